Source: an optimization exercise on an open RTL-to-GDS flow (aim: small area, a short achievable clock period and few clock cycles). Production flows keep margins and buffers that such runs may drop.
RTL that was checked went through simulation tests only; none was proved equivalent to the original.
Order is by start time. A run may have started before the one above it ended, and the first run may already hold edits.
Some runs may be left out. An edit can pass the tests and still lose a function that they never use.
No functional check of the RTL was part of runs 1, 11, 13, 21 and 24 to 26.
No activity file was given, so power comes from the tool's default toggle rates.

### flow/config.mk
export PLATFORM = sky130hd
export DESIGN_NAME = crossbar
export DESIGN_NICKNAME = crossbar
export VERILOG_FILES = /design/flow/design.v
export SDC_FILE = /design/flow/constraint.sdc
export NUM_CORES = 4
export LEC_CHECK = 0
export CAP_MARGIN = 20
export CORE_AREA = 5 5 295 295
export DIE_AREA = 0 0 300 300
export SLEW_MARGIN = 20
### flow/constraint.sdc
create_clock -name core_clock -period 6.0 [get_ports {clk}]
set_input_delay 1.2000 -clock core_clock [delete_from_list [all_inputs] [get_ports {clk}]]
set_output_delay 1.2000 -clock core_clock [all_outputs]
set_load 0.01 [all_outputs]
### flow/design.v
module arbiter (
	clk,    
	reset,    
	req3,
	req2,
	req1,
	req0,   
	gnt3,   
	gnt2,   
	gnt1,   
	gnt0
	);
	input  clk;    
	input  reset;    
	input  req3;             
	input  req2;   
	input  req1;                          
	input  req0;   
	output gnt3;             
	output gnt2;   
	output gnt1;   
	output gnt0;
	wire beg       ;         
        wire comreq    ;         
	wire [1:0] gnt ;         
	reg  lgnt0     ;         
	reg  lgnt1     ;
	reg  lgnt2     ;
	reg  lgnt3     ;
	reg  enmask    ;         
	reg  mask0     ;         
	reg  mask1     ;  
	always @ (posedge clk)
	if (reset) begin         
	  lgnt0 <= 0;
	  lgnt1 <= 0;
	  lgnt2 <= 0;
	  lgnt3 <= 0;
	end 
        else 
          begin 
            lgnt0 <= (~comreq & ~mask1 & ~mask0 & ~req3 & ~req2 & ~req1 & req0)     
                   | (~comreq & ~mask1 &  mask0 & ~req3 & ~req2 &  req0)             
                   | (~comreq &  mask1 & ~mask0 & ~req3 &  req0)                     
                   | (~comreq &  mask1 &  mask0 & req0)                              
                   | ( comreq &  lgnt0);
            lgnt1 <= (~comreq & ~mask1 & ~mask0 &  req1)
                   | (~comreq & ~mask1 &  mask0 & ~req3 & ~req2 &  req1 & ~req0)
                   | (~comreq &  mask1 & ~mask0 & ~req3 &  req1 & ~req0)
                   | (~comreq &  mask1 &  mask0 &  req1 & ~req0)
                   | ( comreq &  lgnt1);
            lgnt2 <= (~comreq & ~mask1 & ~mask0 &  req2 & ~req1)
                   | (~comreq & ~mask1 &  mask0 &  req2)
                   | (~comreq &  mask1 & ~mask0 & ~req3 &  req2 & ~req1 & ~req0)
                   | (~comreq &  mask1 &  mask0 &  req2 & ~req1 & ~req0)
                   | ( comreq &  lgnt2);
            lgnt3 <= (~comreq & ~mask1 & ~mask0 & req3  & ~req2 & ~req1)
                   | (~comreq & ~mask1 &  mask0 & req3  & ~req2)
                   | (~comreq &  mask1 & ~mask0 & req3)
                   | (~comreq &  mask1 &  mask0 & req3  & ~req2 & ~req1 & ~req0)
                   | ( comreq &  lgnt3);
	  end 
	assign beg = (req3 | req2 | req1 | req0) & ~comreq;  
	always @ (posedge clk) begin                                                                       
          enmask <= (beg & ~enmask);                            
	end 
	assign comreq = (req3 & lgnt3)
		      | (req2 & lgnt2)
		      | (req1 & lgnt1)
		      | (req0 & lgnt0);
	assign gnt = {(lgnt3 | lgnt2),(lgnt3 | lgnt1)};
	always @ (posedge clk) begin
	  if(reset) begin
	    mask1 <= 0;
	    mask0 <= 0;
	  end else if (enmask) begin  
	    mask1 <= gnt[1];         
	    mask0 <= gnt[0];
	  end else begin
	    mask1 <= mask1;
	    mask0 <= mask0;
	  end 
        end
	assign gnt3 = lgnt3;   
	assign gnt2 = lgnt2;
	assign gnt1 = lgnt1;
	assign gnt0 = lgnt0;
endmodule
module crossbar (
	input clk,                                        
	input reset,                                      
	input  master_0_req,				  
	output master_0_ack,                              
	input  master_0_cmd,				  
	output master_0_resp,                             
	input  [31:0] master_0_addr,                      
	input  [31:0] master_0_wdata,                     
	output [31:0] master_0_rdata,                     
	input  master_1_req,				
	output master_1_ack,
	input  master_1_cmd,				
	output master_1_resp,
	input  [31:0] master_1_addr,
	input  [31:0] master_1_wdata,
	output [31:0] master_1_rdata,
	input  master_2_req,
	output master_2_ack,
	input  master_2_cmd,
	output master_2_resp,
	input  [31:0] master_2_addr,
	input  [31:0] master_2_wdata,
	output [31:0] master_2_rdata,
	input  master_3_req,
	output master_3_ack,
	input  master_3_cmd,
	output master_3_resp,
	input  [31:0] master_3_addr,
	input  [31:0] master_3_wdata,
	output [31:0] master_3_rdata,
	output slave_0_req,
	input  slave_0_ack,
	output slave_0_cmd,
	input  slave_0_resp,
	input  [31:0] slave_0_rdata,
	output [31:0] slave_0_wdata,
	output [31:0] slave_0_addr,
	output slave_1_req,
	input  slave_1_ack,
	output slave_1_cmd,
	input  slave_1_resp,
	input  [31:0] slave_1_rdata,
	output [31:0] slave_1_wdata,
	output [31:0] slave_1_addr,
	output slave_2_req,
	input  slave_2_ack,
	output slave_2_cmd,
	input  slave_2_resp,
	input  [31:0] slave_2_rdata,
	output [31:0] slave_2_wdata,
	output [31:0] slave_2_addr,
	output slave_3_req,
	input  slave_3_ack,
	output slave_3_cmd,
	input  slave_3_resp,
	input  [31:0] slave_3_rdata,
	output [31:0] slave_3_wdata,
	output [31:0] slave_3_addr
	);
	wire [3:0] slave_resp = {slave_3_resp, slave_2_resp, slave_1_resp, slave_0_resp}; 
	wire [3:0] slave_ack = {slave_3_ack, slave_2_ack, slave_1_ack, slave_0_ack};
	wire [3:0] master;
	reg  [3:0] master_read;	 
	arbiter arb(
	  .clk(clk),
	  .reset(reset),
	  .req0(master_0_req),
	  .req1(master_1_req),
	  .req2(master_2_req),
	  .req3(master_3_req),
	  .gnt0(master[0]),
	  .gnt1(master[1]),
	  .gnt2(master[2]),
	  .gnt3(master[3])
	);   
	always @(posedge clk) begin
	  if (reset)
	    master_read <= 0;  
	  else if (slave_resp)
	    master_read <= 0;
	  else if (master)
	    master_read <= (master[0] && !master_0_cmd) ? 4'b0001 :
			   (master[1] && !master_1_cmd) ? 4'b0010 :
			   (master[2] && !master_2_cmd) ? 4'b0100 : 
			   (master[3] && !master_3_cmd) ? 4'b1000 : 4'b0000;
	end    
	assign master_0_rdata = (master_0_resp) ?
				   slave_0_resp ? slave_0_rdata:
				   slave_1_resp ? slave_1_rdata:
				   slave_2_resp ? slave_2_rdata:
				   slave_3_resp ? slave_3_rdata: 0 : 0;
	assign master_1_rdata = (master_1_resp) ?
			           slave_0_resp ? slave_0_rdata:
				   slave_1_resp ? slave_1_rdata:
				   slave_2_resp ? slave_2_rdata:
				   slave_3_resp ? slave_3_rdata: 0 : 0;
	assign master_2_rdata = (master_2_resp) ?
				   slave_0_resp ? slave_0_rdata:
				   slave_1_resp ? slave_1_rdata:
			           slave_2_resp ? slave_2_rdata:
				   slave_3_resp ? slave_3_rdata: 0 : 0;
	assign master_3_rdata = (master_3_resp) ?
				   slave_0_resp ? slave_0_rdata:
				   slave_1_resp ? slave_1_rdata:
				   slave_2_resp ? slave_2_rdata:
				   slave_3_resp ? slave_3_rdata: 0 : 0;
	assign master_0_resp = (master_read == 4'b0001 && slave_resp) ? 1'b1 : 1'b0;  
	assign master_1_resp = (master_read == 4'b0010 && slave_resp) ? 1'b1 : 1'b0;
	assign master_2_resp = (master_read == 4'b0100 && slave_resp) ? 1'b1 : 1'b0;
	assign master_3_resp = (master_read == 4'b1000 && slave_resp) ? 1'b1 : 1'b0; 
	assign master_0_ack = (master == 4'b0001 && slave_ack) ? 1'b1 : 1'b0;     
	assign master_1_ack = (master == 4'b0010 && slave_ack) ? 1'b1 : 1'b0;
	assign master_2_ack = (master == 4'b0100 && slave_ack) ? 1'b1 : 1'b0;
	assign master_3_ack = (master == 4'b1000 && slave_ack) ? 1'b1 : 1'b0;  
	assign slave_0_addr = (slave_0_req) ?
		        (master == 4'b0001) ? master_0_addr:
			(master == 4'b0010) ? master_1_addr:
			(master == 4'b0100) ? master_2_addr:
			(master == 4'b1000) ? master_3_addr: 0 : 0;
	assign slave_1_addr = (slave_1_req) ?
		        (master == 4'b0001) ? master_0_addr:
		        (master == 4'b0010) ? master_1_addr:
		        (master == 4'b0100) ? master_2_addr:
		        (master == 4'b1000) ? master_3_addr: 0 : 0;
	assign slave_2_addr = (slave_2_req) ?
		        (master == 4'b0001) ? master_0_addr:
		        (master == 4'b0010) ? master_1_addr:
			(master == 4'b0100) ? master_2_addr:
			(master == 4'b1000) ? master_3_addr: 0 : 0;
	assign slave_3_addr = (slave_3_req) ?
		        (master == 4'b0001) ? master_0_addr:
		        (master == 4'b0010) ? master_1_addr:
		        (master == 4'b0100) ? master_2_addr:
		        (master == 4'b1000) ? master_3_addr: 0 : 0;
	assign slave_0_cmd = (slave_0_req) ?
		       (master == 4'b0001) ? master_0_cmd:
		       (master == 4'b0010) ? master_1_cmd:
		       (master == 4'b0100) ? master_2_cmd:
		       (master == 4'b1000) ? master_3_cmd: 1'b0 : 1'b0;
	assign slave_1_cmd = (slave_1_req) ?
		       (master == 4'b0001) ? master_0_cmd:
		       (master == 4'b0010) ? master_1_cmd:
		       (master == 4'b0100) ? master_2_cmd:
		       (master == 4'b1000) ? master_3_cmd: 1'b0 : 1'b0;
	assign slave_2_cmd = (slave_2_req) ?
		       (master == 4'b0001) ? master_0_cmd:
		       (master == 4'b0010) ? master_1_cmd:
		       (master == 4'b0100) ? master_2_cmd:
		       (master == 4'b1000) ? master_3_cmd: 1'b0 : 1'b0;
	assign slave_3_cmd = (slave_3_req) ?
		       (master == 4'b0001) ? master_0_cmd:
		       (master == 4'b0010) ? master_1_cmd:
		       (master == 4'b0100) ? master_2_cmd:
		       (master == 4'b1000) ? master_3_cmd: 1'b0 : 1'b0;
	assign slave_0_wdata = (slave_0_req) ?
		         (master == 4'b0001) ? master_0_wdata:
		         (master == 4'b0010) ? master_1_wdata:
			 (master == 4'b0100) ? master_2_wdata:
			 (master == 4'b1000) ? master_3_wdata: 0 : 0;
	assign slave_1_wdata = (slave_1_req) ?
			 (master == 4'b0001) ? master_0_wdata:
			 (master == 4'b0010) ? master_1_wdata:
		         (master == 4'b0100) ? master_2_wdata:
		         (master == 4'b1000) ? master_3_wdata: 0 : 0;
	assign slave_2_wdata = (slave_2_req) ?
			 (master == 4'b0001) ? master_0_wdata:
		         (master == 4'b0010) ? master_1_wdata:
			 (master == 4'b0100) ? master_2_wdata:
			 (master == 4'b1000) ? master_3_wdata: 0 : 0;
	assign slave_3_wdata = (slave_3_req) ?
			 (master == 4'b0001) ? master_0_wdata:
			 (master == 4'b0010) ? master_1_wdata:
			 (master == 4'b0100) ? master_2_wdata:
			 (master == 4'b1000) ? master_3_wdata: 0 : 0;
        reg slave_0_ack_delayed;
        reg slave_1_ack_delayed;
        reg slave_2_ack_delayed;
        reg slave_3_ack_delayed;
        always @(posedge clk) begin
          slave_0_ack_delayed <= slave_0_ack;
          slave_1_ack_delayed <= slave_1_ack;
          slave_2_ack_delayed <= slave_2_ack;
          slave_3_ack_delayed <= slave_3_ack;
        end
        assign slave_0_req = (((master == 4'b0001 && master_0_addr[31:30] == 2'b00) ||
			       (master == 4'b0010 && master_1_addr[31:30] == 2'b00) ||
			       (master == 4'b0100 && master_2_addr[31:30] == 2'b00) ||
			       (master == 4'b1000 && master_3_addr[31:30] == 2'b00)) && ~slave_0_ack_delayed) ? 1'b1 : 1'b0;
        assign slave_1_req = (((master == 4'b0001 && master_0_addr[31:30] == 2'b01) ||
			       (master == 4'b0010 && master_1_addr[31:30] == 2'b01) ||
			       (master == 4'b0100 && master_2_addr[31:30] == 2'b01) ||
			       (master == 4'b1000 && master_3_addr[31:30] == 2'b01)) && ~slave_1_ack_delayed) ? 1'b1 : 1'b0;
        assign slave_2_req = (((master == 4'b0001 && master_0_addr[31:30] == 2'b10) ||
			       (master == 4'b0010 && master_1_addr[31:30] == 2'b10) ||
			       (master == 4'b0100 && master_2_addr[31:30] == 2'b10) ||
			       (master == 4'b1000 && master_3_addr[31:30] == 2'b10)) && ~slave_2_ack_delayed) ? 1'b1 : 1'b0;
        assign slave_3_req = (((master == 4'b0001 && master_0_addr[31:30] == 2'b11) ||
			       (master == 4'b0010 && master_1_addr[31:30] == 2'b11) ||
			       (master == 4'b0100 && master_2_addr[31:30] == 2'b11) ||
			       (master == 4'b1000 && master_3_addr[31:30] == 2'b11)) && ~slave_3_ack_delayed) ? 1'b1 : 1'b0;
endmodule
### flow/run.sh
#!/bin/bash
# synth_recipe.tcl (not shown) runs the flow's synth.tcl, then flattens the netlist and writes it again
# the make line also repeats each setting of config.mk as NAME=value (left out here)
make -C /OpenROAD-flow-scripts/flow DESIGN_CONFIG=/design/flow/config.mk WORK_HOME=/design/flow/orfs CLKGATE_MAP_FILE= SYNTH_SCRIPT=/design/flow/synth_recipe.tcl finish
==> results of run 1 <==
==> report_power, final <==
group	total [mW]	switching [mW]	internal (mW)	leakage, nW
Sequential	0.152	0.0379	0.114	0.126
Combinational	1.55	0.926	0.626	5.14
Clock	0.154	0.0632	0.0907	0.0371
==> sequential cells by signal, summed over array words and instances (netlist names) <==
| name | flops |
|---|---|
| arb.lgnt1 | 1 |
| arb.mask0 | 1 |
| slave_0_ack_delayed | 1 |
| arb.lgnt2 | 1 |
| arb.mask1 | 1 |
| master_read | 4 |
| slave_3_ack_delayed | 1 |
| slave_2_ack_delayed | 1 |
| arb.lgnt3 | 1 |
| arb.lgnt0 | 1 |
| slave_1_ack_delayed | 1 |
| arb.enmask | 1 |
==> layout make-up <==
| type | count | share of cell area (%) |
|---|---|---|
| sequential | 15 | 2.02 |
| tap | 1080 | 8.81 |
| antenna | 4 | 0.0653 |
| inverter | 82 | 2.01 |
| multi-input combinational | 862 | 31.9 |
| clock inverter | 1 | 0.0490 |
| timing repair buffer | 848 | 54.7 |
| clock buffer | 3 | 0.490 |
==> through the flow <==
stage          instance area (um^2)  total power [mW]  util (%)  worst slack [ns]  cells
2_1_floorplan                  5960             0.772         -              2.38   1087
3_3_place_gp                  15200              1.72      18.2             0.743   2887
3_5_place_dp                  15200              1.72      18.2             0.707   2887
4_1_cts                       15300              1.89      18.3             0.691   2891
5_1_grt                       15300              1.98      18.3             0.527   2891
6_report                      15300              1.86      18.4             0.682   2895
==> worst paths after layout <==
check | slack [ns] | start | endpoint | cells after the start
min | 0.51 | arb.enmask$_DFF_P_ | arb.enmask$_DFF_P_ | 1
max reg2reg | 4.00 | arb.lgnt0$_SDFF_PP0_ | arb.lgnt3$_SDFF_PP0_ | 6
min reg2reg | 0.51 | arb.enmask$_DFF_P_ | arb.enmask$_DFF_P_ | 1
max | 0.68 | slave_2_resp | master_3_rdata[16] | 7
==> worst max-delay path: stages <==
cell	delay, ns
clkdlybuf4s50_1	0.56
buf_4	0.33
nor4_1	0.13
nor2_1	0.20
nand3_2	0.72
nor2_1	0.35
clkdlybuf4s50_1	0.58
==> routing by layer <==
layer | vias to the layer above | part of all wire [%] | global-route usage, % | routed length [um]
met5 | - | 0.061 | 0 | 41
met3 | 58 | 8.1 | 3.72 | 5460
li1 | 5211 | - | - | -
met2 | 681 | 49 | 24.4 | 32900
met4 | 6 | 1.9 | 2.13 | 1280
met1 | 5352 | 41 | 17.0 | 28000
==> cells in the final DEF (no fill, tap or decap), drive strengths merged, types with 9 or more instances in the layout <==
cell type | Yosys | routed
clkdlybuf4s50 | 0 | 795
nor2 | 395 | 395
a21oi | 95 | 95
inv | 82 | 82
a22oi | 64 | 64
buf | 23 | 53
nand3b | 45 | 45
nand2 | 41 | 41
a221o | 33 | 33
o211ai | 32 | 32
or4bb | 27 | 27
o22ai | 22 | 22
a21o | 21 | 21
dfxtp | 15 | 15
a22o | 11 | 11
a222oi | 10 | 10
nor3 | 9 | 9
==> kinds of logic (layout without fill, tap and decap cells) <==
| group | after synthesis | count (layout) | synth area share (%) |
|---|---|---|---|
| buffers and inverters | 210 | 934 | 14.4 |
| muxes | 1 | 1 | 0.168 |
| AOI/OAI and AO/OA | 306 | 306 | 36.5 |
| and+or+nand+nor | 551 | 551 | 43.9 |
| DFF | 15 | 15 | 5.05 |
| other | 1 | 8 | 0.0631 |
==> results by group, run 1 <==
Pwr
  – Max VDD drop: 0.0897 mV
  – Standby leakage power: 5.30 nW
  – Power per standard cell area: 121 mW/mm^2

Layout
  – Fill cell total of the finished layout: 9486
  – Footprint of the multi-input gates: 0.00488 mm^2
  – Fraction of final layout cells with drive strength greater than 1: 4.36%
  – Number of nets at the end of the flow: 2214
  – Combined flip-flop and latch cell area: 310 um^2
  – Post-synthesis to final-layout area growth: 158%

Clock network
  – Number of clock buffers inserted by TritonCTS: 3
  – Clk pin slew, worst setup/hold paths: 0.06 ns
  – Hold buffers post-CTS: 0
  – Htree depth: 1
  – Clock net sink count: 15
  – Setup bufs post-CTS: 0
  – Root Driver: clkbuf_16
  – CTS resizes: 0
  – Buffer levels on the longest clock path: 2
  – Clock tree from TritonCTS: yes
  – Clock insertion delay at the later pin of the skew report: 0.27 ns

Drt
  – Number of vias per cell after detailed routing: 3.91
  – Number of routed nets with antenna violations: 0
  – Detailed Route WL: 67700 um
  – Count of routing violations after the opening detailed-route iteration: 1049
  – Number of iterations in the first detailed-routing pass: 8
  – Total via count in the routed design: 11300
  – DRC: 0
  – Routed len/inst: 23.4 um

GRT
  – Initial antenna violation count: 7
  – Global-route usage over all layers: 13.8%
  – Global-route wire length before repair: 89200 um
  – Remaining global-route overflow: 0
  – Largest net degree at the start of global routing: 65
  – Vias in the first global route: 11100

Floorplan
  – Initial core utilization: 7.12%
  – Horizontal die dimension: 300 um
  – Die ar.: 0.0900 mm^2
  – Row cnt: 106
  – Total I/O pin count: 802
  – Floorplan core area: 0.0836 mm^2
  – Height of the die: 300 um

Place
  – IO buf count: 797
  – Final GP Congestion: 0.875
  – Half-perimeter wire length after detailed placement: 57300 um

Yosys
  – Distinct cell type count of the synthesized netlist: 48
  – Syn. warnings: 2
  – Library cell with the highest instance count after synthesis: nor2_1
  – Flip-flop and latch count after synthesis: 15
  – FFs w/ async S/R, synth: 0%
  – Main flop type after synthesis: dfxtp_1
  – Number of enable-type register cells in the synthesized netlist: 0
  – Area contributors post-synth: nor2_1 25%, a22oi_1 8.1%, a21oi_1 8.0%
  – Mean instance size in the synthesized netlist: 5.49 um^2
  – Cell accounting for the most synthesized area: nor2_1
  – Area share of the largest cell type after synthesis: 24.9%
  – Netlist area before placement: 0.00595 mm^2
  – Most frequent cells after synthesis: 395 x nor2_1, 105 x clkbuf_1, 95 x a21oi_1, 80 x inv_1, 64 x a22oi_1
  – Post-synthesis sequential area ratio: 5.05%
  – Syn Inst Count: 1084

Worst hold path
  – Type of the tightest min-delay check: flip-flop to flip-flop

STA
  – Number of hold violations in the final report: 0
  – Final-report max-slew violation count: 0
  – Final setup viols: 0
  – Worst-margin pin slew: 0.994 ns
  – Total negative slack: 0 ns
  – Min Clock Period, post-route: 5.32 ns
  – Period Utilization, post-route: 88.6%
  – Setup repair after global routing missed its margin: no
  – WHS: 0.513 ns
  – Layout Skew: 0.0113 ns
  – Max-slew headroom: 33.7%
  – Fmax: 188 MHz

Run
  – Maxcap violations: 0

Worst setup path
  – Endpoint type of the worst setup path: primary output
  – CP startpoint kind: input pin
  – Kind of critical path: input pin to primary output
  – Worst Path Arrival: 4.12 ns
  – Data required time of the worst path: 4.80 ns
  – Top fanout value on the critical path: 33

Run status
  – Status: no timing/DRC/antenna violations
==> inputs of run 2 (changes only) <==
==> flow/design.v (replaced) <==
module arbiter (
	input        clk,
	input        reset,
	input  [3:0] req,
	input        ack,           
	output [3:0] gnt
	);
	reg [1:0] last;             
	reg [3:0] beats [0:3];
	integer m, k;
	always @(*) begin
	  for (m = 0; m < 4; m = m + 1) begin
	    beats[m] = 4'b0000;
	    for (k = 0; k < 4; k = k + 1)
	      if (k != m && ((k - last - 1) & 3) < ((m - last - 1) & 3))
	        beats[m][k] = 1'b1;
	  end
	end
	assign gnt[0] = req[0] & ~|(req & beats[0]);
	assign gnt[1] = req[1] & ~|(req & beats[1]);
	assign gnt[2] = req[2] & ~|(req & beats[2]);
	assign gnt[3] = req[3] & ~|(req & beats[3]);
	always @(posedge clk) begin
	  if (reset)
	    last <= 2'd3;
	  else if (ack && |gnt)
	    last <= {gnt[3] | gnt[2], gnt[3] | gnt[1]};
	end
endmodule
module crossbar (
	input clk,                                        
	input reset,                                      
	input  master_0_req,				  
	output master_0_ack,                              
	input  master_0_cmd,				  
	output master_0_resp,                             
	input  [31:0] master_0_addr,                      
	input  [31:0] master_0_wdata,                     
	output [31:0] master_0_rdata,                     
	input  master_1_req,				
	output master_1_ack,
	input  master_1_cmd,				
	output master_1_resp,
	input  [31:0] master_1_addr,
	input  [31:0] master_1_wdata,
	output [31:0] master_1_rdata,
	input  master_2_req,
	output master_2_ack,
	input  master_2_cmd,
	output master_2_resp,
	input  [31:0] master_2_addr,
	input  [31:0] master_2_wdata,
	output [31:0] master_2_rdata,
	input  master_3_req,
	output master_3_ack,
	input  master_3_cmd,
	output master_3_resp,
	input  [31:0] master_3_addr,
	input  [31:0] master_3_wdata,
	output [31:0] master_3_rdata,
	output slave_0_req,
	input  slave_0_ack,
	output slave_0_cmd,
	input  slave_0_resp,
	input  [31:0] slave_0_rdata,
	output [31:0] slave_0_wdata,
	output [31:0] slave_0_addr,
	output slave_1_req,
	input  slave_1_ack,
	output slave_1_cmd,
	input  slave_1_resp,
	input  [31:0] slave_1_rdata,
	output [31:0] slave_1_wdata,
	output [31:0] slave_1_addr,
	output slave_2_req,
	input  slave_2_ack,
	output slave_2_cmd,
	input  slave_2_resp,
	input  [31:0] slave_2_rdata,
	output [31:0] slave_2_wdata,
	output [31:0] slave_2_addr,
	output slave_3_req,
	input  slave_3_ack,
	output slave_3_cmd,
	input  slave_3_resp,
	input  [31:0] slave_3_rdata,
	output [31:0] slave_3_wdata,
	output [31:0] slave_3_addr
	);
	wire [3:0]  m_req   = {master_3_req, master_2_req, master_1_req, master_0_req};
	wire [3:0]  m_cmd   = {master_3_cmd, master_2_cmd, master_1_cmd, master_0_cmd};
	wire [31:0] m_addr [0:3];
	wire [31:0] m_wdata[0:3];
	assign m_addr[0] = master_0_addr;  assign m_wdata[0] = master_0_wdata;
	assign m_addr[1] = master_1_addr;  assign m_wdata[1] = master_1_wdata;
	assign m_addr[2] = master_2_addr;  assign m_wdata[2] = master_2_wdata;
	assign m_addr[3] = master_3_addr;  assign m_wdata[3] = master_3_wdata;
	wire [3:0]  s_ack   = {slave_3_ack, slave_2_ack, slave_1_ack, slave_0_ack};
	wire [3:0]  s_resp  = {slave_3_resp, slave_2_resp, slave_1_resp, slave_0_resp};
	wire [31:0] s_rdata[0:3];
	assign s_rdata[0] = slave_0_rdata;
	assign s_rdata[1] = slave_1_rdata;
	assign s_rdata[2] = slave_2_rdata;
	assign s_rdata[3] = slave_3_rdata;
	wire [3:0] r [0:3];
	wire [3:0] g [0:3];           
	genvar s, m;
	generate
	  for (s = 0; s < 4; s = s + 1) begin : sl
	    for (m = 0; m < 4; m = m + 1) begin : ms
	      assign r[s][m] = m_req[m] & (m_addr[m][31:30] == s);
	    end
	    arbiter arb (
	      .clk(clk), .reset(reset),
	      .req(r[s]), .ack(s_ack[s]), .gnt(g[s])
	    );
	  end
	endgenerate
	wire [3:0]  sl_req, sl_cmd;
	wire [31:0] sl_addr [0:3];
	wire [31:0] sl_wdata[0:3];
	generate
	  for (s = 0; s < 4; s = s + 1) begin : so
	    assign sl_req[s] = |g[s];
	    assign sl_cmd[s] = |(g[s] & m_cmd);
	    assign sl_addr[s][31:30] = sl_req[s] ? s : 2'b00;
	    assign sl_addr[s][29:0] = ({30{g[s][0]}} & m_addr[0][29:0])
	                            | ({30{g[s][1]}} & m_addr[1][29:0])
	                            | ({30{g[s][2]}} & m_addr[2][29:0])
	                            | ({30{g[s][3]}} & m_addr[3][29:0]);
	    assign sl_wdata[s] = ({32{g[s][0]}} & m_wdata[0])
	                       | ({32{g[s][1]}} & m_wdata[1])
	                       | ({32{g[s][2]}} & m_wdata[2])
	                       | ({32{g[s][3]}} & m_wdata[3]);
	  end
	endgenerate
	assign slave_0_req = sl_req[0]; assign slave_0_cmd = sl_cmd[0];
	assign slave_1_req = sl_req[1]; assign slave_1_cmd = sl_cmd[1];
	assign slave_2_req = sl_req[2]; assign slave_2_cmd = sl_cmd[2];
	assign slave_3_req = sl_req[3]; assign slave_3_cmd = sl_cmd[3];
	assign slave_0_addr = sl_addr[0]; assign slave_0_wdata = sl_wdata[0];
	assign slave_1_addr = sl_addr[1]; assign slave_1_wdata = sl_wdata[1];
	assign slave_2_addr = sl_addr[2]; assign slave_2_wdata = sl_wdata[2];
	assign slave_3_addr = sl_addr[3]; assign slave_3_wdata = sl_wdata[3];
	wire [3:0] m_ack;
	generate
	  for (m = 0; m < 4; m = m + 1) begin : ma
	    assign m_ack[m] = (g[0][m] & s_ack[0]) | (g[1][m] & s_ack[1])
	                    | (g[2][m] & s_ack[2]) | (g[3][m] & s_ack[3]);
	  end
	endgenerate
	assign master_0_ack = m_ack[0];
	assign master_1_ack = m_ack[1];
	assign master_2_ack = m_ack[2];
	assign master_3_ack = m_ack[3];
	reg  [3:0] rsel [0:3];
	wire [3:0] rv   [0:3];
	wire [31:0] m_rdata[0:3];
	generate
	  for (m = 0; m < 4; m = m + 1) begin : mr
	    always @(posedge clk) begin
	      if (reset)
	        rsel[m] <= 4'b0000;
	      else
	        rsel[m] <= {g[3][m] & s_ack[3], g[2][m] & s_ack[2],
	                    g[1][m] & s_ack[1], g[0][m] & s_ack[0]} & {4{~m_cmd[m]}};
	    end
	    assign rv[m] = rsel[m] & s_resp;
	    assign m_rdata[m] = ({32{rv[m][0]}} & s_rdata[0])
	                      | ({32{rv[m][1]}} & s_rdata[1])
	                      | ({32{rv[m][2]}} & s_rdata[2])
	                      | ({32{rv[m][3]}} & s_rdata[3]);
	  end
	endgenerate
	assign master_0_resp = |rv[0]; assign master_0_rdata = m_rdata[0];
	assign master_1_resp = |rv[1]; assign master_1_rdata = m_rdata[1];
	assign master_2_resp = |rv[2]; assign master_2_rdata = m_rdata[2];
	assign master_3_resp = |rv[3]; assign master_3_rdata = m_rdata[3];
endmodule
==> results by group, run 2 <==
Yosys
  – Netlist area before placement: 0.0100 mm^2 (was 0.00595 mm^2)
  – Syn. warnings: 5 (was 2)
  – Flip-flop and latch count after synthesis: 24 (was 15)
  – Area contributors post-synth: a22oi_1 57%, nand2_1 15%, dfxtp_1 4.8% (was nor2_1 25%, a22oi_1 8.1%, a21oi_1 8.0%)
  – Area share of the largest cell type after synthesis: 57.0% (was 24.9%)
  – Number of enable-type register cells in the synthesized netlist: 0 (unchanged)
  – Library cell with the highest instance count after synthesis: a22oi_1 (was nor2_1)
  – Cell accounting for the most synthesized area: a22oi_1 (was nor2_1)
  – Post-synthesis mux area share: 0% (was 0.168%)
  – Adder-cell share of the synthesized area: 2.00% (was 0%)
  – Most frequent cells after synthesis: 760 x a22oi_1, 396 x nand2_1, 91 x clkbuf_1, 75 x buf_2, 24 x dfxtp_1 (was 395 x nor2_1, 105 x clkbuf_1, 95 x a21oi_1, 80 x inv_1, 64 x a22oi_1)
  – Post-Synth Simple-Gate Area: 24.8% (was 43.9%)
  – Main flop type after synthesis: dfxtp_1 (unchanged)
  – Main combinational cell family by area after synthesis: compound AO/OA/AOI/OAI gates (was simple AND/OR/NAND/NOR gates)
  – Synth Area in XOR/XNOR: 0% (unchanged)
  – Complex-gate fraction of the synthesized area: 58.6% (was 36.5%)
  – Mean instance size in the synthesized netlist: 6.45 um^2 (was 5.49 um^2)
  – Post-synthesis sequential area ratio: 4.80% (was 5.05%)
  – Distinct cell type count of the synthesized netlist: 38 (was 48)
  – Syn Inst Count: 1554 (was 1084)
  – FFs w/ async S/R, synth: 0% (unchanged)

Clock network
  – Clock net sink count: 24 (was 15)
  – Number of clock buffers inserted by TritonCTS: 3 (unchanged)
  – Setup bufs post-CTS: 0 (unchanged)
  – Htree depth: 1 (unchanged)
  – Root Driver: clkbuf_16 (unchanged)
  – Buffer levels on the longest clock path: 2 (unchanged)
  – Hold buffers post-CTS: 0 (unchanged)
  – Clock tree from TritonCTS: yes (unchanged)
  – Clock insertion delay at the later pin of the skew report: 0.27 ns (about the same)
  – Clk pin slew, worst setup/hold paths: 0.07 ns (was 0.06 ns)
  – CTS resizes: 0 (unchanged)

Drt
  – Top Metal Used: met5 (unchanged)
  – Routed length on met2: 49700 um (was 32900 um)
  – Count of routing violations after the opening detailed-route iteration: 2249 (was 1049)
  – Number of iterations in the first detailed-routing pass: 6 (was 8)
  – Routed len/inst: 32.0 um (was 23.4 um)
  – Number of vias per cell after detailed routing: 5.40 (was 3.91)
  – DRC: 0 (unchanged)
  – Total via count in the routed design: 17800 (was 11300)
  – Number of routed nets with antenna violations: 0 (unchanged)
  – Detailed Route WL: 106000 um (was 67700 um)
  – Total met3 wirelength after detailed routing: 10900 um (was 5460 um)
  – Met1 layer wirelength in the final routing: 40700 um (was 28000 um)

Layout
  – Register name with the most flops: rsel (was master_read)
  – Leading cell types in the layout, fill and taps excluded: 791 x clkdlybuf4s50_1, 760 x a22oi_1, 396 x nand2_1, 30 x buf_12, 25 x buf_4 (was 795 x clkdlybuf4s50_1, 395 x nor2_1, 95 x a21oi_1, 80 x inv_1, 64 x a22oi_1)
  – Most frequent standard cell in the layout excluding fill and tap cells: clkdlybuf4s50_1 (unchanged)
  – Final cell count without fillers: 3307 (was 2895)
  – Fill cell total of the finished layout: 9259 (was 9486)
  – Largest registers in the final layout: rsel (16), sl.arb.last (8)
  – Number of flip-flops in the largest register: 16 (was 4)
  – Post-synthesis to final-layout area growth: 94.1% (was 158%)
  – Number of nets at the end of the flow: 2623 (was 2214)
  – Fraction of final layout cells with drive strength greater than 1: 4.22% (was 4.36%)

Place
  – Instance count after placement with tap cells included: 3280 (was 2887)
  – IO buf count: 797 (unchanged)
  – Half-perimeter wire length after detailed placement: 85500 um (was 57300 um)
  – Final GP Congestion: 0.921 (was 0.875)

STA
  – WHS: 0.568 ns (was 0.513 ns)
  – Period Utilization, post-route: 90.3% (was 88.6%)
  – Layout Skew: 0.00830 ns (was 0.0113 ns)
  – Final setup viols: 0 (unchanged)
  – Fmax: 185 MHz (was 188 MHz)
  – Final-report max-slew violation count: 0 (unchanged)
  – Total negative slack: 0 ns (unchanged)
  – Worst-margin pin slew: 1.06 ns (was 0.994 ns)
  – Setup repair after global routing missed its margin: no (unchanged)
  – Min Clock Period, post-route: 5.42 ns (was 5.32 ns)
  – Number of hold violations in the final report: 0 (unchanged)
  – Max-slew headroom: 28.9% (was 33.7%)

Worst setup path
  – Slowest cell on the critical path: clkdlybuf4s50_1 (was nand3_2)
  – Worst-path cell chain: clkdlybuf4s50_1, or3b_1, nor4_4, buf_4, a22oi_1, nand2_1, clkdlybuf4s50_1 (was clkdlybuf4s50_1, buf_4, nor4_1, nor2_1, nand3_2, nor2_1, clkdlybuf4s50_1)
  – Endpoint type of the worst setup path: primary output (unchanged)
  – Number of buffer and inverter instances along the worst setup path: 3 (unchanged)
  – Critical Path Max Stage Delay: 0.78 ns (was 0.72 ns)
  – Top fanout value on the critical path: 26 (was 33)
  – CP most frequent cell: clkdlybuf4s50_1
  – Data required time of the worst path: 4.80 ns (about the same)
  – CP startpoint kind: input pin (unchanged)
  – Worst Path Arrival: 4.22 ns (was 4.12 ns)
  – Kind of cell adding the most delay to the critical path: buffers and inverters (unchanged)
  – Kind of critical path: input pin to primary output (unchanged)
  – Total stage count of the critical path: 7 (unchanged)
  – Logic depth of the worst register-to-register path: 7 (was 6)

Pwr
  – Clock share of power: 10.9% (was 8.3%)
  – Pint: 0.993 mW (was 0.830 mW)
  – Total design power: 1.81 mW (was 1.86 mW)
  – Standby leakage power: 7.38 nW (was 5.30 nW)
  – Power spent charging and discharging nets: 0.815 mW (was 1.03 mW)
  – Max VDD drop: 0.0970 mV (was 0.0897 mV)
  – Relative contribution of sequential cells to total power: 9.3% (was 8.2%)
  – Power per standard cell area: 93.0 mW/mm^2 (was 121 mW/mm^2)
  – Combinational group share of total power: 79.7% (was 83.6%)
  – Sw frac: 45.1% (was 55.3%)

Floorplan
  – Total I/O pin count: 802 (unchanged)
  – Floorplan core area: 0.0836 mm^2 (unchanged)
  – Row cnt: 106 (unchanged)
  – Horizontal die dimension: 300 um (unchanged)
  – Die ar.: 0.0900 mm^2 (unchanged)
  – Initial core utilization: 12.0% (was 7.12%)
  – Height of the die: 300 um (unchanged)

GRT
  – Vias in the first global route: 17100 (was 11100)
  – Initial antenna violation count: 54 (was 7)
  – Global-route usage over all layers: 21.8% (was 13.8%)
  – Remaining global-route overflow: 0 (unchanged)
  – Global-route wire length before repair: 144000 um (was 89200 um)
  – Largest net degree at the start of global routing: 68 (was 65)

Worst hold path
  – Type of the tightest min-delay check: flip-flop to flip-flop (unchanged)
  – Number of cells on the worst hold path: 1 (unchanged)

Run status
  – Status: no timing/DRC/antenna violations (unchanged)

Run
  – Maxcap violations: 0 (unchanged)
==> run 2: cell types whose count changed after synthesis, sizes merged, moves of 38 or more <==
cell and delta:
a21oi -95, inv -74, nand2 +355, nor2 -395
nand3b -38, buf +89, a22oi +696
==> run 2: cells by family (layout without fill, tap and decap cells) <==
family	after synthesis	in the layout
flops	24	24
buf+inv	211	858
other cells	1	27
simple gates	520	520
compound gates	782	782
fa+ha+maj	16	16
==> run 2: through the flow <==
step                      cell area [um^2]  worst slack [ns]  util [%]
after floorplan                      10000              2.22         -
after global placement               19300             0.570      23.1
after detailed placement             19300             0.526      23.1
after CTS                            19400             0.511      23.2
after global routing                 19400             0.373      23.2
final                                19400             0.585      23.3
==> run 2: routing by layer <==
layer	up-vias	global-route usage, %
met5	-	0
met2	1366	36.8
met1	8696	26.6
met3	209	6.82
met4	36	6.86
li1	7537	-
==> run 2: path summary, 6_finish.rpt <==
check | startpoint | end | slack, ns
max | master_3_req | slave_0_wdata[30] | 0.58
min | sl[1].arb.last[0]$_SDFFE_PP1P_ | sl[1].arb.last[0]$_SDFFE_PP1P_ | 0.57
max reg2reg | sl[3].arb.last[0]$_SDFFE_PP1P_ | sl[3].arb.last[1]$_SDFFE_PP1P_ | 3.57
min reg2reg | sl[1].arb.last[0]$_SDFFE_PP1P_ | sl[1].arb.last[0]$_SDFFE_PP1P_ | 0.57
==> run 2: area by class of cell <==
cell class / count / area (um^2) / share of cell area, %
Tap cell: 1080 / 1350 / 6.95
Clock buffer: 3 / 75.1 / 0.386
Timing Repair Buffer: 846 / 8710 / 44.8
Inverter: 8 / 30.0 / 0.154
Antenna cell: 23 / 57.6 / 0.296
Multi-Input combinational cell: 1322 / 8720 / 44.8
Clock inverter: 1 / 30.0 / 0.154
Sequential cell: 24 / 480 / 2.47
==> run 2: power groups by stage <==
stage,clock network (mW),registers [mW],logic (mW)
floorplan,0,0.170,0.428
global placement,0,0.172,1.43
detailed placement,0,0.172,1.44
CTS,0.200,0.168,1.44
global route,0.205,0.169,1.51
finish,0.198,0.169,1.44
Testbench counts for the RTL of run 2, summed over its fixed seeds: cycles 3,369.
==> inputs of run 3 (changes only) <==
--- a/flow/config.mk
+++ b/flow/config.mk
@@ -10,2 +10,3 @@
 export DIE_AREA = 0 0 300 300
+export SETUP_SLACK_MARGIN = 3.0
 export SLEW_MARGIN = 20
==> results by group, run 3 <==
Clock network
  – Clk pin slew, worst setup/hold paths: 0.08 ns (was 0.07 ns)
  – Clock net sink count: 24 (unchanged)
  – Number of clock buffers inserted by TritonCTS: 3 (unchanged)
  – Buffer levels on the longest clock path: 2 (unchanged)
  – Hold buffers post-CTS: 0 (unchanged)
  – Root Driver: clkbuf_16 (unchanged)
  – Clock tree from TritonCTS: yes (unchanged)
  – Clock insertion delay at the later pin of the skew report: 0.27 ns (about the same)
  – Htree depth: 1 (unchanged)

Worst setup path
  – CP startpoint kind: input pin (unchanged)
  – Data required time of the worst path: 4.80 ns (about the same)
  – Top fanout value on the critical path: 15 (was 26)
  – Worst Path Arrival: 3.10 ns (was 4.22 ns)
  – Kind of critical path: input pin to primary output (unchanged)
  – Endpoint type of the worst setup path: primary output (unchanged)
  – Critical register-to-register path startpoint: sl[0].arb.last[1]$_SDFFE_PP1P_ (was sl[3].arb.last[0]$_SDFFE_PP1P_)
  – Reg2Reg Setup Slack: 3.12 ns (was 3.57 ns)
  – Startpoint of the worst setup timing path: master_2_addr[31] (was master_3_req)

Drt
  – Number of routed nets with antenna violations: 0 (unchanged)
  – Number of vias per cell after detailed routing: 5.74 (was 5.40)
  – Detailed Route WL: 159000 um (was 106000 um)
  – Total via count in the routed design: 23000 (was 17800)
  – DRC: 0 (unchanged)
  – Count of routing violations after the opening detailed-route iteration: 2130 (was 2249)
  – Number of iterations in the first detailed-routing pass: 6 (unchanged)
  – Routed len/inst: 39.5 um (was 32.0 um)

GRT
  – Initial antenna violation count: 40 (was 54)
  – Global-route wire length before repair: 194000 um (was 144000 um)
  – Vias in the first global route: 21800 (was 17100)
  – Largest net degree at the start of global routing: 45 (was 68)
  – Remaining global-route overflow: 0 (unchanged)
  – Global-route usage over all layers: 30.5% (was 21.8%)

Floorplan
  – Die ar.: 0.0900 mm^2 (unchanged)
  – Row cnt: 106 (unchanged)
  – Floorplan core area: 0.0836 mm^2 (unchanged)
  – Initial core utilization: 12.0% (unchanged)
  – Total I/O pin count: 802 (unchanged)
  – Height of the die: 300 um (unchanged)
  – Horizontal die dimension: 300 um (unchanged)

Layout
  – Leading cell types in the layout, fill and taps excluded: 646 x a22oi_2, 415 x buf_6, 323 x nand2_1, 257 x clkdlybuf4s50_1, 211 x buf_4 (was 791 x clkdlybuf4s50_1, 760 x a22oi_1, 396 x nand2_1, 30 x buf_12, 25 x buf_4)
  – Number of flip-flops in the largest register: 16 (unchanged)
  – Register name with the most flops: rsel (unchanged)
  – Largest registers in the final layout: rsel (16), sl.arb.last (8) (unchanged)
  – Fraction of final layout cells with drive strength greater than 1: 67.7% (was 4.22%)
  – Post-synthesis to final-layout area growth: 235% (was 94.1%)
  – Most frequent standard cell in the layout excluding fill and tap cells: a22oi_2 (was clkdlybuf4s50_1)
  – Number of nets at the end of the flow: 3331 (was 2623)

STA
  – Total negative slack: 0 ns (unchanged)
  – Period Utilization, post-route: 71.6% (was 90.3%)
  – Max-slew headroom: 25.9% (was 28.9%)
  – Final-report max-slew violation count: 0 (unchanged)
  – Layout Skew: 0.0101 ns (was 0.00830 ns)
  – Min Clock Period, post-route: 4.30 ns (was 5.42 ns)
  – Number of hold violations in the final report: 0 (unchanged)
  – Final setup viols: 0 (unchanged)
  – Fmax: 233 MHz (was 185 MHz)
  – Setup repair after global routing missed its margin: yes (was no)
  – Worst-margin pin slew: 1.11 ns (was 1.06 ns)
  – Setup slack of the critical path after layout: 1.70 ns (was 0.585 ns)

Pwr
  – Max VDD drop: 0.0990 mV (was 0.0970 mV)
  – Combinational group share of total power: 85.8% (was 79.7%)
  – Standby leakage power: 14.2 nW (was 7.38 nW)
  – Relative contribution of sequential cells to total power: 6.5% (was 9.3%)
  – Power per standard cell area: 78.9 mW/mm^2 (was 93.0 mW/mm^2)
  – Power spent charging and discharging nets: 1.23 mW (was 0.815 mW)
  – Clock share of power: 7.7% (was 10.9%)
  – Sw frac: 46.6% (was 45.1%)
  – Pint: 1.41 mW (was 0.993 mW)

Yosys
  – Syn Inst Count: 1554 (unchanged)
  – Number of enable-type register cells in the synthesized netlist: 0 (unchanged)
  – Flip-flop and latch count after synthesis: 24 (unchanged)
  – Mean instance size in the synthesized netlist: 6.45 um^2 (unchanged)
  – Main flop type after synthesis: dfxtp_1 (unchanged)
  – FFs w/ async S/R, synth: 0% (unchanged)
  – Syn. warnings: 5 (unchanged)
  – Post-synthesis sequential area ratio: 4.80% (unchanged)
  – Library cell with the highest instance count after synthesis: a22oi_1 (unchanged)
  – Netlist area before placement: 0.0100 mm^2 (unchanged)
  – Area share of the largest cell type after synthesis: 57.0% (unchanged)
  – Most frequent cells after synthesis: 760 x a22oi_1, 396 x nand2_1, 91 x clkbuf_1, 75 x buf_2, 24 x dfxtp_1 (unchanged)
  – Area contributors post-synth: a22oi_1 57%, nand2_1 15%, dfxtp_1 4.8% (unchanged)
  – Cell accounting for the most synthesized area: a22oi_1 (unchanged)
  – Distinct cell type count of the synthesized netlist: 38 (unchanged)

Worst hold path
  – Worst min-delay path startpoint: sl[3].arb.last[0]$_SDFFE_PP1P_ (was sl[1].arb.last[0]$_SDFFE_PP1P_)
  – Type of the tightest min-delay check: flip-flop to flip-flop (unchanged)

Place
  – Final GP Congestion: 0.925 (was 0.921)
  – Setup WS pre-CTS: 0.620 ns (was 0.526 ns)
  – IO buf count: 797 (unchanged)
  – Half-perimeter wire length after detailed placement: 80100 um (was 85500 um)

Run
  – Maxcap violations: 0 (unchanged)

Run status
  – Status: no timing/DRC/antenna violations (unchanged)
## run 3: cell counts after synthesis
No cell type changed its count.
## run 3: worst max-delay path, stage by stage
cell and delay, ns:
buf_12 0.11, buf_4 0.13, nor4bb_2 0.48, nor4b_4 0.11
buf_12 0.17, buf_12 0.12, buf_16 0.16, a22oi_1 0.18
nand2_1 0.15, clkdlybuf4s15_2 0.26
## run 3: area by class of cell
class	instances	area, um^2
clock buffers	3	75.1
well taps	1080	1350
inverters	8	30.0
multi-input cells	1347	12800
clock inverters	1	30.0
fillers	7953	50000
flip-flops and latches	24	480
diodes	26	65.1
repair buffers	1529	18700
## run 3: logic make-up after synthesis
logic type	count (synthesis)	share of synthesized area (%)
adder cells (fa/ha/maj)	16	2.00
AO/OA/AOI/OAI	782	58.6
AND/OR/NAND/NOR	520	24.8
buffers and inverters	211	9.70
flip-flops	24	4.80
other	1	0.0374
## run 3: per-layer routing
| metal | track usage (%) | vias up | share of wire (%) |
|---|---|---|---|
| met5 | 0 | - | 0.13 |
| met4 | 18.6 | 20 | 10 |
| met3 | 7.96 | 695 | 10 |
| met2 | 53.6 | 2047 | 47 |
| met1 | 32.7 | 11200 | 33 |
| li1 | - | 9070 | - |
## run 3: what timing repair did
item                                    4_1_cts  5_1_grt
endpoints found under the setup margin      420      398
resized for setup                          2518      535
gates cloned                                107       33
setup buffers                               401      165
hold endpoints to repair                      0        0
pin swaps                                   281      374
## run 3: power groups by stage
stage	Sequential (mW)	Combinational, mW	Clock [mW]
after floorplan	0.170	0.527	0
after global placement	0.172	1.52	0
after detailed placement	0.172	1.52	0
after CTS	0.171	1.97	0.203
after global routing	0.172	2.32	0.210
final	0.172	2.27	0.202
## run 3: path summary, 6_finish.rpt
check / to / cells after the start
worst max-delay path: slave_1_addr[22] / 10
worst min-delay path: sl[3].arb.last[0]$_SDFFE_PP1P_ / 1
worst max register to register: sl[0].arb.last[0]$_SDFFE_PP1P_ / 12
worst min register to register: sl[3].arb.last[0]$_SDFFE_PP1P_ / 1
## run 3: through the flow
| stage | util [%] | hold slack [ns] | instances | power [mW] | area [um^2] |
|---|---|---|---|---|---|
| final | 40.1 | 0.568 | 4018 | 2.64 | 33500 |
| after global routing | 40.1 | 0.585 | 4006 | 2.70 | 33500 |
| after CTS | 35.1 | 0.570 | 3794 | 2.34 | 29300 |
| after detailed placement | 25.6 | 0.552 | 3282 | 1.69 | 21400 |
| after global placement | 25.6 | 0.517 | 3282 | 1.69 | 21400 |
| after floorplan | - | 0.490 | 1557 | 0.697 | 13700 |
==> inputs of run 4 (changes only) <==
--- a/flow/design.v
+++ b/flow/design.v
@@ -8,16 +8,15 @@
 	reg [1:0] last;             
-	reg [3:0] beats [0:3];
-	integer m, k;
+	reg [3:0] b0, b1, b2, b3;
 	always @(*) begin
-	  for (m = 0; m < 4; m = m + 1) begin
-	    beats[m] = 4'b0000;
-	    for (k = 0; k < 4; k = k + 1)
-	      if (k != m && ((k - last - 1) & 3) < ((m - last - 1) & 3))
-	        beats[m][k] = 1'b1;
-	  end
+	  case (last)
+	    2'd0:    begin b0 = 4'b1110; b1 = 4'b0000; b2 = 4'b0010; b3 = 4'b0110; end  
+	    2'd1:    begin b0 = 4'b1100; b1 = 4'b1101; b2 = 4'b0000; b3 = 4'b0100; end  
+	    2'd2:    begin b0 = 4'b1000; b1 = 4'b1001; b2 = 4'b1011; b3 = 4'b0000; end  
+	    default: begin b0 = 4'b0000; b1 = 4'b0001; b2 = 4'b0011; b3 = 4'b0111; end  
+	  endcase
 	end
-	assign gnt[0] = req[0] & ~|(req & beats[0]);
-	assign gnt[1] = req[1] & ~|(req & beats[1]);
-	assign gnt[2] = req[2] & ~|(req & beats[2]);
-	assign gnt[3] = req[3] & ~|(req & beats[3]);
+	assign gnt[0] = req[0] & ~|(req & b0);
+	assign gnt[1] = req[1] & ~|(req & b1);
+	assign gnt[2] = req[2] & ~|(req & b2);
+	assign gnt[3] = req[3] & ~|(req & b3);
 	always @(posedge clk) begin
@@ -104,5 +103,11 @@
 	assign s_rdata[3] = slave_3_rdata;
+	wire [3:0] sel [0:3];
+	genvar s, m;
+	generate
+	  for (m = 0; m < 4; m = m + 1) begin : md
+	    assign sel[m] = 4'b0001 << m_addr[m][31:30];
+	  end
+	endgenerate
 	wire [3:0] r [0:3];
-	wire [3:0] g [0:3];           
-	genvar s, m;
+	wire [3:0] g [0:3];
 	generate
@@ -110,3 +115,3 @@
 	    for (m = 0; m < 4; m = m + 1) begin : ms
-	      assign r[s][m] = m_req[m] & (m_addr[m][31:30] == s);
+	      assign r[s][m] = m_req[m] & sel[m][s];
 	    end
@@ -155,15 +160,14 @@
 	assign master_3_ack = m_ack[3];
-	reg  [3:0] rsel [0:3];
-	wire [3:0] rv   [0:3];
+	reg  [3:0]  rpend;
+	wire [3:0]  rv   [0:3];
 	wire [31:0] m_rdata[0:3];
+	always @(posedge clk) begin
+	  if (reset)
+	    rpend <= 4'b0000;
+	  else
+	    rpend <= m_ack & ~m_cmd;
+	end
 	generate
 	  for (m = 0; m < 4; m = m + 1) begin : mr
-	    always @(posedge clk) begin
-	      if (reset)
-	        rsel[m] <= 4'b0000;
-	      else
-	        rsel[m] <= {g[3][m] & s_ack[3], g[2][m] & s_ack[2],
-	                    g[1][m] & s_ack[1], g[0][m] & s_ack[0]} & {4{~m_cmd[m]}};
-	    end
-	    assign rv[m] = rsel[m] & s_resp;
+	    assign rv[m] = sel[m] & s_resp & {4{rpend[m]}};
 	    assign m_rdata[m] = ({32{rv[m][0]}} & s_rdata[0])
--- a/flow/config.mk
+++ b/flow/config.mk
@@ -10,3 +10,2 @@
 export DIE_AREA = 0 0 300 300
-export SETUP_SLACK_MARGIN = 3.0
 export SLEW_MARGIN = 20
==> results by group, run 4 <==
GRT
  – Global-route usage over all layers: 19.4% (was 30.5%)
  – Largest net degree at the start of global routing: 68 (was 45)
  – Initial antenna violation count: 27 (was 40)
  – Remaining global-route overflow: 0 (unchanged)
  – Vias in the first global route: 16100 (was 21800)
  – Global-route wire length before repair: 130000 um (was 194000 um)

Yosys
  – Syn Inst Count: 1428 (was 1554)
  – Post-Synth Simple-Gate Area: 28.4% (was 24.8%)
  – Library cell with the highest instance count after synthesis: nand2_1 (was a22oi_1)
  – Mean instance size in the synthesized netlist: 6.54 um^2 (was 6.45 um^2)
  – FFs w/ async S/R, synth: 0% (unchanged)
  – Post-synthesis mux area share: 0% (unchanged)
  – Syn. warnings: 2 (was 5)
  – Area contributors post-synth: a222oi_1 27%, nand2_1 22%, a221o_1 11% (was a22oi_1 57%, nand2_1 15%, dfxtp_1 4.8%)
  – Cell accounting for the most synthesized area: a222oi_1 (was a22oi_1)
  – Complex-gate fraction of the synthesized area: 55.8% (was 58.6%)
  – Adder-cell share of the synthesized area: 3.21% (was 2.00%)
  – Flip-flop and latch count after synthesis: 12 (was 24)
  – Number of enable-type register cells in the synthesized netlist: 0 (unchanged)
  – Most frequent cells after synthesis: 545 x nand2_1, 252 x a222oi_1, 105 x clkbuf_1, 99 x a221o_1, 96 x a22o_1 (was 760 x a22oi_1, 396 x nand2_1, 91 x clkbuf_1, 75 x buf_2, 24 x dfxtp_1)
  – Post-synthesis sequential area ratio: 2.57% (was 4.80%)
  – Distinct cell type count of the synthesized netlist: 55 (was 38)
  – Synth Area in XOR/XNOR: 0% (unchanged)
  – Main combinational cell family by area after synthesis: compound AO/OA/AOI/OAI gates (unchanged)
  – Area share of the largest cell type after synthesis: 27.0% (was 57.0%)
  – Main flop type after synthesis: dfxtp_1 (unchanged)
  – Netlist area before placement: 0.00935 mm^2 (was 0.0100 mm^2)

Run status
  – Status: no timing/DRC/antenna violations (unchanged)

STA
  – Number of hold violations in the final report: 0 (unchanged)
  – Min Clock Period, post-route: 5.89 ns (was 4.30 ns)
  – Final-report max-slew violation count: 0 (unchanged)
  – Worst-margin pin slew: 0.811 ns (was 1.11 ns)
  – Layout Skew: 0.00867 ns (was 0.0101 ns)
  – Final setup viols: 0 (unchanged)
  – Fmax: 170 MHz (was 233 MHz)
  – Total negative slack: 0 ns (unchanged)
  – Setup slack of the critical path after layout: 0.110 ns (was 1.70 ns)
  – Period Utilization, post-route: 98.2% (was 71.6%)
  – WHS: 0.556 ns (was 0.568 ns)
  – Setup repair after global routing missed its margin: no (was yes)
  – Max-slew headroom: 45.9% (was 25.9%)

Clock network
  – Clk pin slew, worst setup/hold paths: 0.04 ns (was 0.08 ns)
  – Buffer levels on the longest clock path: 2 (unchanged)
  – Clock insertion delay at the later pin of the skew report: 0.25 ns (was 0.27 ns)
  – Root Driver: clkbuf_16 (unchanged)
  – Setup bufs post-CTS: 0 (was 401)
  – Htree depth: 1 (unchanged)
  – Clock tree from TritonCTS: yes (unchanged)
  – Clock net sink count: 12 (was 24)
  – Hold buffers post-CTS: 0 (unchanged)
  – Number of clock buffers inserted by TritonCTS: 3 (unchanged)
  – CTS resizes: 0 (was 2518)

Floorplan
  – Row cnt: 106 (unchanged)
  – Floorplan core area: 0.0836 mm^2 (unchanged)
  – Die ar.: 0.0900 mm^2 (unchanged)
  – Height of the die: 300 um (unchanged)
  – Initial core utilization: 11.2% (was 12.0%)
  – Horizontal die dimension: 300 um (unchanged)
  – Total I/O pin count: 802 (unchanged)

Layout
  – Register name with the most flops: sl.arb.last (was rsel)
  – Footprint of the multi-input gates: 0.00834 mm^2 (was 0.0128 mm^2)
  – Number of nets at the end of the flow: 2519 (was 3331)
  – Leading cell types in the layout, fill and taps excluded: 796 x clkdlybuf4s50_1, 545 x nand2_1, 252 x a222oi_1, 99 x a221o_1, 96 x a22o_1 (was 646 x a22oi_2, 415 x buf_6, 323 x nand2_1, 257 x clkdlybuf4s50_1, 211 x buf_4)
  – Most frequent standard cell in the layout excluding fill and tap cells: clkdlybuf4s50_1 (was a22oi_2)
  – Largest registers in the final layout: sl.arb.last (8), rpend (4) (was rsel (16), sl.arb.last (8))
  – Combined flip-flop and latch cell area: 240 um^2 (was 480 um^2)
  – Number of flip-flops in the largest register: 8 (was 16)
  – Final cell count without fillers: 3179 (was 4018)
  – Post-route cell area: 0.0187 mm^2 (was 0.0335 mm^2)
  – Final standard cell utilization of the core: 22.4% (was 40.1%)
  – Fill cell total of the finished layout: 9320 (was 7953)
  – Post-synthesis to final-layout area growth: 100% (was 235%)
  – Fraction of final layout cells with drive strength greater than 1: 3.87% (was 67.7%)

Worst setup path
  – Startpoint of the worst setup timing path: master_2_addr[31] (unchanged)
  – CP startpoint kind: input pin (unchanged)
  – CP most frequent cell: clkdlybuf4s50_1 (was buf_12)
  – Critical Path Max Stage Delay: 0.80 ns (was 0.48 ns)
  – Number of buffer and inverter instances along the worst setup path: 3 (was 6)
  – Endpoint type of the worst setup path: primary output (unchanged)
  – Kind of critical path: input pin to primary output (unchanged)
  – Critical register-to-register path startpoint: sl[0].arb.last[0]$_SDFFE_PP1P_ (was sl[0].arb.last[1]$_SDFFE_PP1P_)
  – Top fanout value on the critical path: 67 (was 15)
  – Worst-path cell chain: clkdlybuf4s50_1, nor3b_1, nor3b_2, a311oi_4, buf_12, a222oi_1, nand2_1, clkdlybuf4s50_1 (was buf_12, buf_4, nor4bb_2, nor4b_4, buf_12, buf_12, buf_16, a22oi_1, nand2_1, clkdlybuf4s15_2)
  – Slowest cell on the critical path: a222oi_1 (was nor4bb_2)
  – Data required time of the worst path: 4.80 ns (about the same)
  – Worst Path Arrival: 4.69 ns (was 3.10 ns)
  – Kind of cell adding the most delay to the critical path: buffers and inverters (unchanged)

Drt
  – Detailed Route WL: 95500 um (was 159000 um)
  – DRC: 0 (unchanged)
  – Number of iterations in the first detailed-routing pass: 19 (was 6)
  – Routed len/inst: 30.1 um (was 39.5 um)
  – Number of routed nets with antenna violations: 0 (unchanged)
  – Count of routing violations after the opening detailed-route iteration: 3021 (was 2130)
  – Number of vias per cell after detailed routing: 5.39 (was 5.74)
  – Total via count in the routed design: 17200 (was 23000)

Pwr
  – Max VDD drop: 0.0769 mV (was 0.0990 mV)
  – Standby leakage power: 7.25 nW (was 14.2 nW)
  – Total design power: 1.66 mW (was 2.64 mW)
  – Power per standard cell area: 88.5 mW/mm^2 (was 78.9 mW/mm^2)

Place
  – Final GP Congestion: 0.931 (was 0.925)
  – Instance area after placement: 0.0186 mm^2 (was 0.0214 mm^2)
  – Instance count after placement with tap cells included: 3168 (was 3282)
  – IO buf count: 797 (unchanged)
  – Half-perimeter wire length after detailed placement: 74400 um (was 80100 um)
  – Setup WS pre-CTS: 0.265 ns (was 0.620 ns)

Run
  – Maxcap violations: 0 (unchanged)

Worst hold path
  – Type of the tightest min-delay check: flip-flop to flip-flop (unchanged)
  – Worst min-delay path startpoint: sl[0].arb.last[1]$_SDFFE_PP1P_ (was sl[3].arb.last[0]$_SDFFE_PP1P_)
[run 4: cell count changes in the layout (fill, tap and decap cells not counted), moves of 96 or more]
cell,delta
dlygate4sd2_1,-126
buf_16,-104
a222oi_1,+252
buf_4,-177
clkdlybuf4s50_1,+539
nand2_1,+222
a22o_1,+96
buf_2,-155
buf_12,-161
a22oi_2,-646
buf_6,-415
[run 4: worst reg2reg max path: cells and delay by family (launching register included)]
kind | cells | cell delay, ns
adders and majority gates | 1 | 0.28
and+or+nand+nor | 1 | 0.58
AOI/OAI and AO/OA | 4 | 1.00
buffers and inverters | 1 | 0.30
DFF | 1 | 0.42
[run 4: layer usage]
layer / up-vias / share of wire, % / GRT usage [%]
met2: 1469 / 49 / 34.6
li1: 7245 / - / -
met1: 8226 / 37 / 24.0
met4: 4 / 4.0 / 5.01
met5: - / 0.035 / 0
met3: 206 / 10 / 3.72
[run 4: power by group]
| group | internal (mW) | leakage, nW | switching, mW |
|---|---|---|---|
| combinational | 0.698 | 7.10 | 0.722 |
| sequential | 0.0842 | 0.0982 | 0.00880 |
| clock | 0.101 | 0.0442 | 0.0425 |
| total | 0.883 | 7.25 | 0.773 |
[run 4: final timing paths]
kind / to / slack [ns] / cells past startpoint
setup / recovery: slave_0_addr[6] / 0.11 / 8
hold / removal: sl[0].arb.last[1]$_SDFFE_PP1P_ / 0.56 / 1
hold reg to reg: sl[0].arb.last[1]$_SDFFE_PP1P_ / 0.56 / 1
setup reg to reg: sl[0].arb.last[1]$_SDFFE_PP1P_ / 3.31 / 7
[run 4: cell type report]
| cell class | count | area share [%] |
|---|---|---|
| Antenna cell | 7 | 0.0936 |
| Clock buffer | 4 | 0.475 |
| Inverter | 13 | 0.261 |
| Multi-Input combinational cell | 1213 | 44.6 |
| Sequential cell | 12 | 1.28 |
| Tap cell | 1080 | 7.22 |
| Timing Repair Buffer | 850 | 46.1 |
[run 4: cell families (layout without fill, tap and decap cells)]
logic type	Yosys count	count (layout)
adder cells (fa/ha/maj)	24	24
buffers and inverters	206	867
other	1	11
flip-flops	12	12
AND/OR/NAND/NOR	626	626
AO/OA/AOI/OAI	559	559
Testbench counts for the RTL of run 4, summed over its fixed seeds: cycles 3,369.
==> inputs of run 5 (changes only) <==
--- a/flow/config.mk
+++ b/flow/config.mk
@@ -8,4 +8,4 @@
 export CAP_MARGIN = 20
-export CORE_AREA = 5 5 295 295
-export DIE_AREA = 0 0 300 300
+export CORE_AREA = 5 5 195 195
+export DIE_AREA = 0 0 200 200
 export SLEW_MARGIN = 20
==> results by group, run 5 <==
Run status
  – Error that halted the flow: [ERROR PPL-0024] Number of IO pins (802) exceeds maximum number of available positions (718). Increase the die perimeter from 800.00um to 1090.72um.
  – Stage where the flow stopped: I/O pin placement (3_2_place_iop)
  – Status: stopped before the end (was no timing/DRC/antenna violations)

Yosys
  – Main flop type after synthesis: dfxtp_1 (unchanged)
  – Syn Inst Count: 1428 (unchanged)
  – Post-synthesis sequential area ratio: 2.57% (unchanged)
  – Mean instance size in the synthesized netlist: 6.54 um^2 (unchanged)
  – Number of enable-type register cells in the synthesized netlist: 0 (unchanged)
  – Library cell with the highest instance count after synthesis: nand2_1 (unchanged)
  – FFs w/ async S/R, synth: 0% (unchanged)
  – Distinct cell type count of the synthesized netlist: 55 (unchanged)
  – Netlist area before placement: 0.00935 mm^2 (unchanged)
  – Cell accounting for the most synthesized area: a222oi_1 (unchanged)
  – Flip-flop and latch count after synthesis: 12 (unchanged)
  – Syn. warnings: 2 (unchanged)
  – Area share of the largest cell type after synthesis: 27.0% (unchanged)
  – Most frequent cells after synthesis: 545 x nand2_1, 252 x a222oi_1, 105 x clkbuf_1, 99 x a221o_1, 96 x a22o_1 (unchanged)
  – Area contributors post-synth: a222oi_1 27%, nand2_1 22%, a221o_1 11% (unchanged)

Floorplan
  – Initial core utilization: 26.3% (was 11.2%)
  – Height of the die: 200 um (was 300 um)
  – Row cnt: 69 (was 106)
  – Horizontal die dimension: 200 um (was 300 um)
## run 5: kinds of logic after synthesis
logic type,Yosys count,synth area share [%]
and+or+nand+nor,626,28.4
AOI/OAI and AO/OA,559,55.8
buffers and inverters,206,9.97
adders and majority gates,24,3.21
DFF,12,2.57
other,1,0.0401
==> inputs of run 6 (changes only) <==
--- a/flow/config.mk
+++ b/flow/config.mk
@@ -8,4 +8,6 @@
 export CAP_MARGIN = 20
-export CORE_AREA = 5 5 195 195
-export DIE_AREA = 0 0 200 200
+export CELL_PAD_IN_SITES_DETAIL_PLACEMENT = 1
+export CORE_AREA = 5 5 295 295
+export DIE_AREA = 0 0 300 300
+export PLACE_DENSITY = 0.35
 export SLEW_MARGIN = 20
==> results by group, run 6 <==
STA
  – Max-slew headroom: 43.1%
  – Fmax: 172 MHz
  – Period Utilization, post-route: 96.8%
  – Total negative slack: 0 ns
  – Final-report max-slew violation count: 0
  – Worst-margin pin slew: 0.853 ns
  – Number of hold violations in the final report: 0
  – Setup repair after global routing missed its margin: no
  – Final setup viols: 0
  – Layout Skew: 0.000421 ns
  – Min Clock Period, post-route: 5.81 ns

Layout
  – Fraction of final layout cells with drive strength greater than 1: 3.96%
  – Leading cell types in the layout, fill and taps excluded: 797 x clkdlybuf4s50_1, 545 x nand2_1, 252 x a222oi_1, 99 x a221o_1, 96 x a22o_1
  – Post-synthesis to final-layout area growth: 100%
  – Register name with the most flops: sl.arb.last
  – Most frequent standard cell in the layout excluding fill and tap cells: clkdlybuf4s50_1
  – Number of nets at the end of the flow: 2521
  – Largest registers in the final layout: sl.arb.last (8), rpend (4)
  – Number of flip-flops in the largest register: 8

Worst setup path
  – Top fanout value on the critical path: 67
  – Slowest cell on the critical path: clkdlybuf4s50_1
  – CP most frequent cell: clkdlybuf4s50_1
  – CP startpoint kind: input pin
  – Data required time of the worst path: 4.80 ns
  – Reg2Reg Setup Slack: 3.14 ns
  – Kind of critical path: input pin to primary output
  – Worst-path cell chain: clkdlybuf4s50_1, nand3b_1, o311ai_1, a31oi_4, buf_12, a222oi_1, nand2_1, clkdlybuf4s50_1
  – Endpoint type of the worst setup path: primary output
  – Crit Reg-Reg Endpoint: rpend[0]$_SDFF_PP0_
  – Critical register-to-register path startpoint: sl[3].arb.last[0]$_SDFFE_PP1P_
  – Worst Path Arrival: 4.61 ns
  – Logic depth of the worst register-to-register path: 9
  – Critical Path Max Stage Delay: 0.78 ns

Worst hold path
  – Worst min-delay path startpoint: sl[2].arb.last[1]$_SDFFE_PP1P_
  – Type of the tightest min-delay check: flip-flop to flip-flop
  – Number of cells on the worst hold path: 1
  – Min-Delay Endpoint: sl[2].arb.last[1]$_SDFFE_PP1P_

Place
  – Half-perimeter wire length after detailed placement: 75500 um
  – IO buf count: 797
  – Final GP Congestion: 0.907

GRT
  – Initial antenna violation count: 37
  – Largest net degree at the start of global routing: 68
  – Global-route usage over all layers: 20.7%
  – Global-route wire length before repair: 140000 um
  – Vias in the first global route: 17400
  – Remaining global-route overflow: 0

Yosys
  – Flip-flop and latch count after synthesis: 12 (unchanged)
  – Area share of the largest cell type after synthesis: 27.0% (unchanged)
  – Number of enable-type register cells in the synthesized netlist: 0 (unchanged)
  – Main flop type after synthesis: dfxtp_1 (unchanged)
  – Post-synthesis sequential area ratio: 2.57% (unchanged)
  – Most frequent cells after synthesis: 545 x nand2_1, 252 x a222oi_1, 105 x clkbuf_1, 99 x a221o_1, 96 x a22o_1 (unchanged)
  – FFs w/ async S/R, synth: 0% (unchanged)
  – Mean instance size in the synthesized netlist: 6.54 um^2 (unchanged)
  – Syn Inst Count: 1428 (unchanged)
  – Distinct cell type count of the synthesized netlist: 55 (unchanged)
  – Netlist area before placement: 0.00935 mm^2 (unchanged)
  – Syn. warnings: 2 (unchanged)
  – Area contributors post-synth: a222oi_1 27%, nand2_1 22%, a221o_1 11% (unchanged)
  – Cell accounting for the most synthesized area: a222oi_1 (unchanged)
  – Library cell with the highest instance count after synthesis: nand2_1 (unchanged)

Clock network
  – Number of clock buffers inserted by TritonCTS: 3
  – Clock net sink count: 12
  – Root Driver: clkbuf_16
  – Clock insertion delay at the later pin of the skew report: 0.25 ns
  – Htree depth: 1
  – Clk pin slew, worst setup/hold paths: 0.05 ns
  – Buffer levels on the longest clock path: 2
  – Hold buffers post-CTS: 0
  – Clock tree from TritonCTS: yes

Floorplan
  – Initial core utilization: 11.2% (was 26.3%)
  – Floorplan core area: 0.0836 mm^2
  – Height of the die: 300 um (was 200 um)
  – Horizontal die dimension: 300 um (was 200 um)
  – Die ar.: 0.0900 mm^2
  – Total I/O pin count: 802
  – Row cnt: 106 (was 69)

Run
  – Maxcap violations: 0

Drt
  – Number of iterations in the first detailed-routing pass: 10
  – Routed len/inst: 31.7 um
  – Number of routed nets with antenna violations: 0
  – Number of vias per cell after detailed routing: 5.30
  – Count of routing violations after the opening detailed-route iteration: 2310
  – DRC: 0
  – Detailed Route WL: 101000 um
  – Total via count in the routed design: 16900

Run status
  – Status: no timing/DRC/antenna violations (was stopped before the end)

Pwr
  – Max VDD drop: 0.0762 mV
  – Standby leakage power: 7.25 nW
  – Power per standard cell area: 87.9 mW/mm^2
  – Total design power: 1.65 mW
-- run 6: worst max-delay path, delay by kind of cell --
kind | cells | cell delay [ns]
buffers and inverters | 3 | 1.56
AND/OR/NAND/NOR | 2 | 0.43
AO/OA/AOI/OAI | 3 | 1.28
-- run 6: cell type report --
class                           instances  area [um^2]
Fill cell                            9972        64800
Timing Repair Buffer                  852         8600
Multi-Input combinational cell       1213         8350
Tap cell                             1080         1350
Sequential cell                        12          240
Clock buffer                            4         88.8
Inverter                               13         48.8
Antenna cell                           17         42.5
-- run 6: power by group --
group          switching [mW]  leakage (nW)  internal, mW  total [mW]
registers             0.00800        0.0982        0.0843      0.0923
logic                   0.718          7.11         0.694        1.41
clock network          0.0409        0.0443         0.101       0.142
-- run 6: worst max path at each step --
| stage | endpoint | startpoint | depth (start not counted) | slack, ns |
|---|---|---|---|---|
| after floorplan | slave_1_addr[30] | master_2_req | 7 | 2.02 |
| after global placement | slave_1_cmd | master_2_addr[30] | 8 | 0.24 |
| after detailed placement | slave_0_addr[26] | master_2_addr[30] | 8 | 0.23 |
| after CTS | slave_1_cmd | master_2_addr[30] | 8 | 0.21 |
| after global routing | slave_1_cmd | master_2_addr[30] | 8 | 0.06 |
| final | slave_1_cmd | master_2_addr[30] | 8 | 0.19 |
-- run 6: stage by stage --
stage          area (um^2)  cells  util, %  setup slack (ns)  hold slack [ns]
3_3_place_gp         18600   3170     22.2             0.240            0.522
6_report             18700   3191     22.4             0.194            0.553
5_1_grt              18700   3187     22.4            0.0621            0.587
3_5_place_dp         18600   3170     22.2             0.226            0.544
4_1_cts              18700   3174     22.3             0.206            0.556
2_1_floorplan         9360   1431        -              2.02            0.490
-- run 6: cell families after synthesis --
logic type / Yosys count / share of synthesized area (%)
AOI/OAI and AO/OA: 559 / 55.8
adders and majority gates: 24 / 3.21
buffers and inverters: 206 / 9.97
DFF: 12 / 2.57
other: 1 / 0.0401
and+or+nand+nor: 626 / 28.4
-- run 6: routing by layer --
metal | wire, um | global-route usage (%)
met5 | 141 | 0
met4 | 2650 | 4.80
met3 | 9980 | 6.14
met2 | 51500 | 38.1
met1 | 37000 | 23.6
-- run 6: timing repair --
item | 4_1_cts | 5_1_grt
endpoints found under the setup margin | 0 | 2
gates resized for setup | 0 | 1
setup buffers | 0 | 0
==> inputs of run 7 (changes only) <==
--- a/flow/config.mk
+++ b/flow/config.mk
@@ -12,2 +12,3 @@
 export PLACE_DENSITY = 0.35
+export SETUP_SLACK_MARGIN = 1.5
 export SLEW_MARGIN = 20
==> results by group, run 7 <==
Layout
  – Fill cell total of the finished layout: 9899 (was 9972)
  – Register name with the most flops: sl.arb.last (unchanged)
  – Final standard cell utilization of the core: 24.5% (was 22.4%)
  – Fraction of final layout cells with drive strength greater than 1: 10.4% (was 3.96%)
  – Most frequent standard cell in the layout excluding fill and tap cells: clkdlybuf4s50_1 (unchanged)
  – Post-route cell area: 0.0205 mm^2 (was 0.0187 mm^2)
  – Footprint of the multi-input gates: 0.00867 mm^2 (was 0.00835 mm^2)
  – Largest registers in the final layout: sl.arb.last (8), rpend (4) (unchanged)
  – Number of flip-flops in the largest register: 8 (unchanged)
  – Post-synthesis to final-layout area growth: 119% (was 100%)
  – Leading cell types in the layout, fill and taps excluded: 556 x clkdlybuf4s50_1, 545 x nand2_1, 252 x a222oi_1, 177 x dlygate4sd2_1, 99 x a221o_1 (was 797 x clkdlybuf4s50_1, 545 x nand2_1, 252 x a222oi_1, 99 x a221o_1, 96 x a22o_1)
  – Final cell count without fillers: 3282 (was 3191)
  – Combined flip-flop and latch cell area: 240 um^2 (unchanged)
  – Number of nets at the end of the flow: 2610 (was 2521)

Yosys
  – Area share of the largest cell type after synthesis: 27.0% (unchanged)
  – Netlist area before placement: 0.00935 mm^2 (unchanged)
  – Syn Inst Count: 1428 (unchanged)
  – Most frequent cells after synthesis: 545 x nand2_1, 252 x a222oi_1, 105 x clkbuf_1, 99 x a221o_1, 96 x a22o_1 (unchanged)
  – Mean instance size in the synthesized netlist: 6.54 um^2 (unchanged)
  – FFs w/ async S/R, synth: 0% (unchanged)
  – Syn. warnings: 2 (unchanged)
  – Post-synthesis sequential area ratio: 2.57% (unchanged)
  – Flip-flop and latch count after synthesis: 12 (unchanged)
  – Number of enable-type register cells in the synthesized netlist: 0 (unchanged)
  – Cell accounting for the most synthesized area: a222oi_1 (unchanged)
  – Distinct cell type count of the synthesized netlist: 55 (unchanged)
  – Library cell with the highest instance count after synthesis: nand2_1 (unchanged)
  – Area contributors post-synth: a222oi_1 27%, nand2_1 22%, a221o_1 11% (unchanged)
  – Main flop type after synthesis: dfxtp_1 (unchanged)

STA
  – Setup slack of the critical path after layout: 1.38 ns (was 0.194 ns)
  – Final-report max-slew violation count: 0 (unchanged)
  – Worst-margin pin slew: 0.836 ns (was 0.853 ns)
  – WHS: 0.555 ns (was 0.553 ns)
  – Min Clock Period, post-route: 4.62 ns (was 5.81 ns)
  – Final setup viols: 0 (unchanged)
  – Layout Skew: 0.000493 ns (was 0.000421 ns)
  – Period Utilization, post-route: 77.0% (was 96.8%)
  – Fmax: 216 MHz (was 172 MHz)
  – Total negative slack: 0 ns (unchanged)
  – Setup repair after global routing missed its margin: yes (was no)
  – Max-slew headroom: 44.3% (was 43.1%)
  – Number of hold violations in the final report: 0 (unchanged)

Floorplan
  – Initial core utilization: 11.2% (unchanged)
  – Row cnt: 106 (unchanged)
  – Total I/O pin count: 802 (unchanged)
  – Height of the die: 300 um (unchanged)
  – Floorplan core area: 0.0836 mm^2 (unchanged)
  – Horizontal die dimension: 300 um (unchanged)
  – Die ar.: 0.0900 mm^2 (unchanged)

Worst setup path
  – Top fanout value on the critical path: 33 (was 67)
  – Worst Path Arrival: 3.42 ns (was 4.61 ns)
  – Crit Reg-Reg Endpoint: rpend[0]$_SDFF_PP0_ (unchanged)
  – Critical register-to-register path startpoint: sl[3].arb.last[0]$_SDFFE_PP1P_ (unchanged)
  – CP startpoint kind: input pin (unchanged)
  – Kind of critical path: input pin to primary output (unchanged)
  – Data required time of the worst path: 4.80 ns (about the same)
  – Logic depth of the worst register-to-register path: 9 (unchanged)
  – Reg2Reg Setup Slack: 3.31 ns (was 3.14 ns)
  – Endpoint type of the worst setup path: primary output (unchanged)

Drt
  – Detailed Route WL: 118000 um (was 101000 um)
  – Number of iterations in the first detailed-routing pass: 10 (unchanged)
  – Number of vias per cell after detailed routing: 5.40 (was 5.30)
  – Total via count in the routed design: 17700 (was 16900)
  – DRC: 0 (unchanged)
  – Number of routed nets with antenna violations: 0 (unchanged)
  – Count of routing violations after the opening detailed-route iteration: 2616 (was 2310)
  – Routed len/inst: 36.1 um (was 31.7 um)

Pwr
  – Max VDD drop: 0.0771 mV (was 0.0762 mV)
  – Power per standard cell area: 84.6 mW/mm^2 (was 87.9 mW/mm^2)
  – Standby leakage power: 9.29 nW (was 7.25 nW)
  – Total design power: 1.73 mW (was 1.65 mW)

Place
  – Instance area after placement: 0.0186 mm^2 (unchanged)
  – Instance count after placement with tap cells included: 3170 (unchanged)
  – Half-perimeter wire length after detailed placement: 75500 um (unchanged)
  – Final GP Congestion: 0.907 (unchanged)
  – IO buf count: 797 (unchanged)
  – Setup WS pre-CTS: 0.226 ns (unchanged)

GRT
  – Largest net degree at the start of global routing: 41 (was 68)
  – Remaining global-route overflow: 0 (unchanged)
  – Initial antenna violation count: 31 (was 37)
  – Global-route usage over all layers: 24.0% (was 20.7%)
  – Global-route wire length before repair: 157000 um (was 140000 um)
  – Vias in the first global route: 18500 (was 17400)

Clock network
  – Htree depth: 1 (unchanged)
  – Clock insertion delay at the later pin of the skew report: 0.25 ns (about the same)
  – Number of clock buffers inserted by TritonCTS: 3 (unchanged)
  – Root Driver: clkbuf_16 (unchanged)
  – Clock net sink count: 12 (unchanged)
  – Clk pin slew, worst setup/hold paths: 0.05 ns (about the same)
  – Hold buffers post-CTS: 0 (unchanged)
  – Clock tree from TritonCTS: yes (unchanged)
  – Buffer levels on the longest clock path: 2 (unchanged)

Run
  – Maxcap violations: 0 (unchanged)

Worst hold path
  – Worst min-delay path startpoint: sl[2].arb.last[1]$_SDFFE_PP1P_ (unchanged)
  – Min-Delay Endpoint: sl[2].arb.last[1]$_SDFFE_PP1P_ (unchanged)
  – Number of cells on the worst hold path: 1 (unchanged)
  – Type of the tightest min-delay check: flip-flop to flip-flop (unchanged)

Run status
  – Status: no timing/DRC/antenna violations (unchanged)
run 7: area by class of cell:
type / instances / area share, %
repair buffers: 939 / 49.0
multi-input cells: 1215 / 42.4
well taps: 1080 / 6.60
flip-flops and latches: 12 / 1.17
clock buffers: 4 / 0.434
inverters: 13 / 0.238
diodes: 19 / 0.232
run 7: worst max-delay path by stage:
stage                       from               end  slack [ns]  cells after the start
3_5_place_dp   master_2_addr[30]  slave_0_addr[26]        0.23                      8
4_1_cts             master_0_req  slave_1_addr[15]        1.33                     10
2_1_floorplan       master_2_req  slave_1_addr[30]        2.02                      7
6_report       master_2_addr[31]       slave_1_cmd        1.38                      9
5_1_grt        master_2_addr[31]  slave_2_addr[20]        1.34                     11
3_3_place_gp   master_2_addr[30]       slave_1_cmd        0.24                      8
run 7: worst max-delay path: stages:
cell	delay [ns]
buf_2	0.15
nand3b_1	0.25
o311ai_2	0.33
a31oi_4	0.06
buf_12	0.16
buf_16	0.21
a222oi_1	0.74
nand2_1	0.11
buf_2	0.19
run 7: repair_timing:
item,CTS,global route
setup endpoints to repair,396,145
setup buffers,50,8
gates cloned,27,4
pin swaps,72,39
gates resized for setup,404,83
run 7: cell families after synthesis:
| group | synth area share [%] |
|---|---|
| buf+inv | 9.97 |
| fa+ha+maj | 3.21 |
| compound gates | 55.8 |
| flops | 2.57 |
| simple gates | 28.4 |
| other cells | 0.0401 |
run 7: per-layer routing:
metal	global-route usage [%]	up-vias	part of all wire, %
met5	0	-	0.078
met4	6.17	12	2.7
met3	6.73	150	9.3
met2	44.3	1123	51
met1	27.2	8975	37
li1	-	7478	-
run 7: report_power, final:
group | internal (mW) | leakage (nW) | switching, mW
combinational | 0.695 | 9.14 | 0.800
sequential | 0.0842 | 0.0982 | 0.00805
clock | 0.101 | 0.0443 | 0.0429
total | 0.881 | 9.29 | 0.851
==> inputs of run 8 (changes only) <==
==> flow/flow/run.sh (new file) <==
#!/bin/bash
# Standard ORFS layout; the only change is the cell used for the port
# buffers (a plain buffer instead of the delay cell buffer_ports picks).
set -euo pipefail
BUF=${PORT_BUF:-sky130_fd_sc_hd__buf_1}
bash standard.sh "BUFFER_PORTS_ARGS=-buffer_cell $BUF" finish > flow_make.log 2>&1
==> flow/standard.sh (new file) <==
#!/bin/bash
# synth_recipe.tcl (not shown) runs the flow's synth.tcl, then flattens the netlist and writes it again
# the make line also repeats each setting of config.mk as NAME=value (left out here)
make -C /OpenROAD-flow-scripts/flow DESIGN_CONFIG=/design/flow/config.mk WORK_HOME=/design/flow/orfs CLKGATE_MAP_FILE= SYNTH_SCRIPT=/design/flow/synth_recipe.tcl "${@:-finish}"
removed: flow/run.sh
==> results by group, run 8 <==
Run status
  – Status: no timing/DRC/antenna violations (unchanged)

GRT
  – Largest net degree at the start of global routing: 68 (was 41)
  – Remaining global-route overflow: 0 (unchanged)
  – Global-route usage over all layers: 18.2% (was 24.0%)
  – Global-route wire length before repair: 125000 um (was 157000 um)
  – Initial antenna violation count: 33 (was 31)
  – Vias in the first global route: 16700 (was 18500)

Yosys
  – Main flop type after synthesis: dfxtp_1 (unchanged)
  – Area contributors post-synth: a222oi_1 27%, nand2_1 22%, a221o_1 11% (unchanged)
  – Area share of the largest cell type after synthesis: 27.0% (unchanged)
  – Number of enable-type register cells in the synthesized netlist: 0 (unchanged)
  – Syn. warnings: 2 (unchanged)
  – Netlist area before placement: 0.00935 mm^2 (unchanged)
  – Distinct cell type count of the synthesized netlist: 55 (unchanged)
  – Library cell with the highest instance count after synthesis: nand2_1 (unchanged)
  – Post-synthesis sequential area ratio: 2.57% (unchanged)
  – Most frequent cells after synthesis: 545 x nand2_1, 252 x a222oi_1, 105 x clkbuf_1, 99 x a221o_1, 96 x a22o_1 (unchanged)
  – Syn Inst Count: 1428 (unchanged)
  – Flip-flop and latch count after synthesis: 12 (unchanged)
  – FFs w/ async S/R, synth: 0% (unchanged)
  – Mean instance size in the synthesized netlist: 6.54 um^2 (unchanged)
  – Cell accounting for the most synthesized area: a222oi_1 (unchanged)

Pwr
  – Power per standard cell area: 88.0 mW/mm^2 (was 84.6 mW/mm^2)
  – Power spent charging and discharging nets: 0.742 mW (was 0.851 mW)
  – Clock share of power: 10.1% (was 8.3%)
  – Sw frac: 60.2% (was 49.1%)
  – Standby leakage power: 5.35 nW (was 9.29 nW)
  – Combinational group share of total power: 82.4% (was 86.3%)
  – Relative contribution of sequential cells to total power: 7.5% (was 5.3%)
  – Max VDD drop: 0.0675 mV (was 0.0771 mV)
  – Pint: 0.490 mW (was 0.881 mW)

Run
  – Maxcap violations: 0 (unchanged)

Layout
  – Register name with the most flops: sl.arb.last (unchanged)
  – Largest registers in the final layout: sl.arb.last (8), rpend (4) (unchanged)
  – Leading cell types in the layout, fill and taps excluded: 785 x buf_1, 545 x nand2_1, 252 x a222oi_1, 99 x a221o_1, 96 x a22o_1 (was 556 x clkdlybuf4s50_1, 545 x nand2_1, 252 x a222oi_1, 177 x dlygate4sd2_1, 99 x a221o_1)
  – Number of flip-flops in the largest register: 8 (unchanged)
  – Number of nets at the end of the flow: 2532 (was 2610)
  – Post-synthesis to final-layout area growth: 49.8% (was 119%)
  – Fraction of final layout cells with drive strength greater than 1: 5.42% (was 10.4%)
  – Most frequent standard cell in the layout excluding fill and tap cells: buf_1 (was clkdlybuf4s50_1)
  – Final cell count without fillers: 3199 (was 3282)

Floorplan
  – Die ar.: 0.0900 mm^2 (unchanged)
  – Initial core utilization: 11.2% (unchanged)
  – Floorplan core area: 0.0836 mm^2 (unchanged)
  – Total I/O pin count: 802 (unchanged)
  – Horizontal die dimension: 300 um (unchanged)
  – Height of the die: 300 um (unchanged)
  – Row cnt: 106 (unchanged)

Worst setup path
  – Data required time of the worst path: 4.80 ns (about the same)
  – Kind of critical path: input pin to primary output (unchanged)
  – Critical register-to-register path startpoint: sl[3].arb.last[0]$_SDFFE_PP1P_ (unchanged)
  – Kind of cell adding the most delay to the critical path: buffers and inverters (was compound AO/OA/AOI/OAI gates)
  – Worst-path cell chain: clkbuf_4, buf_4, nor4bb_2, nor4_4, bufbuf_16, buf_6, a222oi_1, nand2_1, buf_1 (was buf_2, nand3b_1, o311ai_2, a31oi_4, buf_12, buf_16, a222oi_1, nand2_1, buf_2)
  – Crit Reg-Reg Endpoint: rpend[0]$_SDFF_PP0_ (unchanged)
  – Reg2Reg Setup Slack: 2.88 ns (was 3.31 ns)
  – Worst Path Arrival: 3.35 ns (was 3.42 ns)
  – CP startpoint kind: input pin (unchanged)
  – Top fanout value on the critical path: 22 (was 33)
  – Number of buffer and inverter instances along the worst setup path: 5 (was 4)
  – Slowest cell on the critical path: a222oi_1 (unchanged)
  – Endpoint type of the worst setup path: primary output (unchanged)
  – Critical Path Max Stage Delay: 0.52 ns (was 0.74 ns)
  – Logic depth of the worst register-to-register path: 8 (was 9)

Clock network
  – Clock tree from TritonCTS: yes (unchanged)
  – Clock insertion delay at the later pin of the skew report: 0.24 ns (was 0.25 ns)
  – Clk pin slew, worst setup/hold paths: 0.04 ns (was 0.05 ns)
  – Buffer levels on the longest clock path: 2 (unchanged)
  – Clock net sink count: 12 (unchanged)
  – Root Driver: clkbuf_16 (unchanged)
  – Htree depth: 1 (unchanged)
  – Number of clock buffers inserted by TritonCTS: 3 (unchanged)

STA
  – Setup repair after global routing missed its margin: yes (unchanged)
  – Min Clock Period, post-route: 4.55 ns (was 4.62 ns)
  – Layout Skew: 0.00594 ns (was 0.000493 ns)
  – Final setup viols: 0 (unchanged)
  – Period Utilization, post-route: 75.8% (was 77.0%)
  – Fmax: 220 MHz (was 216 MHz)
  – Final-report max-slew violation count: 0 (unchanged)
  – Max-slew headroom: 36.0% (was 44.3%)
  – Number of hold violations in the final report: 0 (unchanged)
  – Worst-margin pin slew: 0.954 ns (was 0.836 ns)
  – WHS: 0.531 ns (was 0.555 ns)
  – Total negative slack: 0 ns (unchanged)

Place
  – Half-perimeter wire length after detailed placement: 67500 um (was 75500 um)
  – IO buf count: 797 (unchanged)
  – Final GP Congestion: 0.919 (was 0.907)
  – Instance count after placement with tap cells included: 3165 (was 3170)

Drt
  – Routed len/inst: 28.5 um (was 36.1 um)
  – Number of iterations in the first detailed-routing pass: 9 (was 10)
  – Detailed Route WL: 91200 um (was 118000 um)
  – Number of routed nets with antenna violations: 0 (unchanged)
  – Number of vias per cell after detailed routing: 5.29 (was 5.40)
  – Total via count in the routed design: 16900 (was 17700)
  – DRC: 0 (unchanged)
  – Count of routing violations after the opening detailed-route iteration: 2607 (was 2616)

Worst hold path
  – Worst min-delay path startpoint: sl[0].arb.last[1]$_SDFFE_PP1P_ (was sl[2].arb.last[1]$_SDFFE_PP1P_)
  – Min-Delay Endpoint: sl[0].arb.last[1]$_SDFFE_PP1P_ (was sl[2].arb.last[1]$_SDFFE_PP1P_)
  – Number of cells on the worst hold path: 1 (unchanged)
  – Type of the tightest min-delay check: flip-flop to flip-flop (unchanged)
-- run 8: cell count changes in the layout (fill, tap and decap cells not counted), sizes merged, moves of 4 or more --
cell           before  now
buf               144  857
clkdlybuf4s50     556    0
dlygate4sd2       177    0
dlymetal6s2s       34    0
clkbuf             16    6
bufbuf              9    1
clkdlybuf4s15       7    0
diode              19   15
-- run 8: metal layers --
metal | global-route usage [%] | vias up | share of wire (%)
li1 | - | 7291 | -
met1 | 22.4 | 8368 | 39
met2 | 32.2 | 1136 | 49
met3 | 3.35 | 134 | 8.6
met4 | 5.45 | 4 | 3.5
met5 | 0 | - | 0.030
-- run 8: what timing repair did --
action | 4_1_cts | 5_1_grt
buffers inserted | 6 | 5
pin swaps | 5 | 6
resized for setup | 30 | 11
endpoints found under the setup margin | 263 | 119
hold buffers | 0 | 0
gates cloned | 3 | 2
-- run 8: power groups by stage --
stage / registers (mW) / logic, mW / clock network, mW
final: 0.0920 / 1.02 / 0.125
after global routing: 0.0930 / 1.09 / 0.131
after CTS: 0.0922 / 1.00 / 0.128
after detailed placement: 0.0938 / 0.975 / 0
after global placement: 0.0935 / 0.975 / 0
after floorplan: 0.0895 / 0.436 / 0
-- run 8: layout make-up --
class	instances	area [um^2]
repair buffers	861	3790
fillers	10600	69600
diodes	15	37.5
well taps	1080	1350
inverters	13	48.8
clock buffers	3	75.1
flip-flops and latches	12	240
multi-input cells	1215	8450
-- run 8: worst max path at each step --
stage,startpoint,cells after the start,to
detailed placement,master_2_addr[30],8,slave_1_addr[1]
CTS,master_0_addr[30],7,slave_3_cmd
global route,master_0_addr[31],9,slave_2_wdata[25]
finish,master_0_addr[31],9,slave_2_wdata[2]
global placement,master_0_addr[30],6,slave_3_addr[31]
floorplan,master_2_req,7,slave_1_addr[30]
-- run 8: worst reg2reg max path, stage by stage, from the launching register on --
cell and delay, ns:
dfxtp_1 0.48, inv_1 0.14, ha_1 0.34, o21bai_1 0.18, o22ai_1 0.13, a211oi_4 0.22
buf_12 0.29, a22oi_1 0.35, a311oi_1 0.79
-- run 8: per-stage QoR --
stage / total power, mW / util [%] / setup WS [ns] / instance area, um^2
after CTS: 1.22 / 16.5 / 1.49 / 13800
after global routing: 1.31 / 16.8 / 1.41 / 14000
after floorplan: 0.526 / - / 2.02 / 9360
final: 1.23 / 16.8 / 1.45 / 14000
after global placement: 1.07 / 16.2 / 1.02 / 13500
after detailed placement: 1.07 / 16.2 / 0.989 / 13500
-- run 8: cell families (layout without fill, tap and decap cells) --
family / count (synthesis) / in the layout / share of synthesized area (%)
adders and majority gates: 24 / 24 / 3.21
and+or+nand+nor: 626 / 626 / 28.4
other: 1 / 19 / 0.0401
DFF: 12 / 12 / 2.57
buffers and inverters: 206 / 877 / 9.97
AOI/OAI and AO/OA: 559 / 561 / 55.8
==> inputs of run 9 (changes only) <==
--- a/flow/config.mk
+++ b/flow/config.mk
@@ -9,4 +9,4 @@
 export CELL_PAD_IN_SITES_DETAIL_PLACEMENT = 1
-export CORE_AREA = 5 5 295 295
-export DIE_AREA = 0 0 300 300
+export CORE_AREA = 5 5 275 275
+export DIE_AREA = 0 0 280 280
 export PLACE_DENSITY = 0.35
==> results by group, run 9 <==
Run status
  – Status: no timing/DRC/antenna violations (unchanged)

Drt
  – Count of routing violations after the opening detailed-route iteration: 2674 (was 2607)
  – Number of vias per cell after detailed routing: 5.59 (was 5.29)
  – DRC: 0 (unchanged)
  – Total via count in the routed design: 17300 (was 16900)
  – Number of routed nets with antenna violations: 0 (unchanged)
  – Number of iterations in the first detailed-routing pass: 11 (was 9)
  – Routed len/inst: 30.5 um (was 28.5 um)
  – Detailed Route WL: 94300 um (was 91200 um)

STA
  – Max-slew headroom: 34.5% (was 36.0%)
  – Period Utilization, post-route: 76.4% (was 75.8%)
  – Total negative slack: 0 ns (unchanged)
  – Number of hold violations in the final report: 0 (unchanged)
  – Setup repair after global routing missed its margin: yes (unchanged)
  – Final setup viols: 0 (unchanged)
  – Worst-margin pin slew: 0.982 ns (was 0.954 ns)
  – Final-report max-slew violation count: 0 (unchanged)
  – Fmax: 218 MHz (was 220 MHz)
  – Layout Skew: 0.00150 ns (was 0.00594 ns)
  – Min Clock Period, post-route: 4.58 ns (was 4.55 ns)

Layout
  – Footprint of the multi-input gates: 0.00857 mm^2 (was 0.00845 mm^2)
  – Final cell count without fillers: 3096 (was 3199)
  – Combined flip-flop and latch cell area: 240 um^2 (unchanged)
  – Leading cell types in the layout, fill and taps excluded: 781 x buf_1, 545 x nand2_1, 252 x a222oi_1, 99 x a221o_1, 96 x a22o_1 (was 785 x buf_1, 545 x nand2_1, 252 x a222oi_1, 99 x a221o_1, 96 x a22o_1)
  – Post-synthesis to final-layout area growth: 52.1% (was 49.8%)
  – Final standard cell utilization of the core: 19.6% (was 16.8%)
  – Fraction of final layout cells with drive strength greater than 1: 7.10% (was 5.42%)
  – Largest registers in the final layout: sl.arb.last (8), rpend (4) (unchanged)
  – Number of nets at the end of the flow: 2554 (was 2532)
  – Number of flip-flops in the largest register: 8 (unchanged)
  – Register name with the most flops: sl.arb.last (unchanged)
  – Fill cell total of the finished layout: 9281 (was 10600)
  – Post-route cell area: 0.0142 mm^2 (was 0.0140 mm^2)
  – Most frequent standard cell in the layout excluding fill and tap cells: buf_1 (unchanged)

Clock network
  – Clock net sink count: 12 (unchanged)
  – Clk pin slew, worst setup/hold paths: 0.05 ns (was 0.04 ns)
  – Hold buffers post-CTS: 0 (unchanged)
  – Number of clock buffers inserted by TritonCTS: 3 (unchanged)
  – Clock tree from TritonCTS: yes (unchanged)
  – Root Driver: clkbuf_16 (unchanged)
  – Htree depth: 1 (unchanged)
  – Clock insertion delay at the later pin of the skew report: 0.24 ns (about the same)
  – Buffer levels on the longest clock path: 2 (unchanged)

Place
  – Half-perimeter wire length after detailed placement: 64700 um (was 67500 um)
  – Instance area after placement: 0.0133 mm^2 (was 0.0135 mm^2)
  – IO buf count: 797 (unchanged)
  – Instance count after placement with tap cells included: 3042 (was 3165)
  – Final GP Congestion: 0.932 (was 0.919)

Yosys
  – Mean instance size in the synthesized netlist: 6.54 um^2 (unchanged)
  – Synth Area in XOR/XNOR: 0% (unchanged)
  – Post-synthesis sequential area ratio: 2.57% (unchanged)
  – Post-synthesis mux area share: 0% (unchanged)
  – Most frequent cells after synthesis: 545 x nand2_1, 252 x a222oi_1, 105 x clkbuf_1, 99 x a221o_1, 96 x a22o_1 (unchanged)
  – Area contributors post-synth: a222oi_1 27%, nand2_1 22%, a221o_1 11% (unchanged)
  – Netlist area before placement: 0.00935 mm^2 (unchanged)
  – Area share of the largest cell type after synthesis: 27.0% (unchanged)
  – Number of enable-type register cells in the synthesized netlist: 0 (unchanged)
  – Library cell with the highest instance count after synthesis: nand2_1 (unchanged)
  – Main flop type after synthesis: dfxtp_1 (unchanged)
  – Cell accounting for the most synthesized area: a222oi_1 (unchanged)
  – Post-Synth Simple-Gate Area: 28.4% (unchanged)
  – Syn. warnings: 2 (unchanged)
  – Syn Inst Count: 1428 (unchanged)
  – FFs w/ async S/R, synth: 0% (unchanged)
  – Distinct cell type count of the synthesized netlist: 55 (unchanged)
  – Complex-gate fraction of the synthesized area: 55.8% (unchanged)
  – Main combinational cell family by area after synthesis: compound AO/OA/AOI/OAI gates (unchanged)
  – Flip-flop and latch count after synthesis: 12 (unchanged)
  – Adder-cell share of the synthesized area: 3.21% (unchanged)

Worst setup path
  – CP startpoint kind: input pin (unchanged)
  – Worst Path Arrival: 3.38 ns (was 3.35 ns)
  – Critical Path Max Stage Delay: 0.52 ns (about the same)
  – CP most frequent cell: buf_1
  – Kind of critical path: input pin to primary output (unchanged)
  – Data required time of the worst path: 4.80 ns (about the same)
  – Slowest cell on the critical path: nand4b_1 (was a222oi_1)
  – Worst-path cell chain: buf_1, buf_6, nand4b_1, o2111a_4, buf_12, a222oi_1, nand2_1, buf_1 (was clkbuf_4, buf_4, nor4bb_2, nor4_4, bufbuf_16, buf_6, a222oi_1, nand2_1, buf_1)
  – Top fanout value on the critical path: 11 (was 22)
  – Endpoint type of the worst setup path: primary output (unchanged)

Floorplan
  – Floorplan core area: 0.0726 mm^2 (was 0.0836 mm^2)
  – Horizontal die dimension: 280 um (was 300 um)
  – Initial core utilization: 12.9% (was 11.2%)
  – Height of the die: 280 um (was 300 um)
  – Row cnt: 99 (was 106)
  – Total I/O pin count: 802 (unchanged)
  – Die ar.: 0.0784 mm^2 (was 0.0900 mm^2)

Pwr
  – Power spent charging and discharging nets: 0.767 mW (was 0.742 mW)
  – Sw frac: 59.6% (was 60.2%)
  – Power per standard cell area: 90.6 mW/mm^2 (was 88.0 mW/mm^2)
  – Combinational group share of total power: 81.7% (was 82.4%)
  – Max VDD drop: 0.0989 mV (was 0.0675 mV)
  – Clock share of power: 11.0% (was 10.1%)
  – Relative contribution of sequential cells to total power: 7.3% (was 7.5%)
  – Pint: 0.521 mW (was 0.490 mW)
  – Standby leakage power: 5.53 nW (was 5.35 nW)

GRT
  – Vias in the first global route: 17200 (was 16700)
  – Global-route usage over all layers: 21.7% (was 18.2%)
  – Remaining global-route overflow: 0 (unchanged)
  – Global-route wire length before repair: 129000 um (was 125000 um)
  – Largest net degree at the start of global routing: 68 (unchanged)
  – Initial antenna violation count: 22 (was 33)

Worst hold path
  – Type of the tightest min-delay check: flip-flop to flip-flop (unchanged)

Run
  – Maxcap violations: 0 (unchanged)
run 9: through the flow:
step / total power, mW / hold slack [ns] / setup WS, ns
final: 1.29 / 0.601 / 1.42
after global routing: 1.37 / 0.657 / 1.45
after CTS: 1.27 / 0.607 / 1.51
after detailed placement: 1.07 / 0.595 / 0.819
after global placement: 1.07 / 0.596 / 0.845
after floorplan: 0.526 / 0.490 / 2.02
run 9: timing repair:
item	4_1_cts	5_1_grt
gates cloned	8	2
hold endpoints to repair	0	0
buffers inserted	19	11
pin swaps	8	21
setup endpoints to repair	288	125
resized for setup	28	42
run 9: worst max-delay path: cells and delay by family:
family	cells	cell delay (ns)
and+or+nand+nor	2	0.70
AOI/OAI and AO/OA	2	0.87
buffers and inverters	4	0.59
run 9: cells by family after synthesis:
| kind of cell | count (synthesis) |
|---|---|
| other | 1 |
| adder cells (fa/ha/maj) | 24 |
| buffers and inverters | 206 |
| flip-flops | 12 |
| AND/OR/NAND/NOR | 626 |
| AO/OA/AOI/OAI | 559 |
run 9: layout make-up:
| class | instances | area share, % |
|---|---|---|
| tap | 959 | 8.44 |
| antenna | 10 | 0.176 |
| clock buffer | 4 | 0.625 |
| timing repair buffer | 879 | 28.4 |
| sequential | 12 | 1.69 |
| multi-input combinational | 1219 | 60.3 |
| inverter | 13 | 0.343 |
run 9: path summary, 6_finish.rpt:
check                            startpoint                             end  slack [ns]  depth (start not counted)
max                       master_2_addr[31]                slave_3_addr[22]        1.42                          8
min          sl[0].arb.last[1]$_SDFFE_PP1P_  sl[0].arb.last[1]$_SDFFE_PP1P_        0.60                          1
max reg2reg  sl[3].arb.last[0]$_SDFFE_PP1P_             rpend[0]$_SDFF_PP0_        2.96                          8
min reg2reg  sl[0].arb.last[1]$_SDFFE_PP1P_  sl[0].arb.last[1]$_SDFFE_PP1P_        0.60                          1
run 9: power groups by stage:
stage,registers [mW],clock network (mW),logic [mW]
after floorplan,0.0895,0,0.436
after global placement,0.0961,0,0.973
after detailed placement,0.0961,0,0.971
after CTS,0.0944,0.148,1.02
after global routing,0.0951,0.151,1.12
final,0.0944,0.141,1.05
run 9: metal layers:
layer | global-route usage [%] | vias to the layer above | part of all wire (%)
met5 | 0 | - | 0
met4 | 7.61 | 0 | 4.0
met3 | 3.80 | 171 | 8.8
met2 | 38.5 | 1255 | 49
met1 | 26.4 | 8527 | 38
li1 | - | 7341 | -
==> inputs of run 10 (changes only) <==
--- a/flow/config.mk
+++ b/flow/config.mk
@@ -9,6 +9,6 @@
 export CELL_PAD_IN_SITES_DETAIL_PLACEMENT = 1
-export CORE_AREA = 5 5 275 275
-export DIE_AREA = 0 0 280 280
+export CORE_AREA = 5 5 295 295
+export DIE_AREA = 0 0 300 300
 export PLACE_DENSITY = 0.35
-export SETUP_SLACK_MARGIN = 1.5
+export SETUP_SLACK_MARGIN = 1.8
 export SLEW_MARGIN = 20
==> results by group, run 10 <==
Run status
  – Status: no timing/DRC/antenna violations (unchanged)

GRT
  – Initial antenna violation count: 34 (was 22)
  – Vias in the first global route: 17400 (was 17200)
  – Remaining global-route overflow: 0 (unchanged)
  – Largest net degree at the start of global routing: 68 (unchanged)
  – Global-route wire length before repair: 137000 um (was 129000 um)
  – Global-route usage over all layers: 20.3% (was 21.7%)

Yosys
  – FFs w/ async S/R, synth: 0% (unchanged)
  – Flip-flop and latch count after synthesis: 12 (unchanged)
  – Area share of the largest cell type after synthesis: 27.0% (unchanged)
  – Mean instance size in the synthesized netlist: 6.54 um^2 (unchanged)
  – Main flop type after synthesis: dfxtp_1 (unchanged)
  – Syn Inst Count: 1428 (unchanged)
  – Area contributors post-synth: a222oi_1 27%, nand2_1 22%, a221o_1 11% (unchanged)
  – Library cell with the highest instance count after synthesis: nand2_1 (unchanged)
  – Cell accounting for the most synthesized area: a222oi_1 (unchanged)
  – Most frequent cells after synthesis: 545 x nand2_1, 252 x a222oi_1, 105 x clkbuf_1, 99 x a221o_1, 96 x a22o_1 (unchanged)
  – Netlist area before placement: 0.00935 mm^2 (unchanged)
  – Number of enable-type register cells in the synthesized netlist: 0 (unchanged)
  – Distinct cell type count of the synthesized netlist: 55 (unchanged)
  – Syn. warnings: 2 (unchanged)
  – Post-synthesis sequential area ratio: 2.57% (unchanged)

Place
  – Half-perimeter wire length after detailed placement: 67500 um (was 64700 um)
  – Final GP Congestion: 0.919 (was 0.932)
  – IO buf count: 797 (unchanged)
  – Setup WS pre-CTS: 0.989 ns (was 0.819 ns)

STA
  – Setup repair after global routing missed its margin: yes (unchanged)
  – Max-slew headroom: 32.6% (was 34.5%)
  – Final-report max-slew violation count: 0 (unchanged)
  – Layout Skew: 0.00565 ns (was 0.00150 ns)
  – Min Clock Period, post-route: 4.34 ns (was 4.58 ns)
  – Period Utilization, post-route: 72.4% (was 76.4%)
  – Number of hold violations in the final report: 0 (unchanged)
  – Setup slack of the critical path after layout: 1.66 ns (was 1.42 ns)
  – Final setup viols: 0 (unchanged)
  – WHS: 0.541 ns (was 0.601 ns)
  – Worst-margin pin slew: 1.00 ns (was 0.982 ns)
  – Fmax: 230 MHz (was 218 MHz)
  – Total negative slack: 0 ns (unchanged)

Clock network
  – Clk pin slew, worst setup/hold paths: 0.04 ns (was 0.05 ns)
  – Number of clock buffers inserted by TritonCTS: 3 (unchanged)
  – Root Driver: clkbuf_16 (unchanged)
  – Htree depth: 1 (unchanged)
  – Clock tree from TritonCTS: yes (unchanged)
  – Clock net sink count: 12 (unchanged)
  – Buffer levels on the longest clock path: 2 (unchanged)
  – Hold buffers post-CTS: 0 (unchanged)
  – Clock insertion delay at the later pin of the skew report: 0.24 ns (about the same)

Layout
  – Number of flip-flops in the largest register: 8 (unchanged)
  – Register name with the most flops: sl.arb.last (unchanged)
  – Largest registers in the final layout: sl.arb.last (8), rpend (4) (unchanged)
  – Number of nets at the end of the flow: 2640 (was 2554)
  – Most frequent standard cell in the layout excluding fill and tap cells: buf_1 (unchanged)
  – Leading cell types in the layout, fill and taps excluded: 675 x buf_1, 543 x nand2_1, 252 x a222oi_1, 99 x a221o_1, 96 x a22o_1 (was 781 x buf_1, 545 x nand2_1, 252 x a222oi_1, 99 x a221o_1, 96 x a22o_1)
  – Fraction of final layout cells with drive strength greater than 1: 16.2% (was 7.10%)
  – Post-synthesis to final-layout area growth: 76.6% (was 52.1%)

Floorplan
  – Die ar.: 0.0900 mm^2 (was 0.0784 mm^2)
  – Initial core utilization: 11.2% (was 12.9%)
  – Row cnt: 106 (was 99)
  – Horizontal die dimension: 300 um (was 280 um)
  – Height of the die: 300 um (was 280 um)
  – Total I/O pin count: 802 (unchanged)
  – Floorplan core area: 0.0836 mm^2 (was 0.0726 mm^2)

Worst setup path
  – CP most frequent cell: buf_12 (was buf_1)
  – Slowest cell on the critical path: a222oi_1 (was nand4b_1)
  – Kind of critical path: input pin to primary output (unchanged)
  – Worst-path cell chain: buf_12, nand3b_1, o311ai_4, a31oi_4, buf_12, buf_4, buf_16, a222oi_1, nand2_1, clkbuf_2 (was buf_1, buf_6, nand4b_1, o2111a_4, buf_12, a222oi_1, nand2_1, buf_1)
  – Data required time of the worst path: 4.80 ns (about the same)
  – Top fanout value on the critical path: 8 (was 11)
  – Reg2Reg Setup Slack: 2.74 ns (was 2.96 ns)
  – CP startpoint kind: input pin (unchanged)
  – Worst Path Arrival: 3.14 ns (was 3.38 ns)
  – Endpoint type of the worst setup path: primary output (unchanged)
  – Critical Path Max Stage Delay: 0.38 ns (was 0.52 ns)

Drt
  – Number of routed nets with antenna violations: 0 (unchanged)
  – Number of vias per cell after detailed routing: 5.52 (was 5.59)
  – Count of routing violations after the opening detailed-route iteration: 3065 (was 2674)
  – Routed len/inst: 33.7 um (was 30.5 um)
  – Total via count in the routed design: 18200 (was 17300)
  – DRC: 0 (unchanged)
  – Number of iterations in the first detailed-routing pass: 12 (was 11)
  – Detailed Route WL: 111000 um (was 94300 um)

Worst hold path
  – Type of the tightest min-delay check: flip-flop to flip-flop (unchanged)

Run
  – Maxcap violations: 0 (unchanged)

Pwr
  – Total design power: 1.49 mW (was 1.29 mW)
  – Standby leakage power: 6.77 nW (was 5.53 nW)
  – Max VDD drop: 0.0695 mV (was 0.0989 mV)
  – Power per standard cell area: 90.1 mW/mm^2 (was 90.6 mW/mm^2)
-- run 10: cell counts after synthesis --
No cell type changed its count.
-- run 10: power breakdown --
group,internal [mW],switching (mW),leakage (nW),total [mW]
Sequential,0.0843,0.00803,0.0982,0.0924
Clock,0.0871,0.0373,0.0371,0.124
Combinational,0.461,0.810,6.64,1.27
Total,0.632,0.855,6.77,1.49
-- run 10: final timing paths --
check | from | end | cells after the start
worst max-delay path | master_2_addr[31] | slave_1_wdata[2] | 10
worst min-delay path | sl[0].arb.last[1]$_SDFFE_PP1P_ | sl[0].arb.last[1]$_SDFFE_PP1P_ | 1
worst max register to register | sl[3].arb.last[0]$_SDFFE_PP1P_ | rpend[0]$_SDFF_PP0_ | 9
worst min register to register | sl[0].arb.last[1]$_SDFFE_PP1P_ | sl[0].arb.last[1]$_SDFFE_PP1P_ | 1
-- run 10: final cells by class --
cell class	count	area, um^2
sequential	12	240
multi-input combinational	1218	8690
inverter	13	48.8
tap	1080	1350
clock buffer	3	75.1
fill	10500	67100
antenna	14	35.0
timing repair buffer	966	6060
-- run 10: per-stage QoR --
step,std cells,utilization (%),area [um^2]
global placement,3165,16.2,13500
floorplan,1431,-,9360
finish,3306,19.7,16500
detailed placement,3165,16.2,13500
global route,3305,19.7,16500
CTS,3239,18.3,15300
-- run 10: timing repair --
item | 4_1_cts | 5_1_grt
resized for setup | 173 | 145
setup buffers | 44 | 28
setup endpoints to repair | 324 | 206
pin swaps | 88 | 119
gates cloned | 27 | 25
-- run 10: metal layers --
layer	track usage, %	vias up	routed length [um]	share of wire [%]
met3	4.05	237	10500	9.4
met1	25.2	9016	43200	39
met4	7.19	4	5350	4.8
met5	0	-	34	0.031
met2	35.2	1446	52300	47
li1	-	7534	-	-
-- run 10: critical path, delay by kind of cell --
family	cells	cell delay, ns
compound gates	3	0.81
buf+inv	5	0.77
simple gates	2	0.32
-- run 10: cells by family after synthesis --
group | after synthesis | share of synthesized area (%)
AND/OR/NAND/NOR | 626 | 28.4
AO/OA/AOI/OAI | 559 | 55.8
buffers and inverters | 206 | 9.97
adder cells (fa/ha/maj) | 24 | 3.21
flip-flops | 12 | 2.57
other | 1 | 0.0401
==> inputs of run 11 (changes only) <==
--- a/flow/design.v
+++ b/flow/design.v
@@ -104,3 +104,3 @@
 	wire [3:0] sel [0:3];
-	genvar s, m;
+	genvar s, m, b;
 	generate
@@ -128,13 +128,11 @@
 	  for (s = 0; s < 4; s = s + 1) begin : so
-	    assign sl_req[s] = |g[s];
+	    assign sl_req[s] = |r[s];
 	    assign sl_cmd[s] = |(g[s] & m_cmd);
 	    assign sl_addr[s][31:30] = sl_req[s] ? s : 2'b00;
-	    assign sl_addr[s][29:0] = ({30{g[s][0]}} & m_addr[0][29:0])
-	                            | ({30{g[s][1]}} & m_addr[1][29:0])
-	                            | ({30{g[s][2]}} & m_addr[2][29:0])
-	                            | ({30{g[s][3]}} & m_addr[3][29:0]);
-	    assign sl_wdata[s] = ({32{g[s][0]}} & m_wdata[0])
-	                       | ({32{g[s][1]}} & m_wdata[1])
-	                       | ({32{g[s][2]}} & m_wdata[2])
-	                       | ({32{g[s][3]}} & m_wdata[3]);
+	    for (b = 0; b < 30; b = b + 1) begin : ab
+	      andor4 u (.g(g[s]), .d({m_addr[3][b], m_addr[2][b], m_addr[1][b], m_addr[0][b]}), .y(sl_addr[s][b]));
+	    end
+	    for (b = 0; b < 32; b = b + 1) begin : wb
+	      andor4 u (.g(g[s]), .d({m_wdata[3][b], m_wdata[2][b], m_wdata[1][b], m_wdata[0][b]}), .y(sl_wdata[s][b]));
+	    end
 	  end
@@ -172,6 +170,5 @@
 	    assign rv[m] = sel[m] & s_resp & {4{rpend[m]}};
-	    assign m_rdata[m] = ({32{rv[m][0]}} & s_rdata[0])
-	                      | ({32{rv[m][1]}} & s_rdata[1])
-	                      | ({32{rv[m][2]}} & s_rdata[2])
-	                      | ({32{rv[m][3]}} & s_rdata[3]);
+	    for (b = 0; b < 32; b = b + 1) begin : rb
+	      andor4 u (.g(rv[m]), .d({s_rdata[3][b], s_rdata[2][b], s_rdata[1][b], s_rdata[0][b]}), .y(m_rdata[m][b]));
+	    end
 	  end
@@ -183 +180,8 @@
 endmodule
+module andor4 (
+	input  [3:0] g,
+	input  [3:0] d,
+	output       y
+	);
+	assign y = |(g & d);
+endmodule
--- a/flow/config.mk
+++ b/flow/config.mk
@@ -12,3 +12,5 @@
 export PLACE_DENSITY = 0.35
-export SETUP_SLACK_MARGIN = 1.8
+export SETUP_SLACK_MARGIN = 1.5
 export SLEW_MARGIN = 20
+export SYNTH_HIERARCHICAL = 1
+export SYNTH_MINIMUM_KEEP_SIZE = 0
==> results by group, run 11 <==
Yosys
  – Syn Inst Count: 1376 (was 1428)
  – Distinct cell type count of the synthesized netlist: 32 (was 55)
  – Main flop type after synthesis: dfxtp_1 (unchanged)
  – Number of enable-type register cells in the synthesized netlist: 0 (unchanged)
  – Library cell with the highest instance count after synthesis: a22oi_1 (was nand2_1)
  – Post-synthesis sequential area ratio: 2.66% (was 2.57%)
  – Area contributors post-synth: a22oi_1 64%, nand2_1 17%, ha_1 3.9% (was a222oi_1 27%, nand2_1 22%, a221o_1 11%)
  – Flip-flop and latch count after synthesis: 12 (unchanged)
  – Syn. warnings: 8 (was 2)
  – Mean instance size in the synthesized netlist: 6.57 um^2 (was 6.54 um^2)
  – FFs w/ async S/R, synth: 0% (unchanged)
  – Area share of the largest cell type after synthesis: 63.8% (was 27.0%)
  – Netlist area before placement: 0.00904 mm^2 (was 0.00935 mm^2)
  – Most frequent cells after synthesis: 768 x a22oi_1, 400 x nand2_1, 28 x ha_1, 20 x nand2b_1, 19 x inv_1 (was 545 x nand2_1, 252 x a222oi_1, 105 x clkbuf_1, 99 x a221o_1, 96 x a22o_1)
  – Cell accounting for the most synthesized area: a22oi_1 (was a222oi_1)

Clock network
  – Clk pin slew, worst setup/hold paths: 0.05 ns (was 0.04 ns)
  – Htree depth: 1 (unchanged)
  – Hold buffers post-CTS: 0 (unchanged)
  – Buffer levels on the longest clock path: 2 (unchanged)
  – Clock insertion delay at the later pin of the skew report: 0.24 ns (about the same)
  – Root Driver: clkbuf_16 (unchanged)
  – Clock net sink count: 12 (unchanged)
  – Number of clock buffers inserted by TritonCTS: 3 (unchanged)
  – Clock tree from TritonCTS: yes (unchanged)

Floorplan
  – Die ar.: 0.0900 mm^2 (unchanged)
  – Row cnt: 106 (unchanged)
  – Floorplan core area: 0.0836 mm^2 (unchanged)
  – Horizontal die dimension: 300 um (unchanged)
  – Total I/O pin count: 802 (unchanged)
  – Height of the die: 300 um (unchanged)
  – Initial core utilization: 10.8% (was 11.2%)

GRT
  – Initial antenna violation count: 34 (unchanged)
  – Global-route usage over all layers: 21.6% (was 20.3%)
  – Global-route wire length before repair: 144000 um (was 137000 um)
  – Vias in the first global route: 18100 (was 17400)
  – Remaining global-route overflow: 0 (unchanged)
  – Largest net degree at the start of global routing: 65 (was 68)

Drt
  – Count of routing violations after the opening detailed-route iteration: 1735 (was 3065)
  – Detailed Route WL: 108000 um (was 111000 um)
  – Number of vias per cell after detailed routing: 5.39 (was 5.52)
  – Number of routed nets with antenna violations: 0 (unchanged)
  – DRC: 0 (unchanged)
  – Number of iterations in the first detailed-routing pass: 6 (was 12)
  – Routed len/inst: 31.9 um (was 33.7 um)
  – Total via count in the routed design: 18200 (about the same)

Place
  – Final GP Congestion: 0.929 (was 0.919)
  – Half-perimeter wire length after detailed placement: 77000 um (was 67500 um)
  – IO buf count: 797 (unchanged)

Run
  – Maxcap violations: 0 (unchanged)

Worst setup path
  – Kind of critical path: input pin to primary output (unchanged)
  – Reg2Reg Setup Slack: 3.38 ns (was 2.74 ns)
  – Endpoint type of the worst setup path: primary output (unchanged)
  – Crit Reg-Reg Endpoint: rpend[0]$_SDFF_PP0_ (unchanged)
  – Critical register-to-register path startpoint: sl[3].arb.last[1]$_SDFFE_PP1P_ (was sl[3].arb.last[0]$_SDFFE_PP1P_)
  – CP startpoint kind: input pin (unchanged)
  – Logic depth of the worst register-to-register path: 8 (was 9)
  – Data required time of the worst path: 4.80 ns (about the same)
  – Top fanout value on the critical path: 20 (was 8)
  – Worst Path Arrival: 3.33 ns (was 3.14 ns)

Pwr
  – Power spent charging and discharging nets: 0.818 mW (was 0.855 mW)
  – Sw frac: 61.6% (was 57.5%)
  – Relative contribution of sequential cells to total power: 6.7% (was 6.2%)
  – Combinational group share of total power: 82.8% (was 85.4%)
  – Power per standard cell area: 89.4 mW/mm^2 (was 90.1 mW/mm^2)
  – Clock share of power: 10.5% (was 8.4%)
  – Max VDD drop: 0.0806 mV (was 0.0695 mV)
  – Pint: 0.510 mW (was 0.632 mW)
  – Standby leakage power: 5.70 nW (was 6.77 nW)

STA
  – Final-report max-slew violation count: 0 (unchanged)
  – Max-slew headroom: 28.4% (was 32.6%)
  – Fmax: 221 MHz (was 230 MHz)
  – Worst-margin pin slew: 1.07 ns (was 1.00 ns)
  – WHS: 0.591 ns (was 0.541 ns)
  – Setup repair after global routing missed its margin: yes (unchanged)
  – Layout Skew: 0.00624 ns (was 0.00565 ns)
  – Min Clock Period, post-route: 4.53 ns (was 4.34 ns)
  – Total negative slack: 0 ns (unchanged)
  – Period Utilization, post-route: 75.6% (was 72.4%)
  – Final setup viols: 0 (unchanged)
  – Number of hold violations in the final report: 0 (unchanged)

Layout
  – Largest registers in the final layout: sl.arb.last (8), rpend (4) (unchanged)
  – Number of flip-flops in the largest register: 8 (unchanged)
  – Number of nets at the end of the flow: 2711 (was 2640)
  – Most frequent standard cell in the layout excluding fill and tap cells: buf_1 (unchanged)
  – Combined flip-flop and latch cell area: 240 um^2 (unchanged)
  – Fraction of final layout cells with drive strength greater than 1: 8.90% (was 16.2%)
  – Register name with the most flops: sl.arb.last (unchanged)
  – Leading cell types in the layout, fill and taps excluded: 777 x buf_1, 763 x a22oi_1, 392 x nand2_1, 71 x buf_4, 28 x ha_1 (was 675 x buf_1, 543 x nand2_1, 252 x a222oi_1, 99 x a221o_1, 96 x a22o_1)
  – Post-synthesis to final-layout area growth: 64.4% (was 76.6%)
  – Footprint of the multi-input gates: 0.00902 mm^2 (was 0.00869 mm^2)
  – Fill cell total of the finished layout: 10700 (was 10500)

Worst hold path
  – Number of cells on the worst hold path: 2 (was 1)
  – Worst min-delay path startpoint: sl[3].arb.last[1]$_SDFFE_PP1P_ (was sl[0].arb.last[1]$_SDFFE_PP1P_)
  – Type of the tightest min-delay check: flip-flop to flip-flop (unchanged)
  – Min-Delay Endpoint: sl[3].arb.last[1]$_SDFFE_PP1P_ (was sl[0].arb.last[1]$_SDFFE_PP1P_)

Run status
  – Status: no timing/DRC/antenna violations (unchanged)
## run 11: cell count changes in the layout (fill, tap and decap cells not counted), moves of 15 or more
cell and delta:
buf_16 -29, buf_1 +102, buf_12 -15, buf_6 -27, nand2_1 -151, clkbuf_16 -22, buf_2 -38, a22oi_1 +694
nand2b_1 +15, a22o_1 -96, a222oi_1 -252, clkbuf_2 -40, a221o_1 -99
## run 11: worst max-delay path by stage
| stage | from | to | slack, ns | cells past startpoint |
|---|---|---|---|---|
| after floorplan | master_0_addr[30] | master_2_ack | 1.46 | 6 |
| after global placement | master_2_addr[31] | slave_3_wdata[5] | 1.07 | 10 |
| after detailed placement | master_2_addr[30] | slave_3_wdata[14] | 1.01 | 10 |
| after CTS | master_3_addr[31] | slave_1_wdata[17] | 1.40 | 7 |
| after global routing | master_3_addr[31] | slave_1_addr[18] | 1.42 | 8 |
| final | master_2_req | slave_0_wdata[2] | 1.47 | 8 |
## run 11: layout make-up
class | instances | share of cell area, %
Timing Repair inverter | 2 | 0.0926
Sequential cell | 12 | 1.62
Inverter | 23 | 0.977
Antenna cell | 17 | 0.286
Timing Repair Buffer | 889 | 26.6
Tap cell | 1080 | 9.09
Multi-Input combinational cell | 1350 | 60.7
Clock buffer | 4 | 0.598
## run 11: layer usage
| metal | GRT usage [%] | part of all wire, % | wire length (um) |
|---|---|---|---|
| met5 | 0 | 0.043 | 46 |
| met4 | 8.21 | 4.5 | 4890 |
| met3 | 5.21 | 8.6 | 9220 |
| met2 | 36.5 | 47 | 50900 |
| met1 | 26.5 | 40 | 42600 |
## run 11: logic make-up (layout without fill, tap and decap cells)
kind of cell	after synthesis	in the layout	share of synthesized area (%)
and+or+nand+nor	492	498	23.9
adders and majority gates	28	28	3.88
other	1	21	0.0415
DFF	12	12	2.66
AOI/OAI and AO/OA	812	820	67.9
buffers and inverters	31	918	1.62
## run 11: Yosys stat by module, one instance, submodules excluded
module	cells	copies in the design	flip-flops and latches
andor4	3	376	0
crossbar	84	1	4
arbiter	41	4	2
## run 11: repair_timing
| action | CTS | global route |
|---|---|---|
| resized for setup | 36 | 31 |
| buffers inserted | 29 | 6 |
| cloned | 12 | 4 |
| pin swaps | 12 | 9 |
| endpoints found under the setup margin | 250 | 138 |
## run 11: per-stage QoR
step                      instance area [um^2]  utilization (%)  total power [mW]  cells  setup slack, ns
final                                    14900             17.8              1.33   3377             1.47
after global routing                     14900             17.8              1.39   3374             1.42
after CTS                                14600             17.5              1.30   3350             1.40
after detailed placement                 14000             16.7              1.09   3305             1.01
after global placement                   14000             16.7              1.09   3305             1.07
after floorplan                           9070                -             0.486   1379             1.46
## run 11: worst max-delay path, stage by stage
cell and delay, ns:
buf_1 0.10, nor3b_1 0.15, buf_4 0.16, nand2b_1 0.32, and4_2 0.87, a22oi_1 0.19, nand2_1 0.15, buf_1 0.18
## run 11: power groups by stage
stage	combinational, mW	sequential (mW)	clock (mW)
floorplan	0.398	0.0879	0
global placement	1.00	0.0899	0
detailed placement	1.00	0.0899	0
CTS	1.07	0.0884	0.141
global route	1.16	0.0890	0.143
finish	1.10	0.0886	0.140
==> inputs of run 12 (changes only) <==
--- a/flow/design.v
+++ b/flow/design.v
@@ -104,3 +104,3 @@
 	wire [3:0] sel [0:3];
-	genvar s, m, b;
+	genvar s, m;
 	generate
@@ -128,11 +128,13 @@
 	  for (s = 0; s < 4; s = s + 1) begin : so
-	    assign sl_req[s] = |r[s];
+	    assign sl_req[s] = |g[s];
 	    assign sl_cmd[s] = |(g[s] & m_cmd);
 	    assign sl_addr[s][31:30] = sl_req[s] ? s : 2'b00;
-	    for (b = 0; b < 30; b = b + 1) begin : ab
-	      andor4 u (.g(g[s]), .d({m_addr[3][b], m_addr[2][b], m_addr[1][b], m_addr[0][b]}), .y(sl_addr[s][b]));
-	    end
-	    for (b = 0; b < 32; b = b + 1) begin : wb
-	      andor4 u (.g(g[s]), .d({m_wdata[3][b], m_wdata[2][b], m_wdata[1][b], m_wdata[0][b]}), .y(sl_wdata[s][b]));
-	    end
+	    assign sl_addr[s][29:0] = ({30{g[s][0]}} & m_addr[0][29:0])
+	                            | ({30{g[s][1]}} & m_addr[1][29:0])
+	                            | ({30{g[s][2]}} & m_addr[2][29:0])
+	                            | ({30{g[s][3]}} & m_addr[3][29:0]);
+	    assign sl_wdata[s] = ({32{g[s][0]}} & m_wdata[0])
+	                       | ({32{g[s][1]}} & m_wdata[1])
+	                       | ({32{g[s][2]}} & m_wdata[2])
+	                       | ({32{g[s][3]}} & m_wdata[3]);
 	  end
@@ -170,5 +172,6 @@
 	    assign rv[m] = sel[m] & s_resp & {4{rpend[m]}};
-	    for (b = 0; b < 32; b = b + 1) begin : rb
-	      andor4 u (.g(rv[m]), .d({s_rdata[3][b], s_rdata[2][b], s_rdata[1][b], s_rdata[0][b]}), .y(m_rdata[m][b]));
-	    end
+	    assign m_rdata[m] = ({32{rv[m][0]}} & s_rdata[0])
+	                      | ({32{rv[m][1]}} & s_rdata[1])
+	                      | ({32{rv[m][2]}} & s_rdata[2])
+	                      | ({32{rv[m][3]}} & s_rdata[3]);
 	  end
@@ -180,8 +183 @@
 endmodule
-module andor4 (
-	input  [3:0] g,
-	input  [3:0] d,
-	output       y
-	);
-	assign y = |(g & d);
-endmodule
--- a/flow/config.mk
+++ b/flow/config.mk
@@ -10,2 +10,3 @@
 export CORE_AREA = 5 5 295 295
+export CTS_BUF_LIST = sky130_fd_sc_hd__clkbuf_4 sky130_fd_sc_hd__clkbuf_8
 export DIE_AREA = 0 0 300 300
@@ -14,3 +15 @@
 export SLEW_MARGIN = 20
-export SYNTH_HIERARCHICAL = 1
-export SYNTH_MINIMUM_KEEP_SIZE = 0
==> results by group, run 12 <==
Layout
  – Post-synthesis to final-layout area growth: 49.5% (was 64.4%)
  – Most frequent standard cell in the layout excluding fill and tap cells: buf_1 (unchanged)
  – Fraction of final layout cells with drive strength greater than 1: 5.42% (was 8.90%)
  – Leading cell types in the layout, fill and taps excluded: 785 x buf_1, 545 x nand2_1, 252 x a222oi_1, 99 x a221o_1, 96 x a22o_1 (was 777 x buf_1, 763 x a22oi_1, 392 x nand2_1, 71 x buf_4, 28 x ha_1)
  – Footprint of the multi-input gates: 0.00845 mm^2 (was 0.00902 mm^2)
  – Final standard cell utilization of the core: 16.7% (was 17.8%)
  – Largest registers in the final layout: sl.arb.last (8), rpend (4) (unchanged)
  – Register name with the most flops: sl.arb.last (unchanged)
  – Combined flip-flop and latch cell area: 240 um^2 (unchanged)
  – Number of nets at the end of the flow: 2532 (was 2711)
  – Final cell count without fillers: 3201 (was 3377)
  – Number of flip-flops in the largest register: 8 (unchanged)
  – Fill cell total of the finished layout: 10600 (was 10700)

Floorplan
  – Floorplan core area: 0.0836 mm^2 (unchanged)
  – Row cnt: 106 (unchanged)
  – Initial core utilization: 11.2% (was 10.8%)
  – Height of the die: 300 um (unchanged)
  – Die ar.: 0.0900 mm^2 (unchanged)
  – Total I/O pin count: 802 (unchanged)
  – Horizontal die dimension: 300 um (unchanged)

STA
  – Setup slack of the critical path after layout: 1.47 ns (about the same)
  – Fmax: 221 MHz (about the same)
  – Final setup viols: 0 (unchanged)
  – Min Clock Period, post-route: 4.53 ns (about the same)
  – Final-report max-slew violation count: 0 (unchanged)
  – Total negative slack: 0 ns (unchanged)
  – Period Utilization, post-route: 75.5% (was 75.6%)
  – Number of hold violations in the final report: 0 (unchanged)
  – Setup repair after global routing missed its margin: yes (unchanged)
  – Max-slew headroom: 35.6% (was 28.4%)
  – Layout Skew: 0.00395 ns (was 0.00624 ns)
  – Worst-margin pin slew: 0.965 ns (was 1.07 ns)

Place
  – Half-perimeter wire length after detailed placement: 67500 um (was 77000 um)
  – IO buf count: 797 (unchanged)
  – Setup WS pre-CTS: 0.989 ns (was 1.01 ns)
  – Final GP Congestion: 0.919 (was 0.929)
  – Instance count after placement with tap cells included: 3165 (was 3305)

Yosys
  – Flip-flop and latch count after synthesis: 12 (unchanged)
  – Cell accounting for the most synthesized area: a222oi_1 (was a22oi_1)
  – Area contributors post-synth: a222oi_1 27%, nand2_1 22%, a221o_1 11% (was a22oi_1 64%, nand2_1 17%, ha_1 3.9%)
  – Distinct cell type count of the synthesized netlist: 55 (was 32)
  – Library cell with the highest instance count after synthesis: nand2_1 (was a22oi_1)
  – Syn Inst Count: 1428 (was 1376)
  – Syn. warnings: 2 (was 8)
  – Mean instance size in the synthesized netlist: 6.54 um^2 (was 6.57 um^2)
  – Number of enable-type register cells in the synthesized netlist: 0 (unchanged)
  – Main flop type after synthesis: dfxtp_1 (unchanged)
  – FFs w/ async S/R, synth: 0% (unchanged)
  – Netlist area before placement: 0.00935 mm^2 (was 0.00904 mm^2)
  – Post-synthesis sequential area ratio: 2.57% (was 2.66%)
  – Most frequent cells after synthesis: 545 x nand2_1, 252 x a222oi_1, 105 x clkbuf_1, 99 x a221o_1, 96 x a22o_1 (was 768 x a22oi_1, 400 x nand2_1, 28 x ha_1, 20 x nand2b_1, 19 x inv_1)
  – Area share of the largest cell type after synthesis: 27.0% (was 63.8%)

Worst setup path
  – Top fanout value on the critical path: 22 (was 20)
  – Logic depth of the worst register-to-register path: 8 (unchanged)
  – Reg2Reg Setup Slack: 2.89 ns (was 3.38 ns)
  – Data required time of the worst path: 4.80 ns (about the same)
  – Kind of critical path: input pin to primary output (unchanged)
  – Critical register-to-register path startpoint: sl[3].arb.last[0]$_SDFFE_PP1P_ (was sl[3].arb.last[1]$_SDFFE_PP1P_)
  – Endpoint type of the worst setup path: primary output (unchanged)
  – Crit Reg-Reg Endpoint: rpend[0]$_SDFF_PP0_ (unchanged)
  – CP startpoint kind: input pin (unchanged)
  – Worst Path Arrival: 3.33 ns (about the same)

Drt
  – Count of routing violations after the opening detailed-route iteration: 2608 (was 1735)
  – Routed len/inst: 28.5 um (was 31.9 um)
  – Total met3 wirelength after detailed routing: 7620 um (was 9220 um)
  – Top Metal Used: met5 (unchanged)
  – DRC: 0 (unchanged)
  – Met1 layer wirelength in the final routing: 35500 um (was 42600 um)
  – Total via count in the routed design: 17100 (was 18200)
  – Detailed Route WL: 91400 um (was 108000 um)
  – Number of iterations in the first detailed-routing pass: 14 (was 6)
  – Routed length on met2: 45100 um (was 50900 um)
  – Number of routed nets with antenna violations: 0 (unchanged)
  – Number of vias per cell after detailed routing: 5.34 (was 5.39)

Clock network
  – Root Driver: clkbuf_8 (was clkbuf_16)
  – Clk pin slew, worst setup/hold paths: 0.05 ns (about the same)
  – Clock net sink count: 12 (unchanged)
  – Buffer levels on the longest clock path: 2 (unchanged)
  – Clock insertion delay at the later pin of the skew report: 0.24 ns (about the same)
  – Hold buffers post-CTS: 0 (unchanged)
  – Htree depth: 1 (unchanged)
  – Clock tree from TritonCTS: yes (unchanged)
  – Number of clock buffers inserted by TritonCTS: 3 (unchanged)

Worst hold path
  – Min-Delay Endpoint: sl[0].arb.last[1]$_SDFFE_PP1P_ (was sl[3].arb.last[1]$_SDFFE_PP1P_)
  – Number of cells on the worst hold path: 1 (was 2)
  – Type of the tightest min-delay check: flip-flop to flip-flop (unchanged)
  – Worst min-delay path startpoint: sl[0].arb.last[1]$_SDFFE_PP1P_ (was sl[3].arb.last[1]$_SDFFE_PP1P_)

Pwr
  – Power per standard cell area: 84.8 mW/mm^2 (was 89.4 mW/mm^2)
  – Standby leakage power: 5.34 nW (was 5.70 nW)
  – Max VDD drop: 0.0444 mV (was 0.0806 mV)

GRT
  – Global-route usage over all layers: 18.2% (was 21.6%)
  – Global-route wire length before repair: 125000 um (was 144000 um)
  – Largest net degree at the start of global routing: 68 (was 65)
  – Remaining global-route overflow: 0 (unchanged)
  – Vias in the first global route: 16700 (was 18100)
  – Initial antenna violation count: 34 (unchanged)

Run status
  – Status: no timing/DRC/antenna violations (unchanged)

Run
  – Maxcap violations: 0 (unchanged)
==> run 12: cell families (layout without fill, tap and decap cells) <==
logic type,after synthesis,after routing,synth area share [%]
other cells,1,21,0.0401
flops,12,12,2.57
fa+ha+maj,24,24,3.21
buf+inv,206,877,9.97
simple gates,626,626,28.4
compound gates,559,561,55.8
==> run 12: layout make-up <==
type | count | area share (%)
Antenna cell | 17 | 0.304
Clock buffer | 3 | 0.295
Inverter | 13 | 0.349
Multi-Input combinational cell | 1215 | 60.5
Sequential cell | 12 | 1.72
Tap cell | 1080 | 9.67
Timing Repair Buffer | 861 | 27.2
==> run 12: through the flow <==
step	cell area [um^2]	power (mW)	hold slack, ns
global placement	13500	1.07	0.522
floorplan	9360	0.526	0.490
finish	14000	1.19	0.534
detailed placement	13500	1.07	0.537
global route	14000	1.26	0.572
CTS	13800	1.18	0.551
==> run 12: layer usage <==
| layer | up-vias | track usage (%) |
|---|---|---|
| met1 | 8446 | 22.4 |
| met2 | 1199 | 32.2 |
| met5 | - | 0 |
| li1 | 7296 | - |
| met3 | 135 | 3.33 |
| met4 | 4 | 5.45 |
==> run 12: repair_timing <==
action,CTS,global route
setup buffers,6,5
cloned,3,2
gates resized for setup,30,11
hold endpoints to repair,0,0
pin swaps,5,6
setup endpoints to repair,263,119
==> run 12: how the worst max path moves through the flow <==
stage                                 start           endpoint  slack, ns  cells past startpoint
final                     master_0_addr[31]        slave_2_req       1.47                      8
after detailed placement  master_2_addr[30]    slave_1_addr[1]       0.99                      8
after global routing      master_0_addr[31]  slave_2_wdata[25]       1.41                      9
after global placement    master_0_addr[30]   slave_3_addr[31]       1.02                      6
after CTS                 master_0_addr[30]        slave_3_cmd       1.49                      7
after floorplan                master_2_req   slave_1_addr[30]       2.02                      7
==> run 12: report_power, final <==
group | internal [mW] | leakage, nW | switching [mW]
combinational | 0.318 | 5.22 | 0.699
sequential | 0.0841 | 0.0982 | 0.00794
clock | 0.0443 | 0.0217 | 0.0317
total | 0.447 | 5.34 | 0.739
==> run 12: critical path: stages <==
cell and delay [ns]:
clkbuf_4 0.19, buf_4 0.18, nor4bb_2 0.34, nor4_4 0.09, bufbuf_16 0.33, or2_2 0.39, or3_1 0.41, buf_1 0.16
Testbench counts for the RTL of run 12, summed over its fixed seeds: cycles 3,369.
==> inputs of run 13 (changes only) <==
--- a/flow/design.v
+++ b/flow/design.v
@@ -104,3 +104,3 @@
 	wire [3:0] sel [0:3];
-	genvar s, m;
+	genvar s, m, b;
 	generate
@@ -128,13 +128,11 @@
 	  for (s = 0; s < 4; s = s + 1) begin : so
-	    assign sl_req[s] = |g[s];
+	    assign sl_req[s] = |r[s];
 	    assign sl_cmd[s] = |(g[s] & m_cmd);
 	    assign sl_addr[s][31:30] = sl_req[s] ? s : 2'b00;
-	    assign sl_addr[s][29:0] = ({30{g[s][0]}} & m_addr[0][29:0])
-	                            | ({30{g[s][1]}} & m_addr[1][29:0])
-	                            | ({30{g[s][2]}} & m_addr[2][29:0])
-	                            | ({30{g[s][3]}} & m_addr[3][29:0]);
-	    assign sl_wdata[s] = ({32{g[s][0]}} & m_wdata[0])
-	                       | ({32{g[s][1]}} & m_wdata[1])
-	                       | ({32{g[s][2]}} & m_wdata[2])
-	                       | ({32{g[s][3]}} & m_wdata[3]);
+	    for (b = 0; b < 30; b = b + 1) begin : ab
+	      andor4 u (.g(g[s]), .d({m_addr[3][b], m_addr[2][b], m_addr[1][b], m_addr[0][b]}), .y(sl_addr[s][b]));
+	    end
+	    for (b = 0; b < 32; b = b + 1) begin : wb
+	      andor4 u (.g(g[s]), .d({m_wdata[3][b], m_wdata[2][b], m_wdata[1][b], m_wdata[0][b]}), .y(sl_wdata[s][b]));
+	    end
 	  end
@@ -172,6 +170,5 @@
 	    assign rv[m] = sel[m] & s_resp & {4{rpend[m]}};
-	    assign m_rdata[m] = ({32{rv[m][0]}} & s_rdata[0])
-	                      | ({32{rv[m][1]}} & s_rdata[1])
-	                      | ({32{rv[m][2]}} & s_rdata[2])
-	                      | ({32{rv[m][3]}} & s_rdata[3]);
+	    for (b = 0; b < 32; b = b + 1) begin : rb
+	      andor4 u (.g(rv[m]), .d({s_rdata[3][b], s_rdata[2][b], s_rdata[1][b], s_rdata[0][b]}), .y(m_rdata[m][b]));
+	    end
 	  end
@@ -183 +180,23 @@
 endmodule
+module andor4 (
+	input  [3:0] g,
+	input  [3:0] d,
+	output       y
+	);
+	wire x, z;
+	aoi222 u0 (.a1(g[0]), .a2(d[0]), .b1(g[1]), .b2(d[1]), .c1(g[2]), .c2(d[2]), .y(x));
+	nand2  u1 (.a(g[3]), .b(d[3]), .y(z));
+	nand2  u2 (.a(x), .b(z), .y(y));
+endmodule
+module aoi222 (
+	input  a1, a2, b1, b2, c1, c2,
+	output y
+	);
+	assign y = ~((a1 & a2) | (b1 & b2) | (c1 & c2));
+endmodule
+module nand2 (
+	input  a, b,
+	output y
+	);
+	assign y = ~(a & b);
+endmodule
--- a/flow/config.mk
+++ b/flow/config.mk
@@ -10,3 +10,2 @@
 export CORE_AREA = 5 5 295 295
-export CTS_BUF_LIST = sky130_fd_sc_hd__clkbuf_4 sky130_fd_sc_hd__clkbuf_8
 export DIE_AREA = 0 0 300 300
@@ -15 +14,3 @@
 export SLEW_MARGIN = 20
+export SYNTH_HIERARCHICAL = 1
+export SYNTH_MINIMUM_KEEP_SIZE = 0
==> results by group, run 13 <==
Yosys
  – Netlist area before placement: 0.00857 mm^2 (was 0.00935 mm^2)
  – Most frequent cells after synthesis: 776 x nand2_1, 376 x a222oi_1, 28 x ha_1, 20 x nand2b_1, 19 x inv_1 (was 545 x nand2_1, 252 x a222oi_1, 105 x clkbuf_1, 99 x a221o_1, 96 x a22o_1)
  – Cell accounting for the most synthesized area: a222oi_1 (unchanged)
  – Syn. warnings: 8 (was 2)
  – Distinct cell type count of the synthesized netlist: 33 (was 55)
  – Post-synthesis sequential area ratio: 2.80% (was 2.57%)
  – Syn Inst Count: 1376 (was 1428)
  – Main flop type after synthesis: dfxtp_1 (unchanged)
  – Mean instance size in the synthesized netlist: 6.23 um^2 (was 6.54 um^2)
  – Library cell with the highest instance count after synthesis: nand2_1 (unchanged)
  – Area share of the largest cell type after synthesis: 43.9% (was 27.0%)
  – Area contributors post-synth: a222oi_1 44%, nand2_1 34%, ha_1 4.1% (was a222oi_1 27%, nand2_1 22%, a221o_1 11%)
  – FFs w/ async S/R, synth: 0% (unchanged)
  – Flip-flop and latch count after synthesis: 12 (unchanged)
  – Number of enable-type register cells in the synthesized netlist: 0 (unchanged)

STA
  – Number of hold violations in the final report: 0 (unchanged)
  – Min Clock Period, post-route: 4.56 ns (was 4.53 ns)
  – Total negative slack: 0 ns (unchanged)
  – Final setup viols: 0 (unchanged)
  – Layout Skew: 0.00767 ns (was 0.00395 ns)
  – Period Utilization, post-route: 76.0% (was 75.5%)
  – Final-report max-slew violation count: 0 (unchanged)
  – Worst-margin pin slew: 1.14 ns (was 0.965 ns)
  – Max-slew headroom: 24.3% (was 35.6%)
  – Fmax: 219 MHz (was 221 MHz)
  – Setup repair after global routing missed its margin: yes (unchanged)

Drt
  – Detailed Route WL: 122000 um (was 91400 um)
  – Number of routed nets with antenna violations: 0 (unchanged)
  – Number of iterations in the first detailed-routing pass: 13 (was 14)
  – Routed len/inst: 35.5 um (was 28.5 um)
  – Count of routing violations after the opening detailed-route iteration: 3961 (was 2608)
  – Number of vias per cell after detailed routing: 5.61 (was 5.34)
  – Total via count in the routed design: 19200 (was 17100)
  – DRC: 0 (unchanged)

Pwr
  – Sw frac: 61.5% (was 62.3%)
  – Standby leakage power: 6.19 nW (was 5.34 nW)
  – Clock share of power: 10.2% (was 6.4%)
  – Power per standard cell area: 95.4 mW/mm^2 (was 84.8 mW/mm^2)
  – Pint: 0.555 mW (was 0.447 mW)
  – Combinational group share of total power: 83.7% (was 85.8%)
  – Max VDD drop: 0.0750 mV (was 0.0444 mV)
  – Power spent charging and discharging nets: 0.886 mW (was 0.739 mW)
  – Relative contribution of sequential cells to total power: 6.1% (was 7.8%)

Layout
  – Most frequent standard cell in the layout excluding fill and tap cells: buf_1 (unchanged)
  – Register name with the most flops: sl.arb.last (unchanged)
  – Number of nets at the end of the flow: 2744 (was 2532)
  – Post-synthesis to final-layout area growth: 76.3% (was 49.5%)
  – Largest registers in the final layout: sl.arb.last (8), rpend (4) (unchanged)
  – Footprint of the multi-input gates: 0.00857 mm^2 (was 0.00845 mm^2)
  – Fill cell total of the finished layout: 10700 (was 10600)
  – Fraction of final layout cells with drive strength greater than 1: 10.8% (was 5.42%)
  – Number of flip-flops in the largest register: 8 (unchanged)
  – Leading cell types in the layout, fill and taps excluded: 773 x buf_1, 769 x nand2_1, 376 x a222oi_1, 78 x buf_4, 28 x ha_1 (was 785 x buf_1, 545 x nand2_1, 252 x a222oi_1, 99 x a221o_1, 96 x a22o_1)
  – Post-route cell area: 0.0151 mm^2 (was 0.0140 mm^2)
  – Combined flip-flop and latch cell area: 240 um^2 (unchanged)

Place
  – Final GP Congestion: 0.940 (was 0.919)
  – IO buf count: 797 (unchanged)
  – Half-perimeter wire length after detailed placement: 79800 um (was 67500 um)
  – Instance area after placement: 0.0134 mm^2 (was 0.0135 mm^2)

GRT
  – Global-route wire length before repair: 148000 um (was 125000 um)
  – Initial antenna violation count: 44 (was 34)
  – Remaining global-route overflow: 0 (unchanged)
  – Vias in the first global route: 17900 (was 16700)
  – Global-route usage over all layers: 22.5% (was 18.2%)
  – Largest net degree at the start of global routing: 65 (was 68)

Floorplan
  – Die ar.: 0.0900 mm^2 (unchanged)
  – Height of the die: 300 um (unchanged)
  – Initial core utilization: 10.3% (was 11.2%)
  – Total I/O pin count: 802 (unchanged)
  – Floorplan core area: 0.0836 mm^2 (unchanged)
  – Horizontal die dimension: 300 um (unchanged)
  – Row cnt: 106 (unchanged)

Clock network
  – Number of clock buffers inserted by TritonCTS: 3 (unchanged)
  – Clock insertion delay at the later pin of the skew report: 0.25 ns (was 0.24 ns)
  – Clock net sink count: 12 (unchanged)
  – Root Driver: clkbuf_16 (was clkbuf_8)
  – Htree depth: 1 (unchanged)
  – Clock tree from TritonCTS: yes (unchanged)
  – Clk pin slew, worst setup/hold paths: 0.05 ns (about the same)
  – Buffer levels on the longest clock path: 2 (unchanged)
  – Hold buffers post-CTS: 0 (unchanged)

Worst setup path
  – Data required time of the worst path: 4.80 ns (about the same)
  – Kind of critical path: input pin to primary output (unchanged)
  – CP startpoint kind: input pin (unchanged)
  – Critical register-to-register path startpoint: sl[3].arb.last[0]$_SDFFE_PP1P_ (unchanged)
  – Endpoint type of the worst setup path: primary output (unchanged)
  – Startpoint of the worst setup timing path: master_2_addr[30] (was master_0_addr[31])
  – Top fanout value on the critical path: 7 (was 22)
  – Worst Path Arrival: 3.36 ns (was 3.33 ns)

Worst hold path
  – Type of the tightest min-delay check: flip-flop to flip-flop (unchanged)
  – Worst min-delay path startpoint: sl[2].arb.last[1]$_SDFFE_PP1P_ (was sl[0].arb.last[1]$_SDFFE_PP1P_)

Run status
  – Status: no timing/DRC/antenna violations (unchanged)

Run
  – Maxcap violations: 0 (unchanged)
## run 13: cell count changes after synthesis, sizes merged, moves of 20 or more
cell | before | now
a221o | 99 | 4
a222oi | 252 | 376
a22o | 96 | 0
a22oi | 71 | 16
buf | 88 | 8
clkbuf | 105 | 0
nand2 | 545 | 776
nand2b | 0 | 20
## run 13: Yosys stat by module, one instance, submodules excluded, excerpt
module	copies in the design	cell area (um^2)	flops+latches
arbiter	4	322	2
crossbar	1	696	4
nand2	752	3.75	0
aoi222	376	10.0	0
## run 13: power groups by stage
stage               registers [mW]  clock network [mW]  logic [mW]
CTS                         0.0875               0.146        1.09
global route                0.0881               0.151        1.25
floorplan                   0.0879                   0       0.404
global placement            0.0892                   0        1.02
detailed placement          0.0892                   0        1.02
finish                      0.0877               0.147        1.21
## run 13: cell families after synthesis
kind of cell | count (synthesis) | share of synthesized area, %
simple gates | 868 | 41.6
fa+ha+maj | 28 | 4.09
compound gates | 436 | 49.7
buf+inv | 31 | 1.71
other cells | 1 | 0.0438
flops | 12 | 2.80
## run 13: layer usage
metal	share of wire (%)	global-route usage (%)	wire length, um
met5	0.16	0	200
met4	6.3	11.2	7650
met2	45	36.8	54700
met3	11	4.76	13000
met1	38	28.0	46100
## run 13: path summary, 6_finish.rpt
| check | depth (start not counted) | endpoint | slack [ns] |
|---|---|---|---|
| hold reg to reg | 2 | sl[2].arb.last[1]$_SDFFE_PP1P_ | 0.58 |
| setup reg to reg | 8 | rpend[0]$_SDFF_PP0_ | 3.29 |
| setup / recovery | 12 | slave_0_addr[4] | 1.44 |
| hold / removal | 2 | sl[2].arb.last[1]$_SDFFE_PP1P_ | 0.58 |
## run 13: worst max-delay path, cell delays in order
cell       delay [ns]
buf_12           0.11
nor3b_2          0.18
buf_4            0.19
nand2b_4         0.07
o2111ai_4        0.23
buf_12           0.16
clkinv_8         0.06
buf_16           0.16
buf_4            0.17
a222oi_1         0.54
nand2_1          0.11
clkbuf_2         0.16
## run 13: per-stage QoR
step	utilization [%]	power (mW)	setup slack, ns	hold WS (ns)	std cells
after global placement	16.0	1.11	0.992	0.572	3292
after CTS	16.9	1.33	1.44	0.581	3342
after global routing	18.1	1.49	1.46	0.619	3414
final	18.1	1.44	1.44	0.583	3421
after floorplan	-	0.492	1.48	0.527	1379
after detailed placement	16.0	1.11	0.968	0.570	3292
## run 13: what timing repair did
| action | in CTS | in global routing |
|---|---|---|
| endpoints found under the setup margin | 250 | 167 |
| hold endpoints to repair | 0 | 0 |
| pin swaps | 17 | 35 |
| buffers inserted | 34 | 32 |
| gates cloned | 12 | 19 |
| resized for setup | 41 | 76 |
## run 13: final cells by class
class                   count  area share, %
multi-input cells        1350           56.8
repair buffers            920           30.5
well taps                1080           8.95
flip-flops and latches     12           1.59
inverters                  23          0.961
clock buffers               4          0.588
diodes                     28          0.464
repair inverters            4          0.215
==> inputs of run 14 (changes only) <==
--- a/flow/design.v
+++ b/flow/design.v
@@ -7,16 +7,15 @@
 	);
-	reg [1:0] last;             
-	reg [3:0] b0, b1, b2, b3;
-	always @(*) begin
-	  case (last)
-	    2'd0:    begin b0 = 4'b1110; b1 = 4'b0000; b2 = 4'b0010; b3 = 4'b0110; end  
-	    2'd1:    begin b0 = 4'b1100; b1 = 4'b1101; b2 = 4'b0000; b3 = 4'b0100; end  
-	    2'd2:    begin b0 = 4'b1000; b1 = 4'b1001; b2 = 4'b1011; b3 = 4'b0000; end  
-	    default: begin b0 = 4'b0000; b1 = 4'b0001; b2 = 4'b0011; b3 = 4'b0111; end  
-	  endcase
-	end
-	assign gnt[0] = req[0] & ~|(req & b0);
-	assign gnt[1] = req[1] & ~|(req & b1);
-	assign gnt[2] = req[2] & ~|(req & b2);
-	assign gnt[3] = req[3] & ~|(req & b3);
+	reg  [1:0] last;            
+	wire [3:0] e = 4'b0001 << last;
+	genvar m;
+	generate
+	  for (m = 0; m < 4; m = m + 1) begin : gm
+	    wire p1 = ~e[(m + 3) % 4];
+	    wire p2 = e[m] | e[(m + 1) % 4];
+	    wire p3 = e[m];
+	    assign gnt[m] = req[m] & ~((req[(m + 3) % 4] & p1) |
+	                               (req[(m + 2) % 4] & p2) |
+	                               (req[(m + 1) % 4] & p3));
+	  end
+	endgenerate
 	always @(posedge clk) begin
@@ -24,3 +23,3 @@
 	    last <= 2'd3;
-	  else if (ack && |gnt)
+	  else if (ack && |req)
 	    last <= {gnt[3] | gnt[2], gnt[3] | gnt[1]};
@@ -185,18 +184,3 @@
 	);
-	wire x, z;
-	aoi222 u0 (.a1(g[0]), .a2(d[0]), .b1(g[1]), .b2(d[1]), .c1(g[2]), .c2(d[2]), .y(x));
-	nand2  u1 (.a(g[3]), .b(d[3]), .y(z));
-	nand2  u2 (.a(x), .b(z), .y(y));
+	assign y = |(g & d);
 endmodule
-module aoi222 (
-	input  a1, a2, b1, b2, c1, c2,
-	output y
-	);
-	assign y = ~((a1 & a2) | (b1 & b2) | (c1 & c2));
-endmodule
-module nand2 (
-	input  a, b,
-	output y
-	);
-	assign y = ~(a & b);
-endmodule
==> results by group, run 14 <==
Layout
  – Number of flip-flops in the largest register: 8 (unchanged)
  – Post-synthesis to final-layout area growth: 59.8% (was 76.3%)
  – Largest registers in the final layout: sl.arb.last (8), rpend (4) (unchanged)
  – Leading cell types in the layout, fill and taps excluded: 784 x buf_1, 768 x a22oi_1, 400 x nand2_1, 31 x buf_4, 20 x ha_1 (was 773 x buf_1, 769 x nand2_1, 376 x a222oi_1, 78 x buf_4, 28 x ha_1)
  – Number of nets at the end of the flow: 2621 (was 2744)
  – Register name with the most flops: sl.arb.last (unchanged)
  – Post-route cell area: 0.0140 mm^2 (was 0.0151 mm^2)
  – Fraction of final layout cells with drive strength greater than 1: 5.83% (was 10.8%)
  – Final cell count without fillers: 3287 (was 3421)
  – Most frequent standard cell in the layout excluding fill and tap cells: buf_1 (unchanged)

Pwr
  – Total design power: 1.31 mW (was 1.44 mW)
  – Standby leakage power: 5.32 nW (was 6.19 nW)
  – Max VDD drop: 0.0490 mV (was 0.0750 mV)
  – Power per standard cell area: 93.2 mW/mm^2 (was 95.4 mW/mm^2)

Worst setup path
  – Kind of critical path: input pin to primary output (unchanged)
  – Slowest cell on the critical path: bufinv_8 (was a222oi_1)
  – Kind of cell adding the most delay to the critical path: buffers and inverters (unchanged)
  – Data required time of the worst path: 4.80 ns (about the same)
  – Top fanout value on the critical path: 32 (was 7)
  – Endpoint type of the worst setup path: primary output (unchanged)
  – Worst-path cell chain: buf_1, and3b_2, nand2_1, nand4_1, bufinv_8, buf_12, a22oi_1, nand2_1, buf_1 (was buf_12, nor3b_2, buf_4, nand2b_4, o2111ai_4, buf_12, clkinv_8, buf_16, buf_4, a222oi_1, nand2_1, clkbuf_2)
  – Worst Path Arrival: 3.25 ns (was 3.36 ns)
  – Number of buffer and inverter instances along the worst setup path: 4 (was 7)
  – CP startpoint kind: input pin (unchanged)
  – Critical Path Max Stage Delay: 0.40 ns (was 0.54 ns)

Drt
  – Detailed Route WL: 101000 um (was 122000 um)
  – Count of routing violations after the opening detailed-route iteration: 1515 (was 3961)
  – Total via count in the routed design: 17500 (was 19200)
  – DRC: 0 (unchanged)
  – Routed len/inst: 30.9 um (was 35.5 um)
  – Number of iterations in the first detailed-routing pass: 7 (was 13)
  – Number of routed nets with antenna violations: 0 (unchanged)
  – Number of vias per cell after detailed routing: 5.32 (was 5.61)

Place
  – Instance area after placement: 0.0135 mm^2 (was 0.0134 mm^2)
  – IO buf count: 797 (unchanged)
  – Final GP Congestion: 0.894 (was 0.940)
  – Half-perimeter wire length after detailed placement: 79100 um (was 79800 um)
  – Instance count after placement with tap cells included: 3254 (was 3292)

STA
  – Layout Skew: 0.00208 ns (was 0.00767 ns)
  – Total negative slack: 0 ns (unchanged)
  – Fmax: 225 MHz (was 219 MHz)
  – Max-slew headroom: 25.6% (was 24.3%)
  – Final-report max-slew violation count: 0 (unchanged)
  – Period Utilization, post-route: 74.2% (was 76.0%)
  – Min Clock Period, post-route: 4.45 ns (was 4.56 ns)
  – Worst-margin pin slew: 1.12 ns (was 1.14 ns)
  – Number of hold violations in the final report: 0 (unchanged)
  – Setup repair after global routing missed its margin: yes (unchanged)
  – Final setup viols: 0 (unchanged)
  – WHS: 0.604 ns (was 0.583 ns)

Yosys
  – Area contributors post-synth: a22oi_1 66%, nand2_1 17%, ha_1 2.9% (was a222oi_1 44%, nand2_1 34%, ha_1 4.1%)
  – Mean instance size in the synthesized netlist: 6.51 um^2 (was 6.23 um^2)
  – Cell accounting for the most synthesized area: a22oi_1 (was a222oi_1)
  – Flip-flop and latch count after synthesis: 12 (unchanged)
  – FFs w/ async S/R, synth: 0% (unchanged)
  – Syn. warnings: 8 (unchanged)
  – Post-synthesis sequential area ratio: 2.74% (was 2.80%)
  – Main flop type after synthesis: dfxtp_1 (unchanged)
  – Netlist area before placement: 0.00877 mm^2 (was 0.00857 mm^2)
  – Area share of the largest cell type after synthesis: 65.7% (was 43.9%)
  – Distinct cell type count of the synthesized netlist: 29 (was 33)
  – Number of enable-type register cells in the synthesized netlist: 0 (unchanged)
  – Most frequent cells after synthesis: 768 x a22oi_1, 400 x nand2_1, 27 x inv_1, 20 x ha_1 (was 776 x nand2_1, 376 x a222oi_1, 28 x ha_1, 20 x nand2b_1, 19 x inv_1)
  – Library cell with the highest instance count after synthesis: a22oi_1 (was nand2_1)
  – Syn Inst Count: 1348 (was 1376)

Floorplan
  – Initial core utilization: 10.5% (was 10.3%)
  – Horizontal die dimension: 300 um (unchanged)
  – Die ar.: 0.0900 mm^2 (unchanged)
  – Row cnt: 106 (unchanged)
  – Floorplan core area: 0.0836 mm^2 (unchanged)
  – Height of the die: 300 um (unchanged)
  – Total I/O pin count: 802 (unchanged)

Clock network
  – Htree depth: 1 (unchanged)
  – Clk pin slew, worst setup/hold paths: 0.04 ns (was 0.05 ns)
  – Clock insertion delay at the later pin of the skew report: 0.24 ns (was 0.25 ns)
  – Clock tree from TritonCTS: yes (unchanged)
  – Root Driver: clkbuf_16 (unchanged)
  – Clock net sink count: 12 (unchanged)
  – Buffer levels on the longest clock path: 2 (unchanged)
  – Number of clock buffers inserted by TritonCTS: 3 (unchanged)
  – Hold buffers post-CTS: 0 (unchanged)

Run
  – Maxcap violations: 0 (unchanged)

GRT
  – Global-route wire length before repair: 139000 um (was 148000 um)
  – Largest net degree at the start of global routing: 65 (unchanged)
  – Initial antenna violation count: 30 (was 44)
  – Remaining global-route overflow: 0 (unchanged)
  – Global-route usage over all layers: 20.8% (was 22.5%)
  – Vias in the first global route: 17400 (was 17900)

Run status
  – Status: no timing/DRC/antenna violations (unchanged)

Worst hold path
  – Type of the tightest min-delay check: flip-flop to flip-flop (unchanged)
[run 14: changes by cell type after synthesis, sizes merged, moves of 8 or more]
cell | previous run | this run
nand3 | 16 | 0
a222oi | 376 | 0
nand4 | 0 | 8
nand2 | 776 | 400
a31oi | 0 | 8
nor3 | 0 | 8
a22oi | 16 | 768
nor2 | 8 | 0
ha | 28 | 20
nor2b | 0 | 8
nand2b | 20 | 12
[run 14: per-stage QoR]
stage                     util [%]  setup WS [ns]
after floorplan                  -           1.56
after global placement        16.1          0.968
after detailed placement      16.1          0.883
after CTS                     16.6           1.47
after global routing          16.8           1.48
final                         16.8           1.55
[run 14: worst paths after layout]
kind                                  start                              to  slack [ns]  cells past startpoint
max                       master_2_addr[31]               slave_1_wdata[15]        1.55                      9
max reg2reg  sl[3].arb.last[0]$_SDFFE_PP1P_             rpend[0]$_SDFF_PP0_        3.79                      7
min reg2reg  sl[3].arb.last[1]$_SDFFE_PP1P_  sl[3].arb.last[1]$_SDFFE_PP1P_        0.60                      2
min          sl[3].arb.last[1]$_SDFFE_PP1P_  sl[3].arb.last[1]$_SDFFE_PP1P_        0.60                      2
[run 14: Yosys stat by module, one instance, submodules excluded]
module	flops+latches	cells	area, um^2	copies in the design
arbiter	2	34	255	4
andor4	0	3	18.8	376
crossbar	4	84	696	1
[run 14: routing by layer]
layer	vias up	track usage [%]	share of wire, %
li1	7433	-	-
met1	8702	25.8	40
met2	1150	35.1	47
met3	186	4.12	7.9
met4	14	8.65	5.0
met5	-	0	0.095
[run 14: kinds of logic (layout without fill, tap and decap cells)]
| group | after synthesis | in the layout | share of synthesized area, % |
|---|---|---|---|
| buf+inv | 35 | 878 | 1.84 |
| fa+ha+maj | 20 | 20 | 2.85 |
| simple gates | 480 | 483 | 24.3 |
| other cells | 1 | 14 | 0.0427 |
| compound gates | 800 | 800 | 68.2 |
| flops | 12 | 12 | 2.74 |
[run 14: timing repair]
action | CTS | global route
endpoints found under the setup margin | 225 | 130
pin swaps | 5 | 2
gates resized for setup | 42 | 27
cloned | 4 | 0
setup buffers | 15 | 1
[run 14: power by group]
part	switching (mW)	leakage [nW]	internal (mW)	total (mW)
Clock	0.0360	0.0370	0.0869	0.123
Sequential	0.00736	0.0985	0.0858	0.0932
Combinational	0.770	5.19	0.321	1.09
Total	0.813	5.32	0.494	1.31
[run 14: cell type report]
type,count,area [um^2]
Fill cell,10700,69500
Multi-Input combinational cell,1307,8560
Timing Repair Buffer,847,3560
Tap cell,1080,1350
Sequential cell,12,240
Inverter,27,203
Clock buffer,3,75.1
Antenna cell,10,25.0
Timing Repair inverter,1,5.00
[run 14: worst min-delay path: cells and delay by family, from the launching register on]
kind | cells | cell delay, ns
AND/OR/NAND/NOR | 1 | 0.07
AO/OA/AOI/OAI | 1 | 0.12
flip-flops | 1 | 0.37
Testbench counts for the RTL of run 14, summed over its fixed seeds: cycles 3,369.
==> inputs of run 15 (changes only) <==
==> flow/design.v: back to that of run 4 <==
--- a/flow/config.mk
+++ b/flow/config.mk
@@ -10,7 +10,6 @@
 export CORE_AREA = 5 5 295 295
+export CTS_BUF_LIST = sky130_fd_sc_hd__clkbuf_4 sky130_fd_sc_hd__clkbuf_8
 export DIE_AREA = 0 0 300 300
 export PLACE_DENSITY = 0.35
-export SETUP_SLACK_MARGIN = 1.5
+export SETUP_SLACK_MARGIN = 1.65
 export SLEW_MARGIN = 20
-export SYNTH_HIERARCHICAL = 1
-export SYNTH_MINIMUM_KEEP_SIZE = 0
==> results by group, run 15 <==
Drt
  – Number of routed nets with antenna violations: 0 (unchanged)
  – Routed len/inst: 30.6 um (was 30.9 um)
  – DRC: 0 (unchanged)
  – Detailed Route WL: 98800 um (was 101000 um)
  – Total via count in the routed design: 17200 (was 17500)
  – Number of iterations in the first detailed-routing pass: 10 (was 7)
  – Number of vias per cell after detailed routing: 5.33 (was 5.32)
  – Count of routing violations after the opening detailed-route iteration: 2740 (was 1515)

STA
  – Number of hold violations in the final report: 0 (unchanged)
  – Total negative slack: 0 ns (unchanged)
  – Min Clock Period, post-route: 4.36 ns (was 4.45 ns)
  – Period Utilization, post-route: 72.7% (was 74.2%)
  – Setup slack of the critical path after layout: 1.64 ns (was 1.55 ns)
  – Final setup viols: 0 (unchanged)
  – Worst-margin pin slew: 0.981 ns (was 1.12 ns)
  – WHS: 0.543 ns (was 0.604 ns)
  – Max-slew headroom: 34.1% (was 25.6%)
  – Fmax: 229 MHz (was 225 MHz)
  – Setup repair after global routing missed its margin: yes (unchanged)
  – Final-report max-slew violation count: 0 (unchanged)
  – Layout Skew: 0.00421 ns (was 0.00208 ns)

Place
  – Instance count after placement with tap cells included: 3165 (was 3254)
  – Setup WS pre-CTS: 0.989 ns (was 0.883 ns)
  – Final GP Congestion: 0.919 (was 0.894)
  – Half-perimeter wire length after detailed placement: 67500 um (was 79100 um)
  – IO buf count: 797 (unchanged)
  – Instance area after placement: 0.0135 mm^2 (about the same)

GRT
  – Initial antenna violation count: 31 (was 30)
  – Largest net degree at the start of global routing: 68 (was 65)
  – Global-route usage over all layers: 18.8% (was 20.8%)
  – Remaining global-route overflow: 0 (unchanged)
  – Vias in the first global route: 16800 (was 17400)
  – Global-route wire length before repair: 128000 um (was 139000 um)

Worst setup path
  – Endpoint type of the worst setup path: primary output (unchanged)
  – Top fanout value on the critical path: 34 (was 32)
  – Critical register-to-register path startpoint: sl[3].arb.last[0]$_SDFFE_PP1P_ (unchanged)
  – Crit Reg-Reg Endpoint: rpend[0]$_SDFF_PP0_ (unchanged)
  – Worst Path Arrival: 3.16 ns (was 3.25 ns)
  – CP startpoint kind: input pin (unchanged)
  – Reg2Reg Setup Slack: 2.87 ns (was 3.79 ns)
  – Logic depth of the worst register-to-register path: 8 (was 7)
  – Data required time of the worst path: 4.80 ns (about the same)
  – Kind of critical path: input pin to primary output (unchanged)

Layout
  – Register name with the most flops: sl.arb.last (unchanged)
  – Number of nets at the end of the flow: 2561 (was 2621)
  – Final cell count without fillers: 3229 (was 3287)
  – Most frequent standard cell in the layout excluding fill and tap cells: buf_1 (unchanged)
  – Number of flip-flops in the largest register: 8 (unchanged)
  – Fill cell total of the finished layout: 10600 (was 10700)
  – Post-route cell area: 0.0147 mm^2 (was 0.0140 mm^2)
  – Post-synthesis to final-layout area growth: 57.1% (was 59.8%)
  – Largest registers in the final layout: sl.arb.last (8), rpend (4) (unchanged)
  – Final standard cell utilization of the core: 17.6% (was 16.8%)
  – Leading cell types in the layout, fill and taps excluded: 769 x buf_1, 545 x nand2_1, 252 x a222oi_1, 99 x a221o_1, 96 x a22o_1 (was 784 x buf_1, 768 x a22oi_1, 400 x nand2_1, 31 x buf_4, 20 x ha_1)
  – Fraction of final layout cells with drive strength greater than 1: 7.92% (was 5.83%)

Floorplan
  – Floorplan core area: 0.0836 mm^2 (unchanged)
  – Height of the die: 300 um (unchanged)
  – Initial core utilization: 11.2% (was 10.5%)
  – Die ar.: 0.0900 mm^2 (unchanged)
  – Total I/O pin count: 802 (unchanged)
  – Horizontal die dimension: 300 um (unchanged)
  – Row cnt: 106 (unchanged)

Clock network
  – Clock net sink count: 12 (unchanged)
  – Buffer levels on the longest clock path: 2 (unchanged)
  – Clock insertion delay at the later pin of the skew report: 0.24 ns (about the same)
  – Htree depth: 1 (unchanged)
  – Clk pin slew, worst setup/hold paths: 0.05 ns (was 0.04 ns)
  – Number of clock buffers inserted by TritonCTS: 3 (unchanged)
  – Root Driver: clkbuf_8 (was clkbuf_16)
  – Clock tree from TritonCTS: yes (unchanged)

Run status
  – Status: no timing/DRC/antenna violations (unchanged)

Yosys
  – Area contributors post-synth: a222oi_1 27%, nand2_1 22%, a221o_1 11% (was a22oi_1 66%, nand2_1 17%, ha_1 2.9%)
  – Number of enable-type register cells in the synthesized netlist: 0 (unchanged)
  – Main flop type after synthesis: dfxtp_1 (unchanged)
  – Library cell with the highest instance count after synthesis: nand2_1 (was a22oi_1)
  – Most frequent cells after synthesis: 545 x nand2_1, 252 x a222oi_1, 105 x clkbuf_1, 99 x a221o_1, 96 x a22o_1 (was 768 x a22oi_1, 400 x nand2_1, 27 x inv_1, 20 x ha_1)
  – Distinct cell type count of the synthesized netlist: 55 (was 29)
  – Post-synthesis sequential area ratio: 2.57% (was 2.74%)
  – Flip-flop and latch count after synthesis: 12 (unchanged)
  – Syn Inst Count: 1428 (was 1348)
  – FFs w/ async S/R, synth: 0% (unchanged)
  – Netlist area before placement: 0.00935 mm^2 (was 0.00877 mm^2)
  – Cell accounting for the most synthesized area: a222oi_1 (was a22oi_1)
  – Area share of the largest cell type after synthesis: 27.0% (was 65.7%)
  – Mean instance size in the synthesized netlist: 6.54 um^2 (was 6.51 um^2)
  – Syn. warnings: 2 (was 8)

Worst hold path
  – Worst min-delay path startpoint: sl[0].arb.last[1]$_SDFFE_PP1P_ (was sl[3].arb.last[1]$_SDFFE_PP1P_)
  – Min-Delay Endpoint: sl[0].arb.last[1]$_SDFFE_PP1P_ (was sl[3].arb.last[1]$_SDFFE_PP1P_)
  – Type of the tightest min-delay check: flip-flop to flip-flop (unchanged)
  – Number of cells on the worst hold path: 1 (was 2)

Pwr
  – Power per standard cell area: 85.8 mW/mm^2 (was 93.2 mW/mm^2)
  – Total design power: 1.26 mW (was 1.31 mW)
  – Standby leakage power: 5.68 nW (was 5.32 nW)
  – Max VDD drop: 0.0448 mV (was 0.0490 mV)

Run
  – Maxcap violations: 0 (unchanged)
-- run 15: cell types whose count changed after synthesis, moves of 12 or more --
cell      previous run  this run
a221o_1              0        99
a222oi_1             0       252
a22o_1               0        96
a22oi_1            768        71
buf_2                0        61
clkbuf_1             0       105
inv_1               27        13
nand2_1            400       545
nand2b_1            12         0
-- run 15: how the worst max path moves through the flow --
stage	to	from	cells after the start	slack, ns
5_1_grt	master_1_ack	master_1_addr[31]	7	1.61
3_3_place_gp	slave_3_addr[31]	master_0_addr[30]	6	1.02
2_1_floorplan	slave_1_addr[30]	master_2_req	7	2.02
6_report	slave_2_wdata[2]	master_1_addr[30]	9	1.64
3_5_place_dp	slave_1_addr[1]	master_2_addr[30]	8	0.99
4_1_cts	slave_3_addr[31]	master_1_addr[31]	6	1.55
-- run 15: where the power goes --
group	leakage (nW)	internal, mW	switching [mW]
combinational	5.56	0.355	0.736
clock	0.0217	0.0443	0.0322
sequential	0.0982	0.0841	0.00800
total	5.68	0.484	0.777
-- run 15: cell families after synthesis --
kind of cell,after synthesis,synth area share [%]
compound gates,559,55.8
buf+inv,206,9.97
fa+ha+maj,24,3.21
other cells,1,0.0401
simple gates,626,28.4
flops,12,2.57
-- run 15: critical path, stage by stage --
cell and delay (ns):
clkbuf_4 0.20, nand3b_1 0.32, o22ai_2 0.24, nor3_4 0.08
buf_12 0.15, clkbuf_16 0.19, a222oi_1 0.43, nand2_1 0.09
buf_2 0.16
-- run 15: layer usage --
layer  part of all wire [%]  vias to the layer above  global-route usage (%)  wire length [um]
met2                     47                     1236                    32.9             46900
met3                    8.8                      177                    3.43              8660
met1                     39                     8450                    23.2             38600
li1                       -                     7353                       -                 -
met5                  0.013                        -                       0                13
met4                    4.7                        2                    6.17              4660
-- run 15: what timing repair did --
| item | in CTS | in global routing |
|---|---|---|
| buffers inserted | 17 | 9 |
| gates resized for setup | 75 | 40 |
| pin swaps | 18 | 24 |
| setup endpoints to repair | 307 | 112 |
| hold buffers | 0 | 0 |
| gates cloned | 7 | 12 |
-- run 15: area by class of cell --
type / instances / area (um^2) / area share [%]
Tap cell: 1080 / 1350 / 9.20
Antenna cell: 16 / 40.0 / 0.273
Timing Repair Buffer: 889 / 4380 / 29.8
Inverter: 13 / 48.8 / 0.332
Multi-Input combinational cell: 1216 / 8580 / 58.5
Clock buffer: 3 / 41.3 / 0.281
Sequential cell: 12 / 240 / 1.64
Testbench counts for the RTL of run 15, summed over its fixed seeds: cycles 3,369.
==> inputs of run 16 (changes only) <==
==> flow/design.v: back to that of run 14 <==
--- a/flow/config.mk
+++ b/flow/config.mk
@@ -13,3 +13,5 @@
 export PLACE_DENSITY = 0.35
-export SETUP_SLACK_MARGIN = 1.65
+export SETUP_SLACK_MARGIN = 1.75
 export SLEW_MARGIN = 20
+export SYNTH_HIERARCHICAL = 1
+export SYNTH_MINIMUM_KEEP_SIZE = 0
==> results by group, run 16 <==
Run status
  – Status: no timing/DRC/antenna violations (unchanged)

Layout
  – Combined flip-flop and latch cell area: 240 um^2 (unchanged)
  – Largest registers in the final layout: sl.arb.last (8), rpend (4) (unchanged)
  – Leading cell types in the layout, fill and taps excluded: 703 x a22oi_1, 701 x buf_1, 387 x nand2_1, 65 x a22oi_2, 58 x buf_4 (was 769 x buf_1, 545 x nand2_1, 252 x a222oi_1, 99 x a221o_1, 96 x a22o_1)
  – Most frequent standard cell in the layout excluding fill and tap cells: a22oi_1 (was buf_1)
  – Post-route cell area: 0.0157 mm^2 (was 0.0147 mm^2)
  – Number of nets at the end of the flow: 2689 (was 2561)
  – Fill cell total of the finished layout: 10600 (about the same)
  – Number of flip-flops in the largest register: 8 (unchanged)
  – Post-synthesis to final-layout area growth: 79.2% (was 57.1%)
  – Fraction of final layout cells with drive strength greater than 1: 16.2% (was 7.92%)
  – Register name with the most flops: sl.arb.last (unchanged)
  – Footprint of the multi-input gates: 0.00910 mm^2 (was 0.00858 mm^2)

Floorplan
  – Total I/O pin count: 802 (unchanged)
  – Floorplan core area: 0.0836 mm^2 (unchanged)
  – Initial core utilization: 10.5% (was 11.2%)
  – Height of the die: 300 um (unchanged)
  – Row cnt: 106 (unchanged)
  – Die ar.: 0.0900 mm^2 (unchanged)
  – Horizontal die dimension: 300 um (unchanged)

Yosys
  – Number of enable-type register cells in the synthesized netlist: 0 (unchanged)
  – Distinct cell type count of the synthesized netlist: 29 (was 55)
  – Area contributors post-synth: a22oi_1 66%, nand2_1 17%, ha_1 2.9% (was a222oi_1 27%, nand2_1 22%, a221o_1 11%)
  – Flip-flop and latch count after synthesis: 12 (unchanged)
  – Most frequent cells after synthesis: 768 x a22oi_1, 400 x nand2_1, 27 x inv_1, 20 x ha_1 (was 545 x nand2_1, 252 x a222oi_1, 105 x clkbuf_1, 99 x a221o_1, 96 x a22o_1)
  – Cell accounting for the most synthesized area: a22oi_1 (was a222oi_1)
  – Syn. warnings: 8 (was 2)
  – Area share of the largest cell type after synthesis: 65.7% (was 27.0%)
  – Post-synthesis sequential area ratio: 2.74% (was 2.57%)
  – Netlist area before placement: 0.00877 mm^2 (was 0.00935 mm^2)
  – FFs w/ async S/R, synth: 0% (unchanged)
  – Library cell with the highest instance count after synthesis: a22oi_1 (was nand2_1)
  – Main flop type after synthesis: dfxtp_1 (unchanged)
  – Syn Inst Count: 1348 (was 1428)
  – Mean instance size in the synthesized netlist: 6.51 um^2 (was 6.54 um^2)

Clock network
  – Number of clock buffers inserted by TritonCTS: 3 (unchanged)
  – Clock insertion delay at the later pin of the skew report: 0.24 ns (about the same)
  – Htree depth: 1 (unchanged)
  – Clock tree from TritonCTS: yes (unchanged)
  – Hold buffers post-CTS: 0 (unchanged)
  – Clk pin slew, worst setup/hold paths: 0.06 ns (was 0.05 ns)
  – Root Driver: clkbuf_8 (unchanged)
  – Clock net sink count: 12 (unchanged)
  – Buffer levels on the longest clock path: 2 (unchanged)

Drt
  – Count of routing violations after the opening detailed-route iteration: 2107 (was 2740)
  – Total via count in the routed design: 18200 (was 17200)
  – Number of vias per cell after detailed routing: 5.42 (was 5.33)
  – DRC: 0 (unchanged)
  – Number of iterations in the first detailed-routing pass: 5 (was 10)
  – Number of routed nets with antenna violations: 0 (unchanged)
  – Routed len/inst: 34.1 um (was 30.6 um)
  – Detailed Route WL: 115000 um (was 98800 um)

Pwr
  – Total design power: 1.43 mW (was 1.26 mW)
  – Standby leakage power: 6.11 nW (was 5.68 nW)
  – Power per standard cell area: 90.8 mW/mm^2 (was 85.8 mW/mm^2)
  – Max VDD drop: 0.0511 mV (was 0.0448 mV)

Worst setup path
  – Endpoint type of the worst setup path: primary output (unchanged)
  – Kind of critical path: input pin to primary output (unchanged)
  – Worst-path cell chain: buf_2, and3_4, nor2b_2, a21oi_4, and3_4, buf_4, a22oi_1, nand2_1, buf_1 (was clkbuf_4, nand3b_1, o22ai_2, nor3_4, buf_12, clkbuf_16, a222oi_1, nand2_1, buf_2)
  – Worst Path Arrival: 3.06 ns (was 3.16 ns)
  – CP startpoint kind: input pin (unchanged)
  – Data required time of the worst path: 4.80 ns (about the same)
  – Slowest cell on the critical path: a22oi_1 (was a222oi_1)
  – Critical Path Max Stage Delay: 0.34 ns (was 0.43 ns)
  – CP most frequent cell: and3_4
  – Top fanout value on the critical path: 8 (was 34)

Place
  – Instance area after placement: 0.0134 mm^2 (was 0.0135 mm^2)
  – Final GP Congestion: 0.880 (was 0.919)
  – Setup WS pre-CTS: 0.899 ns (was 0.989 ns)
  – IO buf count: 797 (unchanged)
  – Half-perimeter wire length after detailed placement: 80000 um (was 67500 um)

STA
  – Total negative slack: 0 ns (unchanged)
  – Final setup viols: 0 (unchanged)
  – Final-report max-slew violation count: 0 (unchanged)
  – Layout Skew: 0.00326 ns (was 0.00421 ns)
  – Fmax: 235 MHz (was 229 MHz)
  – Setup slack of the critical path after layout: 1.74 ns (was 1.64 ns)
  – Period Utilization, post-route: 71.1% (was 72.7%)
  – Setup repair after global routing missed its margin: yes (unchanged)
  – Number of hold violations in the final report: 0 (unchanged)
  – Max-slew headroom: 25.6% (was 34.1%)
  – Min Clock Period, post-route: 4.26 ns (was 4.36 ns)
  – Worst-margin pin slew: 1.12 ns (was 0.981 ns)
  – WHS: 0.604 ns (was 0.543 ns)

GRT
  – Grt met2 use: 38.9% (was 32.9%)
  – Vias in the first global route: 17600 (was 16800)
  – Met3 Track Usage GR: 3.59% (was 3.43%)
  – Initial antenna violation count: 33 (was 31)
  – Global-route usage over all layers: 22.6% (was 18.8%)
  – Remaining global-route overflow: 0 (unchanged)
  – Met1 track demand over resource: 28.6% (was 23.2%)
  – Most crowded layer after global routing: met2 (unchanged)
  – Global-route wire length before repair: 148000 um (was 128000 um)
  – Largest net degree at the start of global routing: 65 (was 68)

Worst hold path
  – Type of the tightest min-delay check: flip-flop to flip-flop (unchanged)

Run
  – Maxcap violations: 0 (unchanged)
run 16: cell count changes in the layout (fill, tap and decap cells not counted), moves of 12 or more:
cell | previous run | this run
buf_2 | 2 | 44
a22o_1 | 96 | 0
nand2_2 | 0 | 13
nand2_1 | 545 | 387
a222oi_1 | 252 | 0
nand2b_1 | 0 | 12
and3_4 | 0 | 15
a221o_1 | 99 | 0
a22oi_1 | 71 | 703
a22oi_2 | 0 | 65
buf_1 | 769 | 701
clkbuf_2 | 14 | 36
run 16: stage by stage:
stage / instances / util (%)
2_1_floorplan: 1351 / -
3_3_place_gp: 3251 / 16.1
3_5_place_dp: 3251 / 16.1
4_1_cts: 3312 / 17.4
5_1_grt: 3360 / 18.8
6_report: 3363 / 18.8
run 16: worst paths after layout:
path / from / to / slack (ns) / depth (start not counted)
worst max-delay path: master_3_addr[31] / slave_3_addr[19] / 1.74 / 9
worst min-delay path: sl[1].arb.last[1]$_SDFFE_PP1P_ / sl[1].arb.last[1]$_SDFFE_PP1P_ / 0.60 / 2
worst max register to register: sl[2].arb.last[0]$_SDFFE_PP1P_ / rpend[0]$_SDFF_PP0_ / 3.53 / 7
worst min register to register: sl[1].arb.last[1]$_SDFFE_PP1P_ / sl[1].arb.last[1]$_SDFFE_PP1P_ / 0.60 / 2
run 16: power breakdown:
group          switching (mW)  internal, mW
registers             0.00746        0.0855
clock network          0.0326        0.0444
logic                   0.849         0.408
run 16: kinds of logic after synthesis:
group                    count (synthesis)  synth area share [%]
flip-flops                              12                  2.74
AO/OA/AOI/OAI                          800                  68.2
adder cells (fa/ha/maj)                 20                  2.85
AND/OR/NAND/NOR                        480                  24.3
other                                    1                0.0427
buffers and inverters                   35                  1.84
run 16: final cells by class:
class	count	area share, %
Antenna cell	18	0.287
Clock buffer	3	0.263
Inverter	27	0.995
Multi-Input combinational cell	1313	57.9
Sequential cell	12	1.53
Tap cell	1080	8.60
Timing Repair Buffer	907	30.3
Timing Repair inverter	3	0.103
run 16: Yosys stat by module (local to each module, per instance):
| module | cell area (um^2) | times used | flops+latches |
|---|---|---|---|
| crossbar | 696 | 1 | 4 |
| arbiter | 255 | 4 | 2 |
| andor4 | 18.8 | 376 | 0 |
run 16: metal layers:
layer | up-vias | wire length [um]
met1 | 9194 | 45400
li1 | 7588 | -
met2 | 1261 | 54600
met4 | 8 | 5530
met5 | - | 48
met3 | 187 | 9220
run 16: worst max-delay path, delay by kind of cell:
kind	cells	cell delay, ns
buf+inv	3	0.55
simple gates	4	0.89
compound gates	2	0.40
run 16: repair_timing:
| action | CTS | global route |
|---|---|---|
| gates cloned | 15 | 12 |
| pin swaps | 12 | 48 |
| endpoints found under the setup margin | 257 | 216 |
| buffers inserted | 43 | 21 |
| gates resized for setup | 130 | 224 |
| hold endpoints to repair | 0 | 0 |
Testbench counts for the RTL of run 16, summed over its fixed seeds: cycles 3,369.
==> inputs of run 17 (changes only) <==
--- a/flow/config.mk
+++ b/flow/config.mk
@@ -13,3 +13,3 @@
 export PLACE_DENSITY = 0.35
-export SETUP_SLACK_MARGIN = 1.75
+export SETUP_SLACK_MARGIN = 1.5
 export SLEW_MARGIN = 20
==> results by group, run 17 <==
Layout
  – Fill cell total of the finished layout: 10700 (was 10600)
  – Most frequent standard cell in the layout excluding fill and tap cells: buf_1 (was a22oi_1)
  – Final cell count without fillers: 3286 (was 3363)
  – Number of flip-flops in the largest register: 8 (unchanged)
  – Post-synthesis to final-layout area growth: 59.4% (was 79.2%)
  – Combined flip-flop and latch cell area: 240 um^2 (unchanged)
  – Fraction of final layout cells with drive strength greater than 1: 5.78% (was 16.2%)
  – Register name with the most flops: sl.arb.last (unchanged)
  – Number of nets at the end of the flow: 2621 (was 2689)
  – Footprint of the multi-input gates: 0.00856 mm^2 (was 0.00910 mm^2)
  – Leading cell types in the layout, fill and taps excluded: 785 x buf_1, 768 x a22oi_1, 400 x nand2_1, 31 x buf_4, 20 x ha_1 (was 703 x a22oi_1, 701 x buf_1, 387 x nand2_1, 65 x a22oi_2, 58 x buf_4)
  – Largest registers in the final layout: sl.arb.last (8), rpend (4) (unchanged)

GRT
  – Largest net degree at the start of global routing: 65 (unchanged)
  – Initial antenna violation count: 29 (was 33)
  – Global-route usage over all layers: 20.8% (was 22.6%)
  – Vias in the first global route: 17400 (was 17600)
  – Global-route wire length before repair: 139000 um (was 148000 um)
  – Remaining global-route overflow: 0 (unchanged)

Yosys
  – FFs w/ async S/R, synth: 0% (unchanged)
  – Syn. warnings: 8 (unchanged)
  – Main flop type after synthesis: dfxtp_1 (unchanged)
  – Netlist area before placement: 0.00877 mm^2 (unchanged)
  – Cell accounting for the most synthesized area: a22oi_1 (unchanged)
  – Area contributors post-synth: a22oi_1 66%, nand2_1 17%, ha_1 2.9% (unchanged)
  – Syn Inst Count: 1348 (unchanged)
  – Post-synthesis sequential area ratio: 2.74% (unchanged)
  – Mean instance size in the synthesized netlist: 6.51 um^2 (unchanged)
  – Most frequent cells after synthesis: 768 x a22oi_1, 400 x nand2_1, 27 x inv_1, 20 x ha_1 (unchanged)
  – Flip-flop and latch count after synthesis: 12 (unchanged)
  – Number of enable-type register cells in the synthesized netlist: 0 (unchanged)
  – Library cell with the highest instance count after synthesis: a22oi_1 (unchanged)
  – Area share of the largest cell type after synthesis: 65.7% (unchanged)
  – Distinct cell type count of the synthesized netlist: 29 (unchanged)

Pwr
  – Power per standard cell area: 90.0 mW/mm^2 (was 90.8 mW/mm^2)
  – Standby leakage power: 5.30 nW (was 6.11 nW)
  – Max VDD drop: 0.0349 mV (was 0.0511 mV)
  – Total design power: 1.26 mW (was 1.43 mW)

Drt
  – Detailed Route WL: 101000 um (was 115000 um)
  – Number of iterations in the first detailed-routing pass: 6 (was 5)
  – Count of routing violations after the opening detailed-route iteration: 1514 (was 2107)
  – Number of routed nets with antenna violations: 0 (unchanged)
  – Number of vias per cell after detailed routing: 5.30 (was 5.42)
  – Total via count in the routed design: 17400 (was 18200)
  – DRC: 0 (unchanged)
  – Routed len/inst: 30.8 um (was 34.1 um)

Worst setup path
  – Reg2Reg Setup Slack: 3.82 ns (was 3.53 ns)
  – CP startpoint kind: input pin (unchanged)
  – Data required time of the worst path: 4.80 ns (about the same)
  – Worst Path Arrival: 3.25 ns (was 3.06 ns)
  – Startpoint of the worst setup timing path: master_2_addr[31] (was master_3_addr[31])
  – Endpoint type of the worst setup path: primary output (unchanged)
  – Critical register-to-register path startpoint: sl[3].arb.last[0]$_SDFFE_PP1P_ (was sl[2].arb.last[0]$_SDFFE_PP1P_)
  – Top fanout value on the critical path: 32 (was 8)
  – Kind of critical path: input pin to primary output (unchanged)

STA
  – Final-report max-slew violation count: 0 (unchanged)
  – Period Utilization, post-route: 74.1% (was 71.1%)
  – Final setup viols: 0 (unchanged)
  – Worst-margin pin slew: 1.11 ns (was 1.12 ns)
  – WHS: 0.606 ns (was 0.604 ns)
  – Setup repair after global routing missed its margin: yes (unchanged)
  – Total negative slack: 0 ns (unchanged)
  – Min Clock Period, post-route: 4.45 ns (was 4.26 ns)
  – Number of hold violations in the final report: 0 (unchanged)
  – Max-slew headroom: 25.9% (was 25.6%)
  – Layout Skew: 0.00448 ns (was 0.00326 ns)
  – Fmax: 225 MHz (was 235 MHz)

Floorplan
  – Die ar.: 0.0900 mm^2 (unchanged)
  – Floorplan core area: 0.0836 mm^2 (unchanged)
  – Height of the die: 300 um (unchanged)
  – Row cnt: 106 (unchanged)
  – Horizontal die dimension: 300 um (unchanged)
  – Total I/O pin count: 802 (unchanged)
  – Initial core utilization: 10.5% (unchanged)

Place
  – Final GP Congestion: 0.894 (was 0.880)
  – Half-perimeter wire length after detailed placement: 79100 um (was 80000 um)
  – Instance count after placement with tap cells included: 3254 (was 3251)
  – IO buf count: 797 (unchanged)

Clock network
  – Clock insertion delay at the later pin of the skew report: 0.24 ns (about the same)
  – Htree depth: 1 (unchanged)
  – Hold buffers post-CTS: 0 (unchanged)
  – Clock net sink count: 12 (unchanged)
  – Clock tree from TritonCTS: yes (unchanged)
  – Root Driver: clkbuf_8 (unchanged)
  – Buffer levels on the longest clock path: 2 (unchanged)
  – Number of clock buffers inserted by TritonCTS: 3 (unchanged)
  – Clk pin slew, worst setup/hold paths: 0.06 ns (about the same)

Run
  – Maxcap violations: 0 (unchanged)

Worst hold path
  – Type of the tightest min-delay check: flip-flop to flip-flop (unchanged)
  – Worst min-delay path startpoint: sl[2].arb.last[1]$_SDFFE_PP1P_ (was sl[1].arb.last[1]$_SDFFE_PP1P_)

Run status
  – Status: no timing/DRC/antenna violations (unchanged)
==> run 17: area by class of cell <==
| type | count | share of cell area, % |
|---|---|---|
| diodes | 9 | 0.161 |
| clock buffers | 3 | 0.295 |
| inverters | 27 | 1.45 |
| multi-input cells | 1307 | 61.2 |
| flip-flops and latches | 12 | 1.72 |
| well taps | 1080 | 9.66 |
| repair buffers | 847 | 25.5 |
| repair inverters | 1 | 0.0358 |
==> run 17: where the power goes <==
group	internal, mW	switching (mW)
sequential	0.0856	0.00734
clock	0.0443	0.0306
combinational	0.321	0.770
total	0.451	0.808
==> run 17: cells by family after synthesis <==
family / Yosys count / share of synthesized area (%)
flops: 12 / 2.74
buf+inv: 35 / 1.84
fa+ha+maj: 20 / 2.85
other cells: 1 / 0.0427
compound gates: 800 / 68.2
simple gates: 480 / 24.3
==> run 17: metal layers <==
metal	track usage [%]	vias to the layer above	part of all wire [%]
met1	25.9	8686	40
met3	4.11	170	8.0
met2	35.1	1104	47
met4	8.53	14	5.0
met5	0	-	0.090
li1	-	7433	-
==> run 17: worst paths after layout <==
kind                                     to  depth (start not counted)
max reg2reg             rpend[0]$_SDFF_PP0_                          7
max                       slave_1_wdata[15]                          9
min reg2reg  sl[2].arb.last[1]$_SDFFE_PP1P_                          2
min          sl[2].arb.last[1]$_SDFFE_PP1P_                          2
==> run 17: worst max-delay path: stages <==
cell,delay (ns)
buf_1,0.24
and3b_2,0.31
nand2_1,0.08
nand4_1,0.18
bufinv_8,0.39
buf_12,0.25
a22oi_1,0.11
nand2_1,0.08
buf_1,0.36
==> run 17: modules after synthesis (local to each module, per instance) <==
module	cells inside	flip-flops and latches
andor4	3	0
arbiter	34	2
crossbar	84	4
==> run 17: timing repair <==
| item | 4_1_cts | 5_1_grt |
|---|---|---|
| pin swaps | 5 | 2 |
| endpoints found under the setup margin | 225 | 129 |
| resized for setup | 43 | 25 |
| setup buffers | 15 | 1 |
| gates cloned | 4 | 0 |
| hold endpoints to repair | 0 | 0 |
==> run 17: through the flow <==
step / setup WS [ns] / util (%) / cell area, um^2
6_report: 1.55 / 16.7 / 14000
5_1_grt: 1.48 / 16.7 / 14000
4_1_cts: 1.47 / 16.6 / 13900
3_5_place_dp: 0.883 / 16.1 / 13500
3_3_place_gp: 0.968 / 16.1 / 13500
2_1_floorplan: 1.56 / - / 8790
==> inputs of run 18 (changes only) <==
--- a/flow/config.mk
+++ b/flow/config.mk
@@ -7,3 +7,3 @@
 export LEC_CHECK = 0
-export CAP_MARGIN = 20
+export CAP_MARGIN = 0
 export CELL_PAD_IN_SITES_DETAIL_PLACEMENT = 1
@@ -14,3 +14,3 @@
 export SETUP_SLACK_MARGIN = 1.5
-export SLEW_MARGIN = 20
+export SLEW_MARGIN = 0
 export SYNTH_HIERARCHICAL = 1
==> results by group, run 18 <==
Layout
  – Number of nets at the end of the flow: 2621 (unchanged)
  – Post-route cell area: 0.0140 mm^2 (unchanged)
  – Leading cell types in the layout, fill and taps excluded: 785 x buf_1, 768 x a22oi_1, 400 x nand2_1, 31 x buf_4, 20 x ha_1 (unchanged)
  – Largest registers in the final layout: sl.arb.last (8), rpend (4) (unchanged)
  – Most frequent standard cell in the layout excluding fill and tap cells: buf_1 (unchanged)
  – Final cell count without fillers: 3286 (unchanged)
  – Post-synthesis to final-layout area growth: 59.4% (unchanged)
  – Fraction of final layout cells with drive strength greater than 1: 5.78% (unchanged)
  – Final standard cell utilization of the core: 16.7% (unchanged)
  – Register name with the most flops: sl.arb.last (unchanged)
  – Number of flip-flops in the largest register: 8 (unchanged)
  – Fill cell total of the finished layout: 10700 (unchanged)

GRT
  – Largest net degree at the start of global routing: 65 (unchanged)
  – Vias in the first global route: 17400 (unchanged)
  – Remaining global-route overflow: 0 (unchanged)
  – Initial antenna violation count: 29 (unchanged)
  – Global-route wire length before repair: 139000 um (unchanged)
  – Global-route usage over all layers: 20.8% (unchanged)

Clock network
  – Buffer levels on the longest clock path: 2 (unchanged)
  – Root Driver: clkbuf_8 (unchanged)
  – Hold buffers post-CTS: 0 (unchanged)
  – Clk pin slew, worst setup/hold paths: 0.06 ns (about the same)
  – Clock insertion delay at the later pin of the skew report: 0.24 ns (about the same)
  – Htree depth: 1 (unchanged)
  – Clock tree from TritonCTS: yes (unchanged)
  – Clock net sink count: 12 (unchanged)
  – Number of clock buffers inserted by TritonCTS: 3 (unchanged)

Yosys
  – Most frequent cells after synthesis: 768 x a22oi_1, 400 x nand2_1, 27 x inv_1, 20 x ha_1 (unchanged)
  – Flip-flop and latch count after synthesis: 12 (unchanged)
  – Cell accounting for the most synthesized area: a22oi_1 (unchanged)
  – Mean instance size in the synthesized netlist: 6.51 um^2 (unchanged)
  – Number of enable-type register cells in the synthesized netlist: 0 (unchanged)
  – Syn Inst Count: 1348 (unchanged)
  – Syn. warnings: 8 (unchanged)
  – Main flop type after synthesis: dfxtp_1 (unchanged)
  – Area share of the largest cell type after synthesis: 65.7% (unchanged)
  – FFs w/ async S/R, synth: 0% (unchanged)
  – Netlist area before placement: 0.00877 mm^2 (unchanged)
  – Distinct cell type count of the synthesized netlist: 29 (unchanged)
  – Area contributors post-synth: a22oi_1 66%, nand2_1 17%, ha_1 2.9% (unchanged)
  – Post-synthesis sequential area ratio: 2.74% (unchanged)
  – Library cell with the highest instance count after synthesis: a22oi_1 (unchanged)

STA
  – Min Clock Period, post-route: 4.45 ns (unchanged)
  – WHS: 0.606 ns (unchanged)
  – Final-report max-slew violation count: 0 (unchanged)
  – Total negative slack: 0 ns (unchanged)
  – Final setup viols: 0 (unchanged)
  – Layout Skew: 0.00448 ns (unchanged)
  – Fmax: 225 MHz (unchanged)
  – Setup slack of the critical path after layout: 1.55 ns (unchanged)
  – Setup repair after global routing missed its margin: yes (unchanged)
  – Worst-margin pin slew: 1.11 ns (unchanged)
  – Period Utilization, post-route: 74.1% (unchanged)
  – Max-slew headroom: 25.9% (unchanged)
  – Number of hold violations in the final report: 0 (unchanged)

Drt
  – Count of routing violations after the opening detailed-route iteration: 1514 (unchanged)
  – Number of routed nets with antenna violations: 0 (unchanged)
  – Number of vias per cell after detailed routing: 5.30 (unchanged)
  – Detailed Route WL: 101000 um (unchanged)
  – Total via count in the routed design: 17400 (unchanged)
  – Routed len/inst: 30.8 um (unchanged)
  – Number of iterations in the first detailed-routing pass: 6 (unchanged)
  – DRC: 0 (unchanged)

Worst setup path
  – Critical register-to-register path startpoint: sl[3].arb.last[0]$_SDFFE_PP1P_ (unchanged)
  – Data required time of the worst path: 4.80 ns (about the same)
  – Endpoint type of the worst setup path: primary output (unchanged)
  – Worst Path Arrival: 3.25 ns (about the same)
  – Reg2Reg Setup Slack: 3.82 ns (about the same)
  – CP startpoint kind: input pin (unchanged)
  – Kind of critical path: input pin to primary output (unchanged)
  – Startpoint of the worst setup timing path: master_2_addr[31] (unchanged)
  – Top fanout value on the critical path: 32 (unchanged)

Place
  – Instance count after placement with tap cells included: 3254 (unchanged)
  – Half-perimeter wire length after detailed placement: 79100 um (unchanged)
  – IO buf count: 797 (unchanged)
  – Final GP Congestion: 0.894 (unchanged)
  – Instance area after placement: 0.0135 mm^2 (unchanged)
  – Setup WS pre-CTS: 0.883 ns (unchanged)

Run
  – Maxcap violations: 0 (unchanged)

Floorplan
  – Floorplan core area: 0.0836 mm^2 (unchanged)
  – Total I/O pin count: 802 (unchanged)
  – Height of the die: 300 um (unchanged)
  – Horizontal die dimension: 300 um (unchanged)
  – Row cnt: 106 (unchanged)
  – Initial core utilization: 10.5% (unchanged)
  – Die ar.: 0.0900 mm^2 (unchanged)

Pwr
  – Standby leakage power: 5.30 nW (unchanged)
  – Max VDD drop: 0.0349 mV (unchanged)
  – Power per standard cell area: 90.0 mW/mm^2 (unchanged)
  – Total design power: 1.26 mW (unchanged)

Worst hold path
  – Type of the tightest min-delay check: flip-flop to flip-flop (unchanged)
  – Worst min-delay path startpoint: sl[2].arb.last[1]$_SDFFE_PP1P_ (unchanged)

Run status
  – Status: no timing/DRC/antenna violations (unchanged)
==> run 18: cell counts in the layout (fill, tap and decap cells not counted) <==
Identical to the previous run, type by type.
==> run 18: final timing paths <==
| kind | end | cells after the start |
|---|---|---|
| worst min-delay path | sl[2].arb.last[1]$_SDFFE_PP1P_ | 2 |
| worst max-delay path | slave_1_wdata[15] | 9 |
| worst max register to register | rpend[0]$_SDFF_PP0_ | 7 |
| worst min register to register | sl[2].arb.last[1]$_SDFFE_PP1P_ | 2 |
==> run 18: cells by family after synthesis <==
logic type / share of synthesized area [%]
DFF: 2.74
adders and majority gates: 2.85
other: 0.0427
buffers and inverters: 1.84
and+or+nand+nor: 24.3
AOI/OAI and AO/OA: 68.2
==> run 18: where the power goes <==
group	switching, mW	leakage [nW]	internal [mW]
clock	0.0306	0.0216	0.0443
combinational	0.770	5.18	0.321
sequential	0.00734	0.0985	0.0856
total	0.808	5.30	0.451
==> run 18: area by class of cell <==
| cell class | instances | area [um^2] | share of cell area (%) |
|---|---|---|---|
| multi-input cells | 1307 | 8560 | 61.2 |
| repair buffers | 847 | 3560 | 25.5 |
| well taps | 1080 | 1350 | 9.66 |
| flip-flops and latches | 12 | 240 | 1.72 |
| inverters | 27 | 203 | 1.45 |
| clock buffers | 3 | 41.3 | 0.295 |
| diodes | 9 | 22.5 | 0.161 |
| repair inverters | 1 | 5.00 | 0.0358 |
==> run 18: worst max-delay path, stage by stage <==
cell	delay [ns]
buf_1	0.24
and3b_2	0.31
nand2_1	0.08
nand4_1	0.18
bufinv_8	0.39
buf_12	0.25
a22oi_1	0.11
nand2_1	0.08
buf_1	0.36
==> run 18: per-module statistics from Yosys, one instance, submodules excluded <==
module	flip-flops and latches	area [um^2]	cells	times used
arbiter	2	255	34	4
crossbar	4	696	84	1
andor4	0	18.8	3	376
==> run 18: what timing repair did <==
| action | 4_1_cts | 5_1_grt |
|---|---|---|
| pin swaps | 5 | 2 |
| endpoints found under the setup margin | 225 | 129 |
| gates cloned | 4 | 0 |
| setup buffers | 15 | 1 |
| resized for setup | 43 | 25 |
==> run 18: metal layers <==
layer	up-vias	share of wire [%]	GRT usage [%]
met4	14	5.0	8.53
met5	-	0.090	0
met2	1104	47	35.1
met3	170	8.0	4.11
met1	8686	40	25.9
li1	7433	-	-
==> inputs of run 19 (changes only) <==
--- a/flow/config.mk
+++ b/flow/config.mk
@@ -7,3 +7,3 @@
 export LEC_CHECK = 0
-export CAP_MARGIN = 0
+export CAP_MARGIN = 20
 export CELL_PAD_IN_SITES_DETAIL_PLACEMENT = 1
@@ -12,5 +12,5 @@
 export DIE_AREA = 0 0 300 300
-export PLACE_DENSITY = 0.35
+export PLACE_DENSITY = 0.5
 export SETUP_SLACK_MARGIN = 1.5
-export SLEW_MARGIN = 0
+export SLEW_MARGIN = 20
 export SYNTH_HIERARCHICAL = 1
==> results by group, run 19 <==
GRT
  – Vias in the first global route: 17800 (was 17400)
  – Largest net degree at the start of global routing: 65 (unchanged)
  – Global-route usage over all layers: 22.4% (was 20.8%)
  – Remaining global-route overflow: 0 (unchanged)
  – Global-route wire length before repair: 147000 um (was 139000 um)
  – Initial antenna violation count: 45 (was 29)

Yosys
  – Distinct cell type count of the synthesized netlist: 29 (unchanged)
  – Adder-cell share of the synthesized area: 2.85% (unchanged)
  – Netlist area before placement: 0.00877 mm^2 (unchanged)
  – Syn Inst Count: 1348 (unchanged)
  – Library cell with the highest instance count after synthesis: a22oi_1 (unchanged)
  – Mean instance size in the synthesized netlist: 6.51 um^2 (unchanged)
  – Area share of the largest cell type after synthesis: 65.7% (unchanged)
  – Synth Area in XOR/XNOR: 0% (unchanged)
  – Syn. warnings: 8 (unchanged)
  – Post-Synth Simple-Gate Area: 24.3% (unchanged)
  – Post-synthesis mux area share: 0% (unchanged)
  – Area contributors post-synth: a22oi_1 66%, nand2_1 17%, ha_1 2.9% (unchanged)
  – Number of enable-type register cells in the synthesized netlist: 0 (unchanged)
  – Most frequent cells after synthesis: 768 x a22oi_1, 400 x nand2_1, 27 x inv_1, 20 x ha_1 (unchanged)
  – Complex-gate fraction of the synthesized area: 68.2% (unchanged)
  – Main flop type after synthesis: dfxtp_1 (unchanged)
  – Cell accounting for the most synthesized area: a22oi_1 (unchanged)
  – Flip-flop and latch count after synthesis: 12 (unchanged)
  – FFs w/ async S/R, synth: 0% (unchanged)
  – Main combinational cell family by area after synthesis: compound AO/OA/AOI/OAI gates (unchanged)
  – Post-synthesis sequential area ratio: 2.74% (unchanged)

STA
  – Max-slew headroom: 33.5% (was 25.9%)
  – Final-report max-slew violation count: 0 (unchanged)
  – Min Clock Period, post-route: 4.49 ns (was 4.45 ns)
  – Final setup viols: 0 (unchanged)
  – Total negative slack: 0 ns (unchanged)
  – Fmax: 223 MHz (was 225 MHz)
  – Period Utilization, post-route: 74.9% (was 74.1%)
  – Number of hold violations in the final report: 0 (unchanged)
  – Worst-margin pin slew: 0.998 ns (was 1.11 ns)
  – Setup slack of the critical path after layout: 1.51 ns (was 1.55 ns)
  – Setup repair after global routing missed its margin: yes (unchanged)
  – Layout Skew: 0.00116 ns (was 0.00448 ns)

Clock network
  – Clk pin slew, worst setup/hold paths: 0.06 ns (about the same)
  – Clock tree from TritonCTS: yes (unchanged)
  – Number of clock buffers inserted by TritonCTS: 3 (unchanged)
  – Clock insertion delay at the later pin of the skew report: 0.25 ns (was 0.24 ns)
  – Buffer levels on the longest clock path: 2 (unchanged)
  – Htree depth: 1 (unchanged)
  – Root Driver: clkbuf_8 (unchanged)
  – Clock net sink count: 12 (unchanged)
  – Hold buffers post-CTS: 0 (unchanged)

Floorplan
  – Initial core utilization: 10.5% (unchanged)
  – Row cnt: 106 (unchanged)
  – Height of the die: 300 um (unchanged)
  – Floorplan core area: 0.0836 mm^2 (unchanged)
  – Horizontal die dimension: 300 um (unchanged)
  – Die ar.: 0.0900 mm^2 (unchanged)
  – Total I/O pin count: 802 (unchanged)

Worst setup path
  – Logic depth of the worst register-to-register path: 8 (was 7)
  – Crit Reg-Reg Endpoint: rpend[2]$_SDFF_PP0_ (was rpend[0]$_SDFF_PP0_)
  – Kind of critical path: input pin to primary output (unchanged)
  – Slowest cell on the critical path: nor3b_4 (was bufinv_8)
  – Critical register-to-register path startpoint: sl[3].arb.last[0]$_SDFFE_PP1P_ (unchanged)
  – CP startpoint kind: input pin (unchanged)
  – Data required time of the worst path: 4.80 ns (about the same)
  – Reg2Reg Setup Slack: 3.65 ns (was 3.82 ns)
  – Startpoint of the worst setup timing path: master_0_addr[31] (was master_2_addr[31])
  – Worst Path Arrival: 3.29 ns (was 3.25 ns)
  – Worst-path cell chain: clkbuf_2, nor3b_4, buf_4, nand2b_1, nand4_1, clkinv_2, buf_12, a22oi_1, nand2_1, clkbuf_2 (was buf_1, and3b_2, nand2_1, nand4_1, bufinv_8, buf_12, a22oi_1, nand2_1, buf_1)
  – CP most frequent cell: clkbuf_2
  – Endpoint type of the worst setup path: primary output (unchanged)
  – Top fanout value on the critical path: 64 (was 32)
  – Critical Path Max Stage Delay: 0.31 ns (was 0.39 ns)

Drt
  – Number of iterations in the first detailed-routing pass: 6 (unchanged)
  – Number of vias per cell after detailed routing: 5.49 (was 5.30)
  – Routed len/inst: 33.3 um (was 30.8 um)
  – DRC: 0 (unchanged)
  – Total via count in the routed design: 18400 (was 17400)
  – Number of routed nets with antenna violations: 0 (unchanged)
  – Count of routing violations after the opening detailed-route iteration: 2107 (was 1514)
  – Detailed Route WL: 111000 um (was 101000 um)

Layout
  – Final standard cell utilization of the core: 17.5% (was 16.7%)
  – Register name with the most flops: sl.arb.last (unchanged)
  – Number of nets at the end of the flow: 2669 (was 2621)
  – Fraction of final layout cells with drive strength greater than 1: 8.68% (was 5.78%)
  – Number of flip-flops in the largest register: 8 (unchanged)
  – Final cell count without fillers: 3346 (was 3286)
  – Post-synthesis to final-layout area growth: 66.3% (was 59.4%)
  – Leading cell types in the layout, fill and taps excluded: 774 x buf_1, 767 x a22oi_1, 400 x nand2_1, 71 x buf_4, 21 x buf_12 (was 785 x buf_1, 768 x a22oi_1, 400 x nand2_1, 31 x buf_4, 20 x ha_1)
  – Largest registers in the final layout: sl.arb.last (8), rpend (4) (unchanged)
  – Most frequent standard cell in the layout excluding fill and tap cells: buf_1 (unchanged)

Worst hold path
  – Number of cells on the worst hold path: 2 (unchanged)
  – Min-Delay Endpoint: sl[1].arb.last[1]$_SDFFE_PP1P_ (was sl[2].arb.last[1]$_SDFFE_PP1P_)
  – Worst min-delay path startpoint: sl[1].arb.last[1]$_SDFFE_PP1P_ (was sl[2].arb.last[1]$_SDFFE_PP1P_)
  – Type of the tightest min-delay check: flip-flop to flip-flop (unchanged)

Place
  – Setup WS pre-CTS: 0.980 ns (was 0.883 ns)
  – Final GP Congestion: 1.01 (was 0.894)
  – IO buf count: 797 (unchanged)
  – Instance count after placement with tap cells included: 3280 (was 3254)
  – Half-perimeter wire length after detailed placement: 85100 um (was 79100 um)

Run status
  – Status: no timing/DRC/antenna violations (unchanged)

Pwr
  – Standby leakage power: 5.63 nW (was 5.30 nW)
  – Max VDD drop: 0.0530 mV (was 0.0349 mV)
  – Power per standard cell area: 93.5 mW/mm^2 (was 90.0 mW/mm^2)
  – Total design power: 1.36 mW (was 1.26 mW)

Run
  – Maxcap violations: 0 (unchanged)
[run 19: cell counts after synthesis]
Identical to the previous run, type by type.
[run 19: where the power goes]
group / total [mW] / leakage [nW] / switching [mW] / internal (mW)
clock: 0.0957 / 0.0289 / 0.0374 / 0.0583
sequential: 0.0925 / 0.0985 / 0.00702 / 0.0855
combinational: 1.18 / 5.50 / 0.827 / 0.349
[run 19: critical path: cells and delay by family]
| kind | cells | cell delay, ns |
|---|---|---|
| AO/OA/AOI/OAI | 1 | 0.30 |
| buffers and inverters | 5 | 0.85 |
| AND/OR/NAND/NOR | 4 | 0.75 |
[run 19: what timing repair did]
| action | in CTS | in global routing |
|---|---|---|
| pin swaps | 5 | 6 |
| gates resized for setup | 47 | 39 |
| cloned | 5 | 3 |
| setup endpoints to repair | 254 | 235 |
| buffers inserted | 19 | 15 |
[run 19: per-module statistics from Yosys (local to each module, per instance)]
| module | flip-flops and latches | times used | cells | cell area (um^2) |
|---|---|---|---|---|
| arbiter | 2 | 4 | 34 | 255 |
| andor4 | 0 | 376 | 3 | 18.8 |
| crossbar | 4 | 1 | 84 | 696 |
[run 19: logic make-up (layout without fill, tap and decap cells)]
group / Yosys count / count (layout)
DFF: 12 / 12
other: 1 / 24
adders and majority gates: 20 / 20
buffers and inverters: 35 / 926
and+or+nand+nor: 480 / 484
AOI/OAI and AO/OA: 800 / 800
[run 19: area by class of cell]
class | instances | area, um^2
Timing Repair Buffer | 892 | 4030
Multi-Input combinational cell | 1308 | 8620
Inverter | 27 | 225
Fill cell | 10700 | 69000
Sequential cell | 12 | 240
Tap cell | 1080 | 1350
Clock buffer | 4 | 55.1
Antenna cell | 20 | 50.0
Timing Repair inverter | 3 | 17.5
[run 19: how the worst max path moves through the flow]
stage / to / slack (ns) / cells after the start
after detailed placement: slave_0_wdata[17] / 0.98 / 9
final: slave_0_wdata[7] / 1.51 / 10
after global routing: slave_3_wdata[8] / 1.46 / 11
after global placement: slave_0_wdata[17] / 1.02 / 9
after floorplan: master_3_ack / 1.56 / 5
after CTS: slave_3_wdata[27] / 1.36 / 8
[run 19: through the flow]
step	instance area, um^2	hold WS (ns)
2_1_floorplan	8790	0.550
3_3_place_gp	13700	0.594
3_5_place_dp	13700	0.591
4_1_cts	14200	0.606
5_1_grt	14600	0.634
6_report	14600	0.608
[run 19: per-layer routing]
| metal | vias up | share of wire [%] | GRT usage [%] |
|---|---|---|---|
| li1 | 7544 | - | - |
| met1 | 8906 | 38 | 27.0 |
| met2 | 1589 | 45 | 36.8 |
| met3 | 316 | 11 | 6.20 |
| met4 | 16 | 6.5 | 10.7 |
| met5 | - | 0.097 | 0.920 |
==> inputs of run 20 (changes only) <==
--- a/flow/config.mk
+++ b/flow/config.mk
@@ -12,3 +12,3 @@
 export DIE_AREA = 0 0 300 300
-export PLACE_DENSITY = 0.5
+export PLACE_DENSITY = 0.25
 export SETUP_SLACK_MARGIN = 1.5
==> results by group, run 20 <==
Layout
  – Final cell count without fillers: 3335 (was 3346)
  – Fill cell total of the finished layout: 10600 (was 10700)
  – Register name with the most flops: sl.arb.last (unchanged)
  – Fraction of final layout cells with drive strength greater than 1: 7.60% (was 8.68%)
  – Number of nets at the end of the flow: 2661 (was 2669)
  – Final standard cell utilization of the core: 17.3% (was 17.5%)
  – Number of flip-flops in the largest register: 8 (unchanged)
  – Leading cell types in the layout, fill and taps excluded: 786 x buf_1, 764 x a22oi_1, 399 x nand2_1, 56 x buf_4, 20 x ha_1 (was 774 x buf_1, 767 x a22oi_1, 400 x nand2_1, 71 x buf_4, 21 x buf_12)
  – Post-synthesis to final-layout area growth: 64.4% (was 66.3%)
  – Post-route cell area: 0.0144 mm^2 (was 0.0146 mm^2)
  – Most frequent standard cell in the layout excluding fill and tap cells: buf_1 (unchanged)
  – Largest registers in the final layout: sl.arb.last (8), rpend (4) (unchanged)

Clock network
  – Clock tree from TritonCTS: yes (unchanged)
  – Clock insertion delay at the later pin of the skew report: 0.25 ns (about the same)
  – Buffer levels on the longest clock path: 2 (unchanged)
  – Root Driver: clkbuf_8 (unchanged)
  – Clk pin slew, worst setup/hold paths: 0.07 ns (was 0.06 ns)
  – Number of clock buffers inserted by TritonCTS: 3 (unchanged)
  – Hold buffers post-CTS: 0 (unchanged)
  – Htree depth: 1 (unchanged)
  – Clock net sink count: 12 (unchanged)

Yosys
  – Syn. warnings: 8 (unchanged)
  – FFs w/ async S/R, synth: 0% (unchanged)
  – Area contributors post-synth: a22oi_1 66%, nand2_1 17%, ha_1 2.9% (unchanged)
  – Distinct cell type count of the synthesized netlist: 29 (unchanged)
  – Syn Inst Count: 1348 (unchanged)
  – Post-synthesis sequential area ratio: 2.74% (unchanged)
  – Cell accounting for the most synthesized area: a22oi_1 (unchanged)
  – Netlist area before placement: 0.00877 mm^2 (unchanged)
  – Mean instance size in the synthesized netlist: 6.51 um^2 (unchanged)
  – Most frequent cells after synthesis: 768 x a22oi_1, 400 x nand2_1, 27 x inv_1, 20 x ha_1 (unchanged)
  – Number of enable-type register cells in the synthesized netlist: 0 (unchanged)
  – Area share of the largest cell type after synthesis: 65.7% (unchanged)
  – Library cell with the highest instance count after synthesis: a22oi_1 (unchanged)
  – Flip-flop and latch count after synthesis: 12 (unchanged)
  – Main flop type after synthesis: dfxtp_1 (unchanged)

Drt
  – Number of vias per cell after detailed routing: 5.36 (was 5.49)
  – Count of routing violations after the opening detailed-route iteration: 1415 (was 2107)
  – Routed len/inst: 34.5 um (was 33.3 um)
  – DRC: 0 (unchanged)
  – Number of iterations in the first detailed-routing pass: 5 (was 6)
  – Total via count in the routed design: 17900 (was 18400)
  – Number of routed nets with antenna violations: 0 (unchanged)
  – Detailed Route WL: 115000 um (was 111000 um)

Floorplan
  – Die ar.: 0.0900 mm^2 (unchanged)
  – Total I/O pin count: 802 (unchanged)
  – Initial core utilization: 10.5% (unchanged)
  – Horizontal die dimension: 300 um (unchanged)
  – Floorplan core area: 0.0836 mm^2 (unchanged)
  – Height of the die: 300 um (unchanged)
  – Row cnt: 106 (unchanged)

GRT
  – Global-route wire length before repair: 155000 um (was 147000 um)
  – Vias in the first global route: 18300 (was 17800)
  – Initial antenna violation count: 45 (unchanged)
  – Remaining global-route overflow: 0 (unchanged)
  – Largest net degree at the start of global routing: 65 (unchanged)
  – Global-route usage over all layers: 23.5% (was 22.4%)

Worst setup path
  – Endpoint type of the worst setup path: primary output (unchanged)
  – Startpoint of the worst setup timing path: master_3_addr[31] (was master_0_addr[31])
  – Critical register-to-register path startpoint: sl[1].arb.last[0]$_SDFFE_PP1P_ (was sl[3].arb.last[0]$_SDFFE_PP1P_)
  – Worst Path Arrival: 3.30 ns (was 3.29 ns)
  – Data required time of the worst path: 4.80 ns (about the same)
  – Kind of critical path: input pin to primary output (unchanged)
  – Top fanout value on the critical path: 10 (was 64)
  – CP startpoint kind: input pin (unchanged)

STA
  – Layout Skew: 0.00885 ns (was 0.00116 ns)
  – Worst-margin pin slew: 1.04 ns (was 0.998 ns)
  – Final setup viols: 0 (unchanged)
  – Min Clock Period, post-route: 4.50 ns (was 4.49 ns)
  – Max-slew headroom: 31.0% (was 33.5%)
  – Total negative slack: 0 ns (unchanged)
  – Period Utilization, post-route: 75.0% (was 74.9%)
  – Fmax: 222 MHz (was 223 MHz)
  – Number of hold violations in the final report: 0 (unchanged)
  – Final-report max-slew violation count: 0 (unchanged)
  – Setup repair after global routing missed its margin: yes (unchanged)

Place
  – Instance area after placement: 0.0135 mm^2 (was 0.0137 mm^2)
  – Final GP Congestion: 0.976 (was 1.01)
  – Instance count after placement with tap cells included: 3271 (was 3280)
  – IO buf count: 797 (unchanged)
  – Half-perimeter wire length after detailed placement: 84600 um (was 85100 um)

Worst hold path
  – Worst min-delay path startpoint: sl[2].arb.last[1]$_SDFFE_PP1P_ (was sl[1].arb.last[1]$_SDFFE_PP1P_)
  – Type of the tightest min-delay check: flip-flop to flip-flop (unchanged)

Pwr
  – Standby leakage power: 5.50 nW (was 5.63 nW)
  – Max VDD drop: 0.0543 mV (was 0.0530 mV)
  – Power per standard cell area: 92.6 mW/mm^2 (was 93.5 mW/mm^2)

Run
  – Maxcap violations: 0 (unchanged)

Run status
  – Status: no timing/DRC/antenna violations (unchanged)
## run 20: area by class of cell
type | instances | area, um^2 | area share [%]
multi-input combinational | 1313 | 8680 | 60.2
timing repair buffer | 876 | 3840 | 26.6
tap | 1080 | 1350 | 9.37
sequential | 12 | 240 | 1.67
inverter | 27 | 174 | 1.21
clock buffer | 4 | 55.1 | 0.382
antenna | 17 | 42.5 | 0.295
timing repair inverter | 6 | 41.3 | 0.286
## run 20: path summary, 6_finish.rpt
path	end	slack [ns]	depth (start not counted)
worst max-delay path	slave_3_addr[13]	1.50	9
worst min-delay path	sl[2].arb.last[1]$_SDFFE_PP1P_	0.61	2
worst max register to register	rpend[2]$_SDFF_PP0_	3.66	7
worst min register to register	sl[2].arb.last[1]$_SDFFE_PP1P_	0.61	2
## run 20: cell families after synthesis
kind of cell    count (synthesis)  synth area share, %
compound gates                800                 68.2
flops                          12                 2.74
buf+inv                        35                 1.84
fa+ha+maj                      20                 2.85
other cells                     1               0.0427
simple gates                  480                 24.3
## run 20: layer usage
metal,vias up,share of wire [%],GRT usage [%]
met5,-,0.15,0
met4,28,4.0,7.64
met3,181,8.4,5.75
met2,1023,50,42.4
met1,9106,38,27.3
li1,7536,-,-
## run 20: report_power, final
part	internal, mW	leakage, nW	switching, mW
registers	0.0855	0.0985	0.00759
logic	0.330	5.38	0.818
clock network	0.0582	0.0289	0.0365
## run 20: what timing repair did
item | in CTS | in global routing
pin swaps | 11 | 4
setup buffers | 22 | 5
gates cloned | 14 | 1
endpoints found under the setup margin | 256 | 207
resized for setup | 58 | 29
## run 20: metrics by stage
step           power, mW  setup WS, ns  hold WS [ns]
3_5_place_dp        1.17         0.904         0.603
3_3_place_gp        1.16         0.954         0.589
2_1_floorplan      0.510          1.56         0.550
4_1_cts             1.32          1.42         0.615
6_report            1.33          1.50         0.614
5_1_grt             1.40          1.47         0.652
## run 20: worst max-delay path, cell delays in order
cell and delay [ns]:
clkbuf_2 0.17, and3_2 0.27, nor2b_1 0.18, a21oi_4 0.25, and3_4 0.40, buf_4 0.27, a22oi_1 0.13, nand2_1 0.20
buf_1 0.22
## run 20: modules after synthesis (local to each module, per instance)
module | cells inside | flip-flops and latches | cell area [um^2]
andor4 | 3 | 0 | 18.8
crossbar | 84 | 4 | 696
arbiter | 34 | 2 | 255
==> inputs of run 21 (changes only) <==
--- a/flow/design.v
+++ b/flow/design.v
@@ -1,9 +1,15 @@
-module arbiter (
+module arbiter #(
+	parameter [1:0] SLAVE = 2'd0
+	) (
 	input        clk,
 	input        reset,
-	input  [3:0] req,
+	input  [3:0] req_in,
+	input  [3:0] a31,
+	input  [3:0] a30,
 	input        ack,           
-	output [3:0] gnt
+	output [3:0] gnt,
+	output       any            
 	);
 	reg  [1:0] last;            
+	wire [3:0] req = req_in & ~(a31 ^ {4{SLAVE[1]}}) & ~(a30 ^ {4{SLAVE[0]}});
 	wire [3:0] e = 4'b0001 << last;
@@ -20,2 +26,3 @@
 	endgenerate
+	assign any = |req;
 	always @(posedge clk) begin
@@ -109,12 +116,12 @@
 	endgenerate
-	wire [3:0] r [0:3];
 	wire [3:0] g [0:3];
+	wire [3:0] any;
+	wire [3:0] a31 = {m_addr[3][31], m_addr[2][31], m_addr[1][31], m_addr[0][31]};
+	wire [3:0] a30 = {m_addr[3][30], m_addr[2][30], m_addr[1][30], m_addr[0][30]};
 	generate
 	  for (s = 0; s < 4; s = s + 1) begin : sl
-	    for (m = 0; m < 4; m = m + 1) begin : ms
-	      assign r[s][m] = m_req[m] & sel[m][s];
-	    end
-	    arbiter arb (
+	    arbiter #(.SLAVE(s)) arb (
 	      .clk(clk), .reset(reset),
-	      .req(r[s]), .ack(s_ack[s]), .gnt(g[s])
+	      .req_in(m_req), .a31(a31), .a30(a30), .ack(s_ack[s]),
+	      .gnt(g[s]), .any(any[s])
 	    );
@@ -127,3 +134,3 @@
 	  for (s = 0; s < 4; s = s + 1) begin : so
-	    assign sl_req[s] = |r[s];
+	    assign sl_req[s] = any[s];
 	    assign sl_cmd[s] = |(g[s] & m_cmd);
--- a/flow/config.mk
+++ b/flow/config.mk
@@ -12,3 +12,3 @@
 export DIE_AREA = 0 0 300 300
-export PLACE_DENSITY = 0.25
+export PLACE_DENSITY = 0.35
 export SETUP_SLACK_MARGIN = 1.5
==> results by group, run 21 <==
STA
  – Setup repair after global routing missed its margin: yes (unchanged)
  – Final-report max-slew violation count: 0 (unchanged)
  – Final setup viols: 0 (unchanged)
  – Min Clock Period, post-route: 4.52 ns (was 4.50 ns)
  – Period Utilization, post-route: 75.3% (was 75.0%)
  – Max-slew headroom: 29.2% (was 31.0%)
  – Layout Skew: 0.00554 ns (was 0.00885 ns)
  – Number of hold violations in the final report: 0 (unchanged)
  – Worst-margin pin slew: 1.06 ns (was 1.04 ns)
  – Fmax: 221 MHz (was 222 MHz)
  – Total negative slack: 0 ns (unchanged)

GRT
  – Grt met2 use: 38.5% (was 42.4%)
  – Vias in the first global route: 17500 (was 18300)
  – Met1 track demand over resource: 26.8% (was 27.3%)
  – Largest net degree at the start of global routing: 67 (was 65)
  – Global-route usage over all layers: 21.6% (was 23.5%)
  – Remaining global-route overflow: 0 (unchanged)
  – Most crowded layer after global routing: met2 (unchanged)
  – Global-route wire length before repair: 144000 um (was 155000 um)
  – Initial antenna violation count: 38 (was 45)
  – Met3 Track Usage GR: 2.92% (was 5.75%)

Clock network
  – Clk pin slew, worst setup/hold paths: 0.08 ns (was 0.07 ns)
  – Htree depth: 1 (unchanged)
  – Clock net sink count: 12 (unchanged)
  – Buffer levels on the longest clock path: 2 (unchanged)
  – Root Driver: clkbuf_8 (unchanged)
  – Hold buffers post-CTS: 0 (unchanged)
  – Clock tree from TritonCTS: yes (unchanged)
  – Clock insertion delay at the later pin of the skew report: 0.26 ns (was 0.25 ns)
  – Number of clock buffers inserted by TritonCTS: 3 (unchanged)

Worst setup path
  – Data required time of the worst path: 4.80 ns (about the same)
  – Kind of critical path: input pin to primary output (unchanged)
  – CP startpoint kind: input pin (unchanged)
  – Top fanout value on the critical path: 65 (was 10)
  – Worst Path Arrival: 3.32 ns (was 3.30 ns)
  – Endpoint type of the worst setup path: primary output (unchanged)
  – Logic depth of the worst register-to-register path: 5 (was 7)

Layout
  – Number of nets at the end of the flow: 2624 (was 2661)
  – Most frequent standard cell in the layout excluding fill and tap cells: buf_1 (unchanged)
  – Largest registers in the final layout: sl.arb.last (8), rpend (4) (unchanged)
  – Post-synthesis to final-layout area growth: 61.6% (was 64.4%)
  – Register name with the most flops: sl.arb.last (unchanged)
  – Fraction of final layout cells with drive strength greater than 1: 7.53% (was 7.60%)
  – Fill cell total of the finished layout: 10600 (about the same)
  – Number of flip-flops in the largest register: 8 (unchanged)
  – Leading cell types in the layout, fill and taps excluded: 782 x buf_1, 767 x a22oi_1, 388 x nand2_1, 48 x buf_4, 17 x buf_12 (was 786 x buf_1, 764 x a22oi_1, 399 x nand2_1, 56 x buf_4, 20 x ha_1)

Yosys
  – Cell accounting for the most synthesized area: a22oi_1 (unchanged)
  – Area contributors post-synth: a22oi_1 64%, nand2_1 16%, dfxtp_1 2.7% (was a22oi_1 66%, nand2_1 17%, ha_1 2.9%)
  – Syn. warnings: 11 (was 8)
  – Netlist area before placement: 0.00904 mm^2 (was 0.00877 mm^2)
  – Post-synthesis sequential area ratio: 2.66% (was 2.74%)
  – Library cell with the highest instance count after synthesis: a22oi_1 (unchanged)
  – Distinct cell type count of the synthesized netlist: 51 (was 29)
  – Most frequent cells after synthesis: 768 x a22oi_1, 389 x nand2_1, 16 x ha_1, 13 x inv_1, 12 x dfxtp_1 (was 768 x a22oi_1, 400 x nand2_1, 27 x inv_1, 20 x ha_1)
  – Mean instance size in the synthesized netlist: 6.80 um^2 (was 6.51 um^2)
  – Area share of the largest cell type after synthesis: 63.8% (was 65.7%)
  – Main flop type after synthesis: dfxtp_1 (unchanged)
  – Syn Inst Count: 1329 (was 1348)
  – Flip-flop and latch count after synthesis: 12 (unchanged)
  – Number of enable-type register cells in the synthesized netlist: 0 (unchanged)
  – FFs w/ async S/R, synth: 0% (unchanged)

Place
  – Half-perimeter wire length after detailed placement: 77500 um (was 84600 um)
  – Final GP Congestion: 0.900 (was 0.976)
  – IO buf count: 797 (unchanged)

Drt
  – Detailed Route WL: 108000 um (was 115000 um)
  – Total via count in the routed design: 17700 (was 17900)
  – Routed len/inst: 32.7 um (was 34.5 um)
  – Number of vias per cell after detailed routing: 5.34 (was 5.36)
  – Count of routing violations after the opening detailed-route iteration: 1713 (was 1415)
  – Number of routed nets with antenna violations: 0 (unchanged)
  – DRC: 0 (unchanged)
  – Number of iterations in the first detailed-routing pass: 6 (was 5)

Floorplan
  – Floorplan core area: 0.0836 mm^2 (unchanged)
  – Row cnt: 106 (unchanged)
  – Initial core utilization: 10.8% (was 10.5%)
  – Horizontal die dimension: 300 um (unchanged)
  – Height of the die: 300 um (unchanged)
  – Die ar.: 0.0900 mm^2 (unchanged)
  – Total I/O pin count: 802 (unchanged)

Run status
  – Status: no timing/DRC/antenna violations (unchanged)

Pwr
  – Power per standard cell area: 91.2 mW/mm^2 (was 92.6 mW/mm^2)
  – Standby leakage power: 5.51 nW (was 5.50 nW)
  – Total design power: 1.33 mW (about the same)
  – Max VDD drop: 0.0615 mV (was 0.0543 mV)

Worst hold path
  – Number of cells on the worst hold path: 2 (unchanged)
  – Type of the tightest min-delay check: flip-flop to flip-flop (unchanged)

Run
  – Maxcap violations: 0 (unchanged)
-- run 21: cell types whose count changed after synthesis, sizes merged, moves of 7 or more --
cell,change
and3,-7
nor2b,-7
a31oi,-8
inv,-14
nand2b,-12
nand2,-10
nor2,+9
-- run 21: routing by layer --
layer	up-vias	wire length, um
li1	7514	-
met4	10	4360
met3	167	7150
met5	-	75
met2	1079	53800
met1	8904	42900
-- run 21: modules after synthesis (local to each module, per instance), a selection --
module / cells / cell area (um^2) / flops+latches / copies in the design
crossbar: 61 / 524 / 4 / 1
andor4: 3 / 18.8 / 0 / 376
-- run 21: power by group --
| part | internal, mW | total [mW] | switching [mW] |
|---|---|---|---|
| clock network | 0.0584 | 0.103 | 0.0442 |
| logic | 0.339 | 1.14 | 0.800 |
| registers | 0.0851 | 0.0907 | 0.00558 |
| total | 0.482 | 1.33 | 0.850 |
-- run 21: kinds of logic (layout without fill, tap and decap cells) --
kind of cell	after synthesis	after routing	synth area share (%)
AO/OA/AOI/OAI	804	810	68.5
AND/OR/NAND/NOR	475	475	25.4
buffers and inverters	21	888	1.20
adder cells (fa/ha/maj)	16	16	2.21
flip-flops	12	12	2.66
other	1	27	0.0415
-- run 21: cell type report --
| class | instances | area [um^2] | area share, % |
|---|---|---|---|
| multi-input combinational | 1305 | 8940 | 61.2 |
| clock buffer | 4 | 55.1 | 0.377 |
| inverter | 13 | 48.8 | 0.334 |
| tap | 1080 | 1350 | 9.25 |
| antenna | 23 | 57.6 | 0.394 |
| timing repair buffer | 871 | 3920 | 26.8 |
| sequential | 12 | 240 | 1.64 |
-- run 21: worst max-delay path, stage by stage --
cell and delay, ns:
buf_2 0.32, or3b_1 0.49, a21oi_2 0.21, nor3_4 0.06, buf_12 0.21, a22oi_1 0.40, nand2_1 0.22, buf_1 0.18
-- run 21: what timing repair did --
item | 4_1_cts | 5_1_grt
cloned | 7 | 4
setup buffers | 19 | 16
endpoints found under the hold margin | 0 | 0
gates resized for setup | 19 | 13
endpoints found under the setup margin | 297 | 53
pin swaps | 11 | 5
-- run 21: worst paths after layout --
path / startpoint / end / slack [ns]
worst max register to register: sl[2].arb.last[0]$_SDFFE_PP1P_ / sl[2].arb.last[1]$_SDFFE_PP1P_ / 3.34
worst min-delay path: sl[3].arb.last[0]$_SDFFE_PP1P_ / sl[3].arb.last[0]$_SDFFE_PP1P_ / 0.59
worst max-delay path: master_0_req / master_2_ack / 1.48
worst min register to register: sl[3].arb.last[0]$_SDFFE_PP1P_ / sl[3].arb.last[0]$_SDFFE_PP1P_ / 0.59
-- run 21: per-stage QoR --
stage	cell area (um^2)	std cells	util [%]	setup slack [ns]	hold slack, ns
finish	14600	3308	17.5	1.48	0.595
global route	14600	3305	17.5	1.42	0.629
CTS	14300	3265	17.1	1.48	0.594
detailed placement	13900	3235	16.6	0.990	0.583
global placement	13900	3235	16.6	1.00	0.588
floorplan	9170	1332	-	0.910	0.545
==> inputs of run 22 (changes only) <==
--- a/flow/design.v
+++ b/flow/design.v
@@ -1,15 +1,9 @@
-module arbiter #(
-	parameter [1:0] SLAVE = 2'd0
-	) (
+module arbiter (
 	input        clk,
 	input        reset,
-	input  [3:0] req_in,
-	input  [3:0] a31,
-	input  [3:0] a30,
+	input  [3:0] req,
 	input        ack,           
-	output [3:0] gnt,
-	output       any            
+	output [3:0] gnt
 	);
 	reg  [1:0] last;            
-	wire [3:0] req = req_in & ~(a31 ^ {4{SLAVE[1]}}) & ~(a30 ^ {4{SLAVE[0]}});
 	wire [3:0] e = 4'b0001 << last;
@@ -26,3 +20,2 @@
 	endgenerate
-	assign any = |req;
 	always @(posedge clk) begin
@@ -116,12 +109,12 @@
 	endgenerate
+	wire [3:0] r [0:3];
 	wire [3:0] g [0:3];
-	wire [3:0] any;
-	wire [3:0] a31 = {m_addr[3][31], m_addr[2][31], m_addr[1][31], m_addr[0][31]};
-	wire [3:0] a30 = {m_addr[3][30], m_addr[2][30], m_addr[1][30], m_addr[0][30]};
 	generate
 	  for (s = 0; s < 4; s = s + 1) begin : sl
-	    arbiter #(.SLAVE(s)) arb (
+	    for (m = 0; m < 4; m = m + 1) begin : ms
+	      assign r[s][m] = m_req[m] & sel[m][s];
+	    end
+	    arbiter arb (
 	      .clk(clk), .reset(reset),
-	      .req_in(m_req), .a31(a31), .a30(a30), .ack(s_ack[s]),
-	      .gnt(g[s]), .any(any[s])
+	      .req(r[s]), .ack(s_ack[s]), .gnt(g[s])
 	    );
@@ -134,3 +127,3 @@
 	  for (s = 0; s < 4; s = s + 1) begin : so
-	    assign sl_req[s] = any[s];
+	    assign sl_req[s] = |r[s];
 	    assign sl_cmd[s] = |(g[s] & m_cmd);
--- a/flow/config.mk
+++ b/flow/config.mk
@@ -13,3 +13,3 @@
 export PLACE_DENSITY = 0.35
-export SETUP_SLACK_MARGIN = 1.5
+export SETUP_SLACK_MARGIN = 1.4
 export SLEW_MARGIN = 20
==> results by group, run 22 <==
Place
  – Setup WS pre-CTS: 1.01 ns (was 0.990 ns)
  – Instance count after placement with tap cells included: 3257 (was 3235)
  – Instance area after placement: 0.0135 mm^2 (was 0.0139 mm^2)
  – Half-perimeter wire length after detailed placement: 79900 um (was 77500 um)
  – Final GP Congestion: 0.913 (was 0.900)
  – IO buf count: 797 (unchanged)

Pwr
  – Power per standard cell area: 91.5 mW/mm^2 (was 91.2 mW/mm^2)
  – Max VDD drop: 0.0540 mV (was 0.0615 mV)
  – Standby leakage power: 5.33 nW (was 5.51 nW)
  – Total design power: 1.28 mW (was 1.33 mW)

GRT
  – Largest net degree at the start of global routing: 65 (was 67)
  – Global-route usage over all layers: 20.0% (was 21.6%)
  – Most crowded layer after global routing: met2 (unchanged)
  – Global-route wire length before repair: 135000 um (was 144000 um)
  – Grt met2 use: 35.7% (was 38.5%)
  – Met3 Track Usage GR: 3.28% (was 2.92%)
  – Initial antenna violation count: 39 (was 38)
  – Remaining global-route overflow: 0 (unchanged)
  – Vias in the first global route: 16900 (was 17500)
  – Met1 track demand over resource: 24.5% (was 26.8%)

Layout
  – Combined flip-flop and latch cell area: 240 um^2 (unchanged)
  – Number of nets at the end of the flow: 2627 (was 2624)
  – Number of flip-flops in the largest register: 8 (unchanged)
  – Most frequent standard cell in the layout excluding fill and tap cells: buf_1 (unchanged)
  – Final cell count without fillers: 3297 (was 3308)
  – Largest registers in the final layout: sl.arb.last (8), rpend (4) (unchanged)
  – Final standard cell utilization of the core: 16.8% (was 17.5%)
  – Footprint of the multi-input gates: 0.00856 mm^2 (was 0.00894 mm^2)
  – Post-synthesis to final-layout area growth: 59.6% (was 61.6%)
  – Fill cell total of the finished layout: 10700 (was 10600)
  – Register name with the most flops: sl.arb.last (unchanged)
  – Leading cell types in the layout, fill and taps excluded: 784 x buf_1, 768 x a22oi_1, 400 x nand2_1, 36 x buf_4, 20 x ha_1 (was 782 x buf_1, 767 x a22oi_1, 388 x nand2_1, 48 x buf_4, 17 x buf_12)
  – Post-route cell area: 0.0140 mm^2 (was 0.0146 mm^2)
  – Fraction of final layout cells with drive strength greater than 1: 6.03% (was 7.53%)

Worst setup path
  – Top fanout value on the critical path: 11 (was 65)
  – Slowest cell on the critical path: and3_4 (was or3b_1)
  – Kind of critical path: input pin to primary output (unchanged)
  – Logic depth of the worst register-to-register path: 7 (was 5)
  – Critical register-to-register path startpoint: sl[2].arb.last[0]$_SDFFE_PP1P_ (unchanged)
  – Number of buffer and inverter instances along the worst setup path: 4 (was 3)
  – Worst-path cell chain: buf_1, nor3b_1, buf_4, o21ai_1, and3_4, buf_4, a22oi_1, nand2_1, buf_1 (was buf_2, or3b_1, a21oi_2, nor3_4, buf_12, a22oi_1, nand2_1, buf_1)
  – Reg2Reg Setup Slack: 3.15 ns (was 3.34 ns)
  – Critical Path Max Stage Delay: 0.42 ns (was 0.49 ns)
  – Crit Reg-Reg Endpoint: rpend[0]$_SDFF_PP0_ (was sl[2].arb.last[1]$_SDFFE_PP1P_)
  – Data required time of the worst path: 4.80 ns (about the same)
  – Worst Path Arrival: 3.38 ns (was 3.32 ns)
  – CP startpoint kind: input pin (unchanged)
  – Kind of cell adding the most delay to the critical path: buffers and inverters (was simple AND/OR/NAND/NOR gates)
  – Endpoint type of the worst setup path: primary output (unchanged)
  – Total stage count of the critical path: 9 (was 8)

Drt
  – Number of iterations in the first detailed-routing pass: 6 (unchanged)
  – Number of vias per cell after detailed routing: 5.28 (was 5.34)
  – Detailed Route WL: 101000 um (was 108000 um)
  – DRC: 0 (unchanged)
  – Number of routed nets with antenna violations: 0 (unchanged)
  – Routed len/inst: 30.6 um (was 32.7 um)
  – Total via count in the routed design: 17400 (was 17700)
  – Count of routing violations after the opening detailed-route iteration: 1465 (was 1713)

STA
  – WHS: 0.610 ns (was 0.595 ns)
  – Min Clock Period, post-route: 4.58 ns (was 4.52 ns)
  – Worst-margin pin slew: 1.11 ns (was 1.06 ns)
  – Period Utilization, post-route: 76.3% (was 75.3%)
  – Fmax: 218 MHz (was 221 MHz)
  – Max-slew headroom: 26.0% (was 29.2%)
  – Total negative slack: 0 ns (unchanged)
  – Layout Skew: 0.00379 ns (was 0.00554 ns)
  – Setup repair after global routing missed its margin: yes (unchanged)
  – Final setup viols: 0 (unchanged)
  – Setup slack of the critical path after layout: 1.42 ns (was 1.48 ns)
  – Number of hold violations in the final report: 0 (unchanged)
  – Final-report max-slew violation count: 0 (unchanged)

Run
  – Maxcap violations: 0 (unchanged)

Yosys
  – Syn. warnings: 8 (was 11)
  – Complex-gate fraction of the synthesized area: 68.2% (was 68.5%)
  – Netlist area before placement: 0.00877 mm^2 (was 0.00904 mm^2)
  – Number of enable-type register cells in the synthesized netlist: 0 (unchanged)
  – Adder-cell share of the synthesized area: 2.85% (was 2.21%)
  – Flip-flop and latch count after synthesis: 12 (unchanged)
  – Most frequent cells after synthesis: 768 x a22oi_1, 400 x nand2_1, 27 x inv_1, 20 x ha_1 (was 768 x a22oi_1, 389 x nand2_1, 16 x ha_1, 13 x inv_1, 12 x dfxtp_1)
  – Library cell with the highest instance count after synthesis: a22oi_1 (unchanged)
  – Post-Synth Simple-Gate Area: 24.3% (was 25.4%)
  – Main flop type after synthesis: dfxtp_1 (unchanged)
  – Mean instance size in the synthesized netlist: 6.51 um^2 (was 6.80 um^2)
  – Syn Inst Count: 1348 (was 1329)
  – Cell accounting for the most synthesized area: a22oi_1 (unchanged)
  – FFs w/ async S/R, synth: 0% (unchanged)
  – Synth Area in XOR/XNOR: 0% (unchanged)
  – Main combinational cell family by area after synthesis: compound AO/OA/AOI/OAI gates (unchanged)
  – Distinct cell type count of the synthesized netlist: 29 (was 51)
  – Post-synthesis mux area share: 0% (unchanged)
  – Area share of the largest cell type after synthesis: 65.7% (was 63.8%)
  – Post-synthesis sequential area ratio: 2.74% (was 2.66%)
  – Area contributors post-synth: a22oi_1 66%, nand2_1 17%, ha_1 2.9% (was a22oi_1 64%, nand2_1 16%, dfxtp_1 2.7%)

Floorplan
  – Row cnt: 106 (unchanged)
  – Die ar.: 0.0900 mm^2 (unchanged)
  – Initial core utilization: 10.5% (was 10.8%)
  – Height of the die: 300 um (unchanged)
  – Horizontal die dimension: 300 um (unchanged)
  – Floorplan core area: 0.0836 mm^2 (unchanged)
  – Total I/O pin count: 802 (unchanged)

Clock network
  – Clock insertion delay at the later pin of the skew report: 0.25 ns (was 0.26 ns)
  – Number of clock buffers inserted by TritonCTS: 3 (unchanged)
  – Clk pin slew, worst setup/hold paths: 0.06 ns (was 0.08 ns)
  – Root Driver: clkbuf_8 (unchanged)
  – Clock tree from TritonCTS: yes (unchanged)
  – Clock net sink count: 12 (unchanged)
  – Buffer levels on the longest clock path: 2 (unchanged)
  – Htree depth: 1 (unchanged)

Worst hold path
  – Worst min-delay path startpoint: sl[1].arb.last[1]$_SDFFE_PP1P_ (was sl[3].arb.last[0]$_SDFFE_PP1P_)
  – Type of the tightest min-delay check: flip-flop to flip-flop (unchanged)
  – Number of cells on the worst hold path: 2 (unchanged)
  – Min-Delay Endpoint: sl[1].arb.last[1]$_SDFFE_PP1P_ (was sl[3].arb.last[0]$_SDFFE_PP1P_)

Run status
  – Status: no timing/DRC/antenna violations (unchanged)
## run 22: Yosys stat by module (local to each module, per instance)
module,times used,cell area (um^2),flops+latches
crossbar,1,696,4
arbiter,4,255,2
andor4,376,18.8,0
## run 22: cells by family (layout without fill, tap and decap cells)
group | after synthesis | count (layout)
AOI/OAI and AO/OA | 800 | 800
adders and majority gates | 20 | 20
buffers and inverters | 35 | 884
DFF | 12 | 12
other | 1 | 17
and+or+nand+nor | 480 | 484
## run 22: cell type report
| cell class | instances | share of cell area (%) |
|---|---|---|
| Sequential cell | 12 | 1.72 |
| Timing Repair inverter | 2 | 0.0715 |
| Clock buffer | 4 | 0.393 |
| Timing Repair Buffer | 851 | 25.4 |
| Tap cell | 1080 | 9.65 |
| Multi-Input combinational cell | 1308 | 61.1 |
| Antenna cell | 13 | 0.232 |
| Inverter | 27 | 1.39 |
## run 22: worst max-delay path by stage
stage | endpoint | startpoint | slack, ns
after CTS | slave_1_addr[5] | master_3_addr[31] | 1.27
after floorplan | master_0_ack | master_3_req | 1.50
after detailed placement | slave_0_wdata[20] | master_1_addr[30] | 1.01
final | slave_0_wdata[31] | master_2_addr[30] | 1.42
after global routing | slave_0_wdata[31] | master_2_addr[30] | 1.25
after global placement | slave_0_addr[10] | master_1_addr[30] | 1.11
## run 22: timing repair
action / in CTS / in global routing
hold buffers: 0 / 0
endpoints found under the setup margin: 181 / 167
gates cloned: 3 / 3
buffers inserted: 2 / 15
resized for setup: 24 / 38
pin swaps: 0 / 6
## run 22: tightest hold or removal path: cells and delay by family, from the launching register on
kind	cells	cell delay (ns)
DFF	1	0.38
AOI/OAI and AO/OA	1	0.12
and+or+nand+nor	1	0.07
## run 22: per-layer routing
| layer | wire (um) | part of all wire (%) |
|---|---|---|
| met2 | 49500 | 49 |
| met5 | 91 | 0.090 |
| met3 | 7430 | 7.4 |
| met1 | 39800 | 39 |
| met4 | 4250 | 4.2 |
## run 22: power breakdown
group	switching [mW]	internal (mW)
Clock	0.0366	0.0582
Combinational	0.774	0.320
Sequential	0.00722	0.0855
Testbench counts for the RTL of run 22, summed over its fixed seeds: cycles 3,369.
==> inputs of run 23 (changes only) <==
--- a/flow/config.mk
+++ b/flow/config.mk
@@ -8,3 +8,3 @@
 export CAP_MARGIN = 20
-export CELL_PAD_IN_SITES_DETAIL_PLACEMENT = 1
+export CELL_PAD_IN_SITES_DETAIL_PLACEMENT = 0
 export CORE_AREA = 5 5 295 295
@@ -13,3 +13,3 @@
 export PLACE_DENSITY = 0.35
-export SETUP_SLACK_MARGIN = 1.4
+export SETUP_SLACK_MARGIN = 1.5
 export SLEW_MARGIN = 20
==> results by group, run 23 <==
Place
  – Setup WS pre-CTS: 0.886 ns (was 1.01 ns)
  – Half-perimeter wire length after detailed placement: 77800 um (was 79900 um)
  – Final GP Congestion: 0.894 (was 0.913)
  – IO buf count: 797 (unchanged)

Yosys
  – Area contributors post-synth: a22oi_1 66%, nand2_1 17%, ha_1 2.9% (unchanged)
  – Syn Inst Count: 1348 (unchanged)
  – Netlist area before placement: 0.00877 mm^2 (unchanged)
  – Post-synthesis sequential area ratio: 2.74% (unchanged)
  – Main flop type after synthesis: dfxtp_1 (unchanged)
  – Library cell with the highest instance count after synthesis: a22oi_1 (unchanged)
  – Area share of the largest cell type after synthesis: 65.7% (unchanged)
  – Cell accounting for the most synthesized area: a22oi_1 (unchanged)
  – Most frequent cells after synthesis: 768 x a22oi_1, 400 x nand2_1, 27 x inv_1, 20 x ha_1 (unchanged)
  – Flip-flop and latch count after synthesis: 12 (unchanged)
  – FFs w/ async S/R, synth: 0% (unchanged)
  – Syn. warnings: 8 (unchanged)
  – Number of enable-type register cells in the synthesized netlist: 0 (unchanged)
  – Distinct cell type count of the synthesized netlist: 29 (unchanged)
  – Mean instance size in the synthesized netlist: 6.51 um^2 (unchanged)

Drt
  – Number of iterations in the first detailed-routing pass: 7 (was 6)
  – DRC: 0 (unchanged)
  – Detailed Route WL: 101000 um (about the same)
  – Routed len/inst: 30.6 um (about the same)
  – Number of vias per cell after detailed routing: 5.31 (was 5.28)
  – Total via count in the routed design: 17500 (was 17400)
  – Count of routing violations after the opening detailed-route iteration: 1921 (was 1465)
  – Number of routed nets with antenna violations: 0 (unchanged)

Floorplan
  – Row cnt: 106 (unchanged)
  – Die ar.: 0.0900 mm^2 (unchanged)
  – Initial core utilization: 10.5% (unchanged)
  – Floorplan core area: 0.0836 mm^2 (unchanged)
  – Horizontal die dimension: 300 um (unchanged)
  – Height of the die: 300 um (unchanged)
  – Total I/O pin count: 802 (unchanged)

Worst setup path
  – Logic depth of the worst register-to-register path: 7 (unchanged)
  – Critical register-to-register path startpoint: sl[1].arb.last[0]$_SDFFE_PP1P_ (was sl[2].arb.last[0]$_SDFFE_PP1P_)
  – Critical Path Max Stage Delay: 0.34 ns (was 0.42 ns)
  – Reg2Reg Setup Slack: 3.80 ns (was 3.15 ns)
  – Top fanout value on the critical path: 63 (was 11)
  – Worst-path cell chain: buf_1, and3_2, inv_1, o2111ai_2, clkinv_2, buf_12, a22oi_1, nand2_1, buf_1 (was buf_1, nor3b_1, buf_4, o21ai_1, and3_4, buf_4, a22oi_1, nand2_1, buf_1)
  – Worst Path Arrival: 3.26 ns (was 3.38 ns)
  – Slowest cell on the critical path: and3_2 (was and3_4)
  – CP startpoint kind: input pin (unchanged)
  – Crit Reg-Reg Endpoint: rpend[0]$_SDFF_PP0_ (unchanged)
  – Endpoint type of the worst setup path: primary output (unchanged)
  – CP most frequent cell: buf_1
  – Kind of critical path: input pin to primary output (unchanged)
  – Data required time of the worst path: 4.80 ns (about the same)

STA
  – Max-slew headroom: 28.2% (was 26.0%)
  – Layout Skew: 0.00572 ns (was 0.00379 ns)
  – Min Clock Period, post-route: 4.46 ns (was 4.58 ns)
  – Period Utilization, post-route: 74.3% (was 76.3%)
  – Number of hold violations in the final report: 0 (unchanged)
  – Final setup viols: 0 (unchanged)
  – Setup slack of the critical path after layout: 1.54 ns (was 1.42 ns)
  – Fmax: 224 MHz (was 218 MHz)
  – Worst-margin pin slew: 1.08 ns (was 1.11 ns)
  – Total negative slack: 0 ns (unchanged)
  – Setup repair after global routing missed its margin: no (was yes)
  – Final-report max-slew violation count: 0 (unchanged)

Clock network
  – Clk pin slew, worst setup/hold paths: 0.06 ns (about the same)
  – Hold buffers post-CTS: 0 (unchanged)
  – Number of clock buffers inserted by TritonCTS: 3 (unchanged)
  – Clock tree from TritonCTS: yes (unchanged)
  – Clock insertion delay at the later pin of the skew report: 0.24 ns (was 0.25 ns)
  – Htree depth: 1 (unchanged)
  – Root Driver: clkbuf_8 (unchanged)
  – Buffer levels on the longest clock path: 2 (unchanged)
  – Clock net sink count: 12 (unchanged)

Layout
  – Most frequent standard cell in the layout excluding fill and tap cells: buf_1 (unchanged)
  – Fill cell total of the finished layout: 9960 (was 10700)
  – Number of flip-flops in the largest register: 8 (unchanged)
  – Largest registers in the final layout: sl.arb.last (8), rpend (4) (unchanged)
  – Fraction of final layout cells with drive strength greater than 1: 6.01% (was 6.03%)
  – Register name with the most flops: sl.arb.last (unchanged)
  – Footprint of the multi-input gates: 0.00856 mm^2 (about the same)
  – Leading cell types in the layout, fill and taps excluded: 781 x buf_1, 766 x a22oi_1, 400 x nand2_1, 31 x buf_4, 20 x ha_1 (was 784 x buf_1, 768 x a22oi_1, 400 x nand2_1, 36 x buf_4, 20 x ha_1)
  – Number of nets at the end of the flow: 2621 (was 2627)
  – Combined flip-flop and latch cell area: 240 um^2 (unchanged)
  – Post-synthesis to final-layout area growth: 59.7% (was 59.6%)

Worst hold path
  – Min-Delay Endpoint: sl[3].arb.last[1]$_SDFFE_PP1P_ (was sl[1].arb.last[1]$_SDFFE_PP1P_)
  – Number of cells on the worst hold path: 2 (unchanged)
  – Worst min-delay path startpoint: sl[3].arb.last[1]$_SDFFE_PP1P_ (was sl[1].arb.last[1]$_SDFFE_PP1P_)
  – Type of the tightest min-delay check: flip-flop to flip-flop (unchanged)

Pwr
  – Standby leakage power: 5.32 nW (was 5.33 nW)
  – Max VDD drop: 0.0389 mV (was 0.0540 mV)
  – Power per standard cell area: 89.6 mW/mm^2 (was 91.5 mW/mm^2)

GRT
  – Global-route wire length before repair: 134000 um (was 135000 um)
  – Vias in the first global route: 16600 (was 16900)
  – Global-route usage over all layers: 20.0% (about the same)
  – Largest net degree at the start of global routing: 65 (unchanged)
  – Initial antenna violation count: 29 (was 39)
  – Remaining global-route overflow: 0 (unchanged)

Run status
  – Status: no timing/DRC/antenna violations (unchanged)

Run
  – Maxcap violations: 0 (unchanged)
==> run 23: critical path: cells and delay by family <==
kind / cells / cell delay, ns
AO/OA/AOI/OAI: 2 / 0.54
buffers and inverters: 5 / 0.82
AND/OR/NAND/NOR: 2 / 0.49
==> run 23: where the power goes <==
part | total (mW) | internal [mW] | leakage, nW | switching [mW]
combinational | 1.09 | 0.322 | 5.20 | 0.767
clock | 0.0727 | 0.0441 | 0.0216 | 0.0286
sequential | 0.0927 | 0.0856 | 0.0985 | 0.00712
total | 1.26 | 0.452 | 5.32 | 0.803
==> run 23: what timing repair did <==
item | 4_1_cts | 5_1_grt
pin swaps | 3 | 4
buffers inserted | 8 | 8
resized for setup | 37 | 32
endpoints found under the setup margin | 225 | 160
cloned | 3 | 1
==> run 23: layout make-up <==
class                   instances  area share [%]
diodes                         12           0.214
repair inverters                1          0.0357
multi-input cells            1307            61.1
inverters                      27            1.45
clock buffers                   3           0.295
repair buffers                847            25.6
well taps                    1080            9.64
flip-flops and latches         12            1.71
==> run 23: worst max-delay path by stage <==
stage / startpoint / endpoint / slack [ns] / cells after the start
after floorplan: master_3_addr[31] / master_3_ack / 1.56 / 5
after CTS: master_3_addr[30] / slave_2_addr[8] / 1.49 / 10
after global routing: master_0_addr[31] / slave_0_addr[22] / 1.49 / 10
after detailed placement: master_3_req / slave_0_addr[17] / 0.89 / 8
final: master_2_addr[31] / slave_3_addr[9] / 1.54 / 9
after global placement: master_3_addr[31] / slave_0_addr[15] / 0.97 / 8
==> run 23: modules after synthesis (local to each module, per instance) <==
module	times used	cell area (um^2)	flops+latches	cells inside
crossbar	1	696	4	84
arbiter	4	255	2	34
andor4	376	18.8	0	3
==> run 23: logic make-up (layout without fill, tap and decap cells) <==
| logic type | count (synthesis) | count (layout) | share of synthesized area [%] |
|---|---|---|---|
| AOI/OAI and AO/OA | 800 | 800 | 68.2 |
| buffers and inverters | 35 | 878 | 1.84 |
| adders and majority gates | 20 | 20 | 2.85 |
| and+or+nand+nor | 480 | 483 | 24.3 |
| other | 1 | 16 | 0.0427 |
| DFF | 12 | 12 | 2.74 |
==> run 23: routing by layer <==
metal | share of wire (%) | wire length [um] | vias to the layer above | track usage [%]
met5 | 0.078 | 78 | - | 0
met2 | 47 | 47700 | 1251 | 34.7
met4 | 4.1 | 4160 | 12 | 6.55
met3 | 8.5 | 8590 | 172 | 3.52
li1 | - | - | 7425 | -
met1 | 40 | 40100 | 8612 | 25.2
==> run 23: stage by stage <==
step                cell area [um^2]  power [mW]  instances  hold WS (ns)  utilization (%)
floorplan                       8790       0.510       1351         0.550                -
detailed placement             13500        1.13       3254         0.598             16.1
CTS                            13800        1.23       3268         0.611             16.5
finish                         14000        1.26       3289         0.598             16.8
global placement               13500        1.13       3254         0.600             16.1
global route                   14000        1.32       3285         0.649             16.8
==> inputs of run 24 (changes only) <==
--- a/flow/design.v
+++ b/flow/design.v
@@ -170,3 +170,3 @@
 	    for (b = 0; b < 32; b = b + 1) begin : rb
-	      andor4 u (.g(rv[m]), .d({s_rdata[3][b], s_rdata[2][b], s_rdata[1][b], s_rdata[0][b]}), .y(m_rdata[m][b]));
+	      andor4s u (.g(rv[m]), .d({s_rdata[3][b], s_rdata[2][b], s_rdata[1][b], s_rdata[0][b]}), .y(m_rdata[m][b]));
 	    end
@@ -186 +186,23 @@
 endmodule
+module andor4s (
+	input  [3:0] g,
+	input  [3:0] d,
+	output       y
+	);
+	wire x, z;
+	aoi222 u0 (.a1(g[0]), .a2(d[0]), .b1(g[1]), .b2(d[1]), .c1(g[2]), .c2(d[2]), .y(x));
+	nand2  u1 (.a(g[3]), .b(d[3]), .y(z));
+	nand2  u2 (.a(x), .b(z), .y(y));
+endmodule
+module aoi222 (
+	input  a1, a2, b1, b2, c1, c2,
+	output y
+	);
+	assign y = ~((a1 & a2) | (b1 & b2) | (c1 & c2));
+endmodule
+module nand2 (
+	input  a, b,
+	output y
+	);
+	assign y = ~(a & b);
+endmodule
--- a/flow/config.mk
+++ b/flow/config.mk
@@ -8,3 +8,3 @@
 export CAP_MARGIN = 20
-export CELL_PAD_IN_SITES_DETAIL_PLACEMENT = 0
+export CELL_PAD_IN_SITES_DETAIL_PLACEMENT = 1
 export CORE_AREA = 5 5 295 295
==> results by group, run 24 <==
Run status
  – Status: no timing/DRC/antenna violations (unchanged)

GRT
  – Remaining global-route overflow: 0 (unchanged)
  – Vias in the first global route: 17300 (was 16600)
  – Global-route usage over all layers: 20.6% (was 20.0%)
  – Global-route wire length before repair: 138000 um (was 134000 um)
  – Largest net degree at the start of global routing: 65 (unchanged)
  – Initial antenna violation count: 35 (was 29)

Clock network
  – Htree depth: 1 (unchanged)
  – Clock tree from TritonCTS: yes (unchanged)
  – Clk pin slew, worst setup/hold paths: 0.05 ns (was 0.06 ns)
  – Number of clock buffers inserted by TritonCTS: 3 (unchanged)
  – Buffer levels on the longest clock path: 2 (unchanged)
  – Root Driver: clkbuf_8 (unchanged)
  – Clock net sink count: 12 (unchanged)
  – Clock insertion delay at the later pin of the skew report: 0.24 ns (about the same)

Layout
  – Most frequent standard cell in the layout excluding fill and tap cells: buf_1 (unchanged)
  – Footprint of the multi-input gates: 0.00848 mm^2 (was 0.00856 mm^2)
  – Number of nets at the end of the flow: 2658 (was 2621)
  – Number of flip-flops in the largest register: 8 (unchanged)
  – Register name with the most flops: sl.arb.last (unchanged)
  – Largest registers in the final layout: sl.arb.last (8), rpend (4) (unchanged)
  – Post-synthesis to final-layout area growth: 64.8% (was 59.7%)
  – Combined flip-flop and latch cell area: 240 um^2 (unchanged)
  – Leading cell types in the layout, fill and taps excluded: 784 x buf_1, 528 x nand2_1, 511 x a22oi_1, 128 x a222oi_1, 61 x buf_4 (was 781 x buf_1, 766 x a22oi_1, 400 x nand2_1, 31 x buf_4, 20 x ha_1)
  – Fraction of final layout cells with drive strength greater than 1: 7.56% (was 6.01%)
  – Fill cell total of the finished layout: 10700 (was 9960)

STA
  – Worst-margin pin slew: 1.09 ns (was 1.08 ns)
  – Number of hold violations in the final report: 0 (unchanged)
  – Min Clock Period, post-route: 4.44 ns (was 4.46 ns)
  – Final-report max-slew violation count: 0 (unchanged)
  – Total negative slack: 0 ns (unchanged)
  – Setup repair after global routing missed its margin: yes (was no)
  – Layout Skew: 0.00392 ns (was 0.00572 ns)
  – Max-slew headroom: 27.3% (was 28.2%)
  – Period Utilization, post-route: 74.0% (was 74.3%)
  – Fmax: 225 MHz (was 224 MHz)
  – WHS: 0.629 ns (was 0.598 ns)
  – Final setup viols: 0 (unchanged)

Yosys
  – Area contributors post-synth: a22oi_1 45%, nand2_1 23%, a222oi_1 15% (was a22oi_1 66%, nand2_1 17%, ha_1 2.9%)
  – Synth Area in XOR/XNOR: 0% (unchanged)
  – Distinct cell type count of the synthesized netlist: 30 (was 29)
  – Syn. warnings: 8 (unchanged)
  – Most frequent cells after synthesis: 528 x nand2_1, 512 x a22oi_1, 128 x a222oi_1, 27 x inv_1, 20 x ha_1 (was 768 x a22oi_1, 400 x nand2_1, 27 x inv_1, 20 x ha_1)
  – Post-synthesis sequential area ratio: 2.79% (was 2.74%)
  – Flip-flop and latch count after synthesis: 12 (unchanged)
  – FFs w/ async S/R, synth: 0% (unchanged)
  – Netlist area before placement: 0.00861 mm^2 (was 0.00877 mm^2)
  – Number of enable-type register cells in the synthesized netlist: 0 (unchanged)
  – Syn Inst Count: 1348 (unchanged)
  – Main combinational cell family by area after synthesis: compound AO/OA/AOI/OAI gates (unchanged)
  – Area share of the largest cell type after synthesis: 44.6% (was 65.7%)
  – Adder-cell share of the synthesized area: 2.91% (was 2.85%)
  – Library cell with the highest instance count after synthesis: nand2_1 (was a22oi_1)
  – Cell accounting for the most synthesized area: a22oi_1 (unchanged)
  – Main flop type after synthesis: dfxtp_1 (unchanged)
  – Mean instance size in the synthesized netlist: 6.39 um^2 (was 6.51 um^2)
  – Post-synthesis mux area share: 0% (unchanged)
  – Post-Synth Simple-Gate Area: 30.3% (was 24.3%)
  – Complex-gate fraction of the synthesized area: 62.1% (was 68.2%)

Worst setup path
  – Top fanout value on the critical path: 26 (was 63)
  – Endpoint type of the worst setup path: primary output (unchanged)
  – Reg2Reg Setup Slack: 3.73 ns (was 3.80 ns)
  – Worst Path Arrival: 3.24 ns (was 3.26 ns)
  – Data required time of the worst path: 4.80 ns (about the same)
  – CP startpoint kind: input pin (unchanged)
  – Kind of critical path: input pin to primary output (unchanged)

Pwr
  – Standby leakage power: 5.57 nW (was 5.32 nW)
  – Pint: 0.467 mW (was 0.452 mW)
  – Max VDD drop: 0.0369 mV (was 0.0389 mV)
  – Clock share of power: 5.9% (was 5.8%)
  – Sw frac: 64.0% (about the same)
  – Relative contribution of sequential cells to total power: 7.2% (was 7.4%)
  – Power spent charging and discharging nets: 0.829 mW (was 0.803 mW)
  – Combinational group share of total power: 87.0% (was 86.8%)
  – Power per standard cell area: 91.3 mW/mm^2 (was 89.6 mW/mm^2)

Floorplan
  – Row cnt: 106 (unchanged)
  – Total I/O pin count: 802 (unchanged)
  – Initial core utilization: 10.3% (was 10.5%)
  – Horizontal die dimension: 300 um (unchanged)
  – Die ar.: 0.0900 mm^2 (unchanged)
  – Height of the die: 300 um (unchanged)
  – Floorplan core area: 0.0836 mm^2 (unchanged)

Drt
  – DRC: 0 (unchanged)
  – Detailed Route WL: 106000 um (was 101000 um)
  – Total via count in the routed design: 17900 (was 17500)
  – Count of routing violations after the opening detailed-route iteration: 2495 (was 1921)
  – Routed len/inst: 31.9 um (was 30.6 um)
  – Number of vias per cell after detailed routing: 5.37 (was 5.31)
  – Number of routed nets with antenna violations: 0 (unchanged)
  – Number of iterations in the first detailed-routing pass: 10 (was 7)

Run
  – Maxcap violations: 0 (unchanged)

Place
  – Final GP Congestion: 0.877 (was 0.894)
  – IO buf count: 797 (unchanged)
  – Half-perimeter wire length after detailed placement: 79900 um (was 77800 um)

Worst hold path
  – Type of the tightest min-delay check: flip-flop to flip-flop (unchanged)
==> run 24: cell types whose count changed after synthesis <==
cell      delta
a22oi_1    -256
a222oi_1   +128
nand2_1    +128
==> run 24: critical path, stage by stage <==
cell and delay, ns:
clkbuf_2 0.19, nand3b_1 0.25, clkinvlp_4 0.20, nand2b_1 0.11
nand4_1 0.18, bufinv_16 0.33, buf_12 0.21, a22oi_1 0.09
nand2_1 0.18, buf_1 0.25
==> run 24: kinds of logic (layout without fill, tap and decap cells) <==
| kind of cell | Yosys count | count (layout) |
|---|---|---|
| AOI/OAI and AO/OA | 672 | 672 |
| and+or+nand+nor | 608 | 615 |
| buffers and inverters | 35 | 911 |
| adders and majority gates | 20 | 20 |
| DFF | 12 | 12 |
| other | 1 | 16 |
==> run 24: per-layer routing <==
metal | vias to the layer above | wire, um | GRT usage (%)
met3 | 167 | 8940 | 3.91
met4 | 10 | 3530 | 5.51
li1 | 7516 | - | -
met1 | 8949 | 42200 | 26.1
met5 | - | 69 | 0
met2 | 1213 | 51400 | 35.8
==> run 24: power by group through the flow <==
stage               logic [mW]  clock network, mW  registers (mW)
finish                    1.13             0.0759          0.0932
global route              1.19             0.0806          0.0942
CTS                       1.08             0.0769          0.0929
detailed placement        1.05                  0          0.0946
global placement          1.04                  0          0.0947
floorplan                0.419                  0          0.0921
==> run 24: final timing paths <==
check / start / to / depth (start not counted)
min: sl[0].arb.last[1]$_SDFFE_PP1P_ / sl[0].arb.last[1]$_SDFFE_PP1P_ / 2
max reg2reg: sl[3].arb.last[0]$_SDFFE_PP1P_ / rpend[0]$_SDFF_PP0_ / 7
min reg2reg: sl[0].arb.last[1]$_SDFFE_PP1P_ / sl[0].arb.last[1]$_SDFFE_PP1P_ / 2
max: master_0_addr[30] / slave_2_addr[3] / 10
==> run 24: cell type report <==
cell class | instances | area share (%)
repair buffers | 877 | 26.9
inverters | 27 | 1.47
repair inverters | 4 | 0.159
flip-flops and latches | 12 | 1.69
diodes | 12 | 0.212
multi-input cells | 1311 | 59.7
clock buffers | 3 | 0.291
well taps | 1080 | 9.52
==> run 24: per-stage QoR <==
step	std cells	cell area [um^2]	power, mW	worst slack (ns)	utilization (%)
6_report	3326	14200	1.30	1.56	17.0
5_1_grt	3322	14200	1.36	1.46	17.0
2_1_floorplan	1351	8630	0.511	1.56	-
3_3_place_gp	3271	13400	1.14	1.01	16.1
3_5_place_dp	3271	13400	1.14	0.994	16.1
4_1_cts	3293	13800	1.25	1.39	16.5
==> run 24: per-module statistics from Yosys (local to each module, per instance), excerpt <==
module / cells / area [um^2]
aoi222: 1 / 10.0
arbiter: 34 / 255
andor4: 3 / 18.8
nand2: 1 / 3.75
crossbar: 84 / 696
==> run 24: repair_timing <==
item,4_1_cts,5_1_grt
hold buffers,0,0
cloned,4,7
pin swaps,2,7
resized for setup,31,43
endpoints found under the setup margin,256,238
buffers inserted,15,14
==> inputs of run 25 (changes only) <==
--- a/flow/design.v
+++ b/flow/design.v
@@ -5,17 +5,14 @@
 	input        ack,           
-	output [3:0] gnt
+	output [3:0] gnt,
+	output [3:0] gnt_a,
+	output [3:0] gnt_w
 	);
 	reg  [1:0] last;            
-	wire [3:0] e = 4'b0001 << last;
-	genvar m;
-	generate
-	  for (m = 0; m < 4; m = m + 1) begin : gm
-	    wire p1 = ~e[(m + 3) % 4];
-	    wire p2 = e[m] | e[(m + 1) % 4];
-	    wire p3 = e[m];
-	    assign gnt[m] = req[m] & ~((req[(m + 3) % 4] & p1) |
-	                               (req[(m + 2) % 4] & p2) |
-	                               (req[(m + 1) % 4] & p3));
-	  end
-	endgenerate
+	wire [3:0] e  = 4'b0001 << last;
+	wire [3:0] p1 = ~{e[2], e[1], e[0], e[3]};
+	wire [3:0] p2 = e | {e[0], e[3], e[2], e[1]};
+	wire [3:0] p3 = e;
+	rr_grant u0 (.req(req), .p1(p1), .p2(p2), .p3(p3), .gnt(gnt));
+	rr_grant u1 (.req(req), .p1(p1), .p2(p2), .p3(p3), .gnt(gnt_a));
+	rr_grant u2 (.req(req), .p1(p1), .p2(p2), .p3(p3), .gnt(gnt_w));
 	always @(posedge clk) begin
@@ -26,2 +23,18 @@
 	end
+endmodule
+module rr_grant (
+	input  [3:0] req,
+	input  [3:0] p1,
+	input  [3:0] p2,
+	input  [3:0] p3,
+	output [3:0] gnt
+	);
+	genvar m;
+	generate
+	  for (m = 0; m < 4; m = m + 1) begin : gm
+	    assign gnt[m] = req[m] & ~((req[(m + 3) % 4] & p1[m]) |
+	                               (req[(m + 2) % 4] & p2[m]) |
+	                               (req[(m + 1) % 4] & p3[m]));
+	  end
+	endgenerate
 endmodule
@@ -111,2 +124,4 @@
 	wire [3:0] g [0:3];
+	wire [3:0] ga [0:3];           
+	wire [3:0] gw [0:3];           
 	generate
@@ -118,3 +133,3 @@
 	      .clk(clk), .reset(reset),
-	      .req(r[s]), .ack(s_ack[s]), .gnt(g[s])
+	      .req(r[s]), .ack(s_ack[s]), .gnt(g[s]), .gnt_a(ga[s]), .gnt_w(gw[s])
 	    );
@@ -131,6 +146,6 @@
 	    for (b = 0; b < 30; b = b + 1) begin : ab
-	      andor4 u (.g(g[s]), .d({m_addr[3][b], m_addr[2][b], m_addr[1][b], m_addr[0][b]}), .y(sl_addr[s][b]));
+	      andor4 u (.g(ga[s]), .d({m_addr[3][b], m_addr[2][b], m_addr[1][b], m_addr[0][b]}), .y(sl_addr[s][b]));
 	    end
 	    for (b = 0; b < 32; b = b + 1) begin : wb
-	      andor4 u (.g(g[s]), .d({m_wdata[3][b], m_wdata[2][b], m_wdata[1][b], m_wdata[0][b]}), .y(sl_wdata[s][b]));
+	      andor4 u (.g(gw[s]), .d({m_wdata[3][b], m_wdata[2][b], m_wdata[1][b], m_wdata[0][b]}), .y(sl_wdata[s][b]));
 	    end
@@ -170,3 +185,3 @@
 	    for (b = 0; b < 32; b = b + 1) begin : rb
-	      andor4s u (.g(rv[m]), .d({s_rdata[3][b], s_rdata[2][b], s_rdata[1][b], s_rdata[0][b]}), .y(m_rdata[m][b]));
+	      andor4 u (.g(rv[m]), .d({s_rdata[3][b], s_rdata[2][b], s_rdata[1][b], s_rdata[0][b]}), .y(m_rdata[m][b]));
 	    end
@@ -186,23 +201 @@
 endmodule
-module andor4s (
-	input  [3:0] g,
-	input  [3:0] d,
-	output       y
-	);
-	wire x, z;
-	aoi222 u0 (.a1(g[0]), .a2(d[0]), .b1(g[1]), .b2(d[1]), .c1(g[2]), .c2(d[2]), .y(x));
-	nand2  u1 (.a(g[3]), .b(d[3]), .y(z));
-	nand2  u2 (.a(x), .b(z), .y(y));
-endmodule
-module aoi222 (
-	input  a1, a2, b1, b2, c1, c2,
-	output y
-	);
-	assign y = ~((a1 & a2) | (b1 & b2) | (c1 & c2));
-endmodule
-module nand2 (
-	input  a, b,
-	output y
-	);
-	assign y = ~(a & b);
-endmodule
==> results by group, run 25 <==
Worst setup path
  – Data required time of the worst path: 4.80 ns (about the same)
  – Worst Path Arrival: 3.30 ns (was 3.24 ns)
  – Number of buffer and inverter instances along the worst setup path: 5 (unchanged)
  – Kind of cell adding the most delay to the critical path: buffers and inverters (unchanged)
  – CP startpoint kind: input pin (unchanged)
  – Critical Path Max Stage Delay: 0.33 ns (about the same)
  – Top fanout value on the critical path: 32 (was 26)
  – Slowest cell on the critical path: buf_6 (was bufinv_16)
  – CP most frequent cell: buf_1
  – Logic depth of the worst register-to-register path: 7 (unchanged)
  – Worst-path cell chain: buf_1, nand3b_1, clkinvlp_4, clkbuf_2, and3_1, buf_6, a22oi_1, nand2_1, buf_1 (was clkbuf_2, nand3b_1, clkinvlp_4, nand2b_1, nand4_1, bufinv_16, buf_12, a22oi_1, nand2_1, buf_1)
  – Total stage count of the critical path: 9 (was 10)
  – Kind of critical path: input pin to primary output (unchanged)
  – Endpoint type of the worst setup path: primary output (unchanged)

Floorplan
  – Horizontal die dimension: 300 um (unchanged)
  – Height of the die: 300 um (unchanged)
  – Floorplan core area: 0.0836 mm^2 (unchanged)
  – Row cnt: 106 (unchanged)
  – Total I/O pin count: 802 (unchanged)
  – Initial core utilization: 11.2% (was 10.3%)
  – Die ar.: 0.0900 mm^2 (unchanged)

Layout
  – Leading cell types in the layout, fill and taps excluded: 815 x a22oi_1, 795 x buf_1, 439 x nand2_1, 46 x buf_4, 35 x and3_1 (was 784 x buf_1, 528 x nand2_1, 511 x a22oi_1, 128 x a222oi_1, 61 x buf_4)
  – Largest registers in the final layout: sl.arb.last (8), rpend (4) (unchanged)
  – Final standard cell utilization of the core: 17.0% (about the same)
  – Number of flip-flops in the largest register: 8 (unchanged)
  – Combined flip-flop and latch cell area: 240 um^2 (unchanged)
  – Most frequent standard cell in the layout excluding fill and tap cells: a22oi_1 (was buf_1)
  – Number of nets at the end of the flow: 2715 (was 2658)
  – Post-synthesis to final-layout area growth: 52.8% (was 64.8%)
  – Footprint of the multi-input gates: 0.00900 mm^2 (was 0.00848 mm^2)
  – Fill cell total of the finished layout: 10800 (was 10700)
  – Register name with the most flops: sl.arb.last (unchanged)
  – Fraction of final layout cells with drive strength greater than 1: 4.57% (was 7.56%)

STA
  – Max-slew headroom: 31.9% (was 27.3%)
  – Setup repair after global routing missed its margin: yes (unchanged)
  – Worst-margin pin slew: 1.02 ns (was 1.09 ns)
  – Fmax: 222 MHz (was 225 MHz)
  – Layout Skew: 0.00461 ns (was 0.00392 ns)
  – Number of hold violations in the final report: 0 (unchanged)
  – Min Clock Period, post-route: 4.50 ns (was 4.44 ns)
  – Total negative slack: 0 ns (unchanged)
  – Final setup viols: 0 (unchanged)
  – Period Utilization, post-route: 75.1% (was 74.0%)
  – Final-report max-slew violation count: 0 (unchanged)

Yosys
  – Syn. warnings: 8 (unchanged)
  – Area share of the largest cell type after synthesis: 65.7% (was 44.6%)
  – Netlist area before placement: 0.00932 mm^2 (was 0.00861 mm^2)
  – Post-synthesis mux area share: 0.859% (was 0%)
  – Complex-gate fraction of the synthesized area: 66.8% (was 62.1%)
  – Library cell with the highest instance count after synthesis: a22oi_1 (was nand2_1)
  – Distinct cell type count of the synthesized netlist: 23 (was 30)
  – Main combinational cell family by area after synthesis: compound AO/OA/AOI/OAI gates (unchanged)
  – Number of enable-type register cells in the synthesized netlist: 0 (unchanged)
  – Flip-flop and latch count after synthesis: 12 (unchanged)
  – Adder-cell share of the synthesized area: 2.15% (was 2.91%)
  – Most frequent cells after synthesis: 816 x a22oi_1, 440 x nand2_1, 36 x and3_1, 31 x inv_1 (was 528 x nand2_1, 512 x a22oi_1, 128 x a222oi_1, 27 x inv_1, 20 x ha_1)
  – Synth Area in XOR/XNOR: 0% (unchanged)
  – Area contributors post-synth: a22oi_1 66%, nand2_1 18%, dfxtp_1 2.6% (was a22oi_1 45%, nand2_1 23%, a222oi_1 15%)
  – Mean instance size in the synthesized netlist: 6.45 um^2 (was 6.39 um^2)
  – FFs w/ async S/R, synth: 0% (unchanged)
  – Syn Inst Count: 1444 (was 1348)
  – Post-synthesis sequential area ratio: 2.58% (was 2.79%)
  – Post-Synth Simple-Gate Area: 25.7% (was 30.3%)
  – Cell accounting for the most synthesized area: a22oi_1 (unchanged)
  – Main flop type after synthesis: dfxtp_1 (unchanged)

Drt
  – Count of routing violations after the opening detailed-route iteration: 1702 (was 2495)
  – Detailed Route WL: 93700 um (was 106000 um)
  – Number of routed nets with antenna violations: 0 (unchanged)
  – Number of vias per cell after detailed routing: 5.34 (was 5.37)
  – DRC: 0 (unchanged)
  – Number of iterations in the first detailed-routing pass: 6 (was 10)
  – Routed len/inst: 27.7 um (was 31.9 um)
  – Total via count in the routed design: 18100 (was 17900)

Clock network
  – Clk pin slew, worst setup/hold paths: 0.06 ns (was 0.05 ns)
  – Number of clock buffers inserted by TritonCTS: 3 (unchanged)
  – Clock net sink count: 12 (unchanged)
  – Htree depth: 1 (unchanged)
  – Hold buffers post-CTS: 0 (unchanged)
  – Root Driver: clkbuf_8 (unchanged)
  – Clock tree from TritonCTS: yes (unchanged)
  – Clock insertion delay at the later pin of the skew report: 0.25 ns (was 0.24 ns)
  – Buffer levels on the longest clock path: 2 (unchanged)

GRT
  – Largest net degree at the start of global routing: 34 (was 65)
  – Initial antenna violation count: 22 (was 35)
  – Global-route wire length before repair: 130000 um (was 138000 um)
  – Global-route usage over all layers: 18.9% (was 20.6%)
  – Remaining global-route overflow: 0 (unchanged)
  – Vias in the first global route: 18000 (was 17300)

Pwr
  – Max VDD drop: 0.0536 mV (was 0.0369 mV)
  – Standby leakage power: 5.53 nW (was 5.57 nW)
  – Power per standard cell area: 89.1 mW/mm^2 (was 91.3 mW/mm^2)

Place
  – Half-perimeter wire length after detailed placement: 71600 um (was 79900 um)
  – IO buf count: 797 (unchanged)
  – Final GP Congestion: 0.882 (was 0.877)

Run status
  – Status: no timing/DRC/antenna violations (unchanged)

Worst hold path
  – Type of the tightest min-delay check: flip-flop to flip-flop (unchanged)
  – Number of cells on the worst hold path: 2 (unchanged)

Run
  – Maxcap violations: 0 (unchanged)
==> run 25: layout make-up <==
type | count | share of cell area, %
multi-input combinational | 1397 | 63.2
timing repair buffer | 852 | 24.4
tap | 1080 | 9.49
sequential | 12 | 1.69
inverter | 31 | 0.844
clock buffer | 4 | 0.387
antenna | 2 | 0.0351
==> run 25: metal layers <==
layer | up-vias | wire length (um) | GRT usage, %
met5 | - | 68 | 0
met4 | 10 | 3060 | 5.26
met3 | 144 | 7410 | 3.41
met2 | 1146 | 44800 | 31.9
met1 | 8953 | 38400 | 24.7
li1 | 7797 | - | -
==> run 25: kinds of logic after synthesis <==
family,after synthesis
multiplexers,8
flip-flops,12
other,1
buffers and inverters,39
adder cells (fa/ha/maj),16
AND/OR/NAND/NOR,544
AO/OA/AOI/OAI,824
==> run 25: per-module statistics from Yosys (local to each module, per instance) <==
module,flops+latches,copies in the design
rr_grant,0,12
crossbar,4,1
andor4,0,376
arbiter,2,4
==> run 25: stage by stage <==
stage | hold slack, ns | cells | setup slack, ns | cell area, um^2 | power (mW)
4_1_cts | 0.571 | 3370 | 1.50 | 14100 | 1.26
2_1_floorplan | 0.523 | 1447 | 1.68 | 9330 | 0.552
5_1_grt | 0.615 | 3376 | 1.40 | 14200 | 1.35
3_5_place_dp | 0.555 | 3366 | 1.17 | 14000 | 1.15
3_3_place_gp | 0.554 | 3366 | 1.20 | 14000 | 1.15
6_report | 0.568 | 3378 | 1.50 | 14200 | 1.27
==> run 25: worst register-to-register path: cells and delay by family, from the launching register on <==
| family | cells | cell delay (ns) |
|---|---|---|
| AOI/OAI and AO/OA | 3 | 0.60 |
| adders and majority gates | 1 | 0.36 |
| buffers and inverters | 2 | 0.19 |
| DFF | 1 | 0.39 |
| and+or+nand+nor | 1 | 0.31 |
==> run 25: worst paths after layout <==
kind                                    end  slack (ns)                      startpoint
max                        slave_2_wdata[6]        1.50               master_0_addr[31]
min          sl[1].arb.last[1]$_SDFFE_PP1P_        0.57  sl[1].arb.last[1]$_SDFFE_PP1P_
max reg2reg             rpend[3]$_SDFF_PP0_        4.06  sl[1].arb.last[0]$_SDFFE_PP1P_
min reg2reg  sl[1].arb.last[1]$_SDFFE_PP1P_        0.57  sl[1].arb.last[1]$_SDFFE_PP1P_
==> run 25: power by group <==
group	internal, mW	leakage, nW	switching, mW
Clock	0.0582	0.0288	0.0360
Sequential	0.0857	0.0986	0.00686
Combinational	0.318	5.40	0.765
==> run 25: repair_timing <==
item                                    in CTS  in global routing
buffers inserted                             0                  5
gates cloned                                 0                  1
resized for setup                           14                 20
endpoints found under the setup margin      88                124
pin swaps                                    0                  4
endpoints found under the hold margin        0                  0
==> inputs of run 26 (changes only) <==
--- a/flow/design.v
+++ b/flow/design.v
@@ -6,3 +6,2 @@
 	output [3:0] gnt,
-	output [3:0] gnt_a,
 	output [3:0] gnt_w
@@ -15,3 +14,2 @@
 	rr_grant u0 (.req(req), .p1(p1), .p2(p2), .p3(p3), .gnt(gnt));
-	rr_grant u1 (.req(req), .p1(p1), .p2(p2), .p3(p3), .gnt(gnt_a));
 	rr_grant u2 (.req(req), .p1(p1), .p2(p2), .p3(p3), .gnt(gnt_w));
@@ -124,3 +122,2 @@
 	wire [3:0] g [0:3];
-	wire [3:0] ga [0:3];           
 	wire [3:0] gw [0:3];           
@@ -133,3 +130,3 @@
 	      .clk(clk), .reset(reset),
-	      .req(r[s]), .ack(s_ack[s]), .gnt(g[s]), .gnt_a(ga[s]), .gnt_w(gw[s])
+	      .req(r[s]), .ack(s_ack[s]), .gnt(g[s]), .gnt_w(gw[s])
 	    );
@@ -146,3 +143,3 @@
 	    for (b = 0; b < 30; b = b + 1) begin : ab
-	      andor4 u (.g(ga[s]), .d({m_addr[3][b], m_addr[2][b], m_addr[1][b], m_addr[0][b]}), .y(sl_addr[s][b]));
+	      andor4 u (.g(g[s]), .d({m_addr[3][b], m_addr[2][b], m_addr[1][b], m_addr[0][b]}), .y(sl_addr[s][b]));
 	    end
==> results by group, run 26 <==
Clock network
  – Clock insertion delay at the later pin of the skew report: 0.26 ns (was 0.25 ns)
  – Clock tree from TritonCTS: yes (unchanged)
  – Clock net sink count: 12 (unchanged)
  – Number of clock buffers inserted by TritonCTS: 3 (unchanged)
  – Root Driver: clkbuf_8 (unchanged)
  – Hold buffers post-CTS: 0 (unchanged)
  – Htree depth: 1 (unchanged)
  – Clk pin slew, worst setup/hold paths: 0.06 ns (about the same)
  – Buffer levels on the longest clock path: 2 (unchanged)

STA
  – Setup repair after global routing missed its margin: yes (unchanged)
  – Worst-margin pin slew: 1.13 ns (was 1.02 ns)
  – Min Clock Period, post-route: 4.48 ns (was 4.50 ns)
  – Number of hold violations in the final report: 0 (unchanged)
  – Final-report max-slew violation count: 0 (unchanged)
  – Final setup viols: 0 (unchanged)
  – Total negative slack: 0 ns (unchanged)
  – Fmax: 223 MHz (was 222 MHz)
  – Period Utilization, post-route: 74.7% (was 75.1%)
  – Layout Skew: 0.00302 ns (was 0.00461 ns)
  – Max-slew headroom: 24.4% (was 31.9%)

Floorplan
  – Initial core utilization: 10.8% (was 11.2%)
  – Floorplan core area: 0.0836 mm^2 (unchanged)
  – Horizontal die dimension: 300 um (unchanged)
  – Row cnt: 106 (unchanged)
  – Die ar.: 0.0900 mm^2 (unchanged)
  – Total I/O pin count: 802 (unchanged)
  – Height of the die: 300 um (unchanged)

Layout
  – Fraction of final layout cells with drive strength greater than 1: 4.87% (was 4.57%)
  – Largest registers in the final layout: sl.arb.last (8), rpend (4) (unchanged)
  – Most frequent standard cell in the layout excluding fill and tap cells: a22oi_1 (unchanged)
  – Final standard cell utilization of the core: 16.7% (was 17.0%)
  – Post-synthesis to final-layout area growth: 54.5% (was 52.8%)
  – Combined flip-flop and latch cell area: 240 um^2 (unchanged)
  – Number of nets at the end of the flow: 2656 (was 2715)
  – Final cell count without fillers: 3328 (was 3378)
  – Post-route cell area: 0.0140 mm^2 (was 0.0142 mm^2)
  – Leading cell types in the layout, fill and taps excluded: 795 x a22oi_1, 793 x buf_1, 424 x nand2_1, 36 x buf_4, 30 x inv_1 (was 815 x a22oi_1, 795 x buf_1, 439 x nand2_1, 46 x buf_4, 35 x and3_1)
  – Number of flip-flops in the largest register: 8 (unchanged)
  – Footprint of the multi-input gates: 0.00883 mm^2 (was 0.00900 mm^2)
  – Fill cell total of the finished layout: 10700 (was 10800)
  – Register name with the most flops: sl.arb.last (unchanged)

Worst hold path
  – Min-Delay Endpoint: sl[0].arb.last[1]$_SDFFE_PP1P_ (was sl[1].arb.last[1]$_SDFFE_PP1P_)
  – Worst min-delay path startpoint: sl[0].arb.last[1]$_SDFFE_PP1P_ (was sl[1].arb.last[1]$_SDFFE_PP1P_)
  – Number of cells on the worst hold path: 2 (unchanged)
  – Type of the tightest min-delay check: flip-flop to flip-flop (unchanged)

Drt
  – Total via count in the routed design: 17900 (was 18100)
  – Number of vias per cell after detailed routing: 5.37 (was 5.34)
  – Routed len/inst: 29.4 um (was 27.7 um)
  – DRC: 0 (unchanged)
  – Number of iterations in the first detailed-routing pass: 7 (was 6)
  – Count of routing violations after the opening detailed-route iteration: 1916 (was 1702)
  – Detailed Route WL: 97700 um (was 93700 um)
  – Number of routed nets with antenna violations: 0 (unchanged)

Worst setup path
  – Top fanout value on the critical path: 16 (was 32)
  – Worst-path cell chain: buf_1, nand3b_1, inv_1, a22oi_2, buf_4, and3_2, a22oi_1, nand2_1, buf_1 (was buf_1, nand3b_1, clkinvlp_4, clkbuf_2, and3_1, buf_6, a22oi_1, nand2_1, buf_1)
  – Kind of critical path: input pin to primary output (unchanged)
  – Critical register-to-register path startpoint: sl[3].arb.last[0]$_SDFFE_PP1P_ (was sl[1].arb.last[0]$_SDFFE_PP1P_)
  – Critical Path Max Stage Delay: 0.54 ns (was 0.33 ns)
  – Worst Path Arrival: 3.28 ns (was 3.30 ns)
  – Kind of cell adding the most delay to the critical path: simple AND/OR/NAND/NOR gates (was buffers and inverters)
  – Endpoint type of the worst setup path: primary output (unchanged)
  – Data required time of the worst path: 4.80 ns (about the same)
  – Logic depth of the worst register-to-register path: 9 (was 7)
  – Reg2Reg Setup Slack: 3.48 ns (was 4.06 ns)
  – CP most frequent cell: buf_1 (unchanged)
  – Number of buffer and inverter instances along the worst setup path: 4 (was 5)
  – Slowest cell on the critical path: and3_2 (was buf_6)
  – CP startpoint kind: input pin (unchanged)
  – Crit Reg-Reg Endpoint: rpend[0]$_SDFF_PP0_ (was rpend[3]$_SDFF_PP0_)

Yosys
  – Netlist area before placement: 0.00903 mm^2 (was 0.00932 mm^2)
  – Cell accounting for the most synthesized area: a22oi_1 (unchanged)
  – Post-synthesis sequential area ratio: 2.66% (was 2.58%)
  – Main flop type after synthesis: dfxtp_1 (unchanged)
  – Area share of the largest cell type after synthesis: 66.5% (was 65.7%)
  – Most frequent cells after synthesis: 800 x a22oi_1, 424 x nand2_1, 31 x inv_1, 24 x and3_1, 16 x ha_1 (was 816 x a22oi_1, 440 x nand2_1, 36 x and3_1, 31 x inv_1)
  – Number of enable-type register cells in the synthesized netlist: 0 (unchanged)
  – Mean instance size in the synthesized netlist: 6.47 um^2 (was 6.45 um^2)
  – Flip-flop and latch count after synthesis: 12 (unchanged)
  – Library cell with the highest instance count after synthesis: a22oi_1 (unchanged)
  – Syn Inst Count: 1396 (was 1444)
  – Distinct cell type count of the synthesized netlist: 23 (unchanged)
  – Area contributors post-synth: a22oi_1 66%, nand2_1 18%, dfxtp_1 2.7% (was a22oi_1 66%, nand2_1 18%, dfxtp_1 2.6%)
  – FFs w/ async S/R, synth: 0% (unchanged)
  – Syn. warnings: 8 (unchanged)

Pwr
  – Total design power: 1.26 mW (was 1.27 mW)
  – Standby leakage power: 5.32 nW (was 5.53 nW)
  – Max VDD drop: 0.0518 mV (was 0.0536 mV)
  – Power per standard cell area: 90.6 mW/mm^2 (was 89.1 mW/mm^2)

Run status
  – Status: no timing/DRC/antenna violations (unchanged)

Place
  – Instance count after placement with tap cells included: 3305 (was 3366)
  – Final GP Congestion: 0.944 (was 0.882)
  – Half-perimeter wire length after detailed placement: 74100 um (was 71600 um)
  – IO buf count: 797 (unchanged)
  – Instance area after placement: 0.0137 mm^2 (was 0.0140 mm^2)

GRT
  – Vias in the first global route: 17700 (was 18000)
  – Global-route wire length before repair: 132000 um (was 130000 um)
  – Remaining global-route overflow: 0 (unchanged)
  – Global-route usage over all layers: 19.2% (was 18.9%)
  – Initial antenna violation count: 25 (was 22)
  – Largest net degree at the start of global routing: 35 (was 34)

Run
  – Maxcap violations: 0 (unchanged)
run 26: cell count changes in the layout (fill, tap and decap cells not counted), moves of 3 or more:
cell | previous run | this run
a22oi_2 | 1 | 5
nor3b_2 | 4 | 0
nand2_1 | 439 | 424
buf_8 | 3 | 0
a22oi_1 | 815 | 795
and3_4 | 9 | 29
nor3b_1 | 0 | 4
diode_2 | 2 | 12
and3_1 | 35 | 2
buf_4 | 46 | 36
run 26: kinds of logic (layout without fill, tap and decap cells):
family,count (synthesis),after routing,share of synthesized area (%)
buffers and inverters,39,872,1.95
flip-flops,12,12,2.66
adder cells (fa/ha/maj),16,16,2.22
AND/OR/NAND/NOR,512,516,24.7
AO/OA/AOI/OAI,808,808,67.5
multiplexers,8,8,0.886
other,1,16,0.0415
run 26: area by class of cell:
class / count / share of cell area, %
Timing Repair Buffer: 838 / 24.0
Sequential cell: 12 / 1.72
Tap cell: 1080 / 9.68
Inverter: 31 / 0.834
Clock buffer: 3 / 0.296
Multi-Input combinational cell: 1352 / 63.2
Antenna cell: 12 / 0.215
run 26: worst max path at each step:
stage                                 start                end  slack (ns)  cells after the start
after global routing      master_1_addr[31]  slave_2_wdata[16]        1.38                      8
after floorplan           master_3_addr[31]       master_3_ack        1.79                      4
after CTS                 master_1_addr[31]   slave_3_wdata[2]        1.51                      8
final                     master_0_addr[30]  slave_2_wdata[27]        1.52                      9
after detailed placement  master_3_addr[31]  slave_1_wdata[27]        1.22                      7
after global placement    master_3_addr[31]  slave_1_wdata[27]        1.20                      7
run 26: worst min-delay path, stage by stage (launching register included):
cell and delay [ns]:
dfxtp_1 0.33, nor2_1 0.11, mux2i_1 0.07
run 26: power by group:
part	switching, mW	internal [mW]	total, mW
Combinational	0.777	0.312	1.09
Clock	0.0382	0.0447	0.0828
Sequential	0.00640	0.0857	0.0921
Total	0.822	0.443	1.26
run 26: per-layer routing:
layer  part of all wire [%]  track usage [%]  wire length, um
met5                  0.049                0               48
met4                    3.8             6.72             3680
met3                    8.5             3.94             8330
met2                     48             33.0            46700
met1                     40             23.8            38900
run 26: stage by stage:
stage	setup WS [ns]	hold slack, ns
detailed placement	1.22	0.563
global placement	1.20	0.549
floorplan	1.79	0.523
global route	1.38	0.607
CTS	1.51	0.572
finish	1.52	0.565
run 26: what timing repair did:
action                     CTS  global route
buffers inserted             0             4
gates cloned                 0             4
resized for setup           32            14
pin swaps                    0             6
setup endpoints to repair  190            42
run 26: per-module statistics from Yosys (local to each module, per instance):
module	area [um^2]	flops+latches	cells
crossbar	696	4	84
arbiter	178	2	22
andor4	18.8	0	3
rr_grant	71.3	0	12
==> inputs of run 27 (changes only) <==
--- a/flow/design.v
+++ b/flow/design.v
@@ -5,12 +5,17 @@
 	input        ack,           
-	output [3:0] gnt,
-	output [3:0] gnt_w
+	output [3:0] gnt
 	);
 	reg  [1:0] last;            
-	wire [3:0] e  = 4'b0001 << last;
-	wire [3:0] p1 = ~{e[2], e[1], e[0], e[3]};
-	wire [3:0] p2 = e | {e[0], e[3], e[2], e[1]};
-	wire [3:0] p3 = e;
-	rr_grant u0 (.req(req), .p1(p1), .p2(p2), .p3(p3), .gnt(gnt));
-	rr_grant u2 (.req(req), .p1(p1), .p2(p2), .p3(p3), .gnt(gnt_w));
+	wire [3:0] e = 4'b0001 << last;
+	genvar m;
+	generate
+	  for (m = 0; m < 4; m = m + 1) begin : gm
+	    wire p1 = ~e[(m + 3) % 4];
+	    wire p2 = e[m] | e[(m + 1) % 4];
+	    wire p3 = e[m];
+	    assign gnt[m] = req[m] & ~((req[(m + 3) % 4] & p1) |
+	                               (req[(m + 2) % 4] & p2) |
+	                               (req[(m + 1) % 4] & p3));
+	  end
+	endgenerate
 	always @(posedge clk) begin
@@ -21,18 +26,2 @@
 	end
-endmodule
-module rr_grant (
-	input  [3:0] req,
-	input  [3:0] p1,
-	input  [3:0] p2,
-	input  [3:0] p3,
-	output [3:0] gnt
-	);
-	genvar m;
-	generate
-	  for (m = 0; m < 4; m = m + 1) begin : gm
-	    assign gnt[m] = req[m] & ~((req[(m + 3) % 4] & p1[m]) |
-	                               (req[(m + 2) % 4] & p2[m]) |
-	                               (req[(m + 1) % 4] & p3[m]));
-	  end
-	endgenerate
 endmodule
@@ -122,3 +111,2 @@
 	wire [3:0] g [0:3];
-	wire [3:0] gw [0:3];           
 	generate
@@ -130,3 +118,3 @@
 	      .clk(clk), .reset(reset),
-	      .req(r[s]), .ack(s_ack[s]), .gnt(g[s]), .gnt_w(gw[s])
+	      .req(r[s]), .ack(s_ack[s]), .gnt(g[s])
 	    );
@@ -146,3 +134,3 @@
 	    for (b = 0; b < 32; b = b + 1) begin : wb
-	      andor4 u (.g(gw[s]), .d({m_wdata[3][b], m_wdata[2][b], m_wdata[1][b], m_wdata[0][b]}), .y(sl_wdata[s][b]));
+	      andor4 u (.g(g[s]), .d({m_wdata[3][b], m_wdata[2][b], m_wdata[1][b], m_wdata[0][b]}), .y(sl_wdata[s][b]));
 	    end
--- a/flow/config.mk
+++ b/flow/config.mk
@@ -12,2 +12,3 @@
 export DIE_AREA = 0 0 300 300
+export GPL_TIMING_DRIVEN = 0
 export PLACE_DENSITY = 0.35
==> results by group, run 27 <==
Run status
  – Status: no timing/DRC/antenna violations (unchanged)

Layout
  – Most frequent standard cell in the layout excluding fill and tap cells: buf_1 (was a22oi_1)
  – Post-route cell area: 0.0142 mm^2 (was 0.0140 mm^2)
  – Number of nets at the end of the flow: 2613 (was 2656)
  – Post-synthesis to final-layout area growth: 62.2% (was 54.5%)
  – Fraction of final layout cells with drive strength greater than 1: 5.71% (was 4.87%)
  – Largest registers in the final layout: sl.arb.last (8), rpend (4) (unchanged)
  – Leading cell types in the layout, fill and taps excluded: 773 x buf_1, 768 x a22oi_1, 400 x nand2_1, 20 x ha_1, 18 x buf_4 (was 795 x a22oi_1, 793 x buf_1, 424 x nand2_1, 36 x buf_4, 30 x inv_1)
  – Register name with the most flops: sl.arb.last (unchanged)
  – Number of flip-flops in the largest register: 8 (unchanged)

GRT
  – Remaining global-route overflow: 0 (unchanged)
  – Global-route usage over all layers: 19.7% (was 19.2%)
  – Initial antenna violation count: 33 (was 25)
  – Vias in the first global route: 16800 (was 17700)
  – Global-route wire length before repair: 133000 um (was 132000 um)
  – Largest net degree at the start of global routing: 54 (was 35)

Clock network
  – Clock insertion delay at the later pin of the skew report: 0.25 ns (was 0.26 ns)
  – Clk pin slew, worst setup/hold paths: 0.06 ns (about the same)
  – Clock net sink count: 12 (unchanged)
  – Number of clock buffers inserted by TritonCTS: 3 (unchanged)
  – Clock tree from TritonCTS: yes (unchanged)
  – Hold buffers post-CTS: 0 (unchanged)
  – Root Driver: clkbuf_8 (unchanged)
  – Buffer levels on the longest clock path: 2 (unchanged)
  – Htree depth: 1 (unchanged)

Worst setup path
  – Top fanout value on the critical path: 47 (was 16)
  – Worst Path Arrival: 3.23 ns (was 3.28 ns)
  – Critical register-to-register path startpoint: sl[2].arb.last[0]$_SDFFE_PP1P_ (was sl[3].arb.last[0]$_SDFFE_PP1P_)
  – Endpoint type of the worst setup path: primary output (unchanged)
  – Critical Path Max Stage Delay: 0.37 ns (was 0.54 ns)
  – Startpoint of the worst setup timing path: master_3_req (was master_0_addr[30])
  – Data required time of the worst path: 4.80 ns (about the same)
  – CP startpoint kind: input pin (unchanged)
  – Kind of critical path: input pin to primary output (unchanged)
  – Worst-path cell chain: buf_1, nor3b_4, o2111ai_2, inv_4, buf_16, a22oi_1, nand2_1, buf_1 (was buf_1, nand3b_1, inv_1, a22oi_2, buf_4, and3_2, a22oi_1, nand2_1, buf_1)
  – CP most frequent cell: buf_1 (unchanged)
  – Slowest cell on the critical path: nor3b_4 (was and3_2)

Floorplan
  – Die ar.: 0.0900 mm^2 (unchanged)
  – Initial core utilization: 10.5% (was 10.8%)
  – Row cnt: 106 (unchanged)
  – Floorplan core area: 0.0836 mm^2 (unchanged)
  – Height of the die: 300 um (unchanged)
  – Total I/O pin count: 802 (unchanged)
  – Horizontal die dimension: 300 um (unchanged)

Yosys
  – Flip-flop and latch count after synthesis: 12 (unchanged)
  – FFs w/ async S/R, synth: 0% (unchanged)
  – Complex-gate fraction of the synthesized area: 68.2% (was 67.5%)
  – Synth Area in XOR/XNOR: 0% (unchanged)
  – Post-synthesis mux area share: 0% (was 0.886%)
  – Main combinational cell family by area after synthesis: compound AO/OA/AOI/OAI gates (unchanged)
  – Most frequent cells after synthesis: 768 x a22oi_1, 400 x nand2_1, 27 x inv_1, 20 x ha_1 (was 800 x a22oi_1, 424 x nand2_1, 31 x inv_1, 24 x and3_1, 16 x ha_1)
  – Mean instance size in the synthesized netlist: 6.51 um^2 (was 6.47 um^2)
  – Adder-cell share of the synthesized area: 2.85% (was 2.22%)
  – Syn Inst Count: 1348 (was 1396)
  – Netlist area before placement: 0.00877 mm^2 (was 0.00903 mm^2)
  – Cell accounting for the most synthesized area: a22oi_1 (unchanged)
  – Library cell with the highest instance count after synthesis: a22oi_1 (unchanged)
  – Area share of the largest cell type after synthesis: 65.7% (was 66.5%)
  – Area contributors post-synth: a22oi_1 66%, nand2_1 17%, ha_1 2.9% (was a22oi_1 66%, nand2_1 18%, dfxtp_1 2.7%)
  – Syn. warnings: 8 (unchanged)
  – Post-Synth Simple-Gate Area: 24.3% (was 24.7%)
  – Number of enable-type register cells in the synthesized netlist: 0 (unchanged)
  – Distinct cell type count of the synthesized netlist: 29 (was 23)
  – Post-synthesis sequential area ratio: 2.74% (was 2.66%)
  – Main flop type after synthesis: dfxtp_1 (unchanged)

Place
  – IO buf count: 797 (unchanged)
  – Final GP Congestion: 0.861 (was 0.944)
  – Half-perimeter wire length after detailed placement: 77600 um (was 74100 um)
  – Instance area after placement: 0.0138 mm^2 (was 0.0137 mm^2)

Drt
  – DRC: 0 (unchanged)
  – Number of vias per cell after detailed routing: 5.28 (was 5.37)
  – Routed len/inst: 29.7 um (was 29.4 um)
  – Number of routed nets with antenna violations: 0 (unchanged)
  – Total via count in the routed design: 17300 (was 17900)
  – Number of iterations in the first detailed-routing pass: 6 (was 7)
  – Detailed Route WL: 97500 um (was 97700 um)
  – Count of routing violations after the opening detailed-route iteration: 1613 (was 1916)

Worst hold path
  – Worst min-delay path startpoint: sl[1].arb.last[1]$_SDFFE_PP1P_ (was sl[0].arb.last[1]$_SDFFE_PP1P_)
  – Type of the tightest min-delay check: flip-flop to flip-flop (unchanged)

STA
  – Worst-margin pin slew: 1.09 ns (was 1.13 ns)
  – Period Utilization, post-route: 73.8% (was 74.7%)
  – Min Clock Period, post-route: 4.43 ns (was 4.48 ns)
  – Max-slew headroom: 27.7% (was 24.4%)
  – Fmax: 226 MHz (was 223 MHz)
  – Layout Skew: 0.00220 ns (was 0.00302 ns)
  – Setup repair after global routing missed its margin: no (was yes)
  – Final-report max-slew violation count: 0 (unchanged)
  – WHS: 0.607 ns (was 0.565 ns)
  – Number of hold violations in the final report: 0 (unchanged)
  – Final setup viols: 0 (unchanged)

Pwr
  – Total design power: 1.28 mW (was 1.26 mW)
  – Standby leakage power: 5.44 nW (was 5.32 nW)
  – Power per standard cell area: 89.7 mW/mm^2 (was 90.6 mW/mm^2)
  – Max VDD drop: 0.0485 mV (was 0.0518 mV)

Run
  – Maxcap violations: 0 (unchanged)
-- run 27: logic make-up (layout without fill, tap and decap cells) --
group                    count (synthesis)  in the layout
AO/OA/AOI/OAI                          800            800
adder cells (fa/ha/maj)                 20             20
buffers and inverters                   35            874
flip-flops                              12             12
other                                    1             14
AND/OR/NAND/NOR                        480            480
-- run 27: layer usage --
metal  wire length (um)  track usage (%)
met1              38200             24.4
met2              47300             34.4
met3               8050             3.65
met4               3850             6.30
met5                146                0
-- run 27: timing repair --
action	4_1_cts	5_1_grt
pin swaps	0	1
setup endpoints to repair	132	112
gates resized for setup	37	18
buffers inserted	9	2
gates cloned	1	2
-- run 27: worst paths after layout --
| check | end | slack (ns) | cells after the start |
|---|---|---|---|
| max | slave_0_wdata[24] | 1.57 | 8 |
| min | sl[1].arb.last[1]$_SDFFE_PP1P_ | 0.61 | 2 |
| max reg2reg | rpend[0]$_SDFF_PP0_ | 3.93 | 7 |
| min reg2reg | sl[1].arb.last[1]$_SDFFE_PP1P_ | 0.61 | 2 |
-- run 27: critical path: cells and delay by family --
| family | cells | cell delay (ns) |
|---|---|---|
| buf+inv | 4 | 1.12 |
| compound gates | 2 | 0.36 |
| simple gates | 2 | 0.44 |
-- run 27: Yosys stat by module, one instance, submodules excluded --
module | cell area [um^2] | cells inside
crossbar | 696 | 84
andor4 | 18.8 | 3
arbiter | 255 | 34
-- run 27: metrics by stage --
stage / cells / utilization, % / setup slack (ns) / TNS (ns)
floorplan: 1351 / - / 1.56 / 0
global placement: 3228 / 15.7 / -0.980 / -101.71
detailed placement: 3252 / 16.5 / 1.15 / 0
CTS: 3266 / 16.9 / 1.48 / 0
global route: 3280 / 17.0 / 1.51 / 0
finish: 3280 / 17.0 / 1.57 / 0
-- run 27: layout make-up --
type	instances	area, um^2
inverters	27	215
flip-flops and latches	12	240
repair buffers	835	3800
well taps	1080	1350
multi-input cells	1304	8480
fillers	10600	69300
diodes	10	25.0
plain buffers	8	60.1
clock buffers	4	55.1
-- run 27: power by group --
group	internal, mW	switching, mW	total, mW
clock	0.0582	0.0362	0.0944
sequential	0.0855	0.00702	0.0925
combinational	0.335	0.755	1.09
Testbench counts for the RTL of run 27, summed over its fixed seeds: cycles 3,369.
==> inputs of run 28 (changes only) <==
--- a/flow/config.mk
+++ b/flow/config.mk
@@ -12,3 +12,2 @@
 export DIE_AREA = 0 0 300 300
-export GPL_TIMING_DRIVEN = 0
 export PLACE_DENSITY = 0.35
@@ -18 +17,2 @@
 export SYNTH_MINIMUM_KEEP_SIZE = 0
+export TNS_END_PERCENT = 10
==> results by group, run 28 <==
Drt
  – Routed len/inst: 31.1 um (was 29.7 um)
  – Detailed Route WL: 102000 um (was 97500 um)
  – Total via count in the routed design: 17500 (was 17300)
  – Number of vias per cell after detailed routing: 5.31 (was 5.28)
  – Number of iterations in the first detailed-routing pass: 6 (unchanged)
  – Count of routing violations after the opening detailed-route iteration: 1553 (was 1613)
  – DRC: 0 (unchanged)
  – Number of routed nets with antenna violations: 0 (unchanged)

Pwr
  – Pint: 0.452 mW (was 0.479 mW)
  – Standby leakage power: 5.30 nW (was 5.44 nW)
  – Max VDD drop: 0.0404 mV (was 0.0485 mV)
  – Combinational group share of total power: 86.7% (was 85.4%)
  – Power per standard cell area: 90.2 mW/mm^2 (was 89.7 mW/mm^2)
  – Clock share of power: 5.9% (was 7.4%)
  – Relative contribution of sequential cells to total power: 7.4% (was 7.2%)
  – Total design power: 1.26 mW (was 1.28 mW)
  – Sw frac: 64.2% (was 62.5%)
  – Power spent charging and discharging nets: 0.810 mW (was 0.798 mW)

Worst setup path
  – Crit Reg-Reg Endpoint: rpend[3]$_SDFF_PP0_ (was rpend[0]$_SDFF_PP0_)
  – Data required time of the worst path: 4.80 ns (about the same)
  – Reg2Reg Setup Slack: 3.79 ns (was 3.93 ns)
  – Kind of critical path: input pin to primary output (unchanged)
  – CP startpoint kind: input pin (unchanged)
  – Endpoint type of the worst setup path: primary output (unchanged)
  – Top fanout value on the critical path: 8 (was 47)
  – Worst Path Arrival: 3.30 ns (was 3.23 ns)
  – Critical register-to-register path startpoint: sl[2].arb.last[0]$_SDFFE_PP1P_ (unchanged)
  – Logic depth of the worst register-to-register path: 8 (was 7)

Worst hold path
  – Type of the tightest min-delay check: flip-flop to flip-flop (unchanged)
  – Min-Delay Endpoint: sl[2].arb.last[1]$_SDFFE_PP1P_ (was sl[1].arb.last[1]$_SDFFE_PP1P_)
  – Worst min-delay path startpoint: sl[2].arb.last[1]$_SDFFE_PP1P_ (was sl[1].arb.last[1]$_SDFFE_PP1P_)
  – Number of cells on the worst hold path: 2 (unchanged)

STA
  – Worst-margin pin slew: 1.09 ns (about the same)
  – Period Utilization, post-route: 74.9% (was 73.8%)
  – Number of hold violations in the final report: 0 (unchanged)
  – Fmax: 222 MHz (was 226 MHz)
  – Total negative slack: 0 ns (unchanged)
  – Final setup viols: 0 (unchanged)
  – Layout Skew: 0.00404 ns (was 0.00220 ns)
  – Final-report max-slew violation count: 0 (unchanged)
  – Min Clock Period, post-route: 4.50 ns (was 4.43 ns)
  – Setup repair after global routing missed its margin: yes (was no)
  – Max-slew headroom: 27.4% (was 27.7%)

Floorplan
  – Row cnt: 106 (unchanged)
  – Die ar.: 0.0900 mm^2 (unchanged)
  – Height of the die: 300 um (unchanged)
  – Total I/O pin count: 802 (unchanged)
  – Floorplan core area: 0.0836 mm^2 (unchanged)
  – Initial core utilization: 10.5% (unchanged)
  – Horizontal die dimension: 300 um (unchanged)

Clock network
  – Clock insertion delay at the later pin of the skew report: 0.24 ns (was 0.25 ns)
  – Clk pin slew, worst setup/hold paths: 0.06 ns (about the same)
  – Clock tree from TritonCTS: yes (unchanged)
  – Root Driver: clkbuf_8 (unchanged)
  – Clock net sink count: 12 (unchanged)
  – Htree depth: 1 (unchanged)
  – Number of clock buffers inserted by TritonCTS: 3 (unchanged)
  – Buffer levels on the longest clock path: 2 (unchanged)

Yosys
  – Distinct cell type count of the synthesized netlist: 29 (unchanged)
  – Post-synthesis sequential area ratio: 2.74% (unchanged)
  – Syn Inst Count: 1348 (unchanged)
  – Cell accounting for the most synthesized area: a22oi_1 (unchanged)
  – Most frequent cells after synthesis: 768 x a22oi_1, 400 x nand2_1, 27 x inv_1, 20 x ha_1 (unchanged)
  – Area contributors post-synth: a22oi_1 66%, nand2_1 17%, ha_1 2.9% (unchanged)
  – Mean instance size in the synthesized netlist: 6.51 um^2 (unchanged)
  – Number of enable-type register cells in the synthesized netlist: 0 (unchanged)
  – Library cell with the highest instance count after synthesis: a22oi_1 (unchanged)
  – Area share of the largest cell type after synthesis: 65.7% (unchanged)
  – Netlist area before placement: 0.00877 mm^2 (unchanged)
  – FFs w/ async S/R, synth: 0% (unchanged)
  – Flip-flop and latch count after synthesis: 12 (unchanged)
  – Syn. warnings: 8 (unchanged)
  – Main flop type after synthesis: dfxtp_1 (unchanged)

Layout
  – Largest registers in the final layout: sl.arb.last (8), rpend (4) (unchanged)
  – Register name with the most flops: sl.arb.last (unchanged)
  – Fill cell total of the finished layout: 10700 (was 10600)
  – Number of nets at the end of the flow: 2619 (was 2613)
  – Post-synthesis to final-layout area growth: 59.4% (was 62.2%)
  – Fraction of final layout cells with drive strength greater than 1: 5.56% (was 5.71%)
  – Final standard cell utilization of the core: 16.7% (was 17.0%)
  – Most frequent standard cell in the layout excluding fill and tap cells: buf_1 (unchanged)
  – Number of flip-flops in the largest register: 8 (unchanged)
  – Leading cell types in the layout, fill and taps excluded: 785 x buf_1, 768 x a22oi_1, 400 x nand2_1, 28 x buf_4, 20 x ha_1 (was 773 x buf_1, 768 x a22oi_1, 400 x nand2_1, 20 x ha_1, 18 x buf_4)

Place
  – Half-perimeter wire length after detailed placement: 79100 um (was 77600 um)
  – IO buf count: 797 (unchanged)
  – Final GP Congestion: 0.894 (was 0.861)

GRT
  – Initial antenna violation count: 29 (was 33)
  – Vias in the first global route: 17200 (was 16800)
  – Remaining global-route overflow: 0 (unchanged)
  – Global-route wire length before repair: 136000 um (was 133000 um)
  – Global-route usage over all layers: 20.1% (was 19.7%)
  – Largest net degree at the start of global routing: 65 (was 54)

Run
  – Maxcap violations: 0 (unchanged)

Run status
  – Status: no timing/DRC/antenna violations (unchanged)
## run 28: layout make-up
class / count / area (um^2) / area share [%]
Clock buffer: 3 / 41.3 / 0.295
Timing Repair Buffer: 845 / 3570 / 25.5
Timing Repair inverter: 1 / 5.00 / 0.0358
Antenna cell: 10 / 25.0 / 0.179
Inverter: 27 / 213 / 1.52
Sequential cell: 12 / 240 / 1.72
Tap cell: 1080 / 1350 / 9.66
Multi-Input combinational cell: 1307 / 8540 / 61.0
## run 28: per-layer routing
metal / GRT usage, % / part of all wire (%) / vias to the layer above / wire length (um)
met2: 34.2 / 47 / 1133 / 47800
met1: 25.1 / 40 / 8686 / 40400
li1: - / - / 7429 / -
met5: 0 / 0.094 / - / 96
met3: 3.70 / 8.3 / 189 / 8480
met4: 8.21 / 5.1 / 14 / 5250
## run 28: cells by family after synthesis
| group | after synthesis | synth area share [%] |
|---|---|---|
| compound gates | 800 | 68.2 |
| simple gates | 480 | 24.3 |
| buf+inv | 35 | 1.84 |
| fa+ha+maj | 20 | 2.85 |
| flops | 12 | 2.74 |
| other cells | 1 | 0.0427 |
## run 28: critical path: stages
cell and delay, ns:
buf_1 0.16, nor3b_4 0.41, nor2b_1 0.27, a21oi_4 0.09, and3_4 0.30, buf_4 0.19
a22oi_1 0.37, nand2_1 0.12, buf_1 0.16
## run 28: power groups by stage
stage / clock, mW / combinational [mW] / sequential, mW
2_1_floorplan: 0 / 0.418 / 0.0921
3_3_place_gp: 0 / 1.04 / 0.0945
3_5_place_dp: 0 / 1.04 / 0.0947
4_1_cts: 0.0764 / 1.05 / 0.0929
5_1_grt: 0.0805 / 1.16 / 0.0940
6_report: 0.0744 / 1.09 / 0.0929
## run 28: worst max-delay path by stage
stage | startpoint | slack (ns) | cells past startpoint | to
6_report | master_3_req | 1.50 | 9 | slave_0_addr[15]
5_1_grt | master_3_req | 1.44 | 9 | slave_0_addr[15]
4_1_cts | master_2_addr[31] | 1.33 | 9 | slave_1_addr[27]
3_5_place_dp | master_3_addr[31] | 0.88 | 8 | slave_0_wdata[19]
3_3_place_gp | master_3_addr[31] | 0.97 | 8 | slave_0_addr[15]
2_1_floorplan | master_3_addr[31] | 1.56 | 5 | master_3_ack
## run 28: metrics by stage
step / instance area, um^2 / hold slack [ns] / std cells / setup WS [ns]
final: 14000 / 0.605 / 3285 / 1.50
after global routing: 14000 / 0.641 / 3284 / 1.44
after CTS: 13600 / 0.612 / 3259 / 1.33
after global placement: 13500 / 0.600 / 3254 / 0.968
after detailed placement: 13500 / 0.598 / 3254 / 0.883
after floorplan: 8790 / 0.550 / 1351 / 1.56
## run 28: Yosys stat by module (local to each module, per instance)
module,flip-flops and latches,area (um^2)
andor4,0,18.8
crossbar,4,696
arbiter,2,255
## run 28: timing repair
action	CTS	global route
endpoints found under the setup margin	225	234
gates resized for setup	15	49
buffers inserted	1	12
gates cloned	1	4
hold buffers	0	0
pin swaps	1	5
==> inputs of run 29 (changes only) <==
--- a/flow/config.mk
+++ b/flow/config.mk
@@ -17,2 +17,2 @@
 export SYNTH_MINIMUM_KEEP_SIZE = 0
-export TNS_END_PERCENT = 10
+export TNS_END_PERCENT = 3
==> results by group, run 29 <==
Run status
  – Status: no timing/DRC/antenna violations (unchanged)

Floorplan
  – Initial core utilization: 10.5% (unchanged)
  – Horizontal die dimension: 300 um (unchanged)
  – Height of the die: 300 um (unchanged)
  – Total I/O pin count: 802 (unchanged)
  – Row cnt: 106 (unchanged)
  – Die ar.: 0.0900 mm^2 (unchanged)
  – Floorplan core area: 0.0836 mm^2 (unchanged)

Worst setup path
  – CP startpoint kind: input pin (unchanged)
  – Critical register-to-register path startpoint: sl[3].arb.last[0]$_SDFFE_PP1P_ (was sl[2].arb.last[0]$_SDFFE_PP1P_)
  – Logic depth of the worst register-to-register path: 7 (was 8)
  – Number of buffer and inverter instances along the worst setup path: 4 (was 3)
  – CP most frequent cell: buf_1 (unchanged)
  – Endpoint type of the worst setup path: primary output (unchanged)
  – Critical Path Max Stage Delay: 0.43 ns (was 0.41 ns)
  – Top fanout value on the critical path: 63 (was 8)
  – Worst-path cell chain: buf_1, and3_2, nand4_1, clkinv_2, clkbuf_8, a22oi_1, nand2_1, buf_1 (was buf_1, nor3b_4, nor2b_1, a21oi_4, and3_4, buf_4, a22oi_1, nand2_1, buf_1)
  – Kind of cell adding the most delay to the critical path: buffers and inverters (was simple AND/OR/NAND/NOR gates)
  – Reg2Reg Setup Slack: 3.80 ns (was 3.79 ns)
  – Data required time of the worst path: 4.80 ns (about the same)
  – Slowest cell on the critical path: clkbuf_8 (was nor3b_4)
  – Kind of critical path: input pin to primary output (unchanged)
  – Worst Path Arrival: 3.30 ns (about the same)
  – Crit Reg-Reg Endpoint: rpend[0]$_SDFF_PP0_ (was rpend[3]$_SDFF_PP0_)

Drt
  – Detailed Route WL: 102000 um (about the same)
  – Routed len/inst: 31.0 um (was 31.1 um)
  – Number of vias per cell after detailed routing: 5.32 (was 5.31)
  – Count of routing violations after the opening detailed-route iteration: 1492 (was 1553)
  – Number of iterations in the first detailed-routing pass: 6 (unchanged)
  – DRC: 0 (unchanged)
  – Total via count in the routed design: 17500 (about the same)
  – Number of routed nets with antenna violations: 0 (unchanged)

Yosys
  – Most frequent cells after synthesis: 768 x a22oi_1, 400 x nand2_1, 27 x inv_1, 20 x ha_1 (unchanged)
  – Syn Inst Count: 1348 (unchanged)
  – Cell accounting for the most synthesized area: a22oi_1 (unchanged)
  – Area contributors post-synth: a22oi_1 66%, nand2_1 17%, ha_1 2.9% (unchanged)
  – Post-synthesis sequential area ratio: 2.74% (unchanged)
  – Library cell with the highest instance count after synthesis: a22oi_1 (unchanged)
  – Netlist area before placement: 0.00877 mm^2 (unchanged)
  – Main flop type after synthesis: dfxtp_1 (unchanged)
  – Number of enable-type register cells in the synthesized netlist: 0 (unchanged)
  – Distinct cell type count of the synthesized netlist: 29 (unchanged)
  – Syn. warnings: 8 (unchanged)
  – Area share of the largest cell type after synthesis: 65.7% (unchanged)
  – Flip-flop and latch count after synthesis: 12 (unchanged)
  – FFs w/ async S/R, synth: 0% (unchanged)
  – Mean instance size in the synthesized netlist: 6.51 um^2 (unchanged)

Pwr
  – Sw frac: 64.2% (about the same)
  – Max VDD drop: 0.0404 mV (about the same)
  – Clock share of power: 5.9% (about the same)
  – Power spent charging and discharging nets: 0.809 mW (was 0.810 mW)
  – Standby leakage power: 5.29 nW (was 5.30 nW)
  – Pint: 0.451 mW (was 0.452 mW)
  – Power per standard cell area: 90.1 mW/mm^2 (was 90.2 mW/mm^2)
  – Relative contribution of sequential cells to total power: 7.4% (about the same)
  – Combinational group share of total power: 86.7% (about the same)

Place
  – IO buf count: 797 (unchanged)
  – Half-perimeter wire length after detailed placement: 79100 um (unchanged)
  – Final GP Congestion: 0.894 (unchanged)

Worst hold path
  – Number of cells on the worst hold path: 2 (unchanged)
  – Type of the tightest min-delay check: flip-flop to flip-flop (unchanged)
  – Worst min-delay path startpoint: sl[3].arb.last[1]$_SDFFE_PP1P_ (was sl[2].arb.last[1]$_SDFFE_PP1P_)
  – Min-Delay Endpoint: sl[3].arb.last[1]$_SDFFE_PP1P_ (was sl[2].arb.last[1]$_SDFFE_PP1P_)

Layout
  – Register name with the most flops: sl.arb.last (unchanged)
  – Number of flip-flops in the largest register: 8 (unchanged)
  – Most frequent standard cell in the layout excluding fill and tap cells: buf_1 (unchanged)
  – Fraction of final layout cells with drive strength greater than 1: 5.51% (was 5.56%)
  – Largest registers in the final layout: sl.arb.last (8), rpend (4) (unchanged)
  – Final standard cell utilization of the core: 16.7% (about the same)
  – Post-synthesis to final-layout area growth: 59.4% (about the same)
  – Leading cell types in the layout, fill and taps excluded: 786 x buf_1, 768 x a22oi_1, 400 x nand2_1, 28 x buf_4, 20 x ha_1 (was 785 x buf_1, 768 x a22oi_1, 400 x nand2_1, 28 x buf_4, 20 x ha_1)
  – Number of nets at the end of the flow: 2619 (unchanged)

STA
  – Min Clock Period, post-route: 4.50 ns (about the same)
  – Final setup viols: 0 (unchanged)
  – Total negative slack: 0 ns (unchanged)
  – Worst-margin pin slew: 1.09 ns (about the same)
  – Setup repair after global routing missed its margin: yes (unchanged)
  – Max-slew headroom: 27.2% (was 27.4%)
  – Period Utilization, post-route: 75.0% (was 74.9%)
  – Number of hold violations in the final report: 0 (unchanged)
  – Final-report max-slew violation count: 0 (unchanged)
  – Layout Skew: 0.00415 ns (was 0.00404 ns)
  – Fmax: 222 MHz (about the same)

GRT
  – Global-route usage over all layers: 20.1% (unchanged)
  – Vias in the first global route: 17200 (unchanged)
  – Largest net degree at the start of global routing: 65 (unchanged)
  – Remaining global-route overflow: 0 (unchanged)
  – Global-route wire length before repair: 136000 um (unchanged)
  – Initial antenna violation count: 29 (unchanged)

Clock network
  – Clock insertion delay at the later pin of the skew report: 0.24 ns (about the same)
  – Root Driver: clkbuf_8 (unchanged)
  – Buffer levels on the longest clock path: 2 (unchanged)
  – Htree depth: 1 (unchanged)
  – Number of clock buffers inserted by TritonCTS: 3 (unchanged)
  – Clock net sink count: 12 (unchanged)
  – Clock tree from TritonCTS: yes (unchanged)
  – Clk pin slew, worst setup/hold paths: 0.06 ns (about the same)

Run
  – Maxcap violations: 0 (unchanged)
run 29: cell counts after synthesis:
No cell type changed its count.
run 29: metal layers:
metal  vias to the layer above  track usage (%)  part of all wire, %
met5                         -                0                0.094
met4                        14             8.21                  5.1
met3                       183             3.70                  8.5
met2                      1150             34.2                   47
met1                      8703             25.1                   39
li1                       7431                -                    -
run 29: per-module statistics from Yosys (local to each module, per instance):
module	flops+latches	cells
andor4	0	3
arbiter	2	34
crossbar	4	84
run 29: cells by family (layout without fill, tap and decap cells):
group	Yosys count	after routing	share of synthesized area, %
and+or+nand+nor	480	483	24.3
buffers and inverters	35	876	1.84
adders and majority gates	20	20	2.85
DFF	12	12	2.74
other	1	16	0.0427
AOI/OAI and AO/OA	800	800	68.2
run 29: power groups by stage:
stage	Sequential (mW)	Clock, mW	Combinational [mW]
after global routing	0.0939	0.0805	1.16
after CTS	0.0929	0.0764	1.05
after floorplan	0.0921	0	0.418
after global placement	0.0945	0	1.04
after detailed placement	0.0947	0	1.04
final	0.0929	0.0744	1.09
run 29: what timing repair did:
item,in CTS,in global routing
gates resized for setup,15,47
pin swaps,1,5
cloned,1,4
setup endpoints to repair,225,234
hold buffers,0,0
buffers inserted,1,12
run 29: worst register-to-register path, cell delays in order (launching register included):
cell	delay (ns)
dfxtp_1	0.41
inv_1	0.09
ha_1	0.27
o21ai_2	0.37
and3_4	0.29
buf_12	0.22
a22oi_1	0.16
a211oi_1	0.28
run 29: final cells by class:
type	count	area, um^2
multi-input combinational	1307	8540
inverter	27	204
sequential	12	240
timing repair buffer	845	3570
fill	10700	69600
timing repair inverter	1	5.00
clock buffer	3	41.3
antenna	12	30.0
tap	1080	1350
run 29: stage by stage:
stage / setup slack [ns] / cells / hold slack (ns) / power [mW] / cell area, um^2
after CTS: 1.33 / 3259 / 0.612 / 1.22 / 13600
after floorplan: 1.56 / 1351 / 0.550 / 0.510 / 8790
final: 1.50 / 3287 / 0.604 / 1.26 / 14000
after detailed placement: 0.883 / 3254 / 0.598 / 1.14 / 13500
after global placement: 0.968 / 3254 / 0.600 / 1.13 / 13500
after global routing: 1.44 / 3284 / 0.641 / 1.33 / 14000
run 29: worst max path at each step:
stage / from / endpoint / slack (ns) / depth (start not counted)
after floorplan: master_3_addr[31] / master_3_ack / 1.56 / 5
after global placement: master_3_addr[31] / slave_0_addr[15] / 0.97 / 8
after detailed placement: master_3_addr[31] / slave_0_wdata[19] / 0.88 / 8
after CTS: master_2_addr[31] / slave_1_addr[27] / 1.33 / 9
after global routing: master_3_req / slave_0_addr[15] / 1.44 / 9
final: master_2_addr[31] / slave_3_addr[9] / 1.50 / 8
==> inputs of run 30 (changes only) <==
--- a/flow/config.mk
+++ b/flow/config.mk
@@ -17,2 +17,2 @@
 export SYNTH_MINIMUM_KEEP_SIZE = 0
-export TNS_END_PERCENT = 3
+export TNS_END_PERCENT = 30
==> results by group, run 30 <==
Run status
  – Status: no timing/DRC/antenna violations (unchanged)

Worst setup path
  – Logic depth of the worst register-to-register path: 8 (was 7)
  – CP startpoint kind: input pin (unchanged)
  – Critical Path Max Stage Delay: 0.35 ns (was 0.43 ns)
  – Kind of critical path: input pin to primary output (unchanged)
  – Endpoint type of the worst setup path: primary output (unchanged)
  – Kind of cell adding the most delay to the critical path: simple AND/OR/NAND/NOR gates (was buffers and inverters)
  – Worst Path Arrival: 3.26 ns (was 3.30 ns)
  – Slowest cell on the critical path: and3_4 (was clkbuf_8)
  – Worst-path cell chain: buf_2, and3b_2, nor2b_1, a21oi_4, and3_4, buf_12, a22oi_1, nand2_1, buf_1 (was buf_1, and3_2, nand4_1, clkinv_2, clkbuf_8, a22oi_1, nand2_1, buf_1)
  – Total stage count of the critical path: 9 (was 8)
  – Number of buffer and inverter instances along the worst setup path: 3 (was 4)
  – Data required time of the worst path: 4.80 ns (about the same)
  – Top fanout value on the critical path: 36 (was 63)

Pwr
  – Power per standard cell area: 89.9 mW/mm^2 (was 90.1 mW/mm^2)
  – Max VDD drop: 0.0404 mV (about the same)
  – Pint: 0.446 mW (was 0.451 mW)
  – Clock share of power: 6.0% (was 5.9%)
  – Total design power: 1.25 mW (was 1.26 mW)
  – Relative contribution of sequential cells to total power: 7.4% (about the same)
  – Standby leakage power: 5.26 nW (was 5.29 nW)
  – Sw frac: 64.4% (was 64.2%)
  – Combinational group share of total power: 86.6% (was 86.7%)
  – Power spent charging and discharging nets: 0.807 mW (was 0.809 mW)

Yosys
  – Post-synthesis sequential area ratio: 2.74% (unchanged)
  – Number of enable-type register cells in the synthesized netlist: 0 (unchanged)
  – Area contributors post-synth: a22oi_1 66%, nand2_1 17%, ha_1 2.9% (unchanged)
  – Syn. warnings: 8 (unchanged)
  – Most frequent cells after synthesis: 768 x a22oi_1, 400 x nand2_1, 27 x inv_1, 20 x ha_1 (unchanged)
  – Mean instance size in the synthesized netlist: 6.51 um^2 (unchanged)
  – Cell accounting for the most synthesized area: a22oi_1 (unchanged)
  – Syn Inst Count: 1348 (unchanged)
  – Flip-flop and latch count after synthesis: 12 (unchanged)
  – FFs w/ async S/R, synth: 0% (unchanged)
  – Main flop type after synthesis: dfxtp_1 (unchanged)
  – Library cell with the highest instance count after synthesis: a22oi_1 (unchanged)
  – Netlist area before placement: 0.00877 mm^2 (unchanged)
  – Area share of the largest cell type after synthesis: 65.7% (unchanged)
  – Distinct cell type count of the synthesized netlist: 29 (unchanged)

Run
  – Maxcap violations: 0 (unchanged)

Layout
  – Post-synthesis to final-layout area growth: 58.8% (was 59.4%)
  – Number of flip-flops in the largest register: 8 (unchanged)
  – Fill cell total of the finished layout: 10700 (about the same)
  – Fraction of final layout cells with drive strength greater than 1: 5.56% (was 5.51%)
  – Most frequent standard cell in the layout excluding fill and tap cells: buf_1 (unchanged)
  – Number of nets at the end of the flow: 2618 (was 2619)
  – Register name with the most flops: sl.arb.last (unchanged)
  – Leading cell types in the layout, fill and taps excluded: 787 x buf_1, 768 x a22oi_1, 400 x nand2_1, 29 x buf_4, 20 x ha_1 (was 786 x buf_1, 768 x a22oi_1, 400 x nand2_1, 28 x buf_4, 20 x ha_1)
  – Largest registers in the final layout: sl.arb.last (8), rpend (4) (unchanged)

GRT
  – Vias in the first global route: 17400 (was 17200)
  – Met1 track demand over resource: 25.7% (was 25.1%)
  – Most crowded layer after global routing: met2 (unchanged)
  – Initial antenna violation count: 29 (unchanged)
  – Met3 Track Usage GR: 4.09% (was 3.70%)
  – Global-route wire length before repair: 138000 um (was 136000 um)
  – Remaining global-route overflow: 0 (unchanged)
  – Global-route usage over all layers: 20.5% (was 20.1%)
  – Grt met2 use: 34.6% (was 34.2%)
  – Largest net degree at the start of global routing: 65 (unchanged)

Worst hold path
  – Type of the tightest min-delay check: flip-flop to flip-flop (unchanged)
  – Number of cells on the worst hold path: 2 (unchanged)

Drt
  – Number of iterations in the first detailed-routing pass: 5 (was 6)
  – Routed len/inst: 30.8 um (was 31.0 um)
  – Detailed Route WL: 101000 um (was 102000 um)
  – DRC: 0 (unchanged)
  – Number of vias per cell after detailed routing: 5.30 (was 5.32)
  – Total via count in the routed design: 17400 (was 17500)
  – Count of routing violations after the opening detailed-route iteration: 1609 (was 1492)
  – Number of routed nets with antenna violations: 0 (unchanged)

STA
  – Setup repair after global routing missed its margin: yes (unchanged)
  – Total negative slack: 0 ns (unchanged)
  – Layout Skew: 0.00512 ns (was 0.00415 ns)
  – Final setup viols: 0 (unchanged)
  – Fmax: 224 MHz (was 222 MHz)
  – Worst-margin pin slew: 1.09 ns (about the same)
  – Min Clock Period, post-route: 4.46 ns (was 4.50 ns)
  – Number of hold violations in the final report: 0 (unchanged)
  – Max-slew headroom: 27.3% (was 27.2%)
  – Setup slack of the critical path after layout: 1.54 ns (was 1.50 ns)
  – Final-report max-slew violation count: 0 (unchanged)
  – Period Utilization, post-route: 74.3% (was 75.0%)

Floorplan
  – Total I/O pin count: 802 (unchanged)
  – Die ar.: 0.0900 mm^2 (unchanged)
  – Horizontal die dimension: 300 um (unchanged)
  – Initial core utilization: 10.5% (unchanged)
  – Floorplan core area: 0.0836 mm^2 (unchanged)
  – Row cnt: 106 (unchanged)
  – Height of the die: 300 um (unchanged)

Clock network
  – Clock tree from TritonCTS: yes (unchanged)
  – Hold buffers post-CTS: 0 (unchanged)
  – Htree depth: 1 (unchanged)
  – Buffer levels on the longest clock path: 2 (unchanged)
  – Clock insertion delay at the later pin of the skew report: 0.24 ns (about the same)
  – Clk pin slew, worst setup/hold paths: 0.06 ns (about the same)
  – Clock net sink count: 12 (unchanged)
  – Root Driver: clkbuf_8 (unchanged)
  – Number of clock buffers inserted by TritonCTS: 3 (unchanged)

Place
  – IO buf count: 797 (unchanged)
  – Setup WS pre-CTS: 0.883 ns (unchanged)
  – Half-perimeter wire length after detailed placement: 79100 um (unchanged)
  – Final GP Congestion: 0.894 (unchanged)
run 30: power groups by stage:
stage,Combinational [mW],Sequential [mW],Clock (mW)
floorplan,0.418,0.0921,0
global placement,1.04,0.0945,0
detailed placement,1.04,0.0947,0
CTS,1.07,0.0929,0.0764
global route,1.15,0.0939,0.0805
finish,1.09,0.0929,0.0750
run 30: final timing paths:
kind,slack (ns),start,end
setup / recovery,1.54,master_3_addr[31],slave_1_addr[4]
hold / removal,0.61,sl[3].arb.last[1]$_SDFFE_PP1P_,sl[3].arb.last[1]$_SDFFE_PP1P_
setup reg to reg,3.82,sl[2].arb.last[0]$_SDFFE_PP1P_,rpend[3]$_SDFF_PP0_
hold reg to reg,0.61,sl[3].arb.last[1]$_SDFFE_PP1P_,sl[3].arb.last[1]$_SDFFE_PP1P_
run 30: Yosys stat by module (local to each module, per instance):
module / times used / cell area [um^2] / cells inside
arbiter: 4 / 255 / 34
andor4: 376 / 18.8 / 3
crossbar: 1 / 696 / 84
run 30: logic make-up (layout without fill, tap and decap cells):
kind of cell,after synthesis,in the layout,synth area share [%]
flip-flops,12,12,2.74
other,1,16,0.0427
adder cells (fa/ha/maj),20,20,2.85
AO/OA/AOI/OAI,800,800,68.2
AND/OR/NAND/NOR,480,483,24.3
buffers and inverters,35,875,1.84
run 30: worst min-delay path, stage by stage, from the launching register on:
cell	delay, ns
dfxtp_1	0.37
nor3_1	0.07
a31oi_1	0.12
run 30: area by class of cell:
class	count	area (um^2)	share of cell area [%]
clock buffer	3	41.3	0.296
multi-input combinational	1307	8560	61.4
sequential	12	240	1.72
inverter	27	180	1.29
antenna	12	30.0	0.216
timing repair buffer	844	3530	25.3
timing repair inverter	1	5.00	0.0359
tap	1080	1350	9.70
run 30: what timing repair did:
action	4_1_cts	5_1_grt
gates cloned	3	1
pin swaps	5	2
resized for setup	30	35
endpoints found under the setup margin	225	162
buffers inserted	10	3
run 30: metrics by stage:
| step | utilization, % | cells | hold slack (ns) | instance area, um^2 |
|---|---|---|---|---|
| finish | 16.7 | 3286 | 0.606 | 13900 |
| global placement | 16.1 | 3254 | 0.600 | 13500 |
| detailed placement | 16.1 | 3254 | 0.598 | 13500 |
| CTS | 16.5 | 3270 | 0.612 | 13700 |
| global route | 16.7 | 3283 | 0.641 | 13900 |
| floorplan | - | 1351 | 0.550 | 8790 |
run 30: routing by layer:
layer	vias up	wire length [um]
li1	7434	-
met1	8684	40500
met2	1120	47900
met3	152	8170
met4	12	4700
met5	-	77

==> port drivers added, routing unchanged <==
In the flow no input, the clock included, has a driving cell. The finished layouts below were timed again as built, in two steps.
Step 1, drivers: a clkbuf_16 drives clk and a buf_2 each remaining input, both assumed.
Step 2 times the ports against the registers' clock, not the clock port: input delays grow and output delays shrink by t, the midpoint of the rising clock arrivals with the driver on.
Three values: ideal ports, drivers, drivers and shift; two values: the first two.
| run | shift t [ns] | setup slack, ns | worst slew at a driven data input, ns |
|---|---|---|---|
| run 1 | 0.315 | 0.682 / 0.635 / 0.635 | 0.18 |
| run 2 | 0.314 | 0.585 / 0.553 / 0.553 | 0.20 |
| run 3 | 0.323 | 1.705 / 1.616 / 1.616 | 0.31 |
| run 4 | 0.288 | 0.110 / 0.070 / 0.070 | 0.19 |
| run 6 | 0.291 | 0.194 / 0.077 / 0.077 | 0.17 |
| run 7 | 0.296 | 1.379 / 1.306 / 1.306 | 0.16 |
| run 8 | 0.284 | 1.450 / 1.347 / 1.347 | 0.18 |
| run 9 | 0.282 | 1.417 / 1.343 / 1.343 | 0.20 |
| run 10 | 0.286 | 1.658 / 1.550 / 1.550 | 0.17 |
| run 11 | 0.270 | 1.466 / 1.396 / 1.396 | 0.19 |
| run 12 | 0.279 | 1.468 / 1.366 / 1.366 | 0.18 |
| run 13 | 0.291 | 1.441 / 1.363 / 1.363 | 0.16 |
| run 14 | 0.273 | 1.549 / 1.457 / 1.457 | 0.16 |
| run 15 | 0.281 | 1.636 / 1.552 / 1.552 | 0.18 |
| run 16 | 0.292 | 1.736 / 1.656 / 1.656 | 0.23 |
| run 17 | 0.267 | 1.552 / 1.451 / 1.451 | 0.16 |
| run 18 | 0.267 | 1.552 / 1.451 / 1.451 | 0.16 |
| run 19 | 0.281 | 1.506 / 1.361 / 1.361 | 0.21 |
| run 20 | 0.281 | 1.501 / 1.437 / 1.437 | 0.17 |
| run 21 | 0.297 | 1.484 / 1.433 / 1.433 | 0.18 |
| run 22 | 0.277 | 1.420 / 1.352 / 1.352 | 0.19 |
| run 23 | 0.260 | 1.543 / 1.460 / 1.460 | 0.17 |
| run 24 | 0.268 | 1.559 / 1.492 / 1.492 | 0.19 |
| run 25 | 0.281 | 1.495 / 1.388 / 1.388 | 0.18 |
| run 26 | 0.295 | 1.520 / 1.406 / 1.406 | 0.17 |
| run 27 | 0.278 | 1.570 / 1.471 / 1.471 | 0.18 |
| run 28 | 0.265 | 1.504 / 1.434 / 1.434 | 0.16 |
| run 29 | 0.265 | 1.503 / 1.418 / 1.418 | 0.16 |
| run 30 | 0.265 | 1.539 / 1.482 / 1.482 | 0.17 |
After both steps setup and hold are still met in every run listed. The setup slack of run 19, which loses most, moves by -0.145 ns with the drivers and by -0.145 ns with both steps.
